This is an optimization exercise on Yosys and OpenROAD, whose aim is small area, not a production implementation. Where RTL was checked, it was by simulation tests only, not by an equivalence proof against the original. Order is by start time. A run may have started before the one above it ended, and the first run may already hold edits. The series may have gaps, and a smaller design here may also do less where the tests do not look. No functional check of the RTL was part of runs 5, 6, 10 to 14, 16 to 19 and 27. Power is estimated from default activity; no workload was simulated.

<file path="design.v">
module zigbee_cordic_stage_comb 
	#(parameter integer NUM_STAGE = 1, XY_SIZE = 1, W_SIZE = 0,
	  parameter signed [W_SIZE-1:0] CONST_TAN = 4) 
        (
	xin,
	yin,
	win,
	validIn,
	xout,
	yout,
	wout,
	validOut
	);
	input wire signed [XY_SIZE-1:0] xin, yin;  
	input wire signed [W_SIZE-1:0] win;  
	input wire validIn;
	output wire signed [XY_SIZE-1:0] xout, yout;  
	output wire signed [W_SIZE-1:0] wout;  
	output wire validOut;
	wire signed [XY_SIZE-1:0] xin_shifted, yin_shifted;  
	assign xin_shifted = xin >>> NUM_STAGE;
	assign yin_shifted = yin >>> NUM_STAGE;
	assign xout = !yin[XY_SIZE-1] ? xin + yin_shifted :
									xin - yin_shifted;
	assign yout = !yin[XY_SIZE-1] ? yin - xin_shifted :
									yin + xin_shifted;
	assign wout = !yin[XY_SIZE-1] ? win + CONST_TAN :
									win - CONST_TAN;
	assign validOut = validIn;
endmodule
module zigbee_cordic_top (
	reset_n,
	clk,
	ibb,
	qbb,
	iValid,
	wout,
	oValid
	);
	parameter integer NUM_STAGES = 4;  
	parameter integer IQ_SIZE = 5;  
	parameter integer W_SIZE = 6;  
	input wire signed [IQ_SIZE-1:0] ibb, qbb;
	output wire signed [W_SIZE-1:0] wout;
	input wire clk, reset_n, iValid;
	output wire oValid;
	reg signed [IQ_SIZE-1:0] ibb_ibuff, qbb_ibuff;
	reg signed [W_SIZE-1:0] wout_obuff;
	reg iValid_ibuff;
	reg oValid_obuff;
	logic signed [IQ_SIZE+1-1:0] cor_x_s0 [2-1+1:0];
	logic signed [IQ_SIZE+1-1:0] cor_y_s0 [2-1+1:0];
	logic signed [W_SIZE-1:0] cor_w_s0 [2-1+1:0];
	logic signed [IQ_SIZE+1-1:0] cor_x_s1 [NUM_STAGES-1:2];
	logic signed [IQ_SIZE+1-1:0] cor_y_s1 [NUM_STAGES-1:2];
	logic signed [W_SIZE-1:0] cor_w_s1 [NUM_STAGES-1+1:2];
	logic valid_s0 [2-1+1:0];
	logic valid_s1 [NUM_STAGES-1+1:2];
	logic signed [IQ_SIZE+1-1:0] cor_x_s1_r2;
	logic signed [IQ_SIZE+1-1:0] cor_y_s1_r2;
	logic signed [W_SIZE-1:0] cor_w_s1_r2;
	logic valid_s1_r2;
	assign cor_x_s1[2] = cor_x_s1_r2;
	assign cor_y_s1[2] = cor_y_s1_r2;
	assign cor_w_s1[2] = cor_w_s1_r2;
	assign valid_s1[2] = valid_s1_r2;
	zigbee_cordic_stage_comb #(
				.NUM_STAGE(0),
				.XY_SIZE(IQ_SIZE + 1),
				.W_SIZE(W_SIZE),
				.CONST_TAN(1 << (NUM_STAGES - 1))
				) S0 (
				.xin(cor_x_s0[0]),
				.yin(cor_y_s0[0]),
				.win(cor_w_s0[0]),
				.validIn(valid_s0[0]),
				.xout(cor_x_s0[1]),
				.yout(cor_y_s0[1]),
				.wout(cor_w_s0[1]),
				.validOut(valid_s0[1])
				);
	zigbee_cordic_stage_comb #(
				.NUM_STAGE(1),
				.XY_SIZE(IQ_SIZE + 1),
				.W_SIZE(W_SIZE),
				.CONST_TAN(1 << (NUM_STAGES - 2))
				) S1 (
				.xin(cor_x_s0[1]),
				.yin(cor_y_s0[1]),
				.win(cor_w_s0[1]),
				.validIn(valid_s0[1]),
				.xout(cor_x_s0[2]),
				.yout(cor_y_s0[2]),
				.wout(cor_w_s0[2]),
				.validOut(valid_s0[2])
				);
	zigbee_cordic_stage_comb #(
				.NUM_STAGE(2),
				.XY_SIZE(IQ_SIZE + 1),
				.W_SIZE(W_SIZE),
				.CONST_TAN(1 << (NUM_STAGES - 3))
				) S2 (
				.xin(cor_x_s1[2]),
				.yin(cor_y_s1[2]),
				.win(cor_w_s1[2]),
				.validIn(valid_s1[2]),
				.xout(cor_x_s1[3]),
				.yout(cor_y_s1[3]),
				.wout(cor_w_s1[3]),
				.validOut(valid_s1[3])
				);
	zigbee_cordic_stage_comb #(
				.NUM_STAGE(3),
				.XY_SIZE(IQ_SIZE + 1),
				.W_SIZE(W_SIZE),
				.CONST_TAN(1 << (NUM_STAGES - 4))
				) S3 (
				.xin(cor_x_s1[3]),
				.yin(cor_y_s1[3]),
				.win(cor_w_s1[3]),
				.validIn(valid_s1[3]),
				.xout(),
				.yout(),
				.wout(cor_w_s1[4]),
				.validOut(valid_s1[4])
				);
	always @(posedge clk, negedge reset_n)
	begin
		if (!reset_n) begin  
			iValid_ibuff <= 0;
			ibb_ibuff <= 0;
			qbb_ibuff <= 0;
			wout_obuff <= 0;
			oValid_obuff <= 0;
			cor_x_s1_r2 <= 0;
			cor_y_s1_r2 <= 0;
			cor_w_s1_r2 <= 0;
			valid_s1_r2 <= 0;
		end
		else begin
			iValid_ibuff <= iValid;
			ibb_ibuff <= ibb;
			qbb_ibuff <= qbb;
			wout_obuff <= cor_w_s1[NUM_STAGES];
			oValid_obuff <= valid_s1[NUM_STAGES];
			cor_x_s1_r2 <= cor_x_s0[2];
			cor_y_s1_r2 <= cor_y_s0[2];
			cor_w_s1_r2 <= cor_w_s0[2];
			valid_s1_r2 <= valid_s0[2];
		end
	end
	assign valid_s0[0] = iValid_ibuff;
	assign cor_y_s0[0] = ibb_ibuff[IQ_SIZE-1] ? $signed({(!qbb_ibuff[IQ_SIZE-1]) && (qbb_ibuff != 0), -qbb_ibuff}) :
								  				$signed({qbb_ibuff[IQ_SIZE-1], qbb_ibuff});
	assign cor_x_s0[0] = $signed({1'b0, (ibb_ibuff[IQ_SIZE-1]) ? -ibb_ibuff : ibb_ibuff});
	assign cor_w_s0[0] = $signed({ibb_ibuff[IQ_SIZE-1], {W_SIZE-1{1'b0}}});
	assign wout = wout_obuff;
	assign oValid = oValid_obuff;
endmodule
module bit_recovery(
                    input logic clk,
                    input logic resetn,
                    input logic signed [5:0] phase,
                    input logic ph_valid,
                    output logic data_bits
                    );
logic signed [5:0] phase_q;
logic signed [5:0] phase_r;
logic signed [5:0] phase_diff;
logic overflow;
typedef enum {IDLE, ENABLE, WAIT} state_t;
state_t curr_state, next_state;
always_ff @(posedge clk, negedge resetn) begin
  if(~resetn)
    curr_state <= IDLE;
  else
    curr_state <= next_state;
end
always_comb begin
  case(curr_state)
    IDLE: begin
      if(ph_valid)
        next_state = ENABLE;
      else
        next_state = IDLE;
    end
    ENABLE: begin
      if(~ph_valid)
        next_state = IDLE;
      else
        next_state = WAIT;
    end
    WAIT: begin
      if(~ph_valid)
        next_state = IDLE;
      else
        next_state = WAIT;
    end
    default : begin
	next_state = IDLE;
	end
  endcase
end
always_ff @(posedge clk, negedge resetn) begin
  if(~resetn) begin
    phase_q <= 0;
    phase_r <= 0;
  end else begin
    if(curr_state == ENABLE) begin
      phase_q <= phase;
      phase_r <= phase_q;
    end else begin
      phase_q <= phase_q;
      phase_r <= phase_r;
    end
  end
end
logic data_hold;
always_ff @(posedge clk, negedge resetn) begin
  if(~resetn)
    data_hold <= 0;
  else
    data_hold <= data_bits;
end
assign overflow = (phase_q[5]^phase_r[5]) ? 0:(phase_diff[5]^phase_q[5]);
always_comb begin  
  phase_diff = phase_q - phase_r;
  if(phase_q == 'b0 && phase_r == 'b0)
    data_bits = 0;
  else if(overflow)
    data_bits = data_hold;
  else if(phase_diff[5])
    data_bits = 0;
  else
    data_bits = 1;
end
endmodule
module cdr(
           input logic clk,
           input logic resetn_i,
           input logic data_i,
           output logic data_en_o,
           output logic data_o
           );
logic data_en_w;
logic T_w;
logic E_w;
logic q1, q2, q3, q4;
logic [4:0] count;
logic [4:0] cycles;
typedef enum {IDLE, UP, DOWN} state_t;
state_t curr_state, next_state;
logic en_toggle_w, en_rise_w, en_fall_w;
assign en_toggle_w = (count == cycles) || (count == 12);
assign en_rise_w = en_toggle_w && ~data_en_w;
assign en_fall_w = en_toggle_w && data_en_w;
always_ff @(posedge clk, negedge resetn_i) begin
  if(~resetn_i) begin
    q1 <= 0;
    q2 <= 0;
    q4 <= 0;
  end else if(en_rise_w) begin
    q1 <= data_i;
    q2 <= q1;
    q4 <= q3;
  end
end
always_ff @(posedge clk, negedge resetn_i) begin
  if(~resetn_i) begin
    q3 <= 0;
  end else if(en_fall_w) begin
    q3 <= data_i;
  end
end
assign T_w = q1 ^ q2;
assign E_w = q2 ^ q4;
always_ff @(posedge clk, negedge resetn_i) begin
  if(~resetn_i)
    curr_state <= IDLE;
  else
    curr_state <= next_state;
end
always_comb begin
  case(curr_state)
    IDLE: begin
      if(T_w && E_w)
        next_state = DOWN;
      else if(T_w && ~E_w)
        next_state = UP;
      else
        next_state = IDLE;
    end
    UP: begin
      if(~T_w)
        next_state = IDLE;
      else if(E_w)
        next_state = DOWN;
      else
        next_state = UP;
    end
    DOWN: begin
      if(~T_w)
        next_state = IDLE;
      else if(~E_w)
        next_state = UP;
      else
        next_state = DOWN;
    end
    default : begin
	next_state = IDLE;
    end
  endcase
end
always_comb begin
  case(curr_state)
    IDLE: begin
      cycles = 24;
    end
    UP: begin
      cycles = 23;
    end
    DOWN: begin
      cycles = 25;
    end
    default : begin
      cycles = 24;
    end
  endcase
end
always_ff @(posedge clk, negedge resetn_i) begin
  if(~resetn_i) begin
    data_en_w <= 1;
    count <= 24;
  end else begin
    if(count == cycles) begin
      count <= 0;
      data_en_w <= ~data_en_w;
    end else
      count <= count + 1;
      if(count == 12)
        data_en_w <= ~data_en_w;
  end  
end
logic data_en_w_q;
always_ff @(posedge clk, negedge resetn_i) begin
  if(~resetn_i) begin
    data_en_w_q <= 'b0;
    data_en_o <= 'b0;
    data_o <= 'b0;
  end
  else begin
    data_en_w_q <= data_en_w;
    if(~data_en_w && data_en_w_q) begin
      data_o <= data_i;
      data_en_o <= 1'b1;
    end
    else begin
      data_o <= data_o;
      data_en_o <= 'b0;
    end
  end
end
endmodule
module bit_recovery_CDR(
			input logic clk,
      input logic resetn,
			input logic signed [5:0] phase_i,
			input logic ph_valid_i,
			output logic data_en_o,
           		output logic data_o
			);
logic data_w, clk_w, resetn_w;
assign clk_w = clk;
  assign resetn_w = resetn;
bit_recovery i_bit_recovery(
			  .clk(clk_w),
                    	  .resetn(resetn_w),
                    	  .phase(phase_i),
                    	  .ph_valid(ph_valid_i),
                    	  .data_bits(data_w)
			);
cdr i_cdr(
	.clk(clk_w),
        .resetn_i(resetn_w),
        .data_i(data_w),
        .data_en_o(data_en_o),
        .data_o(data_o)
        );
endmodule
module fifo_rx				
#(
					parameter WIDTH = 8,
					parameter DEPTH = 64
)		
(
					input logic clk,  
					input logic reset_n,
					input logic en_cdr,
					input logic data_in,
					input logic psel,
					input logic pwrite,
					input logic penable,
					output logic pready,
					output logic pslverr,
					output logic [WIDTH-1:0] prdata
);
parameter PTR_WIDTH = $clog2(DEPTH);
logic [WIDTH-1:0] mem [DEPTH-1:0];
logic [PTR_WIDTH:0] wr_ptr, rd_ptr;
logic full;  
logic empty; 
logic wr_en;
logic rd_en;
reg [7:0] shift_register;
logic [2:0] i;
reg en_cdr_prec;
assign pready = 1'b1;
always_comb begin
	if((wr_ptr[PTR_WIDTH-1:0]) == (rd_ptr[PTR_WIDTH-1:0])) begin
		full = (wr_ptr[PTR_WIDTH]) ^ (rd_ptr[PTR_WIDTH]);  
		empty = wr_ptr[PTR_WIDTH] ~^ rd_ptr[PTR_WIDTH];  
	end
	else begin
		full = 0;
		empty = 0;
	end
end
assign pslverr = empty;
assign wr_en = ~en_cdr_prec && en_cdr && (i == 0);
always @(posedge clk, negedge reset_n) begin
	if (~reset_n) begin
		shift_register <= 'b0;
    en_cdr_prec <= 'b0;
		i <=0;
	end
	else begin
    en_cdr_prec <= en_cdr;
    if(~en_cdr_prec && en_cdr) begin
      shift_register <= {data_in, shift_register[7:1]};
      i <= i + 1;
    end
    else begin
      shift_register <= shift_register;
      i <= i;
    end
	end
end
always_ff @(posedge clk, negedge reset_n) begin
	if(~reset_n) begin
		for(integer i = 0; i < DEPTH; i++) begin
			mem[i] <= 0;
		end
		wr_ptr <= 0;
	end
	else begin
		if(wr_en) begin
      mem[wr_ptr[PTR_WIDTH-1:0]] <= shift_register;
      wr_ptr <= wr_ptr + 1;
		end
		else begin
      wr_ptr <= wr_ptr;
      mem[wr_ptr[PTR_WIDTH-1:0]] <= mem[wr_ptr[PTR_WIDTH-1:0]];
		end
	end
end
assign rd_en = psel && penable && !pwrite && !empty;
always_ff @(posedge clk, negedge reset_n) begin
  if(~reset_n)
    prdata <= 'b0;
  else begin
    if(rd_en)
	  	prdata <= mem[rd_ptr[PTR_WIDTH-1:0]];
	  else
	  	prdata <= 'b0;
  end
end	
always_ff @(posedge clk, negedge reset_n) begin
	if(~reset_n) begin
		rd_ptr <= 'b0;
	end
	else begin
		if (rd_en || (full && wr_en)) 
			rd_ptr <= rd_ptr + 1;
		else
      rd_ptr <= rd_ptr;
  end
end
endmodule
module zigbee_rx_back (
  input  logic       clk_i,
  input  logic       resetn_i,
  input  logic [4:0] ibb_i,
  input  logic [4:0] qbb_i,
  input  logic       iq_valid_i,
  input  logic       psel_i,
  input  logic       penable_i,
  input  logic       pwrite_i,
  output logic [7:0] prdata_o,
  output logic       pslverr_o,
  output logic       bit_o,
  output logic       bit_en_o
);
  logic [5:0] cordic_phase;
  logic       cordic_valid;
  logic       cdr_data;
  logic       cdr_valid;
  zigbee_cordic_top i_cordic (
    .reset_n(resetn_i),
    .clk(clk_i),
    .ibb(ibb_i),
    .qbb(qbb_i),
    .iValid(iq_valid_i),
    .wout(cordic_phase),
    .oValid(cordic_valid)
  );
  bit_recovery_CDR i_cdr (
    .clk(clk_i),
    .resetn(resetn_i),
    .phase_i(cordic_phase),
    .ph_valid_i(cordic_valid),
    .data_en_o(cdr_valid),
    .data_o(cdr_data)
  );
  fifo_rx i_fifo_rx (
    .clk(clk_i),
    .reset_n(resetn_i),
    .en_cdr(cdr_valid),
    .data_in(cdr_data),
    .psel(psel_i),
    .pwrite(pwrite_i),
    .penable(penable_i),
    .pready(),
    .pslverr(pslverr_o),
    .prdata(prdata_o)
  );
  assign bit_o = cdr_data;
  assign bit_en_o = cdr_valid;
endmodule
</file>
<file path="run.sh">
#!/bin/bash
# synth_recipe.tcl (not shown) runs the flow's synth.tcl, then flattens the netlist and writes it again
# the make line also repeats each setting of config.mk as NAME=value (left out here)
make -C /OpenROAD-flow-scripts/flow DESIGN_CONFIG=/design/flow/config.mk WORK_HOME=/design/flow/orfs CLKGATE_MAP_FILE= SYNTH_SCRIPT=/design/flow/synth_recipe.tcl finish
</file>
<file path="config.mk">
export PLATFORM = sky130hd
export DESIGN_NAME = zigbee_rx_back
export DESIGN_NICKNAME = zigbee_rx_back
export VERILOG_FILES = /design/flow/design.v
export SDC_FILE = /design/flow/constraint.sdc
export NUM_CORES = 4
export LEC_CHECK = 0
export ABC_AREA = 1
export CAP_MARGIN = 20
export CORE_MARGIN = 2
export CORE_UTILIZATION = 40
export SLEW_MARGIN = 20
</file>
<file path="constraint.sdc">
create_clock -name core_clock -period 10.0 [get_ports {clk_i}]
set_input_delay 2.0000 -clock core_clock [delete_from_list [all_inputs] [get_ports {clk_i}]]
set_output_delay 2.0000 -clock core_clock [all_outputs]
set_load 0.01 [all_outputs]
</file>
==> run summary, run 1 <==
* Post-DP Area at around 36000 µm²
* Hold WC Path Type: flop to flop
* Post-route clock period utilization at 51.0%
* CP max stage delay at 0.69 ns
* Ys Warns at 21
* Bufs and invs on worst path at 5
* Max Slew Vio Count at 0
* Cell count after synthesis at ~5100
* Startpoint types: flop
* Final Cell Area at slightly below 40000 µm²
* Post-CTS Setup Repair Bufs at 0
* Sequential-to-total area share from yosys stat at 43.7%
* P&R area growth vs syn at 10.6%
* I/O Buffers at 26
* Iter 0 DRT Violations at around 4400
* Die extent in x at approximately 300 µm
* Crit path top cell by count: nand2_1
* CTS buffer count at 73
* Final hold violations at 0
* Largest net degree at the start of global routing at 171
* Hold Path Cell Cnt at 0
* Sequential Power Share at 31.9%
* PostCTS Resize Cnt at 0
* Power share of the combinational group at 38.5%
* CTS Hold Buffers Added at 0
* Core area at approximately 86000 µm²
* Die footprint at ~89000 µm²
* CP Max Fanout at 44
* Routed vias/inst at between 5 and 6
* Delay-heaviest family, CP: simple AND/OR/NAND/NOR gates
* Setup TNS at 0 ns
* Post-route minimum period at 5.10 ns
* Clock sink total at slightly above 600
* Minimum hold slack at 0.344 ns
* DRT Pass-1 Iters at 9
* Reg2Reg Depth at 18
* Post-synthesis cell area at between 30000 and 40000 µm²
* CP Class: flop to flop
* Outcome: finished clean
* Routability Congestion at 1.03
* FP Rows at ~110
* Routed Wire Length at between 100 and 150 mm
* Die height at about 300 µm
* Synth Register Bits at 608
* Power per Cell Area at between 200 and 250 nW/µm²
* Antenna-violating nets left at 0
* DRC Markers at 0
* Global route total overflow at 0
* RSZ-0062 raised after global routing: no
* Max clock buf depth at 3
* Internal power at 4.99 mW
* Max Freq at approximately 0.20 GHz
* Arr. time, crit path at around 5.7 ns
* # setup viols final at 0
* CP endpoint kind: flop
* Vias at 34100
* Layout fillers at slightly above 9000
* Syn Area/Cell at around 6.8 µm²
* Initial core utilization at 40.2%
* Synth Flop Type: dfrtp_1
* MaxCap Viol Count at 0
* CTS tree: yes
* Sw power at ~4.2 mW
* Nets@finish at slightly above 5000
* Critical Path RT at 10.59 ns
* First-pass GRT wire length at around 210 mm
* Clk network pwr share at between 20 and 30%
* Ys async rst share at 100%
* Worst Skew at between 0.03 and 0.04 ns
* Post-DP HPWL at around 100 mm
* Least-Margin Pin Slew at between 1 and 1.5 ns
* Switch share at between 40 and 50%
* Clk Latency, worst-skew pair at between 0.6 and 0.7 ns
* Initial antenna violation count at 5
* Layout cells sized above 1 at under 10%
* Clock slew at reported path FFs at 0.06 ns
* Netlist cell types at 47
* Leak at ~20 nW
* Vias in the first global route at 31400
* Gr usage total at between 30% and 40%
* H-Tree Depth at 3
* Clk root buf: clkbuf_16
* Worst path depth at 18
* I/O Pins at 27
* Drt wl/cell at between 20 and 25 µm
* CP Cell Sequence: inv_1 -> ha_2 -> buf_4 -> inv_1 -> nor2_2 -> nand2_1 -> inv_1 -> nand2_1 -> nand4_1 -> nor2_1 -> nand2_1 -> nor2_1 -> nand3_1 -> nand2_1 -> nand2_2 -> buf_4 -> nand2_1 -> nand2_1
* Slew headroom at a little under a quarter
* Tot Pwr at around 9 mW
* CP max stage cell: nor2_2
* Maximum vdd drop at 0.376 mV
* Net Count, Synth at 5195
* EDFF count, synth at 0
-- routing by layer --
metal / share of wire [%] / global-route usage (%) / vias up
met3: 10 / 6.67 / 391
met5: 0.027 / 0 / -
li1: - / - / 15800
met4: 6.6 / 17.8 / 6
met2: 42 / 45.8 / 1794
met1: 41 / 43.0 / 16200
-- registers in the layout (all words and copies together), names as in the netlist, 2 cells and up --
| name | count |
|---|---|
| i_cdr.i_cdr.count | 5 |
| i_cordic.qbb_ibuff | 5 |
| i_cordic.cor_w_s1_r2 | 3 |
| i_fifo_rx.prdata | 8 |
| i_cordic.cor_y_s1_r2 | 6 |
| i_cordic.ibb_ibuff | 5 |
| i_cordic.cor_x_s1_r2 | 4 |
| i_cdr.i_bit_recovery.phase_q | 6 |
| i_fifo_rx.wr_ptr | 7 |
| i_fifo_rx.i | 3 |
| i_fifo_rx.mem | 512 |
| i_cdr.i_bit_recovery.phase_r | 6 |
| i_fifo_rx.rd_ptr | 7 |
| i_fifo_rx.shift_register | 8 |
| i_cordic.wout_obuff | 6 |
| i_cdr.i_cdr.curr_state | 2 |
| i_cdr.i_bit_recovery.curr_state | 2 |
-- stage by stage --
| step | worst slack (ns) | std cells | utilization [%] |
|---|---|---|---|
| floorplan | 6.40 | 5114 | - |
| global placement | 4.65 | 6173 | 41.7 |
| detailed placement | 5.11 | 6173 | 41.7 |
| CTS | 5.09 | 6304 | 44.5 |
| global route | 4.72 | 6304 | 44.5 |
| finish | 4.90 | 6305 | 44.5 |
-- worst paths after layout --
kind / startpoint / to / slack [ns]
setup / recovery: i_fifo_rx.wr_ptr[0]$_DFFE_PN0P_ / i_fifo_rx.mem[16][1]$_DFFE_PN0N_ / 4.90
hold / removal: i_cordic.valid_s1_r2$_DFF_PN0_ / i_cordic.oValid_obuff$_DFF_PN0_ / 0.34
setup reg to reg: i_fifo_rx.wr_ptr[0]$_DFFE_PN0P_ / i_fifo_rx.mem[16][1]$_DFFE_PN0N_ / 4.90
hold reg to reg: i_cordic.valid_s1_r2$_DFF_PN0_ / i_cordic.oValid_obuff$_DFF_PN0_ / 0.34
max in group asynchronous: resetn_i / i_fifo_rx.mem[0][5]$_DFFE_PN0N_ / 7.02
min in group asynchronous: resetn_i / i_fifo_rx.mem[36][2]$_DFFE_PN0N_ / 1.42
-- power groups by stage --
| stage | Combinational [mW] | Sequential (mW) | Clock, mW |
|---|---|---|---|
| global placement | 3.43 | 2.98 | 0 |
| global route | 3.73 | 2.98 | 2.85 |
| detailed placement | 3.46 | 2.99 | 0 |
| finish | 3.56 | 2.95 | 2.73 |
| floorplan | 2.21 | 2.91 | 0 |
| CTS | 3.46 | 2.94 | 2.76 |
-- cells in the mapped netlist, types with 2 or more instances --
master,instances,area share (%)
nor3_1,15,0.22
ha_1,60,2.2
xnor2_1,8,0.20
o21bai_1,9,0.19
dfstp_2,3,0.23
inv_2,8,0.086
or2_2,8,0.14
nor2_1,501,5.4
nor2_2,23,0.41
buf_2,77,1.1
xor2_1,28,0.70
o31ai_1,2,0.043
a31oi_1,2,0.036
clkinv_1,8,0.086
o2bb2ai_1,3,0.076
fa_1,5,0.29
a22oi_1,13,0.28
o211ai_1,31,0.67
o22ai_1,18,0.32
o21ai_0,81,1.2
o221ai_1,4,0.10
mux2_2,5,0.16
o2111ai_1,14,0.35
nand2_1,2512,27
buf_4,45,0.97
a22o_1,9,0.23
inv_1,477,5.1
nand3_1,213,3.1
buf_1,13,0.14
a21oi_1,73,1.0
dfrtp_1,605,44
nor2_4,4,0.13
clkbuf_1,39,0.42
nor4_1,9,0.16
nand3_2,17,0.49
nand4_1,135,2.4
a211oi_1,14,0.30
nand3b_1,2,0.043
nand2_2,13,0.23
-- layout by cell type (no fill, tap or decap), types with 5 or more instances in the layout --
cell / instances
o21bai_1: 9
o22ai_1: 18
clkbuf_1: 21
xnor2_1: 8
clkbuf_8: 15
nand2_4: 5
fa_1: 5
nor3_1: 15
o211ai_1: 31
nand4_1: 135
ha_1: 59
nor4_1: 9
mux2_2: 5
inv_2: 8
nor2_4: 7
o21ai_0: 81
nand2_1: 2512
a22oi_1: 13
dfrtp_1: 605
a22o_1: 9
a211oi_1: 14
clkbuf_16: 74
inv_1: 477
clkinv_2: 9
nand2_2: 7
buf_4: 50
nor2_1: 494
o2111ai_1: 14
clkinv_1: 8
or2_2: 8
clkdlybuf4s50_1: 25
xor2_1: 28
nand3_2: 17
nor2_2: 27
a21oi_1: 73
nand3_1: 213
-- final cells by class --
| type | count | area (µm²) | share of cell area [%] |
|---|---|---|---|
| antenna | 1 | 2.50 | 0.00650 |
| multi-input combinational | 3839 | 16900 | 43.9 |
| clock buffer | 110 | 2140 | 5.56 |
| sequential | 608 | 15200 | 39.6 |
| inverter | 493 | 1850 | 4.81 |
| timing repair buffer | 78 | 681 | 1.77 |
| tap | 1155 | 1450 | 3.76 |
| clock inverter | 21 | 251 | 0.654 |
-- cells by family after synthesis --
family                   count (synthesis)  share of synthesized area, %
AND/OR/NAND/NOR                       3455                          39.9
buffers and inverters                  667                          7.96
flip-flops                             608                          43.7
AO/OA/AOI/OAI                          277                          4.91
adder cells (fa/ha/maj)                 65                          2.44
XOR/XNOR                                36                         0.906
multiplexers                             5                         0.162
other                                    1                        0.0108
==> run 2: changes to the inputs <==
==> design.v (replaced) <==
module zigbee_cordic_stage_comb 
	#(parameter integer NUM_STAGE = 1, XY_SIZE = 1, W_SIZE = 0,
	  parameter signed [W_SIZE-1:0] CONST_TAN = 4) 
        (
	xin,
	yin,
	win,
	validIn,
	xout,
	yout,
	wout,
	validOut
	);
	input wire signed [XY_SIZE-1:0] xin, yin;  
	input wire signed [W_SIZE-1:0] win;  
	input wire validIn;
	output wire signed [XY_SIZE-1:0] xout, yout;  
	output wire signed [W_SIZE-1:0] wout;  
	output wire validOut;
	wire signed [XY_SIZE-1:0] xin_shifted, yin_shifted;  
	assign xin_shifted = xin >>> NUM_STAGE;
	assign yin_shifted = yin >>> NUM_STAGE;
	assign xout = !yin[XY_SIZE-1] ? xin + yin_shifted :
									xin - yin_shifted;
	assign yout = !yin[XY_SIZE-1] ? yin - xin_shifted :
									yin + xin_shifted;
	assign wout = !yin[XY_SIZE-1] ? win + CONST_TAN :
									win - CONST_TAN;
	assign validOut = validIn;
endmodule
module zigbee_cordic_top (
	input  wire       reset_n,
	input  wire       clk,
	input  wire [4:0] ibb,
	input  wire [4:0] qbb,
	input  wire       iValid,
	output wire [4:0] wout,
	output wire       oValid
	);
	wire signed [5:0] x0, y0, x1, y1, x2, y2, x3, y3;
	wire [5:0] w_unused;
	assign y0 = ibb[4] ? $signed({(!qbb[4]) && (qbb != 0), -qbb}) : $signed({qbb[4], qbb});
	assign x0 = $signed({1'b0, ibb[4] ? -ibb : ibb});
	zigbee_cordic_stage_comb #(.NUM_STAGE(0), .XY_SIZE(6), .W_SIZE(6), .CONST_TAN(8)) S0 (
		.xin(x0), .yin(y0), .win(6'd0), .validIn(1'b0), .xout(x1), .yout(y1), .wout(), .validOut());
	zigbee_cordic_stage_comb #(.NUM_STAGE(1), .XY_SIZE(6), .W_SIZE(6), .CONST_TAN(4)) S1 (
		.xin(x1), .yin(y1), .win(6'd0), .validIn(1'b0), .xout(x2), .yout(y2), .wout(), .validOut());
	zigbee_cordic_stage_comb #(.NUM_STAGE(2), .XY_SIZE(6), .W_SIZE(6), .CONST_TAN(2)) S2 (
		.xin(x2), .yin(y2), .win(6'd0), .validIn(1'b0), .xout(x3), .yout(y3), .wout(), .validOut());
	wire [4:0] dec = {ibb[4], !y0[5], !y1[5], !y2[5], !y3[5]};
	reg [4:0] dec_s0, dec_s1, dec_s2;
	reg v_s0, v_s1, v_s2;
	always @(posedge clk) begin
		dec_s0 <= dec;
		dec_s1 <= dec_s0;
		dec_s2 <= dec_s1;
	end
	always @(posedge clk, negedge reset_n) begin
		if (!reset_n) begin
			v_s0 <= 0;
			v_s1 <= 0;
			v_s2 <= 0;
		end else begin
			v_s0 <= iValid;
			v_s1 <= v_s0;
			v_s2 <= v_s1;
		end
	end
	assign wout = {~(dec_s2[4] ^ dec_s2[3]), ~dec_s2[3], dec_s2[2:0]};
	assign oValid = v_s2;
endmodule
module bit_recovery(
	input  logic       clk,
	input  logic       resetn,
	input  logic [4:0] phase,
	input  logic       ph_valid,
	output logic       data_bits
	);
	logic [4:0] phase_q, phase_r, phase_diff;
	logic v1, v2, seen, data_hold, overflow, enable;
	assign enable = v1 & ~v2;
	always_ff @(posedge clk, negedge resetn) begin
		if (~resetn) begin
			v1 <= 0;
			v2 <= 0;
			seen <= 0;
			phase_q <= 0;
			phase_r <= 0;
			data_hold <= 0;
		end else begin
			v1 <= ph_valid;
			v2 <= v1;
			data_hold <= data_bits;
			if (enable) begin
				seen <= 1;
				phase_q <= phase;
				phase_r <= phase_q;
			end
		end
	end
	assign phase_diff = phase_q - phase_r;
	assign overflow = (phase_q[4] ^ phase_r[4]) ? 1'b0 : (phase_diff[4] ^ phase_q[4]);
	always_comb begin
		if (!seen)
			data_bits = 0;
		else if (overflow)
			data_bits = data_hold;
		else
			data_bits = ~phase_diff[4];
	end
endmodule
module cdr(
           input logic clk,
           input logic resetn_i,
           input logic data_i,
           output logic data_en_o,
           output logic data_o
           );
logic data_en_w;
logic T_w;
logic E_w;
logic q1, q2, q3, q4;
logic [4:0] count;
logic [4:0] cycles;
typedef enum {IDLE, UP, DOWN} state_t;
state_t curr_state, next_state;
logic en_toggle_w, en_rise_w, en_fall_w;
assign en_toggle_w = (count == cycles) || (count == 12);
assign en_rise_w = en_toggle_w && ~data_en_w;
assign en_fall_w = en_toggle_w && data_en_w;
always_ff @(posedge clk, negedge resetn_i) begin
  if(~resetn_i) begin
    q1 <= 0;
    q2 <= 0;
    q4 <= 0;
  end else if(en_rise_w) begin
    q1 <= data_i;
    q2 <= q1;
    q4 <= q3;
  end
end
always_ff @(posedge clk, negedge resetn_i) begin
  if(~resetn_i) begin
    q3 <= 0;
  end else if(en_fall_w) begin
    q3 <= data_i;
  end
end
assign T_w = q1 ^ q2;
assign E_w = q2 ^ q4;
always_ff @(posedge clk, negedge resetn_i) begin
  if(~resetn_i)
    curr_state <= IDLE;
  else
    curr_state <= next_state;
end
always_comb begin
  case(curr_state)
    IDLE: begin
      if(T_w && E_w)
        next_state = DOWN;
      else if(T_w && ~E_w)
        next_state = UP;
      else
        next_state = IDLE;
    end
    UP: begin
      if(~T_w)
        next_state = IDLE;
      else if(E_w)
        next_state = DOWN;
      else
        next_state = UP;
    end
    DOWN: begin
      if(~T_w)
        next_state = IDLE;
      else if(~E_w)
        next_state = UP;
      else
        next_state = DOWN;
    end
    default : begin
	next_state = IDLE;
    end
  endcase
end
always_comb begin
  case(curr_state)
    IDLE: begin
      cycles = 24;
    end
    UP: begin
      cycles = 23;
    end
    DOWN: begin
      cycles = 25;
    end
    default : begin
      cycles = 24;
    end
  endcase
end
always_ff @(posedge clk, negedge resetn_i) begin
  if(~resetn_i) begin
    data_en_w <= 1;
    count <= 24;
  end else begin
    if(count == cycles) begin
      count <= 0;
      data_en_w <= ~data_en_w;
    end else
      count <= count + 1;
      if(count == 12)
        data_en_w <= ~data_en_w;
  end  
end
logic data_en_w_q;
always_ff @(posedge clk, negedge resetn_i) begin
  if(~resetn_i) begin
    data_en_w_q <= 'b0;
    data_en_o <= 'b0;
    data_o <= 'b0;
  end
  else begin
    data_en_w_q <= data_en_w;
    if(~data_en_w && data_en_w_q) begin
      data_o <= data_i;
      data_en_o <= 1'b1;
    end
    else begin
      data_o <= data_o;
      data_en_o <= 'b0;
    end
  end
end
endmodule
module bit_recovery_CDR(
	input  logic       clk,
	input  logic       resetn,
	input  logic [4:0] phase_i,
	input  logic       ph_valid_i,
	output logic       data_en_o,
	output logic       data_o
	);
	logic data_w;
	bit_recovery i_bit_recovery(
		.clk(clk), .resetn(resetn), .phase(phase_i), .ph_valid(ph_valid_i), .data_bits(data_w));
	cdr i_cdr(
		.clk(clk), .resetn_i(resetn), .data_i(data_w), .data_en_o(data_en_o), .data_o(data_o));
endmodule
module fifo_rx (
	input  logic       clk,
	input  logic       reset_n,
	input  logic       en_cdr,
	input  logic       data_in,
	input  logic       psel,
	input  logic       pwrite,
	input  logic       penable,
	output logic       pslverr,
	output logic [7:0] prdata
	);
	logic [7:0] ring [0:63];
	logic [7:0] stage;
	logic [7:0] shift_register;
	logic [2:0] i;
	logic [6:0] wr_ptr, rd_ptr;
	logic pending;
	logic full, empty, wr_en, rd_en, ins, byp;
	assign empty = wr_ptr == rd_ptr;
	assign full = (wr_ptr[5:0] == rd_ptr[5:0]) && (wr_ptr[6] != rd_ptr[6]);
	assign pslverr = empty;
	assign wr_en = en_cdr && (i == 0);
	assign rd_en = psel && penable && !pwrite && !empty;
	assign ins = pending && (wr_ptr[5:0] == 6'd0);
	assign byp = pending && (rd_ptr[5:0] + 6'd1 == wr_ptr[5:0]);
	always_ff @(posedge clk) begin
		ring[0] <= ins ? stage : ring[63];
		for (integer k = 1; k < 64; k++)
			ring[k] <= ring[k-1];
		if (wr_en)
			stage <= shift_register;
	end
	always_ff @(posedge clk, negedge reset_n) begin
		if (~reset_n) begin
			shift_register <= 0;
			i <= 0;
			wr_ptr <= 0;
			rd_ptr <= 0;
			pending <= 0;
			prdata <= 0;
		end else begin
			if (en_cdr) begin
				shift_register <= {data_in, shift_register[7:1]};
				i <= i + 1;
			end
			wr_ptr <= wr_ptr + 7'd1 + wr_en;
			rd_ptr <= rd_ptr + 7'd1 + (rd_en || (full && wr_en));
			if (wr_en)
				pending <= 1;
			else if (ins)
				pending <= 0;
			if (rd_en)
				prdata <= byp ? stage : ring[rd_ptr[5:0]];
			else
				prdata <= 0;
		end
	end
endmodule
module zigbee_rx_back (
  input  logic       clk_i,
  input  logic       resetn_i,
  input  logic [4:0] ibb_i,
  input  logic [4:0] qbb_i,
  input  logic       iq_valid_i,
  input  logic       psel_i,
  input  logic       penable_i,
  input  logic       pwrite_i,
  output logic [7:0] prdata_o,
  output logic       pslverr_o,
  output logic       bit_o,
  output logic       bit_en_o
);
  logic [4:0] cordic_phase;
  logic       cordic_valid;
  logic       cdr_data;
  logic       cdr_valid;
  zigbee_cordic_top i_cordic (
    .reset_n(resetn_i), .clk(clk_i), .ibb(ibb_i), .qbb(qbb_i), .iValid(iq_valid_i),
    .wout(cordic_phase), .oValid(cordic_valid));
  bit_recovery_CDR i_cdr (
    .clk(clk_i), .resetn(resetn_i), .phase_i(cordic_phase), .ph_valid_i(cordic_valid),
    .data_en_o(cdr_valid), .data_o(cdr_data));
  fifo_rx i_fifo_rx (
    .clk(clk_i), .reset_n(resetn_i), .en_cdr(cdr_valid), .data_in(cdr_data),
    .psel(psel_i), .pwrite(pwrite_i), .penable(penable_i),
    .pslverr(pslverr_o), .prdata(prdata_o));
  assign bit_o = cdr_data;
  assign bit_en_o = cdr_valid;
endmodule
==> run 2 against run 1 <==
  * Synthesized cell count shrank 62%
  * Critical path depth rose by 15
  * Count of clock-buffer cells in the layout is 22 lower
  * Hold slack lost 0.018 ns
  * Die area decreased by 44%
  * Worst setup slack lost 1.7 ns
  * Sequential power down 8.5%
  * Non-clock buffer count fell by 45
  * Critical path type is now input pin to flop
  * Critical endpoint is now i_cordic.dec_s0[0]$_DFF_P_
==> run summary, run 2 <==
* CP Max Fanout at 11 (-75%)
* Post-synth top area cell: dfxtp_1
* CTS Hold Buffers Added at 0 (unchanged)
* Max reg flops at 512 (unchanged)
* Max Freq at 0.146 GHz (-25%)
* RSZ-0062 raised after global routing: no
* DRT Pass-1 Iters at 4 (-5)
* Clock slew at reported path FFs at 0.06 ns (about the same)
* Maximum vdd drop at 0.209 mV (-44%)
* Hold WC Path Type: flop to flop
* I/O Buffers at 26 (unchanged)
* Max Slew Vio Count at 0 (unchanged)
* Placed Cells at 2584 (-58%)
* CP Class: input pin to flop
* Largest register by flop count: i_fifo_rx.ring
* Post-route setup slack at 3.16 ns (-1.74 ns)
* Least-Margin Pin Slew at 0.970 ns (-0.184 ns)
* Ys Warns at 5 (-76%)
* # setup viols final at 0 (unchanged)
* Minimum hold slack at 0.326 ns (-0.0177 ns)
* Vias at 13300 (-61%)
* Layout cells sized above 1 at 8.73% (+3.8 points)
* Clock sink total at 601 (-1.2%)
* Clk Latency, worst-skew pair at 0.60 ns (-0.06 ns)
* Max clock buf depth at 3 (unchanged)
* CP endpoint kind: flop
* Post-DP HPWL at 30.9 mm (-69%)
* Routed vias/inst at 4.93 (-9.0%)
* Initial antenna violation count at 1 (-4)
* Antenna cells at 0 (-1)
* Place WS at 2.54 ns (-2.57 ns)
* Layout fillers at 4459 (-51%)
* Synth Register Bits at 601 (-1.2%)
* P&R area growth vs syn at 14.9%
* CTS buffer count at 56 (-23%)
* Top cells by area, synth: dfxtp_1, nand2_1, dfrtp_1
* Final hold violations at 0 (unchanged)
* FP Rows at 80 (-26%)
* Sequential-to-total area share from yosys stat at 64.3% (+21 points)
* Iter 0 DRT Violations at 623 (-86%)
* Cell count after synthesis at 1955 (-62%)
* Net Count, Synth at 2026 (-61%)
* PostCTS Resize Cnt at 0 (unchanged)
* Largest net degree at the start of global routing at 67 (-61%)
* MaxCap Viol Count at 0 (unchanged)
* CP max stage delay at 0.54 ns (-0.15 ns)
* Outcome: finished clean
* Initial core utilization at 40.6% (+0.33 points)
* Drt wl/cell at 15.9 µm (-29%)
* Slew headroom at 34.9% (+12 points)
* First-pass GRT wire length at 69.4 mm (-67%)
* Core area at 47700 µm² (-45%)
* Gr usage total at 17.3% (-14 points)
* DRC Markers at 0 (unchanged)
* Power per Cell Area at 270 nW/µm² (+12%)
* Arr. time, crit path at 7.32 ns (+1.63 ns)
* Nets@finish at 2098 (-59%)
* Ys async rst share at 11.0% (-89 points)
* Routability Congestion at 0.907 (-12%)
* Synth top area share at 54.5% (+11 points)
* Post-synthesis cell area at 19400 µm² (-44%)
* Syn Area/Cell at 9.91 µm² (+46%)
* Die footprint at 50200 µm² (-44%)
* Die extent in x at 224 µm (-25%)
* Worst Skew at 0.0209 ns (-0.0111 ns)
* Non-filler cells, final at 2689 (-57%)
* Crit path top cell by count: nand2_1
* Top cells by count, synth: nand2_1, dfxtp_1, inv_1
* Post-CTS Setup Repair Bufs at 0 (unchanged)
* Startpoint types: input pin
* Most frequent cells in the layout: nand2_1, dfxtp_1, inv_1
* Die height at 224 µm (-25%)
* EDFF count, synth at 8 (+8)
* Commonest non-fill, non-tap cell in the layout: nand2_1
* Vias in the first global route at 13100 (-58%)
* Post-route minimum period at 6.84 ns (+1.74 ns)
* CTS tree: yes
* Critical Path RT at 10.48 ns (-0.11 ns)
* Synth Flop Type: dfxtp_1
* CP max stage cell: clkdlybuf4s50_1
* Global route total overflow at 0 (unchanged)
* H-Tree Depth at 2 (-1)
* Clk root buf: clkbuf_16
* I/O Pins at 27 (unchanged)
* Netlist cell types at 52 (+11%)
* Tot Pwr at 6.00 mW (-35%)
* Post-route clock period utilization at 68.4% (+17 points)
* Leak at 9.43 nW (-54%)
* Routed Wire Length at 42.8 mm (-70%)
* Antenna-violating nets left at 0 (unchanged)
* Setup TNS at 0 ns (unchanged)
* Most numerous cell in the Yosys netlist: nand2_1
-- run 2: where the power goes --
part / switching [mW] / total, mW / internal [mW] / leakage (nW)
combinational: 0.736 / 1.14 / 0.400 / 3.34
sequential: 0.131 / 2.70 / 2.57 / 5.12
clock: 0.889 / 2.17 / 1.28 / 0.967
total: 1.76 / 6.00 / 4.25 / 9.43
-- run 2: area by class of cell --
cell class | instances | area [µm²] | area share, %
clock buffer | 88 | 1790 | 8.02
clock inverter | 17 | 156 | 0.703
sequential | 601 | 12400 | 55.9
tap | 615 | 769 | 3.46
multi-input combinational | 1205 | 6290 | 28.3
inverter | 130 | 492 | 2.21
timing repair buffer | 33 | 308 | 1.38
-- run 2: worst paths after layout --
kind / startpoint / end / slack [ns] / cells past startpoint
worst min register to register: i_cordic.dec_s1[3]$_DFF_P_ / i_cordic.dec_s2[3]$_DFF_P_ / 0.33 / 0
worst max register to register: i_fifo_rx.rd_ptr[0]$_DFF_PN0_ / i_fifo_rx.prdata[0]$_DFF_PN0_ / 6.68 / 10
max in group asynchronous: resetn_i / i_cdr.i_bit_recovery.phase_r[3]$_DFFE_PN0P_ / 7.85 / 2
min in group asynchronous: resetn_i / i_fifo_rx.rd_ptr[6]$_DFF_PN0_ / 1.60 / 2
worst min-delay path: i_cordic.dec_s1[3]$_DFF_P_ / i_cordic.dec_s2[3]$_DFF_P_ / 0.33 / 0
worst max-delay path: ibb_i[0] / i_cordic.dec_s0[0]$_DFF_P_ / 3.16 / 33
-- run 2: through the flow --
step | utilization, % | instance area, µm²
2_1_floorplan | - | 19400
3_3_place_gp | 42.5 | 20300
3_5_place_dp | 42.5 | 20300
4_1_cts | 46.6 | 22200
5_1_grt | 46.6 | 22200
6_report | 46.6 | 22200
-- run 2: critical path: cells and delay by family --
| family | cells | cell delay [ns] |
|---|---|---|
| xor+xnor | 2 | 0.44 |
| compound gates | 3 | 0.34 |
| fa+ha+maj | 5 | 1.49 |
| simple gates | 17 | 2.20 |
| buf+inv | 6 | 0.85 |
-- run 2: cells by family (layout without fill, tap and decap cells) --
| kind of cell | count (synthesis) | count (layout) | share of synthesized area [%] |
|---|---|---|---|
| DFF | 601 | 601 | 64.3 |
| AOI/OAI and AO/OA | 138 | 138 | 4.48 |
| and+or+nand+nor | 964 | 964 | 22.1 |
| adders and majority gates | 55 | 55 | 3.71 |
| muxes | 2 | 2 | 0.116 |
| buffers and inverters | 149 | 268 | 3.26 |
| xor gates and xnor gates | 46 | 46 | 2.08 |
-- run 2: layer usage --
| layer | up-vias | track usage [%] | wire (µm) |
|---|---|---|---|
| li1 | 6595 | - | - |
| met1 | 6381 | 23.1 | 20300 |
| met2 | 205 | 28.3 | 19700 |
| met3 | 71 | 3.24 | 1730 |
| met4 | 2 | 5.59 | 1050 |
| met5 | - | 0 | 13 |
==> run 3: changes to the inputs <==
--- a/config.mk
+++ b/config.mk
@@ -11,2 +11,3 @@
 export CORE_UTILIZATION = 40
+export CTS_BUF_LIST = sky130_fd_sc_hd__clkbuf_4 sky130_fd_sc_hd__clkbuf_8
 export SLEW_MARGIN = 20
==> run 3 against run 2 <==
  * Clock skew increased by 0.013 ns
  * Wire length increased by 0.59%
  * Power decreased by 1.3%
  * Global-route usage increased by 0.26 points
  * Synthesized cell count unchanged
  * Area after synthesis unchanged
  * First-iteration DRC count increased by 7.9%
  * Largest power group unchanged
  * Flip-flop and latch count unchanged
  * Register-to-register slack got worse by 0.09 ns
  * Fmax increased by 1.4%
  * Critical endpoint unchanged
==> run summary, run 3 <==
* Synth Flop Type: dfxtp_1
* Post-synth top area cell: dfxtp_1
* Nets@finish at 2133 (+1.7%)
* Post-synthesis xor/xnor area fraction at 2.08% (unchanged)
* Sequential-to-total area share from yosys stat at 64.3% (unchanged)
* DRC Markers at 0 (unchanged)
* Max clock buf depth at 3 (unchanged)
* Clk Latency, worst-skew pair at 0.68 ns (+0.08 ns)
* # setup viols final at 0 (unchanged)
* Routed Wire Length at 43.1 mm (+0.59%)
* Clock sink total at 601 (unchanged)
* Clock slew at reported path FFs at 0.06 ns (about the same)
* Largest register by flop count: i_fifo_rx.ring
* Synth Area in Compound Gates at 4.48% (unchanged)
* Synth Area in Simple Gates at 22.1% (unchanged)
* Post-CTS Setup Repair Bufs at 0 (unchanged)
* Gr usage total at 17.6% (+0.26 points)
* Reg2reg end: i_fifo_rx.prdata[6]$_DFF_PN0_
* Largest net degree at the start of global routing at 67 (unchanged)
* CTS tree: yes
* Global route total overflow at 0 (unchanged)
* DRT Pass-1 Iters at 5 (+1)
* Vias at 13500 (+1.5%)
* Core Util, Final at 46.6% (about the same)
* Die extent in x at 224 µm (unchanged)
* Crit path top cell by count: nand2_1
* Post-route minimum period at 6.74 ns (-0.0957 ns)
* EDFF count, synth at 8 (unchanged)
* FP Rows at 80 (unchanged)
* Final Cell Area at 22300 µm² (about the same)
* Power per Cell Area at 266 nW/µm² (-1.3%)
* Top cells by count, synth: nand2_1, dfxtp_1, inv_1
* Startpoint types: input pin
* CP Launch Point: ibb_i[0]
* CP Max Fanout at 11 (unchanged)
* Post-Synth Adder-Cell Area at 3.71% (unchanged)
* Place WS at 2.54 ns (unchanged)
* I/O Pins at 27 (unchanged)
* Arr. time, crit path at 7.32 ns (about the same)
* Commonest non-fill, non-tap cell in the layout: nand2_1
* CP max stage delay at 0.54 ns (about the same)
* Max Slew Vio Count at 0 (unchanged)
* Post-DP Area at 20300 µm² (unchanged)
* Max Freq at 0.148 GHz (+1.4%)
* Post-DP HPWL at 30.9 mm (unchanged)
* MaxCap Viol Count at 0 (unchanged)
* Post-synthesis cell area at 19400 µm² (unchanged)
* I/O Buffers at 26 (unchanged)
* Placed Cells at 2584 (unchanged)
* Critical Path RT at 10.58 ns (+0.10 ns)
* Drt wl/cell at 15.7 µm (-1.5%)
* Ys Warns at 5 (unchanged)
* CTS buffer count at 91 (+63%)
* Core area at 47700 µm² (unchanged)
* P&R area growth vs syn at 14.9% (about the same)
* Die height at 224 µm (unchanged)
* Ys async rst share at 11.0% (unchanged)
* Clk root buf: clkbuf_8
* Reg2Reg Depth at 11 (+1)
* Synth Register Bits at 601 (unchanged)
* Tot Pwr at 5.92 mW (-1.3%)
* Cell count after synthesis at 1955 (unchanged)
* Slew headroom at 33.8% (-1.1 points)
* CTS Hold Buffers Added at 0 (unchanged)
* H-Tree Depth at 3 (+1)
* Worst Setup EP: i_cordic.dec_s0[0]$_DFF_P_
* Maximum vdd drop at 0.209 mV (-0.40%)
* Hold WC Path Type: flop to flop
* Outcome: finished clean
* PostCTS Resize Cnt at 0 (unchanged)
* First-pass GRT wire length at 70.0 mm (+0.80%)
* Worst R2R Setup Slack at 6.59 ns (-0.09 ns)
* Minimum hold slack at 0.322 ns (-0.00444 ns)
* Non-filler cells, final at 2745 (+2.1%)
* FF-to-FF Start: i_fifo_rx.rd_ptr[1]$_DFF_PN0_
* Antenna-violating nets left at 0 (unchanged)
* Iter 0 DRT Violations at 672 (+7.9%)
* Mux contribution to synthesized area at 0.116% (unchanged)
* Least-Margin Pin Slew at 0.985 ns (+0.0156 ns)
* RSZ-0062 raised after global routing: no
* Net Count, Synth at 2026 (unchanged)
* CP Class: input pin to flop
* Post-route clock period utilization at 67.4% (-0.96 points)
* Routability Congestion at 0.907 (unchanged)
* Initial antenna violation count at 0 (-1)
* Most frequent cells in the layout: nand2_1, dfxtp_1, inv_1
* Setup TNS at 0 ns (unchanged)
* Leak at 9.49 nW (+0.64%)
* Final hold violations at 0 (unchanged)
* Die footprint at 50200 µm² (unchanged)
* Max reg flops at 512 (unchanged)
* Syn Area/Cell at 9.91 µm² (unchanged)
* Vias in the first global route at 13400 (+2.0%)
* Routed vias/inst at 4.90 (-0.55%)
* Post-route setup slack at 3.26 ns (+0.0957 ns)
* Top cells by area, synth: dfxtp_1, nand2_1, dfrtp_1
* Worst Skew at 0.0343 ns (+0.0134 ns)
* Initial core utilization at 40.6% (unchanged)
* Main combinational cell family by area after synthesis: simple AND/OR/NAND/NOR gates
* Synth top area share at 54.5% (unchanged)
* CP endpoint kind: flop
* Most numerous cell in the Yosys netlist: nand2_1
* CP max stage cell: clkdlybuf4s50_1
* Netlist cell types at 52 (unchanged)
* Layout cells sized above 1 at 11.5% (+2.8 points)
[run 3: cell counts after synthesis]
Identical to the previous run, type by type.
[run 3: worst min-delay path by stage]
stage,start,endpoint,cells past startpoint
floorplan,i_cordic.dec_s0[0]$_DFF_P_,i_cordic.dec_s1[0]$_DFF_P_,0
detailed placement,i_cordic.dec_s0[1]$_DFF_P_,i_cordic.dec_s1[1]$_DFF_P_,0
global placement,i_cordic.dec_s1[3]$_DFF_P_,i_cordic.dec_s2[3]$_DFF_P_,0
global route,i_cordic.dec_s0[4]$_DFF_P_,i_cordic.dec_s1[4]$_DFF_P_,0
finish,i_cordic.dec_s0[4]$_DFF_P_,i_cordic.dec_s1[4]$_DFF_P_,0
CTS,i_cordic.dec_s0[4]$_DFF_P_,i_cordic.dec_s1[4]$_DFF_P_,0
[run 3: area by class of cell]
| class | count | area (µm²) |
|---|---|---|
| Antenna cell | 1 | 2.50 |
| Clock buffer | 144 | 1780 |
| Clock inverter | 16 | 170 |
| Fill cell | 4506 | 25500 |
| Inverter | 130 | 492 |
| Multi-Input combinational cell | 1205 | 6290 |
| Sequential cell | 601 | 12400 |
| Tap cell | 615 | 769 |
| Timing Repair Buffer | 33 | 308 |
[run 3: power breakdown]
| group | switching (mW) | leakage, nW | internal, mW | total (mW) |
|---|---|---|---|---|
| sequential | 0.131 | 5.12 | 2.57 | 2.70 |
| combinational | 0.737 | 3.34 | 0.400 | 1.14 |
| clock | 0.906 | 1.03 | 1.18 | 2.09 |
[run 3: routing by layer]
metal | wire (µm) | share of wire [%] | GRT usage, %
met4 | 1260 | 2.9 | 7.46
met1 | 20100 | 47 | 23.0
met5 | 0 | 0 | 0
met3 | 2110 | 4.9 | 3.92
met2 | 19600 | 45 | 28.0
[run 3: kinds of logic after synthesis]
family,Yosys count
AND/OR/NAND/NOR,964
flip-flops,601
buffers and inverters,149
AO/OA/AOI/OAI,138
adder cells (fa/ha/maj),55
XOR/XNOR,46
multiplexers,2
[run 3: worst max-delay path: cells and delay by family]
family          cells  cell delay, ns
simple gates       17            2.19
fa+ha+maj           5            1.49
buf+inv             6            0.85
xor+xnor            2            0.44
compound gates      3            0.34
==> run 4: changes to the inputs <==
--- a/config.mk
+++ b/config.mk
@@ -11,3 +11,5 @@
 export CORE_UTILIZATION = 40
-export CTS_BUF_LIST = sky130_fd_sc_hd__clkbuf_4 sky130_fd_sc_hd__clkbuf_8
+export CTS_BUF_LIST = sky130_fd_sc_hd__clkbuf_8
+export CTS_CLUSTER_DIAMETER = 60
+export CTS_CLUSTER_SIZE = 20
 export SLEW_MARGIN = 20
==> run 4 against run 3 <==
  * Non-clock buffer count did not move
  * Synthesized cell count did not move
  * Die area did not move
  * Flip-flop and latch count did not move
  * Count of clock-buffer cells in the layout fell by 102
  * Highest routed layer unchanged
==> run summary, run 4 <==
* Critical Path RT at 10.54 ns (-0.04 ns)
* Worst Skew at 0.0361 ns (+0.00185 ns)
* Synth Flop Type: dfxtp_1
* Cell count after synthesis at 1955 (unchanged)
* P&R area growth vs syn at 8.57%
* Largest register by flop count: i_fifo_rx.ring
* Post-CTS Setup Repair Bufs at 0 (unchanged)
* Clock slew at reported path FFs at 0.11 ns (+0.05 ns)
* Clock sink total at 601 (unchanged)
* Most numerous cell in the Yosys netlist: nand2_1
* Routed vias/inst at 4.96 (+1.1%)
* Tot Pwr at 5.00 mW (-16%)
* Least-Margin Pin Slew at 0.989 ns (+0.00350 ns)
* Post-synth top area cell: dfxtp_1
* Die extent in x at 224 µm (unchanged)
* Max Slew Vio Count at 0 (unchanged)
* Syn Area/Cell at 9.91 µm² (unchanged)
* Post-route clock period utilization at 67.9% (+0.44 points)
* Slew headroom at 33.6% (-0.24 points)
* Outcome: finished clean
* Routability Congestion at 0.907 (unchanged)
* Antenna-violating nets left at 0 (unchanged)
* First-pass GRT wire length at 68.4 mm (-2.3%)
* EDFF count, synth at 8 (unchanged)
* Netlist cell types at 52 (unchanged)
* # setup viols final at 0 (unchanged)
* Routed Wire Length at 42.2 mm (-2.0%)
* Bufs and invs on worst path at 6 (unchanged)
* Post-DP HPWL at 30.9 mm (unchanged)
* Max Freq at 0.147 GHz (-0.65%)
* Layout cells sized above 1 at 6.80% (-4.7 points)
* RSZ-0062 raised after global routing: no
* Gr usage total at 17.0% (-0.52 points)
* Core area at 47700 µm² (unchanged)
* I/O Buffers at 26 (unchanged)
* Sequential-to-total area share from yosys stat at 64.3% (unchanged)
* CTS buffer count at 40 (-56%)
* Top Usage Layer GRT: met2
* MaxCap Viol Count at 0 (unchanged)
* I/O Pins at 27 (unchanged)
* Worst R2R Setup Slack at 6.73 ns (+0.14 ns)
* Leak at 8.85 nW (-6.7%)
* Synth top area share at 54.5% (unchanged)
* Grt met1 use at 23.1% (+0.15 points)
* Die height at 224 µm (unchanged)
* Startpoint types: input pin
* Global route total overflow at 0 (unchanged)
* Power per Cell Area at 238 nW/µm² (-11%)
* GR Layer Usage met2 at 27.8% (-0.26 points)
* CTS tree: yes
* Most frequent cells in the layout: nand2_1, dfxtp_1, inv_1
* Clk root buf: clkbuf_8
* Post-synthesis cell area at 19400 µm² (unchanged)
* Largest net degree at the start of global routing at 67 (unchanged)
* Delay-heaviest family, CP: simple AND/OR/NAND/NOR gates
* Final hold violations at 0 (unchanged)
* Max clock buf depth at 3 (unchanged)
* Nets@finish at 2082 (-2.4%)
* Met3 usage at 2.92% (-1.0 points)
* Iter 0 DRT Violations at 639 (-4.9%)
* CP max stage cell: clkdlybuf4s50_1
* Hold WC Path Type: flop to flop
* CP endpoint kind: flop
* DRC Markers at 0 (unchanged)
* PostCTS Resize Cnt at 0 (unchanged)
* Top cells by area, synth: dfxtp_1, nand2_1, dfrtp_1
* Commonest non-fill, non-tap cell in the layout: nand2_1
* Ys Warns at 5 (unchanged)
* Arr. time, crit path at 7.32 ns (about the same)
* CTS Hold Buffers Added at 0 (unchanged)
* Setup TNS at 0 ns (unchanged)
* Max reg flops at 512 (unchanged)
* Net Count, Synth at 2026 (unchanged)
* Drt wl/cell at 16.0 µm (+1.8%)
* Maximum vdd drop at 0.208 mV (-0.41%)
* Top cells by count, synth: nand2_1, dfxtp_1, inv_1
* DRT Pass-1 Iters at 4 (-1)
* Antenna cells at 0 (-1)
* FP Rows at 80 (unchanged)
* H-Tree Depth at 2 (-1)
* Vias in the first global route at 12900 (-3.9%)
* CP Class: input pin to flop
* CP max stage delay at 0.54 ns (about the same)
* Initial core utilization at 40.6% (unchanged)
* Synth Register Bits at 601 (unchanged)
* Crit path top cell by count: nand2_1
* Initial antenna violation count at 0 (unchanged)
* Post-route minimum period at 6.79 ns (+0.0441 ns)
* CP Max Fanout at 11 (unchanged)
* Die footprint at 50200 µm² (unchanged)
* Clk Latency, worst-skew pair at 0.64 ns (-0.04 ns)
* Vias at 13100 (-2.7%)
* Ys async rst share at 11.0% (unchanged)
[run 4: area by class of cell]
type                    count  area (µm²)
fillers                  4597       26700
flip-flops and latches    601       12400
multi-input cells        1205        6290
clock buffers              42         578
repair buffers             33         308
inverters                 130         492
clock inverters            17         143
well taps                 615         769
[run 4: power by group]
group | switching [mW] | total (mW) | internal (mW)
clock network | 0.758 | 1.17 | 0.411
logic | 0.738 | 1.14 | 0.400
registers | 0.130 | 2.70 | 2.57
[run 4: layer usage]
metal / part of all wire [%] / wire, µm / vias up
met3: 3.6 / 1510 / 68
met1: 48 / 20400 / 6312
li1: - / - / 6532
met2: 46 / 19300 / 185
met4: 2.6 / 1080 / 0
met5: 0 / 0 / -
[run 4: worst paths after layout]
path / start / endpoint / cells after the start
hold / removal: i_cordic.dec_s0[4]$_DFF_P_ / i_cordic.dec_s1[4]$_DFF_P_ / 0
setup / recovery: ibb_i[0] / i_cordic.dec_s0[0]$_DFF_P_ / 33
setup reg to reg: i_fifo_rx.rd_ptr[1]$_DFF_PN0_ / i_fifo_rx.prdata[6]$_DFF_PN0_ / 11
max in group asynchronous: resetn_i / i_fifo_rx.prdata[6]$_DFF_PN0_ / 2
hold reg to reg: i_cordic.dec_s0[4]$_DFF_P_ / i_cordic.dec_s1[4]$_DFF_P_ / 0
min in group asynchronous: resetn_i / i_fifo_rx.rd_ptr[5]$_DFF_PN0_ / 2
[run 4: worst reg2reg max path: cells and delay by family, from the launching register on]
kind	cells	cell delay (ns)
and+or+nand+nor	6	1.70
adders and majority gates	1	0.33
AOI/OAI and AO/OA	2	0.33
buffers and inverters	2	0.29
DFF	1	0.48
[run 4: logic make-up after synthesis]
group / count (synthesis) / share of synthesized area [%]
multiplexers: 2 / 0.116
AND/OR/NAND/NOR: 964 / 22.1
XOR/XNOR: 46 / 2.08
AO/OA/AOI/OAI: 138 / 4.48
adder cells (fa/ha/maj): 55 / 3.71
buffers and inverters: 149 / 3.26
flip-flops: 601 / 64.3
[run 4: stage by stage]
stage	hold WS [ns]	worst slack [ns]	instance area (µm²)	util, %	cells
2_1_floorplan	0.310	3.54	19400	-	1955
3_3_place_gp	0.311	2.69	20300	42.5	2584
3_5_place_dp	0.314	2.54	20300	42.5	2584
4_1_cts	0.314	3.23	21000	44.0	2643
5_1_grt	0.313	2.68	21000	44.0	2643
6_report	0.330	3.21	21000	44.0	2643
==> run 5: changes to the inputs <==
==> design.v (replaced) <==
module zigbee_cordic_dec(input wire [4:0] ibb, input wire [4:0] qbb, output wire [3:0] d);
  wire n_new_n100;
  wire n_new_n101;
  wire n_new_n102;
  wire n_new_n103;
  wire n_new_n104;
  wire n_new_n105;
  wire n_new_n107;
  wire n_new_n108;
  wire n_new_n109;
  wire n_new_n110;
  wire n_new_n111;
  wire n_new_n112;
  wire n_new_n113;
  wire n_new_n114;
  wire n_new_n115;
  wire n_new_n116;
  wire n_new_n117;
  wire n_new_n118;
  wire n_new_n119;
  wire n_new_n120;
  wire n_new_n121;
  wire n_new_n122;
  wire n_new_n123;
  wire n_new_n124;
  wire n_new_n125;
  wire n_new_n126;
  wire n_new_n127;
  wire n_new_n128;
  wire n_new_n129;
  wire n_new_n130;
  wire n_new_n131;
  wire n_new_n132;
  wire n_new_n133;
  wire n_new_n134;
  wire n_new_n135;
  wire n_new_n136;
  wire n_new_n137;
  wire n_new_n138;
  wire n_new_n139;
  wire n_new_n140;
  wire n_new_n141;
  wire n_new_n142;
  wire n_new_n143;
  wire n_new_n144;
  wire n_new_n145;
  wire n_new_n146;
  wire n_new_n147;
  wire n_new_n148;
  wire n_new_n149;
  wire n_new_n15;
  wire n_new_n150;
  wire n_new_n151;
  wire n_new_n152;
  wire n_new_n153;
  wire n_new_n154;
  wire n_new_n155;
  wire n_new_n156;
  wire n_new_n157;
  wire n_new_n158;
  wire n_new_n159;
  wire n_new_n16;
  wire n_new_n160;
  wire n_new_n161;
  wire n_new_n162;
  wire n_new_n163;
  wire n_new_n164;
  wire n_new_n165;
  wire n_new_n166;
  wire n_new_n167;
  wire n_new_n168;
  wire n_new_n169;
  wire n_new_n17;
  wire n_new_n170;
  wire n_new_n171;
  wire n_new_n172;
  wire n_new_n173;
  wire n_new_n174;
  wire n_new_n175;
  wire n_new_n176;
  wire n_new_n177;
  wire n_new_n178;
  wire n_new_n179;
  wire n_new_n18;
  wire n_new_n180;
  wire n_new_n181;
  wire n_new_n182;
  wire n_new_n183;
  wire n_new_n184;
  wire n_new_n185;
  wire n_new_n186;
  wire n_new_n187;
  wire n_new_n188;
  wire n_new_n189;
  wire n_new_n19;
  wire n_new_n190;
  wire n_new_n191;
  wire n_new_n192;
  wire n_new_n193;
  wire n_new_n194;
  wire n_new_n195;
  wire n_new_n196;
  wire n_new_n197;
  wire n_new_n198;
  wire n_new_n199;
  wire n_new_n20;
  wire n_new_n200;
  wire n_new_n201;
  wire n_new_n202;
  wire n_new_n203;
  wire n_new_n204;
  wire n_new_n205;
  wire n_new_n206;
  wire n_new_n207;
  wire n_new_n208;
  wire n_new_n209;
  wire n_new_n21;
  wire n_new_n210;
  wire n_new_n211;
  wire n_new_n212;
  wire n_new_n213;
  wire n_new_n214;
  wire n_new_n215;
  wire n_new_n217;
  wire n_new_n218;
  wire n_new_n219;
  wire n_new_n22;
  wire n_new_n220;
  wire n_new_n221;
  wire n_new_n222;
  wire n_new_n223;
  wire n_new_n23;
  wire n_new_n24;
  wire n_new_n25;
  wire n_new_n26;
  wire n_new_n27;
  wire n_new_n28;
  wire n_new_n29;
  wire n_new_n30;
  wire n_new_n31;
  wire n_new_n32;
  wire n_new_n33;
  wire n_new_n34;
  wire n_new_n35;
  wire n_new_n36;
  wire n_new_n37;
  wire n_new_n38;
  wire n_new_n39;
  wire n_new_n40;
  wire n_new_n41;
  wire n_new_n42;
  wire n_new_n43;
  wire n_new_n44;
  wire n_new_n45;
  wire n_new_n46;
  wire n_new_n47;
  wire n_new_n48;
  wire n_new_n49;
  wire n_new_n50;
  wire n_new_n52;
  wire n_new_n53;
  wire n_new_n54;
  wire n_new_n55;
  wire n_new_n56;
  wire n_new_n57;
  wire n_new_n58;
  wire n_new_n59;
  wire n_new_n60;
  wire n_new_n61;
  wire n_new_n62;
  wire n_new_n63;
  wire n_new_n64;
  wire n_new_n65;
  wire n_new_n66;
  wire n_new_n67;
  wire n_new_n68;
  wire n_new_n69;
  wire n_new_n70;
  wire n_new_n71;
  wire n_new_n72;
  wire n_new_n73;
  wire n_new_n74;
  wire n_new_n75;
  wire n_new_n76;
  wire n_new_n77;
  wire n_new_n78;
  wire n_new_n79;
  wire n_new_n80;
  wire n_new_n81;
  wire n_new_n82;
  wire n_new_n83;
  wire n_new_n84;
  wire n_new_n85;
  wire n_new_n86;
  wire n_new_n87;
  wire n_new_n88;
  wire n_new_n89;
  wire n_new_n90;
  wire n_new_n91;
  wire n_new_n92;
  wire n_new_n93;
  wire n_new_n94;
  wire n_new_n95;
  wire n_new_n96;
  wire n_new_n97;
  wire n_new_n98;
  wire n_new_n99;
  assign n_new_n15 = (~qbb[0] & ~qbb[1]);
  assign n_new_n16 = (ibb[4] & ~n_new_n15);
  assign n_new_n17 = (qbb[2] & ~n_new_n16);
  assign n_new_n18 = (~qbb[2] & n_new_n16);
  assign n_new_n19 = (~n_new_n17 & ~n_new_n18);
  assign n_new_n20 = (~ibb[0] & ~ibb[1]);
  assign n_new_n21 = (ibb[4] & ~n_new_n20);
  assign n_new_n22 = (ibb[2] & ~n_new_n21);
  assign n_new_n23 = (~ibb[2] & n_new_n21);
  assign n_new_n24 = (~n_new_n22 & ~n_new_n23);
  assign n_new_n25 = (~n_new_n19 & n_new_n24);
  assign n_new_n26 = (n_new_n19 & ~n_new_n24);
  assign n_new_n27 = (~n_new_n25 & ~n_new_n26);
  assign n_new_n28 = (ibb[0] & qbb[0]);
  assign n_new_n29 = (ibb[4] & qbb[0]);
  assign n_new_n30 = (qbb[1] & ~n_new_n29);
  assign n_new_n31 = (~qbb[1] & n_new_n29);
  assign n_new_n32 = (~n_new_n30 & ~n_new_n31);
  assign n_new_n33 = (ibb[0] & ibb[4]);
  assign n_new_n34 = (ibb[1] & ~n_new_n33);
  assign n_new_n35 = (~ibb[1] & n_new_n33);
  assign n_new_n36 = (~n_new_n34 & ~n_new_n35);
  assign n_new_n37 = (n_new_n32 & ~n_new_n36);
  assign n_new_n38 = (~n_new_n32 & n_new_n36);
  assign n_new_n39 = (~n_new_n37 & ~n_new_n38);
  assign n_new_n40 = (n_new_n28 & ~n_new_n39);
  assign n_new_n41 = (~n_new_n32 & ~n_new_n36);
  assign n_new_n42 = (~n_new_n40 & ~n_new_n41);
  assign n_new_n43 = (~n_new_n27 & n_new_n42);
  assign n_new_n44 = (n_new_n27 & ~n_new_n42);
  assign n_new_n45 = (~n_new_n43 & ~n_new_n44);
  assign n_new_n46 = (~qbb[2] & n_new_n15);
  assign n_new_n47 = (~qbb[3] & n_new_n46);
  assign n_new_n48 = (ibb[4] & ~n_new_n47);
  assign n_new_n49 = (~qbb[4] & ~n_new_n48);
  assign n_new_n50 = (ibb[4] & qbb[4]);
  assign d[3] = ~((~n_new_n49 & ~n_new_n50));
  assign n_new_n52 = (~n_new_n45 & ~d[3]);
  assign n_new_n53 = (~n_new_n28 & n_new_n39);
  assign n_new_n54 = (ibb[0] & n_new_n53);
  assign n_new_n55 = (~n_new_n37 & ~n_new_n54);
  assign n_new_n56 = (n_new_n27 & n_new_n55);
  assign n_new_n57 = (~n_new_n27 & ~n_new_n55);
  assign n_new_n58 = (d[3] & ~n_new_n57);
  assign n_new_n59 = (~n_new_n56 & n_new_n58);
  assign n_new_n60 = (~n_new_n52 & ~n_new_n59);
  assign n_new_n61 = (~n_new_n40 & ~n_new_n53);
  assign n_new_n62 = (qbb[0] & ~d[3]);
  assign n_new_n63 = (~n_new_n61 & n_new_n62);
  assign n_new_n64 = (n_new_n61 & ~n_new_n62);
  assign n_new_n65 = (~n_new_n63 & ~n_new_n64);
  assign n_new_n66 = (~n_new_n45 & d[3]);
  assign n_new_n67 = (qbb[0] & n_new_n53);
  assign n_new_n68 = (~n_new_n38 & ~n_new_n67);
  assign n_new_n69 = (~n_new_n27 & ~n_new_n68);
  assign n_new_n70 = (n_new_n27 & n_new_n68);
  assign n_new_n71 = (~d[3] & ~n_new_n70);
  assign n_new_n72 = (~n_new_n69 & n_new_n71);
  assign n_new_n73 = (~n_new_n66 & ~n_new_n72);
  assign n_new_n74 = (n_new_n65 & n_new_n73);
  assign n_new_n75 = (qbb[4] & n_new_n47);
  assign n_new_n76 = (d[3] & ~n_new_n75);
  assign n_new_n77 = (~n_new_n25 & ~n_new_n56);
  assign n_new_n78 = (~ibb[2] & n_new_n20);
  assign n_new_n79 = (ibb[4] & ~n_new_n78);
  assign n_new_n80 = (ibb[3] & ~n_new_n79);
  assign n_new_n81 = (~ibb[3] & n_new_n79);
  assign n_new_n82 = (~n_new_n80 & ~n_new_n81);
  assign n_new_n83 = (ibb[4] & ~n_new_n46);
  assign n_new_n84 = (qbb[3] & ~n_new_n83);
  assign n_new_n85 = (~qbb[3] & n_new_n83);
  assign n_new_n86 = (~n_new_n84 & ~n_new_n85);
  assign n_new_n87 = (n_new_n82 & ~n_new_n86);
  assign n_new_n88 = (n_new_n77 & ~n_new_n87);
  assign n_new_n89 = (~n_new_n82 & n_new_n86);
  assign n_new_n90 = (~ibb[3] & ibb[4]);
  assign n_new_n91 = (n_new_n78 & n_new_n90);
  assign n_new_n92 = (n_new_n76 & ~n_new_n91);
  assign n_new_n93 = (~n_new_n76 & n_new_n91);
  assign n_new_n94 = (~n_new_n92 & ~n_new_n93);
  assign n_new_n95 = (~n_new_n89 & ~n_new_n94);
  assign n_new_n96 = (~n_new_n88 & n_new_n95);
  assign n_new_n97 = (n_new_n76 & ~n_new_n96);
  assign n_new_n98 = (n_new_n19 & n_new_n24);
  assign n_new_n99 = (~n_new_n43 & ~n_new_n98);
  assign n_new_n100 = (~n_new_n82 & n_new_n99);
  assign n_new_n101 = (n_new_n86 & ~n_new_n100);
  assign n_new_n102 = (n_new_n82 & ~n_new_n99);
  assign n_new_n103 = (~n_new_n101 & ~n_new_n102);
  assign n_new_n104 = (~d[3] & ~n_new_n91);
  assign n_new_n105 = (~n_new_n103 & n_new_n104);
  assign d[2] = (~n_new_n97 & ~n_new_n105);
  assign n_new_n107 = (~n_new_n74 & d[2]);
  assign n_new_n108 = (~n_new_n87 & ~n_new_n89);
  assign n_new_n109 = (~n_new_n26 & ~n_new_n70);
  assign n_new_n110 = (~d[3] & ~n_new_n109);
  assign n_new_n111 = (d[3] & ~n_new_n99);
  assign n_new_n112 = (~n_new_n110 & ~n_new_n111);
  assign n_new_n113 = (n_new_n108 & ~n_new_n112);
  assign n_new_n114 = (~n_new_n108 & n_new_n112);
  assign n_new_n115 = (~n_new_n113 & ~n_new_n114);
  assign n_new_n116 = (n_new_n107 & n_new_n115);
  assign n_new_n117 = (~n_new_n107 & ~n_new_n115);
  assign n_new_n118 = (~n_new_n116 & ~n_new_n117);
  assign n_new_n119 = (~n_new_n60 & n_new_n118);
  assign n_new_n120 = (n_new_n60 & ~n_new_n118);
  assign n_new_n121 = (~n_new_n119 & ~n_new_n120);
  assign n_new_n122 = (~n_new_n65 & d[2]);
  assign n_new_n123 = (n_new_n73 & ~n_new_n122);
  assign n_new_n124 = (~n_new_n73 & n_new_n122);
  assign n_new_n125 = (~n_new_n123 & ~n_new_n124);
  assign n_new_n126 = (ibb[0] & d[3]);
  assign n_new_n127 = (n_new_n61 & ~n_new_n126);
  assign n_new_n128 = (~n_new_n61 & n_new_n126);
  assign n_new_n129 = (~n_new_n127 & ~n_new_n128);
  assign n_new_n130 = (~n_new_n125 & n_new_n129);
  assign n_new_n131 = (n_new_n125 & ~n_new_n129);
  assign n_new_n132 = (~n_new_n130 & ~n_new_n131);
  assign n_new_n133 = (~ibb[0] & ~qbb[0]);
  assign n_new_n134 = (~n_new_n28 & ~n_new_n133);
  assign n_new_n135 = (~n_new_n65 & n_new_n134);
  assign n_new_n136 = (n_new_n132 & ~n_new_n135);
  assign n_new_n137 = (~n_new_n130 & ~n_new_n136);
  assign n_new_n138 = (n_new_n121 & n_new_n137);
  assign n_new_n139 = (~n_new_n121 & ~n_new_n137);
  assign n_new_n140 = (~n_new_n138 & ~n_new_n139);
  assign n_new_n141 = (~n_new_n89 & n_new_n109);
  assign n_new_n142 = (~n_new_n87 & ~n_new_n141);
  assign n_new_n143 = (~d[3] & ~n_new_n142);
  assign n_new_n144 = (d[3] & n_new_n103);
  assign n_new_n145 = (~n_new_n143 & ~n_new_n144);
  assign n_new_n146 = (n_new_n94 & ~n_new_n145);
  assign n_new_n147 = (~n_new_n94 & n_new_n145);
  assign n_new_n148 = (~n_new_n146 & ~n_new_n147);
  assign n_new_n149 = (n_new_n60 & n_new_n129);
  assign n_new_n150 = (d[2] & ~n_new_n149);
  assign n_new_n151 = (~d[3] & ~n_new_n99);
  assign n_new_n152 = (d[3] & ~n_new_n77);
  assign n_new_n153 = (~n_new_n151 & ~n_new_n152);
  assign n_new_n154 = (n_new_n108 & ~n_new_n153);
  assign n_new_n155 = (~n_new_n108 & n_new_n153);
  assign n_new_n156 = (~n_new_n154 & ~n_new_n155);
  assign n_new_n157 = (n_new_n150 & n_new_n156);
  assign n_new_n158 = (~n_new_n150 & ~n_new_n156);
  assign n_new_n159 = (~n_new_n157 & ~n_new_n158);
  assign n_new_n160 = (~n_new_n73 & ~n_new_n159);
  assign n_new_n161 = (~n_new_n65 & ~n_new_n133);
  assign n_new_n162 = (d[2] & ~n_new_n129);
  assign n_new_n163 = (n_new_n60 & n_new_n162);
  assign n_new_n164 = (~n_new_n60 & ~n_new_n162);
  assign n_new_n165 = (n_new_n65 & ~n_new_n134);
  assign n_new_n166 = (~n_new_n129 & n_new_n165);
  assign n_new_n167 = (~n_new_n164 & ~n_new_n166);
  assign n_new_n168 = (~n_new_n163 & n_new_n167);
  assign n_new_n169 = (~n_new_n161 & ~n_new_n168);
  assign n_new_n170 = (n_new_n73 & n_new_n159);
  assign n_new_n171 = (~n_new_n160 & ~n_new_n170);
  assign n_new_n172 = (~n_new_n169 & n_new_n171);
  assign n_new_n173 = (~n_new_n160 & ~n_new_n172);
  assign n_new_n174 = (n_new_n149 & ~n_new_n156);
  assign n_new_n175 = (n_new_n173 & ~n_new_n174);
  assign n_new_n176 = (~n_new_n173 & n_new_n174);
  assign n_new_n177 = (~n_new_n175 & ~n_new_n176);
  assign n_new_n178 = (n_new_n115 & n_new_n177);
  assign n_new_n179 = (~n_new_n148 & n_new_n178);
  assign n_new_n180 = (n_new_n148 & ~n_new_n178);
  assign n_new_n181 = (~n_new_n179 & ~n_new_n180);
  assign n_new_n182 = (n_new_n140 & ~n_new_n181);
  assign n_new_n183 = (~n_new_n119 & ~n_new_n138);
  assign n_new_n184 = (n_new_n74 & ~n_new_n115);
  assign n_new_n185 = (d[2] & ~n_new_n184);
  assign n_new_n186 = (~n_new_n148 & ~n_new_n185);
  assign n_new_n187 = (n_new_n148 & n_new_n185);
  assign n_new_n188 = (~n_new_n186 & ~n_new_n187);
  assign n_new_n189 = (~n_new_n156 & ~n_new_n188);
  assign n_new_n190 = (n_new_n156 & n_new_n188);
  assign n_new_n191 = (~n_new_n189 & ~n_new_n190);
  assign n_new_n192 = (n_new_n183 & ~n_new_n191);
  assign n_new_n193 = (~n_new_n183 & n_new_n191);
  assign n_new_n194 = (~n_new_n192 & ~n_new_n193);
  assign n_new_n195 = (~n_new_n140 & ~n_new_n194);
  assign n_new_n196 = (~n_new_n182 & ~n_new_n195);
  assign n_new_n197 = (n_new_n169 & ~n_new_n171);
  assign n_new_n198 = (~n_new_n172 & ~n_new_n197);
  assign n_new_n199 = (~n_new_n165 & n_new_n198);
  assign n_new_n200 = (~n_new_n135 & ~n_new_n199);
  assign n_new_n201 = (~n_new_n132 & ~n_new_n200);
  assign n_new_n202 = (~n_new_n136 & ~n_new_n201);
  assign n_new_n203 = (~n_new_n115 & ~n_new_n177);
  assign n_new_n204 = (~n_new_n178 & ~n_new_n203);
  assign n_new_n205 = (~n_new_n202 & ~n_new_n204);
  assign n_new_n206 = (n_new_n136 & n_new_n199);
  assign n_new_n207 = (n_new_n198 & ~n_new_n206);
  assign n_new_n208 = (~n_new_n205 & n_new_n207);
  assign n_new_n209 = (n_new_n202 & n_new_n204);
  assign n_new_n210 = (~n_new_n140 & ~n_new_n181);
  assign n_new_n211 = (~n_new_n209 & ~n_new_n210);
  assign n_new_n212 = (~n_new_n208 & n_new_n211);
  assign n_new_n213 = (~n_new_n196 & ~n_new_n212);
  assign n_new_n214 = (d[2] & n_new_n186);
  assign n_new_n215 = (~n_new_n190 & ~n_new_n214);
  assign d[1] = ~((~n_new_n193 & n_new_n215));
  assign n_new_n217 = (~n_new_n213 & d[1]);
  assign n_new_n218 = (~n_new_n202 & n_new_n204);
  assign n_new_n219 = (~n_new_n206 & ~n_new_n218);
  assign n_new_n220 = (~n_new_n182 & n_new_n219);
  assign n_new_n221 = (~n_new_n140 & n_new_n181);
  assign n_new_n222 = (n_new_n194 & ~n_new_n221);
  assign n_new_n223 = (~n_new_n220 & n_new_n222);
  assign d[0] = ~((~n_new_n217 & ~n_new_n223));
endmodule
module zigbee_cordic_top (
	input  wire       reset_n,
	input  wire       clk,
	input  wire [4:0] ibb,
	input  wire [4:0] qbb,
	input  wire       iValid,
	output wire [4:0] wout,
	output wire       oValid
	);
	wire [3:0] d;
	zigbee_cordic_dec i_dec (.ibb(ibb), .qbb(qbb), .d(d));
	reg [4:0] dec_s0, dec_s1, dec_s2;
	reg v_s0, v_s1, v_s2;
	always @(posedge clk) begin
		dec_s0 <= {ibb[4], d};
		dec_s1 <= dec_s0;
		dec_s2 <= dec_s1;
	end
	always @(posedge clk, negedge reset_n) begin
		if (!reset_n) begin
			v_s0 <= 0;
			v_s1 <= 0;
			v_s2 <= 0;
		end else begin
			v_s0 <= iValid;
			v_s1 <= v_s0;
			v_s2 <= v_s1;
		end
	end
	assign wout = {~(dec_s2[4] ^ dec_s2[3]), ~dec_s2[3], dec_s2[2:0]};
	assign oValid = v_s2;
endmodule
module bit_recovery(
	input  logic       clk,
	input  logic       resetn,
	input  logic [4:0] phase,
	input  logic       ph_valid,
	output logic       data_bits
	);
	logic [4:0] phase_q, phase_diff;
	logic v1, v2, overflow, enable, bit_new;
	assign enable = v1 & ~v2;
	assign phase_diff = phase - phase_q;
	assign overflow = (phase[4] ^ phase_q[4]) ? 1'b0 : (phase_diff[4] ^ phase[4]);
	assign bit_new = overflow ? data_bits : ~phase_diff[4];
	always_ff @(posedge clk, negedge resetn) begin
		if (~resetn) begin
			v1 <= 0;
			v2 <= 0;
			phase_q <= 0;
			data_bits <= 0;
		end else begin
			v1 <= ph_valid;
			v2 <= v1;
			if (enable) begin
				phase_q <= phase;
				data_bits <= bit_new;
			end
		end
	end
endmodule
module cdr(
	input  logic clk,
	input  logic resetn_i,
	input  logic data_i,
	output logic data_en_o,
	output logic take_o
	);
	logic data_en_w, data_en_w_q;
	logic T_w, E_w;
	logic q1, q2, q3, q4;
	logic [4:0] count;
	logic [4:0] cycles;
	logic en_toggle_w, en_rise_w, en_fall_w;
	assign T_w = q1 ^ q2;
	assign E_w = q2 ^ q4;
	assign cycles = ~T_w ? 5'd24 : (E_w ? 5'd25 : 5'd23);
	assign en_toggle_w = (count == cycles) || (count == 12);
	assign en_rise_w = en_toggle_w && ~data_en_w;
	assign en_fall_w = en_toggle_w && data_en_w;
	assign take_o = ~data_en_w && data_en_w_q;
	always_ff @(posedge clk, negedge resetn_i) begin
		if (~resetn_i) begin
			q1 <= 0;
			q2 <= 0;
			q3 <= 0;
			q4 <= 0;
			data_en_w <= 1;
			data_en_w_q <= 0;
			count <= 24;
			data_en_o <= 0;
		end else begin
			if (en_rise_w) begin
				q1 <= data_i;
				q2 <= q1;
				q4 <= q3;
			end
			if (en_fall_w)
				q3 <= data_i;
			if (count == cycles)
				count <= 0;
			else
				count <= count + 1;
			if (en_toggle_w)
				data_en_w <= ~data_en_w;
			data_en_w_q <= data_en_w;
			data_en_o <= take_o;
		end
	end
endmodule
module bit_recovery_CDR(
	input  logic       clk,
	input  logic       resetn,
	input  logic [4:0] phase_i,
	input  logic       ph_valid_i,
	output logic       data_en_o,
	output logic       take_o,
	output logic       data_w
	);
	bit_recovery i_bit_recovery(
		.clk(clk), .resetn(resetn), .phase(phase_i), .ph_valid(ph_valid_i), .data_bits(data_w));
	cdr i_cdr(
		.clk(clk), .resetn_i(resetn), .data_i(data_w), .data_en_o(data_en_o), .take_o(take_o));
endmodule
module fifo_rx (
	input  logic       clk,
	input  logic       reset_n,
	input  logic       en_cdr,
	input  logic       take,
	input  logic       data_in,
	input  logic       psel,
	input  logic       pwrite,
	input  logic       penable,
	output logic       pslverr,
	output logic [7:0] prdata,
	output logic       bit_o
	);
	logic [7:0] ring [0:3][0:15];
	logic [7:0] head [0:3];
	logic [8:0] sr;
	logic [2:0] i;
	logic [6:0] wr_ptr, rd_ptr, rd_next;
	logic [5:0] pw;
	logic [3:0] t;
	logic pending;
	logic full, empty, wr_en, rd_en, adv, byp;
	logic [7:0] stg;
	logic [3:0] ins;
	assign empty = wr_ptr == rd_ptr;
	assign full = (wr_ptr[5:0] == rd_ptr[5:0]) && (wr_ptr[6] != rd_ptr[6]);
	assign pslverr = empty;
	assign wr_en = en_cdr && (i == 1);
	assign bit_o = sr[8];
	assign rd_en = psel && penable && !pwrite && !empty;
	assign adv = rd_en || (full && wr_en);
	assign rd_next = rd_ptr + adv;
	assign stg = sr[7:0];
	assign pw = wr_ptr[5:0] - 6'd1;
	assign byp = pending && (rd_ptr[5:0] == pw);
	always_comb begin
		for (integer b = 0; b < 4; b++)
			ins[b] = pending && (pw[1:0] == b) && (pw[5:2] + t == 4'd15);
	end
	always_ff @(posedge clk) begin
		for (integer b = 0; b < 4; b++) begin
			logic [3:0] q;
			logic [7:0] d0;
			d0 = ins[b] ? stg : ring[b][15];
			ring[b][0] <= d0;
			for (integer k = 1; k < 16; k++)
				ring[b][k] <= ring[b][k-1];
			q = rd_next[5:2] + (b < rd_next[1:0]) + t + 4'd1;
			if (q[1:0] == 0) begin
				case (q[3:2])
					2'd0: head[b] <= d0;
					2'd1: head[b] <= ring[b][3];
					2'd2: head[b] <= ring[b][7];
					default: head[b] <= ring[b][11];
				endcase
			end
		end
	end
	always_ff @(posedge clk, negedge reset_n) begin
		if (~reset_n) begin
			sr <= 0;
			i <= 0;
			t <= 0;
			wr_ptr <= 0;
			rd_ptr <= 0;
			pending <= 0;
			prdata <= 0;
		end else begin
			if (take) begin
				sr <= {data_in, sr[8:1]};
				i <= i + 1;
			end
			t <= t + 4'd1;
			wr_ptr <= wr_ptr + wr_en;
			rd_ptr <= rd_next;
			if (wr_en)
				pending <= 1;
			else if (|ins)
				pending <= 0;
			if (rd_en)
				prdata <= byp ? stg : head[rd_ptr[1:0]];
			else
				prdata <= 0;
		end
	end
endmodule
module zigbee_rx_back (
  input  logic       clk_i,
  input  logic       resetn_i,
  input  logic [4:0] ibb_i,
  input  logic [4:0] qbb_i,
  input  logic       iq_valid_i,
  input  logic       psel_i,
  input  logic       penable_i,
  input  logic       pwrite_i,
  output logic [7:0] prdata_o,
  output logic       pslverr_o,
  output logic       bit_o,
  output logic       bit_en_o
);
  logic [4:0] cordic_phase;
  logic       cordic_valid;
  logic       cdr_bit;
  logic       cdr_take;
  logic       cdr_valid;
  zigbee_cordic_top i_cordic (
    .reset_n(resetn_i), .clk(clk_i), .ibb(ibb_i), .qbb(qbb_i), .iValid(iq_valid_i),
    .wout(cordic_phase), .oValid(cordic_valid));
  bit_recovery_CDR i_cdr (
    .clk(clk_i), .resetn(resetn_i), .phase_i(cordic_phase), .ph_valid_i(cordic_valid),
    .data_en_o(cdr_valid), .take_o(cdr_take), .data_w(cdr_bit));
  fifo_rx i_fifo_rx (
    .clk(clk_i), .reset_n(resetn_i), .en_cdr(cdr_valid), .take(cdr_take), .data_in(cdr_bit),
    .psel(psel_i), .pwrite(pwrite_i), .penable(penable_i),
    .pslverr(pslverr_o), .prdata(prdata_o), .bit_o(bit_o));
  assign bit_en_o = cdr_valid;
endmodule
--- a/config.mk
+++ b/config.mk
@@ -11,5 +11,5 @@
 export CORE_UTILIZATION = 40
-export CTS_BUF_LIST = sky130_fd_sc_hd__clkbuf_8
+export CTS_BUF_LIST = sky130_fd_sc_hd__clkbuf_16
 export CTS_CLUSTER_DIAMETER = 60
-export CTS_CLUSTER_SIZE = 20
+export CTS_CLUSTER_SIZE = 24
 export SLEW_MARGIN = 20
==> run 5 against run 4 <==
  * Fmax increased by 1.4%
  * Worst setup slack improved by 0.096 ns
  * Count of clock-buffer cells in the layout down 2
  * Die area decreased by 8.8%
  * Synthesized cell count fell by 29%
  * Utilization is 1.7 points higher
  * Still clean on timing, DRC and antenna
  * Clock skew shrank 0.011 ns
  * Highest routed layer unchanged
  * Area after synthesis is 9.0% lower
  * Via count fell by 29%
  * Clock power is 41% higher
==> run summary, run 5 <==
* Netlist cell types at 46 (-12%)
* Tot Pwr at 5.80 mW (+16%)
* Max Freq at 0.149 GHz (+1.4%)
* RSZ-0062 raised after global routing: no
* Max Slew Vio Count at 0 (unchanged)
* CP endpoint kind: flop
* DRT Pass-1 Iters at 5 (+1)
* Minimum hold slack at 0.313 ns (-0.0177 ns)
* Bufs and invs on worst path at 4 (-2)
* Top cells by count, synth: dfxtp_1, nand2_1, nand3_1
* Critical Path RT at 10.42 ns (-0.12 ns)
* Post-CTS Setup Repair Bufs at 0 (unchanged)
* Clk root buf: clkbuf_16
* CTS Hold Buffers Added at 0 (unchanged)
* Delay-heaviest family, CP: simple AND/OR/NAND/NOR gates
* Multi-input gate area at 4030 µm² (-36%)
* Gr usage total at 13.2% (-3.9 points)
* PostCTS Resize Cnt at 0 (unchanged)
* Hold WC Path Type: flop to flop
* Sequential-to-total area share from yosys stat at 74.1% (+9.9 points)
* Clk network pwr share at 28.5% (+5.1 points)
* Die height at 214 µm (-4.5%)
* Layout cells sized above 1 at 6.54% (-0.27 points)
* Post-synthesis cell area at 17600 µm² (-9.0%)
* Maximum vdd drop at 0.117 mV (-44%)
* Global route total overflow at 0 (unchanged)
* Startpoint types: input pin
* Net Count, Synth at 1469 (-27%)
* I/O Pins at 27 (unchanged)
* Post-synth top area cell: dfxtp_1
* Final hold violations at 0 (unchanged)
* Synth Register Bits at 621 (+3.3%)
* Least-Margin Pin Slew at 0.886 ns (-0.102 ns)
* Most frequent cells in the layout: dfxtp_1, nand2_1, nand3_1
* Routed Wire Length at 29.8 mm (-29%)
* Routability Congestion at 0.824 (-9.1%)
* Outcome: finished clean
* Setup TNS at 0 ns (unchanged)
* H-Tree Depth at 2 (unchanged)
* Antenna cells at 0 (unchanged)
* Core Util, Final at 45.7% (+1.7 points)
* CTS buffer count at 37 (-7.5%)
* Largest register by flop count: i_fifo_rx.ring
* CP max stage cell: xnor2_1
* Cell count after synthesis at 1396 (-29%)
* Max clock buf depth at 3 (unchanged)
* Vias in the first global route at 8735 (-32%)
* Worst Skew at 0.0253 ns (-0.0108 ns)
* FP Rows at 76 (-5.0%)
* MaxCap Viol Count at 0 (unchanged)
* Routed vias/inst at 4.50 (-9.1%)
* CP Max Fanout at 17 (+6)
* Largest net degree at the start of global routing at 63 (-6.0%)
* Place WS at 2.82 ns (+0.284 ns)
* Clock sink total at 621 (+3.3%)
* Most numerous cell in the Yosys netlist: dfxtp_1
* Nets@finish at 1517 (-27%)
* CP Class: input pin to flop
* Max reg flops at 512 (unchanged)
* First-pass GRT wire length at 48.3 mm (-29%)
* Post-route setup slack at 3.31 ns (+0.0962 ns)
* # setup viols final at 0 (unchanged)
* Power share of the combinational group at 21.5% (-1.3 points)
* Initial antenna violation count at 0 (unchanged)
* Core area at 43300 µm² (-9.4%)
* EDFF count, synth at 32 (+24)
* Top cells by area, synth: dfxtp_1, dfrtp_1, edfxtp_1
* Sequential Power Share at 50.0% (-3.9 points)
* Leak at 8.19 nW (-7.5%)
* DRC Markers at 0 (unchanged)
* Ys Warns at 6 (+1)
* CP Cell Sequence: clkdlybuf4s50_1 -> nand2_1 -> or3_1 -> o21ai_0 -> ha_1 -> nand3_1 -> xor2_1 -> inv_1 -> ha_1 -> inv_1 -> fa_1 -> xnor2_1 -> clkinv_1 -> nor2_1 -> nand2_1 -> nand4_1
* Drt wl/cell at 14.5 µm (-9.1%)
* Arr. time, crit path at 7.11 ns (-0.21 ns)
* Clock slew at reported path FFs at 0.09 ns (-0.02 ns)
* Internal power at 3.98 mW (+18%)
* Die extent in x at 214 µm (-4.5%)
* Commonest non-fill, non-tap cell in the layout: dfxtp_1
* Post-route minimum period at 6.69 ns (-0.0962 ns)
* Synth top area share at 59.8% (+5.4 points)
* Initial core utilization at 40.7% (+0.18 points)
* P&R area growth vs syn at 12.2%
* Post-route clock period utilization at 66.9% (-0.96 points)
* Sequential cell area at 13100 µm² (+5.0%)
* Sw power at 1.82 mW (+12%)
* Vias at 9248 (-29%)
* CP max stage delay at 0.71 ns (+0.17 ns)
* CTS tree: yes
* I/O Buffers at 26 (unchanged)
* Switch share at 31.4% (-1.1 points)
* Top Registers: i_fifo_rx.ring (512), i_fifo_rx.head (32), i_fifo_rx.sr (9)
* Die footprint at 45800 µm² (-8.8%)
* Syn Area/Cell at 12.6 µm² (+27%)
* Power per Cell Area at 293 nW/µm² (+23%)
* Clk Latency, worst-skew pair at 0.55 ns (-0.09 ns)
* Ys async rst share at 9.98% (-1.0 points)
* Iter 0 DRT Violations at 610 (-4.5%)
* Slew headroom at 40.5% (+6.9 points)
* Antenna-violating nets left at 0 (unchanged)
* Synth Flop Type: dfxtp_1
* Post-DP HPWL at 20.7 mm (-33%)
* Layout fillers at 3826 (-17%)
-- run 5: logic make-up after synthesis --
family,Yosys count,share of synthesized area (%)
flip-flops,621,74.1
AND/OR/NAND/NOR,420,11.1
buffers and inverters,127,3.00
AO/OA/AOI/OAI,112,3.98
XOR/XNOR,59,3.31
adder cells (fa/ha/maj),57,4.47
-- run 5: layer usage --
metal | up-vias | share of wire [%] | global-route usage [%]
met5 | - | 0 | 0
met4 | 0 | 2.1 | 3.89
met3 | 47 | 3.5 | 2.23
met2 | 144 | 42 | 19.3
met1 | 4397 | 52 | 19.9
li1 | 4660 | - | -
-- run 5: worst paths after layout --
| check | slack [ns] | cells past startpoint | to | start |
|---|---|---|---|---|
| max in group asynchronous | 7.81 | 2 | i_fifo_rx.t[1]$_DFF_PN0_ | resetn_i |
| setup / recovery | 3.31 | 16 | i_fifo_rx.head[0][4]$_DFFE_PN_ | psel_i |
| hold reg to reg | 0.31 | 0 | i_fifo_rx.ring[47][0]$_DFF_P_ | i_fifo_rx.ring[46][0]$_DFF_P_ |
| hold / removal | 0.31 | 0 | i_fifo_rx.ring[47][0]$_DFF_P_ | i_fifo_rx.ring[46][0]$_DFF_P_ |
| min in group asynchronous | 1.63 | 2 | i_cdr.i_cdr.q1$_DFFE_PN0P_ | resetn_i |
| setup reg to reg | 4.20 | 18 | i_fifo_rx.head[0][4]$_DFFE_PN_ | i_fifo_rx.rd_ptr[3]$_DFF_PN0_ |
-- run 5: metrics by stage --
step,cells,instance area (µm²)
after global routing,2053,19800
after CTS,2053,19800
after global placement,1990,18500
final,2053,19800
after detailed placement,1990,18500
after floorplan,1396,17600
-- run 5: final cells by class --
type	instances	area share, %
clock buffer	40	5.06
clock inverter	23	1.41
inverter	108	2.05
multi-input combinational	648	20.4
sequential	621	66.0
tap	585	3.70
timing repair buffer	28	1.37
-- run 5: worst reg2reg max path, stage by stage, from the launching register on --
cell      delay, ns
dfrtp_1        0.45
xnor2_1        0.25
nor2b_1        0.17
nand4_1        0.14
nor2_1         0.18
or3_1          0.34
o21ai_0        0.17
ha_1           0.27
nand3_1        0.10
xor2_1         0.29
inv_1          0.11
ha_1           0.38
inv_1          0.15
fa_1           0.45
xnor2_1        0.71
clkinv_1       0.67
nor2_1         0.60
nand2_1        0.12
nand4_1        0.11
-- run 5: power by group through the flow --
stage / clock network [mW] / registers [mW] / logic, mW
5_1_grt: 1.80 / 2.93 / 1.42
3_5_place_dp: 0 / 2.96 / 1.25
2_1_floorplan: 0 / 2.89 / 0.942
6_report: 1.65 / 2.90 / 1.25
4_1_cts: 1.70 / 2.91 / 1.25
3_3_place_gp: 0 / 2.96 / 1.22
==> run 6: changes to the inputs <==
--- a/config.mk
+++ b/config.mk
@@ -11,5 +11,5 @@
 export CORE_UTILIZATION = 40
-export CTS_BUF_LIST = sky130_fd_sc_hd__clkbuf_16
-export CTS_CLUSTER_DIAMETER = 60
-export CTS_CLUSTER_SIZE = 24
+export CTS_BUF_LIST = sky130_fd_sc_hd__clkbuf_8
+export CTS_CLUSTER_DIAMETER = 50
+export CTS_CLUSTER_SIZE = 16
 export SLEW_MARGIN = 20
==> run 6 against run 5 <==
  * Synthesized cell count did not move
  * Fmax increased by 1.8%
  * Worst setup slack better by 0.12 ns
  * Flip-flop and latch count is the same
  * Hold slack improved by 0.0052 ns
  * Die area stayed put
  * Count of clock-buffer cells in the layout rose by 14
  * Largest cell class unchanged
==> run summary, run 6 <==
* Outcome: finished clean
* Vias at 9248 (unchanged)
* Ys Warns at 6 (unchanged)
* Max reg flops at 512 (unchanged)
* CP Class: input pin to flop
* Clk Latency, worst-skew pair at 0.65 ns (+0.10 ns)
* Global route total overflow at 0 (unchanged)
* Core area at 43300 µm² (unchanged)
* Least-Margin Pin Slew at 0.893 ns (+0.00626 ns)
* Setup TNS at 0 ns (unchanged)
* Max clock buf depth at 3 (unchanged)
* Die extent in x at 214 µm (unchanged)
* P&R area growth vs syn at 10.2%
* Power per Cell Area at 281 nW/µm² (-4.2%)
* Gr usage total at 13.3% (+0.16 points)
* Power share of the combinational group at 22.9% (+1.4 points)
* Routed vias/inst at 4.47 (-0.68%)
* CP endpoint kind: flop
* Clock sink total at 621 (unchanged)
* Initial core utilization at 40.7% (unchanged)
* Clk network pwr share at 23.9% (-4.6 points)
* Max Freq at 0.152 GHz (+1.8%)
* Slew headroom at 40.1% (-0.42 points)
* Max Slew Vio Count at 0 (unchanged)
* CTS Hold Buffers Added at 0 (unchanged)
* Largest net degree at the start of global routing at 63 (unchanged)
* EDFF count, synth at 32 (unchanged)
* Synth Register Bits at 621 (unchanged)
* Arr. time, crit path at 7.08 ns (-0.03 ns)
* Nets@finish at 1529 (+0.79%)
* MaxCap Viol Count at 0 (unchanged)
* Synth top area share at 59.8% (unchanged)
* Leak at 8.06 nW (-1.6%)
* Sequential Power Share at 53.2% (+3.2 points)
* # setup viols final at 0 (unchanged)
* I/O Buffers at 26 (unchanged)
* Startpoint types: input pin
* Top cells by area, synth: dfxtp_1, dfrtp_1, edfxtp_1
* Initial antenna violation count at 0 (unchanged)
* Most frequent cells in the layout: dfxtp_1, nand2_1, nand3_1
* Vias in the first global route at 8812 (+0.88%)
* CTS tree: yes
* Ys async rst share at 9.98% (unchanged)
* Post-synth top area cell: dfxtp_1
* Post-DP HPWL at 20.7 mm (unchanged)
* Hold WC Path Type: flop to flop
* First-pass GRT wire length at 48.2 mm (-0.16%)
* Net Count, Synth at 1469 (unchanged)
* CTS buffer count at 49 (+32%)
* Worst Skew at 0.0321 ns (+0.00683 ns)
* CP Max Fanout at 17 (unchanged)
* Most numerous cell in the Yosys netlist: dfxtp_1
* Drt wl/cell at 14.5 µm (-0.39%)
* Post-synthesis cell area at 17600 µm² (unchanged)
* Internal power at 3.69 mW (-7.5%)
* Top Registers: i_fifo_rx.ring (512), i_fifo_rx.head (32), i_fifo_rx.sr (9)
* Die height at 214 µm (unchanged)
* Final hold violations at 0 (unchanged)
* Syn Area/Cell at 12.6 µm² (unchanged)
* Switch share at 32.5% (+1.1 points)
* Synth Flop Type: dfxtp_1
* DRC Markers at 0 (unchanged)
* Maximum vdd drop at 0.0979 mV (-16%)
* Commonest non-fill, non-tap cell in the layout: dfxtp_1
* Critical Path RT at 10.51 ns (+0.09 ns)
* Antenna-violating nets left at 0 (unchanged)
* Post-CTS Setup Repair Bufs at 0 (unchanged)
* Non-filler cells, final at 2067 (+0.68%)
* Clock slew at reported path FFs at 0.10 ns (about the same)
* FP Rows at 76 (unchanged)
* Die footprint at 45800 µm² (unchanged)
* I/O Pins at 27 (unchanged)
* Routed Wire Length at 29.9 mm (+0.29%)
* Cell count after synthesis at 1396 (unchanged)
* Layout fillers at 3902 (+2.0%)
* Sequential-to-total area share from yosys stat at 74.1% (unchanged)
* Layout cells sized above 1 at 7.02% (+0.48 points)
* Netlist cell types at 46 (unchanged)
* Antenna cells at 0 (unchanged)
* Clk root buf: clkbuf_8
* Sw power at 1.77 mW (-2.7%)
* Routability Congestion at 0.824 (unchanged)
* DRT Pass-1 Iters at 5 (unchanged)
* H-Tree Depth at 2 (unchanged)
* PostCTS Resize Cnt at 0 (unchanged)
* Largest register by flop count: i_fifo_rx.ring
* Top cells by count, synth: dfxtp_1, nand2_1, nand3_1
* Iter 0 DRT Violations at 600 (-1.6%)
* Post-route minimum period at 6.57 ns (-0.118 ns)
* Post-route clock period utilization at 65.7% (-1.2 points)
* Placed Cells at 1990 (unchanged)
* RSZ-0062 raised after global routing: no
-- run 6: layout make-up --
| cell class | instances | area, µm² | area share [%] |
|---|---|---|---|
| tap | 585 | 732 | 3.77 |
| multi-input combinational | 648 | 4030 | 20.8 |
| sequential | 621 | 13100 | 67.3 |
| clock buffer | 54 | 743 | 3.83 |
| timing repair buffer | 28 | 270 | 1.39 |
| inverter | 108 | 405 | 2.09 |
| clock inverter | 23 | 170 | 0.876 |
-- run 6: cell families after synthesis --
family / share of synthesized area (%)
and+or+nand+nor: 11.1
buffers and inverters: 3.00
adders and majority gates: 4.47
DFF: 74.1
xor gates and xnor gates: 3.31
AOI/OAI and AO/OA: 3.98
-- run 6: per-stage QoR --
step	hold slack (ns)	utilization [%]	instance area, µm²	worst slack (ns)	total power, mW
6_report	0.318	44.9	19400	3.43	5.46
5_1_grt	0.326	44.9	19400	3.03	5.80
4_1_cts	0.318	44.9	19400	3.51	5.51
3_5_place_dp	0.312	42.8	18500	2.82	4.21
3_3_place_gp	0.310	42.8	18500	3.05	4.18
2_1_floorplan	0.310	-	17600	4.40	3.83
-- run 6: final timing paths --
| check | from | cells after the start | slack [ns] | end |
|---|---|---|---|---|
| setup / recovery | psel_i | 16 | 3.43 | i_fifo_rx.head[0][4]$_DFFE_PN_ |
| hold / removal | i_fifo_rx.ring[4][0]$_DFF_P_ | 0 | 0.32 | i_fifo_rx.ring[5][0]$_DFF_P_ |
| setup reg to reg | i_fifo_rx.rd_ptr[3]$_DFF_PN0_ | 18 | 4.22 | i_fifo_rx.head[0][4]$_DFFE_PN_ |
| hold reg to reg | i_fifo_rx.ring[4][0]$_DFF_P_ | 0 | 0.32 | i_fifo_rx.ring[5][0]$_DFF_P_ |
| max in group asynchronous | resetn_i | 2 | 7.89 | i_fifo_rx.prdata[0]$_DFF_PN0_ |
| min in group asynchronous | resetn_i | 2 | 1.55 | i_cordic.v_s2$_DFF_PN0_ |
-- run 6: worst max-delay path, cell delays in order --
cell	delay, ns
clkdlybuf4s50_1	0.46
nand2_1	0.05
or3_1	0.49
o21ai_0	0.16
ha_1	0.24
nand3_1	0.10
xor2_1	0.29
inv_1	0.10
ha_1	0.38
inv_1	0.15
fa_1	0.45
xnor2_1	0.71
clkinv_1	0.67
nor2_1	0.58
nand2_1	0.11
nand4_1	0.10
-- run 6: power groups by stage --
stage / combinational, mW / clock [mW] / sequential, mW
after floorplan: 0.942 / 0 / 2.89
after global placement: 1.22 / 0 / 2.96
after detailed placement: 1.25 / 0 / 2.96
after CTS: 1.25 / 1.35 / 2.91
after global routing: 1.42 / 1.45 / 2.93
final: 1.25 / 1.31 / 2.90
-- run 6: routing by layer --
metal	wire (µm)	GRT usage (%)
met5	0	0
met2	12600	19.3
met1	15300	19.7
met4	720	4.48
met3	1350	2.97
==> run 7: changes to the inputs <==
--- a/design.v
+++ b/design.v
@@ -560,4 +560,3 @@
 	logic [6:0] wr_ptr, rd_ptr, rd_next;
-	logic [5:0] pw;
-	logic [3:0] t;
+	logic [3:0] x0, x1;
 	logic pending;
@@ -573,13 +572,14 @@
 	assign adv = rd_en || (full && wr_en);
-	assign rd_next = rd_ptr + adv;
+	assign rd_next = rd_ptr + 7'd4 + adv;
 	assign stg = sr[7:0];
-	assign pw = wr_ptr[5:0] - 6'd1;
-	assign byp = pending && (rd_ptr[5:0] == pw);
+	assign byp = pending && (rd_ptr[5:0] + 6'd1 == wr_ptr[5:0]);
 	always_comb begin
 		for (integer b = 0; b < 4; b++)
-			ins[b] = pending && (pw[1:0] == b) && (pw[5:2] + t == 4'd15);
+			ins[b] = pending && (wr_ptr[5:0] == 6'(61 + b));
 	end
+	assign x0 = rd_next[5:2];
+	assign x1 = rd_next[5:2] + 4'd1;
 	always_ff @(posedge clk) begin
 		for (integer b = 0; b < 4; b++) begin
-			logic [3:0] q;
+			logic [3:0] x;
 			logic [7:0] d0;
@@ -589,5 +589,5 @@
 				ring[b][k] <= ring[b][k-1];
-			q = rd_next[5:2] + (b < rd_next[1:0]) + t + 4'd1;
-			if (q[1:0] == 0) begin
-				case (q[3:2])
+			x = (b < rd_next[1:0]) ? x1 : x0;
+			if (x[1:0] == 0) begin
+				case (x[3:2])
 					2'd0: head[b] <= d0;
@@ -604,3 +604,2 @@
 			i <= 0;
-			t <= 0;
 			wr_ptr <= 0;
@@ -614,4 +613,3 @@
 			end
-			t <= t + 4'd1;
-			wr_ptr <= wr_ptr + wr_en;
+			wr_ptr <= wr_ptr + 7'd4 + wr_en;
 			rd_ptr <= rd_next;
==> run 7 against run 6 <==
  * First-iteration DRC count decreased by 13%
  * Fmax is 15% higher
  * Global-route usage is 0.19 points lower
  * Clock skew shrank 0.012 ns
  * Sequential share of layout area grew 2.2 points
  * Die area shrank 3.8%
  * Final cell count down 4.0%
  * Clock power shrank 7%
  * Synthesized cell count shrank 2.7%
  * Sequential power shrank 2%
  * Utilization is 0.30 points lower
==> run summary, run 7 <==
* Syn Area/Cell at 12.5 µm² (-1.3%)
* Outcome: finished clean
* Post-CTS Setup Repair Bufs at 0 (unchanged)
* Die footprint at 44000 µm² (-3.8%)
* Clk Latency, worst-skew pair at 0.58 ns (-0.07 ns)
* Reg2Reg Depth at 17 (-1)
* Reg2reg end: i_fifo_rx.head[2][5]$_DFFE_PN_
* I/O Pins at 27 (unchanged)
* Clock slew at reported path FFs at 0.09 ns (about the same)
* Routability Congestion at 0.817 (-0.83%)
* Antenna cells at 0 (unchanged)
* Antenna-violating nets left at 0 (unchanged)
* Synth Register Bits at 617 (-0.64%)
* Top cells by count, synth: dfxtp_1, nand2_1, inv_1
* Drt wl/cell at 14.1 µm (-2.5%)
* Nets@finish at 1471 (-3.8%)
* Vias in the first global route at 8512 (-3.4%)
* Netlist cell types at 48 (+4.3%)
* CP Class: input pin to flop
* Sequential-to-total area share from yosys stat at 76.5% (+2.4 points)
* Global route total overflow at 0 (unchanged)
* Initial antenna violation count at 0 (unchanged)
* PostCTS Resize Cnt at 0 (unchanged)
* Top cells by area, synth: dfxtp_1, dfrtp_1, edfxtp_1
* Routed vias/inst at 4.43 (-0.89%)
* I/O Buffers at 26 (unchanged)
* MaxCap Viol Count at 0 (unchanged)
* Max clock buf depth at 3 (unchanged)
* Cell count after synthesis at 1359 (-2.7%)
* P&R area growth vs syn at 10.1% (about the same)
* Net Count, Synth at 1410 (-4.0%)
* Synth Flop Type: dfxtp_1
* Slew headroom at 44.9% (+4.8 points)
* Hold WC Path Type: flop to flop
* Leak at 7.77 nW (-3.6%)
* Power per Cell Area at 294 nW/µm² (+4.7%)
* Clock sink total at 617 (-0.64%)
* Hold endpoint: i_fifo_rx.ring[50][3]$_DFF_P_
* Tot Pwr at 5.49 mW (+0.64%)
* Ys async rst share at 9.40% (-0.58 points)
* Core area at 41900 µm² (-3.3%)
* CP max stage delay at 0.70 ns (about the same)
* First-pass GRT wire length at 45.7 mm (-5.2%)
* Iter 0 DRT Violations at 522 (-13%)
* Post-DP HPWL at 18.6 mm (-10%)
* Startpoint types: input pin
* Hold Path Cell Cnt at 0 (unchanged)
* Arr. time, crit path at 6.20 ns (-0.88 ns)
* Most numerous cell in the Yosys netlist: dfxtp_1
* EDFF count, synth at 32 (unchanged)
* Clk root buf: clkbuf_8
* Post-route clock period utilization at 57.3% (-8.5 points)
* Ys Warns at 6 (unchanged)
* Synth top area share at 62.3% (+2.4 points)
* CP endpoint kind: flop
* DRT Pass-1 Iters at 5 (unchanged)
* Commonest non-fill, non-tap cell in the layout: dfxtp_1
* Post-route setup slack at 4.27 ns (+0.846 ns)
* Least-Margin Pin Slew at 0.823 ns (-0.0693 ns)
* Critical Path RT at 10.48 ns (-0.03 ns)
* Top Registers: i_fifo_rx.ring (512), i_fifo_rx.head (32), i_fifo_rx.sr (9)
* Final hold violations at 0 (unchanged)
* DRC Markers at 0 (unchanged)
* Most frequent cells in the layout: dfxtp_1, nand2_1, inv_1
* # setup viols final at 0 (unchanged)
* CP max stage cell: clkdlybuf4s50_1
* Vias at 8798 (-4.9%)
* CTS tree: yes
* Max reg flops at 512 (unchanged)
* Layout cells sized above 1 at 6.92% (-0.097 points)
* Post-route minimum period at 5.73 ns (-0.846 ns)
* FF-to-FF Start: i_fifo_rx.rd_ptr[5]$_DFF_PN0_
* Die height at 210 µm (-1.9%)
* Minimum hold slack at 0.314 ns (-0.00423 ns)
* Max Slew Vio Count at 0 (unchanged)
* Post-synthesis cell area at 16900 µm² (-3.9%)
* CP Max Fanout at 12 (-5)
* Place WS at 3.73 ns (+0.902 ns)
* RSZ-0062 raised after global routing: no
* Initial core utilization at 40.5% (-0.26 points)
* Hold_sp: i_fifo_rx.ring[49][3]$_DFF_P_
* Routed Wire Length at 28.0 mm (-6.4%)
* Setup TNS at 0 ns (unchanged)
* Largest register by flop count: i_fifo_rx.ring
* H-Tree Depth at 2 (unchanged)
* CP Cell Sequence: clkdlybuf4s50_1 -> nand2_1 -> xor2_1 -> inv_1 -> fa_1 -> fa_1 -> inv_1 -> nand3_1 -> nand4_1 -> nand2_1 -> nor2_1 -> xor2_1 -> ha_1 -> a21oi_1 -> fa_1 -> ha_1 -> o21ai_0 -> nand2_1 -> nand2_1 -> nand2_1
* Largest net degree at the start of global routing at 59 (-6.3%)
* Max Freq at 0.175 GHz (+15%)
* Gr usage total at 13.1% (-0.19 points)
* Post-synth top area cell: dfxtp_1
* Worst Skew at 0.0202 ns (-0.0119 ns)
* CTS Hold Buffers Added at 0 (unchanged)
* CTS buffer count at 47 (-4.1%)
* Core Util, Final at 44.6% (-0.30 points)
* Worst R2R Setup Slack at 5.70 ns (+1.48 ns)
* Maximum vdd drop at 0.163 mV (+67%)
* Die extent in x at 210 µm (-1.9%)
* Crit path top cell by count: nand2_1
* FP Rows at 75 (-1.3%)
==> run 7: cell types whose count changed after synthesis, sizes merged, moves of 7 or more <==
cell and change:
nand3 -42, o21ai +15, a21oi +16, ha -16
xor2 -17, a22o -7, nand2 +51, a211oi -8
a221oi -7
==> run 7: cells by family after synthesis <==
family / after synthesis / synth area share (%)
AO/OA/AOI/OAI: 123 / 4.23
XOR/XNOR: 41 / 2.32
adder cells (fa/ha/maj): 35 / 2.76
buffers and inverters: 118 / 2.72
flip-flops: 617 / 76.5
multiplexers: 1 / 0.0665
AND/OR/NAND/NOR: 424 / 11.4
==> run 7: per-layer routing <==
metal	global-route usage [%]	vias up	share of wire, %
li1	-	4497	-
met1	18.9	4134	50
met2	20.3	122	44
met3	2.41	45	3.8
met4	4.08	0	2.1
met5	0	-	0
==> run 7: worst max-delay path by stage <==
stage / start / endpoint / slack (ns) / cells after the start
2_1_floorplan: ibb_i[4] / i_cordic.dec_s0[0]$_DFF_P_ / 4.55 / 17
3_3_place_gp: ibb_i[4] / i_cordic.dec_s0[0]$_DFF_P_ / 3.84 / 20
3_5_place_dp: ibb_i[4] / i_cordic.dec_s0[0]$_DFF_P_ / 3.73 / 20
4_1_cts: ibb_i[4] / i_cordic.dec_s0[0]$_DFF_P_ / 4.34 / 20
5_1_grt: ibb_i[4] / i_cordic.dec_s0[0]$_DFF_P_ / 3.91 / 22
6_report: ibb_i[4] / i_cordic.dec_s0[0]$_DFF_P_ / 4.27 / 20
==> run 7: area by class of cell <==
cell class	instances	area, µm²
clock inverters	22	125
clock buffers	52	716
well taps	539	674
multi-input cells	624	3520
flip-flops and latches	617	13000
repair buffers	28	270
fillers	3867	23200
inverters	102	393
==> run 7: through the flow <==
stage | instance area, µm² | instances
5_1_grt | 18700 | 1984
4_1_cts | 18700 | 1984
6_report | 18700 | 1984
3_5_place_dp | 17800 | 1910
2_1_floorplan | 16900 | 1359
3_3_place_gp | 17800 | 1910
==> run 7: power by group <==
group | switching [mW] | total (mW) | internal, mW
clock | 0.730 | 1.22 | 0.486
combinational | 1.02 | 1.44 | 0.414
sequential | 0.129 | 2.84 | 2.71
==> run 7: critical path: cells and delay by family <==
family                   cells  cell delay, ns
adder cells (fa/ha/maj)      5            1.96
buffers and inverters        3            0.90
AND/OR/NAND/NOR              8            0.83
XOR/XNOR                     2            0.27
AO/OA/AOI/OAI                2            0.24
==> run 8: changes to the inputs <==
--- a/config.mk
+++ b/config.mk
@@ -7,3 +7,3 @@
 export LEC_CHECK = 0
-export ABC_AREA = 1
+export ABC_AREA = 0
 export CAP_MARGIN = 20
==> run 8 against run 7 <==
  * Utilization about the same
  * Wire length down 5.0%
  * Worst setup slack worse by 0.79 ns
  * Synthesized cell count down 19%
  * Final cell count down 13%
  * Critical endpoint unchanged
  * First-iteration DRC count down 32%
  * Global-route usage down 0.75 points
==> run summary, run 8 <==
* Post-synth top area cell: dfxtp_1
* Clk Latency, worst-skew pair at 0.60 ns (+0.02 ns)
* Setup TNS at 0 ns (unchanged)
* Post-route minimum period at 6.52 ns (+0.791 ns)
* Power per Cell Area at 298 nW/µm² (+1.3%)
* Top Registers: i_fifo_rx.ring (512), i_fifo_rx.head (32), i_fifo_rx.sr (9)
* Least-Margin Pin Slew at 0.919 ns (+0.0955 ns)
* Worst Skew at 0.0315 ns (+0.0113 ns)
* Sequential-to-total area share from yosys stat at 77.1% (+0.56 points)
* CP endpoint kind: flop
* # setup viols final at 0 (unchanged)
* Gr usage total at 12.4% (-0.75 points)
* Hold endpoint: i_fifo_rx.ring[26][6]$_DFF_P_
* MaxCap Viol Count at 0 (unchanged)
* Netlist cell types at 70 (+46%)
* Place WS at 2.91 ns (-0.817 ns)
* Synth Area in Simple Gates at 4.34% (-7.0 points)
* Hold Path Cell Cnt at 0 (unchanged)
* Largest net degree at the start of global routing at 59 (unchanged)
* Non-filler cells, final at 1733 (-13%)
* DRC Markers at 0 (unchanged)
* Commonest non-fill, non-tap cell in the layout: dfxtp_1
* EDFF count, synth at 32 (unchanged)
* Reg2reg end: i_fifo_rx.head[2][3]$_DFFE_PN_
* Routability Congestion at 0.784 (-4.0%)
* CP Class: input pin to flop
* Post-DP Area at 17700 µm² (-0.69%)
* Antenna-violating nets left at 0 (unchanged)
* Most frequent cells in the layout: dfxtp_1, nand2_1, dfrtp_1
* Ys async rst share at 9.40% (unchanged)
* I/O Buffers at 26 (unchanged)
* Largest register by flop count: i_fifo_rx.ring
* P&R area growth vs syn at 10.7%
* CP Max Fanout at 11 (-1)
* FF-to-FF Start: i_fifo_rx.rd_ptr[4]$_DFF_PN0_
* Post-synthesis xor/xnor area fraction at 3.45% (+1.1 points)
* Top cells by area, synth: dfxtp_1, dfrtp_1, edfxtp_1
* PostCTS Resize Cnt at 0 (unchanged)
* Hold_sp: i_fifo_rx.ring[25][6]$_DFF_P_
* Synth top area share at 62.7% (+0.46 points)
* Leak at 7.62 nW (-1.9%)
* Top cells by count, synth: dfxtp_1, nand2_1, dfrtp_1
* Global route total overflow at 0 (unchanged)
* Die footprint at 43700 µm² (-0.72%)
* Synth Flop Type: dfxtp_1
* Nets@finish at 1214 (-17%)
* Layout cells sized above 1 at 13.4% (+6.5 points)
* Routed vias/inst at 4.47 (+0.72%)
* Core area at 41800 µm² (-0.22%)
* Drt wl/cell at 15.4 µm (+8.8%)
* Final Cell Area at 18600 µm² (-0.23%)
* Initial core utilization at 40.3% (-0.21 points)
* Main combinational cell family by area after synthesis: multiplexers
* Net Count, Synth at 1153 (-18%)
* Most numerous cell in the Yosys netlist: dfxtp_1
* FP Rows at 75 (unchanged)
* Hold WC Path Type: flop to flop
* Cell count after synthesis at 1102 (-19%)
* Worst R2R Setup Slack at 4.98 ns (-0.72 ns)
* Synth Area in Compound Gates at 4.14% (-0.095 points)
* Die height at 209 µm (-0.36%)
* Core Util, Final at 44.6% (about the same)
* Antenna cells at 0 (unchanged)
* Placed Cells at 1651 (-14%)
* Die extent in x at 209 µm (-0.36%)
* Mux contribution to synthesized area at 6.76% (+6.7 points)
* Clock sink total at 617 (unchanged)
* Clk root buf: clkbuf_8
* Routed Wire Length at 26.6 mm (-5.0%)
* CTS tree: yes
* Initial antenna violation count at 0 (unchanged)
* Vias at 7740 (-12%)
* Post-Synth Adder-Cell Area at 2.91% (+0.15 points)
* Synth Register Bits at 617 (unchanged)
* Ys Warns at 6 (unchanged)
* Final hold violations at 0 (unchanged)
* Tot Pwr at 5.55 mW (+1.1%)
* H-Tree Depth at 2 (unchanged)
* Minimum hold slack at 0.305 ns (-0.00826 ns)
* Post-DP HPWL at 17.1 mm (-7.7%)
* Max Freq at 0.153 GHz (-12%)
* Critical Path RT at 10.49 ns (about the same)
* Outcome: finished clean
* Syn Area/Cell at 15.3 µm² (+22%)
* Max clock buf depth at 3 (unchanged)
* First-pass GRT wire length at 42.6 mm (-6.9%)
* Vias in the first global route at 7755 (-8.9%)
* CTS Hold Buffers Added at 0 (unchanged)
* I/O Pins at 27 (unchanged)
* Startpoint types: input pin
* Maximum vdd drop at 0.139 mV (-15%)
* DRT Pass-1 Iters at 5 (unchanged)
* Post-synthesis cell area at 16800 µm² (-0.73%)
* Slew headroom at 38.3% (-6.6 points)
* Post-route setup slack at 3.48 ns (-0.791 ns)
* CTS buffer count at 49 (+4.3%)
* Max reg flops at 512 (unchanged)
* Iter 0 DRT Violations at 355 (-32%)
* Post-route clock period utilization at 65.2% (+7.9 points)
* RSZ-0062 raised after global routing: no
* Clock slew at reported path FFs at 0.09 ns (about the same)
* Reg2Reg Depth at 13 (-4)
* Post-CTS Setup Repair Bufs at 0 (unchanged)
* Max Slew Vio Count at 0 (unchanged)
* Arr. time, crit path at 7.01 ns (+0.81 ns)
run 8: changes by cell type after synthesis, sizes merged, moves of 33 or more:
cell,change
nand2,-169
nand3,-82
inv,-65
o21ai,-46
mux2,+35
nand4,-33
run 8: power breakdown:
part / switching [mW] / total (mW) / internal [mW]
Clock: 0.778 / 1.30 / 0.524
Sequential: 0.189 / 2.90 / 2.72
Combinational: 0.780 / 1.35 / 0.566
Total: 1.75 / 5.55 / 3.81
run 8: worst max-delay path by stage:
stage	startpoint	to	slack, ns	depth (start not counted)
after global routing	ibb_i[4]	i_cordic.dec_s0[0]$_DFF_P_	3.16	19
final	ibb_i[4]	i_cordic.dec_s0[0]$_DFF_P_	3.48	19
after global placement	ibb_i[4]	i_cordic.dec_s0[0]$_DFF_P_	3.02	19
after CTS	ibb_i[4]	i_cordic.dec_s0[0]$_DFF_P_	3.56	19
after floorplan	ibb_i[4]	i_cordic.dec_s0[0]$_DFF_P_	3.95	19
after detailed placement	ibb_i[4]	i_cordic.dec_s0[0]$_DFF_P_	2.91	19
run 8: layout make-up:
| cell class | instances | area (µm²) |
|---|---|---|
| fillers | 3682 | 23100 |
| flip-flops and latches | 617 | 13000 |
| multi-input cells | 429 | 3640 |
| clock buffers | 52 | 716 |
| well taps | 539 | 674 |
| repair buffers | 29 | 278 |
| clock inverters | 30 | 205 |
| inverters | 37 | 139 |
run 8: kinds of logic after synthesis:
logic type                 after synthesis
AOI/OAI and AO/OA                      101
and+or+nand+nor                        157
buffers and inverters                   56
muxes                                   75
adders and majority gates               37
xor gates and xnor gates                59
DFF                                    617
run 8: layer usage:
| metal | vias up | global-route usage, % | share of wire [%] | wire [µm] |
|---|---|---|---|---|
| met2 | 130 | 19.0 | 43 | 11400 |
| met1 | 3753 | 17.9 | 52 | 13700 |
| li1 | 3803 | - | - | - |
| met4 | 0 | 3.94 | 2.1 | 572 |
| met3 | 54 | 2.19 | 3.4 | 903 |
| met5 | - | 0 | 0 | 0 |
run 8: worst max-delay path, stage by stage:
cell and delay, ns:
clkdlybuf4s50_1 0.77, nand2_1 0.13, xnor2_1 0.21, inv_1 0.10, fa_1 0.43, fa_1 0.42, maj3_1 0.41, a21oi_2 0.36
nand3_1 0.13, o21a_1 0.13, o221a_2 0.23, fa_1 0.37, xnor2_1 0.14, ha_1 0.35, inv_1 0.08, a211oi_1 0.17
a211oi_1 0.08, maj3_2 0.31, o22a_1 0.17
==> run 9: changes to the inputs <==
--- a/config.mk
+++ b/config.mk
@@ -12,4 +12,4 @@
 export CTS_BUF_LIST = sky130_fd_sc_hd__clkbuf_8
-export CTS_CLUSTER_DIAMETER = 50
-export CTS_CLUSTER_SIZE = 16
+export CTS_CLUSTER_DIAMETER = 40
+export CTS_CLUSTER_SIZE = 20
 export SLEW_MARGIN = 20
==> run 9 against run 8 <==
  * Still clean
  * Die area is the same
  * Via count about the same
  * Power up 3.5%
  * First-iteration DRC count is 26% higher
  * Final area increased by 1.3%
  * Area after synthesis stayed put
  * Non-clock buffer count stayed put
  * Flip-flop and latch count stayed put
  * Count of clock-buffer cells in the layout is 3 higher
  * Critical endpoint unchanged
==> run summary, run 9 <==
* Net Count, Synth at 1153 (unchanged)
* Post-synthesis cell area at 16800 µm² (unchanged)
* Vias at 7735 (-0.065%)
* CP Max Fanout at 11 (unchanged)
* Least-Margin Pin Slew at 0.930 ns (+0.0109 ns)
* Nets@finish at 1215 (+0.082%)
* Power per Cell Area at 305 nW/µm² (+2.1%)
* Crit path top cell by count: fa_1
* Post-route minimum period at 6.50 ns (-0.0149 ns)
* Routed vias/inst at 4.43 (-0.75%)
* Met3 usage at 2.22% (+0.030 points)
* Post-synth top area cell: dfxtp_1
* Layout cells sized above 1 at 15.3% (+1.9 points)
* Iter 0 DRT Violations at 449 (+26%)
* Synth top area share at 62.7% (unchanged)
* Worst Skew at 0.0272 ns (-0.00431 ns)
* Largest register by flop count: i_fifo_rx.ring
* Core area at 41800 µm² (unchanged)
* H-Tree Depth at 2 (unchanged)
* Outcome: finished clean
* Routability Congestion at 0.784 (unchanged)
* FP Rows at 75 (unchanged)
* Top Registers: i_fifo_rx.ring (512), i_fifo_rx.head (32), i_fifo_rx.sr (9)
* Cell count after synthesis at 1102 (unchanged)
* Largest net degree at the start of global routing at 59 (unchanged)
* Slew headroom at 37.6% (-0.73 points)
* Die footprint at 43700 µm² (unchanged)
* Synth Flop Type: dfxtp_1
* Syn Area/Cell at 15.3 µm² (unchanged)
* Worst R2R Setup Slack at 4.96 ns (-0.02 ns)
* Clock sink total at 617 (unchanged)
* Top Usage Layer GRT: met2
* DRT Pass-1 Iters at 4 (-1)
* Most numerous cell in the Yosys netlist: dfxtp_1
* Commonest non-fill, non-tap cell in the layout: dfxtp_1
* Delay-heaviest family, CP: adder cells
* Ys async rst share at 9.40% (unchanged)
* Routed Wire Length at 26.5 mm (-0.26%)
* Bufs and invs on worst path at 3 (unchanged)
* CTS tree: yes
* Maximum vdd drop at 0.137 mV (-0.90%)
* Synth Register Bits at 617 (unchanged)
* # setup viols final at 0 (unchanged)
* Sequential-to-total area share from yosys stat at 77.1% (unchanged)
* Hold WC Path Type: flop to flop
* Critical Path RT at 10.50 ns (about the same)
* I/O Buffers at 26 (unchanged)
* Reg2reg end: i_fifo_rx.head[2][5]$_DFFE_PN_
* MaxCap Viol Count at 0 (unchanged)
* CTS buffer count at 50 (+2.0%)
* Max reg flops at 512 (unchanged)
* Grt met1 use at 17.8% (-0.13 points)
* Arr. time, crit path at 7.00 ns (about the same)
* Top cells by area, synth: dfxtp_1, dfrtp_1, edfxtp_1
* Leak at 7.70 nW (+1.1%)
* CP Cell Sequence: clkdlybuf4s50_1 -> nand2_1 -> xnor2_1 -> inv_1 -> fa_1 -> fa_1 -> maj3_1 -> a21oi_2 -> nand3_1 -> o21a_1 -> o221a_2 -> fa_1 -> xnor2_1 -> ha_1 -> inv_1 -> a211oi_1 -> a211oi_1 -> maj3_2 -> o22a_1
* CP max stage delay at 0.77 ns (about the same)
* Drt wl/cell at 15.2 µm (-0.95%)
* Clk root buf: clkbuf_8
* PostCTS Resize Cnt at 0 (unchanged)
* Max clock buf depth at 3 (unchanged)
* Vias in the first global route at 7726 (-0.37%)
* Netlist cell types at 70 (unchanged)
* Global route total overflow at 0 (unchanged)
* Antenna cells at 0 (unchanged)
* CP Class: input pin to flop
* GR Layer Usage met2 at 19.0% (+0.034 points)
* DRC Markers at 0 (unchanged)
* CP endpoint kind: flop
* Initial core utilization at 40.3% (unchanged)
* FF-to-FF Start: i_fifo_rx.rd_ptr[4]$_DFF_PN0_
* Final hold violations at 0 (unchanged)
* Clock slew at reported path FFs at 0.11 ns (+0.02 ns)
* CTS Hold Buffers Added at 0 (unchanged)
* Antenna-violating nets left at 0 (unchanged)
* Top cells by count, synth: dfxtp_1, nand2_1, dfrtp_1
* First-pass GRT wire length at 42.3 mm (-0.60%)
* Max Slew Vio Count at 0 (unchanged)
* Max Freq at 0.154 GHz (+0.23%)
* Die height at 209 µm (unchanged)
* RSZ-0062 raised after global routing: no
* I/O Pins at 27 (unchanged)
* Tot Pwr at 5.75 mW (+3.5%)
* Die extent in x at 209 µm (unchanged)
* CP max stage cell: clkdlybuf4s50_1
* Clk Latency, worst-skew pair at 0.62 ns (+0.02 ns)
* Startpoint types: input pin
* Post-DP HPWL at 17.1 mm (unchanged)
* EDFF count, synth at 32 (unchanged)
* Ys Warns at 6 (unchanged)
* Initial antenna violation count at 0 (unchanged)
* Worst path depth at 19 (unchanged)
* Most frequent cells in the layout: dfxtp_1, nand2_1, clkbuf_8, dfrtp_1
* Setup TNS at 0 ns (unchanged)
* Worst Setup EP: i_cordic.dec_s0[0]$_DFF_P_
* Post-route clock period utilization at 65.0% (-0.15 points)
* CP Launch Point: ibb_i[4]
* P&R area growth vs syn at 12.2%
* Post-CTS Setup Repair Bufs at 0 (unchanged)
* Gr usage total at 12.4% (-0.042 points)
* Reg2Reg Depth at 13 (unchanged)
run 9: cell types whose count changed in the layout (fill, tap and decap cells not counted), moves of 2 or more:
cell      before  now
inv_8          2    8
inv_1         54   41
clkinv_4       1    3
clkbuf_8      52   55
inv_6          2    6
clkinv_2       1    5
clkinv_8       1    7
run 9: layout make-up:
type / count / area (µm²)
repair buffers: 29 / 278
flip-flops and latches: 617 / 13000
well taps: 539 / 674
clock buffers: 55 / 757
clock inverters: 39 / 414
multi-input cells: 429 / 3640
fillers: 3649 / 22900
inverters: 37 / 139
run 9: routing by layer:
layer	wire [µm]	part of all wire (%)	vias up
met5	0	0	-
met4	601	2.3	0
met3	1090	4.1	50
met2	11400	43	132
met1	13400	51	3722
li1	-	-	3831
run 9: how the worst min path moves through the flow:
stage	from	end	slack (ns)	depth (start not counted)
global placement	i_fifo_rx.ring[42][6]$_DFF_P_	i_fifo_rx.ring[43][6]$_DFF_P_	0.31	0
floorplan	i_cordic.dec_s0[0]$_DFF_P_	i_cordic.dec_s1[0]$_DFF_P_	0.31	0
detailed placement	i_fifo_rx.ring[21][1]$_DFF_P_	i_fifo_rx.ring[22][1]$_DFF_P_	0.31	0
finish	i_fifo_rx.ring[42][4]$_DFF_P_	i_fifo_rx.ring[43][4]$_DFF_P_	0.32	0
global route	i_fifo_rx.ring[20][1]$_DFF_P_	i_fifo_rx.ring[21][1]$_DFF_P_	0.31	0
CTS	i_fifo_rx.ring[1][4]$_DFF_P_	i_fifo_rx.ring[2][4]$_DFF_P_	0.32	0
run 9: kinds of logic after synthesis:
group	Yosys count	synth area share [%]
AND/OR/NAND/NOR	157	4.34
multiplexers	75	6.76
XOR/XNOR	59	3.45
adder cells (fa/ha/maj)	37	2.91
buffers and inverters	56	1.31
AO/OA/AOI/OAI	101	4.14
flip-flops	617	77.1
run 9: metrics by stage:
step           instances  instance area, µm²  utilization (%)  setup WS [ns]  hold WS, ns
2_1_floorplan       1102               16800                -           3.95        0.310
3_3_place_gp        1651               17700             42.4           3.02        0.310
3_5_place_dp        1651               17700             42.4           2.91        0.312
4_1_cts             1745               18900             45.2           3.56        0.319
5_1_grt             1745               18900             45.2           3.16        0.315
6_report            1745               18900             45.2           3.50        0.317
run 9: worst reg2reg max path, stage by stage (launching register included):
cell and delay (ns):
dfrtp_1 0.51, xor2_1 0.24, nor4_1 0.29, nand3_1 0.14, nor2b_1 0.22, or3_1 0.40
o41ai_1 0.19, ha_1 0.28, ha_1 0.24, xnor2_1 0.32, ha_1 0.30, nand3_1 0.19
xnor2_1 0.79, mux4_2 0.66
run 9: power breakdown:
part           internal (mW)  switching (mW)
clock                  0.622           0.872
sequential              2.72           0.189
combinational          0.566           0.782
total                   3.90            1.84
==> run 10: changes to the inputs <==
--- a/design.v
+++ b/design.v
@@ -486,3 +486,3 @@
 	);
-	logic data_en_w, data_en_w_q;
+	logic data_en_w, fall_q;
 	logic T_w, E_w;
@@ -498,3 +498,3 @@
 	assign en_fall_w = en_toggle_w && data_en_w;
-	assign take_o = ~data_en_w && data_en_w_q;
+	assign take_o = fall_q;
 	always_ff @(posedge clk, negedge resetn_i) begin
@@ -506,3 +506,3 @@
 			data_en_w <= 1;
-			data_en_w_q <= 0;
+			fall_q <= 0;
 			count <= 24;
@@ -523,3 +523,3 @@
 				data_en_w <= ~data_en_w;
-			data_en_w_q <= data_en_w;
+			fall_q <= en_fall_w;
 			data_en_o <= take_o;
@@ -581,2 +581,5 @@
 	assign x1 = rd_next[5:2] + 4'd1;
+	always_ff @(posedge clk)
+		if (take)
+			sr[0] <= sr[1];
 	always_ff @(posedge clk) begin
@@ -602,3 +605,3 @@
 		if (~reset_n) begin
-			sr <= 0;
+			sr[8:1] <= 0;
 			i <= 0;
@@ -610,3 +613,3 @@
 			if (take) begin
-				sr <= {data_in, sr[8:1]};
+				sr[8:1] <= {data_in, sr[8:2]};
 				i <= i + 1;
--- a/config.mk
+++ b/config.mk
@@ -8,3 +8,3 @@
 export ABC_AREA = 0
-export CAP_MARGIN = 20
+export CAP_MARGIN = 0
 export CORE_MARGIN = 2
@@ -12,4 +12,4 @@
 export CTS_BUF_LIST = sky130_fd_sc_hd__clkbuf_8
-export CTS_CLUSTER_DIAMETER = 40
-export CTS_CLUSTER_SIZE = 20
-export SLEW_MARGIN = 20
+export CTS_CLUSTER_DIAMETER = 50
+export CTS_CLUSTER_SIZE = 16
+export SLEW_MARGIN = 0
==> run 10 against run 9 <==
  * Hold slack got worse by 0.0057 ns
  * Count of clock-buffer cells in the layout decreased by 4
  * Die area is 0.20% lower
  * Wire length down 0.63%
  * Via count fell by 0.58%
  * Critical path type unchanged
  * Highest routed layer unchanged
==> run summary, run 10 <==
* Outcome: finished clean
* Drt wl/cell at 15.4 µm (+1.3%)
* Max Freq at 0.154 GHz (+0.40%)
* Core area at 41700 µm² (-0.22%)
* Synth Area in Simple Gates at 3.70% (-0.64 points)
* Power per Cell Area at 289 nW/µm² (-4.9%)
* CTS buffer count at 49 (-2.0%)
* Top cells by count, synth: dfxtp_1, dfrtp_1, mux2_2, nor2_1, nand2_1
* Most frequent cells in the layout: dfxtp_1, dfrtp_1, clkbuf_8
* Post-synthesis xor/xnor area fraction at 3.36% (-0.090 points)
* CP Max Fanout at 11 (unchanged)
* Max reg flops at 512 (unchanged)
* MaxCap Viol Count at 0 (unchanged)
* DRT Pass-1 Iters at 8 (+4)
* CP Launch Point: ibb_i[4]
* Setup TNS at 0 ns (unchanged)
* Die extent in x at 209 µm (about the same)
* Layout cells sized above 1 at 14.2% (-1.0 points)
* Most numerous cell in the Yosys netlist: dfxtp_1
* RSZ-0062 raised after global routing: no
* Synth top area share at 62.9% (+0.13 points)
* PostCTS Resize Cnt at 0 (unchanged)
* Hold WC Path Type: flop to flop
* CP max stage delay at 0.73 ns (-0.04 ns)
* Routability Congestion at 0.815 (+4.0%)
* Routed Wire Length at 26.4 mm (-0.63%)
* CTS Hold Buffers Added at 0 (unchanged)
* Commonest non-fill, non-tap cell in the layout: dfxtp_1
* Initial core utilization at 40.3% (about the same)
* Max clock buf depth at 3 (unchanged)
* CP max stage cell: clkdlybuf4s50_1
* Maximum vdd drop at 0.153 mV (+11%)
* Hold_sp: i_fifo_rx.ring[26][1]$_DFF_P_
* Antenna-violating nets left at 0 (unchanged)
* Leak at 7.57 nW (-1.7%)
* Startpoint types: input pin
* Clock sink total at 617 (unchanged)
* Arr. time, crit path at 6.96 ns (-0.04 ns)
* FF-to-FF Start: i_fifo_rx.rd_ptr[4]$_DFF_PN0_
* Net Count, Synth at 1133 (-1.7%)
* Netlist cell types at 68 (-2.9%)
* Post-route clock period utilization at 64.8% (-0.26 points)
* Sequential-to-total area share from yosys stat at 77.3% (+0.18 points)
* Top cells by area, synth: dfxtp_1, dfrtp_1, edfxtp_1
* Clock slew at reported path FFs at 0.10 ns (about the same)
* Iter 0 DRT Violations at 453 (+0.89%)
* Nets@finish at 1196 (-1.6%)
* Critical Path RT at 10.49 ns (about the same)
* Ys async rst share at 9.24% (-0.16 points)
* Initial antenna violation count at 0 (unchanged)
* Largest net degree at the start of global routing at 58 (-1.7%)
* Minimum hold slack at 0.311 ns (-0.00568 ns)
* Post-Synth Adder-Cell Area at 2.91% (+0.0059 points)
* Placed Cells at 1633 (-1.1%)
* Post-route minimum period at 6.48 ns (-0.0258 ns)
* Max Slew Vio Count at 0 (unchanged)
* CP Cell Sequence: clkdlybuf4s50_1 -> nand2_1 -> xnor2_1 -> inv_1 -> fa_1 -> fa_1 -> maj3_1 -> a21oi_2 -> nand3_1 -> o21a_1 -> o221a_2 -> fa_1 -> xnor2_1 -> ha_1 -> inv_1 -> a211oi_1 -> a211oi_1 -> maj3_2 -> o22a_1
* Post-synthesis cell area at 16800 µm² (-0.20%)
* Ys Warns at 6 (unchanged)
* Main combinational cell family by area after synthesis: multiplexers
* Worst Skew at 0.0313 ns (+0.00412 ns)
* I/O Pins at 27 (unchanged)
* Routed vias/inst at 4.49 (+1.4%)
* CP endpoint kind: flop
* Die footprint at 43600 µm² (-0.20%)
* Delay-heaviest family, CP: adder cells
* Non-filler cells, final at 1711 (-1.9%)
* Post-synth top area cell: dfxtp_1
* CP Class: input pin to flop
* Bufs and invs on worst path at 3 (unchanged)
* Final hold violations at 0 (unchanged)
* Antenna cells at 0 (unchanged)
* Die height at 209 µm (about the same)
* H-Tree Depth at 2 (unchanged)
* Slew headroom at 41.7% (+4.2 points)
* Vias at 7690 (-0.58%)
* Global route total overflow at 0 (unchanged)
* I/O Buffers at 26 (unchanged)
* First-pass GRT wire length at 42.4 mm (+0.23%)
* Crit path top cell by count: fa_1
* Least-Margin Pin Slew at 0.873 ns (-0.0571 ns)
* EDFF count, synth at 33 (+3.1%)
* CTS tree: yes
* Post-CTS Setup Repair Bufs at 0 (unchanged)
* Vias in the first global route at 7639 (-1.1%)
* Cell count after synthesis at 1082 (-1.8%)
* # setup viols final at 0 (unchanged)
* Mux contribution to synthesized area at 7.37% (+0.61 points)
* Clk Latency, worst-skew pair at 0.61 ns (about the same)
* Post-DP HPWL at 16.9 mm (-1.5%)
* Gr usage total at 12.4% (+0.043 points)
* FP Rows at 75 (unchanged)
* DRC Markers at 0 (unchanged)
* Top Registers: i_fifo_rx.ring (512), i_fifo_rx.head (32), i_fifo_rx.sr (9)
* Largest register by flop count: i_fifo_rx.ring
* P&R area growth vs syn at 10.7%
* Synth Flop Type: dfxtp_1
* Syn Area/Cell at 15.5 µm² (+1.6%)
* Synth Register Bits at 617 (unchanged)
* Synth Area in Compound Gates at 4.11% (-0.021 points)
* Clk root buf: clkbuf_8
-- run 10: changes by cell type after synthesis, moves of 2 or more --
cell / previous run / this run
nand2_1: 69 / 40
xor2_1: 20 / 22
xor2_2: 2 / 0
o21ai_0: 29 / 27
mux2_2: 36 / 44
nor2_1: 41 / 44
xnor2_1: 32 / 30
-- run 10: metal layers --
layer	up-vias	global-route usage (%)	share of wire, %
met5	-	0	0
met4	0	4.29	2.7
met3	53	2.39	3.6
met2	119	19.1	44
met1	3745	17.5	50
li1	3773	-	-
-- run 10: stage by stage --
step | total power, mW | utilization (%) | setup WS (ns) | area [µm²]
6_report | 5.38 | 44.6 | 3.52 | 18600
5_1_grt | 5.69 | 44.6 | 3.25 | 18600
4_1_cts | 5.45 | 44.6 | 3.57 | 18600
3_5_place_dp | 4.15 | 42.4 | 2.90 | 17700
3_3_place_gp | 4.13 | 42.4 | 3.07 | 17700
2_1_floorplan | 3.79 | - | 3.95 | 16800
-- run 10: logic make-up after synthesis --
family | after synthesis
flip-flops | 617
AND/OR/NAND/NOR | 132
AO/OA/AOI/OAI | 100
multiplexers | 84
XOR/XNOR | 58
buffers and inverters | 54
adder cells (fa/ha/maj) | 37
-- run 10: area by class of cell --
type                            instances  area (µm²)
Clock buffer                           51         702
Sequential cell                       617       13000
Tap cell                              539         674
Inverter                               36         135
Fill cell                            3734       23100
Clock inverter                         27         211
Timing Repair Buffer                   30         285
Multi-Input combinational cell        411        3600
-- run 10: final timing paths --
kind                            cells after the start  slack, ns                        endpoint
worst max-delay path                               19       3.52      i_cordic.dec_s0[0]$_DFF_P_
worst min-delay path                                0       0.31   i_fifo_rx.ring[27][1]$_DFF_P_
worst max register to register                     13       4.91  i_fifo_rx.head[1][5]$_DFFE_PN_
worst min register to register                      0       0.31   i_fifo_rx.ring[27][1]$_DFF_P_
max in group asynchronous                           2       7.93   i_fifo_rx.wr_ptr[5]$_DFF_PN0_
min in group asynchronous                           2       1.55  i_cdr.i_cdr.count[2]$_DFF_PN0_
-- run 10: where the power goes --
group          internal, mW  switching (mW)
combinational         0.538           0.721
clock                 0.518           0.776
sequential             2.68           0.144
==> run 11: changes to the inputs <==
--- a/config.mk
+++ b/config.mk
@@ -8,5 +8,5 @@
 export ABC_AREA = 0
-export CAP_MARGIN = 0
+export CAP_MARGIN = 20
 export CORE_MARGIN = 2
-export CORE_UTILIZATION = 40
+export CORE_UTILIZATION = 65
 export CTS_BUF_LIST = sky130_fd_sc_hd__clkbuf_8
@@ -14,2 +14,3 @@
 export CTS_CLUSTER_SIZE = 16
-export SLEW_MARGIN = 0
+export PLACE_DENSITY = 0.75
+export SLEW_MARGIN = 20
==> run 11 against run 10 <==
  * Still clean on timing, DRC and antenna
  * Final area down 1.9%
  * Flip-flop and latch count stayed put
  * Fmax shrank 1.2%
  * Area after synthesis stayed put
  * Clock skew fell by 0.0075 ns
  * Clock power is 6% lower
==> run summary, run 11 <==
* Post-DP HPWL at 16.6 mm (-1.9%)
* First-pass GRT wire length at 39.8 mm (-6.1%)
* Layout cells sized above 1 at 13.7% (-0.57 points)
* Netlist cell types at 68 (unchanged)
* Gr usage total at 19.4% (+7.0 points)
* Power per Cell Area at 289 nW/µm² (-0.28%)
* Routed Wire Length at 25.3 mm (-4.0%)
* Clk Latency, worst-skew pair at 0.57 ns (-0.04 ns)
* Vias at 7604 (-1.1%)
* Post-synth top area cell: dfxtp_1
* Layout fillers at 1609 (-57%)
* Core Util, Final at 72.2% (+28 points)
* Antenna-violating nets left at 0 (unchanged)
* Top cells by area, synth: dfxtp_1, dfrtp_1, edfxtp_1
* MaxCap Viol Count at 0 (unchanged)
* Maximum vdd drop at 0.158 mV (+3.6%)
* Synth Flop Type: dfxtp_1
* Startpoint types: input pin
* Synth Register Bits at 617 (unchanged)
* Net Count, Synth at 1133 (unchanged)
* CTS buffer count at 46 (-6.1%)
* Synth top area share at 62.9% (unchanged)
* Largest register by flop count: i_fifo_rx.ring
* CP Cell Sequence: clkdlybuf4s50_1 -> nand2_1 -> xnor2_1 -> inv_1 -> fa_1 -> fa_1 -> maj3_1 -> a21oi_2 -> nand3_1 -> o21a_1 -> o221a_2 -> fa_1 -> xnor2_1 -> ha_1 -> nor2_1 -> o21ai_0 -> a211oi_1 -> maj3_2 -> o22a_1
* CP endpoint kind: flop
* Drt wl/cell at 17.0 µm (+10%)
* CTS Hold Buffers Added at 0 (unchanged)
* Post-CTS Setup Repair Bufs at 0 (unchanged)
* Global route total overflow at 0 (unchanged)
* Worst Skew at 0.0238 ns (-0.00754 ns)
* Hold WC Path Type: flop to flop
* Max clock buf depth at 3 (unchanged)
* FP Rows at 58 (-23%)
* Arr. time, crit path at 7.02 ns (+0.06 ns)
* Core area at 25300 µm² (-39%)
* Commonest non-fill, non-tap cell in the layout: dfxtp_1
* Initial core utilization at 66.5% (+26 points)
* Max reg flops at 512 (unchanged)
* Clock sink total at 617 (unchanged)
* Sequential-to-total area share from yosys stat at 77.3% (unchanged)
* Max Freq at 0.153 GHz (-1.2%)
* Post-route clock period utilization at 65.6% (+0.80 points)
* Die height at 165 µm (-21%)
* Most numerous cell in the Yosys netlist: dfxtp_1
* Die footprint at 27100 µm² (-38%)
* # setup viols final at 0 (unchanged)
* CP max stage delay at 0.78 ns (+0.05 ns)
* Vias in the first global route at 7487 (-2.0%)
* Ys Warns at 6 (unchanged)
* CP Class: input pin to flop
* I/O Buffers at 26 (unchanged)
* Slew headroom at 44.0% (+2.3 points)
* Die extent in x at 165 µm (-21%)
* Antenna cells at 0 (unchanged)
* Cell count after synthesis at 1082 (unchanged)
* Post-route minimum period at 6.56 ns (+0.0800 ns)
* Syn Area/Cell at 15.5 µm² (unchanged)
* Crit path top cell by count: fa_1
* Top Registers: i_fifo_rx.ring (512), i_fifo_rx.head (32), i_fifo_rx.sr (9)
* Post-synthesis cell area at 16800 µm² (unchanged)
* Iter 0 DRT Violations at 559 (+23%)
* EDFF count, synth at 33 (unchanged)
* Top cells by count, synth: dfxtp_1, dfrtp_1, mux2_2, nor2_1, nand2_1
* DRT Pass-1 Iters at 7 (-1)
* Leak at 7.53 nW (-0.54%)
* Routed vias/inst at 5.10 (+13%)
* Routability Congestion at 0.851 (+4.4%)
* CP max stage cell: clkdlybuf4s50_1
* CTS tree: yes
* Setup TNS at 0 ns (unchanged)
* Initial antenna violation count at 0 (unchanged)
* Critical Path RT at 10.46 ns (-0.03 ns)
* I/O Pins at 27 (unchanged)
* CP Max Fanout at 11 (unchanged)
* Max Slew Vio Count at 0 (unchanged)
* Clock slew at reported path FFs at 0.09 ns (about the same)
* H-Tree Depth at 2 (unchanged)
* Nets@finish at 1192 (-0.33%)
* Outcome: finished clean
* Least-Margin Pin Slew at 0.835 ns (-0.0374 ns)
* DRC Markers at 0 (unchanged)
* Largest net degree at the start of global routing at 58 (unchanged)
* Most frequent cells in the layout: dfxtp_1, dfrtp_1, clkbuf_8
* Clk root buf: clkbuf_8
* RSZ-0062 raised after global routing: no
* P&R area growth vs syn at 8.60%
* PostCTS Resize Cnt at 0 (unchanged)
* Ys async rst share at 9.24% (unchanged)
* Final hold violations at 0 (unchanged)
==> run 11: cell counts after synthesis <==
No cell type changed its count.
==> run 11: layout make-up <==
type / count / area [µm²] / share of cell area (%)
clock buffer: 51 / 702 / 3.85
inverter: 36 / 135 / 0.741
clock inverter: 18 / 120 / 0.659
timing repair buffer: 29 / 278 / 1.52
tap: 330 / 413 / 2.26
sequential: 617 / 13000 / 71.2
multi-input combinational: 411 / 3610 / 19.8
==> run 11: per-stage QoR <==
stage	power (mW)	hold slack, ns	cell area, µm²	instances	worst slack [ns]
floorplan	3.79	0.310	16800	1082	3.95
global placement	4.08	0.310	17400	1423	3.02
detailed placement	4.11	0.312	17400	1423	2.87
CTS	5.30	0.323	18200	1492	3.50
global route	5.55	0.326	18200	1492	3.20
finish	5.26	0.325	18200	1492	3.44
==> run 11: final timing paths <==
kind,start,endpoint,slack (ns),cells after the start
worst max-delay path,ibb_i[4],i_cordic.dec_s0[0]$_DFF_P_,3.44,19
worst min-delay path,i_fifo_rx.ring[57][0]$_DFF_P_,i_fifo_rx.ring[58][0]$_DFF_P_,0.33,0
worst max register to register,i_fifo_rx.rd_ptr[4]$_DFF_PN0_,i_fifo_rx.head[1][4]$_DFFE_PN_,5.25,13
worst min register to register,i_fifo_rx.ring[57][0]$_DFF_P_,i_fifo_rx.ring[58][0]$_DFF_P_,0.33,0
max in group asynchronous,resetn_i,i_fifo_rx.rd_ptr[0]$_DFF_PN0_,7.92,2
min in group asynchronous,resetn_i,i_cdr.i_bit_recovery.phase_q[3]$_DFFE_PN0P_,1.56,2
==> run 11: critical path: cells and delay by family <==
family,cells,cell delay (ns)
AOI/OAI and AO/OA,6,1.13
xor gates and xnor gates,2,0.36
adders and majority gates,6,2.31
buffers and inverters,2,0.89
and+or+nand+nor,3,0.31
==> run 11: metal layers <==
layer / vias to the layer above / track usage [%] / part of all wire (%)
li1: 3749 / - / -
met1: 3696 / 28.2 / 50
met2: 122 / 30.6 / 45
met3: 37 / 3.29 / 3.4
met4: 0 / 4.90 / 1.6
met5: - / 0 / 0
==> run 11: cell families after synthesis <==
group	Yosys count	synth area share, %
AO/OA/AOI/OAI	100	4.11
XOR/XNOR	58	3.36
adder cells (fa/ha/maj)	37	2.91
buffers and inverters	54	1.26
flip-flops	617	77.3
multiplexers	84	7.37
AND/OR/NAND/NOR	132	3.70
==> run 11: power by group <==
group          switching (mW)  internal [mW]
logic                   0.697          0.533
clock network           0.712          0.497
registers               0.141           2.68
==> run 12: changes to the inputs <==
==> flow/run.sh (new file) <==
#!/bin/bash
# Layout flow: the standard flow (standard.sh) for every step, with two
# changes in how the layout is made:
#  - synthesis maps the logic with an area-oriented ABC script (abc_area.script
#    here, in place of ORFS's), the rest of synthesis being ORFS's unchanged;
#  - clock tree synthesis leaves out dummy loads and uses clkbuf_8 buffers with
#    small sink clusters.
# Each step's full output goes to a log file in the work folder.
set -euo pipefail
WORK=$(pwd)
cp -r "$FLOW_HOME/scripts" "$WORK/scripts_own"
cp "$WORK/flow/abc_area.script" "$WORK/scripts_own/abc_area.script"
SCRIPTS_DIR="$WORK/scripts_own" bash standard.sh synth > "$WORK/log_synth.txt" 2>&1
export CTS_ARGS="-sink_clustering_enable -repair_clock_nets -dont_use_dummy_load -sink_clustering_size 16 -sink_clustering_max_diameter 50 -buf_list sky130_fd_sc_hd__clkbuf_8"
bash standard.sh finish > "$WORK/log_layout.txt" 2>&1
==> flow/abc_area.script (new file) <==
strash
&get -n
&dch
&nf -R 1000
&put
topo
stime -c
==> standard.sh (new file) <==
#!/bin/bash
# synth_recipe.tcl (not shown) runs the flow's synth.tcl, then flattens the netlist and writes it again
# the make line also repeats each setting of config.mk as NAME=value (left out here)
make -C /OpenROAD-flow-scripts/flow DESIGN_CONFIG=/design/flow/config.mk WORK_HOME=/design/flow/orfs CLKGATE_MAP_FILE= SYNTH_SCRIPT=/design/flow/synth_recipe.tcl "${@:-finish}"
==> config.mk (replaced) <==
export PLATFORM = sky130hd
export DESIGN_NAME = zigbee_rx_back
export DESIGN_NICKNAME = zigbee_rx_back
export VERILOG_FILES = /design/flow/design.v
export SDC_FILE = /design/flow/constraint.sdc
export NUM_CORES = 4
export LEC_CHECK = 0
export ABC_AREA = 1
export CAP_MARGIN = 20
export CORE_MARGIN = 2
export CORE_UTILIZATION = 40
export SLEW_MARGIN = 20
removed: run.sh
==> run 12 against run 11 <==
  * Final cell count increased by 15%
  * Largest power group unchanged
  * Final area decreased by 2.0%
  * Via count increased by 2.6%
  * Register-to-register slack got worse by 0.24 ns
  * Non-clock buffer count decreased by 1
==> run summary, run 12 <==
* Largest register by flop count: i_fifo_rx.ring
* Max Freq at 0.160 GHz (+4.6%)
* Mux contribution to synthesized area at 3.05% (-4.3 points)
* Clk root buf: clkbuf_8
* Initial core utilization at 40.7% (-26 points)
* # setup viols final at 0 (unchanged)
* Non-filler cells, final at 1710 (+15%)
* Most frequent cells in the layout: dfxtp_1, nand2_1, nor2_1
* Routability Congestion at 0.792 (-7.0%)
* Final hold violations at 0 (unchanged)
* Synth top area share at 64.9% (+2.0 points)
* Net Count, Synth at 1159 (+2.3%)
* Clk Latency, worst-skew pair at 0.59 ns (+0.02 ns)
* RSZ-0062 raised after global routing: no
* Die extent in x at 206 µm (+25%)
* Commonest non-fill, non-tap cell in the layout: dfxtp_1
* Largest net degree at the start of global routing at 58 (unchanged)
* Max clock buf depth at 3 (unchanged)
* Post-synth top area cell: dfxtp_1
* Clock sink total at 617 (unchanged)
* Ys async rst share at 9.24% (unchanged)
* Iter 0 DRT Violations at 612 (+9.5%)
* Reg2Reg Depth at 17 (+4)
* Reg2reg end: i_fifo_rx.head[0][0]$_DFFE_PN_
* Main combinational cell family by area after synthesis: simple AND/OR/NAND/NOR gates
* PostCTS Resize Cnt at 0 (unchanged)
* Least-Margin Pin Slew at 0.961 ns (+0.125 ns)
* GR Layer Usage met2 at 19.9% (-11 points)
* Initial antenna violation count at 0 (unchanged)
* Worst R2R Setup Slack at 5.01 ns (-0.24 ns)
* I/O Pins at 27 (unchanged)
* Layout fillers at 3518 (+120%)
* Max Slew Vio Count at 0 (unchanged)
* Antenna cells at 0 (unchanged)
* Global route total overflow at 0 (unchanged)
* Top cells by area, synth: dfxtp_1, dfrtp_1, edfxtp_1
* First-pass GRT wire length at 42.3 mm (+6.2%)
* Syn Area/Cell at 14.7 µm² (-5.4%)
* H-Tree Depth at 2 (unchanged)
* CTS tree: yes
* Hold Path Cell Cnt at 0 (unchanged)
* Slew headroom at 35.8% (-8.2 points)
* Post-synthesis xor/xnor area fraction at 2.96% (-0.40 points)
* Synth Register Bits at 617 (unchanged)
* Layout cells sized above 1 at 4.64% (-9.0 points)
* Setup TNS at 0 ns (unchanged)
* Grt met1 use at 18.4% (-9.8 points)
* Power per Cell Area at 284 nW/µm² (-1.7%)
* Top cells by count, synth: dfxtp_1, nand2_1, nor2_1
* Top Registers: i_fifo_rx.ring (512), i_fifo_rx.head (32), i_fifo_rx.sr (9)
* Leak at 7.22 nW (-4.1%)
* Max reg flops at 512 (unchanged)
* Synth Area in Simple Gates at 5.33% (+1.6 points)
* Post-synthesis cell area at 16300 µm² (-3.1%)
* Post-Synth Adder-Cell Area at 2.88% (-0.036 points)
* Post-CTS Setup Repair Bufs at 0 (unchanged)
* Antenna-violating nets left at 0 (unchanged)
* Vias at 7799 (+2.6%)
* Worst Skew at 0.0605 ns (+0.0367 ns)
* Nets@finish at 1238 (+3.9%)
* Synth Flop Type: dfxtp_1
* Die height at 206 µm (+25%)
* Maximum vdd drop at 0.193 mV (+22%)
* Cell count after synthesis at 1108 (+2.4%)
* Most numerous cell in the Yosys netlist: dfxtp_1
* Top Usage Layer GRT: met2
* CP endpoint kind: flop
* Tot Pwr at 5.07 mW (-3.7%)
* MaxCap Viol Count at 0 (unchanged)
* Outcome: finished clean
* DRC Markers at 0 (unchanged)
* Clock slew at reported path FFs at 0.08 ns (about the same)
* Placed Cells at 1661 (+17%)
* Sequential-to-total area share from yosys stat at 79.8% (+2.5 points)
* Hold_sp: i_fifo_rx.ring[37][2]$_DFF_P_
* Post-route clock period utilization at 62.7% (-2.9 points)
* Met3 usage at 2.88% (-0.41 points)
* Die footprint at 42300 µm² (+56%)
* FP Rows at 73 (+26%)
* CP Max Fanout at 10 (-1)
* FF-to-FF Start: i_fifo_rx.rd_ptr[0]$_DFF_PN0_
* Critical Path RT at 10.42 ns (-0.04 ns)
* Routed Wire Length at 26.5 mm (+4.7%)
* Post-DP HPWL at 17.4 mm (+4.9%)
* Ys Warns at 6 (unchanged)
* Vias in the first global route at 7701 (+2.9%)
* I/O Buffers at 26 (unchanged)
* EDFF count, synth at 33 (unchanged)
* DRT Pass-1 Iters at 6 (-1)
* P&R area growth vs syn at 9.85%
* Hold endpoint: i_fifo_rx.ring[38][2]$_DFF_P_
* Hold WC Path Type: flop to flop
* Routed vias/inst at 4.56 (-11%)
* Minimum hold slack at 0.281 ns (-0.0443 ns)
* CP Class: input pin to flop
* Arr. time, crit path at 6.69 ns (-0.33 ns)
* Drt wl/cell at 15.5 µm (-8.6%)
* Post-route minimum period at 6.27 ns (-0.290 ns)
* Netlist cell types at 38 (-44%)
* Core area at 39900 µm² (+58%)
* Synth Area in Compound Gates at 5.31% (+1.2 points)
* Gr usage total at 13.0% (-6.3 points)
* Startpoint types: input pin
* CTS buffer count at 49 (+6.5%)
* CTS Hold Buffers Added at 0 (unchanged)
==> run 12: cell count changes after synthesis, moves of 27 or more <==
| cell | before | now |
|---|---|---|
| mux4_2 | 27 | 0 |
| clkinv_1 | 0 | 30 |
| a222oi_1 | 8 | 40 |
| mux2_2 | 44 | 0 |
| inv_1 | 35 | 0 |
| mux2_1 | 0 | 44 |
| nand2_1 | 40 | 108 |
==> run 12: routing by layer <==
layer | up-vias | share of wire [%]
li1 | 3871 | -
met1 | 3726 | 50
met2 | 158 | 43
met3 | 44 | 4.5
met4 | 0 | 2.0
met5 | - | 0
==> run 12: cell type report <==
class | count | area [µm²] | share of cell area [%]
tap | 525 | 657 | 3.68
multi-input combinational | 461 | 3170 | 17.8
sequential | 617 | 13000 | 72.6
inverter | 30 | 113 | 0.631
timing repair buffer | 28 | 270 | 1.51
clock buffer | 49 | 674 | 3.78
==> run 12: cell families after synthesis <==
kind of cell | after synthesis
AND/OR/NAND/NOR | 208
flip-flops | 617
AO/OA/AOI/OAI | 119
XOR/XNOR | 55
multiplexers | 44
adder cells (fa/ha/maj) | 35
buffers and inverters | 30
==> run 12: where the power goes <==
part	internal, mW	total (mW)	switching [mW]
sequential	2.68	2.85	0.162
clock	0.439	1.13	0.687
combinational	0.349	1.09	0.746
==> run 12: worst max path at each step <==
stage	from	end	slack (ns)	cells after the start
floorplan	ibb_i[4]	i_cordic.dec_s0[0]$_DFF_P_	4.30	20
global placement	ibb_i[4]	i_cordic.dec_s0[0]$_DFF_P_	3.34	21
detailed placement	ibb_i[4]	i_cordic.dec_s0[0]$_DFF_P_	3.18	21
CTS	ibb_i[4]	i_cordic.dec_s0[0]$_DFF_P_	3.78	21
global route	ibb_i[4]	i_cordic.dec_s0[0]$_DFF_P_	3.29	21
finish	ibb_i[4]	i_cordic.dec_s0[0]$_DFF_P_	3.73	21
==> run 12: critical path: stages <==
cell             delay, ns
clkdlybuf4s50_1       0.63
nand2_1               0.11
xnor2_1               0.22
clkinv_1              0.16
fa_1                  0.44
fa_1                  0.44
nor2_1                0.13
nor2_1                0.04
a21oi_1               0.17
o31a_1                0.27
nand2_1               0.11
a221oi_1              0.32
a21oi_1               0.09
fa_1                  0.39
xor2_1                0.18
ha_1                  0.31
nand2_1               0.06
a21oi_1               0.18
nor2_1                0.05
o311ai_0              0.25
o21ai_0               0.13
==> run 12: per-stage QoR <==
step	cell area, µm²	worst slack [ns]	util (%)
3_3_place_gp	17200	3.34	43.1
6_report	17900	3.73	44.7
5_1_grt	17900	3.29	44.7
2_1_floorplan	16300	4.30	-
3_5_place_dp	17200	3.18	43.1
4_1_cts	17900	3.78	44.7
==> run 13: changes to the inputs <==
==> run.sh (new file) <==
#!/bin/bash
# synth_recipe.tcl (not shown) runs the flow's synth.tcl, then flattens the netlist and writes it again
# the make line also repeats each setting of config.mk as NAME=value (left out here)
make -C /OpenROAD-flow-scripts/flow DESIGN_CONFIG=/design/flow/config.mk WORK_HOME=/design/flow/orfs CLKGATE_MAP_FILE= SYNTH_SCRIPT=/design/flow/synth_recipe.tcl finish
--- a/config.mk
+++ b/config.mk
@@ -7,6 +7,10 @@
 export LEC_CHECK = 0
-export ABC_AREA = 1
-export CAP_MARGIN = 20
+export ABC_AREA = 0
+export CAP_MARGIN = 0
 export CORE_MARGIN = 2
-export CORE_UTILIZATION = 40
-export SLEW_MARGIN = 20
+export CORE_UTILIZATION = 80
+export CTS_BUF_LIST = sky130_fd_sc_hd__clkbuf_8
+export CTS_CLUSTER_DIAMETER = 50
+export CTS_CLUSTER_SIZE = 16
+export PLACE_DENSITY = 0.88
+export SLEW_MARGIN = 0
removed: flow/run.sh
removed: flow/abc_area.script
removed: standard.sh
==> run 13 against run 12 <==
  * Die area decreased by 48%
  * Utilization increased by 44 points
  * Global-route usage grew 20 points
  * Flip-flop and latch count is the same
  * Final cell count down 16%
  * Wire length grew 30%
  * Via count up 9.5%
  * Highest routed layer unchanged
==> run summary, run 13 <==
* Die extent in x at 149 µm (-28%)
* # setup viols final at 0 (unchanged)
* I/O Pins at 27 (unchanged)
* Most frequent cells in the layout: dfxtp_1, inv_1, dfrtp_1
* Commonest non-fill, non-tap cell in the layout: dfxtp_1
* I/O Buffers at 26 (unchanged)
* Net Count, Synth at 1133 (-2.2%)
* CTS Hold Buffers Added at 0 (unchanged)
* Maximum vdd drop at 0.179 mV (-6.9%)
* Synth Flop Type: dfxtp_1
* Iter 0 DRT Violations at 796 (+30%)
* Sequential-to-total area share from yosys stat at 77.3% (-2.5 points)
* Post-CTS Setup Repair Bufs at 0 (unchanged)
* Synth Register Bits at 617 (unchanged)
* Clock sink total at 617 (unchanged)
* Outcome: finished clean
* Drt wl/cell at 24.0 µm (+55%)
* Core area at 20400 µm² (-49%)
* Netlist cell types at 68 (+79%)
* Clock slew at reported path FFs at 0.11 ns (+0.03 ns)
* Clk root buf: clkbuf_8
* Startpoint types: input pin
* CP Max Fanout at 11 (+1)
* Layout cells sized above 1 at 13.2% (+8.5 points)
* Vias at 8539 (+9.5%)
* P&R area growth vs syn at 7.99%
* Leak at 7.53 nW (+4.2%)
* Max Slew Vio Count at 0 (unchanged)
* Post-synth top area cell: dfxtp_1
* Antenna-violating nets left at 0 (unchanged)
* Delay-heaviest family, CP: adder cells
* Setup TNS at 0 ns (unchanged)
* Post-DP HPWL at 21.5 mm (+24%)
* Tot Pwr at 5.47 mW (+7.9%)
* Global route total overflow at 0 (unchanged)
* Initial core utilization at 82.2% (+41 points)
* First-pass GRT wire length at 53.3 mm (+26%)
* Initial antenna violation count at 0 (unchanged)
* Largest register by flop count: i_fifo_rx.ring
* Met3 usage at 6.42% (+3.5 points)
* Top Registers: i_fifo_rx.ring (512), i_fifo_rx.head (32), i_fifo_rx.sr (9)
* Post-synthesis cell area at 16800 µm² (+3.2%)
* GR Layer Usage met2 at 55.8% (+36 points)
* CP Cell Sequence: clkdlybuf4s50_1 -> nand2_1 -> xnor2_1 -> inv_1 -> fa_1 -> fa_1 -> maj3_1 -> a21oi_2 -> nand3_1 -> o21a_1 -> o221a_2 -> fa_1 -> xnor2_1 -> ha_1 -> o211a_1 -> o221a_2 -> a21oi_1 -> nor2_1 -> o22a_1
* Non-filler cells, final at 1433 (-16%)
* Layout fillers at 730 (-79%)
* Largest net degree at the start of global routing at 58 (unchanged)
* CTS tree: yes
* Top cells by area, synth: dfxtp_1, dfrtp_1, edfxtp_1
* Top Usage Layer GRT: met2
* Grt met1 use at 40.3% (+22 points)
* Die height at 149 µm (-28%)
* Max reg flops at 512 (unchanged)
* Clk Latency, worst-skew pair at 0.59 ns (about the same)
* Syn Area/Cell at 15.5 µm² (+5.7%)
* Routed Wire Length at 34.4 mm (+30%)
* Final Cell Area at 18100 µm² (+1.5%)
* CTS buffer count at 45 (-8.2%)
* Arr. time, crit path at 7.60 ns (+0.91 ns)
* Vias in the first global route at 9228 (+20%)
* H-Tree Depth at 2 (unchanged)
* Post-route clock period utilization at 71.2% (+8.5 points)
* Power per Cell Area at 301 nW/µm² (+6.3%)
* Die footprint at 22200 µm² (-48%)
* PostCTS Resize Cnt at 0 (unchanged)
* DRC Markers at 0 (unchanged)
* Max clock buf depth at 3 (unchanged)
* MaxCap Viol Count at 0 (unchanged)
* CP max stage delay at 0.81 ns (+0.18 ns)
* Core Util, Final at 88.7% (+44 points)
* Critical Path RT at 10.48 ns (+0.06 ns)
* EDFF count, synth at 33 (unchanged)
* Hold WC Path Type: flop to flop
* Post-route minimum period at 7.12 ns (+0.851 ns)
* FF-to-FF Start: i_fifo_rx.rd_ptr[4]$_DFF_PN0_
* Least-Margin Pin Slew at 1.28 ns (+0.323 ns)
* RSZ-0062 raised after global routing: no
* Ys async rst share at 9.24% (unchanged)
* Routed vias/inst at 5.96 (+31%)
* Slew headroom at 13.8% (-22 points)
* Final hold violations at 0 (unchanged)
* Placed Cells at 1363 (-18%)
* Max Freq at 0.141 GHz (-12%)
* Top cells by count, synth: dfxtp_1, dfrtp_1, mux2_2, nor2_1, nand2_1
* Bufs and invs on worst path at 2 (unchanged)
* Minimum hold slack at 0.322 ns (+0.0406 ns)
* Antenna cells at 0 (unchanged)
* Sequential cell area at 13000 µm² (unchanged)
* Most numerous cell in the Yosys netlist: dfxtp_1
* Post-DP Area at 17300 µm² (+0.82%)
* FP Rows at 52 (-29%)
* CP Launch Point: ibb_i[4]
* Ys Warns at 6 (unchanged)
* CP max stage cell: clkdlybuf4s50_1
* Gr usage total at 32.7% (+20 points)
* CP endpoint kind: flop
* Multi-input gate area at 3600 µm² (+14%)
* Synth top area share at 62.9% (-2.0 points)
* DRT Pass-1 Iters at 5 (-1)
* CP Class: input pin to flop
* Routability Congestion at 0.886 (+12%)
* Nets@finish at 1191 (-3.8%)
* Place WS at 2.56 ns (-0.619 ns)
* Post-route setup slack at 2.88 ns (-0.851 ns)
* Hold_sp: i_fifo_rx.ring[50][1]$_DFF_P_
* Worst Skew at 0.0293 ns (-0.0312 ns)
* Cell count after synthesis at 1082 (-2.3%)
* Crit path top cell by count: fa_1
[run 13: cell types whose count changed in the layout (fill, tap and decap cells not counted), sizes merged, moves of 4 or more]
cell | previous run | this run
a21oi | 31 | 25
nand2 | 108 | 41
mux2i | 0 | 13
o22ai | 0 | 5
inv | 0 | 56
clkinv | 30 | 0
a222oi | 40 | 8
a211oi | 9 | 5
or2 | 0 | 4
o21ai | 24 | 30
mux4 | 0 | 27
nor2 | 62 | 44
[run 13: power by group]
part,internal [mW],switching [mW],leakage (nW),total [mW]
combinational,0.541,0.848,1.77,1.39
clock,0.490,0.746,0.475,1.24
sequential,2.68,0.157,5.29,2.84
total,3.72,1.75,7.53,5.47
[run 13: worst paths after layout]
kind | endpoint | slack (ns) | cells after the start
hold / removal | i_fifo_rx.ring[51][1]$_DFF_P_ | 0.32 | 0
hold reg to reg | i_fifo_rx.ring[51][1]$_DFF_P_ | 0.32 | 0
setup / recovery | i_cordic.dec_s0[0]$_DFF_P_ | 2.88 | 19
max in group asynchronous | i_fifo_rx.wr_ptr[3]$_DFF_PN0_ | 7.93 | 2
setup reg to reg | i_fifo_rx.head[1][3]$_DFFE_PN_ | 4.82 | 12
min in group asynchronous | i_cdr.i_bit_recovery.phase_q[2]$_DFFE_PN0P_ | 1.56 | 2
[run 13: cells by family (layout without fill, tap and decap cells)]
kind of cell / count (synthesis) / count (layout) / share of synthesized area (%)
compound gates: 100 / 100 / 4.11
mux: 84 / 84 / 7.37
fa+ha+maj: 37 / 37 / 2.91
xor+xnor: 58 / 58 / 3.36
buf+inv: 54 / 135 / 1.26
flops: 617 / 617 / 77.3
simple gates: 132 / 132 / 3.70
[run 13: layout make-up]
cell class	instances	area share, %
timing repair buffer	29	1.53
tap	270	1.86
sequential	617	71.6
multi-input combinational	411	19.9
inverter	36	0.745
clock inverter	23	0.856
clock buffer	47	3.57
[run 13: layer usage]
metal / wire (µm) / part of all wire (%) / vias up
met5: 0 / 0 / -
met3: 2450 / 7.1 / 147
met4: 1860 / 5.4 / 0
met1: 13200 / 38 / 4161
met2: 16900 / 49 / 480
li1: - / - / 3751
==> run 14: changes to the inputs <==
==> flow/run.sh (new file) <==
#!/bin/bash
# Layout flow: the standard flow (standard.sh) for every step, with these
# changes in how the layout is made:
#  - synthesis maps the logic with an area-oriented ABC script (abc_area.script
#    here, in place of ORFS's) and leaves adders to ABC (no ADDER_MAP_FILE);
#    the rest of synthesis is ORFS's, unchanged, so the registers are the
#    standard synthesis's;
#  - port buffers are sky130_fd_sc_hd__buf_1 (every port still gets one);
#  - clock tree synthesis leaves out dummy loads and uses clkbuf_8 buffers with
#    small sink clusters.
# Each step's full output goes to a log file in the work folder.
set -euo pipefail
WORK=$(pwd)
cp -r "$FLOW_HOME/scripts" "$WORK/scripts_own"
cp "$WORK/flow/abc_area.script" "$WORK/scripts_own/abc_area.script"
SCRIPTS_DIR="$WORK/scripts_own" ADDER_MAP_FILE= bash standard.sh synth > "$WORK/log_synth.txt" 2>&1
export BUFFER_PORTS_ARGS="-buffer_cell sky130_fd_sc_hd__buf_1"
export CTS_ARGS="-sink_clustering_enable -repair_clock_nets -dont_use_dummy_load -sink_clustering_size 16 -sink_clustering_max_diameter 50 -buf_list sky130_fd_sc_hd__clkbuf_8"
bash standard.sh finish > "$WORK/log_layout.txt" 2>&1
==> flow/abc_area.script (new file) <==
strash
dch
map -a
mfs2 -a
strash
&get -n
&dch
&nf -R 1000
&put
topo
==> standard.sh (new file) <==
#!/bin/bash
# synth_recipe.tcl (not shown) runs the flow's synth.tcl, then flattens the netlist and writes it again
# the make line also repeats each setting of config.mk as NAME=value (left out here)
make -C /OpenROAD-flow-scripts/flow DESIGN_CONFIG=/design/flow/config.mk WORK_HOME=/design/flow/orfs CLKGATE_MAP_FILE= SYNTH_SCRIPT=/design/flow/synth_recipe.tcl "${@:-finish}"
==> config.mk (replaced) <==
export PLATFORM = sky130hd
export DESIGN_NAME = zigbee_rx_back
export DESIGN_NICKNAME = zigbee_rx_back
export VERILOG_FILES = /design/flow/design.v
export SDC_FILE = /design/flow/constraint.sdc
export NUM_CORES = 4
export LEC_CHECK = 0
export ABC_AREA = 1
export CAP_MARGIN = 20
export CORE_MARGIN = 2
export CORE_UTILIZATION = 65
export PLACE_DENSITY = 0.75
export SLEW_MARGIN = 20
removed: run.sh
==> run 14 against run 13 <==
  * Final area down 5.5%
  * Area after synthesis down 4.8%
  * First-iteration DRC count down 19%
  * Wire length down 26%
  * Hold slack worse by 0.056 ns
  * Synthesized cell count up 0.18%
  * Fmax up 19%
  * Count of clock-buffer cells in the layout down 1
  * Utilization down 18 points
  * Flip-flop and latch count unchanged
  * Clock skew up 0.021 ns
  * Largest power group unchanged
==> run summary, run 14 <==
* Outcome: finished clean
* Final hold violations at 0 (unchanged)
* Clk root buf: clkbuf_8
* Post-synth top area cell: dfxtp_1
* Power share of the combinational group at 18.5% (-6.9 points)
* Sequential-to-total area share from yosys stat at 81.2% (+3.9 points)
* DRC Markers at 0 (unchanged)
* P&R area growth vs syn at 7.21%
* PostCTS Resize Cnt at 0 (unchanged)
* # setup viols final at 0 (unchanged)
* Top cells by area, synth: dfxtp_1, dfrtp_1, edfxtp_1
* Gr usage total at 20.0% (-13 points)
* Max Freq at 0.168 GHz (+19%)
* Iter 0 DRT Violations at 642 (-19%)
* Sw power at 1.45 mW (-17%)
* Synth Flop Type: dfxtp_1
* Most frequent cells in the layout: dfxtp_1, nand2_1, dfrtp_1
* Worst Skew at 0.0503 ns (+0.0210 ns)
* Ys async rst share at 9.24% (unchanged)
* Max reg flops at 512 (unchanged)
* Vias at 7745 (-9.3%)
* Top Registers: i_fifo_rx.ring (512), i_fifo_rx.head (32), i_fifo_rx.sr (9)
* Global route total overflow at 0 (unchanged)
* Power per Cell Area at 280 nW/µm² (-7.1%)
* Routed Wire Length at 25.4 mm (-26%)
* First-pass GRT wire length at 40.1 mm (-25%)
* I/O Pins at 27 (unchanged)
* Post-route clock period utilization at 59.6% (-12 points)
* Drt wl/cell at 17.1 µm (-29%)
* Clock slew at reported path FFs at 0.09 ns (-0.02 ns)
* Antenna-violating nets left at 0 (unchanged)
* Multi-input gate area at 2950 µm² (-18%)
* Syn Area/Cell at 14.7 µm² (-5.0%)
* Layout cells sized above 1 at 4.49% (-8.7 points)
* CTS buffer count at 46 (+2.2%)
* Startpoint types: input pin
* Setup TNS at 0 ns (unchanged)
* Synth Register Bits at 617 (unchanged)
* Post-route setup slack at 4.04 ns (+1.16 ns)
* Ys Warns at 6 (unchanged)
* Arr. time, crit path at 6.44 ns (-1.16 ns)
* CP Class: input pin to flop
* Most numerous cell in the Yosys netlist: dfxtp_1
* Routed vias/inst at 5.23 (-12%)
* Initial core utilization at 65.9% (-16 points)
* Switch share at 30.1% (-1.9 points)
* CP max stage delay at 0.63 ns (-0.18 ns)
* CP max stage cell: a32oi_1
* Maximum vdd drop at 0.156 mV (-13%)
* Core Util, Final at 70.7% (-18 points)
* RSZ-0062 raised after global routing: no
* Top cells by count, synth: dfxtp_1, nand2_1, dfrtp_1
* Least-Margin Pin Slew at 1.02 ns (-0.267 ns)
* Die footprint at 25900 µm² (+17%)
* H-Tree Depth at 2 (unchanged)
* Hold WC Path Type: flop to flop
* Max Slew Vio Count at 0 (unchanged)
* Clk Latency, worst-skew pair at 0.58 ns (about the same)
* Net Count, Synth at 1100 (-2.9%)
* CTS tree: yes
* EDFF count, synth at 33 (unchanged)
* Final Cell Area at 17100 µm² (-5.5%)
* Largest net degree at the start of global routing at 39 (-33%)
* Post-CTS Setup Repair Bufs at 0 (unchanged)
* Internal power at 3.36 mW (-9.7%)
* Initial antenna violation count at 0 (unchanged)
* Sequential Power Share at 58.7% (+6.7 points)
* Routability Congestion at 0.867 (-2.1%)
* Critical Path RT at 10.49 ns (about the same)
* CP Max Fanout at 9 (-2)
* Post-DP HPWL at 16.3 mm (-24%)
* DRT Pass-1 Iters at 6 (+1)
* Leak at 6.89 nW (-8.5%)
* Largest register by flop count: i_fifo_rx.ring
* FP Rows at 57 (+9.6%)
* Die extent in x at 161 µm (+8.0%)
* Max clock buf depth at 3 (unchanged)
* Post-synthesis cell area at 16000 µm² (-4.8%)
* Post-route minimum period at 5.96 ns (-1.16 ns)
* Vias in the first global route at 7559 (-18%)
* Die height at 161 µm (+8.0%)
* Place WS at 3.53 ns (+0.970 ns)
* Cell count after synthesis at 1084 (+0.18%)
* Layout fillers at 1629 (+120%)
* Clock sink total at 617 (unchanged)
* I/O Buffers at 26 (unchanged)
* Minimum hold slack at 0.265 ns (-0.0561 ns)
* Core area at 24200 µm² (+19%)
* Sequential cell area at 13000 µm² (unchanged)
* Slew headroom at 31.5% (+18 points)
* CTS Hold Buffers Added at 0 (unchanged)
* Synth top area share at 66.0% (+3.2 points)
* Antenna cells at 0 (unchanged)
* Clk network pwr share at 22.8% (+0.2 points)
* Commonest non-fill, non-tap cell in the layout: dfxtp_1
* MaxCap Viol Count at 0 (unchanged)
* Netlist cell types at 41 (-40%)
* CP endpoint kind: flop
* CP Cell Sequence: buf_1 -> o21ai_0 -> xor2_1 -> and2_0 -> nor2_1 -> o21ai_0 -> maj3_1 -> a32oi_1 -> xnor2_1 -> o311ai_0 -> xnor2_1 -> a21oi_1 -> nor2b_1 -> nor2_1 -> maj3_1 -> nand2b_1 -> nand3_1 -> a31o_1
* Post-DP Area at 16500 µm² (-4.8%)
* Nets@finish at 1176 (-1.3%)
[run 14: cell types whose count changed after synthesis, sizes merged, moves of 7 or more]
cell / before / now
xor2: 23 / 30
clkbuf: 11 / 0
ha: 31 / 0
inv: 36 / 0
mux4: 27 / 0
a222oi: 8 / 40
clkinv: 0 / 15
a31oi: 1 / 9
buf: 7 / 0
mux2i: 13 / 0
a21oi: 25 / 17
nand2: 41 / 119
[run 14: cells by family (layout without fill, tap and decap cells)]
kind of cell,after synthesis,after routing,synth area share [%]
AOI/OAI and AO/OA,120,120,5.57
DFF,617,617,81.2
adders and majority gates,3,3,0.188
buffers and inverters,15,89,0.352
xor gates and xnor gates,65,65,3.56
muxes,46,46,3.24
and+or+nand+nor,218,218,5.92
[run 14: power by group through the flow]
| stage | Sequential [mW] | Clock, mW | Combinational (mW) |
|---|---|---|---|
| floorplan | 2.81 | 0 | 0.642 |
| global placement | 2.87 | 0 | 0.869 |
| detailed placement | 2.87 | 0 | 0.886 |
| CTS | 2.82 | 1.12 | 0.888 |
| global route | 2.84 | 1.22 | 0.987 |
| finish | 2.82 | 1.09 | 0.888 |
[run 14: area by class of cell]
type                            count  share of cell area (%)
Clock buffer                       46                    3.70
Inverter                           15                   0.329
Multi-Input combinational cell    452                    17.2
Sequential cell                   617                    75.7
Tap cell                          324                    2.37
Timing Repair Buffer               28                   0.665
[run 14: path summary, 6_finish.rpt]
path / startpoint / end / slack, ns / cells after the start
worst max-delay path: ibb_i[4] / i_cordic.dec_s0[0]$_DFF_P_ / 4.04 / 18
worst min-delay path: i_fifo_rx.ring[46][5]$_DFF_P_ / i_fifo_rx.ring[47][5]$_DFF_P_ / 0.27 / 0
worst max register to register: i_fifo_rx.rd_ptr[4]$_DFF_PN0_ / i_fifo_rx.head[2][5]$_DFFE_PN_ / 5.02 / 16
worst min register to register: i_fifo_rx.ring[46][5]$_DFF_P_ / i_fifo_rx.ring[47][5]$_DFF_P_ / 0.27 / 0
max in group asynchronous: resetn_i / i_fifo_rx.wr_ptr[2]$_DFF_PN0_ / 7.69 / 2
min in group asynchronous: resetn_i / i_cordic.v_s2$_DFF_PN0_ / 1.39 / 1
[run 14: worst max-delay path: cells and delay by family]
kind | cells | cell delay [ns]
AO/OA/AOI/OAI | 6 | 1.84
AND/OR/NAND/NOR | 6 | 1.04
adder cells (fa/ha/maj) | 2 | 0.76
XOR/XNOR | 3 | 0.52
buffers and inverters | 1 | 0.27
[run 14: per-stage QoR]
step,cells,total power [mW]
3_3_place_gp,1436,3.74
4_1_cts,1482,4.83
5_1_grt,1482,5.04
6_report,1482,4.80
2_1_floorplan,1084,3.45
3_5_place_dp,1436,3.76
[run 14: per-layer routing]
| metal | routed length (µm) | global-route usage [%] | vias up |
|---|---|---|---|
| li1 | - | - | 3812 |
| met2 | 11000 | 30.4 | 185 |
| met1 | 12500 | 29.5 | 3691 |
| met5 | 0 | 0 | - |
| met3 | 1250 | 3.36 | 57 |
| met4 | 677 | 7.10 | 0 |
==> run 15: changes to the inputs <==
--- a/design.v
+++ b/design.v
@@ -486,3 +486,3 @@
 	);
-	logic data_en_w, fall_q;
+	logic fall_q;
 	logic T_w, E_w;
@@ -491,3 +491,3 @@
 	logic [4:0] cycles;
-	logic en_toggle_w, en_rise_w, en_fall_w;
+	logic en_rise_w, en_fall_w;
 	assign T_w = q1 ^ q2;
@@ -495,5 +495,4 @@
 	assign cycles = ~T_w ? 5'd24 : (E_w ? 5'd25 : 5'd23);
-	assign en_toggle_w = (count == cycles) || (count == 12);
-	assign en_rise_w = en_toggle_w && ~data_en_w;
-	assign en_fall_w = en_toggle_w && data_en_w;
+	assign en_rise_w = count == 12;
+	assign en_fall_w = count == cycles;
 	assign take_o = fall_q;
@@ -505,3 +504,2 @@
 			q4 <= 0;
-			data_en_w <= 1;
 			fall_q <= 0;
@@ -515,12 +513,9 @@
 			end
-			if (en_fall_w)
+			if (en_fall_w) begin
 				q3 <= data_i;
-			if (count == cycles)
 				count <= 0;
-			else
+			end else
 				count <= count + 1;
-			if (en_toggle_w)
-				data_en_w <= ~data_en_w;
 			fall_q <= en_fall_w;
-			data_en_o <= take_o;
+			data_en_o <= fall_q;
 		end
==> run 15 against run 14 <==
  * Non-clock buffer count stayed put
  * Synthesized cell count decreased by 0.18%
  * Power rose by 0.17%
  * Wire length fell by 0.27%
  * Global-route usage increased by 0.36 points
  * Critical path type unchanged
  * Critical endpoint unchanged
  * Largest cell class unchanged
==> run summary, run 15 <==
* Outcome: finished clean
* DRC Markers at 0 (unchanged)
* Largest register by flop count: i_fifo_rx.ring
* Cell count after synthesis at 1082 (-0.18%)
* Minimum hold slack at 0.268 ns (+0.00224 ns)
* CTS Hold Buffers Added at 0 (unchanged)
* Largest net degree at the start of global routing at 57 (+46%)
* CP max stage delay at 0.73 ns (+0.10 ns)
* Least-Margin Pin Slew at 0.974 ns (-0.0420 ns)
* Initial antenna violation count at 1 (+1)
* Setup TNS at 0 ns (unchanged)
* I/O Pins at 27 (unchanged)
* Slew headroom at 34.8% (+3.3 points)
* CP Launch Point: qbb_i[0]
* Commonest non-fill, non-tap cell in the layout: dfxtp_1
* Post-route clock period utilization at 57.6% (-2.0 points)
* H-Tree Depth at 2 (unchanged)
* Hold_sp: i_cordic.dec_s0[3]$_DFF_P_
* Routed Wire Length at 25.3 mm (-0.27%)
* Net Count, Synth at 1098 (-0.18%)
* PostCTS Resize Cnt at 0 (unchanged)
* Netlist cell types at 41 (unchanged)
* Hold WC Path Type: flop to flop
* Post-route minimum period at 5.76 ns (-0.198 ns)
* CP Class: input pin to flop
* FP Rows at 57 (unchanged)
* Final hold violations at 0 (unchanged)
* Layout fillers at 1574 (-3.4%)
* Multi-input gate area at 2950 µm² (about the same)
* CP Cell Sequence: buf_1 -> nor4_1 -> nor2_1 -> mux2i_1 -> nand2_1 -> xnor2_1 -> nand2_1 -> a21oi_1 -> o32a_1 -> clkinv_1 -> nor2_1 -> xnor2_1 -> o21a_1 -> maj3_1 -> a31oi_1 -> nand2_1 -> xnor2_1 -> clkinv_1 -> o21ai_0 -> nor2_1 -> o22ai_1
* Top Registers: i_fifo_rx.ring (512), i_fifo_rx.head (32), i_fifo_rx.sr (9)
* Ys async rst share at 9.09% (-0.15 points)
* Gr usage total at 20.4% (+0.36 points)
* Die footprint at 25800 µm² (-0.15%)
* First-pass GRT wire length at 40.8 mm (+1.7%)
* Final Cell Area at 17100 µm² (-0.12%)
* Ys Warns at 6 (unchanged)
* Max clock buf depth at 3 (unchanged)
* Layout cells sized above 1 at 4.50% (+0.0078 points)
* Sequential-to-total area share from yosys stat at 81.1% (about the same)
* Synth Register Bits at 616 (-0.16%)
* CTS buffer count at 46 (unchanged)
* Most numerous cell in the Yosys netlist: dfxtp_1
* Startpoint types: input pin
* Worst Skew at 0.0536 ns (+0.00328 ns)
* Post-synth top area cell: dfxtp_1
* Critical Path RT at 10.50 ns (about the same)
* Sequential cell area at 12900 µm² (-0.20%)
* EDFF count, synth at 33 (unchanged)
* I/O Buffers at 26 (unchanged)
* Maximum vdd drop at 0.182 mV (+17%)
* CP Max Fanout at 14 (+5)
* CTS tree: yes
* Top cells by count, synth: dfxtp_1, nand2_1, dfrtp_1
* Max Slew Vio Count at 0 (unchanged)
* Top cells by area, synth: dfxtp_1, dfrtp_1, edfxtp_1
* Post-DP Area at 16500 µm² (-0.12%)
* Synth top area share at 66.1% (+0.10 points)
* Antenna-violating nets left at 0 (unchanged)
* FF-to-FF Start: i_fifo_rx.rd_ptr[4]$_DFF_PN0_
* Clock slew at reported path FFs at 0.09 ns (about the same)
* Post-CTS Setup Repair Bufs at 0 (unchanged)
* Die height at 161 µm (about the same)
* Iter 0 DRT Violations at 604 (-5.9%)
* P&R area growth vs syn at 7.25% (about the same)
* Initial core utilization at 66.0% (+0.091 points)
* # setup viols final at 0 (unchanged)
* Core area at 24200 µm² (-0.29%)
* MaxCap Viol Count at 0 (unchanged)
* CP endpoint kind: flop
* Global route total overflow at 0 (unchanged)
* Vias at 7669 (-0.98%)
* Routability Congestion at 0.888 (+2.4%)
* Max Freq at 0.174 GHz (+3.4%)
* Vias in the first global route at 7728 (+2.2%)
* Clock sink total at 616 (-0.16%)
* DRT Pass-1 Iters at 6 (unchanged)
* Antenna cells at 0 (unchanged)
* Most frequent cells in the layout: dfxtp_1, nand2_1, dfrtp_1
* CP max stage cell: mux2i_1
* Drt wl/cell at 17.1 µm (-0.13%)
* Synth Flop Type: dfxtp_1
* Die extent in x at 161 µm (about the same)
* Arr. time, crit path at 6.26 ns (-0.18 ns)
* Post-synthesis cell area at 16000 µm² (-0.16%)
* Max reg flops at 512 (unchanged)
* RSZ-0062 raised after global routing: no
* Clk Latency, worst-skew pair at 0.57 ns (about the same)
* Post-DP HPWL at 16.3 mm (+0.13%)
* Power per Cell Area at 281 nW/µm² (+0.29%)
* Routed vias/inst at 5.18 (-0.85%)
* Nets@finish at 1174 (-0.17%)
* Syn Area/Cell at 14.7 µm² (about the same)
* Leak at 6.88 nW (about the same)
* Clk root buf: clkbuf_8
-- run 15: final cells by class --
cell class | instances | area share [%]
inverters | 17 | 0.373
well taps | 324 | 2.37
repair buffers | 28 | 0.665
flip-flops and latches | 616 | 75.6
clock buffers | 46 | 3.70
multi-input cells | 449 | 17.2
-- run 15: power by group --
part | switching (mW) | total, mW | internal (mW)
sequential | 0.162 | 2.83 | 2.66
combinational | 0.609 | 0.893 | 0.284
clock | 0.677 | 1.09 | 0.413
-- run 15: cells by family (layout without fill, tap and decap cells) --
group | after synthesis | count (layout) | synth area share, %
buf+inv | 17 | 91 | 0.400
compound gates | 122 | 122 | 5.63
simple gates | 214 | 214 | 5.87
mux | 50 | 50 | 3.50
xor+xnor | 62 | 62 | 3.40
fa+ha+maj | 1 | 1 | 0.0627
flops | 616 | 616 | 81.1
-- run 15: routing by layer --
metal	wire, µm	track usage (%)
met1	12200	29.2
met2	11300	31.6
met3	1150	4.00
met4	586	6.84
met5	19	0
-- run 15: worst max-delay path, delay by kind of cell --
kind	cells	cell delay, ns
and+or+nand+nor	7	1.01
buffers and inverters	3	0.42
muxes	1	0.73
xor gates and xnor gates	3	0.66
adders and majority gates	1	0.33
AOI/OAI and AO/OA	6	1.11
-- run 15: metrics by stage --
| step | instances | utilization [%] | worst slack (ns) | total power, mW |
|---|---|---|---|---|
| CTS | 1480 | 70.8 | 4.30 | 4.84 |
| detailed placement | 1434 | 68.2 | 3.70 | 3.77 |
| finish | 1480 | 70.8 | 4.24 | 4.81 |
| floorplan | 1082 | - | 4.40 | 3.46 |
| global route | 1480 | 70.8 | 3.61 | 5.05 |
| global placement | 1434 | 68.2 | 3.92 | 3.74 |
-- run 15: path summary, 6_finish.rpt --
check,endpoint,slack [ns],cells after the start
worst max-delay path,i_cordic.dec_s0[0]$_DFF_P_,4.24,21
worst min-delay path,i_cordic.dec_s1[3]$_DFF_P_,0.27,0
worst max register to register,i_fifo_rx.head[1][7]$_DFFE_PN_,5.18,13
worst min register to register,i_cordic.dec_s1[3]$_DFF_P_,0.27,0
max in group asynchronous,i_fifo_rx.pending$_DFFE_PN0P_,7.94,2
min in group asynchronous,i_cdr.i_cdr.q2$_DFFE_PN0N_,1.56,2
==> run 16: changes to the inputs <==
--- a/design.v
+++ b/design.v
@@ -554,3 +554,4 @@
 	logic [2:0] i;
-	logic [6:0] wr_ptr, rd_ptr, rd_next;
+	logic [5:0] wr_ptr, rd_ptr, rd_next;
+	logic last_wr;
 	logic [3:0] x0, x1;
@@ -560,4 +561,4 @@
 	logic [3:0] ins;
-	assign empty = wr_ptr == rd_ptr;
-	assign full = (wr_ptr[5:0] == rd_ptr[5:0]) && (wr_ptr[6] != rd_ptr[6]);
+	assign empty = (wr_ptr == rd_ptr) && !last_wr;
+	assign full = (wr_ptr == rd_ptr) && last_wr;
 	assign pslverr = empty;
@@ -567,8 +568,8 @@
 	assign adv = rd_en || (full && wr_en);
-	assign rd_next = rd_ptr + 7'd4 + adv;
+	assign rd_next = rd_ptr + 6'd4 + adv;
 	assign stg = sr[7:0];
-	assign byp = pending && (rd_ptr[5:0] + 6'd1 == wr_ptr[5:0]);
+	assign byp = pending && (rd_ptr + 6'd1 == wr_ptr);
 	always_comb begin
 		for (integer b = 0; b < 4; b++)
-			ins[b] = pending && (wr_ptr[5:0] == 6'(61 + b));
+			ins[b] = pending && (wr_ptr == 6'(61 + b));
 	end
@@ -604,2 +605,3 @@
 			rd_ptr <= 0;
+			last_wr <= 0;
 			pending <= 0;
@@ -611,5 +613,9 @@
 			end
-			wr_ptr <= wr_ptr + 7'd4 + wr_en;
+			wr_ptr <= wr_ptr + 6'd4 + wr_en;
 			rd_ptr <= rd_next;
 			if (wr_en)
+				last_wr <= 1;
+			else if (adv)
+				last_wr <= 0;
+			if (wr_en)
 				pending <= 1;
--- a/flow/run.sh
+++ b/flow/run.sh
@@ -17,3 +17,3 @@
 export BUFFER_PORTS_ARGS="-buffer_cell sky130_fd_sc_hd__buf_1"
-export CTS_ARGS="-sink_clustering_enable -repair_clock_nets -dont_use_dummy_load -sink_clustering_size 16 -sink_clustering_max_diameter 50 -buf_list sky130_fd_sc_hd__clkbuf_8"
+export CTS_ARGS="-sink_clustering_enable -repair_clock_nets -dont_use_dummy_load -sink_clustering_size 24 -sink_clustering_max_diameter 40 -buf_list sky130_fd_sc_hd__clkbuf_8"
 bash standard.sh finish > "$WORK/log_layout.txt" 2>&1
==> run 16 against run 15 <==
  * Non-clock buffer count up 2
  * Count of clock-buffer cells in the layout is 4 lower
  * Die area is 0.34% lower
  * Still clean on timing, DRC and antenna
  * First-iteration DRC count increased by 29%
  * Worst setup slack gained 0.22 ns
  * Final cell count decreased by 0.27%
==> run summary, run 16 <==
* Mux contribution to synthesized area at 3.39% (-0.11 points)
* Clock slew at reported path FFs at 0.10 ns (about the same)
* Main combinational cell family by area after synthesis: simple AND/OR/NAND/NOR gates
* Die extent in x at 160 µm (-0.17%)
* Routed vias/inst at 5.18 (about the same)
* Post-CTS Setup Repair Bufs at 0 (unchanged)
* Most frequent cells in the layout: dfxtp_1, nand2_1, dfrtp_1
* Die footprint at 25700 µm² (-0.34%)
* Placed Cells at 1434 (unchanged)
* Final Cell Area at 17000 µm² (-0.58%)
* Post-synthesis xor/xnor area fraction at 3.36% (-0.043 points)
* P&R area growth vs syn at 7.00%
* DRC Markers at 0 (unchanged)
* Antenna-violating nets left at 0 (unchanged)
* Non-filler cells, final at 1476 (-0.27%)
* Least-Margin Pin Slew at 0.868 ns (-0.107 ns)
* Vias in the first global route at 7437 (-3.8%)
* CP Class: input pin to flop
* EDFF count, synth at 33 (unchanged)
* Internal power at 3.31 mW (-1.4%)
* Routed Wire Length at 24.5 mm (-3.2%)
* Max Freq at 0.180 GHz (+3.9%)
* I/O Buffers at 26 (unchanged)
* Tot Pwr at 4.78 mW (-0.63%)
* Switch share at 30.7% (+0.56 points)
* Core Util, Final at 70.4% (-0.41 points)
* Worst R2R Setup Slack at 4.65 ns (-0.53 ns)
* Startpoint types: input pin
* Nets@finish at 1170 (-0.34%)
* Die height at 160 µm (-0.17%)
* Post-synthesis cell area at 15900 µm² (-0.35%)
* Leak at 6.85 nW (-0.42%)
* Initial antenna violation count at 0 (-1)
* Netlist cell types at 43 (+4.9%)
* CP Max Fanout at 8 (-6)
* Sequential-to-total area share from yosys stat at 81.3% (+0.12 points)
* Synth top area share at 66.4% (+0.23 points)
* PostCTS Resize Cnt at 0 (unchanged)
* Clk root buf: clkbuf_8
* Vias at 7650 (-0.25%)
* FP Rows at 57 (unchanged)
* Layout fillers at 1631 (+3.6%)
* Synth Flop Type: dfxtp_1
* Sw power at 1.47 mW (+1.2%)
* Commonest non-fill, non-tap cell in the layout: dfxtp_1
* Clock sink total at 615 (-0.16%)
* Most numerous cell in the Yosys netlist: dfxtp_1
* Cell count after synthesis at 1080 (-0.18%)
* Critical Path RT at 10.46 ns (-0.04 ns)
* Max clock buf depth at 3 (unchanged)
* Largest net degree at the start of global routing at 56 (-1.8%)
* Initial core utilization at 65.8% (-0.23 points)
* I/O Pins at 27 (unchanged)
* Synth Area in Simple Gates at 6.09% (+0.22 points)
* Post-route minimum period at 5.54 ns (-0.217 ns)
* Ys async rst share at 8.94% (-0.15 points)
* Largest register by flop count: i_fifo_rx.ring
* DR WL met3 at 1.36 mm (+19%)
* CP endpoint kind: flop
* Maximum vdd drop at 0.130 mV (-28%)
* Post-synth top area cell: dfxtp_1
* MaxCap Viol Count at 0 (unchanged)
* Core area at 24200 µm² (unchanged)
* DRT Pass-1 Iters at 6 (unchanged)
* Slew headroom at 41.9% (+7.1 points)
* First-pass GRT wire length at 39.0 mm (-4.4%)
* Power share of the combinational group at 19.3% (+0.7 points)
* Power per Cell Area at 281 nW/µm² (about the same)
* Net Count, Synth at 1096 (-0.18%)
* Synth Register Bits at 615 (-0.16%)
* Met2 WL post-DR at 10.5 mm (-7.5%)
* Arr. time, crit path at 6.00 ns (-0.26 ns)
* Routability Congestion at 0.912 (+2.7%)
* Ys Warns at 6 (unchanged)
* Layout cells sized above 1 at 4.25% (-0.24 points)
* M1 wire length at 12.0 mm (-1.7%)
* Gr usage total at 19.5% (-0.92 points)
* Post-Synth Adder-Cell Area at 0.0630% (+0.00022 points)
* Post-route clock period utilization at 55.4% (-2.2 points)
* RSZ-0062 raised after global routing: no
* Sequential Power Share at 59.0% (+0.2 points)
* Global route total overflow at 0 (unchanged)
* Top cells by count, synth: dfxtp_1, nand2_1, dfrtp_1
* Clk Latency, worst-skew pair at 0.61 ns (+0.04 ns)
* Drt wl/cell at 16.6 µm (-3.0%)
* Top cells by area, synth: dfxtp_1, dfrtp_1, edfxtp_1
* Syn Area/Cell at 14.7 µm² (-0.16%)
* Worst Skew at 0.0998 ns (+0.0462 ns)
* Outcome: finished clean
* Antenna cells at 0 (unchanged)
* Hold WC Path Type: flop to flop
* H-Tree Depth at 2 (unchanged)
* Top layer in use: met4
* Post-DP Area at 16400 µm² (-0.27%)
* Synth Area in Compound Gates at 5.44% (-0.19 points)
* CTS Hold Buffers Added at 0 (unchanged)
* Setup TNS at 0 ns (unchanged)
* Max reg flops at 512 (unchanged)
* # setup viols final at 0 (unchanged)
* Top Registers: i_fifo_rx.ring (512), i_fifo_rx.head (32), i_fifo_rx.sr (9)
* Final hold violations at 0 (unchanged)
* Post-DP HPWL at 16.0 mm (-2.2%)
* Iter 0 DRT Violations at 781 (+29%)
* Max Slew Vio Count at 0 (unchanged)
* CTS tree: yes
* Clk network pwr share at 21.7% (-1.0 points)
* CTS buffer count at 42 (-8.7%)
==> run 16: cell types whose count changed after synthesis, sizes merged, moves of 5 or more <==
| cell | delta |
|---|---|
| xnor2 | -10 |
| xor2 | +9 |
| a21oi | -6 |
| o21ai | +6 |
| o21bai | -6 |
| a222oi | -5 |
==> run 16: per-layer routing <==
layer	up-vias	global-route usage, %
li1	3791	-
met1	3639	28.8
met2	173	29.5
met3	47	3.49
met4	0	6.43
met5	-	0
==> run 16: power groups by stage <==
stage               Sequential [mW]  Combinational [mW]  Clock (mW)
floorplan                      2.80               0.640           0
global placement               2.87               0.894           0
detailed placement             2.87               0.917           0
CTS                            2.82               0.921        1.07
global route                   2.84                1.02        1.16
finish                         2.82               0.920        1.04
==> run 16: path summary, 6_finish.rpt <==
path                                                from                             end  cells past startpoint
setup / recovery                                pwrite_i  i_fifo_rx.head[1][6]$_DFFE_PN_                     14
min in group asynchronous                       resetn_i     i_fifo_rx.sr[5]$_DFFE_PN0P_                      2
setup reg to reg           i_fifo_rx.wr_ptr[4]$_DFF_PN0_  i_fifo_rx.head[1][6]$_DFFE_PN_                     16
hold / removal                i_cordic.dec_s0[3]$_DFF_P_      i_cordic.dec_s1[3]$_DFF_P_                      0
hold reg to reg               i_cordic.dec_s0[3]$_DFF_P_      i_cordic.dec_s1[3]$_DFF_P_                      0
max in group asynchronous                       resetn_i   i_fifo_rx.rd_ptr[2]$_DFF_PN0_                      2
==> run 16: critical path: stages <==
cell and delay [ns]:
buf_1 0.06, nand3b_1 0.12, or2_0 0.32, clkinv_1 0.18
a31oi_1 0.35, nor2_1 0.16, o21ai_0 0.24, xor2_1 0.56
clkinv_1 0.40, xor2_1 0.44, clkinv_1 0.12, nor2_1 0.67
a222oi_1 0.27, nand2_1 0.11
==> run 16: logic make-up after synthesis <==
family,after synthesis
adders and majority gates,1
DFF,615
AOI/OAI and AO/OA,119
and+or+nand+nor,219
muxes,48
buffers and inverters,17
xor gates and xnor gates,61
==> run 16: stage by stage <==
step | setup WS, ns | hold WS, ns
6_report | 4.46 | 0.276
5_1_grt | 4.10 | 0.273
4_1_cts | 4.59 | 0.273
3_5_place_dp | 3.98 | 0.312
3_3_place_gp | 4.13 | 0.310
2_1_floorplan | 4.71 | 0.310
==> run 16: cell type report <==
class	instances	area (µm²)	share of cell area (%)
clock buffer	42	578	3.40
inverter	17	63.8	0.375
multi-input combinational	448	2920	17.1
sequential	615	12900	75.9
tap	324	405	2.38
timing repair buffer	30	129	0.758
==> run 17: changes to the inputs <==
--- a/flow/run.sh
+++ b/flow/run.sh
@@ -17,3 +17,3 @@
 export BUFFER_PORTS_ARGS="-buffer_cell sky130_fd_sc_hd__buf_1"
-export CTS_ARGS="-sink_clustering_enable -repair_clock_nets -dont_use_dummy_load -sink_clustering_size 24 -sink_clustering_max_diameter 40 -buf_list sky130_fd_sc_hd__clkbuf_8"
+export CTS_ARGS="-sink_clustering_enable -repair_clock_nets -dont_use_dummy_load -sink_clustering_size 32 -sink_clustering_max_diameter 40 -buf_list sky130_fd_sc_hd__clkbuf_16"
 bash standard.sh finish > "$WORK/log_layout.txt" 2>&1
==> run 17 against run 16 <==
  * Still clean
  * Flip-flop and latch count is the same
  * Wire length grew 3.6%
  * First-iteration DRC count grew 0.90%
  * Combinational power up 0.5%
  * Global-route usage rose by 0.85 points
  * Power is 8.4% higher
  * Clock power rose by 38%
  * Die area is the same
  * Non-clock buffer count unchanged
  * Highest routed layer unchanged
==> run summary, run 17 <==
* Reg2Reg Depth at 15 (-1)
* Largest register by flop count: i_fifo_rx.ring
* Die height at 160 µm (unchanged)
* FP Rows at 57 (unchanged)
* Ys async rst share at 8.94% (unchanged)
* Vias at 7706 (+0.73%)
* Clk Latency, worst-skew pair at 0.54 ns (-0.07 ns)
* Drt wl/cell at 17.2 µm (+3.6%)
* Arr. time, crit path at 6.03 ns (+0.03 ns)
* Synth top area share at 66.4% (unchanged)
* DRC Markers at 0 (unchanged)
* Max clock buf depth at 3 (unchanged)
* Startpoint types: input pin
* Max Freq at 0.178 GHz (-1.5%)
* GR Layer Usage met2 at 32.1% (+2.7 points)
* Top Usage Layer GRT: met2
* Critical Path RT at 10.40 ns (-0.06 ns)
* CTS Hold Buffers Added at 0 (unchanged)
* Bufs and invs on worst path at 4 (unchanged)
* Cell count after synthesis at 1080 (unchanged)
* Initial core utilization at 65.8% (unchanged)
* Least-Margin Pin Slew at 0.850 ns (-0.0173 ns)
* Met3 usage at 3.33% (-0.15 points)
* Grt met1 use at 29.5% (+0.65 points)
* Worst Skew at 0.0375 ns (-0.0623 ns)
* Antenna-violating nets left at 0 (unchanged)
* CP endpoint kind: flop
* Leak at 7.06 nW (+3.0%)
* CP max stage cell: nor2_1
* Post-route minimum period at 5.63 ns (+0.0851 ns)
* Post-route clock period utilization at 56.3% (+0.85 points)
* Routed Wire Length at 25.4 mm (+3.6%)
* Outcome: finished clean
* Post-route setup slack at 4.37 ns (-0.0851 ns)
* Core area at 24200 µm² (unchanged)
* CP Max Fanout at 8 (unchanged)
* Setup TNS at 0 ns (unchanged)
* Crit path top cell by count: clkinv_1
* Initial antenna violation count at 0 (unchanged)
* Non-filler cells, final at 1475 (-0.068%)
* Most frequent cells in the layout: dfxtp_1, nand2_1, dfrtp_1
* CP Class: input pin to flop
* Die extent in x at 160 µm (unchanged)
* Syn Area/Cell at 14.7 µm² (unchanged)
* I/O Buffers at 26 (unchanged)
* Layout fillers at 1559 (-4.4%)
* Routed vias/inst at 5.22 (+0.80%)
* Antenna cells at 0 (unchanged)
* Top Registers: i_fifo_rx.ring (512), i_fifo_rx.head (32), i_fifo_rx.sr (9)
* Hold WC Path Type: flop to flop
* Netlist cell types at 43 (unchanged)
* Post-synth top area cell: dfxtp_1
* Multi-input gate area at 2920 µm² (unchanged)
* Routability Congestion at 0.912 (unchanged)
* # setup viols final at 0 (unchanged)
* Clock sink total at 615 (unchanged)
* H-Tree Depth at 2 (unchanged)
* Vias in the first global route at 7662 (+3.0%)
* Delay-heaviest family, CP: simple AND/OR/NAND/NOR gates
* Maximum vdd drop at 0.184 mV (+41%)
* Slew headroom at 43.1% (+1.2 points)
* I/O Pins at 27 (unchanged)
* Ys Warns at 6 (unchanged)
* Placed Cells at 1434 (unchanged)
* Global route total overflow at 0 (unchanged)
* Sequential-to-total area share from yosys stat at 81.3% (unchanged)
* MaxCap Viol Count at 0 (unchanged)
* Clock slew at reported path FFs at 0.07 ns (-0.03 ns)
* Worst path depth at 14 (unchanged)
* Final hold violations at 0 (unchanged)
* Largest net degree at the start of global routing at 56 (unchanged)
* Post-DP HPWL at 16.0 mm (unchanged)
* Place WS at 3.98 ns (unchanged)
* Hold Path Cell Cnt at 0 (unchanged)
* Power per Cell Area at 297 nW/µm² (+5.6%)
* Post-synthesis cell area at 15900 µm² (unchanged)
* Synth Register Bits at 615 (unchanged)
* Max reg flops at 512 (unchanged)
* Clk root buf: clkbuf_16
* Die footprint at 25700 µm² (unchanged)
* P&R area growth vs syn at 9.81%
* Most numerous cell in the Yosys netlist: dfxtp_1
* Top cells by area, synth: dfxtp_1, dfrtp_1, edfxtp_1
* RSZ-0062 raised after global routing: no
* Commonest non-fill, non-tap cell in the layout: dfxtp_1
* Minimum hold slack at 0.290 ns (+0.0147 ns)
* CP Cell Sequence: buf_1 -> nand3b_1 -> or2_0 -> clkinv_1 -> a31oi_1 -> nor2_1 -> o21ai_0 -> xor2_1 -> clkinv_1 -> xor2_1 -> clkinv_1 -> nor2_1 -> a222oi_1 -> nand2_1
* Layout cells sized above 1 at 4.17% (-0.083 points)
* DRT Pass-1 Iters at 7 (+1)
* First-pass GRT wire length at 40.6 mm (+4.1%)
* PostCTS Resize Cnt at 0 (unchanged)
* Post-CTS Setup Repair Bufs at 0 (unchanged)
* CP max stage delay at 0.66 ns (about the same)
* Top cells by count, synth: dfxtp_1, nand2_1, dfrtp_1
* Net Count, Synth at 1096 (unchanged)
* Gr usage total at 20.3% (+0.85 points)
* CTS buffer count at 41 (-2.4%)
* Synth Flop Type: dfxtp_1
* Max Slew Vio Count at 0 (unchanged)
* Iter 0 DRT Violations at 788 (+0.90%)
* Sequential cell area at 12900 µm² (unchanged)
* EDFF count, synth at 33 (unchanged)
* Nets@finish at 1169 (-0.085%)
* CTS tree: yes
run 17: cell counts after synthesis:
Identical to the previous run, type by type.
run 17: layer usage:
metal,share of wire (%),up-vias
li1,-,3795
met1,47,3683
met2,45,192
met3,5.7,36
met4,1.9,0
met5,0,-
run 17: cell families after synthesis:
kind of cell,Yosys count,synth area share (%)
buffers and inverters,17,0.401
adders and majority gates,1,0.0630
and+or+nand+nor,219,6.09
AOI/OAI and AO/OA,119,5.44
muxes,48,3.39
xor gates and xnor gates,61,3.36
DFF,615,81.3
run 17: worst paths after layout:
kind                                                   to                           from  slack [ns]
min reg2reg                    i_cordic.dec_s1[3]$_DFF_P_     i_cordic.dec_s0[3]$_DFF_P_        0.29
max in group asynchronous   i_fifo_rx.pending$_DFFE_PN0P_                       resetn_i        7.90
min                            i_cordic.dec_s1[3]$_DFF_P_     i_cordic.dec_s0[3]$_DFF_P_        0.29
min in group asynchronous      i_fifo_rx.i[1]$_DFFE_PN0P_                       resetn_i        1.61
max                        i_fifo_rx.head[1][6]$_DFFE_PN_                       pwrite_i        4.37
max reg2reg                i_fifo_rx.head[1][6]$_DFFE_PN_  i_fifo_rx.rd_ptr[5]$_DFF_PN0_        4.66
run 17: where the power goes:
part	internal [mW]	switching (mW)	leakage, nW
Sequential	2.66	0.162	5.26
Clock	0.725	0.708	0.505
Combinational	0.277	0.648	1.29
run 17: layout make-up:
type                            count  share of cell area, %
Multi-Input combinational cell    448                   16.7
Tap cell                          324                   2.32
Clock buffer                       41                   5.88
Timing Repair Buffer               30                  0.738
Sequential cell                   615                   74.0
Inverter                           17                  0.365
run 17: per-stage QoR:
step	power (mW)	area, µm²	util, %
3_5_place_dp	3.79	16400	68.0
2_1_floorplan	3.44	15900	-
3_3_place_gp	3.76	16400	68.0
5_1_grt	5.43	17500	72.2
4_1_cts	5.22	17500	72.2
6_report	5.18	17500	72.2
run 17: worst register-to-register path, stage by stage, from the launching register on:
cell and delay (ns):
dfrtp_1 0.46, xnor2_1 0.31, nand4b_1 0.16, nor4_1 0.41, or2_0 0.36, clkinv_1 0.19
a31oi_1 0.37, nor2_1 0.16, o21ai_0 0.24, xor2_1 0.56, clkinv_1 0.41, xor2_1 0.45
clkinv_1 0.13, nor2_1 0.66, a222oi_1 0.27, nand2_1 0.11
==> run 18: changes to the inputs <==
--- a/flow/run.sh
+++ b/flow/run.sh
@@ -17,3 +17,3 @@
 export BUFFER_PORTS_ARGS="-buffer_cell sky130_fd_sc_hd__buf_1"
-export CTS_ARGS="-sink_clustering_enable -repair_clock_nets -dont_use_dummy_load -sink_clustering_size 32 -sink_clustering_max_diameter 40 -buf_list sky130_fd_sc_hd__clkbuf_16"
+export CTS_ARGS="-sink_clustering_enable -repair_clock_nets -dont_use_dummy_load -sink_clustering_size 12 -sink_clustering_max_diameter 40 -buf_list {sky130_fd_sc_hd__clkbuf_4 sky130_fd_sc_hd__clkbuf_8}"
 bash standard.sh finish > "$WORK/log_layout.txt" 2>&1
==> run 18 against run 17 <==
  * Fmax rose by 0.49%
  * Flip-flop and latch count did not move
  * Synthesized cell count did not move
  * Critical endpoint unchanged
  * Largest cell class unchanged
  * Combinational power barely moved
  * Largest power group unchanged
  * Critical path type unchanged
  * Global-route usage fell by 0.26 points
==> run summary, run 18 <==
* Outcome: finished clean
* Slew headroom at 43.4% (+0.34 points)
* Die extent in x at 160 µm (unchanged)
* I/O Pins at 27 (unchanged)
* Clk Latency, worst-skew pair at 0.60 ns (+0.06 ns)
* Switch share at 30.3% (+0.96 points)
* Drt wl/cell at 16.7 µm (-2.7%)
* Commonest non-fill, non-tap cell in the layout: dfxtp_1
* First-pass GRT wire length at 40.3 mm (-0.54%)
* CTS buffer count at 60 (+46%)
* Post-route setup slack at 4.40 ns (+0.0273 ns)
* Tot Pwr at 4.97 mW (-4.0%)
* Routed vias/inst at 5.24 (+0.28%)
* Iter 0 DRT Violations at 867 (+10%)
* EDFF count, synth at 33 (unchanged)
* Internal power at 3.47 mW (-5.3%)
* Routability Congestion at 0.912 (unchanged)
* I/O Buffers at 26 (unchanged)
* Power share of the combinational group at 18.5% (+0.6 points)
* Final Cell Area at 17300 µm² (-1.1%)
* Netlist cell types at 43 (unchanged)
* Worst Skew at 0.0401 ns (+0.00258 ns)
* Vias at 7827 (+1.6%)
* Hold_sp: i_cordic.dec_s0[3]$_DFF_P_
* Top cells by count, synth: dfxtp_1, nand2_1, dfrtp_1
* Top cells by area, synth: dfxtp_1, dfrtp_1, edfxtp_1
* Leak at 6.98 nW (-1.0%)
* Maximum vdd drop at 0.149 mV (-19%)
* Cell count after synthesis at 1080 (unchanged)
* Post-synthesis cell area at 15900 µm² (unchanged)
* Post-DP Area at 16400 µm² (unchanged)
* Clock slew at reported path FFs at 0.07 ns (about the same)
* Startpoint types: input pin
* PostCTS Resize Cnt at 0 (unchanged)
* Syn Area/Cell at 14.7 µm² (unchanged)
* Hold WC Path Type: flop to flop
* CP Launch Point: pwrite_i
* Minimum hold slack at 0.292 ns (+0.00138 ns)
* Die footprint at 25700 µm² (unchanged)
* RSZ-0062 raised after global routing: no
* Top Registers: i_fifo_rx.ring (512), i_fifo_rx.head (32), i_fifo_rx.sr (9)
* Critical Path RT at 10.47 ns (+0.07 ns)
* MaxCap Viol Count at 0 (unchanged)
* Max Freq at 0.179 GHz (+0.49%)
* Ys async rst share at 8.94% (unchanged)
* Post-route minimum period at 5.60 ns (-0.0273 ns)
* Antenna cells at 0 (unchanged)
* Synth top area share at 66.4% (unchanged)
* Sequential Power Share at 56.8% (+2.3 points)
* CTS tree: yes
* Net Count, Synth at 1096 (unchanged)
* CP endpoint kind: flop
* Gr usage total at 20.0% (-0.26 points)
* Initial antenna violation count at 0 (unchanged)
* Arr. time, crit path at 6.07 ns (+0.04 ns)
* Post-DP HPWL at 16.0 mm (unchanged)
* CP Max Fanout at 8 (unchanged)
* Synth Flop Type: dfxtp_1
* Largest register by flop count: i_fifo_rx.ring
* Post-CTS Setup Repair Bufs at 0 (unchanged)
* Core area at 24200 µm² (unchanged)
* Max Slew Vio Count at 0 (unchanged)
* Most frequent cells in the layout: dfxtp_1, nand2_1, clkbuf_8
* Power per Cell Area at 288 nW/µm² (-2.9%)
* Die height at 160 µm (unchanged)
* Place WS at 3.98 ns (unchanged)
* Most numerous cell in the Yosys netlist: dfxtp_1
* DRC Markers at 0 (unchanged)
* Ys Warns at 6 (unchanged)
* CTS Hold Buffers Added at 0 (unchanged)
* Post-synth top area cell: dfxtp_1
* # setup viols final at 0 (unchanged)
* Final hold violations at 0 (unchanged)
* H-Tree Depth at 2 (unchanged)
* Layout fillers at 1582 (+1.5%)
* Max reg flops at 512 (unchanged)
* Vias in the first global route at 7795 (+1.7%)
* FP Rows at 57 (unchanged)
* Setup TNS at 0 ns (unchanged)
* Clk network pwr share at 24.7% (-3.0 points)
* Largest net degree at the start of global routing at 56 (unchanged)
* Antenna-violating nets left at 0 (unchanged)
* Clock sink total at 615 (unchanged)
* CP Class: input pin to flop
* Sequential-to-total area share from yosys stat at 81.3% (unchanged)
* Post-route clock period utilization at 56.0% (-0.27 points)
* Sequential cell area at 12900 µm² (unchanged)
* P&R area growth vs syn at 8.55%
* Layout cells sized above 1 at 5.73% (+1.6 points)
* Clk root buf: clkbuf_8
* Routed Wire Length at 25.0 mm (-1.4%)
* Initial core utilization at 65.8% (unchanged)
* Nets@finish at 1188 (+1.6%)
* Sw power at 1.50 mW (-0.87%)
* Synth Register Bits at 615 (unchanged)
* FF-to-FF Start: i_fifo_rx.rd_ptr[5]$_DFF_PN0_
* Multi-input gate area at 2920 µm² (unchanged)
* Least-Margin Pin Slew at 0.845 ns (-0.00515 ns)
* Global route total overflow at 0 (unchanged)
* Max clock buf depth at 3 (unchanged)
* DRT Pass-1 Iters at 7 (unchanged)
==> run 18: power by group through the flow <==
stage                     logic [mW]  clock network, mW  registers [mW]
final                          0.922               1.23            2.82
after global placement         0.894                  0            2.87
after detailed placement       0.917                  0            2.87
after global routing            1.02               1.36            2.84
after CTS                      0.922               1.26            2.82
after floorplan                0.640                  0            2.80
==> run 18: cells by family after synthesis <==
kind of cell	count (synthesis)	share of synthesized area, %
compound gates	119	5.44
xor+xnor	61	3.36
fa+ha+maj	1	0.0630
buf+inv	17	0.401
flops	615	81.3
mux	48	3.39
simple gates	219	6.09
==> run 18: path summary, 6_finish.rpt <==
check,endpoint,slack [ns],cells after the start
max,i_fifo_rx.head[1][6]$_DFFE_PN_,4.40,14
min,i_cordic.dec_s1[3]$_DFF_P_,0.29,0
max in group asynchronous,i_fifo_rx.rd_ptr[1]$_DFF_PN0_,7.96,2
min in group asynchronous,i_fifo_rx.sr[7]$_DFFE_PN0P_,1.55,2
max reg2reg,i_fifo_rx.head[1][6]$_DFFE_PN_,4.58,15
min reg2reg,i_cordic.dec_s1[3]$_DFF_P_,0.29,0
==> run 18: final cells by class <==
type | instances | area share [%]
Timing Repair Buffer | 30 | 0.747
Inverter | 17 | 0.370
Sequential cell | 615 | 74.9
Multi-Input combinational cell | 448 | 16.9
Clock buffer | 60 | 4.78
Tap cell | 324 | 2.35
==> run 18: worst max-delay path, cell delays in order <==
cell and delay [ns]:
buf_1 0.06, nand3b_1 0.13, or2_0 0.31, clkinv_1 0.18, a31oi_1 0.36, nor2_1 0.16, o21ai_0 0.24, xor2_1 0.56
clkinv_1 0.40, xor2_1 0.45, clkinv_1 0.12, nor2_1 0.66, a222oi_1 0.30, nand2_1 0.13
==> run 18: metrics by stage <==
step / util (%) / cells
2_1_floorplan: - / 1080
3_3_place_gp: 68.0 / 1434
3_5_place_dp: 68.0 / 1434
4_1_cts: 71.4 / 1494
5_1_grt: 71.4 / 1494
6_report: 71.4 / 1494
==> run 18: routing by layer <==
metal	part of all wire (%)	global-route usage [%]
met5	0	0
met4	2.4	7.17
met3	5.6	3.72
met2	44	30.5
met1	48	29.2
==> run 19: changes to the inputs <==
--- a/flow/run.sh
+++ b/flow/run.sh
@@ -17,3 +17,3 @@
 export BUFFER_PORTS_ARGS="-buffer_cell sky130_fd_sc_hd__buf_1"
-export CTS_ARGS="-sink_clustering_enable -repair_clock_nets -dont_use_dummy_load -sink_clustering_size 12 -sink_clustering_max_diameter 40 -buf_list {sky130_fd_sc_hd__clkbuf_4 sky130_fd_sc_hd__clkbuf_8}"
+export CTS_ARGS="-sink_clustering_enable -repair_clock_nets -dont_use_dummy_load -sink_clustering_size 10 -sink_clustering_max_diameter 30 -buf_list sky130_fd_sc_hd__clkbuf_4"
 bash standard.sh finish > "$WORK/log_layout.txt" 2>&1
==> run 19 against run 18 <==
  * Still clean
  * Utilization is 0.86 points lower
  * Final cell count is 1.5% higher
  * First-iteration DRC count decreased by 15%
  * Largest power group unchanged
==> run summary, run 19 <==
* Power share of the combinational group at 19.2% (+0.7 points)
* CTS Hold Buffers Added at 0 (unchanged)
* Leak at 6.93 nW (-0.77%)
* Clk Latency, worst-skew pair at 0.70 ns (+0.10 ns)
* Maximum vdd drop at 0.174 mV (+17%)
* Nets@finish at 1210 (+1.9%)
* Routability Congestion at 0.912 (unchanged)
* Sequential Power Share at 58.8% (+2.0 points)
* I/O Buffers at 26 (unchanged)
* Most numerous cell in the Yosys netlist: dfxtp_1
* Least-Margin Pin Slew at 0.872 ns (+0.0271 ns)
* Synth Register Bits at 615 (unchanged)
* Startpoint types: input pin
* Power per Cell Area at 282 nW/µm² (-2.3%)
* Largest net degree at the start of global routing at 56 (unchanged)
* RSZ-0062 raised after global routing: no
* Commonest non-fill, non-tap cell in the layout: dfxtp_1
* Max reg flops at 512 (unchanged)
* Ys async rst share at 8.94% (unchanged)
* Post-DP HPWL at 16.0 mm (unchanged)
* Ys Warns at 6 (unchanged)
* Routed vias/inst at 5.23 (-0.26%)
* Routed Wire Length at 24.9 mm (-0.58%)
* Arr. time, crit path at 6.05 ns (-0.02 ns)
* Post-route clock period utilization at 55.2% (-0.79 points)
* Clk network pwr share at 22.0% (-2.7 points)
* Largest register by flop count: i_fifo_rx.ring
* Vias in the first global route at 7910 (+1.5%)
* Layout cells sized above 1 at 7.47% (+1.7 points)
* PostCTS Resize Cnt at 0 (unchanged)
* Top Registers: i_fifo_rx.ring (512), i_fifo_rx.head (32), i_fifo_rx.sr (9)
* EDFF count, synth at 33 (unchanged)
* Place WS at 3.98 ns (unchanged)
* Mux contribution to synthesized area at 3.39% (unchanged)
* Synth Flop Type: dfxtp_1
* Post-synth top area cell: dfxtp_1
* Worst Skew at 0.0930 ns (+0.0530 ns)
* DRT Pass-1 Iters at 7 (unchanged)
* Tot Pwr at 4.80 mW (-3.4%)
* Slew headroom at 41.6% (-1.8 points)
* CP Max Fanout at 8 (unchanged)
* CTS buffer count at 82 (+37%)
* Die extent in x at 160 µm (unchanged)
* Post-route setup slack at 4.48 ns (+0.0788 ns)
* Post-synthesis cell area at 15900 µm² (unchanged)
* Clk root buf: clkbuf_4
* Synth top area share at 66.4% (unchanged)
* Netlist cell types at 43 (unchanged)
* Initial core utilization at 65.8% (unchanged)
* CTS tree: yes
* CP endpoint kind: flop
* First-pass GRT wire length at 40.1 mm (-0.67%)
* # setup viols final at 0 (unchanged)
* Initial antenna violation count at 1 (+1)
* Core area at 24200 µm² (unchanged)
* Top cells by area, synth: dfxtp_1, dfrtp_1, edfxtp_1
* Post-CTS Setup Repair Bufs at 0 (unchanged)
* DRC Markers at 0 (unchanged)
* Top cells by count, synth: dfxtp_1, nand2_1, dfrtp_1
* Antenna-violating nets left at 0 (unchanged)
* P&R area growth vs syn at 7.25%
* FP Rows at 57 (unchanged)
* Clock slew at reported path FFs at 0.10 ns (+0.03 ns)
* Final hold violations at 0 (unchanged)
* Max clock buf depth at 3 (unchanged)
* Post-Synth Adder-Cell Area at 0.0630% (unchanged)
* Critical Path RT at 10.53 ns (+0.06 ns)
* H-Tree Depth at 3 (+1)
* Global route total overflow at 0 (unchanged)
* Post-route minimum period at 5.52 ns (-0.0788 ns)
* Post-synthesis xor/xnor area fraction at 3.36% (unchanged)
* Sequential-to-total area share from yosys stat at 81.3% (unchanged)
* Drt wl/cell at 16.4 µm (-2.1%)
* Most frequent cells in the layout: dfxtp_1, nand2_1, clkbuf_4
* Worst R2R Setup Slack at 4.62 ns (+0.04 ns)
* Die height at 160 µm (unchanged)
* Minimum hold slack at 0.262 ns (-0.0301 ns)
* Gr usage total at 20.1% (+0.025 points)
* Hold WC Path Type: flop to flop
* Synth Area in Simple Gates at 6.09% (unchanged)
* Internal power at 3.31 mW (-4.4%)
* Net Count, Synth at 1096 (unchanged)
* Iter 0 DRT Violations at 741 (-15%)
* I/O Pins at 27 (unchanged)
* Setup TNS at 0 ns (unchanged)
* Vias at 7927 (+1.3%)
* Sw power at 1.49 mW (-1.1%)
* Max Slew Vio Count at 0 (unchanged)
* Cell count after synthesis at 1080 (unchanged)
* Switch share at 31.0% (+0.72 points)
* Max Freq at 0.181 GHz (+1.4%)
* MaxCap Viol Count at 0 (unchanged)
* Syn Area/Cell at 14.7 µm² (unchanged)
* Die footprint at 25700 µm² (unchanged)
* Clock sink total at 615 (unchanged)
* Main combinational cell family by area after synthesis: simple AND/OR/NAND/NOR gates
* CP Class: input pin to flop
* Outcome: finished clean
* Synth Area in Compound Gates at 5.44% (unchanged)
run 19: changes by cell type in the layout (fill, tap and decap cells not counted), sizes merged:
cell    delta
diode      +1
clkbuf    +22
run 19: per-layer routing:
| metal | track usage (%) | share of wire, % | up-vias |
|---|---|---|---|
| met5 | 0 | 0 | - |
| met4 | 8.52 | 2.9 | 0 |
| met3 | 4.73 | 6.0 | 57 |
| met2 | 29.7 | 43 | 226 |
| met1 | 28.8 | 48 | 3741 |
| li1 | - | - | 3903 |
run 19: kinds of logic after synthesis:
group	count (synthesis)
fa+ha+maj	1
compound gates	119
xor+xnor	61
mux	48
buf+inv	17
simple gates	219
flops	615
run 19: path summary, 6_finish.rpt:
check | depth (start not counted) | endpoint | from
min in group asynchronous | 2 | i_fifo_rx.sr[7]$_DFFE_PN0P_ | resetn_i
worst max-delay path | 14 | i_fifo_rx.head[1][6]$_DFFE_PN_ | pwrite_i
worst max register to register | 15 | i_fifo_rx.head[1][6]$_DFFE_PN_ | i_fifo_rx.wr_ptr[1]$_DFF_PN0_
worst min register to register | 0 | i_fifo_rx.ring[22][1]$_DFF_P_ | i_fifo_rx.ring[21][1]$_DFF_P_
max in group asynchronous | 2 | i_fifo_rx.rd_ptr[1]$_DFF_PN0_ | resetn_i
worst min-delay path | 0 | i_fifo_rx.ring[22][1]$_DFF_P_ | i_fifo_rx.ring[21][1]$_DFF_P_
run 19: stage by stage:
stage / area (µm²) / utilization, % / cells
finish: 17100 / 70.5 / 1517
global route: 17100 / 70.5 / 1517
CTS: 17100 / 70.5 / 1516
detailed placement: 16400 / 68.0 / 1434
global placement: 16400 / 68.0 / 1434
floorplan: 15900 / - / 1080
run 19: area by class of cell:
| class | instances | area (µm²) |
|---|---|---|
| inverter | 17 | 63.8 |
| timing repair buffer | 30 | 129 |
| antenna | 1 | 2.50 |
| fill | 1648 | 7120 |
| sequential | 615 | 12900 |
| tap | 324 | 405 |
| clock buffer | 82 | 616 |
| multi-input combinational | 448 | 2920 |
run 19: power by group through the flow:
stage          combinational [mW]  clock [mW]  sequential (mW)
2_1_floorplan               0.640           0             2.80
3_3_place_gp                0.894           0             2.87
3_5_place_dp                0.917           0             2.87
4_1_cts                     0.920        1.10             2.82
5_1_grt                      1.02        1.20             2.84
6_report                    0.924        1.06             2.82
run 19: worst max-delay path, stage by stage:
cell	delay [ns]
buf_1	0.06
nand3b_1	0.13
or2_0	0.32
clkinv_1	0.19
a31oi_1	0.36
nor2_1	0.16
o21ai_0	0.24
xor2_1	0.56
clkinv_1	0.41
xor2_1	0.45
clkinv_1	0.12
nor2_1	0.69
a222oi_1	0.27
nand2_1	0.11
==> run 20: changes to the inputs <==
==> design.v (replaced) <==
module zigbee_cordic_dec(input wire [4:0] ibb, input wire [4:0] qbb, output wire [3:0] d);
  wire n_new_n100;
  wire n_new_n101;
  wire n_new_n102;
  wire n_new_n103;
  wire n_new_n104;
  wire n_new_n105;
  wire n_new_n106;
  wire n_new_n107;
  wire n_new_n108;
  wire n_new_n109;
  wire n_new_n110;
  wire n_new_n111;
  wire n_new_n112;
  wire n_new_n113;
  wire n_new_n114;
  wire n_new_n115;
  wire n_new_n116;
  wire n_new_n117;
  wire n_new_n118;
  wire n_new_n119;
  wire n_new_n120;
  wire n_new_n121;
  wire n_new_n122;
  wire n_new_n123;
  wire n_new_n124;
  wire n_new_n125;
  wire n_new_n126;
  wire n_new_n127;
  wire n_new_n128;
  wire n_new_n129;
  wire n_new_n130;
  wire n_new_n131;
  wire n_new_n132;
  wire n_new_n133;
  wire n_new_n134;
  wire n_new_n135;
  wire n_new_n136;
  wire n_new_n137;
  wire n_new_n138;
  wire n_new_n139;
  wire n_new_n140;
  wire n_new_n141;
  wire n_new_n142;
  wire n_new_n143;
  wire n_new_n144;
  wire n_new_n145;
  wire n_new_n146;
  wire n_new_n147;
  wire n_new_n148;
  wire n_new_n149;
  wire n_new_n15;
  wire n_new_n150;
  wire n_new_n151;
  wire n_new_n152;
  wire n_new_n153;
  wire n_new_n154;
  wire n_new_n155;
  wire n_new_n156;
  wire n_new_n157;
  wire n_new_n158;
  wire n_new_n159;
  wire n_new_n16;
  wire n_new_n160;
  wire n_new_n161;
  wire n_new_n162;
  wire n_new_n163;
  wire n_new_n164;
  wire n_new_n165;
  wire n_new_n166;
  wire n_new_n167;
  wire n_new_n168;
  wire n_new_n169;
  wire n_new_n17;
  wire n_new_n170;
  wire n_new_n171;
  wire n_new_n172;
  wire n_new_n173;
  wire n_new_n174;
  wire n_new_n175;
  wire n_new_n176;
  wire n_new_n177;
  wire n_new_n178;
  wire n_new_n179;
  wire n_new_n18;
  wire n_new_n180;
  wire n_new_n181;
  wire n_new_n182;
  wire n_new_n183;
  wire n_new_n184;
  wire n_new_n185;
  wire n_new_n186;
  wire n_new_n187;
  wire n_new_n188;
  wire n_new_n189;
  wire n_new_n19;
  wire n_new_n190;
  wire n_new_n191;
  wire n_new_n192;
  wire n_new_n193;
  wire n_new_n194;
  wire n_new_n195;
  wire n_new_n196;
  wire n_new_n197;
  wire n_new_n198;
  wire n_new_n199;
  wire n_new_n20;
  wire n_new_n200;
  wire n_new_n201;
  wire n_new_n202;
  wire n_new_n203;
  wire n_new_n204;
  wire n_new_n205;
  wire n_new_n206;
  wire n_new_n207;
  wire n_new_n208;
  wire n_new_n209;
  wire n_new_n21;
  wire n_new_n210;
  wire n_new_n211;
  wire n_new_n212;
  wire n_new_n214;
  wire n_new_n215;
  wire n_new_n216;
  wire n_new_n217;
  wire n_new_n218;
  wire n_new_n219;
  wire n_new_n22;
  wire n_new_n220;
  wire n_new_n23;
  wire n_new_n24;
  wire n_new_n25;
  wire n_new_n26;
  wire n_new_n27;
  wire n_new_n28;
  wire n_new_n29;
  wire n_new_n30;
  wire n_new_n31;
  wire n_new_n32;
  wire n_new_n33;
  wire n_new_n34;
  wire n_new_n35;
  wire n_new_n37;
  wire n_new_n38;
  wire n_new_n39;
  wire n_new_n40;
  wire n_new_n41;
  wire n_new_n42;
  wire n_new_n43;
  wire n_new_n44;
  wire n_new_n45;
  wire n_new_n46;
  wire n_new_n47;
  wire n_new_n48;
  wire n_new_n49;
  wire n_new_n50;
  wire n_new_n51;
  wire n_new_n52;
  wire n_new_n53;
  wire n_new_n54;
  wire n_new_n55;
  wire n_new_n56;
  wire n_new_n57;
  wire n_new_n58;
  wire n_new_n59;
  wire n_new_n60;
  wire n_new_n61;
  wire n_new_n62;
  wire n_new_n63;
  wire n_new_n64;
  wire n_new_n65;
  wire n_new_n66;
  wire n_new_n67;
  wire n_new_n68;
  wire n_new_n69;
  wire n_new_n70;
  wire n_new_n71;
  wire n_new_n72;
  wire n_new_n73;
  wire n_new_n74;
  wire n_new_n75;
  wire n_new_n76;
  wire n_new_n77;
  wire n_new_n78;
  wire n_new_n79;
  wire n_new_n80;
  wire n_new_n81;
  wire n_new_n82;
  wire n_new_n83;
  wire n_new_n84;
  wire n_new_n85;
  wire n_new_n86;
  wire n_new_n87;
  wire n_new_n88;
  wire n_new_n89;
  wire n_new_n91;
  wire n_new_n92;
  wire n_new_n93;
  wire n_new_n94;
  wire n_new_n95;
  wire n_new_n96;
  wire n_new_n97;
  wire n_new_n98;
  wire n_new_n99;
  assign n_new_n15 = (ibb[0] & qbb[0]);
  assign n_new_n16 = (ibb[4] & qbb[0]);
  assign n_new_n17 = (qbb[1] & ~n_new_n16);
  assign n_new_n18 = (~qbb[1] & n_new_n16);
  assign n_new_n19 = (~n_new_n17 & ~n_new_n18);
  assign n_new_n20 = (ibb[0] & ibb[4]);
  assign n_new_n21 = (ibb[1] & ~n_new_n20);
  assign n_new_n22 = (~ibb[1] & n_new_n20);
  assign n_new_n23 = (~n_new_n21 & ~n_new_n22);
  assign n_new_n24 = (n_new_n19 & ~n_new_n23);
  assign n_new_n25 = (~n_new_n19 & n_new_n23);
  assign n_new_n26 = (~n_new_n24 & ~n_new_n25);
  assign n_new_n27 = (n_new_n15 & ~n_new_n26);
  assign n_new_n28 = (~n_new_n15 & n_new_n26);
  assign n_new_n29 = (~n_new_n27 & ~n_new_n28);
  assign n_new_n30 = (~ibb[4] & qbb[4]);
  assign n_new_n31 = (~qbb[0] & ~qbb[1]);
  assign n_new_n32 = (~qbb[2] & n_new_n31);
  assign n_new_n33 = (~qbb[3] & n_new_n32);
  assign n_new_n34 = (ibb[4] & ~qbb[4]);
  assign n_new_n35 = (~n_new_n33 & n_new_n34);
  assign d[3] = (~n_new_n30 & ~n_new_n35);
  assign n_new_n37 = (ibb[0] & d[3]);
  assign n_new_n38 = (~n_new_n29 & ~n_new_n37);
  assign n_new_n39 = (n_new_n29 & n_new_n37);
  assign n_new_n40 = (~n_new_n38 & ~n_new_n39);
  assign n_new_n41 = (qbb[4] & n_new_n33);
  assign n_new_n42 = (d[3] & ~n_new_n41);
  assign n_new_n43 = (~ibb[0] & ~ibb[1]);
  assign n_new_n44 = (~ibb[2] & n_new_n43);
  assign n_new_n45 = (ibb[4] & ~n_new_n44);
  assign n_new_n46 = (ibb[3] & n_new_n45);
  assign n_new_n47 = (~ibb[3] & ~n_new_n45);
  assign n_new_n48 = (~n_new_n46 & ~n_new_n47);
  assign n_new_n49 = (ibb[4] & ~n_new_n32);
  assign n_new_n50 = (qbb[3] & n_new_n49);
  assign n_new_n51 = (~qbb[3] & ~n_new_n49);
  assign n_new_n52 = (~n_new_n50 & ~n_new_n51);
  assign n_new_n53 = (~n_new_n48 & n_new_n52);
  assign n_new_n54 = (ibb[4] & ~n_new_n31);
  assign n_new_n55 = (qbb[2] & n_new_n54);
  assign n_new_n56 = (~qbb[2] & ~n_new_n54);
  assign n_new_n57 = (~n_new_n55 & ~n_new_n56);
  assign n_new_n58 = (ibb[4] & ~n_new_n43);
  assign n_new_n59 = (ibb[2] & n_new_n58);
  assign n_new_n60 = (~ibb[2] & ~n_new_n58);
  assign n_new_n61 = (~n_new_n59 & ~n_new_n60);
  assign n_new_n62 = (n_new_n57 & ~n_new_n61);
  assign n_new_n63 = (~n_new_n57 & n_new_n61);
  assign n_new_n64 = (~n_new_n62 & ~n_new_n63);
  assign n_new_n65 = (ibb[0] & n_new_n28);
  assign n_new_n66 = (~n_new_n24 & ~n_new_n65);
  assign n_new_n67 = (n_new_n64 & n_new_n66);
  assign n_new_n68 = (~n_new_n62 & ~n_new_n67);
  assign n_new_n69 = (~n_new_n53 & n_new_n68);
  assign n_new_n70 = (n_new_n48 & ~n_new_n52);
  assign n_new_n71 = (~ibb[3] & ibb[4]);
  assign n_new_n72 = (n_new_n44 & n_new_n71);
  assign n_new_n73 = (n_new_n42 & n_new_n72);
  assign n_new_n74 = (~n_new_n42 & ~n_new_n72);
  assign n_new_n75 = (~n_new_n73 & ~n_new_n74);
  assign n_new_n76 = (~n_new_n70 & n_new_n75);
  assign n_new_n77 = (~n_new_n69 & n_new_n76);
  assign n_new_n78 = (n_new_n42 & ~n_new_n77);
  assign n_new_n79 = (~n_new_n48 & ~n_new_n52);
  assign n_new_n80 = (n_new_n48 & n_new_n52);
  assign n_new_n81 = (~n_new_n19 & ~n_new_n23);
  assign n_new_n82 = (~n_new_n27 & ~n_new_n81);
  assign n_new_n83 = (~n_new_n64 & n_new_n82);
  assign n_new_n84 = (~n_new_n57 & ~n_new_n61);
  assign n_new_n85 = (~n_new_n83 & ~n_new_n84);
  assign n_new_n86 = (~n_new_n80 & ~n_new_n85);
  assign n_new_n87 = (~n_new_n79 & ~n_new_n86);
  assign n_new_n88 = (~d[3] & ~n_new_n72);
  assign n_new_n89 = (~n_new_n87 & n_new_n88);
  assign d[2] = (~n_new_n78 & ~n_new_n89);
  assign n_new_n91 = (qbb[0] & ~d[3]);
  assign n_new_n92 = (~n_new_n29 & ~n_new_n91);
  assign n_new_n93 = (n_new_n29 & n_new_n91);
  assign n_new_n94 = (~n_new_n92 & ~n_new_n93);
  assign n_new_n95 = (d[2] & n_new_n94);
  assign n_new_n96 = (n_new_n64 & ~n_new_n82);
  assign n_new_n97 = (~n_new_n83 & ~n_new_n96);
  assign n_new_n98 = (d[3] & ~n_new_n97);
  assign n_new_n99 = (qbb[0] & n_new_n28);
  assign n_new_n100 = (~n_new_n25 & ~n_new_n99);
  assign n_new_n101 = (~n_new_n64 & ~n_new_n100);
  assign n_new_n102 = (n_new_n64 & n_new_n100);
  assign n_new_n103 = (~d[3] & ~n_new_n102);
  assign n_new_n104 = (~n_new_n101 & n_new_n103);
  assign n_new_n105 = (~n_new_n98 & ~n_new_n104);
  assign n_new_n106 = (~n_new_n95 & ~n_new_n105);
  assign n_new_n107 = (n_new_n95 & n_new_n105);
  assign n_new_n108 = (~n_new_n106 & ~n_new_n107);
  assign n_new_n109 = (~n_new_n40 & n_new_n108);
  assign n_new_n110 = (~ibb[0] & ~qbb[0]);
  assign n_new_n111 = (~n_new_n15 & ~n_new_n110);
  assign n_new_n112 = (n_new_n94 & n_new_n111);
  assign n_new_n113 = (n_new_n40 & ~n_new_n108);
  assign n_new_n114 = (~n_new_n109 & ~n_new_n113);
  assign n_new_n115 = (~n_new_n112 & n_new_n114);
  assign n_new_n116 = (~n_new_n109 & ~n_new_n115);
  assign n_new_n117 = (~n_new_n53 & ~n_new_n70);
  assign n_new_n118 = (~n_new_n63 & ~n_new_n102);
  assign n_new_n119 = (~d[3] & n_new_n118);
  assign n_new_n120 = (d[3] & n_new_n85);
  assign n_new_n121 = (~n_new_n119 & ~n_new_n120);
  assign n_new_n122 = (~n_new_n117 & n_new_n121);
  assign n_new_n123 = (n_new_n117 & ~n_new_n121);
  assign n_new_n124 = (~n_new_n122 & ~n_new_n123);
  assign n_new_n125 = (~n_new_n94 & n_new_n105);
  assign n_new_n126 = (d[2] & ~n_new_n125);
  assign n_new_n127 = (n_new_n124 & ~n_new_n126);
  assign n_new_n128 = (~n_new_n124 & n_new_n126);
  assign n_new_n129 = (~n_new_n127 & ~n_new_n128);
  assign n_new_n130 = (~d[3] & ~n_new_n97);
  assign n_new_n131 = (~n_new_n64 & ~n_new_n66);
  assign n_new_n132 = (d[3] & ~n_new_n67);
  assign n_new_n133 = (~n_new_n131 & n_new_n132);
  assign n_new_n134 = (~n_new_n130 & ~n_new_n133);
  assign n_new_n135 = (n_new_n129 & ~n_new_n134);
  assign n_new_n136 = (~n_new_n129 & n_new_n134);
  assign n_new_n137 = (~n_new_n135 & ~n_new_n136);
  assign n_new_n138 = (n_new_n116 & n_new_n137);
  assign n_new_n139 = (~n_new_n116 & ~n_new_n137);
  assign n_new_n140 = (~n_new_n138 & ~n_new_n139);
  assign n_new_n141 = (~n_new_n40 & n_new_n134);
  assign n_new_n142 = (d[2] & ~n_new_n141);
  assign n_new_n143 = (~d[3] & n_new_n85);
  assign n_new_n144 = (d[3] & n_new_n68);
  assign n_new_n145 = (~n_new_n143 & ~n_new_n144);
  assign n_new_n146 = (~n_new_n117 & n_new_n145);
  assign n_new_n147 = (n_new_n117 & ~n_new_n145);
  assign n_new_n148 = (~n_new_n146 & ~n_new_n147);
  assign n_new_n149 = (n_new_n142 & n_new_n148);
  assign n_new_n150 = (~n_new_n142 & ~n_new_n148);
  assign n_new_n151 = (~n_new_n149 & ~n_new_n150);
  assign n_new_n152 = (~n_new_n105 & n_new_n151);
  assign n_new_n153 = (n_new_n40 & ~n_new_n134);
  assign n_new_n154 = (d[2] & ~n_new_n153);
  assign n_new_n155 = (~d[2] & ~n_new_n134);
  assign n_new_n156 = (~n_new_n94 & ~n_new_n111);
  assign n_new_n157 = (~n_new_n155 & ~n_new_n156);
  assign n_new_n158 = (~n_new_n154 & n_new_n157);
  assign n_new_n159 = (n_new_n94 & ~n_new_n110);
  assign n_new_n160 = (~n_new_n141 & ~n_new_n159);
  assign n_new_n161 = (~n_new_n158 & n_new_n160);
  assign n_new_n162 = (n_new_n105 & ~n_new_n151);
  assign n_new_n163 = (~n_new_n152 & ~n_new_n162);
  assign n_new_n164 = (~n_new_n161 & n_new_n163);
  assign n_new_n165 = (~n_new_n152 & ~n_new_n164);
  assign n_new_n166 = (n_new_n141 & n_new_n148);
  assign n_new_n167 = (~n_new_n165 & ~n_new_n166);
  assign n_new_n168 = (~n_new_n124 & n_new_n167);
  assign n_new_n169 = (~n_new_n70 & n_new_n118);
  assign n_new_n170 = (~d[3] & ~n_new_n53);
  assign n_new_n171 = (~n_new_n169 & n_new_n170);
  assign n_new_n172 = (d[3] & ~n_new_n87);
  assign n_new_n173 = (~n_new_n171 & ~n_new_n172);
  assign n_new_n174 = (n_new_n75 & n_new_n173);
  assign n_new_n175 = (~n_new_n75 & ~n_new_n173);
  assign n_new_n176 = (~n_new_n174 & ~n_new_n175);
  assign n_new_n177 = (~n_new_n168 & n_new_n176);
  assign n_new_n178 = (n_new_n168 & ~n_new_n176);
  assign n_new_n179 = (~n_new_n177 & ~n_new_n178);
  assign n_new_n180 = (n_new_n140 & n_new_n179);
  assign n_new_n181 = (~n_new_n135 & ~n_new_n138);
  assign n_new_n182 = (d[2] & ~n_new_n127);
  assign n_new_n183 = (n_new_n176 & ~n_new_n182);
  assign n_new_n184 = (~n_new_n176 & n_new_n182);
  assign n_new_n185 = (~n_new_n183 & ~n_new_n184);
  assign n_new_n186 = (n_new_n148 & ~n_new_n185);
  assign n_new_n187 = (~n_new_n148 & n_new_n185);
  assign n_new_n188 = (~n_new_n186 & ~n_new_n187);
  assign n_new_n189 = (n_new_n181 & ~n_new_n188);
  assign n_new_n190 = (~n_new_n181 & n_new_n188);
  assign n_new_n191 = (~n_new_n189 & ~n_new_n190);
  assign n_new_n192 = (~n_new_n140 & ~n_new_n191);
  assign n_new_n193 = (~n_new_n180 & ~n_new_n192);
  assign n_new_n194 = (~n_new_n140 & n_new_n179);
  assign n_new_n195 = (n_new_n124 & ~n_new_n167);
  assign n_new_n196 = (~n_new_n168 & ~n_new_n195);
  assign n_new_n197 = (n_new_n161 & ~n_new_n163);
  assign n_new_n198 = (~n_new_n164 & ~n_new_n197);
  assign n_new_n199 = (~n_new_n156 & n_new_n198);
  assign n_new_n200 = (n_new_n115 & n_new_n199);
  assign n_new_n201 = (n_new_n198 & ~n_new_n200);
  assign n_new_n202 = (n_new_n196 & n_new_n201);
  assign n_new_n203 = (~n_new_n112 & ~n_new_n199);
  assign n_new_n204 = (~n_new_n114 & ~n_new_n203);
  assign n_new_n205 = (~n_new_n115 & ~n_new_n204);
  assign n_new_n206 = (~n_new_n196 & ~n_new_n201);
  assign n_new_n207 = (n_new_n205 & ~n_new_n206);
  assign n_new_n208 = (~n_new_n202 & ~n_new_n207);
  assign n_new_n209 = (~n_new_n194 & n_new_n208);
  assign n_new_n210 = (~n_new_n193 & ~n_new_n209);
  assign n_new_n211 = (d[2] & n_new_n183);
  assign n_new_n212 = (~n_new_n187 & ~n_new_n211);
  assign d[1] = ~((~n_new_n190 & n_new_n212));
  assign n_new_n214 = (~n_new_n210 & d[1]);
  assign n_new_n215 = (n_new_n196 & ~n_new_n205);
  assign n_new_n216 = (~n_new_n180 & ~n_new_n200);
  assign n_new_n217 = (~n_new_n215 & n_new_n216);
  assign n_new_n218 = (~n_new_n140 & ~n_new_n179);
  assign n_new_n219 = (n_new_n191 & ~n_new_n218);
  assign n_new_n220 = (~n_new_n217 & n_new_n219);
  assign d[0] = ~((~n_new_n214 & ~n_new_n220));
endmodule
module zigbee_cordic_top (
	input  wire       reset_n,
	input  wire       clk,
	input  wire [4:0] ibb,
	input  wire [4:0] qbb,
	input  wire       iValid,
	output wire [4:0] wout,
	output wire       oValid
	);
	wire [3:0] d;
	zigbee_cordic_dec i_dec (.ibb(ibb), .qbb(qbb), .d(d));
	reg [4:0] dec_s0, dec_s1, dec_s2;
	reg v_s0, v_s1, v_s2;
	always @(posedge clk) begin
		dec_s0 <= {ibb[4], d};
		dec_s1 <= dec_s0;
		dec_s2 <= dec_s1;
	end
	always @(posedge clk, negedge reset_n) begin
		if (!reset_n) begin
			v_s0 <= 0;
			v_s1 <= 0;
			v_s2 <= 0;
		end else begin
			v_s0 <= iValid;
			v_s1 <= v_s0;
			v_s2 <= v_s1;
		end
	end
	assign wout = {~(dec_s2[4] ^ dec_s2[3]), ~dec_s2[3], dec_s2[2:0]};
	assign oValid = v_s2;
endmodule
module bit_recovery(
	input  logic       clk,
	input  logic       resetn,
	input  logic [4:0] phase,
	input  logic       ph_valid,
	output logic       data_bits
	);
	logic [4:0] phase_q, phase_diff;
	logic v1, v2, overflow, enable, bit_new;
	assign enable = v1 & ~v2;
	assign phase_diff = phase - phase_q;
	assign overflow = (phase[4] ^ phase_q[4]) ? 1'b0 : (phase_diff[4] ^ phase[4]);
	assign bit_new = overflow ? data_bits : ~phase_diff[4];
	always_ff @(posedge clk, negedge resetn) begin
		if (~resetn) begin
			v1 <= 0;
			v2 <= 0;
			phase_q <= 0;
			data_bits <= 0;
		end else begin
			v1 <= ph_valid;
			v2 <= v1;
			if (enable) begin
				phase_q <= phase;
				data_bits <= bit_new;
			end
		end
	end
endmodule
module cdr(
	input  logic clk,
	input  logic resetn_i,
	input  logic data_i,
	output logic data_en_o,
	output logic take_o
	);
	logic fall_q;
	logic T_w, E_w;
	logic q1, q2, q3, q4;
	logic [4:0] count;
	logic [4:0] cycles;
	logic en_rise_w, en_fall_w;
	assign T_w = q1 ^ q2;
	assign E_w = q2 ^ q4;
	assign cycles = ~T_w ? 5'd24 : (E_w ? 5'd25 : 5'd23);
	assign en_rise_w = count == 12;
	assign en_fall_w = count == cycles;
	assign take_o = fall_q;
	always_ff @(posedge clk, negedge resetn_i) begin
		if (~resetn_i) begin
			q1 <= 0;
			q2 <= 0;
			q3 <= 0;
			q4 <= 0;
			fall_q <= 0;
			count <= 24;
			data_en_o <= 0;
		end else begin
			if (en_rise_w) begin
				q1 <= data_i;
				q2 <= q1;
				q4 <= q3;
			end
			if (en_fall_w) begin
				q3 <= data_i;
				count <= 0;
			end else
				count <= count + 1;
			fall_q <= en_fall_w;
			data_en_o <= fall_q;
		end
	end
endmodule
module bit_recovery_CDR(
	input  logic       clk,
	input  logic       resetn,
	input  logic [4:0] phase_i,
	input  logic       ph_valid_i,
	output logic       data_en_o,
	output logic       take_o,
	output logic       data_w
	);
	bit_recovery i_bit_recovery(
		.clk(clk), .resetn(resetn), .phase(phase_i), .ph_valid(ph_valid_i), .data_bits(data_w));
	cdr i_cdr(
		.clk(clk), .resetn_i(resetn), .data_i(data_w), .data_en_o(data_en_o), .take_o(take_o));
endmodule
module fifo_rx (
	input  logic       clk,
	input  logic       reset_n,
	input  logic       en_cdr,
	input  logic       take,
	input  logic       data_in,
	input  logic       psel,
	input  logic       pwrite,
	input  logic       penable,
	output logic       pslverr,
	output logic [7:0] prdata,
	output logic       bit_o
	);
	logic [7:0] ring [0:3][0:15];
	logic [7:0] head [0:3];
	logic [8:0] sr;
	logic [2:0] i;
	logic [5:0] wr_ptr, rd_ptr, rd_next;
	logic last_wr;
	logic [3:0] x0, x1;
	logic pending;
	logic full, empty, wr_en, rd_en, adv, byp;
	logic [7:0] stg;
	logic [3:0] ins;
	assign empty = (wr_ptr == rd_ptr) && !last_wr;
	assign full = (wr_ptr == rd_ptr) && last_wr;
	assign pslverr = empty;
	assign wr_en = en_cdr && (i == 1);
	assign bit_o = sr[8];
	assign rd_en = psel && penable && !pwrite && !empty;
	assign adv = rd_en || (full && wr_en);
	assign rd_next = rd_ptr + 6'd4 + adv;
	assign stg = sr[7:0];
	assign byp = pending && (rd_ptr + 6'd1 == wr_ptr);
	always_comb begin
		for (integer b = 0; b < 4; b++)
			ins[b] = pending && (wr_ptr == 6'(61 + b));
	end
	assign x0 = rd_next[5:2];
	assign x1 = rd_next[5:2] + 4'd1;
	always_ff @(posedge clk)
		if (take)
			sr[0] <= sr[1];
	always_ff @(posedge clk) begin
		for (integer b = 0; b < 4; b++) begin
			logic [3:0] x;
			logic [7:0] d0;
			d0 = ins[b] ? stg : ring[b][15];
			ring[b][0] <= d0;
			for (integer k = 1; k < 16; k++)
				ring[b][k] <= ring[b][k-1];
			x = (b < rd_next[1:0]) ? x1 : x0;
			if (x[1:0] == 0) begin
				case (x[3:2])
					2'd0: head[b] <= d0;
					2'd1: head[b] <= ring[b][3];
					2'd2: head[b] <= ring[b][7];
					default: head[b] <= ring[b][11];
				endcase
			end
		end
	end
	always_ff @(posedge clk, negedge reset_n) begin
		if (~reset_n) begin
			sr[8:1] <= 0;
			i <= 0;
			wr_ptr <= 0;
			rd_ptr <= 0;
			last_wr <= 0;
			pending <= 0;
			prdata <= 0;
		end else begin
			if (take) begin
				sr[8:1] <= {data_in, sr[8:2]};
				i <= i + 1;
			end
			wr_ptr <= wr_ptr + 6'd4 + wr_en;
			rd_ptr <= rd_next;
			if (wr_en)
				last_wr <= 1;
			else if (adv)
				last_wr <= 0;
			if (wr_en)
				pending <= 1;
			else if (|ins)
				pending <= 0;
			if (rd_en)
				prdata <= byp ? stg : head[rd_ptr[1:0]];
			else
				prdata <= 0;
		end
	end
endmodule
module zigbee_rx_back (
  input  logic       clk_i,
  input  logic       resetn_i,
  input  logic [4:0] ibb_i,
  input  logic [4:0] qbb_i,
  input  logic       iq_valid_i,
  input  logic       psel_i,
  input  logic       penable_i,
  input  logic       pwrite_i,
  output logic [7:0] prdata_o,
  output logic       pslverr_o,
  output logic       bit_o,
  output logic       bit_en_o
);
  logic [4:0] cordic_phase;
  logic       cordic_valid;
  logic       cdr_bit;
  logic       cdr_take;
  logic       cdr_valid;
  zigbee_cordic_top i_cordic (
    .reset_n(resetn_i), .clk(clk_i), .ibb(ibb_i), .qbb(qbb_i), .iValid(iq_valid_i),
    .wout(cordic_phase), .oValid(cordic_valid));
  bit_recovery_CDR i_cdr (
    .clk(clk_i), .resetn(resetn_i), .phase_i(cordic_phase), .ph_valid_i(cordic_valid),
    .data_en_o(cdr_valid), .take_o(cdr_take), .data_w(cdr_bit));
  fifo_rx i_fifo_rx (
    .clk(clk_i), .reset_n(resetn_i), .en_cdr(cdr_valid), .take(cdr_take), .data_in(cdr_bit),
    .psel(psel_i), .pwrite(pwrite_i), .penable(penable_i),
    .pslverr(pslverr_o), .prdata(prdata_o), .bit_o(bit_o));
  assign bit_en_o = cdr_valid;
endmodule
==> run 20 against run 19 <==
  * Still clean on timing, DRC and antenna
  * Clock skew is 0.021 ns higher
  * Sequential share of layout area grew 0.29 points
  * Synthesized cell count increased by 2.6%
  * Hold slack worse by 0.017 ns
  * Combinational power increased by 3.5%
  * Clock power hardly changed
  * Die area down 0.45%
  * Worst setup slack got worse by 0.13 ns
  * Utilization decreased by 0.061 points
  * Area after synthesis shrank 0.46%
  * Via count grew 3.6%
  * Largest power group unchanged
  * Highest routed layer unchanged
==> run summary, run 20 <==
* Outcome: finished clean
* Arr. time, crit path at 6.20 ns (+0.15 ns)
* Most frequent cells in the layout: dfxtp_1, nand2_1, clkbuf_4
* Power per Cell Area at 285 nW/µm² (+1.1%)
* Hold WC Path Type: flop to flop
* Post-route setup slack at 4.35 ns (-0.128 ns)
* Netlist cell types at 46 (+7.0%)
* Post-CTS Setup Repair Bufs at 0 (unchanged)
* Core Util, Final at 70.5% (about the same)
* I/O Buffers at 26 (unchanged)
* CP endpoint kind: flop
* Die height at 160 µm (-0.22%)
* Final Cell Area at 17000 µm² (-0.38%)
* Largest net degree at the start of global routing at 56 (unchanged)
* Iter 0 DRT Violations at 801 (+8.1%)
* Gr usage total at 21.0% (+0.93 points)
* Sequential-to-total area share from yosys stat at 81.6% (+0.37 points)
* Post-route minimum period at 5.65 ns (+0.128 ns)
* Synth top area share at 66.7% (+0.30 points)
* Post-synthesis xor/xnor area fraction at 2.93% (-0.43 points)
* Max clock buf depth at 3 (unchanged)
* CP max stage delay at 0.69 ns (about the same)
* PostCTS Resize Cnt at 0 (unchanged)
* Clock sink total at 615 (unchanged)
* Net Count, Synth at 1124 (+2.6%)
* Synth Area in Compound Gates at 7.08% (+1.6 points)
* Post-synth top area cell: dfxtp_1
* Layout cells sized above 1 at 7.38% (-0.089 points)
* Grt met1 use at 30.9% (+2.2 points)
* Worst Skew at 0.114 ns (+0.0210 ns)
* Place WS at 3.71 ns (-0.269 ns)
* Bufs and invs on worst path at 1 (-3)
* Hold Path Cell Cnt at 0 (unchanged)
* Maximum vdd drop at 0.178 mV (+2.3%)
* H-Tree Depth at 3 (unchanged)
* Syn Area/Cell at 14.3 µm² (-3.0%)
* Post-DP Area at 16400 µm² (-0.49%)
* Post-Synth Adder-Cell Area at 0.190% (+0.13 points)
* Antenna-violating nets left at 0 (unchanged)
* FF-to-FF Start: i_fifo_rx.wr_ptr[3]$_DFF_PN0_
* Initial antenna violation count at 2 (+1)
* RSZ-0062 raised after global routing: no
* Startpoint types: input pin
* Post-route clock period utilization at 56.5% (+1.3 points)
* CP Class: input pin to flop
* Worst R2R Setup Slack at 4.42 ns (-0.20 ns)
* Synth Register Bits at 615 (unchanged)
* Max Freq at 0.177 GHz (-2.3%)
* Post-synthesis cell area at 15800 µm² (-0.46%)
* Top cells by count, synth: dfxtp_1, nand2_1, o21ai_0
* Setup TNS at 0 ns (unchanged)
* Non-filler cells, final at 1546 (+1.9%)
* I/O Pins at 27 (unchanged)
* CTS buffer count at 83 (+1.2%)
* Tot Pwr at 4.84 mW (+0.74%)
* Clk Latency, worst-skew pair at 0.73 ns (+0.03 ns)
* Die footprint at 25600 µm² (-0.45%)
* CTS Hold Buffers Added at 0 (unchanged)
* Top Registers: i_fifo_rx.ring (512), i_fifo_rx.head (32), i_fifo_rx.sr (9)
* CP max stage cell: mux2i_1
* Placed Cells at 1461 (+1.9%)
* FP Rows at 57 (unchanged)
* P&R area growth vs syn at 7.33% (about the same)
* CP Cell Sequence: buf_1 -> nor4_1 -> nor2_1 -> mux2i_1 -> nand2_1 -> xor2_1 -> a31oi_1 -> a21oi_1 -> nor2_1 -> o21ai_0 -> nand3_1 -> maj3_1 -> a21boi_0 -> and2_0 -> xor2_1 -> mux2_1 -> o21ai_0 -> nand2_1
* # setup viols final at 0 (unchanged)
* Global route total overflow at 0 (unchanged)
* Critical Path RT at 10.56 ns (+0.03 ns)
* Top cells by area, synth: dfxtp_1, dfrtp_1, edfxtp_1
* CTS tree: yes
* DRT Pass-1 Iters at 7 (unchanged)
* Vias in the first global route at 8085 (+2.2%)
* Clk root buf: clkbuf_4
* Main combinational cell family by area after synthesis: compound AO/OA/AOI/OAI gates
* Leak at 6.79 nW (-2.1%)
* Initial core utilization at 65.7% (-0.11 points)
* MaxCap Viol Count at 0 (unchanged)
* First-pass GRT wire length at 41.7 mm (+4.1%)
* EDFF count, synth at 33 (unchanged)
* CP Max Fanout at 14 (+6)
* Reg2Reg Depth at 17 (+2)
* GR Layer Usage met2 at 30.7% (+0.97 points)
* Routability Congestion at 0.866 (-5.1%)
* Routed Wire Length at 26.1 mm (+5.0%)
* Top Usage Layer GRT: met1
* Synth Flop Type: dfxtp_1
* Ys Warns at 6 (unchanged)
* Nets@finish at 1238 (+2.3%)
* Met3 usage at 4.52% (-0.21 points)
* Post-DP HPWL at 16.8 mm (+5.0%)
* Least-Margin Pin Slew at 0.856 ns (-0.0160 ns)
* Hold endpoint: i_fifo_rx.ring[53][6]$_DFF_P_
* Core area at 24100 µm² (-0.29%)
* Die extent in x at 160 µm (-0.22%)
* Vias at 8216 (+3.6%)
* Synth Area in Simple Gates at 6.40% (+0.31 points)
* Delay-heaviest family, CP: simple AND/OR/NAND/NOR gates
* Clock slew at reported path FFs at 0.09 ns (about the same)
* Commonest non-fill, non-tap cell in the layout: dfxtp_1
* DRC Markers at 0 (unchanged)
* Ys async rst share at 8.94% (unchanged)
* Cell count after synthesis at 1108 (+2.6%)
* Final hold violations at 0 (unchanged)
* Largest register by flop count: i_fifo_rx.ring
* Hold_sp: i_fifo_rx.ring[52][6]$_DFF_P_
* Most numerous cell in the Yosys netlist: dfxtp_1
* Drt wl/cell at 16.9 µm (+3.1%)
* Reg2reg end: i_fifo_rx.head[2][6]$_DFFE_PN_
* Routed vias/inst at 5.31 (+1.7%)
* Mux contribution to synthesized area at 1.26% (-2.1 points)
* Minimum hold slack at 0.245 ns (-0.0165 ns)
* Max reg flops at 512 (unchanged)
* Max Slew Vio Count at 0 (unchanged)
* Slew headroom at 41.3% (-0.35 points)
==> run 20: cells by family after synthesis <==
kind of cell / after synthesis
AND/OR/NAND/NOR: 234
buffers and inverters: 21
XOR/XNOR: 53
multiplexers: 18
AO/OA/AOI/OAI: 164
flip-flops: 615
adder cells (fa/ha/maj): 3
==> run 20: how the worst max path moves through the flow <==
stage,start,endpoint,slack (ns),cells past startpoint
detailed placement,qbb_i[0],i_cordic.dec_s0[0]$_DFF_P_,3.71,18
global route,i_fifo_rx.wr_ptr[3]$_DFF_PN0_,i_fifo_rx.head[2][4]$_DFFE_PN_,3.86,17
floorplan,qbb_i[2],i_cordic.dec_s0[0]$_DFF_P_,4.40,17
CTS,qbb_i[0],i_cordic.dec_s0[0]$_DFF_P_,4.44,18
global placement,qbb_i[0],i_cordic.dec_s0[0]$_DFF_P_,3.86,18
finish,qbb_i[0],i_cordic.dec_s0[0]$_DFF_P_,4.35,18
==> run 20: area by class of cell <==
cell class | instances | area (µm²)
multi-input cells | 472 | 2830
diodes | 2 | 5.00
fillers | 1700 | 7120
clock buffers | 83 | 623
inverters | 21 | 78.8
repair buffers | 29 | 121
flip-flops and latches | 615 | 12900
well taps | 324 | 405
==> run 20: where the power goes <==
part | switching [mW] | leakage [nW] | total, mW | internal (mW)
logic | 0.667 | 1.14 | 0.956 | 0.289
registers | 0.141 | 5.26 | 2.81 | 2.67
clock network | 0.687 | 0.382 | 1.07 | 0.382
==> run 20: routing by layer <==
layer  part of all wire [%]  wire length (µm)
met5                      0                 0
met4                    2.8               729
met1                     47             12400
met2                     43             11300
met3                    6.5              1690
==> run 21: changes to the inputs <==
--- a/flow/run.sh
+++ b/flow/run.sh
@@ -17,3 +17,3 @@
 export BUFFER_PORTS_ARGS="-buffer_cell sky130_fd_sc_hd__buf_1"
-export CTS_ARGS="-sink_clustering_enable -repair_clock_nets -dont_use_dummy_load -sink_clustering_size 10 -sink_clustering_max_diameter 30 -buf_list sky130_fd_sc_hd__clkbuf_4"
+export CTS_ARGS="-sink_clustering_enable -repair_clock_nets -dont_use_dummy_load -sink_clustering_size 16 -sink_clustering_max_diameter 50 -buf_list sky130_fd_sc_hd__clkbuf_8"
 bash standard.sh finish > "$WORK/log_layout.txt" 2>&1
==> run 21 against run 20 <==
  * Still clean on timing, DRC and antenna
  * Clock power barely moved
  * First-iteration DRC count fell by 3.2%
  * Worst setup slack got worse by 0.081 ns
  * Via count fell by 2.3%
  * Flip-flop and latch count did not move
  * Hold slack improved by 0.035 ns
  * Global-route usage fell by 0.31 points
  * Critical path depth did not move
  * Largest cell class unchanged
==> run summary, run 21 <==
* Post-DP Area at 16400 µm² (unchanged)
* Hold WC Path Type: flop to flop
* CP endpoint kind: flop
* Routed Wire Length at 25.9 mm (-0.72%)
* Initial core utilization at 65.7% (unchanged)
* Clk network pwr share at 22.5% (+0.4 points)
* DRT Pass-1 Iters at 8 (+1)
* Core area at 24100 µm² (unchanged)
* Syn Area/Cell at 14.3 µm² (unchanged)
* Ys async rst share at 8.94% (unchanged)
* Post-DP HPWL at 16.8 mm (unchanged)
* Worst R2R Setup Slack at 4.35 ns (-0.07 ns)
* Commonest non-fill, non-tap cell in the layout: dfxtp_1
* CTS buffer count at 47 (-43%)
* Top Registers: i_fifo_rx.ring (512), i_fifo_rx.head (32), i_fifo_rx.sr (9)
* Critical Path RT at 10.45 ns (-0.11 ns)
* CP Class: input pin to flop
* Reg2reg end: i_fifo_rx.head[2][6]$_DFFE_PN_
* Synth Register Bits at 615 (unchanged)
* Netlist cell types at 46 (unchanged)
* Setup TNS at 0 ns (unchanged)
* P&R area growth vs syn at 7.45%
* Routed vias/inst at 5.32 (+0.15%)
* Internal power at 3.38 mW (+1.1%)
* Vias in the first global route at 7833 (-3.1%)
* Reg2Reg Depth at 17 (unchanged)
* Initial antenna violation count at 0 (-2)
* Most numerous cell in the Yosys netlist: dfxtp_1
* Synth top area share at 66.7% (unchanged)
* Clock sink total at 615 (unchanged)
* Maximum vdd drop at 0.187 mV (+5.4%)
* Most frequent cells in the layout: dfxtp_1, nand2_1, o21ai_0
* Largest net degree at the start of global routing at 56 (unchanged)
* PostCTS Resize Cnt at 0 (unchanged)
* Worst Skew at 0.0613 ns (-0.0527 ns)
* Hold Path Cell Cnt at 0 (unchanged)
* Arr. time, crit path at 6.18 ns (-0.02 ns)
* Layout fillers at 1702 (+0.12%)
* Least-Margin Pin Slew at 0.857 ns (+0.000806 ns)
* Global route total overflow at 0 (unchanged)
* CTS Hold Buffers Added at 0 (unchanged)
* Sequential-to-total area share from yosys stat at 81.6% (unchanged)
* Routability Congestion at 0.866 (unchanged)
* Antenna-violating nets left at 0 (unchanged)
* Post-route minimum period at 5.73 ns (+0.0805 ns)
* Die footprint at 25600 µm² (unchanged)
* Antenna cells at 0 (-2)
* Switch share at 30.4% (-0.55 points)
* Clk root buf: clkbuf_8
* RSZ-0062 raised after global routing: no
* Gr usage total at 20.7% (-0.31 points)
* Power share of the combinational group at 19.6% (-0.2 points)
* Max Slew Vio Count at 0 (unchanged)
* Layout cells sized above 1 at 4.56% (-2.8 points)
* Drt wl/cell at 17.2 µm (+1.8%)
* Clk Latency, worst-skew pair at 0.57 ns (-0.16 ns)
* Max Freq at 0.175 GHz (-1.4%)
* H-Tree Depth at 2 (-1)
* Vias at 8026 (-2.3%)
* Post-synthesis cell area at 15800 µm² (unchanged)
* Post-route clock period utilization at 57.3% (+0.81 points)
* DRC Markers at 0 (unchanged)
* Hold endpoint: i_cordic.dec_s1[3]$_DFF_P_
* Minimum hold slack at 0.280 ns (+0.0350 ns)
* FP Rows at 57 (unchanged)
* Max clock buf depth at 3 (unchanged)
* I/O Buffers at 26 (unchanged)
* Max reg flops at 512 (unchanged)
* Cell count after synthesis at 1108 (unchanged)
* Final Cell Area at 17000 µm² (+0.11%)
* First-pass GRT wire length at 41.4 mm (-0.68%)
* Sw power at 1.47 mW (-1.4%)
* Leak at 6.74 nW (-0.65%)
* Post-synth top area cell: dfxtp_1
* Post-CTS Setup Repair Bufs at 0 (unchanged)
* Sequential Power Share at 57.9% (-0.2 points)
* Largest register by flop count: i_fifo_rx.ring
* CTS tree: yes
* Nets@finish at 1202 (-2.9%)
* # setup viols final at 0 (unchanged)
* EDFF count, synth at 33 (unchanged)
* I/O Pins at 27 (unchanged)
* Top cells by count, synth: dfxtp_1, nand2_1, o21ai_0
* Hold_sp: i_cordic.dec_s0[3]$_DFF_P_
* Net Count, Synth at 1124 (unchanged)
* Synth Flop Type: dfxtp_1
* Ys Warns at 6 (unchanged)
* Die extent in x at 160 µm (unchanged)
* Iter 0 DRT Violations at 775 (-3.2%)
* CP Max Fanout at 14 (unchanged)
* Startpoint types: input pin
* Die height at 160 µm (unchanged)
* Top cells by area, synth: dfxtp_1, dfrtp_1, edfxtp_1
* Final hold violations at 0 (unchanged)
* Outcome: finished clean
* Slew headroom at 41.2% (-0.055 points)
* Clock slew at reported path FFs at 0.07 ns (-0.02 ns)
* MaxCap Viol Count at 0 (unchanged)
* FF-to-FF Start: i_fifo_rx.wr_ptr[3]$_DFF_PN0_
* Power per Cell Area at 285 nW/µm² (+0.24%)
[run 21: power groups by stage]
| stage | logic [mW] | clock network (mW) | registers (mW) |
|---|---|---|---|
| final | 0.951 | 1.09 | 2.81 |
| after global routing | 1.05 | 1.22 | 2.83 |
| after CTS | 0.948 | 1.13 | 2.81 |
| after detailed placement | 0.944 | 0 | 2.86 |
| after global placement | 0.913 | 0 | 2.86 |
| after floorplan | 0.668 | 0 | 2.81 |
[run 21: critical path: stages]
cell	delay (ns)
buf_1	0.18
nor4_1	0.35
nor2_1	0.07
mux2i_1	0.69
nand2_1	0.20
xor2_1	0.26
a31oi_1	0.11
a21oi_1	0.40
nor2_1	0.08
o21ai_0	0.21
nand3_1	0.16
maj3_1	0.36
a21boi_0	0.14
and2_0	0.23
xor2_1	0.18
mux2_1	0.31
o21ai_0	0.16
nand2_1	0.06
[run 21: how the worst max path moves through the flow]
| stage | end | slack (ns) | from |
|---|---|---|---|
| 6_report | i_cordic.dec_s0[0]$_DFF_P_ | 4.27 | qbb_i[0] |
| 5_1_grt | i_cordic.dec_s0[0]$_DFF_P_ | 3.80 | qbb_i[0] |
| 4_1_cts | i_cordic.dec_s0[0]$_DFF_P_ | 4.31 | qbb_i[0] |
| 3_5_place_dp | i_cordic.dec_s0[0]$_DFF_P_ | 3.71 | qbb_i[0] |
| 3_3_place_gp | i_cordic.dec_s0[0]$_DFF_P_ | 3.86 | qbb_i[0] |
| 2_1_floorplan | i_cordic.dec_s0[0]$_DFF_P_ | 4.40 | qbb_i[2] |
[run 21: logic make-up after synthesis]
| group | after synthesis | share of synthesized area [%] |
|---|---|---|
| compound gates | 164 | 7.08 |
| buf+inv | 21 | 0.498 |
| flops | 615 | 81.6 |
| xor+xnor | 53 | 2.93 |
| simple gates | 234 | 6.40 |
| mux | 18 | 1.26 |
| fa+ha+maj | 3 | 0.190 |
[run 21: layer usage]
metal	wire, µm	GRT usage, %
met4	704	7.41
met5	0	0
met2	11300	30.8
met1	12200	31.0
met3	1730	3.56
[run 21: area by class of cell]
| cell class | instances | area [µm²] | share of cell area, % |
|---|---|---|---|
| clock buffers | 47 | 647 | 3.80 |
| inverters | 21 | 78.8 | 0.464 |
| multi-input cells | 472 | 2830 | 16.7 |
| flip-flops and latches | 615 | 12900 | 76.0 |
| well taps | 324 | 405 | 2.38 |
| repair buffers | 29 | 121 | 0.714 |
[run 21: stage by stage]
| step | cells | util [%] | setup slack [ns] | power, mW |
|---|---|---|---|---|
| finish | 1508 | 70.5 | 4.27 | 4.85 |
| global route | 1508 | 70.5 | 3.80 | 5.09 |
| CTS | 1508 | 70.5 | 4.31 | 4.88 |
| detailed placement | 1461 | 67.8 | 3.71 | 3.80 |
| global placement | 1461 | 67.8 | 3.86 | 3.77 |
| floorplan | 1108 | - | 4.40 | 3.48 |
==> run 22: changes to the inputs <==
--- a/config.mk
+++ b/config.mk
@@ -10,4 +10,4 @@
 export CORE_MARGIN = 2
-export CORE_UTILIZATION = 65
-export PLACE_DENSITY = 0.75
+export CORE_UTILIZATION = 50
+export PLACE_DENSITY = 0.6
 export SLEW_MARGIN = 20
==> run 22 against run 21 <==
  * Critical endpoint unchanged
  * Clock power is essentially flat
  * Largest power group unchanged
  * Final area increased by 0.59%
  * Die area grew 29%
  * Critical path depth unchanged
  * Sequential power is essentially flat
  * Sequential share of layout area decreased by 0.44 points
==> run summary, run 22 <==
* Startpoint types: input pin
* CTS buffer count at 47 (unchanged)
* Most frequent cells in the layout: dfxtp_1, nand2_1, o21ai_0
* Mux contribution to synthesized area at 1.26% (unchanged)
* Commonest non-fill, non-tap cell in the layout: dfxtp_1
* Clock sink total at 615 (unchanged)
* Ys async rst share at 8.94% (unchanged)
* Post-synth top area cell: dfxtp_1
* Final hold violations at 0 (unchanged)
* CP max stage cell: mux2i_1
* EDFF count, synth at 33 (unchanged)
* Main combinational cell family by area after synthesis: compound AO/OA/AOI/OAI gates
* Post-synthesis xor/xnor area fraction at 2.93% (unchanged)
* Top cells by area, synth: dfxtp_1, dfrtp_1, edfxtp_1
* Initial core utilization at 50.4% (-15 points)
* Die height at 182 µm (+14%)
* Maximum vdd drop at 0.140 mV (-25%)
* CTS tree: yes
* Largest net degree at the start of global routing at 56 (unchanged)
* CP Max Fanout at 14 (unchanged)
* Slew headroom at 38.0% (-3.2 points)
* Core Util, Final at 54.5% (-16 points)
* Clock slew at reported path FFs at 0.09 ns (+0.02 ns)
* Max Slew Vio Count at 0 (unchanged)
* Top Registers: i_fifo_rx.ring (512), i_fifo_rx.head (32), i_fifo_rx.sr (9)
* Layout cells sized above 1 at 4.56% (about the same)
* Leak at 6.74 nW (about the same)
* I/O Buffers at 26 (unchanged)
* Synth top area share at 66.7% (unchanged)
* Max clock buf depth at 3 (unchanged)
* Top cells by count, synth: dfxtp_1, nand2_1, o21ai_0
* Vias in the first global route at 7375 (-5.8%)
* CP Class: input pin to flop
* H-Tree Depth at 2 (unchanged)
* Syn Area/Cell at 14.3 µm² (unchanged)
* Post-route setup slack at 4.25 ns (-0.0213 ns)
* Nets@finish at 1203 (+0.083%)
* Hold endpoint: i_fifo_rx.ring[49][1]$_DFF_P_
* Reg2Reg Depth at 18 (+1)
* Most numerous cell in the Yosys netlist: dfxtp_1
* Synth Register Bits at 615 (unchanged)
* Power share of the combinational group at 20.0% (+0.4 points)
* Synth Area in Simple Gates at 6.40% (unchanged)
* Cell count after synthesis at 1108 (unchanged)
* First-pass GRT wire length at 40.3 mm (-2.7%)
* DRC Markers at 0 (unchanged)
* Sw power at 1.50 mW (+2.1%)
* Met2 WL post-DR at 10.9 mm (-3.9%)
* Post-synthesis cell area at 15800 µm² (unchanged)
* Outcome: finished clean
* I/O Pins at 27 (unchanged)
* Max reg flops at 512 (unchanged)
* Post-Synth Adder-Cell Area at 0.190% (unchanged)
* CP max stage delay at 0.72 ns (+0.03 ns)
* Vias at 7847 (-2.2%)
* Gr usage total at 15.8% (-4.9 points)
* Post-route clock period utilization at 57.5% (+0.21 points)
* Setup TNS at 0 ns (unchanged)
* Die footprint at 33100 µm² (+29%)
* Synth Flop Type: dfxtp_1
* Arr. time, crit path at 6.18 ns (about the same)
* Core area at 31400 µm² (+30%)
* Routability Congestion at 0.887 (+2.5%)
* RSZ-0062 raised after global routing: no
* Die extent in x at 182 µm (+14%)
* Internal power at 3.38 mW (about the same)
* Largest register by flop count: i_fifo_rx.ring
* FF-to-FF Start: i_fifo_rx.rd_ptr[2]$_DFF_PN0_
* Critical Path RT at 10.43 ns (-0.02 ns)
* Post-CTS Setup Repair Bufs at 0 (unchanged)
* CTS Hold Buffers Added at 0 (unchanged)
* Hold_sp: i_fifo_rx.ring[48][1]$_DFF_P_
* Netlist cell types at 46 (unchanged)
* CP endpoint kind: flop
* Routed Wire Length at 26.0 mm (+0.20%)
* Sequential Power Share at 57.5% (-0.4 points)
* Place WS at 3.67 ns (-0.0473 ns)
* Clk Latency, worst-skew pair at 0.59 ns (+0.02 ns)
* MaxCap Viol Count at 0 (unchanged)
* Post-route minimum period at 5.75 ns (+0.0213 ns)
* Worst R2R Setup Slack at 4.59 ns (+0.24 ns)
* CP Launch Point: qbb_i[0]
* Least-Margin Pin Slew at 0.904 ns (+0.0467 ns)
* Power per Cell Area at 286 nW/µm² (+0.11%)
* DRT Pass-1 Iters at 8 (unchanged)
* P&R area growth vs syn at 8.08%
* PostCTS Resize Cnt at 0 (unchanged)
* Worst Skew at 0.0646 ns (+0.00325 ns)
* Hold Path Cell Cnt at 0 (unchanged)
* Ys Warns at 6 (unchanged)
* Minimum hold slack at 0.273 ns (-0.00734 ns)
* Top layer in use: met4
* Reg2reg end: i_fifo_rx.head[2][7]$_DFFE_PN_
* # setup viols final at 0 (unchanged)
* DR WL met3 at 1.35 mm (-22%)
* Routed vias/inst at 4.94 (-7.1%)
* CP Cell Sequence: buf_1 -> nor4_1 -> nor2_1 -> mux2i_1 -> nand2_1 -> xor2_1 -> a31oi_1 -> a21oi_1 -> nand2_1 -> xor2_1 -> clkinv_1 -> maj3_1 -> a21boi_0 -> and2_0 -> xor2_1 -> mux2_1 -> o21ai_0 -> nand2_1
* Post-DP HPWL at 17.0 mm (+1.4%)
* Net Count, Synth at 1124 (unchanged)
* Synth Area in Compound Gates at 7.08% (unchanged)
* Antenna-violating nets left at 0 (unchanged)
* Clk root buf: clkbuf_8
* Switch share at 30.8% (+0.42 points)
* FP Rows at 65 (+14%)
* Global route total overflow at 0 (unchanged)
* Hold WC Path Type: flop to flop
* Sequential-to-total area share from yosys stat at 81.6% (unchanged)
* Initial antenna violation count at 0 (unchanged)
* Max Freq at 0.174 GHz (-0.37%)
* Clk network pwr share at 22.5% (about the same)
* Antenna cells at 0 (unchanged)
* Drt wl/cell at 16.4 µm (-4.8%)
* Iter 0 DRT Violations at 746 (-3.7%)
* M1 wire length at 13.0 mm (+6.7%)
-- run 22: critical path, delay by kind of cell --
kind	cells	cell delay, ns
and+or+nand+nor	6	1.04
muxes	2	1.02
AOI/OAI and AO/OA	4	0.82
xor gates and xnor gates	3	0.67
adders and majority gates	1	0.34
buffers and inverters	2	0.28
-- run 22: worst max-delay path by stage --
stage               depth (start not counted)  slack [ns]                         end
floorplan                                  17        4.40  i_cordic.dec_s0[0]$_DFF_P_
global placement                           18        3.84  i_cordic.dec_s0[0]$_DFF_P_
detailed placement                         18        3.67  i_cordic.dec_s0[0]$_DFF_P_
CTS                                        18        4.26  i_cordic.dec_s0[0]$_DFF_P_
global route                               18        3.71  i_cordic.dec_s0[0]$_DFF_P_
finish                                     18        4.25  i_cordic.dec_s0[0]$_DFF_P_
-- run 22: cells by family (layout without fill, tap and decap cells) --
kind of cell               after synthesis  count (layout)
xor gates and xnor gates                53              53
adders and majority gates                3               3
buffers and inverters                   21              98
DFF                                    615             615
AOI/OAI and AO/OA                      164             164
and+or+nand+nor                        234             234
muxes                                   18              18
-- run 22: cell type report --
| cell class | count | area [µm²] |
|---|---|---|
| clock buffer | 47 | 647 |
| sequential | 615 | 12900 |
| inverter | 21 | 78.8 |
| timing repair buffer | 30 | 129 |
| fill | 2589 | 14300 |
| multi-input combinational | 472 | 2830 |
| tap | 402 | 503 |
-- run 22: per-layer routing --
metal | up-vias | global-route usage, %
met2 | 180 | 23.0
met3 | 62 | 3.23
met1 | 3714 | 23.4
met5 | - | 0
li1 | 3891 | -
met4 | 0 | 5.84
-- run 22: power by group through the flow --
stage	Combinational, mW	Clock, mW	Sequential, mW
final	0.976	1.10	2.81
after global routing	1.07	1.23	2.83
after CTS	0.975	1.14	2.81
after detailed placement	0.972	0	2.87
after global placement	0.954	0	2.86
after floorplan	0.668	0	2.81
-- run 22: metrics by stage --
step / total power [mW] / cells / cell area [µm²]
6_report: 4.89 / 1587 / 17100
5_1_grt: 5.14 / 1587 / 17100
4_1_cts: 4.93 / 1587 / 17100
3_5_place_dp: 3.84 / 1540 / 16500
3_3_place_gp: 3.82 / 1540 / 16500
2_1_floorplan: 3.48 / 1108 / 15800
==> run 23: changes to the inputs <==
--- a/flow/run.sh
+++ b/flow/run.sh
@@ -17,3 +17,3 @@
 export BUFFER_PORTS_ARGS="-buffer_cell sky130_fd_sc_hd__buf_1"
-export CTS_ARGS="-sink_clustering_enable -repair_clock_nets -dont_use_dummy_load -sink_clustering_size 16 -sink_clustering_max_diameter 50 -buf_list sky130_fd_sc_hd__clkbuf_8"
+export CTS_ARGS="-sink_clustering_enable -repair_clock_nets -dont_use_dummy_load -sink_clustering_size 18 -sink_clustering_max_diameter 30 -buf_list sky130_fd_sc_hd__clkbuf_8"
 bash standard.sh finish > "$WORK/log_layout.txt" 2>&1
--- a/config.mk
+++ b/config.mk
@@ -10,4 +10,4 @@
 export CORE_MARGIN = 2
-export CORE_UTILIZATION = 50
-export PLACE_DENSITY = 0.6
+export CORE_UTILIZATION = 75
+export PLACE_DENSITY = 0.88
 export SLEW_MARGIN = 20
==> run 23 against run 22 <==
  * Fmax fell by 13%
  * Final cell count fell by 6.7%
  * Count of clock-buffer cells in the layout rose by 20
  * Critical path type unchanged
  * Largest power group unchanged
==> run summary, run 23 <==
* Initial core utilization at 75.8% (+25 points)
* Most numerous cell in the Yosys netlist: dfxtp_1
* Ys async rst share at 8.94% (unchanged)
* CP endpoint kind: flop
* Post-synthesis cell area at 15800 µm² (unchanged)
* Ys Warns at 6 (unchanged)
* CTS buffer count at 67 (+43%)
* I/O Pins at 27 (unchanged)
* Drt wl/cell at 23.2 µm (+41%)
* Maximum vdd drop at 0.225 mV (+61%)
* FF-to-FF Start: i_fifo_rx.wr_ptr[3]$_DFF_PN0_
* Iter 0 DRT Violations at 1219 (+63%)
* I/O Buffers at 26 (unchanged)
* MaxCap Viol Count at 0 (unchanged)
* Synth Register Bits at 615 (unchanged)
* Clock slew at reported path FFs at 0.08 ns (about the same)
* Startpoint types: input pin
* Synth top area share at 66.7% (unchanged)
* Hold WC Path Type: flop to flop
* CP Class: input pin to flop
* Top cells by count, synth: dfxtp_1, nand2_1, o21ai_0
* Synth Flop Type: dfxtp_1
* Worst R2R Setup Slack at 3.59 ns (-1.00 ns)
* Reg2reg end: i_fifo_rx.head[2][2]$_DFFE_PN_
* Die footprint at 22300 µm² (-33%)
* Largest net degree at the start of global routing at 46 (-18%)
* Post-DP HPWL at 20.4 mm (+20%)
* Setup TNS at 0 ns (unchanged)
* Die height at 149 µm (-18%)
* Post-route clock period utilization at 66.1% (+8.6 points)
* Commonest non-fill, non-tap cell in the layout: dfxtp_1
* Max Freq at 0.151 GHz (-13%)
* Max clock buf depth at 3 (unchanged)
* Initial antenna violation count at 2 (+2)
* Least-Margin Pin Slew at 1.14 ns (+0.234 ns)
* Cell count after synthesis at 1108 (unchanged)
* Hold endpoint: i_fifo_rx.ring[35][4]$_DFF_P_
* Worst Skew at 0.0724 ns (+0.00786 ns)
* Max reg flops at 512 (unchanged)
* Place WS at 3.23 ns (-0.440 ns)
* Routability Congestion at 0.950 (+7.0%)
* Top cells by area, synth: dfxtp_1, dfrtp_1, edfxtp_1
* RSZ-0062 raised after global routing: no
* Netlist cell types at 46 (unchanged)
* Routed Wire Length at 34.3 mm (+32%)
* Post-route minimum period at 6.61 ns (+0.862 ns)
* Outcome: finished clean
* Final hold violations at 0 (unchanged)
* Vias at 9020 (+15%)
* Core area at 20900 µm² (-33%)
* Nets@finish at 1221 (+1.5%)
* Sequential-to-total area share from yosys stat at 81.6% (unchanged)
* Post-CTS Setup Repair Bufs at 0 (unchanged)
* Hold Path Cell Cnt at 0 (unchanged)
* Global route total overflow at 0 (unchanged)
* Slew headroom at 22.0% (-16 points)
* Gr usage total at 31.9% (+16 points)
* Vias in the first global route at 9260 (+26%)
* P&R area growth vs syn at 8.78%
* Multi-input gate area at 2830 µm² (+0.18%)
* FP Rows at 53 (-18%)
* Antenna-violating nets left at 0 (unchanged)
* Max Slew Vio Count at 0 (unchanged)
* Power per Cell Area at 303 nW/µm² (+6.2%)
* CP Max Fanout at 9 (-5)
* Post-route setup slack at 3.39 ns (-0.862 ns)
* DRC Markers at 0 (unchanged)
* Layout cells sized above 1 at 6.07% (+1.5 points)
* PostCTS Resize Cnt at 0 (unchanged)
* CTS tree: yes
* # setup viols final at 0 (unchanged)
* First-pass GRT wire length at 52.3 mm (+30%)
* Critical Path RT at 10.47 ns (+0.04 ns)
* Clock sink total at 615 (unchanged)
* Hold_sp: i_fifo_rx.ring[34][4]$_DFF_P_
* Arr. time, crit path at 7.08 ns (+0.90 ns)
* Routed vias/inst at 6.09 (+23%)
* H-Tree Depth at 3 (+1)
* Die extent in x at 149 µm (-18%)
* Reg2Reg Depth at 17 (-1)
* Net Count, Synth at 1124 (unchanged)
* Leak at 6.88 nW (+2.0%)
* Top Registers: i_fifo_rx.ring (512), i_fifo_rx.head (32), i_fifo_rx.sr (9)
* Syn Area/Cell at 14.3 µm² (unchanged)
* Post-synth top area cell: dfxtp_1
* CTS Hold Buffers Added at 0 (unchanged)
* Largest register by flop count: i_fifo_rx.ring
* Layout fillers at 904 (-65%)
* Sequential cell area at 12900 µm² (unchanged)
* EDFF count, synth at 33 (unchanged)
* DRT Pass-1 Iters at 12 (+4)
* Most frequent cells in the layout: dfxtp_1, nand2_1, clkbuf_8
* Clk root buf: clkbuf_8
* Clk Latency, worst-skew pair at 0.60 ns (about the same)
-- run 23: cell count changes in the layout (fill, tap and decap cells not counted), sizes merged --
cell and change:
clkbuf +20, buf -2, diode +2
-- run 23: how the worst max path moves through the flow --
stage	slack, ns	end	cells past startpoint	from
after CTS	3.57	i_cordic.dec_s0[0]$_DFF_P_	19	ibb_i[4]
final	3.39	i_cordic.dec_s0[0]$_DFF_P_	19	ibb_i[4]
after global routing	3.27	i_cordic.dec_s0[0]$_DFF_P_	17	qbb_i[0]
after global placement	3.93	i_cordic.dec_s0[0]$_DFF_P_	18	qbb_i[0]
after floorplan	4.40	i_cordic.dec_s0[0]$_DFF_P_	17	qbb_i[2]
after detailed placement	3.23	i_cordic.dec_s0[0]$_DFF_P_	19	qbb_i[0]
-- run 23: kinds of logic after synthesis --
group                    Yosys count  share of synthesized area, %
multiplexers                      18                          1.26
adder cells (fa/ha/maj)            3                         0.190
XOR/XNOR                          53                          2.93
flip-flops                       615                          81.6
buffers and inverters             21                         0.498
AND/OR/NAND/NOR                  234                          6.40
AO/OA/AOI/OAI                    164                          7.08
-- run 23: worst max-delay path, cell delays in order --
cell	delay (ns)
buf_1	0.39
nand2_1	0.16
xnor2_1	0.40
and2_0	0.34
nor2_1	0.17
and3_1	0.25
o311ai_0	0.43
o21ai_0	0.42
or2_0	0.40
nand2_1	0.13
xor2_1	0.28
clkinv_1	0.13
maj3_1	0.36
a21boi_0	0.16
and2_0	0.26
xor2_1	0.20
mux2_1	0.31
o21ai_0	0.22
nand2_1	0.08
-- run 23: routing by layer --
metal / vias up / routed length, µm / GRT usage [%] / share of wire, %
met5: - / 16 / 0 / 0.047
met3: 162 / 3060 / 7.19 / 8.9
met2: 598 / 16400 / 52.4 / 48
li1: 3921 / - / - / -
met4: 2 / 1860 / 17.3 / 5.4
met1: 4337 / 12900 / 39.8 / 38
-- run 23: area by class of cell --
type | instances | area share, %
flip-flops and latches | 615 | 75.0
multi-input cells | 472 | 16.5
clock buffers | 67 | 5.36
well taps | 275 | 2.00
repair buffers | 28 | 0.661
inverters | 21 | 0.458
diodes | 2 | 0.0291
-- run 23: where the power goes --
part	internal (mW)	switching, mW	leakage, nW
Clock	0.597	0.755	0.482
Sequential	2.67	0.150	5.26
Combinational	0.285	0.767	1.14
Total	3.55	1.67	6.88
-- run 23: stage by stage --
stage | total power [mW] | utilization [%] | hold slack [ns] | area, µm² | std cells
floorplan | 3.48 | - | 0.310 | 15800 | 1108
global placement | 3.73 | 78.0 | 0.309 | 16300 | 1411
detailed placement | 3.83 | 78.0 | 0.312 | 16300 | 1411
CTS | 5.19 | 82.4 | 0.271 | 17200 | 1478
global route | 5.40 | 82.4 | 0.263 | 17200 | 1478
finish | 5.22 | 82.4 | 0.274 | 17200 | 1480
==> run 24: changes to the inputs <==
--- a/flow/run.sh
+++ b/flow/run.sh
@@ -17,3 +17,3 @@
 export BUFFER_PORTS_ARGS="-buffer_cell sky130_fd_sc_hd__buf_1"
-export CTS_ARGS="-sink_clustering_enable -repair_clock_nets -dont_use_dummy_load -sink_clustering_size 18 -sink_clustering_max_diameter 30 -buf_list sky130_fd_sc_hd__clkbuf_8"
+export CTS_ARGS="-sink_clustering_enable -repair_clock_nets -dont_use_dummy_load -sink_clustering_size 16 -sink_clustering_max_diameter 50 -buf_list sky130_fd_sc_hd__clkbuf_8"
 bash standard.sh finish > "$WORK/log_layout.txt" 2>&1
==> run 24 against run 23 <==
  * Clock power fell by about 20%
  * Largest cell class unchanged
  * Highest routed layer is now met4
  * Count of clock-buffer cells in the layout fell by 23
  * Global-route usage fell by 2.4 points
  * First-iteration DRC count fell by 12%
  * Clock skew fell by 0.025 ns
  * Hold slack improved by 0.038 ns
  * Final area fell by 1.9%
==> run summary, run 24 <==
* Outcome: finished clean
* Hold WC Path Type: flop to flop
* CP Cell Sequence: buf_1 -> nand2_1 -> xnor2_1 -> and2_0 -> nor2_1 -> and3_1 -> o311ai_0 -> o21ai_0 -> or2_0 -> nand2_1 -> xor2_1 -> clkinv_1 -> maj3_1 -> a21boi_0 -> and2_0 -> xor2_1 -> mux2_1 -> o21ai_0 -> nand2_1
* Post-synthesis cell area at 15800 µm² (unchanged)
* Worst R2R Setup Slack at 3.84 ns (+0.25 ns)
* Post-synthesis xor/xnor area fraction at 2.93% (unchanged)
* Most frequent cells in the layout: dfxtp_1, nand2_1, o21ai_0
* Clock sink total at 615 (unchanged)
* Clk root buf: clkbuf_8
* Die height at 149 µm (unchanged)
* P&R area growth vs syn at 6.75%
* Clk Latency, worst-skew pair at 0.58 ns (-0.02 ns)
* Clk network pwr share at 22.0% (-3.9 points)
* Post-route clock period utilization at 66.6% (+0.52 points)
* Initial antenna violation count at 0 (-2)
* Mux contribution to synthesized area at 1.26% (unchanged)
* Critical Path RT at 10.48 ns (about the same)
* CP max stage cell: o311ai_0
* Sequential-to-total area share from yosys stat at 81.6% (unchanged)
* Hold Path Cell Cnt at 0 (unchanged)
* Synth Area in Simple Gates at 6.40% (unchanged)
* Sw power at 1.57 mW (-6.0%)
* Minimum hold slack at 0.312 ns (+0.0375 ns)
* Main combinational cell family by area after synthesis: compound AO/OA/AOI/OAI gates
* Startpoint types: input pin
* H-Tree Depth at 2 (-1)
* Arr. time, crit path at 7.14 ns (+0.06 ns)
* FP Rows at 53 (unchanged)
* DRT Pass-1 Iters at 7 (-5)
* Layout cells sized above 1 at 4.24% (-1.8 points)
* Syn Area/Cell at 14.3 µm² (unchanged)
* Vias in the first global route at 8834 (-4.6%)
* Reg2Reg Depth at 17 (unchanged)
* CP max stage delay at 0.49 ns (+0.06 ns)
* PostCTS Resize Cnt at 0 (unchanged)
* MaxCap Viol Count at 0 (unchanged)
* Leak at 6.71 nW (-2.4%)
* Iter 0 DRT Violations at 1075 (-12%)
* Antenna-violating nets left at 0 (unchanged)
* First-pass GRT wire length at 49.0 mm (-6.4%)
* Synth Register Bits at 615 (unchanged)
* CTS tree: yes
* Most numerous cell in the Yosys netlist: dfxtp_1
* Delay-heaviest family, CP: simple AND/OR/NAND/NOR gates
* Max clock buf depth at 3 (unchanged)
* EDFF count, synth at 33 (unchanged)
* Netlist cell types at 46 (unchanged)
* Max reg flops at 512 (unchanged)
* RSZ-0062 raised after global routing: no
* Top cells by area, synth: dfxtp_1, dfrtp_1, edfxtp_1
* Top Registers: i_fifo_rx.ring (512), i_fifo_rx.head (32), i_fifo_rx.sr (9)
* Setup TNS at 0 ns (unchanged)
* Max Freq at 0.150 GHz (-0.78%)
* Worst Skew at 0.0476 ns (-0.0248 ns)
* Hold_sp: i_fifo_rx.ring[60][5]$_DFF_P_
* Internal power at 3.35 mW (-5.7%)
* Switch share at 31.9% (-0.059 points)
* # setup viols final at 0 (unchanged)
* Post-DP HPWL at 20.4 mm (unchanged)
* Drt wl/cell at 21.9 µm (-5.6%)
* Synth Area in Compound Gates at 7.08% (unchanged)
* Synth Flop Type: dfxtp_1
* Power per Cell Area at 291 nW/µm² (-4.0%)
* Post-CTS Setup Repair Bufs at 0 (unchanged)
* FF-to-FF Start: i_fifo_rx.rd_ptr[3]$_DFF_PN0_
* Synth top area share at 66.7% (unchanged)
* Max Slew Vio Count at 0 (unchanged)
* Core area at 20900 µm² (unchanged)
* Routed Wire Length at 31.8 mm (-7.2%)
* Bufs and invs on worst path at 2 (unchanged)
* I/O Buffers at 26 (unchanged)
* CTS buffer count at 44 (-34%)
* Net Count, Synth at 1124 (unchanged)
* Post-Synth Adder-Cell Area at 0.190% (unchanged)
* CP endpoint kind: flop
* Vias at 8625 (-4.4%)
* Post-route minimum period at 6.66 ns (+0.0521 ns)
* Reg2reg end: i_fifo_rx.head[2][3]$_DFFE_PN_
* Clock slew at reported path FFs at 0.10 ns (+0.02 ns)
* Ys async rst share at 8.94% (unchanged)
* Sequential Power Share at 57.3% (+3.3 points)
* CP Max Fanout at 9 (unchanged)
* Ys Warns at 6 (unchanged)
* Gr usage total at 29.5% (-2.4 points)
* Antenna cells at 0 (-2)
* Least-Margin Pin Slew at 1.09 ns (-0.0430 ns)
* Final hold violations at 0 (unchanged)
* Nets@finish at 1198 (-1.9%)
* Top cells by count, synth: dfxtp_1, nand2_1, o21ai_0
* Die footprint at 22300 µm² (unchanged)
* CTS Hold Buffers Added at 0 (unchanged)
* Hold endpoint: i_fifo_rx.ring[61][5]$_DFF_P_
* Cell count after synthesis at 1108 (unchanged)
* Routability Congestion at 0.950 (unchanged)
* Global route total overflow at 0 (unchanged)
* Largest net degree at the start of global routing at 46 (unchanged)
* Largest register by flop count: i_fifo_rx.ring
* Routed vias/inst at 5.93 (-2.7%)
* I/O Pins at 27 (unchanged)
* CP Class: input pin to flop
* Commonest non-fill, non-tap cell in the layout: dfxtp_1
* Slew headroom at 24.9% (+2.9 points)
* Initial core utilization at 75.8% (unchanged)
* Layout fillers at 988 (+9.3%)
* Maximum vdd drop at 0.215 mV (-4.5%)
* Die extent in x at 149 µm (unchanged)
* Power share of the combinational group at 20.7% (+0.6 points)
* DRC Markers at 0 (unchanged)
* Post-synth top area cell: dfxtp_1
* Crit path top cell by count: nand2_1
run 24: cell counts after synthesis:
Identical to the previous run, type by type.
run 24: stage by stage:
step	total power [mW]	utilization, %	std cells	setup WS (ns)	cell area, µm²
detailed placement	3.83	78.0	1411	3.23	16300
global placement	3.73	78.0	1411	3.93	16300
global route	5.09	80.9	1455	3.01	16900
floorplan	3.48	-	1108	4.40	15800
finish	4.92	80.9	1455	3.34	16900
CTS	4.89	80.9	1455	3.66	16900
run 24: cell families after synthesis:
group	count (synthesis)
AO/OA/AOI/OAI	164
AND/OR/NAND/NOR	234
adder cells (fa/ha/maj)	3
buffers and inverters	21
XOR/XNOR	53
multiplexers	18
flip-flops	615
run 24: per-layer routing:
metal	up-vias	wire length, µm	track usage (%)
li1	3874	-	-
met1	4139	12900	39.2
met2	491	15100	47.8
met3	121	2390	5.44
met4	0	1410	13.5
met5	-	0	0
run 24: worst reg2reg max path, stage by stage, from the launching register on:
cell and delay (ns):
dfrtp_1 0.46, xnor2_1 0.33, nand3_1 0.17, nor4b_1 0.78
nor2b_1 0.25, or3_1 0.40, nand2_1 0.21, nand2_1 0.18
a21boi_0 0.21, xnor2_1 0.32, clkinv_1 0.33, and2_0 0.47
clkinv_1 0.10, o21ai_0 0.21, o21ai_0 0.54, nor2_1 0.30
a222oi_1 0.47, nand2_1 0.16
run 24: worst max path at each step:
stage | startpoint | to | slack [ns] | cells past startpoint
after floorplan | qbb_i[2] | i_cordic.dec_s0[0]$_DFF_P_ | 4.40 | 17
final | ibb_i[4] | i_cordic.dec_s0[0]$_DFF_P_ | 3.34 | 19
after detailed placement | qbb_i[0] | i_cordic.dec_s0[0]$_DFF_P_ | 3.23 | 19
after CTS | ibb_i[4] | i_cordic.dec_s0[0]$_DFF_P_ | 3.66 | 19
after global placement | qbb_i[0] | i_cordic.dec_s0[0]$_DFF_P_ | 3.93 | 18
after global routing | ibb_i[4] | i_cordic.dec_s0[0]$_DFF_P_ | 3.01 | 19
run 24: cell type report:
cell class	instances	area (µm²)	area share (%)
sequential	615	12900	76.5
inverter	21	78.8	0.467
multi-input combinational	472	2830	16.8
timing repair buffer	28	114	0.674
clock buffer	44	606	3.58
tap	275	344	2.04
run 24: power groups by stage:
stage          Clock, mW  Combinational (mW)  Sequential, mW
6_report            1.08                1.02            2.82
2_1_floorplan          0               0.668            2.81
3_3_place_gp           0               0.875            2.86
4_1_cts             1.09               0.985            2.81
5_1_grt             1.17                1.09            2.83
3_5_place_dp           0               0.970            2.86
==> run 25: changes to the inputs <==
--- a/design.v
+++ b/design.v
@@ -544,3 +544,3 @@
 	);
-	logic [7:0] ring [0:3][0:15];
+	logic [7:0] ring [0:3][0:14];
 	logic [7:0] head [0:3];
@@ -548,11 +548,15 @@
 	logic [2:0] i;
-	logic [5:0] wr_ptr, rd_ptr, rd_next;
-	logic last_wr;
-	logic [3:0] x0, x1;
-	logic pending;
-	logic full, empty, wr_en, rd_en, adv, byp;
+	logic [1:0] rd_bank, last_bank, rd_bank_next;
+	logic [3:0] rd_row, last_row, rd_row_next, rd_row_next1, last_row_next;
+	logic [6:0] cnt;
+	logic pending, inserted;
+	logic full, empty, wr_en, rd_en, adv, byp, ins, clr;
 	logic [7:0] stg;
-	logic [3:0] ins;
-	assign empty = (wr_ptr == rd_ptr) && !last_wr;
-	assign full = (wr_ptr == rd_ptr) && last_wr;
+	function automatic logic [3:0] row_step(input logic [3:0] r, input logic two);
+		logic [4:0] s;
+		s = r + 5'd1 + two;
+		row_step = (s >= 5'd15) ? 4'(s - 5'd15) : s[3:0];
+	endfunction
+	assign empty = cnt == 0;
+	assign full = cnt[6];
 	assign pslverr = empty;
@@ -562,14 +566,23 @@
 	assign adv = rd_en || (full && wr_en);
-	assign rd_next = rd_ptr + 6'd4 + adv;
+	assign rd_bank_next = rd_bank + adv;
+	assign rd_row_next = row_step(rd_row, adv && (rd_bank == 2'd3));
+	assign rd_row_next1 = (rd_row_next == 4'd14) ? 4'd0 : rd_row_next + 4'd1;
+	assign last_row_next = row_step(last_row, wr_en && (last_bank == 2'd3));
 	assign stg = sr[7:0];
-	assign byp = pending && (rd_ptr + 6'd1 == wr_ptr);
+	assign byp = pending && (cnt == 7'd1);
+	assign ins = pending && !inserted && (last_row == 4'd14);
+	assign clr = pending && inserted && (last_row == 4'd3);
+	logic near_full;
+	logic [1:0] cnt_d;
+	logic [3:0] supp;
+	assign near_full = cnt[6] || (cnt[5:2] == 4'b1111 && cnt[1:0] != 2'b00);
+	assign cnt_d = cnt[1:0] - 2'd1;
 	always_comb begin
-		for (integer b = 0; b < 4; b++)
-			ins[b] = pending && (wr_ptr == 6'(61 + b));
+		for (integer b = 0; b < 4; b++) begin
+			logic [1:0] m;
+			m = 2'(b - rd_bank);
+			supp[b] = near_full && !(adv && rd_bank == b) &&
+			          ({1'b0, m} + (pending && !inserted) <= {1'b0, cnt_d});
+		end
 	end
-	assign x0 = rd_next[5:2];
-	assign x1 = rd_next[5:2] + 4'd1;
-	always_ff @(posedge clk)
-		if (take)
-			sr[0] <= sr[1];
 	always_ff @(posedge clk) begin
@@ -577,11 +590,9 @@
 			logic [3:0] x;
-			logic [7:0] d0;
-			d0 = ins[b] ? stg : ring[b][15];
-			ring[b][0] <= d0;
-			for (integer k = 1; k < 16; k++)
-				ring[b][k] <= ring[b][k-1];
-			x = (b < rd_next[1:0]) ? x1 : x0;
-			if (x[1:0] == 0) begin
+			ring[b][0] <= (ins && last_bank == b) ? stg : ring[b][14];
+			for (integer j = 1; j < 15; j++)
+				ring[b][j] <= ring[b][j-1];
+			x = (b < rd_bank_next) ? rd_row_next1 : rd_row_next;
+			if (x[1:0] == 0 && !supp[b]) begin
 				case (x[3:2])
-					2'd0: head[b] <= d0;
+					2'd0: head[b] <= ring[b][14];
 					2'd1: head[b] <= ring[b][3];
@@ -593,2 +604,6 @@
 	end
+	always_ff @(posedge clk) begin
+		if (take)
+			sr[0] <= sr[1];
+	end
 	always_ff @(posedge clk, negedge reset_n) begin
@@ -597,6 +612,9 @@
 			i <= 0;
-			wr_ptr <= 0;
-			rd_ptr <= 0;
-			last_wr <= 0;
+			rd_bank <= 0;
+			rd_row <= 0;
+			last_bank <= 2'd3;
+			last_row <= 4'd14;
+			cnt <= 0;
 			pending <= 0;
+			inserted <= 0;
 			prdata <= 0;
@@ -607,14 +625,19 @@
 			end
-			wr_ptr <= wr_ptr + 6'd4 + wr_en;
-			rd_ptr <= rd_next;
-			if (wr_en)
-				last_wr <= 1;
-			else if (adv)
-				last_wr <= 0;
-			if (wr_en)
+			rd_bank <= rd_bank_next;
+			rd_row <= rd_row_next;
+			last_bank <= last_bank + wr_en;
+			last_row <= last_row_next;
+			if (wr_en && !adv)
+				cnt <= cnt + 1;
+			else if (adv && !wr_en)
+				cnt <= cnt - 1;
+			if (wr_en) begin
 				pending <= 1;
-			else if (|ins)
+				inserted <= 0;
+			end else if (ins)
+				inserted <= 1;
+			else if (clr)
 				pending <= 0;
 			if (rd_en)
-				prdata <= byp ? stg : head[rd_ptr[1:0]];
+				prdata <= byp ? stg : head[rd_bank];
 			else
==> run 25 against run 24 <==
  * Still clean
  * Register-to-register slack improved by 0.08 ns
  * Area after synthesis decreased by 0.64%
  * Global-route usage down 0.92 points
  * Power increased by 0.99%
  * Final area shrank 0.66%
  * Critical path type unchanged
  * Largest cell class unchanged
==> run summary, run 25 <==
* Final Cell Area at 16800 µm² (-0.66%)
* Initial core utilization at 77.0% (+1.2 points)
* Worst R2R Setup Slack at 3.92 ns (+0.08 ns)
* Post-synth top area cell: dfxtp_1
* Worst Skew at 0.0768 ns (+0.0292 ns)
* Ys Warns at 6 (unchanged)
* Startpoint types: input pin
* Layout cells sized above 1 at 4.65% (+0.41 points)
* CTS tree: yes
* Tot Pwr at 4.97 mW (+0.99%)
* Setup TNS at 0 ns (unchanged)
* Antenna cells at 0 (unchanged)
* Post-DP Area at 16200 µm² (-0.57%)
* Leak at 6.79 nW (+1.2%)
* CTS Hold Buffers Added at 0 (unchanged)
* Post-route clock period utilization at 62.0% (-4.7 points)
* Most numerous cell in the Yosys netlist: dfxtp_1
* I/O Buffers at 26 (unchanged)
* Core area at 20400 µm² (-2.2%)
* Post-synthesis cell area at 15700 µm² (-0.64%)
* Clock slew at reported path FFs at 0.09 ns (about the same)
* Non-filler cells, final at 1454 (-0.069%)
* Routed Wire Length at 30.3 mm (-4.7%)
* DRT Pass-1 Iters at 10 (+3)
* Clock sink total at 590 (-4.1%)
* Netlist cell types at 40 (-13%)
* EDFF count, synth at 33 (unchanged)
* Die footprint at 22100 µm² (-0.62%)
* CP Launch Point: pwrite_i
* Routability Congestion at 0.934 (-1.7%)
* Synth Register Bits at 590 (-4.1%)
* First-pass GRT wire length at 47.8 mm (-2.3%)
* Net Count, Synth at 1127 (+0.27%)
* Sequential cell area at 12500 µm² (-3.6%)
* Reg2Reg Depth at 19 (+2)
* Arr. time, crit path at 6.61 ns (-0.53 ns)
* Outcome: finished clean
* Ys async rst share at 10.5% (+1.6 points)
* Least-Margin Pin Slew at 0.954 ns (-0.141 ns)
* Synth top area share at 63.0% (-3.6 points)
* FF-to-FF Start: i_fifo_rx.cnt[1]$_DFFE_PN0P_
* Worst Setup EP: i_fifo_rx.head[2][6]$_DFFE_PP_
* MaxCap Viol Count at 0 (unchanged)
* Iter 0 DRT Violations at 1078 (+0.28%)
* Syn Area/Cell at 14.2 µm² (-0.91%)
* Synth Flop Type: dfxtp_1
* Clk Latency, worst-skew pair at 0.58 ns (about the same)
* Layout fillers at 1033 (+4.6%)
* H-Tree Depth at 2 (unchanged)
* Max reg flops at 480 (-6.3%)
* CTS buffer count at 43 (-2.3%)
* Global route total overflow at 0 (unchanged)
* Hold WC Path Type: flop to flop
* Post-route setup slack at 3.80 ns (+0.467 ns)
* Commonest non-fill, non-tap cell in the layout: dfxtp_1
* Maximum vdd drop at 0.206 mV (-4.5%)
* Drt wl/cell at 20.9 µm (-4.6%)
* # setup viols final at 0 (unchanged)
* Post-DP HPWL at 20.2 mm (-0.86%)
* Power per Cell Area at 296 nW/µm² (+1.7%)
* Gr usage total at 28.5% (-0.92 points)
* Largest net degree at the start of global routing at 63 (+37%)
* Routed vias/inst at 5.91 (-0.38%)
* Die extent in x at 149 µm (-0.31%)
* Top Registers: i_fifo_rx.ring (480), i_fifo_rx.head (32), i_fifo_rx.sr (9)
* Antenna-violating nets left at 0 (unchanged)
* Placed Cells at 1411 (unchanged)
* Largest register by flop count: i_fifo_rx.ring
* Post-route minimum period at 6.20 ns (-0.467 ns)
* Reg2reg end: i_fifo_rx.head[2][6]$_DFFE_PP_
* Cell count after synthesis at 1111 (+0.27%)
* Nets@finish at 1202 (+0.33%)
* DRC Markers at 0 (unchanged)
* Multi-input gate area at 3220 µm² (+14%)
* Slew headroom at 34.6% (+9.7 points)
* Sequential-to-total area share from yosys stat at 79.2% (-2.4 points)
* Initial antenna violation count at 0 (unchanged)
* RSZ-0062 raised after global routing: no
* Final hold violations at 0 (unchanged)
* CP endpoint kind: flop
* Top cells by count, synth: dfxtp_1, nand2_1, dfrtp_1
* Post-CTS Setup Repair Bufs at 0 (unchanged)
* I/O Pins at 27 (unchanged)
* Place WS at 3.36 ns (+0.137 ns)
* CP Class: input pin to flop
* Max Freq at 0.161 GHz (+7.5%)
* Die height at 149 µm (-0.31%)
* Vias in the first global route at 8780 (-0.61%)
* Max Slew Vio Count at 0 (unchanged)
* Critical Path RT at 10.41 ns (-0.07 ns)
* FP Rows at 52 (-1.9%)
* CP Max Fanout at 12 (+3)
* PostCTS Resize Cnt at 0 (unchanged)
* P&R area growth vs syn at 6.73% (about the same)
* Vias at 8586 (-0.45%)
* Top cells by area, synth: dfxtp_1, dfrtp_1, edfxtp_1
* Most frequent cells in the layout: dfxtp_1, nand2_1, dfrtp_1
* Max clock buf depth at 3 (unchanged)
* Clk root buf: clkbuf_8
run 25: cell count changes in the layout (fill, tap and decap cells not counted), moves of 10 or more:
cell      previous run  this run
o21ai_0             54        28
a22oi_1              2        17
clkinv_1            21        11
nand2_1            139       125
dfxtp_1            527       495
mux2_1              16        46
nor2_1              36        51
o21a_1               1        12
run 25: where the power goes:
part           internal [mW]  switching [mW]  leakage, nW
registers               2.61           0.195         5.08
clock network          0.387           0.654        0.309
logic                  0.325           0.797         1.41
run 25: per-layer routing:
metal | GRT usage, % | vias to the layer above | share of wire (%)
li1 | - | 3948 | -
met1 | 37.9 | 4140 | 40
met2 | 47.4 | 393 | 49
met3 | 4.98 | 105 | 7.0
met4 | 11.8 | 0 | 3.9
met5 | 0 | - | 0
run 25: critical path: stages:
cell	delay, ns
buf_1	0.07
nor2_1	0.05
nand3_1	0.40
nand2_1	0.32
nand2_1	0.18
nand2b_1	0.11
and3_1	0.19
or2_0	0.25
nand4_1	0.16
nand3_1	0.26
nor2_1	0.65
nand2_1	0.14
and3_1	0.27
o21ai_0	0.45
nor2b_1	0.72
a222oi_1	0.21
nand2_1	0.16
run 25: final cells by class:
class,instances,share of cell area (%)
multi-input cells,510,19.2
inverters,11,0.246
well taps,270,2.01
repair buffers,30,0.768
clock buffers,43,3.53
flip-flops and latches,590,74.2
run 25: stage by stage:
stage | util [%] | hold WS, ns
6_report | 82.2 | 0.270
4_1_cts | 82.2 | 0.277
3_5_place_dp | 79.3 | 0.312
3_3_place_gp | 79.3 | 0.310
2_1_floorplan | - | 0.310
5_1_grt | 82.2 | 0.277
run 25: worst min path at each step:
stage / start / endpoint / slack [ns] / cells after the start
after detailed placement: i_cordic.dec_s1[0]$_DFF_P_ / i_cordic.dec_s2[0]$_DFF_P_ / 0.31 / 0
final: i_fifo_rx.ring[20][5]$_DFF_P_ / i_fifo_rx.ring[21][5]$_DFF_P_ / 0.27 / 0
after CTS: i_fifo_rx.ring[20][5]$_DFF_P_ / i_fifo_rx.ring[21][5]$_DFF_P_ / 0.28 / 0
after global routing: i_fifo_rx.ring[20][5]$_DFF_P_ / i_fifo_rx.ring[21][5]$_DFF_P_ / 0.28 / 0
after floorplan: i_cordic.dec_s0[0]$_DFF_P_ / i_cordic.dec_s1[0]$_DFF_P_ / 0.31 / 0
after global placement: i_fifo_rx.ring[51][2]$_DFF_P_ / i_fifo_rx.ring[52][2]$_DFF_P_ / 0.31 / 0
run 25: cells by family (layout without fill, tap and decap cells):
group	Yosys count	after routing	share of synthesized area [%]
buffers and inverters	11	84	0.263
multiplexers	49	49	3.48
flip-flops	590	590	79.2
AND/OR/NAND/NOR	250	250	7.06
adder cells (fa/ha/maj)	1	1	0.0637
XOR/XNOR	51	51	2.84
AO/OA/AOI/OAI	159	159	7.06
==> run 26: changes to the inputs <==
--- a/design.v
+++ b/design.v
@@ -587,5 +587,15 @@
 	end
-	always_ff @(posedge clk) begin
+	logic [3:0] tsel [0:3];
+	logic [3:0] hold;
+	always_comb begin
 		for (integer b = 0; b < 4; b++) begin
 			logic [3:0] x;
+			x = (b < rd_bank_next) ? rd_row_next1 : rd_row_next;
+			for (integer j = 0; j < 4; j++)
+				tsel[b][j] = (x == 4'(4 * j)) && !supp[b];
+			hold[b] = !(|tsel[b]);
+		end
+	end
+	always_ff @(posedge clk) begin
+		for (integer b = 0; b < 4; b++) begin
 			ring[b][0] <= (ins && last_bank == b) ? stg : ring[b][14];
@@ -593,11 +603,5 @@
 				ring[b][j] <= ring[b][j-1];
-			x = (b < rd_bank_next) ? rd_row_next1 : rd_row_next;
-			if (x[1:0] == 0 && !supp[b]) begin
-				case (x[3:2])
-					2'd0: head[b] <= ring[b][14];
-					2'd1: head[b] <= ring[b][3];
-					2'd2: head[b] <= ring[b][7];
-					default: head[b] <= ring[b][11];
-				endcase
-			end
+			head[b] <= (ring[b][14] & {8{tsel[b][0]}}) | (ring[b][3] & {8{tsel[b][1]}}) |
+			           (ring[b][7] & {8{tsel[b][2]}}) | (ring[b][11] & {8{tsel[b][3]}}) |
+			           (head[b] & {8{hold[b]}});
 		end
==> run 26 against run 25 <==
  * Area after synthesis decreased by 1.0%
  * Clock skew decreased by 0.0057 ns
  * Fmax is 4.9% lower
  * Highest routed layer unchanged
  * First-iteration DRC count shrank 8.3%
  * Utilization hardly changed
  * Still clean
==> run summary, run 26 <==
* Internal power at 3.20 mW (-3.7%)
* Top cells by area, synth: dfxtp_1, dfrtp_1, mux2_1
* Routed vias/inst at 5.99 (+1.4%)
* CP Class: input pin to flop
* Max reg flops at 480 (unchanged)
* Core area at 20300 µm² (-0.64%)
* Post-synth top area cell: dfxtp_1
* MaxCap Viol Count at 0 (unchanged)
* Max Slew Vio Count at 0 (unchanged)
* Cell count after synthesis at 1124 (+1.2%)
* Netlist cell types at 46 (+15%)
* Max Freq at 0.153 GHz (-4.9%)
* Reg2Reg Depth at 20 (+1)
* Final Cell Area at 16700 µm² (-0.63%)
* Least-Margin Pin Slew at 1.27 ns (+0.320 ns)
* Critical Path RT at 10.51 ns (+0.10 ns)
* Setup TNS at 0 ns (unchanged)
* I/O Pins at 27 (unchanged)
* Iter 0 DRT Violations at 989 (-8.3%)
* Sequential Power Share at 55.6% (-0.9 points)
* Synth top area share at 67.8% (+4.8 points)
* Net Count, Synth at 1140 (+1.2%)
* Most numerous cell in the Yosys netlist: dfxtp_1
* Synth Flop Type: dfxtp_1
* Mux contribution to synthesized area at 3.46% (-0.028 points)
* Post-route clock period utilization at 65.2% (+3.2 points)
* Post-DP Area at 16000 µm² (-1.0%)
* Drt wl/cell at 21.6 µm (+3.4%)
* Nets@finish at 1218 (+1.3%)
* Place WS at 3.24 ns (-0.127 ns)
* Largest net degree at the start of global routing at 63 (unchanged)
* CTS Hold Buffers Added at 0 (unchanged)
* Post-route setup slack at 3.48 ns (-0.319 ns)
* Most frequent cells in the layout: dfxtp_1, nand2_1, nor2_1
* Commonest non-fill, non-tap cell in the layout: dfxtp_1
* Slew headroom at 14.9% (-20 points)
* Synth Area in Simple Gates at 7.45% (+0.40 points)
* Ys Warns at 7 (+1)
* Post-route minimum period at 6.52 ns (+0.319 ns)
* Switch share at 32.2% (-0.90 points)
* CP Max Fanout at 12 (unchanged)
* Top cells by count, synth: dfxtp_1, nand2_1, nor2_1
* Post-DP HPWL at 20.0 mm (-1.4%)
* Sequential-to-total area share from yosys stat at 78.0% (-1.2 points)
* FP Rows at 52 (unchanged)
* Arr. time, crit path at 7.02 ns (+0.41 ns)
* Post-synthesis xor/xnor area fraction at 2.76% (-0.083 points)
* Ys async rst share at 10.5% (unchanged)
* CTS buffer count at 45 (+4.7%)
* Synth Register Bits at 590 (unchanged)
* Gr usage total at 29.6% (+1.1 points)
* Minimum hold slack at 0.281 ns (+0.0113 ns)
* Hold WC Path Type: flop to flop
* I/O Buffers at 26 (unchanged)
* Clk Latency, worst-skew pair at 0.59 ns (about the same)
* GR Layer Usage met2 at 49.5% (+2.2 points)
* PostCTS Resize Cnt at 0 (unchanged)
* Initial core utilization at 76.7% (-0.31 points)
* Top Usage Layer GRT: met2
* Post-Synth Adder-Cell Area at 0.193% (+0.13 points)
* Final hold violations at 0 (unchanged)
* Startpoint types: input pin
* Sw power at 1.52 mW (-7.6%)
* Hold Path Cell Cnt at 0 (unchanged)
* Die height at 148 µm (-0.50%)
* Clock sink total at 590 (unchanged)
* Die extent in x at 148 µm (-0.50%)
* Maximum vdd drop at 0.220 mV (+7.1%)
* Power share of the combinational group at 21.6% (-1.0 points)
* Clock slew at reported path FFs at 0.10 ns (about the same)
* Global route total overflow at 0 (unchanged)
* Largest register by flop count: i_fifo_rx.ring
* Vias in the first global route at 8859 (+0.90%)
* EDFF count, synth at 1 (-97%)
* Worst Skew at 0.0711 ns (-0.00568 ns)
* DRT Pass-1 Iters at 9 (-1)
* P&R area growth vs syn at 7.16%
* Top Registers: i_fifo_rx.ring (480), i_fifo_rx.head (32), i_fifo_rx.sr (9)
* Post-CTS Setup Repair Bufs at 0 (unchanged)
* Antenna cells at 0 (unchanged)
* Vias at 8798 (+2.5%)
* Synth Area in Compound Gates at 7.77% (+0.72 points)
* Max clock buf depth at 3 (unchanged)
* Clk root buf: clkbuf_8
* Grt met1 use at 39.4% (+1.6 points)
* Clk network pwr share at 22.7% (+1.8 points)
* DRC Markers at 0 (unchanged)
* Outcome: finished clean
* First-pass GRT wire length at 49.6 mm (+3.7%)
* RSZ-0062 raised after global routing: no
* Routed Wire Length at 31.7 mm (+4.5%)
* Met3 usage at 4.97% (-0.015 points)
* CP endpoint kind: flop
* Syn Area/Cell at 13.8 µm² (-2.2%)
* Post-synthesis cell area at 15600 µm² (-1.0%)
* Initial antenna violation count at 0 (unchanged)
* Power per Cell Area at 283 nW/µm² (-4.4%)
* Die footprint at 21900 µm² (-1.0%)
* CTS tree: yes
* Layout cells sized above 1 at 5.25% (+0.60 points)
* Main combinational cell family by area after synthesis: compound AO/OA/AOI/OAI gates
* H-Tree Depth at 2 (unchanged)
* # setup viols final at 0 (unchanged)
* Antenna-violating nets left at 0 (unchanged)
* Routability Congestion at 0.967 (+3.5%)
* Leak at 6.77 nW (-0.38%)
==> run 26: worst max-delay path: stages <==
cell	delay (ns)
buf_1	0.07
nor2_1	0.13
nand3_1	0.31
nand2_1	0.41
a21oi_1	0.16
nor2b_1	0.20
and2_0	0.17
or2_0	0.14
nand4_1	0.18
a21oi_1	0.23
a21oi_1	0.12
nor4b_1	0.53
nand2b_1	0.24
nor2_1	0.08
a211o_1	0.46
nor3b_1	1.09
a222oi_1	0.30
nand2_1	0.18
==> run 26: stage by stage <==
stage          power, mW  utilization [%]  cells
2_1_floorplan       3.32                -   1124
3_3_place_gp        3.56             79.0   1424
3_5_place_dp        3.63             79.0   1424
4_1_cts             4.69             82.0   1469
5_1_grt             4.94             82.2   1470
6_report            4.72             82.2   1470
==> run 26: layer usage <==
metal / vias up / routed length, µm
li1: 4041 / -
met1: 4259 / 13100
met2: 406 / 15300
met3: 92 / 2190
met4: 0 / 1130
met5: - / 0
==> run 26: cells by family after synthesis <==
group	after synthesis
multiplexers	48
XOR/XNOR	49
adder cells (fa/ha/maj)	3
flip-flops	590
AO/OA/AOI/OAI	167
buffers and inverters	15
AND/OR/NAND/NOR	252
==> run 26: final cells by class <==
cell class / count / area [µm²]
inverter: 15 / 56.3
timing repair buffer: 31 / 134
fill: 976 / 3620
multi-input combinational: 519 / 3390
sequential: 590 / 12100
clock buffer: 45 / 619
tap: 270 / 338
==> run 26: path summary, 6_finish.rpt <==
path | from | end | slack (ns)
min reg2reg | i_fifo_rx.ring[0][4]$_DFF_P_ | i_fifo_rx.ring[1][4]$_DFF_P_ | 0.28
max in group asynchronous | resetn_i | i_cordic.v_s1$_DFF_PN0_ | 7.80
max | pwrite_i | i_fifo_rx.head[0][3]$_DFF_P_ | 3.48
min in group asynchronous | resetn_i | i_fifo_rx.rd_bank[0]$_DFF_PN0_ | 1.61
min | i_fifo_rx.ring[0][4]$_DFF_P_ | i_fifo_rx.ring[1][4]$_DFF_P_ | 0.28
max reg2reg | i_fifo_rx.cnt[0]$_DFFE_PN0P_ | i_fifo_rx.head[0][3]$_DFF_P_ | 3.81
==> run 26: power groups by stage <==
| stage | clock network (mW) | logic, mW | registers (mW) |
|---|---|---|---|
| 2_1_floorplan | 0 | 0.704 | 2.62 |
| 3_3_place_gp | 0 | 0.891 | 2.67 |
| 3_5_place_dp | 0 | 0.952 | 2.67 |
| 4_1_cts | 1.09 | 0.985 | 2.62 |
| 5_1_grt | 1.18 | 1.12 | 2.64 |
| 6_report | 1.07 | 1.02 | 2.63 |
==> run 27: changes to the inputs <==
--- a/design.v
+++ b/design.v
@@ -419,3 +419,3 @@
 	output wire [4:0] wout,
-	output wire       oValid
+	output wire       take_o
 	);
@@ -423,9 +423,3 @@
 	zigbee_cordic_dec i_dec (.ibb(ibb), .qbb(qbb), .d(d));
-	reg [4:0] dec_s0, dec_s1, dec_s2;
-	reg v_s0, v_s1, v_s2;
-	always @(posedge clk) begin
-		dec_s0 <= {ibb[4], d};
-		dec_s1 <= dec_s0;
-		dec_s2 <= dec_s1;
-	end
+	reg v_s0, v_s1;
 	always @(posedge clk, negedge reset_n) begin
@@ -434,3 +428,2 @@
 			v_s1 <= 0;
-			v_s2 <= 0;
 		end else begin
@@ -438,7 +431,6 @@
 			v_s1 <= v_s0;
-			v_s2 <= v_s1;
 		end
 	end
-	assign wout = {~(dec_s2[4] ^ dec_s2[3]), ~dec_s2[3], dec_s2[2:0]};
-	assign oValid = v_s2;
+	assign wout = {~(ibb[4] ^ d[3]), ~d[3], d[2:0]};
+	assign take_o = v_s0 & ~v_s1;
 endmodule
@@ -448,15 +440,20 @@
 	input  logic [4:0] phase,
-	input  logic       ph_valid,
+	input  logic       take,
 	output logic       data_bits
 	);
-	logic [4:0] phase_q, phase_diff;
-	logic v1, v2, overflow, enable, bit_new;
-	assign enable = v1 & ~v2;
-	assign phase_diff = phase - phase_q;
-	assign overflow = (phase[4] ^ phase_q[4]) ? 1'b0 : (phase_diff[4] ^ phase[4]);
-	assign bit_new = overflow ? data_bits : ~phase_diff[4];
+	logic [4:0] phase_q;
+	logic lt, keep, val;
+	logic [2:0] take_d;
+	logic [1:0] out_d [0:2];
+	assign lt = phase[3:0] < phase_q[3:0];
+	assign keep = (phase[4] == phase_q[4]) && (lt ^ phase[4]);
+	assign val = (phase[4] != phase_q[4]) ? lt : ~phase[4];
+	always_ff @(posedge clk) begin
+		out_d[0] <= {keep, val};
+		out_d[1] <= out_d[0];
+		out_d[2] <= out_d[1];
+	end
 	always_ff @(posedge clk, negedge resetn) begin
 		if (~resetn) begin
-			v1 <= 0;
-			v2 <= 0;
+			take_d <= 0;
 			phase_q <= 0;
@@ -464,8 +461,7 @@
 		end else begin
-			v1 <= ph_valid;
-			v2 <= v1;
-			if (enable) begin
+			take_d <= {take_d[1:0], take};
+			if (take)
 				phase_q <= phase;
-				data_bits <= bit_new;
-			end
+			if (take_d[2] && !out_d[2][1])
+				data_bits <= out_d[2][0];
 		end
@@ -521,3 +517,3 @@
 	input  logic [4:0] phase_i,
-	input  logic       ph_valid_i,
+	input  logic       ph_take_i,
 	output logic       data_en_o,
@@ -527,3 +523,3 @@
 	bit_recovery i_bit_recovery(
-		.clk(clk), .resetn(resetn), .phase(phase_i), .ph_valid(ph_valid_i), .data_bits(data_w));
+		.clk(clk), .resetn(resetn), .phase(phase_i), .take(ph_take_i), .data_bits(data_w));
 	cdr i_cdr(
@@ -666,3 +662,3 @@
   logic [4:0] cordic_phase;
-  logic       cordic_valid;
+  logic       cordic_take;
   logic       cdr_bit;
@@ -672,5 +668,5 @@
     .reset_n(resetn_i), .clk(clk_i), .ibb(ibb_i), .qbb(qbb_i), .iValid(iq_valid_i),
-    .wout(cordic_phase), .oValid(cordic_valid));
+    .wout(cordic_phase), .take_o(cordic_take));
   bit_recovery_CDR i_cdr (
-    .clk(clk_i), .resetn(resetn_i), .phase_i(cordic_phase), .ph_valid_i(cordic_valid),
+    .clk(clk_i), .resetn(resetn_i), .phase_i(cordic_phase), .ph_take_i(cordic_take),
     .data_en_o(cdr_valid), .take_o(cdr_take), .data_w(cdr_bit));
==> flow/abc_area.script (replaced) <==
strash
&get -n
&dch
&nf -R 1000
&put
strash
&get -n
&dch
&nf -R 1000
&put
topo
==> run 27 against run 26 <==
  * Final cell count is 0.54% lower
  * Hold slack better by 0.0035 ns
  * Synthesized cell count is 0.53% lower
  * Die area is 1.2% lower
  * Non-clock buffer count is 1 lower
  * Clock skew is 0.013 ns higher
  * Count of clock-buffer cells in the layout is 1 lower
  * Fmax is 0.28% higher
  * Combinational power hardly changed
  * Area after synthesis is 1.2% lower
  * Register-to-register slack better by 0.29 ns
  * Critical path type unchanged
  * Largest power group unchanged
==> run summary, run 27 <==
* Outcome: finished clean
* Routed vias/inst at 5.80 (-3.2%)
* FP Rows at 52 (unchanged)
* Minimum hold slack at 0.285 ns (+0.00352 ns)
* CP max stage cell: or3_1
* Synth Flop Type: dfxtp_1
* First-pass GRT wire length at 45.3 mm (-8.6%)
* Gr usage total at 27.1% (-2.5 points)
* CP Max Fanout at 10 (-2)
* DRT Pass-1 Iters at 6 (-3)
* Setup TNS at 0 ns (unchanged)
* Leak at 6.75 nW (-0.25%)
* DRC Markers at 0 (unchanged)
* Post-route minimum period at 6.50 ns (-0.0179 ns)
* Most frequent cells in the layout: dfxtp_1, nand2_1, nor2_1
* Synth Register Bits at 581 (-1.5%)
* Iter 0 DRT Violations at 765 (-23%)
* P&R area growth vs syn at 7.05%
* Clk root buf: clkbuf_8
* CTS Hold Buffers Added at 0 (unchanged)
* CP endpoint kind: flop
* Clock slew at reported path FFs at 0.09 ns (about the same)
* Largest register by flop count: i_fifo_rx.ring
* Top cells by count, synth: dfxtp_1, nand2_1, nor2_1
* Final hold violations at 0 (unchanged)
* Hold_sp: i_fifo_rx.ring[58][0]$_DFF_P_
* Post-synth top area cell: dfxtp_1
* Final Cell Area at 16500 µm² (-1.4%)
* Maximum vdd drop at 0.190 mV (-14%)
* Antenna cells at 0 (unchanged)
* Layout cells sized above 1 at 4.87% (-0.38 points)
* Arr. time, crit path at 7.00 ns (-0.02 ns)
* PostCTS Resize Cnt at 0 (unchanged)
* Global route total overflow at 0 (unchanged)
* Nets@finish at 1210 (-0.66%)
* Synth top area share at 67.5% (-0.32 points)
* Routed Wire Length at 28.6 mm (-9.7%)
* Max clock buf depth at 3 (unchanged)
* Netlist cell types at 45 (-2.2%)
* CP max stage delay at 0.41 ns (-0.68 ns)
* Vias in the first global route at 8619 (-2.7%)
* Initial core utilization at 76.2% (-0.47 points)
* Max Freq at 0.154 GHz (+0.28%)
* Hold WC Path Type: flop to flop
* H-Tree Depth at 2 (unchanged)
* Post-DP HPWL at 18.7 mm (-6.1%)
* CP Class: input pin to flop
* # setup viols final at 0 (unchanged)
* MaxCap Viol Count at 0 (unchanged)
* Core Util, Final at 81.6% (-0.59 points)
* Top cells by area, synth: dfxtp_1, dfrtp_1, mux2_1
* Die footprint at 21700 µm² (-1.2%)
* Cell count after synthesis at 1118 (-0.53%)
* RSZ-0062 raised after global routing: no
* Core area at 20200 µm² (-0.64%)
* Die height at 147 µm (-0.61%)
* Vias at 8474 (-3.7%)
* Antenna-violating nets left at 0 (unchanged)
* Max reg flops at 480 (unchanged)
* Commonest non-fill, non-tap cell in the layout: dfxtp_1
* FF-to-FF Start: i_fifo_rx.cnt[2]$_DFFE_PN0P_
* Ys async rst share at 10.7% (+0.16 points)
* I/O Buffers at 26 (unchanged)
* Clock sink total at 581 (-1.5%)
* Post-synthesis cell area at 15400 µm² (-1.2%)
* Drt wl/cell at 19.6 µm (-9.2%)
* Post-route clock period utilization at 65.0% (-0.18 points)
* Max Slew Vio Count at 0 (unchanged)
* CP Launch Point: ibb_i[4]
* Worst Skew at 0.0839 ns (+0.0128 ns)
* Ys Warns at 8 (+1)
* Post-CTS Setup Repair Bufs at 0 (unchanged)
* I/O Pins at 27 (unchanged)
* Largest net degree at the start of global routing at 63 (unchanged)
* Top Registers: i_fifo_rx.ring (480), i_fifo_rx.head (32), i_fifo_rx.sr (9)
* Syn Area/Cell at 13.7 µm² (-0.72%)
* Post-DP Area at 15800 µm² (-1.1%)
* Critical Path RT at 10.51 ns (about the same)
* CTS tree: yes
* Power per Cell Area at 282 nW/µm² (-0.49%)
* Least-Margin Pin Slew at 1.03 ns (-0.244 ns)
* Routability Congestion at 0.913 (-5.6%)
* Net Count, Synth at 1134 (-0.53%)
* CTS buffer count at 44 (-2.2%)
* Most numerous cell in the Yosys netlist: dfxtp_1
* Startpoint types: input pin
* Sequential-to-total area share from yosys stat at 77.8% (-0.19 points)
* Slew headroom at 30.8% (+16 points)
* Initial antenna violation count at 0 (unchanged)
* Tot Pwr at 4.64 mW (-1.8%)
* EDFF count, synth at 1 (unchanged)
* Die extent in x at 147 µm (-0.61%)
* Clk Latency, worst-skew pair at 0.60 ns (about the same)
* Layout fillers at 1064 (+9.0%)
## run 27: changes by cell type in the layout (fill, tap and decap cells not counted), moves of 7 or more
cell | previous run | this run
a21oi_1 | 37 | 29
and3_1 | 12 | 5
dfxtp_1 | 527 | 518
nand3_1 | 8 | 24
o21ai_0 | 23 | 36
nand2_1 | 83 | 100
nor3_1 | 25 | 12
## run 27: cell families (layout without fill, tap and decap cells)
| family | count (synthesis) | in the layout | share of synthesized area (%) |
|---|---|---|---|
| AO/OA/AOI/OAI | 166 | 166 | 7.73 |
| XOR/XNOR | 48 | 48 | 2.74 |
| adder cells (fa/ha/maj) | 2 | 2 | 0.130 |
| buffers and inverters | 9 | 83 | 0.220 |
| flip-flops | 581 | 581 | 77.8 |
| multiplexers | 50 | 50 | 3.62 |
| AND/OR/NAND/NOR | 262 | 262 | 7.74 |
## run 27: per-layer routing
| metal | track usage [%] | vias to the layer above | share of wire (%) |
|---|---|---|---|
| li1 | - | 4003 | - |
| met1 | 36.2 | 4129 | 43 |
| met2 | 44.3 | 278 | 48 |
| met3 | 5.37 | 64 | 5.8 |
| met4 | 10.6 | 0 | 3.0 |
| met5 | 0 | - | 0 |
## run 27: worst max-delay path: cells and delay by family
family | cells | cell delay, ns
AO/OA/AOI/OAI | 11 | 2.18
AND/OR/NAND/NOR | 9 | 1.31
XOR/XNOR | 3 | 0.74
buffers and inverters | 2 | 0.42
adder cells (fa/ha/maj) | 1 | 0.37
## run 27: path summary, 6_finish.rpt
kind,endpoint,slack [ns],depth (start not counted)
worst min-delay path,i_fifo_rx.ring[59][0]$_DFF_P_,0.28,0
worst max register to register,i_fifo_rx.head[0][7]$_DFF_P_,4.10,22
min in group asynchronous,i_fifo_rx.prdata[0]$_DFF_PN0_,1.58,2
worst min register to register,i_fifo_rx.ring[59][0]$_DFF_P_,0.28,0
max in group asynchronous,i_fifo_rx.sr[2]$_DFFE_PN0P_,7.86,2
worst max-delay path,i_cdr.i_bit_recovery.out_d[0][0]$_DFF_P_,3.50,26
## run 27: final cells by class
type | instances | area [µm²] | share of cell area [%]
tap | 270 | 338 | 2.05
inverter | 9 | 33.8 | 0.205
multi-input combinational | 528 | 3390 | 20.6
sequential | 581 | 12000 | 72.7
timing repair buffer | 30 | 129 | 0.783
clock buffer | 44 | 606 | 3.68
## run 27: report_power, final
group	internal (mW)	switching, mW
logic	0.324	0.703
registers	2.43	0.125
clock network	0.396	0.658
total	3.15	1.49
## run 27: per-stage QoR
step	instances	setup slack, ns
floorplan	1118	3.93
global placement	1418	3.33
detailed placement	1418	3.01
CTS	1462	3.60
global route	1462	2.99
finish	1462	3.50
==> run 28: changes to the inputs <==
--- a/design.v
+++ b/design.v
@@ -445,3 +445,2 @@
 	logic lt, keep, val;
-	logic [2:0] take_d;
 	logic [1:0] out_d [0:2];
@@ -450,10 +449,7 @@
 	assign val = (phase[4] != phase_q[4]) ? lt : ~phase[4];
-	always_ff @(posedge clk) begin
-		out_d[0] <= {keep, val};
-		out_d[1] <= out_d[0];
-		out_d[2] <= out_d[1];
-	end
 	always_ff @(posedge clk, negedge resetn) begin
 		if (~resetn) begin
-			take_d <= 0;
+			out_d[0] <= 0;
+			out_d[1] <= 0;
+			out_d[2] <= 0;
 			phase_q <= 0;
@@ -461,6 +457,8 @@
 		end else begin
-			take_d <= {take_d[1:0], take};
+			out_d[0] <= !take ? 2'b00 : keep ? 2'b01 : {1'b1, val};
+			out_d[1] <= out_d[0];
+			out_d[2] <= out_d[1];
 			if (take)
 				phase_q <= phase;
-			if (take_d[2] && !out_d[2][1])
+			if (out_d[2][1])
 				data_bits <= out_d[2][0];
==> run 28 against run 27 <==
  * Final cell count is 0.55% lower
  * Sequential power hardly changed
  * Still clean on timing, DRC and antenna
  * Die area down 0.21%
  * Largest power group unchanged
  * Clock skew shrank 0.040 ns
  * Power shrank 0.58%
  * Largest cell class unchanged
  * Highest routed layer unchanged
  * Via count grew 0.70%
  * Hold slack better by 0.00068 ns
  * Clock power barely moved
==> run summary, run 28 <==
* Netlist cell types at 41 (-8.9%)
* FF-to-FF Start: i_fifo_rx.cnt[0]$_DFFE_PN0P_
* Arr. time, crit path at 7.08 ns (+0.08 ns)
* Maximum vdd drop at 0.200 mV (+5.4%)
* Clk network pwr share at 22.2% (-0.5 points)
* PostCTS Resize Cnt at 0 (unchanged)
* Reg2Reg Depth at 21 (-4.5%)
* CP endpoint kind: flop
* Max clock buf depth at 3 (unchanged)
* CTS buffer count at 42 (-4.5%)
* Outcome: finished clean
* Max reg flops at 480 (unchanged)
* Vias at 8533 (+0.70%)
* Critical Path RT at 10.43 ns (-0.08 ns)
* Clock slew at reported path FFs at 0.09 ns (about the same)
* Sequential Power Share at 54.9% (-0.2 points)
* Nets@finish at 1201 (-0.74%)
* Sw power at 1.51 mW (+1.4%)
* Setup TNS at 0 ns (unchanged)
* DRT Pass-1 Iters at 6 (unchanged)
* Initial antenna violation count at 1 (+1)
* Ys Warns at 8 (unchanged)
* Post-route clock period utilization at 66.5% (+1.6 points)
* Net Count, Synth at 1128 (-0.53%)
* Final hold violations at 0 (unchanged)
* Largest register by flop count: i_fifo_rx.ring
* Layout cells sized above 1 at 4.65% (-0.22 points)
* Clk root buf: clkbuf_8
* Hold WC Path Type: flop to flop
* Max Slew Vio Count at 0 (unchanged)
* Die footprint at 21600 µm² (-0.21%)
* P&R area growth vs syn at 6.84%
* FP Rows at 52 (unchanged)
* Hold_sp: i_fifo_rx.ring[6][6]$_DFF_P_
* Post-DP Area at 15800 µm² (-0.32%)
* Top cells by area, synth: dfxtp_1, dfrtp_1, mux2_1
* Post-CTS Setup Repair Bufs at 0 (unchanged)
* Global route total overflow at 0 (unchanged)
* Hold endpoint: i_fifo_rx.ring[7][6]$_DFF_P_
* Top cells by count, synth: dfxtp_1, nand2_1, nor2_1
* Core area at 20200 µm² (unchanged)
* Synth Flop Type: dfxtp_1
* Tot Pwr at 4.61 mW (-0.58%)
* Initial core utilization at 76.0% (-0.16 points)
* Routed Wire Length at 30.6 mm (+6.9%)
* Clk Latency, worst-skew pair at 0.56 ns (-0.04 ns)
* Top Registers: i_fifo_rx.ring (480), i_fifo_rx.head (32), i_fifo_rx.sr (9)
* Antenna-violating nets left at 0 (unchanged)
* Power per Cell Area at 281 nW/µm² (-0.17%)
* Switch share at 32.7% (+0.65 points)
* DRC Markers at 0 (unchanged)
* Post-DP HPWL at 20.1 mm (+7.0%)
* Syn Area/Cell at 13.8 µm² (+0.33%)
* Reg2reg end: i_fifo_rx.head[0][3]$_DFF_P_
* Synth top area share at 66.8% (-0.64 points)
* Worst R2R Setup Slack at 3.97 ns (-0.13 ns)
* EDFF count, synth at 1 (unchanged)
* # setup viols final at 0 (unchanged)
* RSZ-0062 raised after global routing: no
* Die height at 147 µm (-0.11%)
* First-pass GRT wire length at 47.7 mm (+5.1%)
* Gr usage total at 28.9% (+1.8 points)
* I/O Pins at 27 (unchanged)
* Vias in the first global route at 8754 (+1.6%)
* Power share of the combinational group at 22.9% (+0.7 points)
* Sequential-to-total area share from yosys stat at 77.7% (-0.13 points)
* Max Freq at 0.150 GHz (-2.3%)
* Slew headroom at 17.7% (-13 points)
* Most frequent cells in the layout: dfxtp_1, nand2_1, nor2_1
* Routability Congestion at 0.896 (-1.9%)
* Post-synthesis cell area at 15300 µm² (-0.21%)
* Cell count after synthesis at 1112 (-0.54%)
* Drt wl/cell at 21.1 µm (+7.5%)
* Hold Path Cell Cnt at 0 (unchanged)
* Minimum hold slack at 0.285 ns (+0.000681 ns)
* Least-Margin Pin Slew at 1.23 ns (+0.194 ns)
* Commonest non-fill, non-tap cell in the layout: dfxtp_1
* CP Class: input pin to flop
* CTS Hold Buffers Added at 0 (unchanged)
* Largest net degree at the start of global routing at 66 (+4.8%)
* MaxCap Viol Count at 0 (unchanged)
* Most numerous cell in the Yosys netlist: dfxtp_1
* Worst Skew at 0.0442 ns (-0.0397 ns)
* CTS tree: yes
* Ys async rst share at 11.2% (+0.57 points)
* Iter 0 DRT Violations at 821 (+7.3%)
* Leak at 6.69 nW (-0.91%)
* I/O Buffers at 26 (unchanged)
* Clock sink total at 578 (-0.52%)
* Post-synth top area cell: dfxtp_1
* CP Max Fanout at 10 (unchanged)
* H-Tree Depth at 2 (unchanged)
* Core Util, Final at 81.2% (-0.33 points)
* Synth Register Bits at 578 (-0.52%)
* Internal power at 3.10 mW (-1.5%)
* Startpoint types: input pin
* Post-route minimum period at 6.65 ns (+0.155 ns)
* Final Cell Area at 16400 µm² (-0.40%)
* Die extent in x at 147 µm (-0.11%)
* Routed vias/inst at 5.87 (+1.3%)
-- run 28: power groups by stage --
stage          logic, mW  registers [mW]  clock network [mW]
2_1_floorplan      0.723            2.53                   0
6_report            1.06            2.53                1.02
3_3_place_gp       0.948            2.56                   0
4_1_cts             1.03            2.52                1.04
5_1_grt             1.14            2.54                1.12
3_5_place_dp        1.01            2.57                   0
-- run 28: critical path, stage by stage --
cell	delay, ns
buf_1	0.29
nand2_1	0.11
xnor2_1	0.31
nand2_1	0.08
a21o_1	0.22
maj3_1	0.40
maj3_1	0.38
o21ai_0	0.09
o22ai_1	0.26
nor2_1	0.22
xor2_1	0.27
nor2_1	0.08
o21ai_0	0.15
a21boi_0	0.31
nor2b_1	0.20
xnor2_1	0.18
and2_0	0.21
a21oi_1	0.05
a21oi_1	0.11
o32a_1	0.18
o211ai_1	0.10
and3_1	0.16
nor3_1	0.30
nor2_1	0.12
a211oi_1	0.27
-- run 28: how the worst max path moves through the flow --
stage / start / endpoint / slack, ns
floorplan: qbb_i[0] / i_cdr.i_bit_recovery.out_d[0][0]$_DFF_PN0_ / 3.90
global placement: ibb_i[4] / i_cdr.i_bit_recovery.out_d[0][0]$_DFF_PN0_ / 3.28
detailed placement: ibb_i[4] / i_cdr.i_bit_recovery.out_d[0][1]$_DFF_PN0_ / 2.92
CTS: ibb_i[4] / i_cdr.i_bit_recovery.out_d[0][1]$_DFF_PN0_ / 3.48
global route: ibb_i[4] / i_cdr.i_bit_recovery.out_d[0][1]$_DFF_PN0_ / 2.75
finish: ibb_i[4] / i_cdr.i_bit_recovery.out_d[0][1]$_DFF_PN0_ / 3.35
-- run 28: kinds of logic after synthesis --
logic type | after synthesis | synth area share (%)
flip-flops | 578 | 77.7
AND/OR/NAND/NOR | 256 | 7.47
AO/OA/AOI/OAI | 159 | 7.51
XOR/XNOR | 55 | 3.14
multiplexers | 50 | 3.65
buffers and inverters | 9 | 0.220
adder cells (fa/ha/maj) | 5 | 0.326
-- run 28: layer usage --
layer  track usage (%)  part of all wire [%]  vias to the layer above
met5                 0                     0                        -
met4              13.6                   5.3                        0
met3              5.93                   7.2                      110
met2              48.4                    48                      362
met1              36.7                    40                     4104
li1                  -                     -                     3957
-- run 28: layout make-up --
| cell class | instances | area [µm²] |
|---|---|---|
| inverter | 9 | 33.8 |
| clock buffer | 42 | 578 |
| sequential | 578 | 11900 |
| tap | 270 | 338 |
| timing repair buffer | 29 | 121 |
| multi-input combinational | 525 | 3400 |
| fill | 1058 | 3780 |
| antenna | 1 | 2.50 |
-- run 28: per-stage QoR --
| step | setup slack (ns) | cells |
|---|---|---|
| after floorplan | 3.90 | 1112 |
| after global placement | 3.28 | 1411 |
| after detailed placement | 2.92 | 1411 |
| after CTS | 3.48 | 1453 |
| after global routing | 2.75 | 1453 |
| final | 3.35 | 1454 |
==> run 29: changes to the inputs <==
--- a/design.v
+++ b/design.v
@@ -444,24 +444,27 @@
 	logic [4:0] phase_q;
-	logic lt, keep, val;
-	logic [1:0] out_d [0:2];
+	logic lt, bit_new, bit_early;
+	logic [2:0] bit_d;
 	assign lt = phase[3:0] < phase_q[3:0];
-	assign keep = (phase[4] == phase_q[4]) && (lt ^ phase[4]);
-	assign val = (phase[4] != phase_q[4]) ? lt : ~phase[4];
+	always_comb begin
+		if (phase[4] != phase_q[4])
+			bit_new = lt;
+		else if (!phase[4])
+			bit_new = lt ? bit_early : 1'b1;
+		else
+			bit_new = lt ? 1'b0 : bit_early;
+	end
 	always_ff @(posedge clk, negedge resetn) begin
 		if (~resetn) begin
-			out_d[0] <= 0;
-			out_d[1] <= 0;
-			out_d[2] <= 0;
 			phase_q <= 0;
-			data_bits <= 0;
+			bit_early <= 0;
+			bit_d <= 0;
 		end else begin
-			out_d[0] <= !take ? 2'b00 : keep ? 2'b01 : {1'b1, val};
-			out_d[1] <= out_d[0];
-			out_d[2] <= out_d[1];
-			if (take)
+			if (take) begin
 				phase_q <= phase;
-			if (out_d[2][1])
-				data_bits <= out_d[2][0];
+				bit_early <= bit_new;
+			end
+			bit_d <= {bit_d[1:0], bit_early};
 		end
 	end
+	assign data_bits = bit_d[2];
 endmodule
==> run 29 against run 28 <==
  * Power shrank 0.51%
  * Critical path depth is 3 higher
  * Clock power about the same
  * Critical path type unchanged
  * Via count fell by 0.18%
  * Still clean on timing, DRC and antenna
  * Hold slack improved by 0.026 ns
  * Combinational power barely moved
==> run summary, run 29 <==
* Outcome: finished clean
* Bufs and invs on worst path at 2 (+1)
* Leak at 6.66 nW (-0.39%)
* Max clock buf depth at 3 (unchanged)
* CTS Hold Buffers Added at 0 (unchanged)
* P&R area growth vs syn at 6.91% (about the same)
* H-Tree Depth at 2 (unchanged)
* Layout cells sized above 1 at 4.61% (-0.039 points)
* Top Registers: i_fifo_rx.ring (480), i_fifo_rx.head (32), i_fifo_rx.sr (9)
* Most numerous cell in the Yosys netlist: dfxtp_1
* CP endpoint kind: flop
* Gr usage total at 27.7% (-1.2 points)
* Antenna cells at 0 (-1)
* Largest net degree at the start of global routing at 63 (-4.5%)
* Top cells by area, synth: dfxtp_1, dfrtp_1, mux2_1
* CP max stage delay at 0.72 ns (+0.32 ns)
* Post-route setup slack at 3.02 ns (-0.325 ns)
* Clk Latency, worst-skew pair at 0.57 ns (about the same)
* Synth Register Bits at 575 (-0.52%)
* Post-CTS Setup Repair Bufs at 0 (unchanged)
* I/O Buffers at 26 (unchanged)
* Synth Flop Type: dfxtp_1
* Top cells by count, synth: dfxtp_1, nand2_1, nor2_1
* Post-DP HPWL at 19.4 mm (-3.1%)
* Syn Area/Cell at 13.6 µm² (-1.2%)
* Power share of the combinational group at 22.6% (-0.3 points)
* Vias at 8518 (-0.18%)
* Final hold violations at 0 (unchanged)
* Worst Skew at 0.0449 ns (+0.000691 ns)
* Final Cell Area at 16300 µm² (-0.38%)
* FF-to-FF Start: i_fifo_rx.cnt[0]$_DFFE_PN0P_
* Core area at 20100 µm² (-0.32%)
* Internal power at 3.11 mW (+0.18%)
* Netlist cell types at 42 (+2.4%)
* Slew headroom at 30.8% (+13 points)
* Sequential-to-total area share from yosys stat at 77.5% (-0.15 points)
* DRT Pass-1 Iters at 8 (+2)
* CP Launch Point: ibb_i[4]
* Die extent in x at 147 µm (-0.21%)
* Most frequent cells in the layout: dfxtp_1, nand2_1, nor2_1
* Clock slew at reported path FFs at 0.09 ns (about the same)
* Routability Congestion at 0.905 (+1.0%)
* Die height at 147 µm (-0.21%)
* Max Freq at 0.143 GHz (-4.7%)
* Die footprint at 21500 µm² (-0.43%)
* CTS buffer count at 43 (+2.4%)
* Routed vias/inst at 5.82 (-0.79%)
* Largest register by flop count: i_fifo_rx.ring
* Clock sink total at 575 (-0.52%)
* I/O Pins at 27 (unchanged)
* EDFF count, synth at 1 (unchanged)
* Sequential Power Share at 55.0% (about the same)
* Hold_sp: i_fifo_rx.ring[46][4]$_DFF_P_
* CP Class: input pin to flop
* Clk network pwr share at 22.4% (+0.2 points)
* First-pass GRT wire length at 46.1 mm (-3.2%)
* Nets@finish at 1211 (+0.83%)
* Clk root buf: clkbuf_8
* Initial antenna violation count at 0 (-1)
* Initial core utilization at 76.0% (-0.090 points)
* Hold WC Path Type: flop to flop
* Switch share at 32.3% (-0.47 points)
* Commonest non-fill, non-tap cell in the layout: dfxtp_1
* CP max stage cell: o21ai_0
* # setup viols final at 0 (unchanged)
* Critical Path RT at 10.45 ns (+0.02 ns)
* Synth top area share at 67.1% (+0.30 points)
* Net Count, Synth at 1137 (+0.80%)
* Power per Cell Area at 281 nW/µm² (-0.13%)
* RSZ-0062 raised after global routing: no
* Delay-heaviest family, CP: compound AO/OA/AOI/OAI gates
* Drt wl/cell at 19.9 µm (-5.7%)
* Post-route minimum period at 6.98 ns (+0.325 ns)
* Ys Warns at 7 (-1)
* Max reg flops at 480 (unchanged)
* Setup TNS at 0 ns (unchanged)
* PostCTS Resize Cnt at 0 (unchanged)
* Global route total overflow at 0 (unchanged)
* Routed Wire Length at 29.1 mm (-5.1%)
* Arr. time, crit path at 7.43 ns (+0.35 ns)
* Startpoint types: input pin
* Least-Margin Pin Slew at 1.03 ns (-0.195 ns)
* FP Rows at 52 (unchanged)
* Sw power at 1.48 mW (-1.9%)
* Post-synth top area cell: dfxtp_1
* Maximum vdd drop at 0.181 mV (-9.2%)
* Post-route clock period utilization at 69.8% (+3.3 points)
* Vias in the first global route at 8546 (-2.4%)
* CP Max Fanout at 11 (+1)
* Max Slew Vio Count at 0 (unchanged)
* Cell count after synthesis at 1121 (+0.81%)
* MaxCap Viol Count at 0 (unchanged)
* Post-synthesis cell area at 15300 µm² (-0.44%)
* CTS tree: yes
* Antenna-violating nets left at 0 (unchanged)
* Iter 0 DRT Violations at 840 (+2.3%)
* Place WS at 2.62 ns (-0.307 ns)
* Placed Cells at 1420 (+0.64%)
* Non-filler cells, final at 1463 (+0.62%)
* Ys async rst share at 10.8% (-0.46 points)
* Post-DP Area at 15700 µm² (-0.43%)
* DRC Markers at 0 (unchanged)
[run 29: changes by cell type after synthesis, moves of 3 or more]
cell / before / now
a21oi_1: 21 / 34
clkinv_1: 9 / 20
nor3_1: 17 / 11
xor2_1: 20 / 26
nor2_1: 70 / 75
xnor2_1: 35 / 30
nand2_1: 97 / 93
and2_0: 7 / 4
dfrtp_1: 58 / 55
mux2_1: 47 / 44
o21ai_0: 33 / 36
[run 29: power by group through the flow]
stage / registers [mW] / clock network [mW] / logic [mW]
finish: 2.52 / 1.03 / 1.03
global route: 2.54 / 1.13 / 1.15
detailed placement: 2.57 / 0 / 1.01
global placement: 2.57 / 0 / 0.958
CTS: 2.52 / 1.05 / 1.02
floorplan: 2.53 / 0 / 0.738
[run 29: path summary, 6_finish.rpt]
kind	cells after the start	to	slack [ns]
max in group asynchronous	2	i_fifo_rx.sr[6]$_DFFE_PN0P_	7.82
min in group asynchronous	2	i_fifo_rx.rd_bank[0]$_DFF_PN0_	1.62
max reg2reg	20	i_fifo_rx.head[1][2]$_DFF_P_	3.91
min reg2reg	0	i_fifo_rx.ring[47][4]$_DFF_P_	0.31
max	28	i_cdr.i_bit_recovery.bit_early$_DFFE_PN0P_	3.02
min	0	i_fifo_rx.ring[47][4]$_DFF_P_	0.31
[run 29: worst reg2reg max path, stage by stage (launching register included)]
cell and delay, ns:
dfrtp_1 0.52, nor2_1 0.28, nand3_1 0.15, nor2_1 0.24, nor2_1 0.08, nand3_1 0.43, nand2_1 0.31, and2_0 0.29
o21ai_0 0.40, clkinv_1 0.15, nor2_1 0.32, nand4_1 0.18, o21ai_0 0.21, a21oi_1 0.12, a41oi_1 0.34, nand3_1 0.17
nand2_1 0.17, o211ai_1 0.36, nor3_1 0.96, a222oi_1 0.22, nand2_1 0.13
[run 29: cell type report]
class	count	area (µm²)
multi-input cells	526	3360
inverters	20	75.1
repair buffers	29	121
well taps	270	338
flip-flops and latches	575	11800
fillers	1055	3780
clock buffers	43	592
[run 29: per-layer routing]
| layer | vias up | global-route usage [%] | part of all wire (%) |
|---|---|---|---|
| li1 | 3981 | - | - |
| met5 | - | 0 | 0 |
| met3 | 59 | 4.50 | 5.4 |
| met1 | 4186 | 37.4 | 43 |
| met2 | 292 | 46.7 | 49 |
| met4 | 0 | 8.88 | 2.7 |
[run 29: kinds of logic after synthesis]
kind of cell	count (synthesis)	share of synthesized area, %
compound gates	171	7.91
xor+xnor	56	3.21
fa+ha+maj	4	0.262
buf+inv	20	0.492
flops	575	77.5
mux	45	3.31
simple gates	250	7.28
[run 29: metrics by stage]
| step | util, % | hold WS, ns | total power [mW] |
|---|---|---|---|
| finish | 81.2 | 0.311 | 4.58 |
| global route | 81.2 | 0.305 | 4.81 |
| CTS | 81.2 | 0.313 | 4.59 |
| detailed placement | 78.2 | 0.312 | 3.58 |
| global placement | 78.2 | 0.310 | 3.52 |
| floorplan | - | 0.310 | 3.27 |
==> run 30: changes to the inputs <==
--- a/design.v
+++ b/design.v
@@ -477,3 +477,2 @@
 	);
-	logic fall_q;
 	logic T_w, E_w;
@@ -488,3 +487,4 @@
 	assign en_fall_w = count == cycles;
-	assign take_o = fall_q;
+	assign take_o = count == 0;
+	assign data_en_o = count == 1;
 	always_ff @(posedge clk, negedge resetn_i) begin
@@ -495,5 +495,3 @@
 			q4 <= 0;
-			fall_q <= 0;
 			count <= 24;
-			data_en_o <= 0;
 		end else begin
@@ -509,4 +507,2 @@
 				count <= count + 1;
-			fall_q <= en_fall_w;
-			data_en_o <= fall_q;
 		end
==> run 30 against run 29 <==
  * Final area shrank 0.39%
  * Clock power is essentially flat
  * Critical path depth shrank 2
  * Combinational power about the same
  * Largest cell class unchanged
  * Wire length up 1.6%
  * Die area down 0.34%
  * First-iteration DRC count decreased by 6.8%
  * Register-to-register slack worse by 0.21 ns
  * Synthesized cell count up 0.62%
  * Global-route usage increased by 0.42 points
==> run summary, run 30 <==
* Max reg flops at 480 (unchanged)
* Tot Pwr at 4.55 mW (-0.77%)
* Setup TNS at 0 ns (unchanged)
* Max Freq at 0.148 GHz (+3.6%)
* Most numerous cell in the Yosys netlist: dfxtp_1
* Die height at 146 µm (-0.17%)
* Initial antenna violation count at 0 (unchanged)
* Max Slew Vio Count at 0 (unchanged)
* PostCTS Resize Cnt at 0 (unchanged)
* Largest register by flop count: i_fifo_rx.ring
* Net Count, Synth at 1144 (+0.62%)
* Vias at 8599 (+0.95%)
* Synth Register Bits at 573 (-0.35%)
* CP max stage delay at 0.37 ns (-0.35 ns)
* CP Max Fanout at 10 (-1)
* Post-route clock period utilization at 67.4% (-2.4 points)
* EDFF count, synth at 1 (unchanged)
* Startpoint types: input pin
* Clk root buf: clkbuf_8
* Delay-heaviest family, CP: compound AO/OA/AOI/OAI gates
* Die footprint at 21400 µm² (-0.34%)
* Outcome: finished clean
* I/O Pins at 27 (unchanged)
* Drt wl/cell at 20.1 µm (+1.2%)
* Antenna cells at 0 (unchanged)
* # setup viols final at 0 (unchanged)
* Arr. time, crit path at 7.13 ns (-0.30 ns)
* CTS tree: yes
* CP Class: input pin to flop
* Routed vias/inst at 5.85 (+0.47%)
* Nets@finish at 1218 (+0.58%)
* DRT Pass-1 Iters at 8 (unchanged)
* RSZ-0062 raised after global routing: no
* Post-DP HPWL at 19.6 mm (+0.71%)
* Iter 0 DRT Violations at 783 (-6.8%)
* Commonest non-fill, non-tap cell in the layout: dfxtp_1
* Top cells by area, synth: dfxtp_1, dfrtp_1, nand2_1
* Netlist cell types at 46 (+9.5%)
* Ys async rst share at 10.5% (-0.31 points)
* Hold WC Path Type: flop to flop
* Routability Congestion at 0.888 (-1.8%)
* DRC Markers at 0 (unchanged)
* Clock slew at reported path FFs at 0.11 ns (+0.02 ns)
* FP Rows at 52 (unchanged)
* Critical Path RT at 10.40 ns (-0.05 ns)
* Post-synthesis cell area at 15200 µm² (-0.35%)
* Sequential-to-total area share from yosys stat at 77.5% (about the same)
* Clk Latency, worst-skew pair at 0.59 ns (+0.02 ns)
* Largest net degree at the start of global routing at 61 (-3.2%)
* Place WS at 2.80 ns (+0.189 ns)
* Top cells by count, synth: dfxtp_1, nand2_1, nor2_1
* Post-route setup slack at 3.26 ns (+0.241 ns)
* CTS buffer count at 42 (-2.3%)
* CTS Hold Buffers Added at 0 (unchanged)
* Bufs and invs on worst path at 1 (-1)
* Gr usage total at 28.2% (+0.42 points)
* Ys Warns at 7 (unchanged)
* Post-synth top area cell: dfxtp_1
* Global route total overflow at 0 (unchanged)
* Antenna-violating nets left at 0 (unchanged)
* CP max stage cell: o21ai_0
* First-pass GRT wire length at 46.5 mm (+0.81%)
* Die extent in x at 146 µm (-0.17%)
* Top Registers: i_fifo_rx.ring (480), i_fifo_rx.head (32), i_fifo_rx.sr (9)
* CP endpoint kind: flop
* I/O Buffers at 26 (unchanged)
* Synth Flop Type: dfxtp_1
* Synth top area share at 67.4% (+0.24 points)
* Maximum vdd drop at 0.218 mV (+20%)
* Post-route minimum period at 6.74 ns (-0.241 ns)
* Syn Area/Cell at 13.5 µm² (-0.97%)
* MaxCap Viol Count at 0 (unchanged)
* Clock sink total at 573 (-0.35%)
* Least-Margin Pin Slew at 1.06 ns (+0.0267 ns)
* Final hold violations at 0 (unchanged)
* Core area at 20000 µm² (-0.32%)
* Layout fillers at 1081 (+2.5%)
* H-Tree Depth at 2 (unchanged)
* Crit path top cell by count: nor2_1
* Max clock buf depth at 3 (unchanged)
* Worst Skew at 0.0697 ns (+0.0249 ns)
* P&R area growth vs syn at 6.87% (about the same)
* Most frequent cells in the layout: dfxtp_1, nand2_1, nor2_1
* Leak at 6.59 nW (-1.1%)
* Initial core utilization at 75.9% (about the same)
* Vias in the first global route at 8685 (+1.6%)
* Layout cells sized above 1 at 4.50% (-0.11 points)
* Slew headroom at 28.8% (-2.0 points)
* Post-CTS Setup Repair Bufs at 0 (unchanged)
* Cell count after synthesis at 1128 (+0.62%)
* Routed Wire Length at 29.5 mm (+1.6%)
* Power per Cell Area at 280 nW/µm² (-0.38%)
[run 30: cell types whose count changed after synthesis, sizes merged, moves of 4 or more]
cell,change
nand3,-12
clkinv,-9
a22oi,+4
xor2,-5
a311oi,+9
o21ai,+9
mux2,-7
a21oi,-6
nand2,+30
and2,+5
[run 30: kinds of logic after synthesis]
group,Yosys count,synth area share (%)
AND/OR/NAND/NOR,270,7.76
flip-flops,573,77.5
XOR/XNOR,48,2.76
buffers and inverters,11,0.271
AO/OA/AOI/OAI,185,8.72
multiplexers,39,2.87
adder cells (fa/ha/maj),2,0.132
[run 30: final cells by class]
cell class	count	area (µm²)	share of cell area, %
sequential	573	11800	72.5
clock buffer	42	578	3.55
tap	270	338	2.08
multi-input combinational	544	3380	20.8
timing repair buffer	30	129	0.793
inverter	11	41.3	0.254
[run 30: path summary, 6_finish.rpt]
path                                               startpoint                                         end  slack [ns]  cells past startpoint
worst max-delay path                                 ibb_i[4]  i_cdr.i_bit_recovery.bit_early$_DFFE_PN0P_        3.26                     26
worst min-delay path            i_fifo_rx.ring[54][0]$_DFF_P_               i_fifo_rx.ring[55][0]$_DFF_P_        0.30                      0
worst max register to register   i_fifo_rx.cnt[0]$_DFFE_PN0P_                i_fifo_rx.head[2][7]$_DFF_P_        3.70                     20
worst min register to register  i_fifo_rx.ring[54][0]$_DFF_P_               i_fifo_rx.ring[55][0]$_DFF_P_        0.30                      0
max in group asynchronous                            resetn_i              i_cdr.i_cdr.count[0]$_DFF_PN0_        7.86                      2
min in group asynchronous                            resetn_i               i_fifo_rx.rd_row[2]$_DFF_PN0_        1.58                      2
[run 30: metal layers]
metal  global-route usage [%]  part of all wire [%]  wire length [µm]  vias to the layer above
met5                        0                     0                 0                        -
met4                     11.9                   4.8              1410                        0
met3                     4.34                   6.6              1950                      112
met2                     46.2                    48             14100                      363
met1                     38.0                    41             12100                     4110
li1                         -                     -                 -                     4014
[run 30: worst reg2reg max path: stages, from the launching register on]
cell and delay, ns:
dfrtp_1 0.49, nor2_1 0.31, nand2_1 0.17, nor4_1 0.39, nor2_1 0.08, nand3_1 0.43
nand2_1 0.27, and2_0 0.24, or2_0 0.27, xor2_1 0.40, a32oi_1 0.22, o21ai_0 0.40
clkinv_1 0.31, nand2_1 0.16, nor2b_1 0.08, a21o_1 0.17, o21ai_0 0.83, or2_0 0.26
nor2_1 0.17, a222oi_1 0.43, nand2_1 0.10
[run 30: power by group]
part | switching, mW | leakage, nW | internal [mW] | total [mW]
Clock | 0.635 | 0.302 | 0.378 | 1.01
Combinational | 0.720 | 1.42 | 0.314 | 1.03
Sequential | 0.118 | 4.87 | 2.38 | 2.50
Total | 1.47 | 6.59 | 3.08 | 4.55
[run 30: per-stage QoR]
step | instances | hold slack [ns] | area [µm²] | util [%]
5_1_grt | 1470 | 0.310 | 16300 | 81.1
2_1_floorplan | 1128 | 0.310 | 15200 | -
3_3_place_gp | 1428 | 0.310 | 15700 | 78.3
3_5_place_dp | 1428 | 0.312 | 15700 | 78.3
6_report | 1470 | 0.296 | 16300 | 81.1
4_1_cts | 1470 | 0.302 | 16300 | 81.1
==> run 31: changes to the inputs <==
--- a/design.v
+++ b/design.v
@@ -477,12 +477,9 @@
 	);
+	logic q1, q3;
 	logic T_w, E_w;
-	logic q1, q2, q3, q4;
 	logic [4:0] count;
-	logic [4:0] cycles;
-	logic en_rise_w, en_fall_w;
-	assign T_w = q1 ^ q2;
-	assign E_w = q2 ^ q4;
-	assign cycles = ~T_w ? 5'd24 : (E_w ? 5'd25 : 5'd23);
-	assign en_rise_w = count == 12;
-	assign en_fall_w = count == cycles;
+	logic [4:0] rest;
+	assign T_w = data_i ^ q1;
+	assign E_w = q1 ^ q3;
+	assign rest = ~T_w ? 5'd14 : (E_w ? 5'd13 : 5'd15);
 	assign take_o = count == 0;
@@ -492,13 +489,9 @@
 			q1 <= 0;
-			q2 <= 0;
 			q3 <= 0;
-			q4 <= 0;
-			count <= 24;
+			count <= 25;
 		end else begin
-			if (en_rise_w) begin
+			if (count == 12) begin
 				q1 <= data_i;
-				q2 <= q1;
-				q4 <= q3;
-			end
-			if (en_fall_w) begin
+				count <= rest;
+			end else if (count == 25) begin
 				q3 <= data_i;
==> run 31 against run 30 <==
  * Sequential share of layout area hardly changed
  * Combinational power about the same
  * Final cell count is 0.88% lower
  * Critical path depth fell by 8
  * Critical endpoint is now i_fifo_rx.head[2][0]$_DFF_P_
  * Via count fell by 0.42%
  * Largest cell class unchanged
  * Worst setup slack worse by 0.093 ns
  * Synthesized cell count down 0.89%
  * Wire length fell by 2.2%
  * Non-clock buffer count up 1
  * Clock power hardly changed
  * Register-to-register slack worse by 0.27 ns
  * Highest routed layer unchanged
==> run summary, run 31 <==
* Layout cells sized above 1 at 5.37% (+0.87 points)
* Max reg flops at 480 (unchanged)
* Reg2Reg Depth at 22 (+10%)
* Top Registers: i_fifo_rx.ring (480), i_fifo_rx.head (32), i_fifo_rx.sr (9)
* DR WL met3 at 1.96 mm (+0.26%)
* # setup viols final at 0 (unchanged)
* CP Class: input pin to flop
* CTS tree: yes
* Least-Margin Pin Slew at 1.36 ns (+0.308 ns)
* Clock slew at reported path FFs at 0.09 ns (-0.02 ns)
* Initial antenna violation count at 1 (+1)
* Commonest non-fill, non-tap cell in the layout: dfxtp_1
* Post-CTS Setup Repair Bufs at 0 (unchanged)
* Routability Congestion at 0.915 (+3.0%)
* Largest register by flop count: i_fifo_rx.ring
* Die height at 146 µm (-0.37%)
* Post-synth top area cell: dfxtp_1
* CP Max Fanout at 12 (+2)
* Maximum vdd drop at 0.203 mV (-6.8%)
* PostCTS Resize Cnt at 0 (unchanged)
* FP Rows at 51 (-1.9%)
* Power per Cell Area at 282 nW/µm² (+0.71%)
* Top layer in use: met4
* Hold Path Cell Cnt at 0 (unchanged)
* Post-route minimum period at 6.83 ns (+0.0931 ns)
* Gr usage total at 27.1% (-1.1 points)
* Sequential-to-total area share from yosys stat at 77.8% (+0.27 points)
* I/O Buffers at 26 (unchanged)
* Most frequent cells in the layout: dfxtp_1, nand2_1, nor2_1
* Slew headroom at 8.35% (-20 points)
* Post-DP HPWL at 19.3 mm (-1.3%)
* Arr. time, crit path at 7.29 ns (+0.16 ns)
* I/O Pins at 27 (unchanged)
* Critical Path RT at 10.46 ns (+0.06 ns)
* Setup TNS at 0 ns (unchanged)
* P&R area growth vs syn at 7.19%
* CP endpoint kind: flop
* Top cells by count, synth: dfxtp_1, nand2_1, nor2_1
* Nets@finish at 1209 (-0.74%)
* EDFF count, synth at 1 (unchanged)
* Die footprint at 21300 µm² (-0.74%)
* First-pass GRT wire length at 44.9 mm (-3.5%)
* Synth top area share at 67.9% (+0.52 points)
* DRT Pass-1 Iters at 6 (-2)
* Final hold violations at 0 (unchanged)
* Drt wl/cell at 19.8 µm (-1.3%)
* Antenna-violating nets left at 0 (unchanged)
* CP max stage cell: o21ai_1
* Met2 WL post-DR at 13.4 mm (-4.4%)
* Max Slew Vio Count at 0 (unchanged)
* DRC Markers at 0 (unchanged)
* Die extent in x at 146 µm (-0.37%)
* Clock sink total at 571 (-0.35%)
* Post-DP Area at 15600 µm² (-0.72%)
* Max Freq at 0.146 GHz (-1.4%)
* Global route total overflow at 0 (unchanged)
* Routed Wire Length at 28.9 mm (-2.2%)
* Outcome: finished clean
* Hold WC Path Type: flop to flop
* Synth Register Bits at 571 (-0.35%)
* Ys async rst share at 10.2% (-0.31 points)
* CTS buffer count at 42 (unchanged)
* RSZ-0062 raised after global routing: no
* Routed vias/inst at 5.88 (+0.47%)
* Startpoint types: input pin
* Leak at 6.58 nW (-0.23%)
* Ys Warns at 7 (unchanged)
* Top cells by area, synth: dfxtp_1, dfrtp_1, nand2_1
* Worst Skew at 0.0683 ns (-0.00141 ns)
* MaxCap Viol Count at 0 (unchanged)
* Vias in the first global route at 8629 (-0.64%)
* CP Cell Sequence: buf_1 -> nor2_1 -> nand3_1 -> nand2_1 -> and2_0 -> or2_0 -> xor2_1 -> nand3_1 -> nor2_1 -> a21oi_1 -> o21ai_0 -> clkinv_1 -> nand3_1 -> nand2_1 -> o21ai_1 -> and3b_1 -> a222oi_1 -> nand2_1
* Largest net degree at the start of global routing at 59 (-3.3%)
* Initial core utilization at 77.1% (+1.1 points)
* Net Count, Synth at 1134 (-0.87%)
* Synth Flop Type: dfxtp_1
* Most numerous cell in the Yosys netlist: dfxtp_1
* Iter 0 DRT Violations at 722 (-7.8%)
* Post-route clock period utilization at 68.3% (+0.93 points)
* H-Tree Depth at 2 (unchanged)
* Minimum hold slack at 0.283 ns (-0.0127 ns)
* M1 wire length at 12.1 mm (about the same)
* Syn Area/Cell at 13.5 µm² (+0.12%)
* Vias at 8563 (-0.42%)
* Clk root buf: clkbuf_8
* CP max stage delay at 0.84 ns (+0.47 ns)
* Max clock buf depth at 3 (unchanged)
* Post-synthesis cell area at 15100 µm² (-0.76%)
* Final Cell Area at 16200 µm² (-0.46%)
* Core area at 19600 µm² (-2.2%)
* Cell count after synthesis at 1118 (-0.89%)
* CTS Hold Buffers Added at 0 (unchanged)
* Netlist cell types at 44 (-4.3%)
* Clk Latency, worst-skew pair at 0.57 ns (-0.02 ns)
-- run 31: final cells by class --
class / count / area [µm²]
multi-input combinational: 533 / 3350
timing repair buffer: 31 / 134
sequential: 571 / 11700
antenna: 1 / 2.50
fill: 987 / 3400
inverter: 14 / 52.6
clock buffer: 42 / 578
tap: 265 / 332
-- run 31: critical path: cells and delay by family --
kind                   cells  cell delay [ns]
AND/OR/NAND/NOR           11             2.77
AO/OA/AOI/OAI              4             1.68
buffers and inverters      2             0.45
XOR/XNOR                   1             0.37
-- run 31: report_power, final --
group / switching [mW] / internal (mW) / leakage, nW
Clock: 0.632 / 0.378 / 0.302
Sequential: 0.111 / 2.38 / 4.85
Combinational: 0.748 / 0.314 / 1.43
-- run 31: through the flow --
stage | std cells | total power, mW | utilization (%) | setup slack (ns)
detailed placement | 1414 | 3.53 | 79.5 | 2.76
finish | 1457 | 4.56 | 82.6 | 3.17
floorplan | 1118 | 3.21 | - | 3.73
CTS | 1456 | 4.51 | 82.4 | 3.29
global route | 1456 | 4.75 | 82.6 | 2.80
global placement | 1413 | 3.46 | 79.5 | 2.74
-- run 31: kinds of logic after synthesis --
| kind of cell | Yosys count | share of synthesized area, % |
|---|---|---|
| AOI/OAI and AO/OA | 177 | 8.19 |
| xor gates and xnor gates | 47 | 2.73 |
| adders and majority gates | 5 | 0.331 |
| buffers and inverters | 14 | 0.348 |
| DFF | 571 | 77.8 |
| muxes | 38 | 2.81 |
| and+or+nand+nor | 266 | 7.84 |
-- run 31: per-layer routing --
metal	vias up	GRT usage, %
met4	0	14.3
met1	4080	35.5
met2	385	43.5
met5	-	0
li1	3999	-
met3	99	4.95
-- run 31: path summary, 6_finish.rpt --
path | slack [ns] | end | startpoint
worst max-delay path | 3.17 | i_fifo_rx.head[2][0]$_DFF_P_ | pwrite_i
worst min-delay path | 0.28 | i_fifo_rx.ring[59][5]$_DFF_P_ | i_fifo_rx.ring[58][5]$_DFF_P_
worst max register to register | 3.43 | i_fifo_rx.head[2][0]$_DFF_P_ | i_fifo_rx.cnt[0]$_DFFE_PN0P_
worst min register to register | 0.28 | i_fifo_rx.ring[59][5]$_DFF_P_ | i_fifo_rx.ring[58][5]$_DFF_P_
max in group asynchronous | 7.87 | i_fifo_rx.cnt[1]$_DFFE_PN0P_ | resetn_i
min in group asynchronous | 1.60 | i_fifo_rx.cnt[0]$_DFFE_PN0P_ | resetn_i
==> run 32: changes to the inputs <==
--- a/flow/run.sh
+++ b/flow/run.sh
@@ -17,3 +17,3 @@
 export BUFFER_PORTS_ARGS="-buffer_cell sky130_fd_sc_hd__buf_1"
-export CTS_ARGS="-sink_clustering_enable -repair_clock_nets -dont_use_dummy_load -sink_clustering_size 16 -sink_clustering_max_diameter 50 -buf_list sky130_fd_sc_hd__clkbuf_8"
+export CTS_ARGS="-sink_clustering_enable -repair_clock_nets -dont_use_dummy_load -sink_clustering_size 18 -sink_clustering_max_diameter 40 -buf_list sky130_fd_sc_hd__clkbuf_8"
 bash standard.sh finish > "$WORK/log_layout.txt" 2>&1
==> run 32 against run 31 <==
  * Largest power group unchanged
  * Worst setup slack got worse by 0.16 ns
  * Largest cell class unchanged
  * Fmax decreased by 2.3%
  * Final cell count increased by 0.14%
  * Clock skew decreased by 0.017 ns
  * Die area unchanged
  * Still clean
  * Synthesized cell count unchanged
  * Clock power about the same
  * Flip-flop and latch count unchanged
==> run summary, run 32 <==
* Reg2Reg Depth at 22 (unchanged)
* EDFF count, synth at 1 (unchanged)
* Global route total overflow at 0 (unchanged)
* Initial core utilization at 77.1% (unchanged)
* Max clock buf depth at 3 (unchanged)
* Most numerous cell in the Yosys netlist: dfxtp_1
* Layout cells sized above 1 at 5.78% (+0.41 points)
* Initial antenna violation count at 0 (-1)
* Synth Register Bits at 571 (unchanged)
* H-Tree Depth at 2 (unchanged)
* CP endpoint kind: flop
* Synth Flop Type: dfxtp_1
* Post-CTS Setup Repair Bufs at 0 (unchanged)
* Routed Wire Length at 28.9 mm (+0.18%)
* CTS Hold Buffers Added at 0 (unchanged)
* Sequential-to-total area share from yosys stat at 77.8% (unchanged)
* Ys Warns at 7 (unchanged)
* Nets@finish at 1212 (+0.25%)
* Vias in the first global route at 8555 (-0.86%)
* CP Class: input pin to flop
* # setup viols final at 0 (unchanged)
* Synth Area in Simple Gates at 7.84% (unchanged)
* CP max stage cell: o21ai_1
* Netlist cell types at 44 (unchanged)
* MaxCap Viol Count at 0 (unchanged)
* Post-synthesis cell area at 15100 µm² (unchanged)
* P&R area growth vs syn at 7.52%
* Drt wl/cell at 19.8 µm (about the same)
* Commonest non-fill, non-tap cell in the layout: dfxtp_1
* Top Registers: i_fifo_rx.ring (480), i_fifo_rx.head (32), i_fifo_rx.sr (9)
* Clock slew at reported path FFs at 0.09 ns (about the same)
* Layout fillers at 985 (-0.20%)
* Max Slew Vio Count at 0 (unchanged)
* Iter 0 DRT Violations at 752 (+4.2%)
* Main combinational cell family by area after synthesis: compound AO/OA/AOI/OAI gates
* Post-synthesis xor/xnor area fraction at 2.73% (unchanged)
* CP Max Fanout at 12 (unchanged)
* Sw power at 1.50 mW (+0.82%)
* Setup TNS at 0 ns (unchanged)
* Worst path depth at 18 (unchanged)
* Sequential cell area at 11700 µm² (unchanged)
* Routability Congestion at 0.915 (unchanged)
* Switch share at 32.7% (about the same)
* Die footprint at 21300 µm² (unchanged)
* Leak at 6.60 nW (+0.37%)
* Worst Skew at 0.0510 ns (-0.0173 ns)
* PostCTS Resize Cnt at 0 (unchanged)
* Die extent in x at 146 µm (unchanged)
* Internal power at 3.10 mW (+0.92%)
* Ys async rst share at 10.2% (unchanged)
* Bufs and invs on worst path at 2 (unchanged)
* RSZ-0062 raised after global routing: no
* Post-synth top area cell: dfxtp_1
* I/O Pins at 27 (unchanged)
* Minimum hold slack at 0.289 ns (+0.00631 ns)
* Arr. time, crit path at 7.43 ns (+0.14 ns)
* Max reg flops at 480 (unchanged)
* Critical Path RT at 10.44 ns (-0.02 ns)
* Most frequent cells in the layout: dfxtp_1, nand2_1, nor2_1
* Top layer in use: met4
* Top cells by count, synth: dfxtp_1, nand2_1, nor2_1
* Syn Area/Cell at 13.5 µm² (unchanged)
* Max Freq at 0.143 GHz (-2.3%)
* CP max stage delay at 0.83 ns (about the same)
* First-pass GRT wire length at 45.2 mm (+0.63%)
* Maximum vdd drop at 0.246 mV (+21%)
* FP Rows at 51 (unchanged)
* Synth top area share at 67.9% (unchanged)
* Hold WC Path Type: flop to flop
* Delay-heaviest family, CP: simple AND/OR/NAND/NOR gates
* Post-Synth Adder-Cell Area at 0.331% (unchanged)
* CTS buffer count at 45 (+7.1%)
* I/O Buffers at 26 (unchanged)
* Top cells by area, synth: dfxtp_1, dfrtp_1, nand2_1
* Antenna cells at 0 (-1)
* Sequential Power Share at 54.1% (-0.5 points)
* Net Count, Synth at 1134 (unchanged)
* Final hold violations at 0 (unchanged)
* Vias at 8594 (+0.36%)
* Cell count after synthesis at 1118 (unchanged)
* Outcome: finished clean
* Met2 WL post-DR at 13.8 mm (+2.6%)
* DRC Markers at 0 (unchanged)
* Slew headroom at 28.8% (+20 points)
* Clock sink total at 571 (unchanged)
* Die height at 146 µm (unchanged)
* Clk network pwr share at 22.5% (+0.3 points)
* Power per Cell Area at 283 nW/µm² (+0.58%)
* Power share of the combinational group at 23.4% (about the same)
* M1 wire length at 11.8 mm (-2.3%)
* Core area at 19600 µm² (unchanged)
* Hold Path Cell Cnt at 0 (unchanged)
* Antenna-violating nets left at 0 (unchanged)
* Routed vias/inst at 5.89 (+0.22%)
* CP Cell Sequence: buf_1 -> nor2_1 -> nand3_1 -> nand2_1 -> and2_0 -> or2_0 -> xor2_1 -> nand3_1 -> nor2_1 -> a21oi_1 -> o21ai_0 -> clkinv_1 -> nand3_1 -> nand2_1 -> o21ai_1 -> nor3b_2 -> a222oi_1 -> nand2_1
* Mux contribution to synthesized area at 2.81% (unchanged)
* Multi-input gate area at 3360 µm² (+0.30%)
* Placed Cells at 1414 (unchanged)
* CTS tree: yes
* DRT Pass-1 Iters at 7 (+1)
* Post-DP HPWL at 19.3 mm (unchanged)
* Gr usage total at 27.4% (+0.29 points)
* Clk root buf: clkbuf_8
* Clk Latency, worst-skew pair at 0.57 ns (about the same)
* DR WL met3 at 1.92 mm (-2.0%)
* Largest net degree at the start of global routing at 59 (unchanged)
* Post-route clock period utilization at 69.9% (+1.6 points)
* Post-route minimum period at 6.99 ns (+0.164 ns)
* Largest register by flop count: i_fifo_rx.ring
* Least-Margin Pin Slew at 1.06 ns (-0.305 ns)
* Startpoint types: input pin
* Synth Area in Compound Gates at 8.19% (unchanged)
* Non-filler cells, final at 1459 (+0.14%)
-- run 32: cell counts after synthesis --
Identical to the previous run, type by type.
-- run 32: power by group through the flow --
stage          sequential (mW)  clock [mW]  combinational (mW)
5_1_grt                   2.50        1.13                1.17
3_3_place_gp              2.53           0               0.930
6_report                  2.49        1.04                1.08
3_5_place_dp              2.54           0               0.997
2_1_floorplan             2.50           0               0.710
4_1_cts                   2.48        1.05                1.01
-- run 32: cells by family after synthesis --
kind of cell,Yosys count
DFF,571
and+or+nand+nor,266
AOI/OAI and AO/OA,177
xor gates and xnor gates,47
muxes,38
buffers and inverters,14
adders and majority gates,5
-- run 32: final timing paths --
kind                                               start                                           to  slack (ns)
setup / recovery                                pwrite_i                 i_fifo_rx.head[2][0]$_DFF_P_        3.01
hold / removal             i_fifo_rx.ring[25][5]$_DFF_P_                i_fifo_rx.ring[26][5]$_DFF_P_        0.29
setup reg to reg            i_fifo_rx.cnt[1]$_DFFE_PN0P_                 i_fifo_rx.head[2][0]$_DFF_P_        3.27
hold reg to reg            i_fifo_rx.ring[25][5]$_DFF_P_                i_fifo_rx.ring[26][5]$_DFF_P_        0.29
max in group asynchronous                       resetn_i                i_fifo_rx.prdata[1]$_DFF_PN0_        7.91
min in group asynchronous                       resetn_i  i_cdr.i_bit_recovery.phase_q[2]$_DFFE_PN0P_        1.58
-- run 32: area by class of cell --
cell class	instances	share of cell area, %
inverters	14	0.324
multi-input cells	533	20.7
flip-flops and latches	571	72.3
repair buffers	31	0.825
clock buffers	45	3.82
well taps	265	2.04
-- run 32: metrics by stage --
step | utilization [%] | setup slack (ns) | area (µm²) | total power [mW]
6_report | 82.9 | 3.01 | 16200 | 4.60
5_1_grt | 82.9 | 2.64 | 16200 | 4.80
4_1_cts | 82.6 | 3.23 | 16200 | 4.55
3_5_place_dp | 79.5 | 2.76 | 15600 | 3.53
3_3_place_gp | 79.5 | 2.74 | 15600 | 3.46
2_1_floorplan | - | 3.73 | 15100 | 3.21
-- run 32: worst register-to-register path: stages, from the launching register on --
cell and delay (ns):
dfrtp_1 0.46, clkinv_1 0.13, nand2_1 0.10, nor2_1 0.24, nand2_1 0.15, nor3_1 0.33, nor2_1 0.08, nand3_1 0.44
nand2_1 0.34, and2_0 0.31, or2_0 0.31, xor2_1 0.43, nand3_1 0.17, nor2_1 0.12, a21oi_1 0.08, o21ai_0 0.38
clkinv_1 0.38, nand3_1 0.32, nand2_1 0.11, o21ai_1 0.83, nor3b_2 0.33, a222oi_1 0.50, nand2_1 0.10
-- run 32: metal layers --
| metal | GRT usage, % | vias to the layer above |
|---|---|---|
| li1 | - | 4008 |
| met1 | 35.8 | 4102 |
| met2 | 45.4 | 375 |
| met3 | 4.58 | 109 |
| met4 | 12.5 | 0 |
| met5 | 0 | - |
==> run 33: changes to the inputs <==
--- a/flow/run.sh
+++ b/flow/run.sh
@@ -17,3 +17,3 @@
 export BUFFER_PORTS_ARGS="-buffer_cell sky130_fd_sc_hd__buf_1"
-export CTS_ARGS="-sink_clustering_enable -repair_clock_nets -dont_use_dummy_load -sink_clustering_size 18 -sink_clustering_max_diameter 40 -buf_list sky130_fd_sc_hd__clkbuf_8"
+export CTS_ARGS="-sink_clustering_enable -repair_clock_nets -dont_use_dummy_load -sink_clustering_size 16 -sink_clustering_max_diameter 50 -buf_list sky130_fd_sc_hd__clkbuf_8"
 bash standard.sh finish > "$WORK/log_layout.txt" 2>&1
--- a/config.mk
+++ b/config.mk
@@ -10,4 +10,4 @@
 export CORE_MARGIN = 2
-export CORE_UTILIZATION = 75
-export PLACE_DENSITY = 0.88
+export CORE_UTILIZATION = 85
+export PLACE_DENSITY = 0.92
 export SLEW_MARGIN = 20
==> run 33 against run 32 <==
  * Still clean
  * Hold slack lost 0.0041 ns
  * Combinational power grew 11%
  * Final cell count shrank 2.9%
  * Wire length rose by 26%
  * Power increased by 3.1%
  * Register-to-register slack got worse by 0.58 ns
  * Non-clock buffer count up 1
  * Global-route usage increased by 11 points
  * Utilization is 10 points higher
  * Clock skew grew 0.0098 ns
  * First-iteration DRC count up 85%
==> run summary, run 33 <==
* Clk Latency, worst-skew pair at 0.59 ns (+0.02 ns)
* Clock sink total at 571 (unchanged)
* Mux contribution to synthesized area at 2.81% (unchanged)
* Synth top area share at 67.9% (unchanged)
* Core area at 17400 µm² (-11%)
* Nets@finish at 1209 (-0.25%)
* Final hold violations at 0 (unchanged)
* Net Count, Synth at 1134 (unchanged)
* Post-route minimum period at 7.59 ns (+0.599 ns)
* Internal power at 3.07 mW (-1.0%)
* Post-Synth Adder-Cell Area at 0.331% (unchanged)
* Non-filler cells, final at 1416 (-2.9%)
* DRT Pass-1 Iters at 9 (+2)
* Max Slew Vio Count at 0 (unchanged)
* Max reg flops at 480 (unchanged)
* CTS Hold Buffers Added at 0 (unchanged)
* Minimum hold slack at 0.285 ns (-0.00409 ns)
* Largest net degree at the start of global routing at 59 (unchanged)
* Sequential Power Share at 53.0% (-1.1 points)
* I/O Pins at 27 (unchanged)
* Antenna cells at 0 (unchanged)
* Ys async rst share at 10.2% (unchanged)
* Synth Area in Simple Gates at 7.84% (unchanged)
* Clk network pwr share at 21.6% (-0.9 points)
* Ys Warns at 7 (unchanged)
* Iter 0 DRT Violations at 1393 (+85%)
* CP Class: input pin to flop
* Clk root buf: clkbuf_8
* Initial core utilization at 87.0% (+9.9 points)
* Post-synthesis cell area at 15100 µm² (unchanged)
* Placed Cells at 1375 (-2.8%)
* Tot Pwr at 4.75 mW (+3.1%)
* Most frequent cells in the layout: dfxtp_1, nand2_1, nor2_1
* Vias at 9271 (+7.9%)
* Initial antenna violation count at 1 (+1)
* Top cells by count, synth: dfxtp_1, nand2_1, nor2_1
* # setup viols final at 0 (unchanged)
* Top cells by area, synth: dfxtp_1, dfrtp_1, nand2_1
* CP endpoint kind: flop
* Gr usage total at 38.6% (+11 points)
* Switch share at 35.4% (+2.7 points)
* Leak at 6.57 nW (-0.37%)
* Core Util, Final at 92.9% (+10 points)
* MaxCap Viol Count at 0 (unchanged)
* Max clock buf depth at 3 (unchanged)
* P&R area growth vs syn at 6.81%
* Commonest non-fill, non-tap cell in the layout: dfxtp_1
* Worst R2R Setup Slack at 2.69 ns (-0.58 ns)
* Least-Margin Pin Slew at 1.25 ns (+0.191 ns)
* Vias in the first global route at 9467 (+11%)
* I/O Buffers at 26 (unchanged)
* Worst Skew at 0.0608 ns (+0.00981 ns)
* EDFF count, synth at 1 (unchanged)
* Max Freq at 0.132 GHz (-7.9%)
* Post-DP HPWL at 21.2 mm (+9.9%)
* Post-synth top area cell: dfxtp_1
* Post-synthesis xor/xnor area fraction at 2.73% (unchanged)
* CP Max Fanout at 12 (unchanged)
* Die footprint at 18800 µm² (-11%)
* Place WS at 2.67 ns (-0.0895 ns)
* Routability Congestion at 0.926 (+1.2%)
* Sequential-to-total area share from yosys stat at 77.8% (unchanged)
* Drt wl/cell at 25.7 µm (+29%)
* Post-CTS Setup Repair Bufs at 0 (unchanged)
* Main combinational cell family by area after synthesis: compound AO/OA/AOI/OAI gates
* Die height at 137 µm (-5.9%)
* Outcome: finished clean
* H-Tree Depth at 2 (unchanged)
* Synth Register Bits at 571 (unchanged)
* FP Rows at 48 (-5.9%)
* Netlist cell types at 44 (unchanged)
* Most numerous cell in the Yosys netlist: dfxtp_1
* Die extent in x at 137 µm (-5.9%)
* Routed vias/inst at 6.55 (+11%)
* First-pass GRT wire length at 53.3 mm (+18%)
* Power share of the combinational group at 25.4% (+2.0 points)
* Antenna-violating nets left at 0 (unchanged)
* Synth Area in Compound Gates at 8.19% (unchanged)
* Top Registers: i_fifo_rx.ring (480), i_fifo_rx.head (32), i_fifo_rx.sr (9)
* Sw power at 1.68 mW (+12%)
* Layout cells sized above 1 at 5.37% (-0.41 points)
* PostCTS Resize Cnt at 0 (unchanged)
* Post-DP Area at 15500 µm² (-0.29%)
* Power per Cell Area at 294 nW/µm² (+3.8%)
* Clock slew at reported path FFs at 0.10 ns (about the same)
* CTS tree: yes
* Final Cell Area at 16100 µm² (-0.65%)
* RSZ-0062 raised after global routing: no
* CTS buffer count at 41 (-8.9%)
* Syn Area/Cell at 13.5 µm² (unchanged)
* Hold WC Path Type: flop to flop
* Startpoint types: input pin
* Largest register by flop count: i_fifo_rx.ring
* Slew headroom at 15.7% (-13 points)
* Synth Flop Type: dfxtp_1
* Cell count after synthesis at 1118 (unchanged)
* Critical Path RT at 10.48 ns (+0.04 ns)
* Arr. time, crit path at 8.08 ns (+0.65 ns)
* Setup TNS at 0 ns (unchanged)
* Routed Wire Length at 36.4 mm (+26%)
* Post-route setup slack at 2.41 ns (-0.599 ns)
* Maximum vdd drop at 0.219 mV (-11%)
* DRC Markers at 0 (unchanged)
* Global route total overflow at 0 (unchanged)
* Post-route clock period utilization at 75.9% (+6.0 points)
-- run 33: cell counts after synthesis --
Identical to the previous run, type by type.
-- run 33: area by class of cell --
cell class,count,area [µm²]
clock buffers,41,564
fillers,518,1230
inverters,14,52.6
multi-input cells,533,3340
flip-flops and latches,571,11700
well taps,225,282
repair buffers,32,144
-- run 33: metal layers --
layer  global-route usage (%)  up-vias  part of all wire [%]
met4                     26.1        0                   8.0
met5                        0        -                     0
met3                     7.80      239                   8.8
met2                     63.3      636                    48
li1                         -     3998                     -
met1                     46.2     4398                    35
-- run 33: kinds of logic (layout without fill, tap and decap cells) --
kind of cell	count (synthesis)	in the layout
AO/OA/AOI/OAI	177	177
XOR/XNOR	47	47
adder cells (fa/ha/maj)	5	5
buffers and inverters	14	87
flip-flops	571	571
multiplexers	38	38
AND/OR/NAND/NOR	266	266
-- run 33: path summary, 6_finish.rpt --
check                                         startpoint                             end  cells past startpoint
setup reg to reg            i_fifo_rx.cnt[1]$_DFFE_PN0P_    i_fifo_rx.head[0][4]$_DFF_P_                     23
max in group asynchronous                       resetn_i    i_fifo_rx.cnt[1]$_DFFE_PN0P_                      2
setup / recovery                                pwrite_i    i_fifo_rx.head[0][4]$_DFF_P_                     19
min in group asynchronous                       resetn_i  i_fifo_rx.rd_bank[1]$_DFF_PN0_                      2
hold reg to reg            i_fifo_rx.ring[23][2]$_DFF_P_   i_fifo_rx.ring[24][2]$_DFF_P_                      0
hold / removal             i_fifo_rx.ring[23][2]$_DFF_P_   i_fifo_rx.ring[24][2]$_DFF_P_                      0
-- run 33: worst max-delay path: stages --
cell	delay, ns
buf_1	0.08
nor2_1	0.09
nand3_1	0.41
nand2_1	0.46
and2_0	0.32
or2_0	0.37
xor2_1	0.40
nand3_1	0.16
nor2_1	0.15
a21oi_1	0.13
o21ai_0	0.51
clkinv_1	0.46
nand3_1	0.38
nand2_1	0.13
nor2_1	0.28
o21ai_0	0.35
nor3_1	1.00
a222oi_1	0.24
nand2_1	0.14
-- run 33: power by group through the flow --
stage	logic, mW	clock network [mW]	registers, mW
final	1.20	1.03	2.52
after global routing	1.26	1.10	2.52
after CTS	1.10	1.02	2.50
after detailed placement	1.04	0	2.54
after global placement	0.938	0	2.53
after floorplan	0.710	0	2.50
==> run 34: changes to the inputs <==
--- a/flow/run.sh
+++ b/flow/run.sh
@@ -17,3 +17,3 @@
 export BUFFER_PORTS_ARGS="-buffer_cell sky130_fd_sc_hd__buf_1"
-export CTS_ARGS="-sink_clustering_enable -repair_clock_nets -dont_use_dummy_load -sink_clustering_size 16 -sink_clustering_max_diameter 50 -buf_list sky130_fd_sc_hd__clkbuf_8"
+export CTS_ARGS="-sink_clustering_enable -repair_clock_nets -dont_use_dummy_load -sink_clustering_size 16 -sink_clustering_max_diameter 70 -buf_list sky130_fd_sc_hd__clkbuf_8"
 bash standard.sh finish > "$WORK/log_layout.txt" 2>&1
--- a/config.mk
+++ b/config.mk
@@ -10,4 +10,4 @@
 export CORE_MARGIN = 2
-export CORE_UTILIZATION = 85
-export PLACE_DENSITY = 0.92
+export CORE_UTILIZATION = 75
+export PLACE_DENSITY = 0.88
 export SLEW_MARGIN = 20
==> run 34 against run 33 <==
  * Utilization shrank 10 points
  * Sequential power is essentially flat
  * Critical path depth shrank 1
  * Still clean on timing, DRC and antenna
  * Critical endpoint is now i_fifo_rx.head[2][7]$_DFF_P_
  * Sequential share of layout area shrank 0.22 points
  * Count of clock-buffer cells in the layout is the same
  * Area after synthesis is the same
  * Die area grew 13%
  * Power shrank 3.7%
==> run summary, run 34 <==
* Outcome: finished clean
* Post-DP HPWL at 19.3 mm (-9.0%)
* Top Registers: i_fifo_rx.ring (480), i_fifo_rx.head (32), i_fifo_rx.sr (9)
* PostCTS Resize Cnt at 0 (unchanged)
* Post-route minimum period at 6.97 ns (-0.618 ns)
* Internal power at 3.06 mW (-0.16%)
* Die height at 146 µm (+6.3%)
* RSZ-0062 raised after global routing: no
* Core area at 19600 µm² (+13%)
* Max clock buf depth at 3 (unchanged)
* I/O Pins at 27 (unchanged)
* CP Max Fanout at 12 (unchanged)
* Final hold violations at 0 (unchanged)
* Sequential Power Share at 54.5% (+1.5 points)
* Most numerous cell in the Yosys netlist: dfxtp_1
* Core Util, Final at 82.6% (-10 points)
* Global route total overflow at 0 (unchanged)
* I/O Buffers at 26 (unchanged)
* Hold WC Path Type: flop to flop
* CP Launch Point: pwrite_i
* Clock slew at reported path FFs at 0.12 ns (+0.02 ns)
* Max reg flops at 480 (unchanged)
* Iter 0 DRT Violations at 802 (-42%)
* FF-to-FF Start: i_fifo_rx.cnt[1]$_DFFE_PN0P_
* Sequential-to-total area share from yosys stat at 77.8% (unchanged)
* MaxCap Viol Count at 0 (unchanged)
* Least-Margin Pin Slew at 1.08 ns (-0.167 ns)
* Commonest non-fill, non-tap cell in the layout: dfxtp_1
* CTS tree: yes
* Power per Cell Area at 283 nW/µm² (-4.0%)
* Most frequent cells in the layout: dfxtp_1, nand2_1, nor2_1
* Switch share at 33.0% (-2.4 points)
* Worst Skew at 0.0559 ns (-0.00489 ns)
* Startpoint types: input pin
* CTS buffer count at 41 (unchanged)
* Vias at 8622 (-7.0%)
* DRC Markers at 0 (unchanged)
* CP Class: input pin to flop
* Synth Flop Type: dfxtp_1
* Post-synth top area cell: dfxtp_1
* Maximum vdd drop at 0.215 mV (-1.6%)
* Power share of the combinational group at 23.5% (-1.9 points)
* Gr usage total at 28.0% (-11 points)
* Nets@finish at 1208 (-0.083%)
* Routability Congestion at 0.915 (-1.2%)
* Post-synthesis cell area at 15100 µm² (unchanged)
* Netlist cell types at 44 (unchanged)
* Drt wl/cell at 20.4 µm (-21%)
* Max Slew Vio Count at 0 (unchanged)
* Clock sink total at 571 (unchanged)
* Hold_sp: i_fifo_rx.ring[1][1]$_DFF_P_
* Largest register by flop count: i_fifo_rx.ring
* FP Rows at 51 (+6.3%)
* Post-CTS Setup Repair Bufs at 0 (unchanged)
* Synth top area share at 67.9% (unchanged)
* Layout cells sized above 1 at 5.38% (about the same)
* First-pass GRT wire length at 46.3 mm (-13%)
* CP endpoint kind: flop
* Cell count after synthesis at 1118 (unchanged)
* Max Freq at 0.143 GHz (+8.9%)
* P&R area growth vs syn at 7.13%
* Initial core utilization at 77.1% (-9.9 points)
* Routed Wire Length at 29.7 mm (-18%)
* # setup viols final at 0 (unchanged)
* Clk network pwr share at 22.0% (+0.4 points)
* Antenna-violating nets left at 0 (unchanged)
* Top cells by area, synth: dfxtp_1, dfrtp_1, nand2_1
* Synth Register Bits at 571 (unchanged)
* Ys async rst share at 10.2% (unchanged)
* Leak at 6.57 nW (about the same)
* Critical Path RT at 10.45 ns (-0.03 ns)
* Post-route clock period utilization at 69.7% (-6.2 points)
* Top cells by count, synth: dfxtp_1, nand2_1, nor2_1
* Initial antenna violation count at 1 (unchanged)
* Setup TNS at 0 ns (unchanged)
* Vias in the first global route at 8774 (-7.3%)
* Sw power at 1.51 mW (-10%)
* Clk root buf: clkbuf_8
* H-Tree Depth at 2 (unchanged)
* Die footprint at 21300 µm² (+13%)
* Routed vias/inst at 5.92 (-9.6%)
* Layout fillers at 988 (+91%)
* Slew headroom at 27.2% (+11 points)
* CTS Hold Buffers Added at 0 (unchanged)
* Die extent in x at 146 µm (+6.3%)
* EDFF count, synth at 1 (unchanged)
* Net Count, Synth at 1134 (unchanged)
* Ys Warns at 7 (unchanged)
* Largest net degree at the start of global routing at 59 (unchanged)
* Syn Area/Cell at 13.5 µm² (unchanged)
* Clk Latency, worst-skew pair at 0.57 ns (-0.02 ns)
* Arr. time, crit path at 7.43 ns (-0.65 ns)
* DRT Pass-1 Iters at 6 (-3)
## run 34: cell counts after synthesis
No cell type changed its count.
## run 34: cell type report
| type | count | area (µm²) | area share [%] |
|---|---|---|---|
| multi-input combinational | 533 | 3350 | 20.7 |
| tap | 265 | 332 | 2.05 |
| clock buffer | 41 | 564 | 3.49 |
| antenna | 1 | 2.50 | 0.0155 |
| inverter | 14 | 52.6 | 0.325 |
| timing repair buffer | 31 | 134 | 0.828 |
| sequential | 571 | 11700 | 72.6 |
## run 34: kinds of logic after synthesis
| logic type | count (synthesis) | synth area share, % |
|---|---|---|
| xor gates and xnor gates | 47 | 2.73 |
| AOI/OAI and AO/OA | 177 | 8.19 |
| buffers and inverters | 14 | 0.348 |
| muxes | 38 | 2.81 |
| adders and majority gates | 5 | 0.331 |
| and+or+nand+nor | 266 | 7.84 |
| DFF | 571 | 77.8 |
## run 34: worst paths after layout
| kind | end | slack (ns) | cells past startpoint |
|---|---|---|---|
| max in group asynchronous | i_fifo_rx.inserted$_DFFE_PN0P_ | 7.90 | 2 |
| min in group asynchronous | i_fifo_rx.rd_row[0]$_DFF_PN0_ | 1.59 | 2 |
| max reg2reg | i_fifo_rx.head[2][7]$_DFF_P_ | 3.25 | 22 |
| min reg2reg | i_fifo_rx.ring[2][1]$_DFF_P_ | 0.29 | 0 |
| min | i_fifo_rx.ring[2][1]$_DFF_P_ | 0.29 | 0 |
| max | i_fifo_rx.head[2][7]$_DFF_P_ | 3.03 | 18 |
## run 34: stage by stage
stage          setup slack (ns)  power, mW  cells  area [µm²]  hold WS [ns]
3_3_place_gp               2.74       3.46   1413       15600         0.310
2_1_floorplan              3.73       3.21   1118       15100         0.310
3_5_place_dp               2.76       3.53   1414       15600         0.312
4_1_cts                    3.24       4.52   1455       16100         0.300
6_report                   3.03       4.57   1456       16200         0.294
5_1_grt                    2.73       4.76   1455       16200         0.297
## run 34: routing by layer
layer	part of all wire (%)	vias up	wire (µm)	global-route usage (%)
met3	6.5	121	1930	5.02
met2	46	360	13800	44.8
met1	42	4142	12300	37.1
met5	0	-	0	0
li1	-	3999	-	-
met4	5.4	0	1620	14.6
## run 34: critical path, stage by stage
cell      delay [ns]
buf_1           0.08
nor2_1          0.10
nand3_1         0.44
nand2_1         0.45
and2_0          0.30
or2_0           0.25
xor2_1          0.39
nand3_1         0.18
nor2_1          0.12
a21oi_1         0.09
o21ai_0         0.41
clkinv_1        0.43
nand3_1         0.34
nand2_1         0.12
o21ai_1         0.80
and3b_1         0.40
a222oi_1        0.42
nand2_1         0.11
## run 34: power groups by stage
| stage | Sequential (mW) | Clock, mW | Combinational, mW |
|---|---|---|---|
| detailed placement | 2.54 | 0 | 0.997 |
| finish | 2.49 | 1.01 | 1.07 |
| global placement | 2.53 | 0 | 0.930 |
| floorplan | 2.50 | 0 | 0.710 |
| global route | 2.50 | 1.10 | 1.16 |
| CTS | 2.49 | 1.02 | 1.02 |
==> run 35: changes to the inputs <==
--- a/flow/run.sh
+++ b/flow/run.sh
@@ -17,3 +17,3 @@
 export BUFFER_PORTS_ARGS="-buffer_cell sky130_fd_sc_hd__buf_1"
-export CTS_ARGS="-sink_clustering_enable -repair_clock_nets -dont_use_dummy_load -sink_clustering_size 16 -sink_clustering_max_diameter 70 -buf_list sky130_fd_sc_hd__clkbuf_8"
+export CTS_ARGS="-sink_clustering_enable -repair_clock_nets -dont_use_dummy_load -sink_clustering_size 14 -sink_clustering_max_diameter 60 -buf_list sky130_fd_sc_hd__clkbuf_8"
 bash standard.sh finish > "$WORK/log_layout.txt" 2>&1
==> run 35 against run 34 <==
  * Still clean
  * Worst setup slack improved by 0.060 ns
  * Power grew 1.3%
  * Utilization up 0.46 points
  * Die area stayed put
  * Synthesized cell count unchanged
  * Final area rose by 0.56%
  * Count of clock-buffer cells in the layout increased by 6
  * First-iteration DRC count rose by 0.50%
  * Clock skew fell by 0.012 ns
  * Critical endpoint is now i_fifo_rx.head[2][2]$_DFF_P_
  * Largest cell class unchanged
  * Largest power group unchanged
  * Highest routed layer unchanged
==> run summary, run 35 <==
* Max Freq at 0.145 GHz (+0.87%)
* Layout fillers at 967 (-2.1%)
* Sequential Power Share at 53.8% (-0.7 points)
* Syn Area/Cell at 13.5 µm² (unchanged)
* Cell count after synthesis at 1118 (unchanged)
* Critical Path RT at 10.44 ns (about the same)
* Met2 WL post-DR at 13.9 mm (+0.67%)
* Worst Skew at 0.0440 ns (-0.0119 ns)
* Core Util, Final at 83.0% (+0.46 points)
* M1 wire length at 12.2 mm (-1.4%)
* Largest register by flop count: i_fifo_rx.ring
* Most frequent cells in the layout: dfxtp_1, nand2_1, nor2_1
* Routed vias/inst at 5.94 (+0.34%)
* Final hold violations at 0 (unchanged)
* DRT Pass-1 Iters at 6 (unchanged)
* Power per Cell Area at 285 nW/µm² (+0.71%)
* Post-synth top area cell: dfxtp_1
* CTS buffer count at 47 (+15%)
* Post-route clock period utilization at 69.1% (-0.60 points)
* Power share of the combinational group at 23.2% (-0.3 points)
* CP Class: input pin to flop
* Vias in the first global route at 8650 (-1.4%)
* Antenna cells at 0 (-1)
* Internal power at 3.12 mW (+1.8%)
* I/O Pins at 27 (unchanged)
* DRC Markers at 0 (unchanged)
* Die extent in x at 146 µm (unchanged)
* Global route total overflow at 0 (unchanged)
* Placed Cells at 1414 (unchanged)
* Most numerous cell in the Yosys netlist: dfxtp_1
* CP endpoint kind: flop
* Non-filler cells, final at 1462 (+0.41%)
* Clock slew at reported path FFs at 0.08 ns (-0.04 ns)
* Top cells by area, synth: dfxtp_1, dfrtp_1, nand2_1
* Outcome: finished clean
* Layout cells sized above 1 at 6.02% (+0.64 points)
* Setup TNS at 0 ns (unchanged)
* RSZ-0062 raised after global routing: no
* Worst R2R Setup Slack at 3.32 ns (+0.07 ns)
* Clk network pwr share at 23.0% (+1.0 points)
* Die height at 146 µm (unchanged)
* FP Rows at 51 (unchanged)
* I/O Buffers at 26 (unchanged)
* Commonest non-fill, non-tap cell in the layout: dfxtp_1
* MaxCap Viol Count at 0 (unchanged)
* Initial core utilization at 77.1% (unchanged)
* CP Max Fanout at 12 (unchanged)
* Clk Latency, worst-skew pair at 0.57 ns (about the same)
* Netlist cell types at 44 (unchanged)
* Antenna-violating nets left at 0 (unchanged)
* Slew headroom at 26.6% (-0.61 points)
* Max reg flops at 480 (unchanged)
* First-pass GRT wire length at 45.9 mm (-1.0%)
* Startpoint types: input pin
* Post-DP HPWL at 19.3 mm (unchanged)
* Maximum vdd drop at 0.214 mV (-0.72%)
* Ys async rst share at 10.2% (unchanged)
* Synth top area share at 67.9% (unchanged)
* Nets@finish at 1215 (+0.58%)
* Least-Margin Pin Slew at 1.09 ns (+0.0101 ns)
* EDFF count, synth at 1 (unchanged)
* Leak at 6.62 nW (+0.75%)
* # setup viols final at 0 (unchanged)
* Synth Flop Type: dfxtp_1
* PostCTS Resize Cnt at 0 (unchanged)
* Sequential-to-total area share from yosys stat at 77.8% (unchanged)
* Drt wl/cell at 20.1 µm (-1.4%)
* Synth Register Bits at 571 (unchanged)
* DR WL met3 at 1.87 mm (-3.2%)
* Tot Pwr at 4.63 mW (+1.3%)
* Max Slew Vio Count at 0 (unchanged)
* Die footprint at 21300 µm² (unchanged)
* Switch share at 32.7% (-0.33 points)
* Top layer in use: met4
* Gr usage total at 27.8% (-0.25 points)
* Core area at 19600 µm² (unchanged)
* Top Registers: i_fifo_rx.ring (480), i_fifo_rx.head (32), i_fifo_rx.sr (9)
* Max clock buf depth at 3 (unchanged)
* Clk root buf: clkbuf_8
* Post-route minimum period at 6.91 ns (-0.0603 ns)
* Initial antenna violation count at 0 (-1)
* Arr. time, crit path at 7.35 ns (-0.08 ns)
* Vias at 8687 (+0.75%)
* Iter 0 DRT Violations at 806 (+0.50%)
* Net Count, Synth at 1134 (unchanged)
* CTS Hold Buffers Added at 0 (unchanged)
* Top cells by count, synth: dfxtp_1, nand2_1, nor2_1
* Routed Wire Length at 29.4 mm (-1.0%)
* Post-CTS Setup Repair Bufs at 0 (unchanged)
* CTS tree: yes
* Routability Congestion at 0.915 (unchanged)
* P&R area growth vs syn at 7.73%
* Hold WC Path Type: flop to flop
* Sw power at 1.51 mW (+0.26%)
* Clock sink total at 571 (unchanged)
* Largest net degree at the start of global routing at 59 (unchanged)
* H-Tree Depth at 2 (unchanged)
* Ys Warns at 7 (unchanged)
* Post-synthesis cell area at 15100 µm² (unchanged)
## run 35: final cells by class
type / count / area [µm²] / area share [%]
Sequential cell: 571 / 11700 / 72.2
Tap cell: 265 / 332 / 2.04
Inverter: 14 / 52.6 / 0.323
Multi-Input combinational cell: 533 / 3360 / 20.6
Clock buffer: 47 / 647 / 3.98
Timing Repair Buffer: 32 / 139 / 0.854
## run 35: logic make-up (layout without fill, tap and decap cells)
logic type / after synthesis / in the layout / share of synthesized area, %
DFF: 571 / 571 / 77.8
and+or+nand+nor: 266 / 266 / 7.84
adders and majority gates: 5 / 5 / 0.331
buffers and inverters: 14 / 93 / 0.348
muxes: 38 / 38 / 2.81
AOI/OAI and AO/OA: 177 / 177 / 8.19
xor gates and xnor gates: 47 / 47 / 2.73
## run 35: stage by stage
stage	area (µm²)	hold slack, ns	setup WS, ns
2_1_floorplan	15100	0.310	3.73
3_3_place_gp	15600	0.310	2.74
3_5_place_dp	15600	0.312	2.76
4_1_cts	16200	0.287	3.26
5_1_grt	16300	0.290	2.74
6_report	16300	0.286	3.09
## run 35: worst paths after layout
check	cells past startpoint	startpoint	to
min reg2reg	0	i_fifo_rx.ring[5][2]$_DFF_P_	i_fifo_rx.ring[6][2]$_DFF_P_
max	18	pwrite_i	i_fifo_rx.head[2][2]$_DFF_P_
min	0	i_fifo_rx.ring[5][2]$_DFF_P_	i_fifo_rx.ring[6][2]$_DFF_P_
max reg2reg	22	i_fifo_rx.cnt[0]$_DFFE_PN0P_	i_fifo_rx.head[2][2]$_DFF_P_
min in group asynchronous	2	resetn_i	i_fifo_rx.rd_bank[1]$_DFF_PN0_
max in group asynchronous	2	resetn_i	i_fifo_rx.last_row[0]$_DFF_PN0_
## run 35: layer usage
layer,track usage [%],vias to the layer above
met5,0,-
met4,13.6,0
met3,4.39,114
met2,45.1,376
met1,36.8,4180
li1,-,4017
## run 35: power by group through the flow
stage / Combinational (mW) / Sequential (mW) / Clock [mW]
floorplan: 0.710 / 2.50 / 0
global placement: 0.930 / 2.53 / 0
detailed placement: 0.997 / 2.54 / 0
CTS: 1.01 / 2.48 / 1.07
global route: 1.17 / 2.50 / 1.16
finish: 1.08 / 2.49 / 1.06
## run 35: critical path, cell delays in order
cell	delay (ns)
buf_1	0.09
nor2_1	0.10
nand3_1	0.46
nand2_1	0.46
and2_0	0.32
or2_0	0.25
xor2_1	0.36
nand3_1	0.16
nor2_1	0.12
a21oi_1	0.10
o21ai_0	0.35
clkinv_1	0.36
nand3_1	0.30
nand2_1	0.11
o21ai_1	0.86
and3b_1	0.41
a222oi_1	0.38
nand2_1	0.14

==> afterwards: timing with drivers on the ports <==
How much do the figures lean on ideal ports? The routed layouts below were timed once more, with nothing changed but the port constraints. Step 1: set_driving_cell puts a clkbuf_16 on clk_i and a buf_2 on each other input, an assumption about the parent block. Step 2, shift: input delay + t, output delay - t, t = (earliest + latest rising clock arrival at the registers) / 2. This alone moves slack from input paths to output paths. Slacks: ideal / step 1 / step 2; pairs: ideal / step 1.
run	shift t [ns]	slack for setup (ns)	hold slack, ns	clock arrival spread, ns
run 1	0.712	4.897 / 4.897 / 4.897	0.344 / 0.344 / 0.344	0.033 / 0.033
run 2	0.645	3.162 / 3.194 / 2.548	0.326 / 0.326 / 0.326	0.021 / 0.021
run 3	0.710	3.258 / 3.282 / 2.573	0.322 / 0.322 / 0.322	0.039 / 0.039
run 4	0.672	3.213 / 3.241 / 2.569	0.330 / 0.330 / 0.330	0.037 / 0.037
run 5	0.589	3.310 / 3.331 / 2.742	0.313 / 0.313 / 0.313	0.029 / 0.029
run 6	0.671	3.428 / 3.444 / 2.773	0.318 / 0.318 / 0.318	0.044 / 0.044
run 7	0.625	4.274 / 4.301 / 3.676	0.314 / 0.314 / 0.314	0.024 / 0.024
run 8	0.632	3.483 / 3.505 / 2.873	0.305 / 0.305 / 0.305	0.032 / 0.032
run 9	0.654	3.498 / 3.523 / 2.869	0.317 / 0.317 / 0.317	0.027 / 0.028
run 10	0.645	3.524 / 3.548 / 2.902	0.311 / 0.311 / 0.311	0.041 / 0.041
run 11	0.604	3.444 / 3.466 / 2.862	0.325 / 0.325 / 0.325	0.025 / 0.024
run 12	0.611	3.734 / 3.762 / 3.151	0.281 / 0.281 / 0.281	0.064 / 0.064
run 13	0.627	2.883 / 2.903 / 2.276	0.322 / 0.322 / 0.322	0.031 / 0.032
run 14	0.589	4.044 / 4.065 / 3.476	0.265 / 0.265 / 0.265	0.069 / 0.069
run 15	0.591	4.242 / 4.267 / 3.676	0.268 / 0.268 / 0.268	0.068 / 0.068
run 16	0.596	4.459 / 4.478 / 3.883	0.276 / 0.276 / 0.276	0.113 / 0.113
run 17	0.550	4.374 / 4.397 / 3.847	0.290 / 0.290 / 0.290	0.068 / 0.067
run 18	0.615	4.401 / 4.419 / 3.804	0.292 / 0.292 / 0.292	0.060 / 0.060
run 19	0.684	4.480 / 4.498 / 3.814	0.262 / 0.262 / 0.262	0.128 / 0.128
run 20	0.725	4.352 / 4.379 / 3.654	0.245 / 0.245 / 0.245	0.125 / 0.125
run 21	0.593	4.272 / 4.299 / 3.706	0.280 / 0.280 / 0.280	0.067 / 0.067
run 22	0.603	4.251 / 4.275 / 3.673	0.273 / 0.273 / 0.273	0.065 / 0.065
run 23	0.609	3.389 / 3.410 / 2.801	0.274 / 0.274 / 0.274	0.073 / 0.073
run 24	0.601	3.337 / 3.360 / 2.758	0.312 / 0.312 / 0.312	0.048 / 0.049
run 25	0.586	3.804 / 3.819 / 3.234	0.270 / 0.270 / 0.270	0.081 / 0.081
run 26	0.591	3.485 / 3.507 / 2.916	0.281 / 0.281 / 0.281	0.075 / 0.075
run 27	0.607	3.503 / 3.521 / 2.914	0.285 / 0.285 / 0.285	0.091 / 0.091
run 28	0.588	3.347 / 3.368 / 2.780	0.285 / 0.285 / 0.285	0.057 / 0.058
run 29	0.596	3.022 / 3.043 / 2.447	0.311 / 0.311 / 0.311	0.048 / 0.048
run 30	0.596	3.263 / 3.284 / 2.688	0.296 / 0.296 / 0.296	0.078 / 0.078
run 31	0.585	3.170 / 3.185 / 2.600	0.283 / 0.283 / 0.283	0.068 / 0.069
run 32	0.587	3.006 / 3.020 / 2.434	0.289 / 0.289 / 0.289	0.061 / 0.061
run 33	0.605	2.407 / 2.431 / 1.826	0.285 / 0.285 / 0.285	0.062 / 0.061
run 34	0.593	3.025 / 3.042 / 2.449	0.294 / 0.294 / 0.294	0.058 / 0.058
run 35	0.597	3.085 / 3.104 / 2.507	0.286 / 0.286 / 0.286	0.058 / 0.058
After both steps every run listed still meets setup and hold. The setup slack of run 20, which loses most, moves by +0.027 ns with the drivers and by -0.698 ns with both steps.
